This design comes from an exercise in tuning for small area, a short achievable clock period and few clock cycles per item on the open sky130 flow, not from production work. At most, simulation tests tie the RTL to the original design; equivalence was not proved. The runs stand in the order in which they began. Some may have run side by side, so a run need not build on the results above it, and the first need not be the original design. Some runs may be left out. An edit can pass the tests and still lose a function that they never use. Function not checked in run 23: the RTL went through the layout flow alone.

## design/flow/run.sh

```bash
#!/bin/bash
# synth_recipe.tcl (not shown) runs the flow's synth.tcl, then flattens the netlist and writes it again
# the make line also repeats each setting of config.mk as NAME=value (left out here)
make -C /OpenROAD-flow-scripts/flow DESIGN_CONFIG=/design/flow/config.mk WORK_HOME=/design/flow/orfs CLKGATE_MAP_FILE= SYNTH_SCRIPT=/design/flow/synth_recipe.tcl finish
```

## design/flow/config.mk

```make
export PLATFORM = sky130hd
export DESIGN_NAME = geofence
export DESIGN_NICKNAME = geofence
export VERILOG_FILES = /design/flow/design.v
export SDC_FILE = /design/flow/constraint.sdc
export NUM_CORES = 4
export LEC_CHECK = 0
export CAP_MARGIN = 20
export CORE_MARGIN = 2
export CORE_UTILIZATION = 40
export SLEW_MARGIN = 20
```

## design/flow/constraint.sdc

```tcl
create_clock -name core_clock -period 11.0 [get_ports {clk}]
set_input_delay 2.2000 -clock core_clock [delete_from_list [all_inputs] [get_ports {clk}]]
set_output_delay 2.2000 -clock core_clock [all_outputs]
set_load 0.01 [all_outputs]
```

## design/flow/design.v

```verilog
module geofence ( clk,reset,X,Y,valid,is_inside);
    input clk;
    input reset;
    input [9:0] X;
    input [9:0] Y;
    output reg valid;
    output reg is_inside;
    reg [3:0] cnt;           
    reg [9:0] ox, oy;        
    reg signed [10:0] wx, wy;    
    reg signed [10:0] rx, ry;    
    reg signed [10:0] lx, ly;    
    reg full;
    wire signed [21:0] cr = rx * wy - ry * wx;
    wire signed [21:0] cl = lx * wy - ly * wx;
    wire cr_neg = cr[21];
    wire cl_neg = cl[21];
    wire cr_zero = (cr == 22'sd0);
    wire cl_zero = (cl == 22'sd0);
    wire cr_pos = !cr_neg && !cr_zero;
    wire cl_pos = !cl_neg && !cl_zero;
    wire w_zero = (wx == 11'sd0) && (wy == 11'sd0);
    wire w_opp = (wx[10] != rx[10]) || (wy[10] != ry[10]);
    wire first = (cnt == 4'd2);
    wire step = (cnt >= 4'd3) && (cnt <= 4'd7);
    wire set_l = cl_pos && cr_pos;
    wire set_r = !cl_pos && cr_neg && cl_neg;
    wire to_full = w_zero
                 || (cl_pos && !cr_pos)
                 || (cr_neg && !cl_neg)
                 || (cr_zero && cl_zero && w_opp);
    always @(posedge clk or posedge reset) begin
        if (reset) begin
            cnt <= 4'd0;
            valid <= 1'b0;
        end else begin
            cnt <= (cnt == 4'd8) ? 4'd0 : cnt + 4'd1;
            valid <= (cnt == 4'd7);
        end
    end
    always @(posedge clk) begin
        if (cnt == 4'd0) begin
            ox <= X;
            oy <= Y;
        end
        wx <= $signed({1'b0, X}) - $signed({1'b0, ox});
        wy <= $signed({1'b0, Y}) - $signed({1'b0, oy});
        if (first) begin
            rx <= wx; ry <= wy;
            lx <= wx; ly <= wy;
            full <= w_zero;
        end else if (step) begin
            if (set_l) begin
                lx <= wx; ly <= wy;
            end
            if (set_r) begin
                rx <= wx; ry <= wy;
            end
            full <= full || to_full;
        end
        is_inside <= full || to_full;
    end
endmodule
```

==> results of run 1 <==
## area by class of cell
cell class,instances,share of cell area (%)
Tap cell,765,3.872
Inverter,685,10.40
Clock buffer,9,0.9111
Clock inverter,7,0.1974
Timing Repair Buffer,41,1.508
Sequential cell,93,10.26
Multi-Input combinational cell,1567,72.85
## sequential cells by signal (all words and copies together) (netlist names), 4 cells and up
signal	flops
lx	11
ly	11
rx	11
ry	11
wx	11
wy	11
ox	10
oy	10
cnt	4
## critical path: stages (launching register included)
cell	delay, ns
dfxtp_1	1.00
nand2_1	0.24
inv_1	0.19
fa_1	0.59
fa_1	0.53
fa_1	0.52
inv_1	0.06
fa_1	0.56
fa_1	0.43
fa_1	0.49
inv_1	0.05
fa_1	0.48
inv_1	0.04
ha_1	0.38
a21oi_1	0.28
nand2_1	0.12
or3_1	0.33
o2111ai_1	0.29
a31oi_1	0.13
or2_0	0.29
xnor2_1	0.20
o21ai_0	0.19
and2_1	0.79
## cells by family (layout without fill, tap and decap cells)
| kind of cell | count (synthesis) | count (layout) |
|---|---|---|
| buffers and inverters | 778 | 742 |
| adder cells (fa/ha/maj) | 719 | 719 |
| AND/OR/NAND/NOR | 628 | 628 |
| AO/OA/AOI/OAI | 148 | 148 |
| flip-flops | 93 | 93 |
| XOR/XNOR | 67 | 67 |
| multiplexers | 5 | 5 |
## per-layer routing
metal | global-route usage, % | up-vias | share of wire (%)
li1 | - | 7031 | -
met1 | 25.87 | 7987 | 43
met2 | 32.44 | 386 | 49
met3 | 2.298 | 78 | 5.2
met4 | 4.563 | 0 | 2.5
met5 | 0 | - | 0
## cell usage after synthesis, types with 3 or more instances
master and n:
a2111oi_0 3, a211o_1 4, a211oi_1 5, a21boi_0 6, a21o_1 10, a21oi_1 31
a31oi_1 6, and2_1 291, clkbuf_1 87, dfrtp_1 5, dfxtp_1 23, edfxtp_1 65
fa_1 532, ha_1 187, inv_1 684, mux2i_1 4, nand2_1 186, nand2b_1 26
nand3_1 9, nand4_1 7, nor2_1 51, nor2b_1 26, nor3_1 9, nor3b_1 3
nor4_1 6, o2111ai_1 4, o211ai_1 5, o21a_1 9, o21ai_0 31, o21bai_1 4
o22ai_1 5, o31ai_1 4, or4_1 3, xnor2_1 53, xor2_1 13
## path summary, 6_finish.rpt
| check | to | startpoint | depth (start not counted) |
|---|---|---|---|
| hold / removal | cnt[0]$_DFF_PP0_ | cnt[0]$_DFF_PP0_ | 1 |
| max in group asynchronous | cnt[1]$_DFF_PP0_ | reset | 2 |
| min in group asynchronous | cnt[0]$_DFF_PP0_ | reset | 2 |
| setup / recovery | ry[4]$_DFFE_PP_ | wx[0]$_DFF_P_ | 22 |
| hold reg to reg | cnt[0]$_DFF_PP0_ | cnt[0]$_DFF_PP0_ | 1 |
| setup reg to reg | ry[4]$_DFFE_PP_ | wx[0]$_DFF_P_ | 22 |
## stage by stage
stage / utilization (%) / hold slack, ns / worst slack (ns) / instance area [sq um] / std cells
CTS: 42.72 / 0.4886 / 2.262 / 24690 / 3166
detailed placement: 42.24 / 0.4788 / 2.286 / 24420 / 3150
global route: 42.76 / 0.5198 / 1.945 / 24720 / 3167
floorplan: - / 0.4237 / 2.902 / 23460 / 2438
finish: 42.76 / 0.4889 / 2.440 / 24720 / 3167
global placement: 42.24 / 0.4633 / 2.495 / 24420 / 3150
==> impl_metrics.env, run 1 <==
export IMPL_syn_area_sq_um=23460
export IMPL_cp_end_kind="flip-flop"
export IMPL_grt_max_degree=29
export IMPL_ys_types=65
export IMPL_grt_pass1_vias=17260
export IMPL_worst_slew_pin_slew_ns=1.139
export IMPL_yosys_area_share_simple_pct=14.25
export IMPL_drt_total_wl_um=53870
export IMPL_netlist_instances=2438
export IMPL_rows=88
export IMPL_synth_compound_area_share_pct=4.283
export IMPL_vias=15480
export IMPL_arrival_ns=8.53
export IMPL_period_minus_slack_ns=8.560
export IMPL_grt_usage_pct=19.05
export IMPL_numPortBuffers=23
export IMPL_grt_pass1_wl_um=90580
export IMPL_fmax_mhz=116.8
export IMPL_cts_tree="built"
export IMPL_worstPathMaxFanout=25
export IMPL_synth_enable_flop_cells=65
export IMPL_hpwl_um=43500
export IMPL_muxShareOfSynthArea_pct=0.2187
export IMPL_yosys_warnings=1
export IMPL_multi_input_area_sq_um=18010
export IMPL_synth_fa_ha_area_share_pct=55.37
export IMPL_grt_antenna_before_repair=0
export IMPL_crit_required_ns=10.97
export IMPL_hold_viol=0
export IMPL_cts_setup_buffers=0
export IMPL_critPathLaunchType="flip-flop"
export IMPL_status="timing/DRC/antenna clean"
export IMPL_fp_dieArea_sq_um=60600
export IMPL_fin_tns_setup_ns=0
export IMPL_clockBufferDepth=2
export IMPL_core_area_sq_um=57810
export IMPL_ys_seq_elements=93
export IMPL_synth_seq_area_share_pct=10.82
export IMPL_fill_cells=5587
export IMPL_register_area_sq_um=2537
export IMPL_ant_nets=0
export IMPL_path_class="flip-flop to flip-flop"
export IMPL_fp_dieH_um=246.2
export IMPL_path_clk_slew_ns=0.07
export IMPL_drt_iter0_drc=851
export IMPL_ys_async_sr_fraction_pct=5.376
export IMPL_gp_congestion=0.8887
export IMPL_synth_top_cell_area_share_pct=45.40
export IMPL_period_share_pct=77.81
export IMPL_cts_root_buf="clkbuf_16"
export IMPL_finalSetupViolations=0
export IMPL_max_cap_viol_count=0
export IMPL_area_growth_pct=5.371
export IMPL_mostFrequentLayoutCells="684 x inv_1, 532 x fa_1, 291 x and2_1"
export IMPL_ctsHoldBuffers=0
export IMPL_hold_path_class="flip-flop to flip-flop"
export IMPL_yosysTopAreaCell="fa_1"
export IMPL_final_nets=3138
export IMPL_diodes=0
export IMPL_fin_skew_ns=0.01031
export IMPL_insertion_delay_ns=0.35
export IMPL_layout_commonest_cell="inv_1"
export IMPL_drc=0
export IMPL_maxSlewViolCount=0
export IMPL_io_pins=24
export IMPL_synth_ff_type="edfxtp_1"
export IMPL_cts_num_sinks=93
export IMPL_overflow=0
export IMPL_viasPerCell=4.889
export IMPL_numCtsBuffers=9
export IMPL_drive_gt1_share_pct=1.749
export IMPL_slew_headroom_pct=23.96
export IMPL_synth_top_family_by_area="adder cells"
export IMPL_synth_area_top_cells="fa_1 45%, inv_1 11%, ha_1 10%"
export IMPL_die_w_um=246.2
export IMPL_synth_xor_area_share_pct=2.560
export IMPL_cts_resized=0
export IMPL_h_tree_depth=3
export IMPL_wl_per_cell_um=17.01
export IMPL_r2r_slack_ns=2.44
export IMPL_rsz0062_at_grt="no"
export IMPL_dr_pass1_iters=6
export IMPL_syn_num_nets=3179
export IMPL_initial_core_util_pct=40.58
export IMPL_synth_area_per_cell_sq_um=9.623
Testbench counts, summed over its fixed seeds: cycles 21,600, items 2,400.
Power of run 1 is left out: the tool's default activity adds up to more than one toggle a clock period on the data nets, which glitch-free logic cannot reach.
==> run 2, diff against run 1 <==
==> design/flow/design.v (replaced) <==
module geofence ( clk,reset,X,Y,valid,is_inside);
    input clk;
    input reset;
    input [9:0] X;
    input [9:0] Y;
    output reg valid;
    output reg is_inside;
    reg [3:0] cnt;           
    reg [9:0] ox, oy;        
    reg wsx, wsy, rsx, rsy, lsx, lsy;
    reg [9:0] wmx, wmy, rmx, rmy, lmx, lmy;
    reg wzx, wzy, rzx, rzy, lzx, lzy;
    reg full;
    wire drs_1, drc_2, drs_3, drc_4, drs_5, drc_6, drs_7, drc_8, drs_9, drc_10, drs_11, drc_12, drs_13, drc_14, drs_15, drc_16, drs_17, drc_18, drs_19, drc_20, drs_21, drc_22, drs_23, drc_24, drs_25, drc_26, drs_27, drc_28, drs_29, drc_30, drs_31, drc_32, drs_33, drc_34, drs_35, drc_36, drs_37, drc_38, drs_39, drc_40, drs_41, drc_42, drs_43, drc_44, drs_45, drc_46, drs_47, drc_48, drs_49, drc_50, drs_51, drc_52, drs_53, drc_54, drs_55, drc_56, drs_57, drc_58, drs_59, drc_60, drs_61, drc_62, drs_63, drc_64, drs_65, drc_66, drs_67, drc_68, drs_69, drc_70, drs_71, drc_72, drs_73, drc_74, drs_75, drc_76, drs_77, drc_78, drs_79, drc_80, drs_81, drc_82, drs_83, drc_84, drs_85, drc_86, drs_87, drc_88, drs_89, drc_90, drs_91, drc_92, drs_93, drc_94, drs_95, drc_96, drs_97, drc_98, drs_99, drc_100, drs_101, drc_102, drs_103, drc_104, drs_105, drc_106, drs_107, drc_108, drs_109, drc_110, drs_111, drc_112, drs_113, drc_114, drs_115, drc_116, drs_117, drc_118, drs_119, drc_120, drs_121, drc_122, drs_123, drc_124, drs_125, drc_126, drs_127, drc_128, drs_129, drc_130, drs_131, drc_132, drs_133, drc_134, drs_135, drc_136, drs_137, drc_138, drs_139, drc_140, drs_141, drc_142, drs_143, drc_144, drs_145, drc_146, drs_147, drc_148, drs_149, drc_150, drs_151, drc_152, drs_153, drc_154, drs_155, drc_156, drs_157, drc_158, drs_159, drc_160, drs_161, drc_162, drs_163, drc_164, drs_165, drc_166, drs_167, drc_168, drs_169, drc_170, drs_171, drc_172, drs_173, drc_174, drs_175, drc_176, drs_177, drc_178, drs_179, drc_180, drs_181, drc_182, drs_183, drc_184, drs_185, drc_186, drs_187, drc_188, drs_189, drc_190, drs_191, drc_192, drs_193, drc_194, drs_195, drc_196, drs_197, drc_198, drs_199, drc_200, drs_201, drc_202, drs_203, drc_204, drs_205, drc_206, drs_207, drc_208, drs_209, drc_210, drs_211, drc_212, drs_213, drc_214, drs_215, drc_216, drs_217, drc_218, drs_219, drc_220, drs_221, drc_222, drs_223, drc_224, drs_225, drc_226, drs_227, drc_228, drs_229, drc_230, drs_231, drc_232, drs_233, drc_234, drs_235, drc_236, drs_237, drc_238, drs_239, drc_240, drs_241, drc_242, drs_243, drc_244, drs_245, drc_246, drs_247, drc_248, drs_249, drc_250, drs_251, drc_252, drs_253, drc_254, drs_255, drc_256, drs_257, drc_258, drs_259, drc_260, drs_261, drc_262, drs_263, drc_264, drs_265, drc_266, drs_267, drc_268, drs_269, drc_270, drs_271, drc_272, drs_273, drc_274, drs_275, drc_276, drs_277, drc_278, drs_279, drc_280, drs_281, drc_282, drs_283, drc_284, drs_285, drc_286, drs_287, drc_288, drs_289, drc_290, drs_291, drc_292, drs_293, drc_294, drs_295, drc_296, drs_297, drc_298, drs_299, drc_300, drs_301, drc_302, drs_303, drc_304, drs_305, drc_306, drs_307, drc_308, drs_309, drc_310, drs_311, drc_312, drs_313, drc_314, drs_315, drc_316, drs_317, drc_318, drs_319, drc_320, drs_321, drc_322, drs_323, drc_324, drs_325, drc_326, drs_327, drc_328, drs_329, drc_330, drs_331, drc_332, drs_333, drc_334, drs_335, drc_336, drs_337, drc_338, drs_339, drc_340, drs_341, drc_342, drs_343, drc_344, drs_345, drc_346, drs_347, drc_348, drs_349, drc_350, drs_351, drc_352, drs_353, drc_354, drs_355, drc_356, drs_357, drc_358, drs_359, drc_360, drs_361, drc_362, drs_363, drc_364, drs_365, drc_366, dls_367, dlc_368, dls_369, dlc_370, dls_371, dlc_372, dls_373, dlc_374, dls_375, dlc_376, dls_377, dlc_378, dls_379, dlc_380, dls_381, dlc_382, dls_383, dlc_384, dls_385, dlc_386, dls_387, dlc_388, dls_389, dlc_390, dls_391, dlc_392, dls_393, dlc_394, dls_395, dlc_396, dls_397, dlc_398, dls_399, dlc_400, dls_401, dlc_402, dls_403, dlc_404, dls_405, dlc_406, dls_407, dlc_408, dls_409, dlc_410, dls_411, dlc_412, dls_413, dlc_414, dls_415, dlc_416, dls_417, dlc_418, dls_419, dlc_420, dls_421, dlc_422, dls_423, dlc_424, dls_425, dlc_426, dls_427, dlc_428, dls_429, dlc_430, dls_431, dlc_432, dls_433, dlc_434, dls_435, dlc_436, dls_437, dlc_438, dls_439, dlc_440, dls_441, dlc_442, dls_443, dlc_444, dls_445, dlc_446, dls_447, dlc_448, dls_449, dlc_450, dls_451, dlc_452, dls_453, dlc_454, dls_455, dlc_456, dls_457, dlc_458, dls_459, dlc_460, dls_461, dlc_462, dls_463, dlc_464, dls_465, dlc_466, dls_467, dlc_468, dls_469, dlc_470, dls_471, dlc_472, dls_473, dlc_474, dls_475, dlc_476, dls_477, dlc_478, dls_479, dlc_480, dls_481, dlc_482, dls_483, dlc_484, dls_485, dlc_486, dls_487, dlc_488, dls_489, dlc_490, dls_491, dlc_492, dls_493, dlc_494, dls_495, dlc_496, dls_497, dlc_498, dls_499, dlc_500, dls_501, dlc_502, dls_503, dlc_504, dls_505, dlc_506, dls_507, dlc_508, dls_509, dlc_510, dls_511, dlc_512, dls_513, dlc_514, dls_515, dlc_516, dls_517, dlc_518, dls_519, dlc_520, dls_521, dlc_522, dls_523, dlc_524, dls_525, dlc_526, dls_527, dlc_528, dls_529, dlc_530, dls_531, dlc_532, dls_533, dlc_534, dls_535, dlc_536, dls_537, dlc_538, dls_539, dlc_540, dls_541, dlc_542, dls_543, dlc_544, dls_545, dlc_546, dls_547, dlc_548, dls_549, dlc_550, dls_551, dlc_552, dls_553, dlc_554, dls_555, dlc_556, dls_557, dlc_558, dls_559, dlc_560, dls_561, dlc_562, dls_563, dlc_564, dls_565, dlc_566, dls_567, dlc_568, dls_569, dlc_570, dls_571, dlc_572, dls_573, dlc_574, dls_575, dlc_576, dls_577, dlc_578, dls_579, dlc_580, dls_581, dlc_582, dls_583, dlc_584, dls_585, dlc_586, dls_587, dlc_588, dls_589, dlc_590, dls_591, dlc_592, dls_593, dlc_594, dls_595, dlc_596, dls_597, dlc_598, dls_599, dlc_600, dls_601, dlc_602, dls_603, dlc_604, dls_605, dlc_606, dls_607, dlc_608, dls_609, dlc_610, dls_611, dlc_612, dls_613, dlc_614, dls_615, dlc_616, dls_617, dlc_618, dls_619, dlc_620, dls_621, dlc_622, dls_623, dlc_624, dls_625, dlc_626, dls_627, dlc_628, dls_629, dlc_630, dls_631, dlc_632, dls_633, dlc_634, dls_635, dlc_636, dls_637, dlc_638, dls_639, dlc_640, dls_641, dlc_642, dls_643, dlc_644, dls_645, dlc_646, dls_647, dlc_648, dls_649, dlc_650, dls_651, dlc_652, dls_653, dlc_654, dls_655, dlc_656, dls_657, dlc_658, dls_659, dlc_660, dls_661, dlc_662, dls_663, dlc_664, dls_665, dlc_666, dls_667, dlc_668, dls_669, dlc_670, dls_671, dlc_672, dls_673, dlc_674, dls_675, dlc_676, dls_677, dlc_678, dls_679, dlc_680, dls_681, dlc_682, dls_683, dlc_684, dls_685, dlc_686, dls_687, dlc_688, dls_689, dlc_690, dls_691, dlc_692, dls_693, dlc_694, dls_695, dlc_696, dls_697, dlc_698, dls_699, dlc_700, dls_701, dlc_702, dls_703, dlc_704, dls_705, dlc_706, dls_707, dlc_708, dls_709, dlc_710, dls_711, dlc_712, dls_713, dlc_714, dls_715, dlc_716, dls_717, dlc_718, dls_719, dlc_720, dls_721, dlc_722, dls_723, dlc_724, dls_725, dlc_726, dls_727, dlc_728, dls_729, dlc_730, dls_731, dlc_732;
    assign drs_1 = (rmx[0] & wmy[9]) ^ (rmx[1] & wmy[8]) ^ (rmx[2] & wmy[7]);
    assign drc_2 = ((rmx[0] & wmy[9]) & (rmx[1] & wmy[8])) | ((rmx[2] & wmy[7]) & ((rmx[0] & wmy[9]) ^ (rmx[1] & wmy[8])));
    assign drs_3 = (rmx[1] & wmy[9]) ^ (rmx[2] & wmy[8]);
    assign drc_4 = (rmx[1] & wmy[9]) & (rmx[2] & wmy[8]);
    assign drs_5 = (rmx[0] & wmy[6]) ^ (rmx[1] & wmy[5]) ^ (rmx[2] & wmy[4]);
    assign drc_6 = ((rmx[0] & wmy[6]) & (rmx[1] & wmy[5])) | ((rmx[2] & wmy[4]) & ((rmx[0] & wmy[6]) ^ (rmx[1] & wmy[5])));
    assign drs_7 = (rmx[0] & wmy[7]) ^ (rmx[1] & wmy[6]) ^ (rmx[2] & wmy[5]);
    assign drc_8 = ((rmx[0] & wmy[7]) & (rmx[1] & wmy[6])) | ((rmx[2] & wmy[5]) & ((rmx[0] & wmy[7]) ^ (rmx[1] & wmy[6])));
    assign drs_9 = (rmx[3] & wmy[4]) ^ (rmx[4] & wmy[3]) ^ (rmx[5] & wmy[2]);
    assign drc_10 = ((rmx[3] & wmy[4]) & (rmx[4] & wmy[3])) | ((rmx[5] & wmy[2]) & ((rmx[3] & wmy[4]) ^ (rmx[4] & wmy[3])));
    assign drs_11 = (rmx[6] & wmy[1]) ^ (rmx[7] & wmy[0]);
    assign drc_12 = (rmx[6] & wmy[1]) & (rmx[7] & wmy[0]);
    assign drs_13 = (rmx[0] & wmy[8]) ^ (rmx[1] & wmy[7]) ^ (rmx[2] & wmy[6]);
    assign drc_14 = ((rmx[0] & wmy[8]) & (rmx[1] & wmy[7])) | ((rmx[2] & wmy[6]) & ((rmx[0] & wmy[8]) ^ (rmx[1] & wmy[7])));
    assign drs_15 = (rmx[3] & wmy[5]) ^ (rmx[4] & wmy[4]) ^ (rmx[5] & wmy[3]);
    assign drc_16 = ((rmx[3] & wmy[5]) & (rmx[4] & wmy[4])) | ((rmx[5] & wmy[3]) & ((rmx[3] & wmy[5]) ^ (rmx[4] & wmy[4])));
    assign drs_17 = (rmx[6] & wmy[2]) ^ (rmx[7] & wmy[1]) ^ (rmx[8] & wmy[0]);
    assign drc_18 = ((rmx[6] & wmy[2]) & (rmx[7] & wmy[1])) | ((rmx[8] & wmy[0]) & ((rmx[6] & wmy[2]) ^ (rmx[7] & wmy[1])));
    assign drs_19 = ~(rmy[0] & wmx[8]) ^ ~(rmy[1] & wmx[7]) ^ ~(rmy[2] & wmx[6]);
    assign drc_20 = (~(rmy[0] & wmx[8]) & ~(rmy[1] & wmx[7])) | (~(rmy[2] & wmx[6]) & (~(rmy[0] & wmx[8]) ^ ~(rmy[1] & wmx[7])));
    assign drs_21 = ~(rmy[3] & wmx[5]) ^ ~(rmy[4] & wmx[4]);
    assign drc_22 = ~(rmy[3] & wmx[5]) & ~(rmy[4] & wmx[4]);
    assign drs_23 = drs_1 ^ (rmx[3] & wmy[6]) ^ (rmx[4] & wmy[5]);
    assign drc_24 = (drs_1 & (rmx[3] & wmy[6])) | ((rmx[4] & wmy[5]) & (drs_1 ^ (rmx[3] & wmy[6])));
    assign drs_25 = (rmx[5] & wmy[4]) ^ (rmx[6] & wmy[3]) ^ (rmx[7] & wmy[2]);
    assign drc_26 = ((rmx[5] & wmy[4]) & (rmx[6] & wmy[3])) | ((rmx[7] & wmy[2]) & ((rmx[5] & wmy[4]) ^ (rmx[6] & wmy[3])));
    assign drs_27 = (rmx[8] & wmy[1]) ^ (rmx[9] & wmy[0]) ^ ~(rmy[0] & wmx[9]);
    assign drc_28 = ((rmx[8] & wmy[1]) & (rmx[9] & wmy[0])) | (~(rmy[0] & wmx[9]) & ((rmx[8] & wmy[1]) ^ (rmx[9] & wmy[0])));
    assign drs_29 = ~(rmy[1] & wmx[8]) ^ ~(rmy[2] & wmx[7]) ^ ~(rmy[3] & wmx[6]);
    assign drc_30 = (~(rmy[1] & wmx[8]) & ~(rmy[2] & wmx[7])) | (~(rmy[3] & wmx[6]) & (~(rmy[1] & wmx[8]) ^ ~(rmy[2] & wmx[7])));
    assign drs_31 = ~(rmy[4] & wmx[5]) ^ ~(rmy[5] & wmx[4]) ^ ~(rmy[6] & wmx[3]);
    assign drc_32 = (~(rmy[4] & wmx[5]) & ~(rmy[5] & wmx[4])) | (~(rmy[6] & wmx[3]) & (~(rmy[4] & wmx[5]) ^ ~(rmy[5] & wmx[4])));
    assign drs_33 = ~(rmy[7] & wmx[2]) ^ ~(rmy[8] & wmx[1]);
    assign drc_34 = ~(rmy[7] & wmx[2]) & ~(rmy[8] & wmx[1]);
    assign drs_35 = drc_2 ^ drs_3 ^ (rmx[3] & wmy[7]);
    assign drc_36 = (drc_2 & drs_3) | ((rmx[3] & wmy[7]) & (drc_2 ^ drs_3));
    assign drs_37 = (rmx[4] & wmy[6]) ^ (rmx[5] & wmy[5]) ^ (rmx[6] & wmy[4]);
    assign drc_38 = ((rmx[4] & wmy[6]) & (rmx[5] & wmy[5])) | ((rmx[6] & wmy[4]) & ((rmx[4] & wmy[6]) ^ (rmx[5] & wmy[5])));
    assign drs_39 = (rmx[7] & wmy[3]) ^ (rmx[8] & wmy[2]) ^ (rmx[9] & wmy[1]);
    assign drc_40 = ((rmx[7] & wmy[3]) & (rmx[8] & wmy[2])) | ((rmx[9] & wmy[1]) & ((rmx[7] & wmy[3]) ^ (rmx[8] & wmy[2])));
    assign drs_41 = ~(rmy[1] & wmx[9]) ^ ~(rmy[2] & wmx[8]) ^ ~(rmy[3] & wmx[7]);
    assign drc_42 = (~(rmy[1] & wmx[9]) & ~(rmy[2] & wmx[8])) | (~(rmy[3] & wmx[7]) & (~(rmy[1] & wmx[9]) ^ ~(rmy[2] & wmx[8])));
    assign drs_43 = ~(rmy[4] & wmx[6]) ^ ~(rmy[5] & wmx[5]) ^ ~(rmy[6] & wmx[4]);
    assign drc_44 = (~(rmy[4] & wmx[6]) & ~(rmy[5] & wmx[5])) | (~(rmy[6] & wmx[4]) & (~(rmy[4] & wmx[6]) ^ ~(rmy[5] & wmx[5])));
    assign drs_45 = ~(rmy[7] & wmx[3]) ^ ~(rmy[8] & wmx[2]) ^ ~(rmy[9] & wmx[1]);
    assign drc_46 = (~(rmy[7] & wmx[3]) & ~(rmy[8] & wmx[2])) | (~(rmy[9] & wmx[1]) & (~(rmy[7] & wmx[3]) ^ ~(rmy[8] & wmx[2])));
    assign drs_47 = drc_4 ^ (rmx[2] & wmy[9]) ^ (rmx[3] & wmy[8]);
    assign drc_48 = (drc_4 & (rmx[2] & wmy[9])) | ((rmx[3] & wmy[8]) & (drc_4 ^ (rmx[2] & wmy[9])));
    assign drs_49 = (rmx[4] & wmy[7]) ^ (rmx[5] & wmy[6]) ^ (rmx[6] & wmy[5]);
    assign drc_50 = ((rmx[4] & wmy[7]) & (rmx[5] & wmy[6])) | ((rmx[6] & wmy[5]) & ((rmx[4] & wmy[7]) ^ (rmx[5] & wmy[6])));
    assign drs_51 = (rmx[7] & wmy[4]) ^ (rmx[8] & wmy[3]) ^ (rmx[9] & wmy[2]);
    assign drc_52 = ((rmx[7] & wmy[4]) & (rmx[8] & wmy[3])) | ((rmx[9] & wmy[2]) & ((rmx[7] & wmy[4]) ^ (rmx[8] & wmy[3])));
    assign drs_53 = ~(rmy[2] & wmx[9]) ^ ~(rmy[3] & wmx[8]) ^ ~(rmy[4] & wmx[7]);
    assign drc_54 = (~(rmy[2] & wmx[9]) & ~(rmy[3] & wmx[8])) | (~(rmy[4] & wmx[7]) & (~(rmy[2] & wmx[9]) ^ ~(rmy[3] & wmx[8])));
    assign drs_55 = ~(rmy[5] & wmx[6]) ^ ~(rmy[6] & wmx[5]) ^ ~(rmy[7] & wmx[4]);
    assign drc_56 = (~(rmy[5] & wmx[6]) & ~(rmy[6] & wmx[5])) | (~(rmy[7] & wmx[4]) & (~(rmy[5] & wmx[6]) ^ ~(rmy[6] & wmx[5])));
    assign drs_57 = (rmx[3] & wmy[9]) ^ (rmx[4] & wmy[8]) ^ (rmx[5] & wmy[7]);
    assign drc_58 = ((rmx[3] & wmy[9]) & (rmx[4] & wmy[8])) | ((rmx[5] & wmy[7]) & ((rmx[3] & wmy[9]) ^ (rmx[4] & wmy[8])));
    assign drs_59 = (rmx[6] & wmy[6]) ^ (rmx[7] & wmy[5]) ^ (rmx[8] & wmy[4]);
    assign drc_60 = ((rmx[6] & wmy[6]) & (rmx[7] & wmy[5])) | ((rmx[8] & wmy[4]) & ((rmx[6] & wmy[6]) ^ (rmx[7] & wmy[5])));
    assign drs_61 = (rmx[9] & wmy[3]) ^ ~(rmy[3] & wmx[9]) ^ ~(rmy[4] & wmx[8]);
    assign drc_62 = ((rmx[9] & wmy[3]) & ~(rmy[3] & wmx[9])) | (~(rmy[4] & wmx[8]) & ((rmx[9] & wmy[3]) ^ ~(rmy[3] & wmx[9])));
    assign drs_63 = (rmx[4] & wmy[9]) ^ (rmx[5] & wmy[8]) ^ (rmx[6] & wmy[7]);
    assign drc_64 = ((rmx[4] & wmy[9]) & (rmx[5] & wmy[8])) | ((rmx[6] & wmy[7]) & ((rmx[4] & wmy[9]) ^ (rmx[5] & wmy[8])));
    assign drs_65 = (rmx[0] & wmy[4]) ^ (rmx[1] & wmy[3]) ^ (rmx[2] & wmy[2]);
    assign drc_66 = ((rmx[0] & wmy[4]) & (rmx[1] & wmy[3])) | ((rmx[2] & wmy[2]) & ((rmx[0] & wmy[4]) ^ (rmx[1] & wmy[3])));
    assign drs_67 = (rmx[0] & wmy[5]) ^ (rmx[1] & wmy[4]) ^ (rmx[2] & wmy[3]);
    assign drc_68 = ((rmx[0] & wmy[5]) & (rmx[1] & wmy[4])) | ((rmx[2] & wmy[3]) & ((rmx[0] & wmy[5]) ^ (rmx[1] & wmy[4])));
    assign drs_69 = (rmx[3] & wmy[2]) ^ (rmx[4] & wmy[1]) ^ (rmx[5] & wmy[0]);
    assign drc_70 = ((rmx[3] & wmy[2]) & (rmx[4] & wmy[1])) | ((rmx[5] & wmy[0]) & ((rmx[3] & wmy[2]) ^ (rmx[4] & wmy[1])));
    assign drs_71 = ~(rmy[0] & wmx[5]) ^ ~(rmy[1] & wmx[4]);
    assign drc_72 = ~(rmy[0] & wmx[5]) & ~(rmy[1] & wmx[4]);
    assign drs_73 = drs_5 ^ (rmx[3] & wmy[3]) ^ (rmx[4] & wmy[2]);
    assign drc_74 = (drs_5 & (rmx[3] & wmy[3])) | ((rmx[4] & wmy[2]) & (drs_5 ^ (rmx[3] & wmy[3])));
    assign drs_75 = (rmx[5] & wmy[1]) ^ (rmx[6] & wmy[0]) ^ ~(rmy[0] & wmx[6]);
    assign drc_76 = ((rmx[5] & wmy[1]) & (rmx[6] & wmy[0])) | (~(rmy[0] & wmx[6]) & ((rmx[5] & wmy[1]) ^ (rmx[6] & wmy[0])));
    assign drs_77 = ~(rmy[1] & wmx[5]) ^ ~(rmy[2] & wmx[4]) ^ ~(rmy[3] & wmx[3]);
    assign drc_78 = (~(rmy[1] & wmx[5]) & ~(rmy[2] & wmx[4])) | (~(rmy[3] & wmx[3]) & (~(rmy[1] & wmx[5]) ^ ~(rmy[2] & wmx[4])));
    assign drs_79 = ~(rmy[4] & wmx[2]) ^ ~(rmy[5] & wmx[1]);
    assign drc_80 = ~(rmy[4] & wmx[2]) & ~(rmy[5] & wmx[1]);
    assign drs_81 = drc_6 ^ drs_7 ^ drs_9;
    assign drc_82 = (drc_6 & drs_7) | (drs_9 & (drc_6 ^ drs_7));
    assign drs_83 = drs_11 ^ ~(rmy[0] & wmx[7]) ^ ~(rmy[1] & wmx[6]);
    assign drc_84 = (drs_11 & ~(rmy[0] & wmx[7])) | (~(rmy[1] & wmx[6]) & (drs_11 ^ ~(rmy[0] & wmx[7])));
    assign drs_85 = ~(rmy[2] & wmx[5]) ^ ~(rmy[3] & wmx[4]) ^ ~(rmy[4] & wmx[3]);
    assign drc_86 = (~(rmy[2] & wmx[5]) & ~(rmy[3] & wmx[4])) | (~(rmy[4] & wmx[3]) & (~(rmy[2] & wmx[5]) ^ ~(rmy[3] & wmx[4])));
    assign drs_87 = ~(rmy[5] & wmx[2]) ^ ~(rmy[6] & wmx[1]) ^ ~(rmy[7] & wmx[0]);
    assign drc_88 = (~(rmy[5] & wmx[2]) & ~(rmy[6] & wmx[1])) | (~(rmy[7] & wmx[0]) & (~(rmy[5] & wmx[2]) ^ ~(rmy[6] & wmx[1])));
    assign drs_89 = drc_8 ^ drc_10 ^ drc_12;
    assign drc_90 = (drc_8 & drc_10) | (drc_12 & (drc_8 ^ drc_10));
    assign drs_91 = drs_13 ^ drs_15 ^ drs_17;
    assign drc_92 = (drs_13 & drs_15) | (drs_17 & (drs_13 ^ drs_15));
    assign drs_93 = drs_19 ^ drs_21 ^ ~(rmy[5] & wmx[3]);
    assign drc_94 = (drs_19 & drs_21) | (~(rmy[5] & wmx[3]) & (drs_19 ^ drs_21));
    assign drs_95 = ~(rmy[6] & wmx[2]) ^ ~(rmy[7] & wmx[1]) ^ ~(rmy[8] & wmx[0]);
    assign drc_96 = (~(rmy[6] & wmx[2]) & ~(rmy[7] & wmx[1])) | (~(rmy[8] & wmx[0]) & (~(rmy[6] & wmx[2]) ^ ~(rmy[7] & wmx[1])));
    assign drs_97 = drc_14 ^ drc_16 ^ drc_18;
    assign drc_98 = (drc_14 & drc_16) | (drc_18 & (drc_14 ^ drc_16));
    assign drs_99 = drc_20 ^ drc_22 ^ drs_23;
    assign drc_100 = (drc_20 & drc_22) | (drs_23 & (drc_20 ^ drc_22));
    assign drs_101 = drs_25 ^ drs_27 ^ drs_29;
    assign drc_102 = (drs_25 & drs_27) | (drs_29 & (drs_25 ^ drs_27));
    assign drs_103 = drs_31 ^ drs_33 ^ ~(rmy[9] & wmx[0]);
    assign drc_104 = (drs_31 & drs_33) | (~(rmy[9] & wmx[0]) & (drs_31 ^ drs_33));
    assign drs_105 = drc_24 ^ drc_26 ^ drc_28;
    assign drc_106 = (drc_24 & drc_26) | (drc_28 & (drc_24 ^ drc_26));
    assign drs_107 = drc_30 ^ drc_32 ^ drc_34;
    assign drc_108 = (drc_30 & drc_32) | (drc_34 & (drc_30 ^ drc_32));
    assign drs_109 = drs_35 ^ drs_37 ^ drs_39;
    assign drc_110 = (drs_35 & drs_37) | (drs_39 & (drs_35 ^ drs_37));
    assign drs_111 = drs_41 ^ drs_43 ^ drs_45;
    assign drc_112 = (drs_41 & drs_43) | (drs_45 & (drs_41 ^ drs_43));
    assign drs_113 = drc_36 ^ drc_38 ^ drc_40;
    assign drc_114 = (drc_36 & drc_38) | (drc_40 & (drc_36 ^ drc_38));
    assign drs_115 = drc_42 ^ drc_44 ^ drc_46;
    assign drc_116 = (drc_42 & drc_44) | (drc_46 & (drc_42 ^ drc_44));
    assign drs_117 = drs_47 ^ drs_49 ^ drs_51;
    assign drc_118 = (drs_47 & drs_49) | (drs_51 & (drs_47 ^ drs_49));
    assign drs_119 = drs_53 ^ drs_55 ^ ~(rmy[8] & wmx[3]);
    assign drc_120 = (drs_53 & drs_55) | (~(rmy[8] & wmx[3]) & (drs_53 ^ drs_55));
    assign drs_121 = drc_48 ^ drc_50 ^ drc_52;
    assign drc_122 = (drc_48 & drc_50) | (drc_52 & (drc_48 ^ drc_50));
    assign drs_123 = drc_54 ^ drc_56 ^ drs_57;
    assign drc_124 = (drc_54 & drc_56) | (drs_57 & (drc_54 ^ drc_56));
    assign drs_125 = drs_59 ^ drs_61 ^ ~(rmy[5] & wmx[7]);
    assign drc_126 = (drs_59 & drs_61) | (~(rmy[5] & wmx[7]) & (drs_59 ^ drs_61));
    assign drs_127 = ~(rmy[6] & wmx[6]) ^ ~(rmy[7] & wmx[5]) ^ ~(rmy[8] & wmx[4]);
    assign drc_128 = (~(rmy[6] & wmx[6]) & ~(rmy[7] & wmx[5])) | (~(rmy[8] & wmx[4]) & (~(rmy[6] & wmx[6]) ^ ~(rmy[7] & wmx[5])));
    assign drs_129 = drc_58 ^ drc_60 ^ drc_62;
    assign drc_130 = (drc_58 & drc_60) | (drc_62 & (drc_58 ^ drc_60));
    assign drs_131 = drs_63 ^ (rmx[7] & wmy[6]) ^ (rmx[8] & wmy[5]);
    assign drc_132 = (drs_63 & (rmx[7] & wmy[6])) | ((rmx[8] & wmy[5]) & (drs_63 ^ (rmx[7] & wmy[6])));
    assign drs_133 = (rmx[9] & wmy[4]) ^ ~(rmy[4] & wmx[9]) ^ ~(rmy[5] & wmx[8]);
    assign drc_134 = ((rmx[9] & wmy[4]) & ~(rmy[4] & wmx[9])) | (~(rmy[5] & wmx[8]) & ((rmx[9] & wmy[4]) ^ ~(rmy[4] & wmx[9])));
    assign drs_135 = ~(rmy[6] & wmx[7]) ^ ~(rmy[7] & wmx[6]) ^ ~(rmy[8] & wmx[5]);
    assign drc_136 = (~(rmy[6] & wmx[7]) & ~(rmy[7] & wmx[6])) | (~(rmy[8] & wmx[5]) & (~(rmy[6] & wmx[7]) ^ ~(rmy[7] & wmx[6])));
    assign drs_137 = drc_64 ^ (rmx[5] & wmy[9]) ^ (rmx[6] & wmy[8]);
    assign drc_138 = (drc_64 & (rmx[5] & wmy[9])) | ((rmx[6] & wmy[8]) & (drc_64 ^ (rmx[5] & wmy[9])));
    assign drs_139 = (rmx[7] & wmy[7]) ^ (rmx[8] & wmy[6]) ^ (rmx[9] & wmy[5]);
    assign drc_140 = ((rmx[7] & wmy[7]) & (rmx[8] & wmy[6])) | ((rmx[9] & wmy[5]) & ((rmx[7] & wmy[7]) ^ (rmx[8] & wmy[6])));
    assign drs_141 = ~(rmy[5] & wmx[9]) ^ ~(rmy[6] & wmx[8]) ^ ~(rmy[7] & wmx[7]);
    assign drc_142 = (~(rmy[5] & wmx[9]) & ~(rmy[6] & wmx[8])) | (~(rmy[7] & wmx[7]) & (~(rmy[5] & wmx[9]) ^ ~(rmy[6] & wmx[8])));
    assign drs_143 = (rmx[6] & wmy[9]) ^ (rmx[7] & wmy[8]) ^ (rmx[8] & wmy[7]);
    assign drc_144 = ((rmx[6] & wmy[9]) & (rmx[7] & wmy[8])) | ((rmx[8] & wmy[7]) & ((rmx[6] & wmy[9]) ^ (rmx[7] & wmy[8])));
    assign drs_145 = (rmx[0] & wmy[2]) ^ (rmx[1] & wmy[1]);
    assign drc_146 = (rmx[0] & wmy[2]) & (rmx[1] & wmy[1]);
    assign drs_147 = (rmx[0] & wmy[3]) ^ (rmx[1] & wmy[2]) ^ (rmx[2] & wmy[1]);
    assign drc_148 = ((rmx[0] & wmy[3]) & (rmx[1] & wmy[2])) | ((rmx[2] & wmy[1]) & ((rmx[0] & wmy[3]) ^ (rmx[1] & wmy[2])));
    assign drs_149 = (rmx[3] & wmy[0]) ^ ~(rmy[0] & wmx[3]) ^ ~(rmy[1] & wmx[2]);
    assign drc_150 = ((rmx[3] & wmy[0]) & ~(rmy[0] & wmx[3])) | (~(rmy[1] & wmx[2]) & ((rmx[3] & wmy[0]) ^ ~(rmy[0] & wmx[3])));
    assign drs_151 = drs_65 ^ (rmx[3] & wmy[1]) ^ (rmx[4] & wmy[0]);
    assign drc_152 = (drs_65 & (rmx[3] & wmy[1])) | ((rmx[4] & wmy[0]) & (drs_65 ^ (rmx[3] & wmy[1])));
    assign drs_153 = ~(rmy[0] & wmx[4]) ^ ~(rmy[1] & wmx[3]) ^ ~(rmy[2] & wmx[2]);
    assign drc_154 = (~(rmy[0] & wmx[4]) & ~(rmy[1] & wmx[3])) | (~(rmy[2] & wmx[2]) & (~(rmy[0] & wmx[4]) ^ ~(rmy[1] & wmx[3])));
    assign drs_155 = ~(rmy[3] & wmx[1]) ^ ~(rmy[4] & wmx[0]);
    assign drc_156 = ~(rmy[3] & wmx[1]) & ~(rmy[4] & wmx[0]);
    assign drs_157 = drc_66 ^ drs_67 ^ drs_69;
    assign drc_158 = (drc_66 & drs_67) | (drs_69 & (drc_66 ^ drs_67));
    assign drs_159 = drs_71 ^ ~(rmy[2] & wmx[3]) ^ ~(rmy[3] & wmx[2]);
    assign drc_160 = (drs_71 & ~(rmy[2] & wmx[3])) | (~(rmy[3] & wmx[2]) & (drs_71 ^ ~(rmy[2] & wmx[3])));
    assign drs_161 = ~(rmy[4] & wmx[1]) ^ ~(rmy[5] & wmx[0]) ^ 1'b1;
    assign drc_162 = (~(rmy[4] & wmx[1]) & ~(rmy[5] & wmx[0])) | (1'b1 & (~(rmy[4] & wmx[1]) ^ ~(rmy[5] & wmx[0])));
    assign drs_163 = drc_68 ^ drc_70 ^ drc_72;
    assign drc_164 = (drc_68 & drc_70) | (drc_72 & (drc_68 ^ drc_70));
    assign drs_165 = drs_73 ^ drs_75 ^ drs_77;
    assign drc_166 = (drs_73 & drs_75) | (drs_77 & (drs_73 ^ drs_75));
    assign drs_167 = drs_79 ^ ~(rmy[6] & wmx[0]) ^ 1'b1;
    assign drc_168 = (drs_79 & ~(rmy[6] & wmx[0])) | (1'b1 & (drs_79 ^ ~(rmy[6] & wmx[0])));
    assign drs_169 = drc_74 ^ drc_76 ^ drc_78;
    assign drc_170 = (drc_74 & drc_76) | (drc_78 & (drc_74 ^ drc_76));
    assign drs_171 = drc_80 ^ drs_81 ^ drs_83;
    assign drc_172 = (drc_80 & drs_81) | (drs_83 & (drc_80 ^ drs_81));
    assign drs_173 = drs_85 ^ drs_87 ^ 1'b1;
    assign drc_174 = (drs_85 & drs_87) | (1'b1 & (drs_85 ^ drs_87));
    assign drs_175 = drc_82 ^ drc_84 ^ drc_86;
    assign drc_176 = (drc_82 & drc_84) | (drc_86 & (drc_82 ^ drc_84));
    assign drs_177 = drc_88 ^ drs_89 ^ drs_91;
    assign drc_178 = (drc_88 & drs_89) | (drs_91 & (drc_88 ^ drs_89));
    assign drs_179 = drs_93 ^ drs_95 ^ 1'b1;
    assign drc_180 = (drs_93 & drs_95) | (1'b1 & (drs_93 ^ drs_95));
    assign drs_181 = drc_90 ^ drc_92 ^ drc_94;
    assign drc_182 = (drc_90 & drc_92) | (drc_94 & (drc_90 ^ drc_92));
    assign drs_183 = drc_96 ^ drs_97 ^ drs_99;
    assign drc_184 = (drc_96 & drs_97) | (drs_99 & (drc_96 ^ drs_97));
    assign drs_185 = drs_101 ^ drs_103 ^ 1'b1;
    assign drc_186 = (drs_101 & drs_103) | (1'b1 & (drs_101 ^ drs_103));
    assign drs_187 = drc_98 ^ drc_100 ^ drc_102;
    assign drc_188 = (drc_98 & drc_100) | (drc_102 & (drc_98 ^ drc_100));
    assign drs_189 = drc_104 ^ drs_105 ^ drs_107;
    assign drc_190 = (drc_104 & drs_105) | (drs_107 & (drc_104 ^ drs_105));
    assign drs_191 = drs_109 ^ drs_111 ^ 1'b1;
    assign drc_192 = (drs_109 & drs_111) | (1'b1 & (drs_109 ^ drs_111));
    assign drs_193 = drc_106 ^ drc_108 ^ drc_110;
    assign drc_194 = (drc_106 & drc_108) | (drc_110 & (drc_106 ^ drc_108));
    assign drs_195 = drc_112 ^ drs_113 ^ drs_115;
    assign drc_196 = (drc_112 & drs_113) | (drs_115 & (drc_112 ^ drs_113));
    assign drs_197 = drs_117 ^ drs_119 ^ ~(rmy[9] & wmx[2]);
    assign drc_198 = (drs_117 & drs_119) | (~(rmy[9] & wmx[2]) & (drs_117 ^ drs_119));
    assign drs_199 = drc_114 ^ drc_116 ^ drc_118;
    assign drc_200 = (drc_114 & drc_116) | (drc_118 & (drc_114 ^ drc_116));
    assign drs_201 = drc_120 ^ drs_121 ^ drs_123;
    assign drc_202 = (drc_120 & drs_121) | (drs_123 & (drc_120 ^ drs_121));
    assign drs_203 = drs_125 ^ drs_127 ^ ~(rmy[9] & wmx[3]);
    assign drc_204 = (drs_125 & drs_127) | (~(rmy[9] & wmx[3]) & (drs_125 ^ drs_127));
    assign drs_205 = drc_122 ^ drc_124 ^ drc_126;
    assign drc_206 = (drc_122 & drc_124) | (drc_126 & (drc_122 ^ drc_124));
    assign drs_207 = drc_128 ^ drs_129 ^ drs_131;
    assign drc_208 = (drc_128 & drs_129) | (drs_131 & (drc_128 ^ drs_129));
    assign drs_209 = drs_133 ^ drs_135 ^ ~(rmy[9] & wmx[4]);
    assign drc_210 = (drs_133 & drs_135) | (~(rmy[9] & wmx[4]) & (drs_133 ^ drs_135));
    assign drs_211 = drc_130 ^ drc_132 ^ drc_134;
    assign drc_212 = (drc_130 & drc_132) | (drc_134 & (drc_130 ^ drc_132));
    assign drs_213 = drc_136 ^ drs_137 ^ drs_139;
    assign drc_214 = (drc_136 & drs_137) | (drs_139 & (drc_136 ^ drs_137));
    assign drs_215 = drs_141 ^ ~(rmy[8] & wmx[6]) ^ ~(rmy[9] & wmx[5]);
    assign drc_216 = (drs_141 & ~(rmy[8] & wmx[6])) | (~(rmy[9] & wmx[5]) & (drs_141 ^ ~(rmy[8] & wmx[6])));
    assign drs_217 = drc_138 ^ drc_140 ^ drc_142;
    assign drc_218 = (drc_138 & drc_140) | (drc_142 & (drc_138 ^ drc_140));
    assign drs_219 = drs_143 ^ (rmx[9] & wmy[6]) ^ ~(rmy[6] & wmx[9]);
    assign drc_220 = (drs_143 & (rmx[9] & wmy[6])) | (~(rmy[6] & wmx[9]) & (drs_143 ^ (rmx[9] & wmy[6])));
    assign drs_221 = ~(rmy[7] & wmx[8]) ^ ~(rmy[8] & wmx[7]) ^ ~(rmy[9] & wmx[6]);
    assign drc_222 = (~(rmy[7] & wmx[8]) & ~(rmy[8] & wmx[7])) | (~(rmy[9] & wmx[6]) & (~(rmy[7] & wmx[8]) ^ ~(rmy[8] & wmx[7])));
    assign drs_223 = drc_144 ^ (rmx[7] & wmy[9]) ^ (rmx[8] & wmy[8]);
    assign drc_224 = (drc_144 & (rmx[7] & wmy[9])) | ((rmx[8] & wmy[8]) & (drc_144 ^ (rmx[7] & wmy[9])));
    assign drs_225 = (rmx[9] & wmy[7]) ^ ~(rmy[7] & wmx[9]) ^ ~(rmy[8] & wmx[8]);
    assign drc_226 = ((rmx[9] & wmy[7]) & ~(rmy[7] & wmx[9])) | (~(rmy[8] & wmx[8]) & ((rmx[9] & wmy[7]) ^ ~(rmy[7] & wmx[9])));
    assign drs_227 = (rmx[0] & wmy[1]) ^ (rmx[1] & wmy[0]);
    assign drc_228 = (rmx[0] & wmy[1]) & (rmx[1] & wmy[0]);
    assign drs_229 = drs_145 ^ (rmx[2] & wmy[0]) ^ ~(rmy[0] & wmx[2]);
    assign drc_230 = (drs_145 & (rmx[2] & wmy[0])) | (~(rmy[0] & wmx[2]) & (drs_145 ^ (rmx[2] & wmy[0])));
    assign drs_231 = ~(rmy[1] & wmx[1]) ^ ~(rmy[2] & wmx[0]);
    assign drc_232 = ~(rmy[1] & wmx[1]) & ~(rmy[2] & wmx[0]);
    assign drs_233 = drc_146 ^ drs_147 ^ drs_149;
    assign drc_234 = (drc_146 & drs_147) | (drs_149 & (drc_146 ^ drs_147));
    assign drs_235 = ~(rmy[2] & wmx[1]) ^ ~(rmy[3] & wmx[0]) ^ 1'b1;
    assign drc_236 = (~(rmy[2] & wmx[1]) & ~(rmy[3] & wmx[0])) | (1'b1 & (~(rmy[2] & wmx[1]) ^ ~(rmy[3] & wmx[0])));
    assign drs_237 = drc_148 ^ drc_150 ^ drs_151;
    assign drc_238 = (drc_148 & drc_150) | (drs_151 & (drc_148 ^ drc_150));
    assign drs_239 = drs_153 ^ drs_155 ^ 1'b1;
    assign drc_240 = (drs_153 & drs_155) | (1'b1 & (drs_153 ^ drs_155));
    assign drs_241 = drc_152 ^ drc_154 ^ drc_156;
    assign drc_242 = (drc_152 & drc_154) | (drc_156 & (drc_152 ^ drc_154));
    assign drs_243 = drs_157 ^ drs_159 ^ drs_161;
    assign drc_244 = (drs_157 & drs_159) | (drs_161 & (drs_157 ^ drs_159));
    assign drs_245 = drc_158 ^ drc_160 ^ drc_162;
    assign drc_246 = (drc_158 & drc_160) | (drc_162 & (drc_158 ^ drc_160));
    assign drs_247 = drs_163 ^ drs_165 ^ drs_167;
    assign drc_248 = (drs_163 & drs_165) | (drs_167 & (drs_163 ^ drs_165));
    assign drs_249 = drc_164 ^ drc_166 ^ drc_168;
    assign drc_250 = (drc_164 & drc_166) | (drc_168 & (drc_164 ^ drc_166));
    assign drs_251 = drs_169 ^ drs_171 ^ drs_173;
    assign drc_252 = (drs_169 & drs_171) | (drs_173 & (drs_169 ^ drs_171));
    assign drs_253 = drc_170 ^ drc_172 ^ drc_174;
    assign drc_254 = (drc_170 & drc_172) | (drc_174 & (drc_170 ^ drc_172));
    assign drs_255 = drs_175 ^ drs_177 ^ drs_179;
    assign drc_256 = (drs_175 & drs_177) | (drs_179 & (drs_175 ^ drs_177));
    assign drs_257 = drc_176 ^ drc_178 ^ drc_180;
    assign drc_258 = (drc_176 & drc_178) | (drc_180 & (drc_176 ^ drc_178));
    assign drs_259 = drs_181 ^ drs_183 ^ drs_185;
    assign drc_260 = (drs_181 & drs_183) | (drs_185 & (drs_181 ^ drs_183));
    assign drs_261 = drc_182 ^ drc_184 ^ drc_186;
    assign drc_262 = (drc_182 & drc_184) | (drc_186 & (drc_182 ^ drc_184));
    assign drs_263 = drs_187 ^ drs_189 ^ drs_191;
    assign drc_264 = (drs_187 & drs_189) | (drs_191 & (drs_187 ^ drs_189));
    assign drs_265 = drc_188 ^ drc_190 ^ drc_192;
    assign drc_266 = (drc_188 & drc_190) | (drc_192 & (drc_188 ^ drc_190));
    assign drs_267 = drs_193 ^ drs_195 ^ drs_197;
    assign drc_268 = (drs_193 & drs_195) | (drs_197 & (drs_193 ^ drs_195));
    assign drs_269 = drc_194 ^ drc_196 ^ drc_198;
    assign drc_270 = (drc_194 & drc_196) | (drc_198 & (drc_194 ^ drc_196));
    assign drs_271 = drs_199 ^ drs_201 ^ drs_203;
    assign drc_272 = (drs_199 & drs_201) | (drs_203 & (drs_199 ^ drs_201));
    assign drs_273 = drc_200 ^ drc_202 ^ drc_204;
    assign drc_274 = (drc_200 & drc_202) | (drc_204 & (drc_200 ^ drc_202));
    assign drs_275 = drs_205 ^ drs_207 ^ drs_209;
    assign drc_276 = (drs_205 & drs_207) | (drs_209 & (drs_205 ^ drs_207));
    assign drs_277 = drc_206 ^ drc_208 ^ drc_210;
    assign drc_278 = (drc_206 & drc_208) | (drc_210 & (drc_206 ^ drc_208));
    assign drs_279 = drs_211 ^ drs_213 ^ drs_215;
    assign drc_280 = (drs_211 & drs_213) | (drs_215 & (drs_211 ^ drs_213));
    assign drs_281 = drc_212 ^ drc_214 ^ drc_216;
    assign drc_282 = (drc_212 & drc_214) | (drc_216 & (drc_212 ^ drc_214));
    assign drs_283 = drs_217 ^ drs_219 ^ drs_221;
    assign drc_284 = (drs_217 & drs_219) | (drs_221 & (drs_217 ^ drs_219));
    assign drs_285 = drc_218 ^ drc_220 ^ drc_222;
    assign drc_286 = (drc_218 & drc_220) | (drc_222 & (drc_218 ^ drc_220));
    assign drs_287 = drs_223 ^ drs_225 ^ ~(rmy[9] & wmx[7]);
    assign drc_288 = (drs_223 & drs_225) | (~(rmy[9] & wmx[7]) & (drs_223 ^ drs_225));
    assign drs_289 = drc_224 ^ drc_226 ^ (rmx[8] & wmy[9]);
    assign drc_290 = (drc_224 & drc_226) | ((rmx[8] & wmy[9]) & (drc_224 ^ drc_226));
    assign drs_291 = (rmx[9] & wmy[8]) ^ ~(rmy[8] & wmx[9]) ^ ~(rmy[9] & wmx[8]);
    assign drc_292 = ((rmx[9] & wmy[8]) & ~(rmy[8] & wmx[9])) | (~(rmy[9] & wmx[8]) & ((rmx[9] & wmy[8]) ^ ~(rmy[8] & wmx[9])));
    assign drs_293 = drs_227 ^ ~(rmy[0] & wmx[1]);
    assign drc_294 = drs_227 & ~(rmy[0] & wmx[1]);
    assign drs_295 = drc_228 ^ drs_229 ^ drs_231;
    assign drc_296 = (drc_228 & drs_229) | (drs_231 & (drc_228 ^ drs_229));
    assign drs_297 = drc_230 ^ drc_232 ^ drs_233;
    assign drc_298 = (drc_230 & drc_232) | (drs_233 & (drc_230 ^ drc_232));
    assign drs_299 = drc_234 ^ drc_236 ^ drs_237;
    assign drc_300 = (drc_234 & drc_236) | (drs_237 & (drc_234 ^ drc_236));
    assign drs_301 = drc_238 ^ drc_240 ^ drs_241;
    assign drc_302 = (drc_238 & drc_240) | (drs_241 & (drc_238 ^ drc_240));
    assign drs_303 = drc_242 ^ drc_244 ^ drs_245;
    assign drc_304 = (drc_242 & drc_244) | (drs_245 & (drc_242 ^ drc_244));
    assign drs_305 = drc_246 ^ drc_248 ^ drs_249;
    assign drc_306 = (drc_246 & drc_248) | (drs_249 & (drc_246 ^ drc_248));
    assign drs_307 = drc_250 ^ drc_252 ^ drs_253;
    assign drc_308 = (drc_250 & drc_252) | (drs_253 & (drc_250 ^ drc_252));
    assign drs_309 = drc_254 ^ drc_256 ^ drs_257;
    assign drc_310 = (drc_254 & drc_256) | (drs_257 & (drc_254 ^ drc_256));
    assign drs_311 = drc_258 ^ drc_260 ^ drs_261;
    assign drc_312 = (drc_258 & drc_260) | (drs_261 & (drc_258 ^ drc_260));
    assign drs_313 = drc_262 ^ drc_264 ^ drs_265;
    assign drc_314 = (drc_262 & drc_264) | (drs_265 & (drc_262 ^ drc_264));
    assign drs_315 = drc_266 ^ drc_268 ^ drs_269;
    assign drc_316 = (drc_266 & drc_268) | (drs_269 & (drc_266 ^ drc_268));
    assign drs_317 = drc_270 ^ drc_272 ^ drs_273;
    assign drc_318 = (drc_270 & drc_272) | (drs_273 & (drc_270 ^ drc_272));
    assign drs_319 = drc_274 ^ drc_276 ^ drs_277;
    assign drc_320 = (drc_274 & drc_276) | (drs_277 & (drc_274 ^ drc_276));
    assign drs_321 = drc_278 ^ drc_280 ^ drs_281;
    assign drc_322 = (drc_278 & drc_280) | (drs_281 & (drc_278 ^ drc_280));
    assign drs_323 = drc_282 ^ drc_284 ^ drs_285;
    assign drc_324 = (drc_282 & drc_284) | (drs_285 & (drc_282 ^ drc_284));
    assign drs_325 = drc_286 ^ drc_288 ^ drs_289;
    assign drc_326 = (drc_286 & drc_288) | (drs_289 & (drc_286 ^ drc_288));
    assign drs_327 = drc_290 ^ drc_292 ^ (rmx[9] & wmy[9]);
    assign drc_328 = (drc_290 & drc_292) | ((rmx[9] & wmy[9]) & (drc_290 ^ drc_292));
    assign drs_329 = (rmx[0] & wmy[0]) ^ ~(rmy[0] & wmx[0]);
    assign drc_330 = (rmx[0] & wmy[0]) & ~(rmy[0] & wmx[0]);
    assign drs_331 = drs_293 ^ ~(rmy[1] & wmx[0]) ^ 1'b1;
    assign drc_332 = (drs_293 & ~(rmy[1] & wmx[0])) | (1'b1 & (drs_293 ^ ~(rmy[1] & wmx[0])));
    assign drs_333 = drc_294 ^ drs_295 ^ 1'b1;
    assign drc_334 = (drc_294 & drs_295) | (1'b1 & (drc_294 ^ drs_295));
    assign drs_335 = drc_296 ^ drs_297 ^ drs_235;
    assign drc_336 = (drc_296 & drs_297) | (drs_235 & (drc_296 ^ drs_297));
    assign drs_337 = drc_298 ^ drs_299 ^ drs_239;
    assign drc_338 = (drc_298 & drs_299) | (drs_239 & (drc_298 ^ drs_299));
    assign drs_339 = drc_300 ^ drs_301 ^ drs_243;
    assign drc_340 = (drc_300 & drs_301) | (drs_243 & (drc_300 ^ drs_301));
    assign drs_341 = drc_302 ^ drs_303 ^ drs_247;
    assign drc_342 = (drc_302 & drs_303) | (drs_247 & (drc_302 ^ drs_303));
    assign drs_343 = drc_304 ^ drs_305 ^ drs_251;
    assign drc_344 = (drc_304 & drs_305) | (drs_251 & (drc_304 ^ drs_305));
    assign drs_345 = drc_306 ^ drs_307 ^ drs_255;
    assign drc_346 = (drc_306 & drs_307) | (drs_255 & (drc_306 ^ drs_307));
    assign drs_347 = drc_308 ^ drs_309 ^ drs_259;
    assign drc_348 = (drc_308 & drs_309) | (drs_259 & (drc_308 ^ drs_309));
    assign drs_349 = drc_310 ^ drs_311 ^ drs_263;
    assign drc_350 = (drc_310 & drs_311) | (drs_263 & (drc_310 ^ drs_311));
    assign drs_351 = drc_312 ^ drs_313 ^ drs_267;
    assign drc_352 = (drc_312 & drs_313) | (drs_267 & (drc_312 ^ drs_313));
    assign drs_353 = drc_314 ^ drs_315 ^ drs_271;
    assign drc_354 = (drc_314 & drs_315) | (drs_271 & (drc_314 ^ drs_315));
    assign drs_355 = drc_316 ^ drs_317 ^ drs_275;
    assign drc_356 = (drc_316 & drs_317) | (drs_275 & (drc_316 ^ drs_317));
    assign drs_357 = drc_318 ^ drs_319 ^ drs_279;
    assign drc_358 = (drc_318 & drs_319) | (drs_279 & (drc_318 ^ drs_319));
    assign drs_359 = drc_320 ^ drs_321 ^ drs_283;
    assign drc_360 = (drc_320 & drs_321) | (drs_283 & (drc_320 ^ drs_321));
    assign drs_361 = drc_322 ^ drs_323 ^ drs_287;
    assign drc_362 = (drc_322 & drs_323) | (drs_287 & (drc_322 ^ drs_323));
    assign drs_363 = drc_324 ^ drs_325 ^ drs_291;
    assign drc_364 = (drc_324 & drs_325) | (drs_291 & (drc_324 ^ drs_325));
    assign drs_365 = drc_326 ^ drs_327 ^ ~(rmy[9] & wmx[9]);
    assign drc_366 = (drc_326 & drs_327) | (~(rmy[9] & wmx[9]) & (drc_326 ^ drs_327));
    wire [20:0] dr_a = {1'b1, drc_366, drc_364, drc_362, drc_360, drc_358, drc_356, drc_354, drc_352, drc_350, drc_348, drc_346, drc_344, drc_342, drc_340, drc_338, drc_336, drc_334, drc_332, drc_330, drs_329};
    wire [20:0] dr_b = {1'b0, drc_328, drs_365, drs_363, drs_361, drs_359, drs_357, drs_355, drs_353, drs_351, drs_349, drs_347, drs_345, drs_343, drs_341, drs_339, drs_337, drs_335, drs_333, drs_331, 1'b1};
    wire [20:0] dr_t = {1'b0, dr_a[19:0]} + {1'b0, dr_b[19:0]};
    wire dr_neg = dr_a[20] ^ dr_b[20] ^ dr_t[20];
    wire dr_zero = ~|(dr_a ^ dr_b ^ {dr_a[19:0] | dr_b[19:0], 1'b0});
    assign dls_367 = (lmx[0] & wmy[9]) ^ (lmx[1] & wmy[8]) ^ (lmx[2] & wmy[7]);
    assign dlc_368 = ((lmx[0] & wmy[9]) & (lmx[1] & wmy[8])) | ((lmx[2] & wmy[7]) & ((lmx[0] & wmy[9]) ^ (lmx[1] & wmy[8])));
    assign dls_369 = (lmx[1] & wmy[9]) ^ (lmx[2] & wmy[8]);
    assign dlc_370 = (lmx[1] & wmy[9]) & (lmx[2] & wmy[8]);
    assign dls_371 = (lmx[0] & wmy[6]) ^ (lmx[1] & wmy[5]) ^ (lmx[2] & wmy[4]);
    assign dlc_372 = ((lmx[0] & wmy[6]) & (lmx[1] & wmy[5])) | ((lmx[2] & wmy[4]) & ((lmx[0] & wmy[6]) ^ (lmx[1] & wmy[5])));
    assign dls_373 = (lmx[0] & wmy[7]) ^ (lmx[1] & wmy[6]) ^ (lmx[2] & wmy[5]);
    assign dlc_374 = ((lmx[0] & wmy[7]) & (lmx[1] & wmy[6])) | ((lmx[2] & wmy[5]) & ((lmx[0] & wmy[7]) ^ (lmx[1] & wmy[6])));
    assign dls_375 = (lmx[3] & wmy[4]) ^ (lmx[4] & wmy[3]) ^ (lmx[5] & wmy[2]);
    assign dlc_376 = ((lmx[3] & wmy[4]) & (lmx[4] & wmy[3])) | ((lmx[5] & wmy[2]) & ((lmx[3] & wmy[4]) ^ (lmx[4] & wmy[3])));
    assign dls_377 = (lmx[6] & wmy[1]) ^ (lmx[7] & wmy[0]);
    assign dlc_378 = (lmx[6] & wmy[1]) & (lmx[7] & wmy[0]);
    assign dls_379 = (lmx[0] & wmy[8]) ^ (lmx[1] & wmy[7]) ^ (lmx[2] & wmy[6]);
    assign dlc_380 = ((lmx[0] & wmy[8]) & (lmx[1] & wmy[7])) | ((lmx[2] & wmy[6]) & ((lmx[0] & wmy[8]) ^ (lmx[1] & wmy[7])));
    assign dls_381 = (lmx[3] & wmy[5]) ^ (lmx[4] & wmy[4]) ^ (lmx[5] & wmy[3]);
    assign dlc_382 = ((lmx[3] & wmy[5]) & (lmx[4] & wmy[4])) | ((lmx[5] & wmy[3]) & ((lmx[3] & wmy[5]) ^ (lmx[4] & wmy[4])));
    assign dls_383 = (lmx[6] & wmy[2]) ^ (lmx[7] & wmy[1]) ^ (lmx[8] & wmy[0]);
    assign dlc_384 = ((lmx[6] & wmy[2]) & (lmx[7] & wmy[1])) | ((lmx[8] & wmy[0]) & ((lmx[6] & wmy[2]) ^ (lmx[7] & wmy[1])));
    assign dls_385 = ~(lmy[0] & wmx[8]) ^ ~(lmy[1] & wmx[7]) ^ ~(lmy[2] & wmx[6]);
    assign dlc_386 = (~(lmy[0] & wmx[8]) & ~(lmy[1] & wmx[7])) | (~(lmy[2] & wmx[6]) & (~(lmy[0] & wmx[8]) ^ ~(lmy[1] & wmx[7])));
    assign dls_387 = ~(lmy[3] & wmx[5]) ^ ~(lmy[4] & wmx[4]);
    assign dlc_388 = ~(lmy[3] & wmx[5]) & ~(lmy[4] & wmx[4]);
    assign dls_389 = dls_367 ^ (lmx[3] & wmy[6]) ^ (lmx[4] & wmy[5]);
    assign dlc_390 = (dls_367 & (lmx[3] & wmy[6])) | ((lmx[4] & wmy[5]) & (dls_367 ^ (lmx[3] & wmy[6])));
    assign dls_391 = (lmx[5] & wmy[4]) ^ (lmx[6] & wmy[3]) ^ (lmx[7] & wmy[2]);
    assign dlc_392 = ((lmx[5] & wmy[4]) & (lmx[6] & wmy[3])) | ((lmx[7] & wmy[2]) & ((lmx[5] & wmy[4]) ^ (lmx[6] & wmy[3])));
    assign dls_393 = (lmx[8] & wmy[1]) ^ (lmx[9] & wmy[0]) ^ ~(lmy[0] & wmx[9]);
    assign dlc_394 = ((lmx[8] & wmy[1]) & (lmx[9] & wmy[0])) | (~(lmy[0] & wmx[9]) & ((lmx[8] & wmy[1]) ^ (lmx[9] & wmy[0])));
    assign dls_395 = ~(lmy[1] & wmx[8]) ^ ~(lmy[2] & wmx[7]) ^ ~(lmy[3] & wmx[6]);
    assign dlc_396 = (~(lmy[1] & wmx[8]) & ~(lmy[2] & wmx[7])) | (~(lmy[3] & wmx[6]) & (~(lmy[1] & wmx[8]) ^ ~(lmy[2] & wmx[7])));
    assign dls_397 = ~(lmy[4] & wmx[5]) ^ ~(lmy[5] & wmx[4]) ^ ~(lmy[6] & wmx[3]);
    assign dlc_398 = (~(lmy[4] & wmx[5]) & ~(lmy[5] & wmx[4])) | (~(lmy[6] & wmx[3]) & (~(lmy[4] & wmx[5]) ^ ~(lmy[5] & wmx[4])));
    assign dls_399 = ~(lmy[7] & wmx[2]) ^ ~(lmy[8] & wmx[1]);
    assign dlc_400 = ~(lmy[7] & wmx[2]) & ~(lmy[8] & wmx[1]);
    assign dls_401 = dlc_368 ^ dls_369 ^ (lmx[3] & wmy[7]);
    assign dlc_402 = (dlc_368 & dls_369) | ((lmx[3] & wmy[7]) & (dlc_368 ^ dls_369));
    assign dls_403 = (lmx[4] & wmy[6]) ^ (lmx[5] & wmy[5]) ^ (lmx[6] & wmy[4]);
    assign dlc_404 = ((lmx[4] & wmy[6]) & (lmx[5] & wmy[5])) | ((lmx[6] & wmy[4]) & ((lmx[4] & wmy[6]) ^ (lmx[5] & wmy[5])));
    assign dls_405 = (lmx[7] & wmy[3]) ^ (lmx[8] & wmy[2]) ^ (lmx[9] & wmy[1]);
    assign dlc_406 = ((lmx[7] & wmy[3]) & (lmx[8] & wmy[2])) | ((lmx[9] & wmy[1]) & ((lmx[7] & wmy[3]) ^ (lmx[8] & wmy[2])));
    assign dls_407 = ~(lmy[1] & wmx[9]) ^ ~(lmy[2] & wmx[8]) ^ ~(lmy[3] & wmx[7]);
    assign dlc_408 = (~(lmy[1] & wmx[9]) & ~(lmy[2] & wmx[8])) | (~(lmy[3] & wmx[7]) & (~(lmy[1] & wmx[9]) ^ ~(lmy[2] & wmx[8])));
    assign dls_409 = ~(lmy[4] & wmx[6]) ^ ~(lmy[5] & wmx[5]) ^ ~(lmy[6] & wmx[4]);
    assign dlc_410 = (~(lmy[4] & wmx[6]) & ~(lmy[5] & wmx[5])) | (~(lmy[6] & wmx[4]) & (~(lmy[4] & wmx[6]) ^ ~(lmy[5] & wmx[5])));
    assign dls_411 = ~(lmy[7] & wmx[3]) ^ ~(lmy[8] & wmx[2]) ^ ~(lmy[9] & wmx[1]);
    assign dlc_412 = (~(lmy[7] & wmx[3]) & ~(lmy[8] & wmx[2])) | (~(lmy[9] & wmx[1]) & (~(lmy[7] & wmx[3]) ^ ~(lmy[8] & wmx[2])));
    assign dls_413 = dlc_370 ^ (lmx[2] & wmy[9]) ^ (lmx[3] & wmy[8]);
    assign dlc_414 = (dlc_370 & (lmx[2] & wmy[9])) | ((lmx[3] & wmy[8]) & (dlc_370 ^ (lmx[2] & wmy[9])));
    assign dls_415 = (lmx[4] & wmy[7]) ^ (lmx[5] & wmy[6]) ^ (lmx[6] & wmy[5]);
    assign dlc_416 = ((lmx[4] & wmy[7]) & (lmx[5] & wmy[6])) | ((lmx[6] & wmy[5]) & ((lmx[4] & wmy[7]) ^ (lmx[5] & wmy[6])));
    assign dls_417 = (lmx[7] & wmy[4]) ^ (lmx[8] & wmy[3]) ^ (lmx[9] & wmy[2]);
    assign dlc_418 = ((lmx[7] & wmy[4]) & (lmx[8] & wmy[3])) | ((lmx[9] & wmy[2]) & ((lmx[7] & wmy[4]) ^ (lmx[8] & wmy[3])));
    assign dls_419 = ~(lmy[2] & wmx[9]) ^ ~(lmy[3] & wmx[8]) ^ ~(lmy[4] & wmx[7]);
    assign dlc_420 = (~(lmy[2] & wmx[9]) & ~(lmy[3] & wmx[8])) | (~(lmy[4] & wmx[7]) & (~(lmy[2] & wmx[9]) ^ ~(lmy[3] & wmx[8])));
    assign dls_421 = ~(lmy[5] & wmx[6]) ^ ~(lmy[6] & wmx[5]) ^ ~(lmy[7] & wmx[4]);
    assign dlc_422 = (~(lmy[5] & wmx[6]) & ~(lmy[6] & wmx[5])) | (~(lmy[7] & wmx[4]) & (~(lmy[5] & wmx[6]) ^ ~(lmy[6] & wmx[5])));
    assign dls_423 = (lmx[3] & wmy[9]) ^ (lmx[4] & wmy[8]) ^ (lmx[5] & wmy[7]);
    assign dlc_424 = ((lmx[3] & wmy[9]) & (lmx[4] & wmy[8])) | ((lmx[5] & wmy[7]) & ((lmx[3] & wmy[9]) ^ (lmx[4] & wmy[8])));
    assign dls_425 = (lmx[6] & wmy[6]) ^ (lmx[7] & wmy[5]) ^ (lmx[8] & wmy[4]);
    assign dlc_426 = ((lmx[6] & wmy[6]) & (lmx[7] & wmy[5])) | ((lmx[8] & wmy[4]) & ((lmx[6] & wmy[6]) ^ (lmx[7] & wmy[5])));
    assign dls_427 = (lmx[9] & wmy[3]) ^ ~(lmy[3] & wmx[9]) ^ ~(lmy[4] & wmx[8]);
    assign dlc_428 = ((lmx[9] & wmy[3]) & ~(lmy[3] & wmx[9])) | (~(lmy[4] & wmx[8]) & ((lmx[9] & wmy[3]) ^ ~(lmy[3] & wmx[9])));
    assign dls_429 = (lmx[4] & wmy[9]) ^ (lmx[5] & wmy[8]) ^ (lmx[6] & wmy[7]);
    assign dlc_430 = ((lmx[4] & wmy[9]) & (lmx[5] & wmy[8])) | ((lmx[6] & wmy[7]) & ((lmx[4] & wmy[9]) ^ (lmx[5] & wmy[8])));
    assign dls_431 = (lmx[0] & wmy[4]) ^ (lmx[1] & wmy[3]) ^ (lmx[2] & wmy[2]);
    assign dlc_432 = ((lmx[0] & wmy[4]) & (lmx[1] & wmy[3])) | ((lmx[2] & wmy[2]) & ((lmx[0] & wmy[4]) ^ (lmx[1] & wmy[3])));
    assign dls_433 = (lmx[0] & wmy[5]) ^ (lmx[1] & wmy[4]) ^ (lmx[2] & wmy[3]);
    assign dlc_434 = ((lmx[0] & wmy[5]) & (lmx[1] & wmy[4])) | ((lmx[2] & wmy[3]) & ((lmx[0] & wmy[5]) ^ (lmx[1] & wmy[4])));
    assign dls_435 = (lmx[3] & wmy[2]) ^ (lmx[4] & wmy[1]) ^ (lmx[5] & wmy[0]);
    assign dlc_436 = ((lmx[3] & wmy[2]) & (lmx[4] & wmy[1])) | ((lmx[5] & wmy[0]) & ((lmx[3] & wmy[2]) ^ (lmx[4] & wmy[1])));
    assign dls_437 = ~(lmy[0] & wmx[5]) ^ ~(lmy[1] & wmx[4]);
    assign dlc_438 = ~(lmy[0] & wmx[5]) & ~(lmy[1] & wmx[4]);
    assign dls_439 = dls_371 ^ (lmx[3] & wmy[3]) ^ (lmx[4] & wmy[2]);
    assign dlc_440 = (dls_371 & (lmx[3] & wmy[3])) | ((lmx[4] & wmy[2]) & (dls_371 ^ (lmx[3] & wmy[3])));
    assign dls_441 = (lmx[5] & wmy[1]) ^ (lmx[6] & wmy[0]) ^ ~(lmy[0] & wmx[6]);
    assign dlc_442 = ((lmx[5] & wmy[1]) & (lmx[6] & wmy[0])) | (~(lmy[0] & wmx[6]) & ((lmx[5] & wmy[1]) ^ (lmx[6] & wmy[0])));
    assign dls_443 = ~(lmy[1] & wmx[5]) ^ ~(lmy[2] & wmx[4]) ^ ~(lmy[3] & wmx[3]);
    assign dlc_444 = (~(lmy[1] & wmx[5]) & ~(lmy[2] & wmx[4])) | (~(lmy[3] & wmx[3]) & (~(lmy[1] & wmx[5]) ^ ~(lmy[2] & wmx[4])));
    assign dls_445 = ~(lmy[4] & wmx[2]) ^ ~(lmy[5] & wmx[1]);
    assign dlc_446 = ~(lmy[4] & wmx[2]) & ~(lmy[5] & wmx[1]);
    assign dls_447 = dlc_372 ^ dls_373 ^ dls_375;
    assign dlc_448 = (dlc_372 & dls_373) | (dls_375 & (dlc_372 ^ dls_373));
    assign dls_449 = dls_377 ^ ~(lmy[0] & wmx[7]) ^ ~(lmy[1] & wmx[6]);
    assign dlc_450 = (dls_377 & ~(lmy[0] & wmx[7])) | (~(lmy[1] & wmx[6]) & (dls_377 ^ ~(lmy[0] & wmx[7])));
    assign dls_451 = ~(lmy[2] & wmx[5]) ^ ~(lmy[3] & wmx[4]) ^ ~(lmy[4] & wmx[3]);
    assign dlc_452 = (~(lmy[2] & wmx[5]) & ~(lmy[3] & wmx[4])) | (~(lmy[4] & wmx[3]) & (~(lmy[2] & wmx[5]) ^ ~(lmy[3] & wmx[4])));
    assign dls_453 = ~(lmy[5] & wmx[2]) ^ ~(lmy[6] & wmx[1]) ^ ~(lmy[7] & wmx[0]);
    assign dlc_454 = (~(lmy[5] & wmx[2]) & ~(lmy[6] & wmx[1])) | (~(lmy[7] & wmx[0]) & (~(lmy[5] & wmx[2]) ^ ~(lmy[6] & wmx[1])));
    assign dls_455 = dlc_374 ^ dlc_376 ^ dlc_378;
    assign dlc_456 = (dlc_374 & dlc_376) | (dlc_378 & (dlc_374 ^ dlc_376));
    assign dls_457 = dls_379 ^ dls_381 ^ dls_383;
    assign dlc_458 = (dls_379 & dls_381) | (dls_383 & (dls_379 ^ dls_381));
    assign dls_459 = dls_385 ^ dls_387 ^ ~(lmy[5] & wmx[3]);
    assign dlc_460 = (dls_385 & dls_387) | (~(lmy[5] & wmx[3]) & (dls_385 ^ dls_387));
    assign dls_461 = ~(lmy[6] & wmx[2]) ^ ~(lmy[7] & wmx[1]) ^ ~(lmy[8] & wmx[0]);
    assign dlc_462 = (~(lmy[6] & wmx[2]) & ~(lmy[7] & wmx[1])) | (~(lmy[8] & wmx[0]) & (~(lmy[6] & wmx[2]) ^ ~(lmy[7] & wmx[1])));
    assign dls_463 = dlc_380 ^ dlc_382 ^ dlc_384;
    assign dlc_464 = (dlc_380 & dlc_382) | (dlc_384 & (dlc_380 ^ dlc_382));
    assign dls_465 = dlc_386 ^ dlc_388 ^ dls_389;
    assign dlc_466 = (dlc_386 & dlc_388) | (dls_389 & (dlc_386 ^ dlc_388));
    assign dls_467 = dls_391 ^ dls_393 ^ dls_395;
    assign dlc_468 = (dls_391 & dls_393) | (dls_395 & (dls_391 ^ dls_393));
    assign dls_469 = dls_397 ^ dls_399 ^ ~(lmy[9] & wmx[0]);
    assign dlc_470 = (dls_397 & dls_399) | (~(lmy[9] & wmx[0]) & (dls_397 ^ dls_399));
    assign dls_471 = dlc_390 ^ dlc_392 ^ dlc_394;
    assign dlc_472 = (dlc_390 & dlc_392) | (dlc_394 & (dlc_390 ^ dlc_392));
    assign dls_473 = dlc_396 ^ dlc_398 ^ dlc_400;
    assign dlc_474 = (dlc_396 & dlc_398) | (dlc_400 & (dlc_396 ^ dlc_398));
    assign dls_475 = dls_401 ^ dls_403 ^ dls_405;
    assign dlc_476 = (dls_401 & dls_403) | (dls_405 & (dls_401 ^ dls_403));
    assign dls_477 = dls_407 ^ dls_409 ^ dls_411;
    assign dlc_478 = (dls_407 & dls_409) | (dls_411 & (dls_407 ^ dls_409));
    assign dls_479 = dlc_402 ^ dlc_404 ^ dlc_406;
    assign dlc_480 = (dlc_402 & dlc_404) | (dlc_406 & (dlc_402 ^ dlc_404));
    assign dls_481 = dlc_408 ^ dlc_410 ^ dlc_412;
    assign dlc_482 = (dlc_408 & dlc_410) | (dlc_412 & (dlc_408 ^ dlc_410));
    assign dls_483 = dls_413 ^ dls_415 ^ dls_417;
    assign dlc_484 = (dls_413 & dls_415) | (dls_417 & (dls_413 ^ dls_415));
    assign dls_485 = dls_419 ^ dls_421 ^ ~(lmy[8] & wmx[3]);
    assign dlc_486 = (dls_419 & dls_421) | (~(lmy[8] & wmx[3]) & (dls_419 ^ dls_421));
    assign dls_487 = dlc_414 ^ dlc_416 ^ dlc_418;
    assign dlc_488 = (dlc_414 & dlc_416) | (dlc_418 & (dlc_414 ^ dlc_416));
    assign dls_489 = dlc_420 ^ dlc_422 ^ dls_423;
    assign dlc_490 = (dlc_420 & dlc_422) | (dls_423 & (dlc_420 ^ dlc_422));
    assign dls_491 = dls_425 ^ dls_427 ^ ~(lmy[5] & wmx[7]);
    assign dlc_492 = (dls_425 & dls_427) | (~(lmy[5] & wmx[7]) & (dls_425 ^ dls_427));
    assign dls_493 = ~(lmy[6] & wmx[6]) ^ ~(lmy[7] & wmx[5]) ^ ~(lmy[8] & wmx[4]);
    assign dlc_494 = (~(lmy[6] & wmx[6]) & ~(lmy[7] & wmx[5])) | (~(lmy[8] & wmx[4]) & (~(lmy[6] & wmx[6]) ^ ~(lmy[7] & wmx[5])));
    assign dls_495 = dlc_424 ^ dlc_426 ^ dlc_428;
    assign dlc_496 = (dlc_424 & dlc_426) | (dlc_428 & (dlc_424 ^ dlc_426));
    assign dls_497 = dls_429 ^ (lmx[7] & wmy[6]) ^ (lmx[8] & wmy[5]);
    assign dlc_498 = (dls_429 & (lmx[7] & wmy[6])) | ((lmx[8] & wmy[5]) & (dls_429 ^ (lmx[7] & wmy[6])));
    assign dls_499 = (lmx[9] & wmy[4]) ^ ~(lmy[4] & wmx[9]) ^ ~(lmy[5] & wmx[8]);
    assign dlc_500 = ((lmx[9] & wmy[4]) & ~(lmy[4] & wmx[9])) | (~(lmy[5] & wmx[8]) & ((lmx[9] & wmy[4]) ^ ~(lmy[4] & wmx[9])));
    assign dls_501 = ~(lmy[6] & wmx[7]) ^ ~(lmy[7] & wmx[6]) ^ ~(lmy[8] & wmx[5]);
    assign dlc_502 = (~(lmy[6] & wmx[7]) & ~(lmy[7] & wmx[6])) | (~(lmy[8] & wmx[5]) & (~(lmy[6] & wmx[7]) ^ ~(lmy[7] & wmx[6])));
    assign dls_503 = dlc_430 ^ (lmx[5] & wmy[9]) ^ (lmx[6] & wmy[8]);
    assign dlc_504 = (dlc_430 & (lmx[5] & wmy[9])) | ((lmx[6] & wmy[8]) & (dlc_430 ^ (lmx[5] & wmy[9])));
    assign dls_505 = (lmx[7] & wmy[7]) ^ (lmx[8] & wmy[6]) ^ (lmx[9] & wmy[5]);
    assign dlc_506 = ((lmx[7] & wmy[7]) & (lmx[8] & wmy[6])) | ((lmx[9] & wmy[5]) & ((lmx[7] & wmy[7]) ^ (lmx[8] & wmy[6])));
    assign dls_507 = ~(lmy[5] & wmx[9]) ^ ~(lmy[6] & wmx[8]) ^ ~(lmy[7] & wmx[7]);
    assign dlc_508 = (~(lmy[5] & wmx[9]) & ~(lmy[6] & wmx[8])) | (~(lmy[7] & wmx[7]) & (~(lmy[5] & wmx[9]) ^ ~(lmy[6] & wmx[8])));
    assign dls_509 = (lmx[6] & wmy[9]) ^ (lmx[7] & wmy[8]) ^ (lmx[8] & wmy[7]);
    assign dlc_510 = ((lmx[6] & wmy[9]) & (lmx[7] & wmy[8])) | ((lmx[8] & wmy[7]) & ((lmx[6] & wmy[9]) ^ (lmx[7] & wmy[8])));
    assign dls_511 = (lmx[0] & wmy[2]) ^ (lmx[1] & wmy[1]);
    assign dlc_512 = (lmx[0] & wmy[2]) & (lmx[1] & wmy[1]);
    assign dls_513 = (lmx[0] & wmy[3]) ^ (lmx[1] & wmy[2]) ^ (lmx[2] & wmy[1]);
    assign dlc_514 = ((lmx[0] & wmy[3]) & (lmx[1] & wmy[2])) | ((lmx[2] & wmy[1]) & ((lmx[0] & wmy[3]) ^ (lmx[1] & wmy[2])));
    assign dls_515 = (lmx[3] & wmy[0]) ^ ~(lmy[0] & wmx[3]) ^ ~(lmy[1] & wmx[2]);
    assign dlc_516 = ((lmx[3] & wmy[0]) & ~(lmy[0] & wmx[3])) | (~(lmy[1] & wmx[2]) & ((lmx[3] & wmy[0]) ^ ~(lmy[0] & wmx[3])));
    assign dls_517 = dls_431 ^ (lmx[3] & wmy[1]) ^ (lmx[4] & wmy[0]);
    assign dlc_518 = (dls_431 & (lmx[3] & wmy[1])) | ((lmx[4] & wmy[0]) & (dls_431 ^ (lmx[3] & wmy[1])));
    assign dls_519 = ~(lmy[0] & wmx[4]) ^ ~(lmy[1] & wmx[3]) ^ ~(lmy[2] & wmx[2]);
    assign dlc_520 = (~(lmy[0] & wmx[4]) & ~(lmy[1] & wmx[3])) | (~(lmy[2] & wmx[2]) & (~(lmy[0] & wmx[4]) ^ ~(lmy[1] & wmx[3])));
    assign dls_521 = ~(lmy[3] & wmx[1]) ^ ~(lmy[4] & wmx[0]);
    assign dlc_522 = ~(lmy[3] & wmx[1]) & ~(lmy[4] & wmx[0]);
    assign dls_523 = dlc_432 ^ dls_433 ^ dls_435;
    assign dlc_524 = (dlc_432 & dls_433) | (dls_435 & (dlc_432 ^ dls_433));
    assign dls_525 = dls_437 ^ ~(lmy[2] & wmx[3]) ^ ~(lmy[3] & wmx[2]);
    assign dlc_526 = (dls_437 & ~(lmy[2] & wmx[3])) | (~(lmy[3] & wmx[2]) & (dls_437 ^ ~(lmy[2] & wmx[3])));
    assign dls_527 = ~(lmy[4] & wmx[1]) ^ ~(lmy[5] & wmx[0]) ^ 1'b1;
    assign dlc_528 = (~(lmy[4] & wmx[1]) & ~(lmy[5] & wmx[0])) | (1'b1 & (~(lmy[4] & wmx[1]) ^ ~(lmy[5] & wmx[0])));
    assign dls_529 = dlc_434 ^ dlc_436 ^ dlc_438;
    assign dlc_530 = (dlc_434 & dlc_436) | (dlc_438 & (dlc_434 ^ dlc_436));
    assign dls_531 = dls_439 ^ dls_441 ^ dls_443;
    assign dlc_532 = (dls_439 & dls_441) | (dls_443 & (dls_439 ^ dls_441));
    assign dls_533 = dls_445 ^ ~(lmy[6] & wmx[0]) ^ 1'b1;
    assign dlc_534 = (dls_445 & ~(lmy[6] & wmx[0])) | (1'b1 & (dls_445 ^ ~(lmy[6] & wmx[0])));
    assign dls_535 = dlc_440 ^ dlc_442 ^ dlc_444;
    assign dlc_536 = (dlc_440 & dlc_442) | (dlc_444 & (dlc_440 ^ dlc_442));
    assign dls_537 = dlc_446 ^ dls_447 ^ dls_449;
    assign dlc_538 = (dlc_446 & dls_447) | (dls_449 & (dlc_446 ^ dls_447));
    assign dls_539 = dls_451 ^ dls_453 ^ 1'b1;
    assign dlc_540 = (dls_451 & dls_453) | (1'b1 & (dls_451 ^ dls_453));
    assign dls_541 = dlc_448 ^ dlc_450 ^ dlc_452;
    assign dlc_542 = (dlc_448 & dlc_450) | (dlc_452 & (dlc_448 ^ dlc_450));
    assign dls_543 = dlc_454 ^ dls_455 ^ dls_457;
    assign dlc_544 = (dlc_454 & dls_455) | (dls_457 & (dlc_454 ^ dls_455));
    assign dls_545 = dls_459 ^ dls_461 ^ 1'b1;
    assign dlc_546 = (dls_459 & dls_461) | (1'b1 & (dls_459 ^ dls_461));
    assign dls_547 = dlc_456 ^ dlc_458 ^ dlc_460;
    assign dlc_548 = (dlc_456 & dlc_458) | (dlc_460 & (dlc_456 ^ dlc_458));
    assign dls_549 = dlc_462 ^ dls_463 ^ dls_465;
    assign dlc_550 = (dlc_462 & dls_463) | (dls_465 & (dlc_462 ^ dls_463));
    assign dls_551 = dls_467 ^ dls_469 ^ 1'b1;
    assign dlc_552 = (dls_467 & dls_469) | (1'b1 & (dls_467 ^ dls_469));
    assign dls_553 = dlc_464 ^ dlc_466 ^ dlc_468;
    assign dlc_554 = (dlc_464 & dlc_466) | (dlc_468 & (dlc_464 ^ dlc_466));
    assign dls_555 = dlc_470 ^ dls_471 ^ dls_473;
    assign dlc_556 = (dlc_470 & dls_471) | (dls_473 & (dlc_470 ^ dls_471));
    assign dls_557 = dls_475 ^ dls_477 ^ 1'b1;
    assign dlc_558 = (dls_475 & dls_477) | (1'b1 & (dls_475 ^ dls_477));
    assign dls_559 = dlc_472 ^ dlc_474 ^ dlc_476;
    assign dlc_560 = (dlc_472 & dlc_474) | (dlc_476 & (dlc_472 ^ dlc_474));
    assign dls_561 = dlc_478 ^ dls_479 ^ dls_481;
    assign dlc_562 = (dlc_478 & dls_479) | (dls_481 & (dlc_478 ^ dls_479));
    assign dls_563 = dls_483 ^ dls_485 ^ ~(lmy[9] & wmx[2]);
    assign dlc_564 = (dls_483 & dls_485) | (~(lmy[9] & wmx[2]) & (dls_483 ^ dls_485));
    assign dls_565 = dlc_480 ^ dlc_482 ^ dlc_484;
    assign dlc_566 = (dlc_480 & dlc_482) | (dlc_484 & (dlc_480 ^ dlc_482));
    assign dls_567 = dlc_486 ^ dls_487 ^ dls_489;
    assign dlc_568 = (dlc_486 & dls_487) | (dls_489 & (dlc_486 ^ dls_487));
    assign dls_569 = dls_491 ^ dls_493 ^ ~(lmy[9] & wmx[3]);
    assign dlc_570 = (dls_491 & dls_493) | (~(lmy[9] & wmx[3]) & (dls_491 ^ dls_493));
    assign dls_571 = dlc_488 ^ dlc_490 ^ dlc_492;
    assign dlc_572 = (dlc_488 & dlc_490) | (dlc_492 & (dlc_488 ^ dlc_490));
    assign dls_573 = dlc_494 ^ dls_495 ^ dls_497;
    assign dlc_574 = (dlc_494 & dls_495) | (dls_497 & (dlc_494 ^ dls_495));
    assign dls_575 = dls_499 ^ dls_501 ^ ~(lmy[9] & wmx[4]);
    assign dlc_576 = (dls_499 & dls_501) | (~(lmy[9] & wmx[4]) & (dls_499 ^ dls_501));
    assign dls_577 = dlc_496 ^ dlc_498 ^ dlc_500;
    assign dlc_578 = (dlc_496 & dlc_498) | (dlc_500 & (dlc_496 ^ dlc_498));
    assign dls_579 = dlc_502 ^ dls_503 ^ dls_505;
    assign dlc_580 = (dlc_502 & dls_503) | (dls_505 & (dlc_502 ^ dls_503));
    assign dls_581 = dls_507 ^ ~(lmy[8] & wmx[6]) ^ ~(lmy[9] & wmx[5]);
    assign dlc_582 = (dls_507 & ~(lmy[8] & wmx[6])) | (~(lmy[9] & wmx[5]) & (dls_507 ^ ~(lmy[8] & wmx[6])));
    assign dls_583 = dlc_504 ^ dlc_506 ^ dlc_508;
    assign dlc_584 = (dlc_504 & dlc_506) | (dlc_508 & (dlc_504 ^ dlc_506));
    assign dls_585 = dls_509 ^ (lmx[9] & wmy[6]) ^ ~(lmy[6] & wmx[9]);
    assign dlc_586 = (dls_509 & (lmx[9] & wmy[6])) | (~(lmy[6] & wmx[9]) & (dls_509 ^ (lmx[9] & wmy[6])));
    assign dls_587 = ~(lmy[7] & wmx[8]) ^ ~(lmy[8] & wmx[7]) ^ ~(lmy[9] & wmx[6]);
    assign dlc_588 = (~(lmy[7] & wmx[8]) & ~(lmy[8] & wmx[7])) | (~(lmy[9] & wmx[6]) & (~(lmy[7] & wmx[8]) ^ ~(lmy[8] & wmx[7])));
    assign dls_589 = dlc_510 ^ (lmx[7] & wmy[9]) ^ (lmx[8] & wmy[8]);
    assign dlc_590 = (dlc_510 & (lmx[7] & wmy[9])) | ((lmx[8] & wmy[8]) & (dlc_510 ^ (lmx[7] & wmy[9])));
    assign dls_591 = (lmx[9] & wmy[7]) ^ ~(lmy[7] & wmx[9]) ^ ~(lmy[8] & wmx[8]);
    assign dlc_592 = ((lmx[9] & wmy[7]) & ~(lmy[7] & wmx[9])) | (~(lmy[8] & wmx[8]) & ((lmx[9] & wmy[7]) ^ ~(lmy[7] & wmx[9])));
    assign dls_593 = (lmx[0] & wmy[1]) ^ (lmx[1] & wmy[0]);
    assign dlc_594 = (lmx[0] & wmy[1]) & (lmx[1] & wmy[0]);
    assign dls_595 = dls_511 ^ (lmx[2] & wmy[0]) ^ ~(lmy[0] & wmx[2]);
    assign dlc_596 = (dls_511 & (lmx[2] & wmy[0])) | (~(lmy[0] & wmx[2]) & (dls_511 ^ (lmx[2] & wmy[0])));
    assign dls_597 = ~(lmy[1] & wmx[1]) ^ ~(lmy[2] & wmx[0]);
    assign dlc_598 = ~(lmy[1] & wmx[1]) & ~(lmy[2] & wmx[0]);
    assign dls_599 = dlc_512 ^ dls_513 ^ dls_515;
    assign dlc_600 = (dlc_512 & dls_513) | (dls_515 & (dlc_512 ^ dls_513));
    assign dls_601 = ~(lmy[2] & wmx[1]) ^ ~(lmy[3] & wmx[0]) ^ 1'b1;
    assign dlc_602 = (~(lmy[2] & wmx[1]) & ~(lmy[3] & wmx[0])) | (1'b1 & (~(lmy[2] & wmx[1]) ^ ~(lmy[3] & wmx[0])));
    assign dls_603 = dlc_514 ^ dlc_516 ^ dls_517;
    assign dlc_604 = (dlc_514 & dlc_516) | (dls_517 & (dlc_514 ^ dlc_516));
    assign dls_605 = dls_519 ^ dls_521 ^ 1'b1;
    assign dlc_606 = (dls_519 & dls_521) | (1'b1 & (dls_519 ^ dls_521));
    assign dls_607 = dlc_518 ^ dlc_520 ^ dlc_522;
    assign dlc_608 = (dlc_518 & dlc_520) | (dlc_522 & (dlc_518 ^ dlc_520));
    assign dls_609 = dls_523 ^ dls_525 ^ dls_527;
    assign dlc_610 = (dls_523 & dls_525) | (dls_527 & (dls_523 ^ dls_525));
    assign dls_611 = dlc_524 ^ dlc_526 ^ dlc_528;
    assign dlc_612 = (dlc_524 & dlc_526) | (dlc_528 & (dlc_524 ^ dlc_526));
    assign dls_613 = dls_529 ^ dls_531 ^ dls_533;
    assign dlc_614 = (dls_529 & dls_531) | (dls_533 & (dls_529 ^ dls_531));
    assign dls_615 = dlc_530 ^ dlc_532 ^ dlc_534;
    assign dlc_616 = (dlc_530 & dlc_532) | (dlc_534 & (dlc_530 ^ dlc_532));
    assign dls_617 = dls_535 ^ dls_537 ^ dls_539;
    assign dlc_618 = (dls_535 & dls_537) | (dls_539 & (dls_535 ^ dls_537));
    assign dls_619 = dlc_536 ^ dlc_538 ^ dlc_540;
    assign dlc_620 = (dlc_536 & dlc_538) | (dlc_540 & (dlc_536 ^ dlc_538));
    assign dls_621 = dls_541 ^ dls_543 ^ dls_545;
    assign dlc_622 = (dls_541 & dls_543) | (dls_545 & (dls_541 ^ dls_543));
    assign dls_623 = dlc_542 ^ dlc_544 ^ dlc_546;
    assign dlc_624 = (dlc_542 & dlc_544) | (dlc_546 & (dlc_542 ^ dlc_544));
    assign dls_625 = dls_547 ^ dls_549 ^ dls_551;
    assign dlc_626 = (dls_547 & dls_549) | (dls_551 & (dls_547 ^ dls_549));
    assign dls_627 = dlc_548 ^ dlc_550 ^ dlc_552;
    assign dlc_628 = (dlc_548 & dlc_550) | (dlc_552 & (dlc_548 ^ dlc_550));
    assign dls_629 = dls_553 ^ dls_555 ^ dls_557;
    assign dlc_630 = (dls_553 & dls_555) | (dls_557 & (dls_553 ^ dls_555));
    assign dls_631 = dlc_554 ^ dlc_556 ^ dlc_558;
    assign dlc_632 = (dlc_554 & dlc_556) | (dlc_558 & (dlc_554 ^ dlc_556));
    assign dls_633 = dls_559 ^ dls_561 ^ dls_563;
    assign dlc_634 = (dls_559 & dls_561) | (dls_563 & (dls_559 ^ dls_561));
    assign dls_635 = dlc_560 ^ dlc_562 ^ dlc_564;
    assign dlc_636 = (dlc_560 & dlc_562) | (dlc_564 & (dlc_560 ^ dlc_562));
    assign dls_637 = dls_565 ^ dls_567 ^ dls_569;
    assign dlc_638 = (dls_565 & dls_567) | (dls_569 & (dls_565 ^ dls_567));
    assign dls_639 = dlc_566 ^ dlc_568 ^ dlc_570;
    assign dlc_640 = (dlc_566 & dlc_568) | (dlc_570 & (dlc_566 ^ dlc_568));
    assign dls_641 = dls_571 ^ dls_573 ^ dls_575;
    assign dlc_642 = (dls_571 & dls_573) | (dls_575 & (dls_571 ^ dls_573));
    assign dls_643 = dlc_572 ^ dlc_574 ^ dlc_576;
    assign dlc_644 = (dlc_572 & dlc_574) | (dlc_576 & (dlc_572 ^ dlc_574));
    assign dls_645 = dls_577 ^ dls_579 ^ dls_581;
    assign dlc_646 = (dls_577 & dls_579) | (dls_581 & (dls_577 ^ dls_579));
    assign dls_647 = dlc_578 ^ dlc_580 ^ dlc_582;
    assign dlc_648 = (dlc_578 & dlc_580) | (dlc_582 & (dlc_578 ^ dlc_580));
    assign dls_649 = dls_583 ^ dls_585 ^ dls_587;
    assign dlc_650 = (dls_583 & dls_585) | (dls_587 & (dls_583 ^ dls_585));
    assign dls_651 = dlc_584 ^ dlc_586 ^ dlc_588;
    assign dlc_652 = (dlc_584 & dlc_586) | (dlc_588 & (dlc_584 ^ dlc_586));
    assign dls_653 = dls_589 ^ dls_591 ^ ~(lmy[9] & wmx[7]);
    assign dlc_654 = (dls_589 & dls_591) | (~(lmy[9] & wmx[7]) & (dls_589 ^ dls_591));
    assign dls_655 = dlc_590 ^ dlc_592 ^ (lmx[8] & wmy[9]);
    assign dlc_656 = (dlc_590 & dlc_592) | ((lmx[8] & wmy[9]) & (dlc_590 ^ dlc_592));
    assign dls_657 = (lmx[9] & wmy[8]) ^ ~(lmy[8] & wmx[9]) ^ ~(lmy[9] & wmx[8]);
    assign dlc_658 = ((lmx[9] & wmy[8]) & ~(lmy[8] & wmx[9])) | (~(lmy[9] & wmx[8]) & ((lmx[9] & wmy[8]) ^ ~(lmy[8] & wmx[9])));
    assign dls_659 = dls_593 ^ ~(lmy[0] & wmx[1]);
    assign dlc_660 = dls_593 & ~(lmy[0] & wmx[1]);
    assign dls_661 = dlc_594 ^ dls_595 ^ dls_597;
    assign dlc_662 = (dlc_594 & dls_595) | (dls_597 & (dlc_594 ^ dls_595));
    assign dls_663 = dlc_596 ^ dlc_598 ^ dls_599;
    assign dlc_664 = (dlc_596 & dlc_598) | (dls_599 & (dlc_596 ^ dlc_598));
    assign dls_665 = dlc_600 ^ dlc_602 ^ dls_603;
    assign dlc_666 = (dlc_600 & dlc_602) | (dls_603 & (dlc_600 ^ dlc_602));
    assign dls_667 = dlc_604 ^ dlc_606 ^ dls_607;
    assign dlc_668 = (dlc_604 & dlc_606) | (dls_607 & (dlc_604 ^ dlc_606));
    assign dls_669 = dlc_608 ^ dlc_610 ^ dls_611;
    assign dlc_670 = (dlc_608 & dlc_610) | (dls_611 & (dlc_608 ^ dlc_610));
    assign dls_671 = dlc_612 ^ dlc_614 ^ dls_615;
    assign dlc_672 = (dlc_612 & dlc_614) | (dls_615 & (dlc_612 ^ dlc_614));
    assign dls_673 = dlc_616 ^ dlc_618 ^ dls_619;
    assign dlc_674 = (dlc_616 & dlc_618) | (dls_619 & (dlc_616 ^ dlc_618));
    assign dls_675 = dlc_620 ^ dlc_622 ^ dls_623;
    assign dlc_676 = (dlc_620 & dlc_622) | (dls_623 & (dlc_620 ^ dlc_622));
    assign dls_677 = dlc_624 ^ dlc_626 ^ dls_627;
    assign dlc_678 = (dlc_624 & dlc_626) | (dls_627 & (dlc_624 ^ dlc_626));
    assign dls_679 = dlc_628 ^ dlc_630 ^ dls_631;
    assign dlc_680 = (dlc_628 & dlc_630) | (dls_631 & (dlc_628 ^ dlc_630));
    assign dls_681 = dlc_632 ^ dlc_634 ^ dls_635;
    assign dlc_682 = (dlc_632 & dlc_634) | (dls_635 & (dlc_632 ^ dlc_634));
    assign dls_683 = dlc_636 ^ dlc_638 ^ dls_639;
    assign dlc_684 = (dlc_636 & dlc_638) | (dls_639 & (dlc_636 ^ dlc_638));
    assign dls_685 = dlc_640 ^ dlc_642 ^ dls_643;
    assign dlc_686 = (dlc_640 & dlc_642) | (dls_643 & (dlc_640 ^ dlc_642));
    assign dls_687 = dlc_644 ^ dlc_646 ^ dls_647;
    assign dlc_688 = (dlc_644 & dlc_646) | (dls_647 & (dlc_644 ^ dlc_646));
    assign dls_689 = dlc_648 ^ dlc_650 ^ dls_651;
    assign dlc_690 = (dlc_648 & dlc_650) | (dls_651 & (dlc_648 ^ dlc_650));
    assign dls_691 = dlc_652 ^ dlc_654 ^ dls_655;
    assign dlc_692 = (dlc_652 & dlc_654) | (dls_655 & (dlc_652 ^ dlc_654));
    assign dls_693 = dlc_656 ^ dlc_658 ^ (lmx[9] & wmy[9]);
    assign dlc_694 = (dlc_656 & dlc_658) | ((lmx[9] & wmy[9]) & (dlc_656 ^ dlc_658));
    assign dls_695 = (lmx[0] & wmy[0]) ^ ~(lmy[0] & wmx[0]);
    assign dlc_696 = (lmx[0] & wmy[0]) & ~(lmy[0] & wmx[0]);
    assign dls_697 = dls_659 ^ ~(lmy[1] & wmx[0]) ^ 1'b1;
    assign dlc_698 = (dls_659 & ~(lmy[1] & wmx[0])) | (1'b1 & (dls_659 ^ ~(lmy[1] & wmx[0])));
    assign dls_699 = dlc_660 ^ dls_661 ^ 1'b1;
    assign dlc_700 = (dlc_660 & dls_661) | (1'b1 & (dlc_660 ^ dls_661));
    assign dls_701 = dlc_662 ^ dls_663 ^ dls_601;
    assign dlc_702 = (dlc_662 & dls_663) | (dls_601 & (dlc_662 ^ dls_663));
    assign dls_703 = dlc_664 ^ dls_665 ^ dls_605;
    assign dlc_704 = (dlc_664 & dls_665) | (dls_605 & (dlc_664 ^ dls_665));
    assign dls_705 = dlc_666 ^ dls_667 ^ dls_609;
    assign dlc_706 = (dlc_666 & dls_667) | (dls_609 & (dlc_666 ^ dls_667));
    assign dls_707 = dlc_668 ^ dls_669 ^ dls_613;
    assign dlc_708 = (dlc_668 & dls_669) | (dls_613 & (dlc_668 ^ dls_669));
    assign dls_709 = dlc_670 ^ dls_671 ^ dls_617;
    assign dlc_710 = (dlc_670 & dls_671) | (dls_617 & (dlc_670 ^ dls_671));
    assign dls_711 = dlc_672 ^ dls_673 ^ dls_621;
    assign dlc_712 = (dlc_672 & dls_673) | (dls_621 & (dlc_672 ^ dls_673));
    assign dls_713 = dlc_674 ^ dls_675 ^ dls_625;
    assign dlc_714 = (dlc_674 & dls_675) | (dls_625 & (dlc_674 ^ dls_675));
    assign dls_715 = dlc_676 ^ dls_677 ^ dls_629;
    assign dlc_716 = (dlc_676 & dls_677) | (dls_629 & (dlc_676 ^ dls_677));
    assign dls_717 = dlc_678 ^ dls_679 ^ dls_633;
    assign dlc_718 = (dlc_678 & dls_679) | (dls_633 & (dlc_678 ^ dls_679));
    assign dls_719 = dlc_680 ^ dls_681 ^ dls_637;
    assign dlc_720 = (dlc_680 & dls_681) | (dls_637 & (dlc_680 ^ dls_681));
    assign dls_721 = dlc_682 ^ dls_683 ^ dls_641;
    assign dlc_722 = (dlc_682 & dls_683) | (dls_641 & (dlc_682 ^ dls_683));
    assign dls_723 = dlc_684 ^ dls_685 ^ dls_645;
    assign dlc_724 = (dlc_684 & dls_685) | (dls_645 & (dlc_684 ^ dls_685));
    assign dls_725 = dlc_686 ^ dls_687 ^ dls_649;
    assign dlc_726 = (dlc_686 & dls_687) | (dls_649 & (dlc_686 ^ dls_687));
    assign dls_727 = dlc_688 ^ dls_689 ^ dls_653;
    assign dlc_728 = (dlc_688 & dls_689) | (dls_653 & (dlc_688 ^ dls_689));
    assign dls_729 = dlc_690 ^ dls_691 ^ dls_657;
    assign dlc_730 = (dlc_690 & dls_691) | (dls_657 & (dlc_690 ^ dls_691));
    assign dls_731 = dlc_692 ^ dls_693 ^ ~(lmy[9] & wmx[9]);
    assign dlc_732 = (dlc_692 & dls_693) | (~(lmy[9] & wmx[9]) & (dlc_692 ^ dls_693));
    wire [20:0] dl_a = {1'b1, dlc_732, dlc_730, dlc_728, dlc_726, dlc_724, dlc_722, dlc_720, dlc_718, dlc_716, dlc_714, dlc_712, dlc_710, dlc_708, dlc_706, dlc_704, dlc_702, dlc_700, dlc_698, dlc_696, dls_695};
    wire [20:0] dl_b = {1'b0, dlc_694, dls_731, dls_729, dls_727, dls_725, dls_723, dls_721, dls_719, dls_717, dls_715, dls_713, dls_711, dls_709, dls_707, dls_705, dls_703, dls_701, dls_699, dls_697, 1'b1};
    wire [20:0] dl_t = {1'b0, dl_a[19:0]} + {1'b0, dl_b[19:0]};
    wire dl_neg = dl_a[20] ^ dl_b[20] ^ dl_t[20];
    wire dl_zero = ~|(dl_a ^ dl_b ^ {dl_a[19:0] | dl_b[19:0], 1'b0});
    function [2:0] cross_sign;   
        input asx, asy, azx, azy, bsx, bsy, bzx, bzy, dneg, dzero;
        reg s1, s2, z;
        begin
            s1 = asx ^ bsy;
            s2 = asy ^ bsx;
            z = (azx | bzy) & (azy | bzx);
            if (s1 == s2)
                cross_sign = s1 ? {dneg, !dneg && !dzero, dzero}
                                : {!dneg && !dzero, dneg, dzero};
            else
                cross_sign = {!s1 && !z, s1 && !z, z};
        end
    endfunction
    wire cr_pos, cr_neg, cr_zero, cl_pos, cl_neg, cl_zero;
    assign {cr_pos, cr_neg, cr_zero} = cross_sign(rsx, rsy, rzx, rzy, wsx, wsy, wzx, wzy, dr_neg, dr_zero);
    assign {cl_pos, cl_neg, cl_zero} = cross_sign(lsx, lsy, lzx, lzy, wsx, wsy, wzx, wzy, dl_neg, dl_zero);
    wire w_zero = wzx && wzy;
    wire w_opp = ((wsx != rsx) && !wzx) || ((wsy != rsy) && !wzy);
    wire first = (cnt == 4'd2);
    wire step = (cnt >= 4'd3) && (cnt <= 4'd7);
    wire set_l = cl_pos && cr_pos;
    wire set_r = cr_neg && cl_neg;
    wire to_full = w_zero
                 || (cl_pos && !cr_pos)
                 || (cr_neg && !cl_neg)
                 || (cr_zero && cl_zero && w_opp);
    wire signed [10:0] dx = $signed({1'b0, X}) - $signed({1'b0, ox});
    wire signed [10:0] dy = $signed({1'b0, Y}) - $signed({1'b0, oy});
    wire [9:0] ax = dx[10] ? -dx[9:0] : dx[9:0];
    wire [9:0] ay = dy[10] ? -dy[9:0] : dy[9:0];
    always @(posedge clk or posedge reset) begin
        if (reset) begin
            cnt <= 4'd0;
            valid <= 1'b0;
        end else begin
            cnt <= (cnt == 4'd8) ? 4'd0 : cnt + 4'd1;
            valid <= (cnt == 4'd7);
        end
    end
    always @(posedge clk) begin
        if (cnt == 4'd0) begin
            ox <= X;
            oy <= Y;
        end
        wsx <= dx[10]; wmx <= ax; wzx <= (dx == 11'sd0);
        wsy <= dy[10]; wmy <= ay; wzy <= (dy == 11'sd0);
        if (first || (step && set_r)) begin
            rsx <= wsx; rmx <= wmx; rzx <= wzx;
            rsy <= wsy; rmy <= wmy; rzy <= wzy;
        end
        if (first || (step && set_l)) begin
            lsx <= wsx; lmx <= wmx; lzx <= wzx;
            lsy <= wsy; lmy <= wmy; lzy <= wzy;
        end
        if (first)
            full <= w_zero;
        else if (step)
            full <= full || to_full;
        is_inside <= full || to_full;
    end
endmodule
==> run 2 against run 1 <==
Still clean. Register-to-register slack gained 0.78 ns. Critical path depth is the same. Sequential cell count rose by 6. Non-clock buffer count is 3 lower. Count of clock-buffer cells in the layout is 1 higher. Die area fell by 28%. Critical endpoint is now rmx[5]$_DFFE_PP_.
==> impl_metrics.env, run 2 <==
export IMPL_status="timing/DRC/antenna clean"
export IMPL_arrival_ns=7.80
export IMPL_cts_root_buf="clkbuf_16"
export IMPL_ys_seq_elements=99
export IMPL_gp_congestion=0.8333
export IMPL_max_cap_viol_count=0
export IMPL_crit_buf_inv=5
export IMPL_fin_tns_setup_ns=0
export IMPL_synth_compound_area_share_pct=3.765
export IMPL_worst_slew_pin_slew_ns=1.080
export IMPL_synthMostInstantiatedCell="inv_1"
export IMPL_critPathMostFrequentCell="fa_1"
export IMPL_syn_area_sq_um=16750
export IMPL_rows=74
export IMPL_crit_required_ns=11.03
export IMPL_path_cells="and2_1 > fa_1 > fa_1 > inv_1 > fa_1 > inv_1 > fa_1 > fa_1 > fa_1 > inv_1 > fa_1 > inv_1 > ha_1 > nand2_1 > o21ai_0 > a211oi_1 > o31ai_1 > nor3b_1 > a211oi_1 > or3b_1 > a21oi_2 > buf_4"
export IMPL_vias=11230
export IMPL_cts_tree="built"
export IMPL_grt_usage_pct=19.32
export IMPL_numCtsBuffers=9
export IMPL_insertion_delay_ns=0.34
export IMPL_hold_viol=0
export IMPL_grt_pass1_vias=12760
export IMPL_period_share_pct=70.71
export IMPL_fin_skew_ns=0.01068
export IMPL_synth_fa_ha_area_share_pct=49.56
export IMPL_grt_antenna_before_repair=1
export IMPL_yosys_area_share_simple_pct=14.99
export IMPL_diodes=0
export IMPL_fp_dieArea_sq_um=43520
export IMPL_final_nets=2235
export IMPL_synth_area_per_cell_sq_um=9.430
export IMPL_yosysTopAreaCell="fa_1"
export IMPL_hold_end="cnt[0]$_DFF_PP0_"
export IMPL_worstPathMaxFanout=22
export IMPL_path_class="flip-flop to flip-flop"
export IMPL_die_w_um=208.6
export IMPL_synth_top_cell_area_share_pct=38.73
export IMPL_synth_area_top_cells="fa_1 39%, edfxtp_1 12%, ha_1 11%"
export IMPL_min_from="cnt[0]$_DFF_PP0_"
export IMPL_ys_async_sr_fraction_pct=5.051
export IMPL_rsz0062_at_grt="no"
export IMPL_slew_headroom_pct=27.87
export IMPL_muxShareOfSynthArea_pct=0
export IMPL_ys_types=55
export IMPL_period_minus_slack_ns=7.778
export IMPL_wl_per_cell_um=16.89
export IMPL_cts_resized=0
export IMPL_hold_path_class="flip-flop to flip-flop"
export IMPL_yosys_warnings=1
export IMPL_cts_num_sinks=99
export IMPL_drc=0
export IMPL_synth_common_cells="443 x inv_1, 324 x fa_1, 265 x nand2_1"
export IMPL_dr_pass1_iters=5
export IMPL_h_tree_depth=3
export IMPL_synth_enable_flop_cells=69
export IMPL_finalSetupViolations=0
export IMPL_mostFrequentLayoutCells="443 x inv_1, 324 x fa_1, 265 x nand2_1"
export IMPL_synth_ff_type="edfxtp_1"
export IMPL_numPortBuffers=23
export IMPL_overflow=0
export IMPL_fmax_mhz=128.6
export IMPL_grt_max_degree=25
export IMPL_maxSlewViolCount=0
export IMPL_cts_setup_buffers=0
export IMPL_path_delay_family="adder cells"
export IMPL_hpwl_um=30010
export IMPL_r2r_slack_ns=3.22
export IMPL_syn_num_nets=2267
export IMPL_drive_gt1_share_pct=2.401
export IMPL_synth_top_family_by_area="adder cells"
export IMPL_grt_pass1_wl_um=65830
export IMPL_ctsHoldBuffers=0
export IMPL_rr_startpoint="wmy[9]$_DFF_P_"
export IMPL_core_area_sq_um=41110
export IMPL_cp_slowest_cell="dfxtp_1"
export IMPL_reg2reg_depth=22
export IMPL_clockBufferDepth=2
export IMPL_fp_dieH_um=208.6
export IMPL_cpPeakStageDelay_ns=0.84
export IMPL_synth_xor_area_share_pct=3.818
export IMPL_timing_rr_end="rmx[5]$_DFFE_PP_"
export IMPL_area_growth_pct=6.126
export IMPL_layout_commonest_cell="inv_1"
export IMPL_cp_end_kind="flip-flop"
export IMPL_viasPerCell=4.923
export IMPL_initial_core_util_pct=40.74
export IMPL_drt_iter0_drc=565
export IMPL_drt_total_wl_um=38520
export IMPL_critPathLaunchType="flip-flop"
export IMPL_netlist_instances=1776
export IMPL_path_clk_slew_ns=0.07
export IMPL_synth_seq_area_share_pct=16.11
export IMPL_io_pins=24
export IMPL_hold_depth=1
export IMPL_ant_nets=0
run 2: per-layer routing:
layer | track usage (%) | up-vias | routed length (um)
met5 | 0 | - | 0
met4 | 5.788 | 0 | 1063
met3 | 2.299 | 63 | 1847
met2 | 32.89 | 298 | 18800
met1 | 26.01 | 5726 | 16810
li1 | - | 5142 | -
run 2: through the flow:
step | instance area, sq um | hold WS [ns] | setup slack [ns] | instances | utilization, %
4_1_cts | 17770 | 0.4942 | 3.299 | 2281 | 43.23
5_1_grt | 17770 | 0.5115 | 2.831 | 2281 | 43.23
6_report | 17770 | 0.4901 | 3.222 | 2281 | 43.23
2_1_floorplan | 16750 | 0.4437 | 2.371 | 1776 | -
3_5_place_dp | 17460 | 0.4817 | 3.326 | 2265 | 42.47
3_3_place_gp | 17460 | 0.4751 | 3.509 | 2265 | 42.47
run 2: layout make-up:
| class | count | area, sq um |
|---|---|---|
| clock buffer | 10 | 229.0 |
| clock inverter | 6 | 83.83 |
| fill | 4036 | 23340 |
| inverter | 443 | 1663 |
| multi-input combinational | 1153 | 12090 |
| sequential | 99 | 2698 |
| tap | 532 | 665.6 |
| timing repair buffer | 38 | 342.8 |
run 2: cell families after synthesis:
logic type / after synthesis
xor gates and xnor gates: 73
AOI/OAI and AO/OA: 94
and+or+nand+nor: 517
adders and majority gates: 469
DFF: 99
buffers and inverters: 524
run 2: worst max path at each step:
| stage | startpoint | end | slack [ns] | cells after the start |
|---|---|---|---|---|
| after global placement | wmy[9]$_DFF_P_ | rmx[4]$_DFFE_PP_ | 3.51 | 22 |
| after floorplan | wmy[9]$_DFF_P_ | lmx[0]$_DFFE_PP_ | 2.37 | 21 |
| final | wmy[9]$_DFF_P_ | rmx[5]$_DFFE_PP_ | 3.22 | 22 |
| after global routing | wmy[9]$_DFF_P_ | rmy[7]$_DFFE_PP_ | 2.83 | 22 |
| after CTS | wmy[9]$_DFF_P_ | rmx[8]$_DFFE_PP_ | 3.30 | 22 |
| after detailed placement | wmy[9]$_DFF_P_ | rmy[8]$_DFFE_PP_ | 3.33 | 22 |
Testbench counts for the RTL of run 2, summed over its fixed seeds: cycles 21,600, items 2,400.
Power of run 2 is left out for the same reason.
==> run 3: too many edits to list; what changed since run 2 <==
design/flow/design.v: 818 -> 650 lines; modules unchanged: 0
  geofence: edited, 818 -> 650 lines, shown in part
==> module geofence as of run 3, first 13 of 650 lines <==
module geofence ( clk,reset,X,Y,valid,is_inside);
    input clk;
    input reset;
    input [9:0] X;
    input [9:0] Y;
    output reg valid;
    output reg is_inside;
    reg [3:0] cnt;           
    reg [9:0] ox, oy;        
    reg wsx, wsy, rsx, rsy, lsx, lsy;
    reg [9:0] wmx, wmy, rmx, rmy, lmx, lmy;
    reg wzx, wzy, rzx, rzy, lzx, lzy;
    reg full;
==> run 3 against run 2 <==
Sequential share of layout area grew 0.29 points. Non-clock buffer count grew 10. Critical path depth grew 1. Still clean on timing, DRC and antenna. Maximum frequency shrank 11%. Die area shrank 1.8%. Global-route usage grew 1.7 points. Register-to-register slack lost 0.92 ns. Via count grew 8.8%. Worst setup slack lost 0.92 ns.
==> impl_metrics.env, run 3 <==
export IMPL_status="timing/DRC/antenna clean"
export IMPL_drt_iter0_drc=1058
export IMPL_hold_depth=0
export IMPL_cts_resized=0
export IMPL_r2r_slack_ns=2.31
export IMPL_path_class="flip-flop to flip-flop"
export IMPL_critPathLaunchType="flip-flop"
export IMPL_cp_slowest_cell="clkinv_1"
export IMPL_die_w_um=206.8
export IMPL_fin_tns_setup_ns=0
export IMPL_syn_num_nets=2150
export IMPL_critPathMostFrequentCell="fa_1"
export IMPL_diodes=0
export IMPL_timing_rr_end="lmx[2]$_DFFE_PP_"
export IMPL_viasPerCell=5.412
export IMPL_grt_pass1_wl_um=69490
export IMPL_synth_top_cell_area_share_pct=25.32
export IMPL_cp_end_kind="flip-flop"
export IMPL_synth_area_top_cells="fa_1 25%, edfxtp_1 13%, ha_1 11%"
export IMPL_numPortBuffers=23
export IMPL_ant_nets=0
export IMPL_drt_total_wl_um=42300
export IMPL_grt_usage_pct=21.06
export IMPL_grt_pass1_vias=12640
export IMPL_ctsHoldBuffers=0
export IMPL_fin_skew_ns=0.01595
export IMPL_initial_core_util_pct=40.37
export IMPL_fp_dieArea_sq_um=42760
export IMPL_layout_commonest_cell="inv_1"
export IMPL_io_pins=24
export IMPL_hpwl_um=32130
export IMPL_cts_tree="built"
export IMPL_path_cells="ha_1 > nand2b_1 > clkinv_1 > xnor2_1 > fa_1 > inv_1 > fa_1 > inv_1 > fa_1 > fa_1 > inv_1 > fa_1 > inv_1 > ha_1 > nand4_1 > nor4_1 > a22oi_1 > and4_1 > or2_2 > o22ai_1 > nand2b_1 > o31ai_4 > buf_4"
export IMPL_period_share_pct=79.03
export IMPL_synth_enable_flop_cells=69
export IMPL_yosys_warnings=1
export IMPL_rows=74
export IMPL_finalSetupViolations=0
export IMPL_min_from="wmx[8]$_DFF_P_"
export IMPL_rsz0062_at_grt="no"
export IMPL_cts_num_sinks=99
export IMPL_hold_path_class="flip-flop to flip-flop"
export IMPL_synth_seq_area_share_pct=16.40
export IMPL_worstPathMaxFanout=14
export IMPL_netlist_instances=1772
export IMPL_final_nets=2098
export IMPL_numCtsBuffers=9
export IMPL_crit_required_ns=11.04
export IMPL_cpPeakStageDelay_ns=0.97
export IMPL_vias=12220
export IMPL_period_minus_slack_ns=8.694
export IMPL_hold_viol=0
export IMPL_mostFrequentLayoutCells="336 x inv_1, 208 x fa_1, 200 x xnor2_1"
export IMPL_worst_slew_pin_slew_ns=1.155
export IMPL_hold_end="lmx[8]$_DFFE_PP_"
export IMPL_synthMostInstantiatedCell="inv_1"
export IMPL_ys_seq_elements=99
export IMPL_reg2reg_depth=23
export IMPL_maxSlewViolCount=0
export IMPL_drc=0
export IMPL_ys_types=60
export IMPL_fp_dieH_um=206.8
export IMPL_fmax_mhz=115.0
export IMPL_cts_root_buf="clkbuf_16"
export IMPL_insertion_delay_ns=0.35
export IMPL_area_growth_pct=6.056
export IMPL_grt_antenna_before_repair=0
export IMPL_dr_pass1_iters=5
export IMPL_syn_area_sq_um=16450
export IMPL_grt_max_degree=39
export IMPL_fill_cells=3956
export IMPL_core_area_sq_um=40740
export IMPL_wl_per_cell_um=18.74
export IMPL_yosysTopAreaCell="fa_1"
export IMPL_path_clk_slew_ns=0.07
export IMPL_drive_gt1_share_pct=3.536
export IMPL_cts_setup_buffers=0
export IMPL_synth_area_per_cell_sq_um=9.282
export IMPL_synth_common_cells="336 x inv_1, 208 x fa_1, 200 x xnor2_1"
export IMPL_h_tree_depth=3
export IMPL_arrival_ns=8.74
export IMPL_rr_startpoint="wmy[7]$_DFF_P_"
export IMPL_max_cap_viol_count=0
export IMPL_synth_ff_type="edfxtp_1"
export IMPL_overflow=0
export IMPL_gp_congestion=0.9033
export IMPL_ys_async_sr_fraction_pct=5.051
export IMPL_clockBufferDepth=2
export IMPL_slew_headroom_pct=22.49
-- run 3: changes by cell type after synthesis, sizes merged, moves of 23 or more --
cell    before  now
and2       166   11
a22oi        1  146
nand2      265  121
xnor2       56  200
fa         324  208
inv        443  339
xor2        17   62
nand2b       1   30
mux2i        0   27
o21ai       22   45
-- run 3: worst max-delay path, delay by kind of cell (launching register included) --
family,cells,cell delay (ns)
fa+ha+maj,7,2.87
simple gates,6,2.08
buf+inv,6,1.52
compound gates,3,1.05
flops,1,0.46
xor+xnor,1,0.39
-- run 3: cell families after synthesis --
| logic type | Yosys count | share of synthesized area [%] |
|---|---|---|
| adders and majority gates | 356 | 36.58 |
| and+or+nand+nor | 282 | 8.429 |
| xor gates and xnor gates | 264 | 14.23 |
| DFF | 99 | 16.40 |
| AOI/OAI and AO/OA | 291 | 12.28 |
| buffers and inverters | 451 | 10.31 |
| muxes | 29 | 1.780 |
-- run 3: worst max path at each step --
stage	cells past startpoint	startpoint	slack, ns	to
floorplan	24	wmy[5]$_DFF_P_	2.67	lmx[0]$_DFFE_PP_
global placement	23	wmy[7]$_DFF_P_	2.44	lmx[1]$_DFFE_PP_
detailed placement	23	wmy[7]$_DFF_P_	2.37	lmx[0]$_DFFE_PP_
CTS	23	wmy[7]$_DFF_P_	2.34	lmx[2]$_DFFE_PP_
global route	23	wmy[7]$_DFF_P_	1.79	lmx[2]$_DFFE_PP_
finish	23	wmy[7]$_DFF_P_	2.31	lmx[2]$_DFFE_PP_
-- run 3: stage by stage --
step	hold WS [ns]	std cells	worst slack [ns]	util [%]	area [sq um]
2_1_floorplan	0.4237	1772	2.667	-	16450
3_3_place_gp	0.4753	2241	2.438	42.06	17140
3_5_place_dp	0.4808	2241	2.373	42.06	17140
4_1_cts	0.4940	2257	2.340	42.82	17440
5_1_grt	0.5128	2257	1.791	42.82	17440
6_report	0.4920	2257	2.306	42.82	17440
-- run 3: layout make-up --
type / count / area (sq um) / area share [%]
multi-input cells: 1222 / 12080 / 69.25
flip-flops and latches: 99 / 2698 / 15.47
inverters: 340 / 1276 / 7.317
well taps: 532 / 665.6 / 3.816
repair buffers: 48 / 417.9 / 2.396
clock buffers: 10 / 239.0 / 1.370
clock inverters: 6 / 67.56 / 0.3873
-- run 3: layer usage --
layer	up-vias	global-route usage, %	wire length (um)	part of all wire (%)
met1	6055	28.76	17850	42
li1	5613	-	-	-
met4	0	5.496	1037	2.5
met5	-	0	0	0
met2	477	35.51	20500	48
met3	70	2.527	2911	6.9
Testbench counts for the RTL of run 3, summed over its fixed seeds: cycles 21,600, items 2,400.
Power of run 3 is left out for the same reason.
==> run 4, diff against run 3 <==
--- a/design/flow/design.v
+++ b/design/flow/design.v
@@ -623,6 +623,6 @@
             valid <= 1'b0;
         end else begin
-            cnt <= (cnt == 4'd8) ? 4'd0 : cnt + 4'd1;
-            valid <= (cnt == 4'd7);
+            cnt <= valid ? 4'd0 : cnt + 4'd1;
+            valid <= !valid && ((cnt == 4'd7) || ((cnt == 4'd5 || cnt == 4'd6) && (full || to_full)));
         end
     end
==> run 4 against run 3 <==
Routed wire length grew 3.4%. Clock skew shrank 0.0022 ns. Via count grew 0.74%. Global-route usage shrank 0.059 points. Worst setup slack gained 0.075 ns. Cell count grew 0.13%. Critical endpoint is now lmy[1]$_DFFE_PP_. Largest cell class unchanged.
==> impl_metrics.env, run 4 <==
export IMPL_viasPerCell=5.445
export IMPL_path_delay_family="adder cells"
export IMPL_fill_cells=3948
export IMPL_path_class="flip-flop to flip-flop"
export IMPL_drive_gt1_share_pct=3.414
export IMPL_yosys_warnings=1
export IMPL_fmax_mhz=116.0
export IMPL_cts_num_sinks=99
export IMPL_fp_dieArea_sq_um=42940
export IMPL_die_w_um=207.2
export IMPL_hpwl_um=33290
export IMPL_grt_usage_pct=21.00
export IMPL_synth_enable_flop_cells=69
export IMPL_numCtsBuffers=9
export IMPL_status="timing/DRC/antenna clean"
export IMPL_slew_headroom_pct=24.16
export IMPL_wl_per_cell_um=19.36
export IMPL_netlist_instances=1775
export IMPL_fp_dieH_um=207.2
export IMPL_worstPathMaxFanout=25
export IMPL_synth_area_top_cells="fa_1 25%, edfxtp_1 13%, ha_1 11%"
export IMPL_diodes=0
export IMPL_core_area_sq_um=40830
export IMPL_path_cells="nand2b_1 > clkinv_1 > xnor2_1 > fa_1 > fa_1 > inv_1 > fa_1 > inv_1 > fa_1 > fa_1 > inv_1 > ha_1 > nand4_1 > nor4_1 > o311ai_1 > a41o_1 > or2_2 > a31o_1 > a21oi_1 > o21ba_1 > buf_8"
export IMPL_cts_resized=0
export IMPL_synth_ff_type="edfxtp_1"
export IMPL_dr_pass1_iters=6
export IMPL_initial_core_util_pct=40.46
export IMPL_synth_top_cell_area_share_pct=25.21
export IMPL_finalSetupViolations=0
export IMPL_yosysTopAreaCell="fa_1"
export IMPL_overflow=0
export IMPL_synthMostInstantiatedCell="inv_1"
export IMPL_period_minus_slack_ns=8.619
export IMPL_cp_end_kind="flip-flop"
export IMPL_multi_input_area_sq_um=12110
export IMPL_grt_antenna_before_repair=0
export IMPL_cts_tree="built"
export IMPL_register_area_sq_um=2698
export IMPL_gp_congestion=0.8795
export IMPL_fin_skew_ns=0.01375
export IMPL_syn_num_nets=2154
export IMPL_grt_pass1_wl_um=71140
export IMPL_worst_slew_pin_slew_ns=1.130
export IMPL_numPortBuffers=23
export IMPL_cts_root_buf="clkbuf_16"
export IMPL_max_cap_viol_count=0
export IMPL_drt_iter0_drc=995
export IMPL_layout_commonest_cell="inv_1"
export IMPL_rsz0062_at_grt="no"
export IMPL_drc=0
export IMPL_critPathMostFrequentCell="fa_1"
export IMPL_hold_path_class="flip-flop to flip-flop"
export IMPL_ys_async_sr_fraction_pct=5.051
export IMPL_ctsHoldBuffers=0
export IMPL_path_clk_slew_ns=0.07
export IMPL_clockBufferDepth=2
export IMPL_hold_viol=0
export IMPL_synth_seq_area_share_pct=16.33
export IMPL_grt_pass1_vias=13110
export IMPL_cp_slowest_cell="clkinv_1"
export IMPL_fin_tns_setup_ns=0
export IMPL_drt_total_wl_um=43750
export IMPL_crit_required_ns=11.05
export IMPL_grt_max_degree=39
export IMPL_maxSlewViolCount=0
export IMPL_ys_types=68
export IMPL_critPathLaunchType="flip-flop"
export IMPL_ant_nets=0
export IMPL_synth_common_cells="342 x inv_1, 208 x fa_1, 186 x xnor2_1"
export IMPL_crit_buf_inv=5
export IMPL_final_nets=2102
export IMPL_syn_area_sq_um=16520
export IMPL_h_tree_depth=3
export IMPL_area_growth_pct=5.870
export IMPL_arrival_ns=8.67
export IMPL_vias=12310
export IMPL_cpPeakStageDelay_ns=0.98
export IMPL_io_pins=24
export IMPL_ys_seq_elements=99
export IMPL_synth_area_per_cell_sq_um=9.307
export IMPL_cts_setup_buffers=0
export IMPL_rows=74
export IMPL_insertion_delay_ns=0.35
export IMPL_period_share_pct=78.35
export IMPL_mostFrequentLayoutCells="342 x inv_1, 208 x fa_1, 186 x xnor2_1"
==> run 4: cell count changes after synthesis, sizes merged, moves of 5 or more <==
cell / change
xor2: +12
or3: -7
nand2: -16
xnor2: -14
nor3b: +5
o211ai: +7
o21ai: +5
inv: +6
==> run 4: worst register-to-register path: stages (launching register included) <==
cell and delay, ns:
dfxtp_1 0.59, nand2b_1 0.82, clkinv_1 0.98, xnor2_1 0.40, fa_1 0.42, fa_1 0.54, inv_1 0.06, fa_1 0.41
inv_1 0.08, fa_1 0.43, fa_1 0.54, inv_1 0.05, ha_1 0.31, nand4_1 0.20, nor4_1 0.38, o311ai_1 0.27
a41o_1 0.35, or2_2 0.31, a31o_1 0.27, a21oi_1 0.14, o21ba_1 0.52, buf_8 0.24
==> run 4: cell type report <==
class	instances	share of cell area, %
timing repair buffer	48	2.432
clock buffer	11	1.331
clock inverter	5	0.3506
multi-input combinational	1219	69.23
inverter	346	7.426
sequential	99	15.42
tap	532	3.806
==> run 4: metal layers <==
layer	global-route usage [%]	share of wire [%]	up-vias
li1	-	-	5629
met1	27.62	41	6095
met2	34.70	48	499
met3	3.238	7.6	82
met4	8.399	4.0	0
met5	0	0	-
==> run 4: final timing paths <==
path | slack (ns) | startpoint | cells past startpoint | endpoint
max in group asynchronous | 8.75 | reset | 2 | valid$_DFF_PP0_
worst max register to register | 2.38 | wmy[9]$_DFF_P_ | 21 | lmy[1]$_DFFE_PP_
worst max-delay path | 2.38 | wmy[9]$_DFF_P_ | 21 | lmy[1]$_DFFE_PP_
worst min-delay path | 0.52 | cnt[0]$_DFF_PP0_ | 1 | cnt[0]$_DFF_PP0_
worst min register to register | 0.52 | cnt[0]$_DFF_PP0_ | 1 | cnt[0]$_DFF_PP0_
min in group asynchronous | 2.08 | reset | 2 | cnt[0]$_DFF_PP0_
==> run 4: logic make-up (layout without fill, tap and decap cells) <==
logic type      count (synthesis)  count (layout)  synth area share [%]
fa+ha+maj                     357             357                 36.49
flops                          99              99                 16.33
mux                            29              29                 1.772
buf+inv                       457             410                 10.46
simple gates                  264             264                 7.847
compound gates                307             307                 13.04
xor+xnor                      262             262                 14.06
==> run 4: stage by stage <==
step	setup WS, ns	cells	instance area, sq um	utilization, %	hold slack, ns
after CTS	2.228	2258	17470	42.78	0.5248
after detailed placement	2.215	2242	17170	42.06	0.5141
after floorplan	3.343	1775	16520	-	0.4202
final	2.381	2260	17490	42.83	0.5151
after global placement	2.395	2242	17170	42.06	0.4921
after global routing	2.068	2260	17490	42.83	0.5310
Testbench counts for the RTL of run 4, summed over its fixed seeds: cycles 20,369, items 2,400.
Power of run 4 is left out for the same reason.
==> run 5, diff against run 4 <==
--- a/design/flow/config.mk
+++ b/design/flow/config.mk
@@ -9,3 +9,4 @@
 export CORE_MARGIN = 2
 export CORE_UTILIZATION = 40
+export SETUP_SLACK_MARGIN = 4.5
 export SLEW_MARGIN = 20
==> run 5 against run 4 <==
Worst setup slack better by 2.1 ns. Synthesized cell count is the same. Maximum frequency increased by 33%. Clock skew barely moved. Via count grew 5.6%. Global-route usage rose by 0.73 points. Critical endpoint is now lsx$_DFFE_PP_. Critical path type unchanged. Count of clock-buffer cells in the layout is 2 higher. Cell count increased by 3.8%. Routed wire length up 8.1%. Cell area is 9.0% higher. Still clean on timing, DRC and antenna. Hold slack worse by 0.0080 ns. Die area unchanged.
==> impl_metrics.env, run 5 <==
export IMPL_fill_cells=3791
export IMPL_maxSlewViolCount=0
export IMPL_period_share_pct=58.88
export IMPL_cts_root_buf="clkbuf_16"
export IMPL_placed_cell_area_sq_um=17170
export IMPL_cts_num_sinks=99
export IMPL_register_area_sq_um=2735
export IMPL_synth_xor_area_share_pct=14.06
export IMPL_fin_area_sq_um=19070
export IMPL_status="timing/DRC/antenna clean"
export IMPL_core_area_sq_um=40830
export IMPL_yosysTopAreaCell="fa_1"
export IMPL_max_cap_viol_count=0
export IMPL_ys_async_sr_fraction_pct=5.051
export IMPL_cts_tree="built"
export IMPL_critPathLaunchType="flip-flop"
export IMPL_dp_cells=2240
export IMPL_clockBufferDepth=2
export IMPL_grt_antenna_before_repair=0
export IMPL_r2r_slack_ns=4.52
export IMPL_path_delay_family="adder cells"
export IMPL_path_class="flip-flop to flip-flop"
export IMPL_fin_skew_ns=0.01342
export IMPL_yosys_warnings=1
export IMPL_final_util_pct=46.70
export IMPL_io_pins=24
export IMPL_min_from="wmy[6]$_DFF_P_"
export IMPL_cpPeakStageDelay_ns=0.54
export IMPL_period_minus_slack_ns=6.477
export IMPL_dr_pass1_iters=6
export IMPL_ys_seq_elements=99
export IMPL_fin_cells=2346
export IMPL_layout_commonest_cell="inv_1"
export IMPL_ant_nets=0
export IMPL_numCtsBuffers=9
export IMPL_hold_depth=0
export IMPL_hold_viol=0
export IMPL_h_tree_depth=3
export IMPL_vias=12990
export IMPL_hold_end="rmy[6]$_DFFE_PP_"
export IMPL_synth_ff_type="edfxtp_1"
export IMPL_area_growth_pct=15.43
export IMPL_crit_buf_inv=8
export IMPL_drt_total_wl_um=47310
export IMPL_synth_top_family_by_area="adder cells"
export IMPL_insertion_delay_ns=0.35
export IMPL_synthMostInstantiatedCell="inv_1"
export IMPL_arrival_ns=6.52
export IMPL_die_w_um=207.2
export IMPL_rsz0062_at_grt="yes"
export IMPL_hpwl_um=32860
export IMPL_grt_pass1_wl_um=73600
export IMPL_synth_enable_flop_cells=69
export IMPL_synth_fa_ha_area_share_pct=36.49
export IMPL_path_clk_slew_ns=0.08
export IMPL_drive_gt1_share_pct=13.62
export IMPL_fin_tns_setup_ns=0
export IMPL_mostFrequentLayoutCells="333 x inv_1, 196 x fa_1, 178 x xnor2_1"
export IMPL_synth_common_cells="342 x inv_1, 208 x fa_1, 186 x xnor2_1"
export IMPL_crit_required_ns=11.05
export IMPL_syn_area_sq_um=16520
export IMPL_fp_dieArea_sq_um=42940
export IMPL_rows=74
export IMPL_diodes=0
export IMPL_yosys_area_share_simple_pct=7.847
export IMPL_grt_max_degree=39
export IMPL_synth_top_cell_area_share_pct=25.21
export IMPL_syn_num_nets=2154
export IMPL_ctsHoldBuffers=0
export IMPL_grt_usage_pct=21.73
export IMPL_numPortBuffers=23
export IMPL_synth_area_per_cell_sq_um=9.307
export IMPL_drc=0
export IMPL_rr_startpoint="wmx[1]$_DFF_P_"
export IMPL_cp_end_kind="flip-flop"
export IMPL_worst_path_stages=26
export IMPL_muxShareOfSynthArea_pct=1.772
export IMPL_ys_types=68
export IMPL_fp_dieH_um=207.2
export IMPL_synth_compound_area_share_pct=13.04
export IMPL_hold_path_class="flip-flop to flip-flop"
export IMPL_wl_per_cell_um=20.17
export IMPL_grt_pass1_vias=13260
export IMPL_gp_congestion=0.8735
export IMPL_overflow=0
export IMPL_synth_area_top_cells="fa_1 25%, edfxtp_1 13%, ha_1 11%"
export IMPL_timing_rr_end="lsx$_DFFE_PP_"
export IMPL_fmax_mhz=154.4
export IMPL_worst_slew_pin_slew_ns=0.7521
export IMPL_initial_core_util_pct=40.46
export IMPL_synth_seq_area_share_pct=16.33
export IMPL_reg2reg_depth=26
export IMPL_worstPathMaxFanout=11
export IMPL_finalSetupViolations=0
export IMPL_multi_input_area_sq_um=12760
export IMPL_netlist_instances=1775
export IMPL_final_nets=2188
export IMPL_viasPerCell=5.536
export IMPL_drt_iter0_drc=1099
export IMPL_slew_headroom_pct=49.86
export IMPL_cp_slowest_cell="fa_2"
## run 5: cell counts after synthesis
No cell type changed its count.
## run 5: how the worst max path moves through the flow
stage                             endpoint            from  slack (ns)
after global placement    rmx[1]$_DFFE_PP_  wmx[1]$_DFF_P_        2.26
final                        lsx$_DFFE_PP_  wmx[1]$_DFF_P_        4.52
after CTS                 lmx[0]$_DFFE_PP_  wmy[6]$_DFF_P_        4.50
after detailed placement  rmx[2]$_DFFE_PP_  wmx[1]$_DFF_P_        2.08
after floorplan           rmx[0]$_DFFE_PP_  wmy[1]$_DFF_P_        4.52
after global routing      rmx[5]$_DFFE_PP_  wmx[1]$_DFF_P_        4.26
## run 5: area by class of cell
cell class	instances	area share, %
clock buffer	13	1.371
clock inverter	3	0.1378
inverter	346	7.133
multi-input combinational	1223	66.94
sequential	99	14.34
tap	532	3.491
timing repair buffer	129	6.562
timing repair inverter	1	0.02625
## run 5: timing repair
| action | CTS | global route |
|---|---|---|
| cloned | 6 | 4 |
| endpoints found under the setup margin | 51 | 51 |
| buffers inserted | 38 | 42 |
| resized for setup | 85 | 103 |
| pin swaps | 14 | 48 |
## run 5: kinds of logic after synthesis
kind of cell | Yosys count
multiplexers | 29
adder cells (fa/ha/maj) | 357
flip-flops | 99
XOR/XNOR | 262
buffers and inverters | 457
AO/OA/AOI/OAI | 307
AND/OR/NAND/NOR | 264
## run 5: metal layers
| metal | part of all wire [%] | vias to the layer above | routed length, um | global-route usage, % |
|---|---|---|---|---|
| met5 | 0 | - | 0 | 0 |
| met4 | 3.0 | 0 | 1435 | 7.192 |
| met3 | 9.7 | 98 | 4595 | 4.206 |
| met2 | 47 | 591 | 22190 | 35.23 |
| met1 | 40 | 6492 | 19090 | 29.19 |
| li1 | - | 5807 | - | - |
## run 5: metrics by stage
stage,setup slack (ns),hold WS [ns]
CTS,4.500,0.5217
floorplan,4.521,0.4202
detailed placement,2.079,0.5097
finish,4.523,0.5071
global route,4.264,0.5165
global placement,2.264,0.4959
Power of run 5 is left out for the same reason.
--- run 6: outline of the changes from run 5 ---
design/flow/design.v: 650 -> 818 lines; modules unchanged: 0
  geofence: edited, 650 -> 818 lines, shown in part
==> module geofence as of run 6, first 13 of 818 lines <==
module geofence ( clk,reset,X,Y,valid,is_inside);
    input clk;
    input reset;
    input [9:0] X;
    input [9:0] Y;
    output reg valid;
    output reg is_inside;
    reg [3:0] cnt;           
    reg [9:0] ox, oy;        
    reg wsx, wsy, rsx, rsy, lsx, lsy;
    reg [9:0] wmx, wmy, rmx, rmy, lmx, lmy;
    reg wzx, wzy, rzx, rzy, lzx, lzy;
    reg full;
==> run 6 against run 5 <==
Synthesized area increased by 2.1%. Sequential share of layout area increased by 0.21 points. Synthesized cell count increased by 0.73%. Sequential cell count unchanged. Global-route usage decreased by 1.8 points. Maximum frequency decreased by 0.61%. Clock skew decreased by 0.0026 ns.
==> impl_metrics.env, run 6 <==
export IMPL_max_cap_viol_count=0
export IMPL_syn_area_sq_um=16870
export IMPL_diodes=0
export IMPL_ctsHoldBuffers=0
export IMPL_rsz0062_at_grt="yes"
export IMPL_grt_usage_pct=19.89
export IMPL_dr_pass1_iters=5
export IMPL_hold_viol=0
export IMPL_ant_nets=0
export IMPL_mostFrequentLayoutCells="438 x inv_1, 315 x fa_1, 258 x nand2_1"
export IMPL_yosys_warnings=1
export IMPL_finalSetupViolations=0
export IMPL_path_class="flip-flop to flip-flop"
export IMPL_crit_required_ns=11.06
export IMPL_ys_async_sr_fraction_pct=5.051
export IMPL_drc=0
export IMPL_fin_skew_ns=0.01077
export IMPL_vias=11590
export IMPL_io_pins=24
export IMPL_synth_common_cells="444 x inv_1, 324 x fa_1, 258 x nand2_1"
export IMPL_hold_end="lmy[8]$_DFFE_PP_"
export IMPL_reg2reg_depth=24
export IMPL_hold_path_class="flip-flop to flip-flop"
export IMPL_synth_top_cell_area_share_pct=38.45
export IMPL_gp_congestion=0.8039
export IMPL_numCtsBuffers=9
export IMPL_final_nets=2294
export IMPL_fp_dieArea_sq_um=43830
export IMPL_ys_types=60
export IMPL_arrival_ns=6.57
export IMPL_fp_dieH_um=209.4
export IMPL_netlist_instances=1788
export IMPL_cts_root_buf="clkbuf_16"
export IMPL_grt_pass1_vias=12830
export IMPL_area_growth_pct=10.33
export IMPL_synth_seq_area_share_pct=15.99
export IMPL_hpwl_um=30600
export IMPL_status="timing/DRC/antenna clean"
export IMPL_synth_enable_flop_cells=69
export IMPL_clockBufferDepth=2
export IMPL_wl_per_cell_um=17.47
export IMPL_synth_area_per_cell_sq_um=9.434
export IMPL_min_from="wmy[8]$_DFF_P_"
export IMPL_synth_area_top_cells="fa_1 38%, edfxtp_1 12%, ha_1 11%"
export IMPL_rr_startpoint="wmy[7]$_DFF_P_"
export IMPL_fin_tns_setup_ns=0
export IMPL_cp_end_kind="flip-flop"
export IMPL_hold_depth=0
export IMPL_rows=75
export IMPL_cts_num_sinks=99
export IMPL_worstPathMaxFanout=6
export IMPL_insertion_delay_ns=0.35
export IMPL_overflow=0
export IMPL_numPortBuffers=23
export IMPL_drive_gt1_share_pct=7.807
export IMPL_grt_antenna_before_repair=0
export IMPL_synthMostInstantiatedCell="inv_1"
export IMPL_period_share_pct=59.24
export IMPL_slew_headroom_pct=34.20
export IMPL_initial_core_util_pct=40.39
export IMPL_period_minus_slack_ns=6.516
export IMPL_fmax_mhz=153.5
export IMPL_die_w_um=209.4
export IMPL_critPathLaunchType="flip-flop"
export IMPL_yosysTopAreaCell="fa_1"
export IMPL_layout_commonest_cell="inv_1"
export IMPL_path_clk_slew_ns=0.07
export IMPL_r2r_slack_ns=4.48
export IMPL_viasPerCell=4.942
export IMPL_syn_num_nets=2280
export IMPL_ys_seq_elements=99
export IMPL_core_area_sq_um=41760
export IMPL_grt_pass1_wl_um=67450
export IMPL_drt_total_wl_um=40970
export IMPL_h_tree_depth=3
export IMPL_cts_tree="built"
export IMPL_drt_iter0_drc=666
export IMPL_synth_ff_type="edfxtp_1"
export IMPL_maxSlewViolCount=0
export IMPL_worst_slew_pin_slew_ns=0.9869
export IMPL_grt_max_degree=23
export IMPL_timing_rr_end="lzx$_DFFE_PP_"
## run 6: changes by cell type after synthesis, sizes merged, moves of 99 or more
cell / before / now
a22oi: 144 / 0
and2: 9 / 164
nand2: 105 / 258
fa: 208 / 324
xnor2: 186 / 46
inv: 345 / 444
## run 6: stage by stage
step	utilization (%)	hold slack [ns]	setup slack (ns)	cell area, sq um	instances
CTS	43.88	0.5141	4.503	18320	2326
global route	44.57	0.5284	4.299	18610	2345
detailed placement	42.17	0.5271	3.572	17610	2286
finish	44.57	0.5250	4.484	18610	2345
floorplan	-	0.4237	4.595	16870	1788
global placement	42.17	0.4968	3.797	17610	2286
## run 6: kinds of logic (layout without fill, tap and decap cells)
| logic type | after synthesis | count (layout) | synth area share [%] |
|---|---|---|---|
| xor gates and xnor gates | 77 | 77 | 3.998 |
| buffers and inverters | 527 | 540 | 11.76 |
| DFF | 99 | 99 | 15.99 |
| and+or+nand+nor | 527 | 532 | 15.60 |
| muxes | 2 | 2 | 0.1187 |
| AOI/OAI and AO/OA | 86 | 86 | 3.249 |
| adders and majority gates | 470 | 470 | 49.28 |
## run 6: area by class of cell
cell class | instances | area [sq um]
Clock buffer | 9 | 225.2
Clock inverter | 6 | 81.33
Fill cell | 4042 | 23150
Inverter | 444 | 1667
Multi-Input combinational cell | 1167 | 12500
Sequential cell | 99 | 2708
Tap cell | 539 | 674.4
Timing Repair Buffer | 81 | 758.2
## run 6: how the worst max path moves through the flow
stage	startpoint	endpoint	slack [ns]	depth (start not counted)
final	wmy[7]$_DFF_P_	lzx$_DFFE_PP_	4.48	24
after global placement	wmy[9]$_DFF_P_	rmx[9]$_DFFE_PP_	3.80	21
after global routing	wmy[7]$_DFF_P_	lmx[3]$_DFFE_PP_	4.30	23
after floorplan	lmx[0]$_DFFE_PP_	rmx[0]$_DFFE_PP_	4.60	22
after CTS	wmy[7]$_DFF_P_	rmx[2]$_DFFE_PP_	4.50	24
after detailed placement	wmy[9]$_DFF_P_	lmy[4]$_DFFE_PP_	3.57	21
## run 6: metal layers
| metal | track usage [%] | part of all wire (%) | vias to the layer above |
|---|---|---|---|
| li1 | - | - | 5284 |
| met1 | 26.16 | 42 | 5898 |
| met2 | 34.24 | 50 | 351 |
| met3 | 2.813 | 6.1 | 57 |
| met4 | 5.862 | 2.5 | 0 |
| met5 | 0 | 0 | - |
## run 6: repair_timing
action,4_1_cts,5_1_grt
buffers inserted,20,17
setup endpoints to repair,51,51
pin swaps,16,21
cloned,5,1
gates resized for setup,38,31
## run 6: worst max-delay path, stage by stage, from the launching register on
cell and delay [ns]:
dfxtp_2 0.33, buf_12 0.13, and2_4 0.15, fa_1 0.47
fa_2 0.54, inv_2 0.04, fa_2 0.52, inv_2 0.04
fa_2 0.52, inv_1 0.06, fa_2 0.35, inv_2 0.06
fa_1 0.40, inv_1 0.08, fa_1 0.45, inv_2 0.09
ha_4 0.21, xnor2_1 0.13, nor4_2 0.23, nand4_1 0.32
a21boi_2 0.27, a221o_1 0.38, a31oi_4 0.25, buf_4 0.17
nor2_4 0.05
Testbench counts for the RTL of run 6, summed over its fixed seeds: cycles 20,369, items 2,400.
Power of run 6 is left out for the same reason.
## Run 7: large edit since run 6, in outline
design/flow/design.v: 818 -> 641 lines; modules unchanged: 0
  geofence: edited, 818 -> 641 lines, shown in part
==> module geofence as of run 7, first 17 of 641 lines <==
module geofence ( clk,reset,X,Y,valid,is_inside);
    input clk;
    input reset;
    input [9:0] X;
    input [9:0] Y;
    output reg valid;
    output reg is_inside;
    reg [3:0] cnt;           
    reg [9:0] ox, oy;        
    reg wsx, wsy, rsx, rsy, lsx, lsy;
    reg [9:0] wmx, wmy, rmx, rmy, lmx, lmy;
    reg wzx, wzy, rzx, rzy, lzx, lzy;
    reg full;
    wire signed [10:0] dx = $signed({1'b0, X}) - $signed({1'b0, ox});
    wire signed [10:0] dy = $signed({1'b0, Y}) - $signed({1'b0, oy});
    wire [9:0] ax = dx[10] ? -dx[9:0] : dx[9:0];
    wire [9:0] ay = dy[10] ? -dy[9:0] : dy[9:0];
==> run 7 against run 6 <==
Still clean on timing, DRC and antenna. Count of clock-buffer cells in the layout up 12. Clock skew up 0.0034 ns. Maximum frequency up 2.7%. Cell count down 0.68%. Utilization up 1.6 points. First-iteration DRC count up 80%. Sequential share of layout area up 2.6 points. Die area up 0.52%. Cell area up 3.9%. Synthesized area up 0.53%. Synthesized cell count down 1.3%. Critical path type unchanged. Critical endpoint is now lmy[6]$_DFFE_PP_. Largest cell class unchanged.
==> impl_metrics.env, run 7 <==
export IMPL_arrival_ns=6.47
export IMPL_r2r_slack_ns=4.66
export IMPL_synth_common_cells="333 x inv_1, 255 x xnor2_1, 208 x fa_1"
export IMPL_numPortBuffers=23
export IMPL_viasPerCell=5.456
export IMPL_cp_slowest_cell="fa_1"
export IMPL_core_area_sq_um=41850
export IMPL_min_from="wmy[7]$_DFF_P_"
export IMPL_cp_end_kind="flip-flop"
export IMPL_crit_required_ns=11.13
export IMPL_path_clk_slew_ns=0.05
export IMPL_yosys_warnings=1
export IMPL_numCtsBuffers=17
export IMPL_grt_pass1_vias=13050
export IMPL_mostFrequentLayoutCells="320 x inv_1, 245 x xnor2_1, 185 x fa_1"
export IMPL_grt_max_degree=25
export IMPL_grt_antenna_before_repair=0
export IMPL_status="timing/DRC/antenna clean"
export IMPL_fp_dieH_um=209.9
export IMPL_area_growth_pct=14.02
export IMPL_period_share_pct=57.67
export IMPL_initial_core_util_pct=40.52
export IMPL_synth_area_top_cells="fa_1 25%, xnor2_1 13%, edfxtp_1 12%"
export IMPL_rows=75
export IMPL_insertion_delay_ns=0.42
export IMPL_syn_num_nets=2144
export IMPL_path_cells="buf_4 > buf_4 > a22oi_2 > xnor2_2 > fa_1 > fa_2 > inv_2 > fa_1 > fa_1 > inv_1 > fa_1 > inv_1 > ha_4 > nand4_1 > nor4_1 > a222oi_1 > buf_4 > nand2_4 > xor2_4 > or3_1 > o211a_1 > nand4bb_4 > a21oi_4 > clkbuf_16"
export IMPL_grt_pass1_wl_um=70890
export IMPL_critPathLaunchType="flip-flop"
export IMPL_hold_viol=0
export IMPL_cp_startpoint="rmx[8]$_DFFE_PP_"
export IMPL_gp_congestion=0.8413
export IMPL_yosysTopAreaCell="fa_1"
export IMPL_dr_pass1_iters=6
export IMPL_rr_startpoint="rmx[8]$_DFFE_PP_"
export IMPL_ys_async_sr_fraction_pct=3.968
export IMPL_ant_nets=0
export IMPL_synth_area_per_cell_sq_um=9.608
export IMPL_syn_area_sq_um=16960
export IMPL_clockBufferDepth=2
export IMPL_ys_types=69
export IMPL_drt_total_wl_um=46170
export IMPL_worst_slew_pin_slew_ns=0.8847
export IMPL_fin_tns_setup_ns=0
export IMPL_synth_top_cell_area_share_pct=24.56
export IMPL_fp_dieArea_sq_um=44060
export IMPL_synthMostInstantiatedCell="inv_1"
export IMPL_drive_gt1_share_pct=14.25
export IMPL_drt_iter0_drc=1198
export IMPL_rsz0062_at_grt="yes"
export IMPL_overflow=0
export IMPL_vias=12710
export IMPL_grt_usage_pct=20.85
export IMPL_maxSlewViolCount=0
export IMPL_h_tree_depth=4
export IMPL_finalSetupViolations=0
export IMPL_layout_commonest_cell="inv_1"
export IMPL_hpwl_um=32800
export IMPL_path_class="flip-flop to flip-flop"
export IMPL_fin_skew_ns=0.01419
export IMPL_synth_enable_flop_cells=69
export IMPL_cts_tree="built"
export IMPL_fmax_mhz=157.6
export IMPL_die_w_um=209.9
export IMPL_synth_seq_area_share_pct=19.10
export IMPL_slew_headroom_pct=40.48
export IMPL_diodes=0
export IMPL_period_minus_slack_ns=6.343
export IMPL_drc=0
export IMPL_final_nets=2158
export IMPL_cts_num_sinks=126
export IMPL_io_pins=24
export IMPL_max_cap_viol_count=0
export IMPL_synth_ff_type="edfxtp_1"
export IMPL_wl_per_cell_um=19.82
export IMPL_ys_seq_elements=126
export IMPL_worstPathMaxFanout=7
export IMPL_cts_root_buf="clkbuf_16"
export IMPL_critPathMostFrequentCell="fa_1"
export IMPL_hold_path_class="flip-flop to flip-flop"
export IMPL_cpPeakStageDelay_ns=0.53
export IMPL_fill_cells=3929
export IMPL_netlist_instances=1765
-- run 7: changes by cell type in the layout (fill, tap and decap cells not counted), sizes merged, moves of 27 or more --
cell and change:
inv -100, and2 -156, dfxtp +27, a22oi +180
nand2 -169, xnor2 +209, fa -116
-- run 7: cell families (layout without fill, tap and decap cells) --
group / Yosys count / in the layout / synth area share (%)
fa+ha+maj: 357 / 357 / 35.55
compound gates: 297 / 298 / 12.62
buf+inv: 451 / 475 / 10.05
mux: 12 / 12 / 0.7674
xor+xnor: 304 / 304 / 15.70
simple gates: 218 / 218 / 6.220
flops: 126 / 126 / 19.10
-- run 7: cell type report --
type	instances	area, sq um	share of cell area (%)
Clock buffer	21	481.7	2.491
Clock inverter	9	85.08	0.4400
Inverter	344	1311	6.782
Multi-Input combinational cell	1189	12540	64.86
Sequential cell	126	3316	17.15
Tap cell	539	674.4	3.488
Timing Repair Buffer	101	925.9	4.789
-- run 7: repair_timing --
action                                 CTS  global route
hold buffers                             0             0
cloned                                   1             3
endpoints found under the hold margin    0             0
resized for setup                       37           135
pin swaps                                4            44
setup endpoints to repair               51            49
setup buffers                           29            37
-- run 7: metrics by stage --
| step | hold slack [ns] | util, % | setup slack [ns] | std cells | cell area (sq um) |
|---|---|---|---|---|---|
| final | 0.4192 | 46.20 | 4.657 | 2329 | 19330 |
| after global routing | 0.4404 | 46.20 | 4.450 | 2329 | 19330 |
| after global placement | 0.4092 | 41.90 | 3.236 | 2229 | 17540 |
| after detailed placement | 0.4135 | 41.90 | 3.121 | 2229 | 17540 |
| after floorplan | 0.4037 | - | 4.502 | 1765 | 16980 |
| after CTS | 0.4199 | 44.09 | 4.513 | 2289 | 18450 |
-- run 7: critical path: cells and delay by family (launching register included) --
family                     cells  cell delay [ns]
adders and majority gates      6             2.60
and+or+nand+nor                5             1.09
buffers and inverters          7             0.94
AOI/OAI and AO/OA              4             0.77
DFF                            1             0.41
xor gates and xnor gates       2             0.22
-- run 7: per-layer routing --
metal | wire [um] | GRT usage [%] | vias to the layer above
li1 | - | - | 5725
met1 | 19210 | 28.25 | 6400
met2 | 22310 | 35.00 | 516
met3 | 3505 | 2.499 | 65
met4 | 1152 | 6.383 | 0
met5 | 0 | 0 | -
-- run 7: path summary, 6_finish.rpt --
| path | to | cells after the start |
|---|---|---|
| setup / recovery | lmy[6]$_DFFE_PP_ | 24 |
| hold reg to reg | lmy[7]$_DFFE_PP_ | 0 |
| hold / removal | lmy[7]$_DFFE_PP_ | 0 |
| setup reg to reg | lmy[6]$_DFFE_PP_ | 24 |
| max in group asynchronous | valid$_DFF_PP0_ | 2 |
| min in group asynchronous | cnt[2]$_DFF_PP0_ | 2 |
Testbench counts for the RTL of run 7, summed over its fixed seeds: cycles 20,369, items 2,400.
Power of run 7 is left out for the same reason.
==> run 8: too many edits to list; what changed since run 7 <==
design/flow/design.v: 641 -> 640 lines; modules unchanged: 0
  geofence: edited, 641 -> 640 lines, shown in part
==> module geofence, changes in run 8, first 15 of 1208 lines <==
@@ -8,600 +8,601 @@
     reg [3:0] cnt;           
     reg [9:0] ox, oy;        
-    reg wsx, wsy, rsx, rsy, lsx, lsy;
-    reg [9:0] wmx, wmy, rmx, rmy, lmx, lmy;
-    reg wzx, wzy, rzx, rzy, lzx, lzy;
+    reg signed [10:0] wx, wy;    
+    reg wzx, wzy;                
+    reg signed [10:0] rx, ry;    
+    reg signed [10:0] lx, ly;    
     reg full;
     wire signed [10:0] dx = $signed({1'b0, X}) - $signed({1'b0, ox});
     wire signed [10:0] dy = $signed({1'b0, Y}) - $signed({1'b0, oy});
-    wire [9:0] ax = dx[10] ? -dx[9:0] : dx[9:0];
-    wire [9:0] ay = dy[10] ? -dy[9:0] : dy[9:0];
--- a/design/flow/config.mk
+++ b/design/flow/config.mk
@@ -9,4 +9,4 @@
 export CORE_MARGIN = 2
 export CORE_UTILIZATION = 40
-export SETUP_SLACK_MARGIN = 4.5
+export SETUP_SLACK_MARGIN = 5
 export SLEW_MARGIN = 20
==> run 8 against run 7 <==
Die area is 2.6% higher. Register-to-register slack improved by 0.33 ns. Routed wire length rose by 11%. Maximum frequency up 5.5%. Count of clock-buffer cells in the layout did not move. Largest cell class unchanged.
==> impl_metrics.env, run 8 <==
export IMPL_fin_skew_ns=0.01204
export IMPL_max_cap_viol_count=0
export IMPL_cp_end_kind="flip-flop"
export IMPL_clockBufferDepth=2
export IMPL_hold_viol=0
export IMPL_fill_cells=4036
export IMPL_drc=0
export IMPL_worst_slew_pin_slew_ns=0.6771
export IMPL_numPortBuffers=23
export IMPL_gr_usage_met3_pct=5.539
export IMPL_reg2reg_depth=22
export IMPL_mostFrequentLayoutCells="335 x inv_1, 260 x xnor2_1, 191 x fa_1"
export IMPL_met2_usage_pct=37.56
export IMPL_core_area_sq_um=42980
export IMPL_worstPathMaxFanout=6
export IMPL_fp_dieArea_sq_um=45180
export IMPL_netlist_instances=1823
export IMPL_ctsHoldBuffers=0
export IMPL_final_nets=2276
export IMPL_yosys_warnings=1
export IMPL_io_pins=24
export IMPL_synth_area_per_cell_sq_um=9.544
export IMPL_rr_startpoint="lx[9]$_DFFE_PP_"
export IMPL_drive_gt1_share_pct=16.63
export IMPL_ys_async_sr_fraction_pct=3.968
export IMPL_syn_num_nets=2212
export IMPL_drt_iter0_drc=1398
export IMPL_busiest_layer="met2"
export IMPL_endpoint="ry[2]$_DFFE_PP_"
export IMPL_status="timing/DRC/antenna clean"
export IMPL_numCtsBuffers=17
export IMPL_grt_pass1_vias=13940
export IMPL_slew_headroom_pct=54.86
export IMPL_initial_core_util_pct=40.48
export IMPL_synth_common_cells="348 x inv_1, 266 x xnor2_1, 212 x fa_1"
export IMPL_h_tree_depth=4
export IMPL_grt_usage_pct=23.01
export IMPL_multi_input_area_sq_um=13020
export IMPL_rsz0062_at_grt="yes"
export IMPL_synth_ff_type="edfxtp_1"
export IMPL_fin_tns_setup_ns=0
export IMPL_overflow=0
export IMPL_ys_types=53
export IMPL_timing_rr_end="ry[2]$_DFFE_PP_"
export IMPL_wl_per_cell_um=20.58
export IMPL_diodes=0
export IMPL_yosysTopAreaCell="fa_1"
export IMPL_worst_slack_ns=4.988
export IMPL_path_class="flip-flop to flip-flop"
export IMPL_hpwl_um=33810
export IMPL_dr_pass1_iters=7
export IMPL_syn_area_sq_um=17400
export IMPL_grt_max_degree=27
export IMPL_register_area_sq_um=3233
export IMPL_fp_dieH_um=212.6
export IMPL_viasPerCell=5.392
export IMPL_hold_path_class="flip-flop to flip-flop"
export IMPL_synthMostInstantiatedCell="inv_1"
export IMPL_fmax_mhz=166.3
export IMPL_vias=13400
export IMPL_rows=76
export IMPL_cts_root_buf="clkbuf_16"
export IMPL_ant_nets=0
export IMPL_synth_area_top_cells="fa_1 24%, xnor2_1 13%, edfxtp_1 11%"
export IMPL_synth_top_cell_area_share_pct=24.39
export IMPL_critPathLaunchType="flip-flop"
export IMPL_drt_total_wl_um=51150
export IMPL_synth_seq_area_share_pct=18.38
export IMPL_grt_pass1_wl_um=78120
export IMPL_cts_tree="built"
export IMPL_period_share_pct=54.65
export IMPL_pre_cts_ws_ns=3.294
export IMPL_layout_commonest_cell="inv_1"
export IMPL_area_growth_pct=18.07
export IMPL_ys_seq_elements=126
export IMPL_insertion_delay_ns=0.41
export IMPL_cp_startpoint="lx[9]$_DFFE_PP_"
export IMPL_use_met1_pct=29.77
export IMPL_finalSetupViolations=0
export IMPL_maxSlewViolCount=0
export IMPL_gp_congestion=0.8466
export IMPL_grt_antenna_before_repair=0
export IMPL_r2r_slack_ns=4.99
export IMPL_period_minus_slack_ns=6.012
export IMPL_die_w_um=212.6
export IMPL_arrival_ns=6.14
export IMPL_path_clk_slew_ns=0.06
export IMPL_cts_num_sinks=126
export IMPL_synth_enable_flop_cells=65
export IMPL_crit_required_ns=11.13
==> run 8: layout make-up <==
type	count	share of cell area, %
well taps	585	3.563
clock inverters	11	0.4568
clock buffers	21	2.241
flip-flops and latches	126	15.74
inverters	353	6.523
multi-input cells	1222	63.40
repair buffers	167	8.082
==> run 8: per-stage QoR <==
stage | instances | instance area, sq um | util [%] | hold WS, ns
after floorplan | 1823 | 17450 | - | 0.4037
after global placement | 2337 | 18150 | 42.22 | 0.4193
after detailed placement | 2337 | 18150 | 42.22 | 0.4224
after CTS | 2455 | 19810 | 46.09 | 0.4345
after global routing | 2485 | 20540 | 47.80 | 0.4396
final | 2485 | 20540 | 47.80 | 0.4379
==> run 8: worst min-delay path by stage <==
| stage | from | endpoint | depth (start not counted) |
|---|---|---|---|
| global placement | wy[4]$_DFF_P_ | ry[4]$_DFFE_PP_ | 0 |
| CTS | wy[4]$_DFF_P_ | ry[4]$_DFFE_PP_ | 0 |
| finish | wy[2]$_DFF_P_ | ry[2]$_DFFE_PP_ | 0 |
| global route | wy[3]$_DFF_P_ | ry[3]$_DFFE_PP_ | 0 |
| floorplan | wx[1]$_DFF_P_ | lx[1]$_DFFE_PP_ | 0 |
| detailed placement | wy[4]$_DFF_P_ | ry[4]$_DFFE_PP_ | 0 |
==> run 8: repair_timing <==
item | CTS | global route
pin swaps | 34 | 79
cloned | 5 | 2
setup endpoints to repair | 47 | 46
gates resized for setup | 84 | 109
buffers inserted | 81 | 28
==> run 8: worst max-delay path, stage by stage, from the launching register on <==
cell and delay (ns):
edfxtp_1 0.52, buf_6 0.20, a22oi_2 0.21, xnor2_2 0.12, fa_1 0.59, inv_1 0.08
fa_1 0.48, fa_1 0.39, inv_1 0.08, fa_1 0.43, fa_1 0.51, inv_1 0.07
ha_4 0.27, nand3_1 0.09, nor3_2 0.16, nand2_1 0.13, a21oi_4 0.20, nor3_2 0.09
buf_4 0.15, or4_4 0.45, buf_6 0.16, a21oi_4 0.17, buf_6 0.16
==> run 8: cell families (layout without fill, tap and decap cells) <==
logic type                 count (synthesis)  count (layout)  share of synthesized area (%)
muxes                                     17              17                          1.050
xor gates and xnor gates                 346             346                          17.62
AOI/OAI and AO/OA                        299             301                          11.94
DFF                                      126             126                          18.38
and+or+nand+nor                          191             191                          5.170
adders and majority gates                367             367                          35.54
buffers and inverters                    477             552                          10.30
==> run 8: layer usage <==
metal  wire length [um]  share of wire, %  vias up
met1              20380                40     6707
met4               1779               3.5        0
met2              24190                47      619
met5                  0                 0        -
met3               4791               9.4      113
li1                   -                 -     5959
Testbench counts for the RTL of run 8, summed over its fixed seeds: cycles 20,369, items 2,400.
Power of run 8 is left out for the same reason.
==> run 9, diff against run 8 <==
==> design/flow/design.v (replaced) <==
module geofence ( clk,reset,X,Y,valid,is_inside);
    input clk;
    input reset;
    input [9:0] X;
    input [9:0] Y;
    output reg valid;
    output reg is_inside;
    reg [3:0] cnt;           
    reg [9:0] ox, oy;        
    reg wsx, wsy, rsx, rsy, lsx, lsy;
    reg [9:0] wmx, wmy, rmx, rmy, lmx, lmy;
    reg wzx, wzy, rzx, rzy, lzx, lzy;
    reg full;
    wire signed [10:0] dx = $signed({1'b0, X}) - $signed({1'b0, ox});
    wire signed [10:0] dy = $signed({1'b0, Y}) - $signed({1'b0, oy});
    wire [9:0] ax = dx[10] ? -dx[9:0] : dx[9:0];
    wire [9:0] ay = dy[10] ? -dy[9:0] : dy[9:0];
    wire r_s1 = rsx ^ wsy, r_s2 = rsy ^ wsx;
    wire l_s1 = lsx ^ wsy, l_s2 = lsy ^ wsx;
    wire r_z = (rzx | wzy) & (rzy | wzx);
    wire l_z = (lzx | wzy) & (lzy | wzx);
    wire dr_cin = !r_s1;
    wire dl_cin = !l_s1;
    wire drs_1, drc_2, drs_3, drc_4, drs_5, drc_6, drs_7, drc_8, drs_9, drc_10, drs_11, drc_12, drs_13, drc_14, drs_15, drc_16, drs_17, drc_18, drs_19, drc_20, drs_21, drc_22, drs_23, drc_24, drs_25, drc_26, drs_27, drc_28, drs_29, drc_30, drs_31, drc_32, drs_33, drc_34, drs_35, drc_36, drs_37, drc_38, drs_39, drc_40, drs_41, drc_42, drs_43, drc_44, drs_45, drc_46, drs_47, drc_48, drs_49, drc_50, drs_51, drc_52, drs_53, drc_54, drs_55, drc_56, drs_57, drc_58, drs_59, drc_60, drs_61, drc_62, drs_63, drc_64, drs_65, drc_66, drs_67, drc_68, drs_69, drc_70, drs_71, drc_72, drs_73, drc_74, drs_75, drc_76, drs_77, drc_78, drs_79, drc_80, drs_81, drc_82, drs_83, drc_84, drs_85, drc_86, drs_87, drc_88, drs_89, drc_90, drs_91, drc_92, drs_93, drc_94, drs_95, drc_96, drs_97, drc_98, drs_99, drc_100, drs_101, drc_102, drs_103, drc_104, drs_105, drc_106, drs_107, drc_108, drs_109, drc_110, drs_111, drc_112, drs_113, drc_114, drs_115, drc_116, drs_117, drc_118, drs_119, drc_120, drs_121, drc_122, drs_123, drc_124, drs_125, drc_126, drs_127, drc_128, drs_129, drc_130, drs_131, drc_132, drs_133, drc_134, drs_135, drc_136, drs_137, drc_138, drs_139, drc_140, drs_141, drc_142, drs_143, drc_144, drs_145, drc_146, drs_147, drc_148, drs_149, drc_150, drs_151, drc_152, drs_153, drc_154, drs_155, drc_156, drs_157, drc_158, drs_159, drc_160, drs_161, drc_162, drs_163, drc_164, drs_165, drc_166, drs_167, drc_168, drs_169, drc_170, drs_171, drc_172, drs_173, drc_174, drs_175, drc_176, drs_177, drc_178, drs_179, drc_180, drs_181, drc_182, drs_183, drc_184, drs_185, drc_186, drs_187, drc_188, drs_189, drc_190, drs_191, drc_192, drs_193, drc_194, drs_195, drc_196, drs_197, drc_198, drs_199, drc_200, drs_201, drc_202, drs_203, drc_204, drs_205, drc_206, drs_207, drc_208, drs_209, drc_210, drs_211, drc_212, drs_213, drc_214, drs_215, drc_216, drs_217, drc_218, drs_219, drc_220, drs_221, drc_222, drs_223, drc_224, drs_225, drc_226, drs_227, drc_228, drs_229, drc_230, drs_231, drc_232, drs_233, drc_234, drs_235, drc_236, drs_237, drc_238, drs_239, drc_240, drs_241, drc_242, drs_243, drc_244, drs_245, drc_246, drs_247, drc_248, drs_249, drc_250, drs_251, drc_252, drs_253, drc_254, drs_255, drc_256, drs_257, drc_258, drs_259, drc_260, drs_261, drc_262, drs_263, drc_264, drs_265, drc_266, drs_267, drc_268, drs_269, drc_270, drs_271, drc_272, drs_273, drc_274, drs_275, drc_276, drs_277, drc_278, drs_279, drc_280, drs_281, drc_282, drs_283, drc_284, drs_285, drc_286, drs_287, drc_288, drs_289, drc_290, drs_291, drc_292, drs_293, drc_294, drs_295, drc_296, drs_297, drc_298, drs_299, drc_300, drs_301, drc_302, drs_303, drc_304, drs_305, drc_306, drs_307, drc_308, drs_309, drc_310, drs_311, drc_312, drs_313, drc_314, drs_315, drc_316, drs_317, drc_318, drs_319, drc_320, drs_321, drc_322, drs_323, drc_324, drs_325, drc_326, drs_327, drc_328, drs_329, drc_330, drs_331, drc_332, drs_333, drc_334, drs_335, drc_336, drs_337, drc_338, drs_339, drc_340, drs_341, drc_342, drs_343, drc_344, drs_345, drc_346, drs_347, drc_348, drs_349, drc_350, drs_351, drc_352, drs_353, drc_354, drs_355, drc_356, drs_357, drc_358, drs_359, drc_360, drs_361, drc_362, drs_363, drc_364, dls_365, dlc_366, dls_367, dlc_368, dls_369, dlc_370, dls_371, dlc_372, dls_373, dlc_374, dls_375, dlc_376, dls_377, dlc_378, dls_379, dlc_380, dls_381, dlc_382, dls_383, dlc_384, dls_385, dlc_386, dls_387, dlc_388, dls_389, dlc_390, dls_391, dlc_392, dls_393, dlc_394, dls_395, dlc_396, dls_397, dlc_398, dls_399, dlc_400, dls_401, dlc_402, dls_403, dlc_404, dls_405, dlc_406, dls_407, dlc_408, dls_409, dlc_410, dls_411, dlc_412, dls_413, dlc_414, dls_415, dlc_416, dls_417, dlc_418, dls_419, dlc_420, dls_421, dlc_422, dls_423, dlc_424, dls_425, dlc_426, dls_427, dlc_428, dls_429, dlc_430, dls_431, dlc_432, dls_433, dlc_434, dls_435, dlc_436, dls_437, dlc_438, dls_439, dlc_440, dls_441, dlc_442, dls_443, dlc_444, dls_445, dlc_446, dls_447, dlc_448, dls_449, dlc_450, dls_451, dlc_452, dls_453, dlc_454, dls_455, dlc_456, dls_457, dlc_458, dls_459, dlc_460, dls_461, dlc_462, dls_463, dlc_464, dls_465, dlc_466, dls_467, dlc_468, dls_469, dlc_470, dls_471, dlc_472, dls_473, dlc_474, dls_475, dlc_476, dls_477, dlc_478, dls_479, dlc_480, dls_481, dlc_482, dls_483, dlc_484, dls_485, dlc_486, dls_487, dlc_488, dls_489, dlc_490, dls_491, dlc_492, dls_493, dlc_494, dls_495, dlc_496, dls_497, dlc_498, dls_499, dlc_500, dls_501, dlc_502, dls_503, dlc_504, dls_505, dlc_506, dls_507, dlc_508, dls_509, dlc_510, dls_511, dlc_512, dls_513, dlc_514, dls_515, dlc_516, dls_517, dlc_518, dls_519, dlc_520, dls_521, dlc_522, dls_523, dlc_524, dls_525, dlc_526, dls_527, dlc_528, dls_529, dlc_530, dls_531, dlc_532, dls_533, dlc_534, dls_535, dlc_536, dls_537, dlc_538, dls_539, dlc_540, dls_541, dlc_542, dls_543, dlc_544, dls_545, dlc_546, dls_547, dlc_548, dls_549, dlc_550, dls_551, dlc_552, dls_553, dlc_554, dls_555, dlc_556, dls_557, dlc_558, dls_559, dlc_560, dls_561, dlc_562, dls_563, dlc_564, dls_565, dlc_566, dls_567, dlc_568, dls_569, dlc_570, dls_571, dlc_572, dls_573, dlc_574, dls_575, dlc_576, dls_577, dlc_578, dls_579, dlc_580, dls_581, dlc_582, dls_583, dlc_584, dls_585, dlc_586, dls_587, dlc_588, dls_589, dlc_590, dls_591, dlc_592, dls_593, dlc_594, dls_595, dlc_596, dls_597, dlc_598, dls_599, dlc_600, dls_601, dlc_602, dls_603, dlc_604, dls_605, dlc_606, dls_607, dlc_608, dls_609, dlc_610, dls_611, dlc_612, dls_613, dlc_614, dls_615, dlc_616, dls_617, dlc_618, dls_619, dlc_620, dls_621, dlc_622, dls_623, dlc_624, dls_625, dlc_626, dls_627, dlc_628, dls_629, dlc_630, dls_631, dlc_632, dls_633, dlc_634, dls_635, dlc_636, dls_637, dlc_638, dls_639, dlc_640, dls_641, dlc_642, dls_643, dlc_644, dls_645, dlc_646, dls_647, dlc_648, dls_649, dlc_650, dls_651, dlc_652, dls_653, dlc_654, dls_655, dlc_656, dls_657, dlc_658, dls_659, dlc_660, dls_661, dlc_662, dls_663, dlc_664, dls_665, dlc_666, dls_667, dlc_668, dls_669, dlc_670, dls_671, dlc_672, dls_673, dlc_674, dls_675, dlc_676, dls_677, dlc_678, dls_679, dlc_680, dls_681, dlc_682, dls_683, dlc_684, dls_685, dlc_686, dls_687, dlc_688, dls_689, dlc_690, dls_691, dlc_692, dls_693, dlc_694, dls_695, dlc_696, dls_697, dlc_698, dls_699, dlc_700, dls_701, dlc_702, dls_703, dlc_704, dls_705, dlc_706, dls_707, dlc_708, dls_709, dlc_710, dls_711, dlc_712, dls_713, dlc_714, dls_715, dlc_716, dls_717, dlc_718, dls_719, dlc_720, dls_721, dlc_722, dls_723, dlc_724, dls_725, dlc_726, dls_727, dlc_728;
    assign {drc_2, drs_1} = {1'b0, (rmx[0] & wmy[9])} + {1'b0, (rmx[1] & wmy[8])} + {1'b0, (rmx[2] & wmy[7])};
    assign {drc_4, drs_3} = {1'b0, (rmx[1] & wmy[9])} + {1'b0, (rmx[2] & wmy[8])};
    assign {drc_6, drs_5} = {1'b0, (rmx[0] & wmy[6])} + {1'b0, (rmx[1] & wmy[5])} + {1'b0, (rmx[2] & wmy[4])};
    assign {drc_8, drs_7} = {1'b0, (rmx[0] & wmy[7])} + {1'b0, (rmx[1] & wmy[6])} + {1'b0, (rmx[2] & wmy[5])};
    assign {drc_10, drs_9} = {1'b0, (rmx[3] & wmy[4])} + {1'b0, (rmx[4] & wmy[3])} + {1'b0, (rmx[5] & wmy[2])};
    assign {drc_12, drs_11} = {1'b0, (rmx[6] & wmy[1])} + {1'b0, (rmx[7] & wmy[0])};
    assign {drc_14, drs_13} = {1'b0, (rmx[0] & wmy[8])} + {1'b0, (rmx[1] & wmy[7])} + {1'b0, (rmx[2] & wmy[6])};
    assign {drc_16, drs_15} = {1'b0, (rmx[3] & wmy[5])} + {1'b0, (rmx[4] & wmy[4])} + {1'b0, (rmx[5] & wmy[3])};
    assign {drc_18, drs_17} = {1'b0, (rmx[6] & wmy[2])} + {1'b0, (rmx[7] & wmy[1])} + {1'b0, (rmx[8] & wmy[0])};
    assign {drc_20, drs_19} = {1'b0, ~(rmy[0] & wmx[8])} + {1'b0, ~(rmy[1] & wmx[7])} + {1'b0, ~(rmy[2] & wmx[6])};
    assign {drc_22, drs_21} = {1'b0, ~(rmy[3] & wmx[5])} + {1'b0, ~(rmy[4] & wmx[4])};
    assign {drc_24, drs_23} = {1'b0, drs_1} + {1'b0, (rmx[3] & wmy[6])} + {1'b0, (rmx[4] & wmy[5])};
    assign {drc_26, drs_25} = {1'b0, (rmx[5] & wmy[4])} + {1'b0, (rmx[6] & wmy[3])} + {1'b0, (rmx[7] & wmy[2])};
    assign {drc_28, drs_27} = {1'b0, (rmx[8] & wmy[1])} + {1'b0, (rmx[9] & wmy[0])} + {1'b0, ~(rmy[0] & wmx[9])};
    assign {drc_30, drs_29} = {1'b0, ~(rmy[1] & wmx[8])} + {1'b0, ~(rmy[2] & wmx[7])} + {1'b0, ~(rmy[3] & wmx[6])};
    assign {drc_32, drs_31} = {1'b0, ~(rmy[4] & wmx[5])} + {1'b0, ~(rmy[5] & wmx[4])} + {1'b0, ~(rmy[6] & wmx[3])};
    assign {drc_34, drs_33} = {1'b0, ~(rmy[7] & wmx[2])} + {1'b0, ~(rmy[8] & wmx[1])};
    assign {drc_36, drs_35} = {1'b0, drc_2} + {1'b0, drs_3} + {1'b0, (rmx[3] & wmy[7])};
    assign {drc_38, drs_37} = {1'b0, (rmx[4] & wmy[6])} + {1'b0, (rmx[5] & wmy[5])} + {1'b0, (rmx[6] & wmy[4])};
    assign {drc_40, drs_39} = {1'b0, (rmx[7] & wmy[3])} + {1'b0, (rmx[8] & wmy[2])} + {1'b0, (rmx[9] & wmy[1])};
    assign {drc_42, drs_41} = {1'b0, ~(rmy[1] & wmx[9])} + {1'b0, ~(rmy[2] & wmx[8])} + {1'b0, ~(rmy[3] & wmx[7])};
    assign {drc_44, drs_43} = {1'b0, ~(rmy[4] & wmx[6])} + {1'b0, ~(rmy[5] & wmx[5])} + {1'b0, ~(rmy[6] & wmx[4])};
    assign {drc_46, drs_45} = {1'b0, ~(rmy[7] & wmx[3])} + {1'b0, ~(rmy[8] & wmx[2])} + {1'b0, ~(rmy[9] & wmx[1])};
    assign {drc_48, drs_47} = {1'b0, drc_4} + {1'b0, (rmx[2] & wmy[9])} + {1'b0, (rmx[3] & wmy[8])};
    assign {drc_50, drs_49} = {1'b0, (rmx[4] & wmy[7])} + {1'b0, (rmx[5] & wmy[6])} + {1'b0, (rmx[6] & wmy[5])};
    assign {drc_52, drs_51} = {1'b0, (rmx[7] & wmy[4])} + {1'b0, (rmx[8] & wmy[3])} + {1'b0, (rmx[9] & wmy[2])};
    assign {drc_54, drs_53} = {1'b0, ~(rmy[2] & wmx[9])} + {1'b0, ~(rmy[3] & wmx[8])} + {1'b0, ~(rmy[4] & wmx[7])};
    assign {drc_56, drs_55} = {1'b0, ~(rmy[5] & wmx[6])} + {1'b0, ~(rmy[6] & wmx[5])} + {1'b0, ~(rmy[7] & wmx[4])};
    assign {drc_58, drs_57} = {1'b0, (rmx[3] & wmy[9])} + {1'b0, (rmx[4] & wmy[8])} + {1'b0, (rmx[5] & wmy[7])};
    assign {drc_60, drs_59} = {1'b0, (rmx[6] & wmy[6])} + {1'b0, (rmx[7] & wmy[5])} + {1'b0, (rmx[8] & wmy[4])};
    assign {drc_62, drs_61} = {1'b0, (rmx[9] & wmy[3])} + {1'b0, ~(rmy[3] & wmx[9])} + {1'b0, ~(rmy[4] & wmx[8])};
    assign {drc_64, drs_63} = {1'b0, (rmx[4] & wmy[9])} + {1'b0, (rmx[5] & wmy[8])} + {1'b0, (rmx[6] & wmy[7])};
    assign {drc_66, drs_65} = {1'b0, (rmx[0] & wmy[4])} + {1'b0, (rmx[1] & wmy[3])} + {1'b0, (rmx[2] & wmy[2])};
    assign {drc_68, drs_67} = {1'b0, (rmx[0] & wmy[5])} + {1'b0, (rmx[1] & wmy[4])} + {1'b0, (rmx[2] & wmy[3])};
    assign {drc_70, drs_69} = {1'b0, (rmx[3] & wmy[2])} + {1'b0, (rmx[4] & wmy[1])} + {1'b0, (rmx[5] & wmy[0])};
    assign {drc_72, drs_71} = {1'b0, ~(rmy[0] & wmx[5])} + {1'b0, ~(rmy[1] & wmx[4])};
    assign {drc_74, drs_73} = {1'b0, drs_5} + {1'b0, (rmx[3] & wmy[3])} + {1'b0, (rmx[4] & wmy[2])};
    assign {drc_76, drs_75} = {1'b0, (rmx[5] & wmy[1])} + {1'b0, (rmx[6] & wmy[0])} + {1'b0, ~(rmy[0] & wmx[6])};
    assign {drc_78, drs_77} = {1'b0, ~(rmy[1] & wmx[5])} + {1'b0, ~(rmy[2] & wmx[4])} + {1'b0, ~(rmy[3] & wmx[3])};
    assign {drc_80, drs_79} = {1'b0, ~(rmy[4] & wmx[2])} + {1'b0, ~(rmy[5] & wmx[1])};
    assign {drc_82, drs_81} = {1'b0, drc_6} + {1'b0, drs_7} + {1'b0, drs_9};
    assign {drc_84, drs_83} = {1'b0, drs_11} + {1'b0, ~(rmy[0] & wmx[7])} + {1'b0, ~(rmy[1] & wmx[6])};
    assign {drc_86, drs_85} = {1'b0, ~(rmy[2] & wmx[5])} + {1'b0, ~(rmy[3] & wmx[4])} + {1'b0, ~(rmy[4] & wmx[3])};
    assign {drc_88, drs_87} = {1'b0, ~(rmy[5] & wmx[2])} + {1'b0, ~(rmy[6] & wmx[1])} + {1'b0, ~(rmy[7] & wmx[0])};
    assign {drc_90, drs_89} = {1'b0, drc_8} + {1'b0, drc_10} + {1'b0, drc_12};
    assign {drc_92, drs_91} = {1'b0, drs_13} + {1'b0, drs_15} + {1'b0, drs_17};
    assign {drc_94, drs_93} = {1'b0, drs_19} + {1'b0, drs_21} + {1'b0, ~(rmy[5] & wmx[3])};
    assign {drc_96, drs_95} = {1'b0, ~(rmy[6] & wmx[2])} + {1'b0, ~(rmy[7] & wmx[1])} + {1'b0, ~(rmy[8] & wmx[0])};
    assign {drc_98, drs_97} = {1'b0, drc_14} + {1'b0, drc_16} + {1'b0, drc_18};
    assign {drc_100, drs_99} = {1'b0, drc_20} + {1'b0, drc_22} + {1'b0, drs_23};
    assign {drc_102, drs_101} = {1'b0, drs_25} + {1'b0, drs_27} + {1'b0, drs_29};
    assign {drc_104, drs_103} = {1'b0, drs_31} + {1'b0, drs_33} + {1'b0, ~(rmy[9] & wmx[0])};
    assign {drc_106, drs_105} = {1'b0, drc_24} + {1'b0, drc_26} + {1'b0, drc_28};
    assign {drc_108, drs_107} = {1'b0, drc_30} + {1'b0, drc_32} + {1'b0, drc_34};
    assign {drc_110, drs_109} = {1'b0, drs_35} + {1'b0, drs_37} + {1'b0, drs_39};
    assign {drc_112, drs_111} = {1'b0, drs_41} + {1'b0, drs_43} + {1'b0, drs_45};
    assign {drc_114, drs_113} = {1'b0, drc_36} + {1'b0, drc_38} + {1'b0, drc_40};
    assign {drc_116, drs_115} = {1'b0, drc_42} + {1'b0, drc_44} + {1'b0, drc_46};
    assign {drc_118, drs_117} = {1'b0, drs_47} + {1'b0, drs_49} + {1'b0, drs_51};
    assign {drc_120, drs_119} = {1'b0, drs_53} + {1'b0, drs_55} + {1'b0, ~(rmy[8] & wmx[3])};
    assign {drc_122, drs_121} = {1'b0, drc_48} + {1'b0, drc_50} + {1'b0, drc_52};
    assign {drc_124, drs_123} = {1'b0, drc_54} + {1'b0, drc_56} + {1'b0, drs_57};
    assign {drc_126, drs_125} = {1'b0, drs_59} + {1'b0, drs_61} + {1'b0, ~(rmy[5] & wmx[7])};
    assign {drc_128, drs_127} = {1'b0, ~(rmy[6] & wmx[6])} + {1'b0, ~(rmy[7] & wmx[5])} + {1'b0, ~(rmy[8] & wmx[4])};
    assign {drc_130, drs_129} = {1'b0, drc_58} + {1'b0, drc_60} + {1'b0, drc_62};
    assign {drc_132, drs_131} = {1'b0, drs_63} + {1'b0, (rmx[7] & wmy[6])} + {1'b0, (rmx[8] & wmy[5])};
    assign {drc_134, drs_133} = {1'b0, (rmx[9] & wmy[4])} + {1'b0, ~(rmy[4] & wmx[9])} + {1'b0, ~(rmy[5] & wmx[8])};
    assign {drc_136, drs_135} = {1'b0, ~(rmy[6] & wmx[7])} + {1'b0, ~(rmy[7] & wmx[6])} + {1'b0, ~(rmy[8] & wmx[5])};
    assign {drc_138, drs_137} = {1'b0, drc_64} + {1'b0, (rmx[5] & wmy[9])} + {1'b0, (rmx[6] & wmy[8])};
    assign {drc_140, drs_139} = {1'b0, (rmx[7] & wmy[7])} + {1'b0, (rmx[8] & wmy[6])} + {1'b0, (rmx[9] & wmy[5])};
    assign {drc_142, drs_141} = {1'b0, ~(rmy[5] & wmx[9])} + {1'b0, ~(rmy[6] & wmx[8])} + {1'b0, ~(rmy[7] & wmx[7])};
    assign {drc_144, drs_143} = {1'b0, (rmx[6] & wmy[9])} + {1'b0, (rmx[7] & wmy[8])} + {1'b0, (rmx[8] & wmy[7])};
    assign {drc_146, drs_145} = {1'b0, (rmx[0] & wmy[2])} + {1'b0, (rmx[1] & wmy[1])};
    assign {drc_148, drs_147} = {1'b0, (rmx[0] & wmy[3])} + {1'b0, (rmx[1] & wmy[2])} + {1'b0, (rmx[2] & wmy[1])};
    assign {drc_150, drs_149} = {1'b0, (rmx[3] & wmy[0])} + {1'b0, ~(rmy[0] & wmx[3])} + {1'b0, ~(rmy[1] & wmx[2])};
    assign {drc_152, drs_151} = {1'b0, drs_65} + {1'b0, (rmx[3] & wmy[1])} + {1'b0, (rmx[4] & wmy[0])};
    assign {drc_154, drs_153} = {1'b0, ~(rmy[0] & wmx[4])} + {1'b0, ~(rmy[1] & wmx[3])} + {1'b0, ~(rmy[2] & wmx[2])};
    assign {drc_156, drs_155} = {1'b0, ~(rmy[3] & wmx[1])} + {1'b0, ~(rmy[4] & wmx[0])};
    assign {drc_158, drs_157} = {1'b0, drc_66} + {1'b0, drs_67} + {1'b0, drs_69};
    assign {drc_160, drs_159} = {1'b0, drs_71} + {1'b0, ~(rmy[2] & wmx[3])} + {1'b0, ~(rmy[3] & wmx[2])};
    assign {drc_162, drs_161} = {1'b0, ~(rmy[4] & wmx[1])} + {1'b0, ~(rmy[5] & wmx[0])} + {1'b0, 1'b1};
    assign {drc_164, drs_163} = {1'b0, drc_68} + {1'b0, drc_70} + {1'b0, drc_72};
    assign {drc_166, drs_165} = {1'b0, drs_73} + {1'b0, drs_75} + {1'b0, drs_77};
    assign {drc_168, drs_167} = {1'b0, drs_79} + {1'b0, ~(rmy[6] & wmx[0])} + {1'b0, 1'b1};
    assign {drc_170, drs_169} = {1'b0, drc_74} + {1'b0, drc_76} + {1'b0, drc_78};
    assign {drc_172, drs_171} = {1'b0, drc_80} + {1'b0, drs_81} + {1'b0, drs_83};
    assign {drc_174, drs_173} = {1'b0, drs_85} + {1'b0, drs_87} + {1'b0, 1'b1};
    assign {drc_176, drs_175} = {1'b0, drc_82} + {1'b0, drc_84} + {1'b0, drc_86};
    assign {drc_178, drs_177} = {1'b0, drc_88} + {1'b0, drs_89} + {1'b0, drs_91};
    assign {drc_180, drs_179} = {1'b0, drs_93} + {1'b0, drs_95} + {1'b0, 1'b1};
    assign {drc_182, drs_181} = {1'b0, drc_90} + {1'b0, drc_92} + {1'b0, drc_94};
    assign {drc_184, drs_183} = {1'b0, drc_96} + {1'b0, drs_97} + {1'b0, drs_99};
    assign {drc_186, drs_185} = {1'b0, drs_101} + {1'b0, drs_103} + {1'b0, 1'b1};
    assign {drc_188, drs_187} = {1'b0, drc_98} + {1'b0, drc_100} + {1'b0, drc_102};
    assign {drc_190, drs_189} = {1'b0, drc_104} + {1'b0, drs_105} + {1'b0, drs_107};
    assign {drc_192, drs_191} = {1'b0, drs_109} + {1'b0, drs_111} + {1'b0, 1'b1};
    assign {drc_194, drs_193} = {1'b0, drc_106} + {1'b0, drc_108} + {1'b0, drc_110};
    assign {drc_196, drs_195} = {1'b0, drc_112} + {1'b0, drs_113} + {1'b0, drs_115};
    assign {drc_198, drs_197} = {1'b0, drs_117} + {1'b0, drs_119} + {1'b0, ~(rmy[9] & wmx[2])};
    assign {drc_200, drs_199} = {1'b0, drc_114} + {1'b0, drc_116} + {1'b0, drc_118};
    assign {drc_202, drs_201} = {1'b0, drc_120} + {1'b0, drs_121} + {1'b0, drs_123};
    assign {drc_204, drs_203} = {1'b0, drs_125} + {1'b0, drs_127} + {1'b0, ~(rmy[9] & wmx[3])};
    assign {drc_206, drs_205} = {1'b0, drc_122} + {1'b0, drc_124} + {1'b0, drc_126};
    assign {drc_208, drs_207} = {1'b0, drc_128} + {1'b0, drs_129} + {1'b0, drs_131};
    assign {drc_210, drs_209} = {1'b0, drs_133} + {1'b0, drs_135} + {1'b0, ~(rmy[9] & wmx[4])};
    assign {drc_212, drs_211} = {1'b0, drc_130} + {1'b0, drc_132} + {1'b0, drc_134};
    assign {drc_214, drs_213} = {1'b0, drc_136} + {1'b0, drs_137} + {1'b0, drs_139};
    assign {drc_216, drs_215} = {1'b0, drs_141} + {1'b0, ~(rmy[8] & wmx[6])} + {1'b0, ~(rmy[9] & wmx[5])};
    assign {drc_218, drs_217} = {1'b0, drc_138} + {1'b0, drc_140} + {1'b0, drc_142};
    assign {drc_220, drs_219} = {1'b0, drs_143} + {1'b0, (rmx[9] & wmy[6])} + {1'b0, ~(rmy[6] & wmx[9])};
    assign {drc_222, drs_221} = {1'b0, ~(rmy[7] & wmx[8])} + {1'b0, ~(rmy[8] & wmx[7])} + {1'b0, ~(rmy[9] & wmx[6])};
    assign {drc_224, drs_223} = {1'b0, drc_144} + {1'b0, (rmx[7] & wmy[9])} + {1'b0, (rmx[8] & wmy[8])};
    assign {drc_226, drs_225} = {1'b0, (rmx[9] & wmy[7])} + {1'b0, ~(rmy[7] & wmx[9])} + {1'b0, ~(rmy[8] & wmx[8])};
    assign {drc_228, drs_227} = {1'b0, (rmx[0] & wmy[1])} + {1'b0, (rmx[1] & wmy[0])};
    assign {drc_230, drs_229} = {1'b0, drs_145} + {1'b0, (rmx[2] & wmy[0])} + {1'b0, ~(rmy[0] & wmx[2])};
    assign {drc_232, drs_231} = {1'b0, ~(rmy[1] & wmx[1])} + {1'b0, ~(rmy[2] & wmx[0])};
    assign {drc_234, drs_233} = {1'b0, drc_146} + {1'b0, drs_147} + {1'b0, drs_149};
    assign {drc_236, drs_235} = {1'b0, ~(rmy[2] & wmx[1])} + {1'b0, ~(rmy[3] & wmx[0])} + {1'b0, 1'b1};
    assign {drc_238, drs_237} = {1'b0, drc_148} + {1'b0, drc_150} + {1'b0, drs_151};
    assign {drc_240, drs_239} = {1'b0, drs_153} + {1'b0, drs_155} + {1'b0, 1'b1};
    assign {drc_242, drs_241} = {1'b0, drc_152} + {1'b0, drc_154} + {1'b0, drc_156};
    assign {drc_244, drs_243} = {1'b0, drs_157} + {1'b0, drs_159} + {1'b0, drs_161};
    assign {drc_246, drs_245} = {1'b0, drc_158} + {1'b0, drc_160} + {1'b0, drc_162};
    assign {drc_248, drs_247} = {1'b0, drs_163} + {1'b0, drs_165} + {1'b0, drs_167};
    assign {drc_250, drs_249} = {1'b0, drc_164} + {1'b0, drc_166} + {1'b0, drc_168};
    assign {drc_252, drs_251} = {1'b0, drs_169} + {1'b0, drs_171} + {1'b0, drs_173};
    assign {drc_254, drs_253} = {1'b0, drc_170} + {1'b0, drc_172} + {1'b0, drc_174};
    assign {drc_256, drs_255} = {1'b0, drs_175} + {1'b0, drs_177} + {1'b0, drs_179};
    assign {drc_258, drs_257} = {1'b0, drc_176} + {1'b0, drc_178} + {1'b0, drc_180};
    assign {drc_260, drs_259} = {1'b0, drs_181} + {1'b0, drs_183} + {1'b0, drs_185};
    assign {drc_262, drs_261} = {1'b0, drc_182} + {1'b0, drc_184} + {1'b0, drc_186};
    assign {drc_264, drs_263} = {1'b0, drs_187} + {1'b0, drs_189} + {1'b0, drs_191};
    assign {drc_266, drs_265} = {1'b0, drc_188} + {1'b0, drc_190} + {1'b0, drc_192};
    assign {drc_268, drs_267} = {1'b0, drs_193} + {1'b0, drs_195} + {1'b0, drs_197};
    assign {drc_270, drs_269} = {1'b0, drc_194} + {1'b0, drc_196} + {1'b0, drc_198};
    assign {drc_272, drs_271} = {1'b0, drs_199} + {1'b0, drs_201} + {1'b0, drs_203};
    assign {drc_274, drs_273} = {1'b0, drc_200} + {1'b0, drc_202} + {1'b0, drc_204};
    assign {drc_276, drs_275} = {1'b0, drs_205} + {1'b0, drs_207} + {1'b0, drs_209};
    assign {drc_278, drs_277} = {1'b0, drc_206} + {1'b0, drc_208} + {1'b0, drc_210};
    assign {drc_280, drs_279} = {1'b0, drs_211} + {1'b0, drs_213} + {1'b0, drs_215};
    assign {drc_282, drs_281} = {1'b0, drc_212} + {1'b0, drc_214} + {1'b0, drc_216};
    assign {drc_284, drs_283} = {1'b0, drs_217} + {1'b0, drs_219} + {1'b0, drs_221};
    assign {drc_286, drs_285} = {1'b0, drc_218} + {1'b0, drc_220} + {1'b0, drc_222};
    assign {drc_288, drs_287} = {1'b0, drs_223} + {1'b0, drs_225} + {1'b0, ~(rmy[9] & wmx[7])};
    assign {drc_290, drs_289} = {1'b0, drc_224} + {1'b0, drc_226} + {1'b0, (rmx[8] & wmy[9])};
    assign {drc_292, drs_291} = {1'b0, (rmx[9] & wmy[8])} + {1'b0, ~(rmy[8] & wmx[9])} + {1'b0, ~(rmy[9] & wmx[8])};
    assign {drc_294, drs_293} = {1'b0, drs_227} + {1'b0, ~(rmy[0] & wmx[1])};
    assign {drc_296, drs_295} = {1'b0, drc_228} + {1'b0, drs_229} + {1'b0, drs_231};
    assign {drc_298, drs_297} = {1'b0, drc_230} + {1'b0, drc_232} + {1'b0, drs_233};
    assign {drc_300, drs_299} = {1'b0, drc_234} + {1'b0, drc_236} + {1'b0, drs_237};
    assign {drc_302, drs_301} = {1'b0, drc_238} + {1'b0, drc_240} + {1'b0, drs_241};
    assign {drc_304, drs_303} = {1'b0, drc_242} + {1'b0, drc_244} + {1'b0, drs_245};
    assign {drc_306, drs_305} = {1'b0, drc_246} + {1'b0, drc_248} + {1'b0, drs_249};
    assign {drc_308, drs_307} = {1'b0, drc_250} + {1'b0, drc_252} + {1'b0, drs_253};
    assign {drc_310, drs_309} = {1'b0, drc_254} + {1'b0, drc_256} + {1'b0, drs_257};
    assign {drc_312, drs_311} = {1'b0, drc_258} + {1'b0, drc_260} + {1'b0, drs_261};
    assign {drc_314, drs_313} = {1'b0, drc_262} + {1'b0, drc_264} + {1'b0, drs_265};
    assign {drc_316, drs_315} = {1'b0, drc_266} + {1'b0, drc_268} + {1'b0, drs_269};
    assign {drc_318, drs_317} = {1'b0, drc_270} + {1'b0, drc_272} + {1'b0, drs_273};
    assign {drc_320, drs_319} = {1'b0, drc_274} + {1'b0, drc_276} + {1'b0, drs_277};
    assign {drc_322, drs_321} = {1'b0, drc_278} + {1'b0, drc_280} + {1'b0, drs_281};
    assign {drc_324, drs_323} = {1'b0, drc_282} + {1'b0, drc_284} + {1'b0, drs_285};
    assign {drc_326, drs_325} = {1'b0, drc_286} + {1'b0, drc_288} + {1'b0, drs_289};
    assign {drc_328, drs_327} = {1'b0, drc_290} + {1'b0, drc_292} + {1'b0, (rmx[9] & wmy[9])};
    assign {drc_330, drs_329} = {1'b0, drs_293} + {1'b0, ~(rmy[1] & wmx[0])};
    assign {drc_332, drs_331} = {1'b0, drc_294} + {1'b0, drs_295} + {1'b0, 1'b1};
    assign {drc_334, drs_333} = {1'b0, drc_296} + {1'b0, drs_297} + {1'b0, drs_235};
    assign {drc_336, drs_335} = {1'b0, drc_298} + {1'b0, drs_299} + {1'b0, drs_239};
    assign {drc_338, drs_337} = {1'b0, drc_300} + {1'b0, drs_301} + {1'b0, drs_243};
    assign {drc_340, drs_339} = {1'b0, drc_302} + {1'b0, drs_303} + {1'b0, drs_247};
    assign {drc_342, drs_341} = {1'b0, drc_304} + {1'b0, drs_305} + {1'b0, drs_251};
    assign {drc_344, drs_343} = {1'b0, drc_306} + {1'b0, drs_307} + {1'b0, drs_255};
    assign {drc_346, drs_345} = {1'b0, drc_308} + {1'b0, drs_309} + {1'b0, drs_259};
    assign {drc_348, drs_347} = {1'b0, drc_310} + {1'b0, drs_311} + {1'b0, drs_263};
    assign {drc_350, drs_349} = {1'b0, drc_312} + {1'b0, drs_313} + {1'b0, drs_267};
    assign {drc_352, drs_351} = {1'b0, drc_314} + {1'b0, drs_315} + {1'b0, drs_271};
    assign {drc_354, drs_353} = {1'b0, drc_316} + {1'b0, drs_317} + {1'b0, drs_275};
    assign {drc_356, drs_355} = {1'b0, drc_318} + {1'b0, drs_319} + {1'b0, drs_279};
    assign {drc_358, drs_357} = {1'b0, drc_320} + {1'b0, drs_321} + {1'b0, drs_283};
    assign {drc_360, drs_359} = {1'b0, drc_322} + {1'b0, drs_323} + {1'b0, drs_287};
    assign {drc_362, drs_361} = {1'b0, drc_324} + {1'b0, drs_325} + {1'b0, drs_291};
    assign {drc_364, drs_363} = {1'b0, drc_326} + {1'b0, drs_327} + {1'b0, ~(rmy[9] & wmx[9])};
    wire [20:0] dr_a = {1'b1, drc_364, drc_362, drc_360, drc_358, drc_356, drc_354, drc_352, drc_350, drc_348, drc_346, drc_344, drc_342, drc_340, drc_338, drc_336, drc_334, drc_332, drc_330, drs_329, (rmx[0] & wmy[0])};
    wire [20:0] dr_b = {1'b0, drc_328, drs_363, drs_361, drs_359, drs_357, drs_355, drs_353, drs_351, drs_349, drs_347, drs_345, drs_343, drs_341, drs_339, drs_337, drs_335, drs_333, drs_331, 1'b1, ~(rmy[0] & wmx[0])};
    wire [20:0] dr_t = {1'b0, dr_a[19:0]} + {1'b0, dr_b[19:0]} + {20'd0, dr_cin};
    wire dr_sgn = dr_a[20] ^ dr_b[20] ^ dr_t[20];
    wire dr_zero = &(dr_a ^ dr_b ^ {dr_a[19:0] & dr_b[19:0], 1'b0});
    assign {dlc_366, dls_365} = {1'b0, (lmx[0] & wmy[9])} + {1'b0, (lmx[1] & wmy[8])} + {1'b0, (lmx[2] & wmy[7])};
    assign {dlc_368, dls_367} = {1'b0, (lmx[1] & wmy[9])} + {1'b0, (lmx[2] & wmy[8])};
    assign {dlc_370, dls_369} = {1'b0, (lmx[0] & wmy[6])} + {1'b0, (lmx[1] & wmy[5])} + {1'b0, (lmx[2] & wmy[4])};
    assign {dlc_372, dls_371} = {1'b0, (lmx[0] & wmy[7])} + {1'b0, (lmx[1] & wmy[6])} + {1'b0, (lmx[2] & wmy[5])};
    assign {dlc_374, dls_373} = {1'b0, (lmx[3] & wmy[4])} + {1'b0, (lmx[4] & wmy[3])} + {1'b0, (lmx[5] & wmy[2])};
    assign {dlc_376, dls_375} = {1'b0, (lmx[6] & wmy[1])} + {1'b0, (lmx[7] & wmy[0])};
    assign {dlc_378, dls_377} = {1'b0, (lmx[0] & wmy[8])} + {1'b0, (lmx[1] & wmy[7])} + {1'b0, (lmx[2] & wmy[6])};
    assign {dlc_380, dls_379} = {1'b0, (lmx[3] & wmy[5])} + {1'b0, (lmx[4] & wmy[4])} + {1'b0, (lmx[5] & wmy[3])};
    assign {dlc_382, dls_381} = {1'b0, (lmx[6] & wmy[2])} + {1'b0, (lmx[7] & wmy[1])} + {1'b0, (lmx[8] & wmy[0])};
    assign {dlc_384, dls_383} = {1'b0, ~(lmy[0] & wmx[8])} + {1'b0, ~(lmy[1] & wmx[7])} + {1'b0, ~(lmy[2] & wmx[6])};
    assign {dlc_386, dls_385} = {1'b0, ~(lmy[3] & wmx[5])} + {1'b0, ~(lmy[4] & wmx[4])};
    assign {dlc_388, dls_387} = {1'b0, dls_365} + {1'b0, (lmx[3] & wmy[6])} + {1'b0, (lmx[4] & wmy[5])};
    assign {dlc_390, dls_389} = {1'b0, (lmx[5] & wmy[4])} + {1'b0, (lmx[6] & wmy[3])} + {1'b0, (lmx[7] & wmy[2])};
    assign {dlc_392, dls_391} = {1'b0, (lmx[8] & wmy[1])} + {1'b0, (lmx[9] & wmy[0])} + {1'b0, ~(lmy[0] & wmx[9])};
    assign {dlc_394, dls_393} = {1'b0, ~(lmy[1] & wmx[8])} + {1'b0, ~(lmy[2] & wmx[7])} + {1'b0, ~(lmy[3] & wmx[6])};
    assign {dlc_396, dls_395} = {1'b0, ~(lmy[4] & wmx[5])} + {1'b0, ~(lmy[5] & wmx[4])} + {1'b0, ~(lmy[6] & wmx[3])};
    assign {dlc_398, dls_397} = {1'b0, ~(lmy[7] & wmx[2])} + {1'b0, ~(lmy[8] & wmx[1])};
    assign {dlc_400, dls_399} = {1'b0, dlc_366} + {1'b0, dls_367} + {1'b0, (lmx[3] & wmy[7])};
    assign {dlc_402, dls_401} = {1'b0, (lmx[4] & wmy[6])} + {1'b0, (lmx[5] & wmy[5])} + {1'b0, (lmx[6] & wmy[4])};
    assign {dlc_404, dls_403} = {1'b0, (lmx[7] & wmy[3])} + {1'b0, (lmx[8] & wmy[2])} + {1'b0, (lmx[9] & wmy[1])};
    assign {dlc_406, dls_405} = {1'b0, ~(lmy[1] & wmx[9])} + {1'b0, ~(lmy[2] & wmx[8])} + {1'b0, ~(lmy[3] & wmx[7])};
    assign {dlc_408, dls_407} = {1'b0, ~(lmy[4] & wmx[6])} + {1'b0, ~(lmy[5] & wmx[5])} + {1'b0, ~(lmy[6] & wmx[4])};
    assign {dlc_410, dls_409} = {1'b0, ~(lmy[7] & wmx[3])} + {1'b0, ~(lmy[8] & wmx[2])} + {1'b0, ~(lmy[9] & wmx[1])};
    assign {dlc_412, dls_411} = {1'b0, dlc_368} + {1'b0, (lmx[2] & wmy[9])} + {1'b0, (lmx[3] & wmy[8])};
    assign {dlc_414, dls_413} = {1'b0, (lmx[4] & wmy[7])} + {1'b0, (lmx[5] & wmy[6])} + {1'b0, (lmx[6] & wmy[5])};
    assign {dlc_416, dls_415} = {1'b0, (lmx[7] & wmy[4])} + {1'b0, (lmx[8] & wmy[3])} + {1'b0, (lmx[9] & wmy[2])};
    assign {dlc_418, dls_417} = {1'b0, ~(lmy[2] & wmx[9])} + {1'b0, ~(lmy[3] & wmx[8])} + {1'b0, ~(lmy[4] & wmx[7])};
    assign {dlc_420, dls_419} = {1'b0, ~(lmy[5] & wmx[6])} + {1'b0, ~(lmy[6] & wmx[5])} + {1'b0, ~(lmy[7] & wmx[4])};
    assign {dlc_422, dls_421} = {1'b0, (lmx[3] & wmy[9])} + {1'b0, (lmx[4] & wmy[8])} + {1'b0, (lmx[5] & wmy[7])};
    assign {dlc_424, dls_423} = {1'b0, (lmx[6] & wmy[6])} + {1'b0, (lmx[7] & wmy[5])} + {1'b0, (lmx[8] & wmy[4])};
    assign {dlc_426, dls_425} = {1'b0, (lmx[9] & wmy[3])} + {1'b0, ~(lmy[3] & wmx[9])} + {1'b0, ~(lmy[4] & wmx[8])};
    assign {dlc_428, dls_427} = {1'b0, (lmx[4] & wmy[9])} + {1'b0, (lmx[5] & wmy[8])} + {1'b0, (lmx[6] & wmy[7])};
    assign {dlc_430, dls_429} = {1'b0, (lmx[0] & wmy[4])} + {1'b0, (lmx[1] & wmy[3])} + {1'b0, (lmx[2] & wmy[2])};
    assign {dlc_432, dls_431} = {1'b0, (lmx[0] & wmy[5])} + {1'b0, (lmx[1] & wmy[4])} + {1'b0, (lmx[2] & wmy[3])};
    assign {dlc_434, dls_433} = {1'b0, (lmx[3] & wmy[2])} + {1'b0, (lmx[4] & wmy[1])} + {1'b0, (lmx[5] & wmy[0])};
    assign {dlc_436, dls_435} = {1'b0, ~(lmy[0] & wmx[5])} + {1'b0, ~(lmy[1] & wmx[4])};
    assign {dlc_438, dls_437} = {1'b0, dls_369} + {1'b0, (lmx[3] & wmy[3])} + {1'b0, (lmx[4] & wmy[2])};
    assign {dlc_440, dls_439} = {1'b0, (lmx[5] & wmy[1])} + {1'b0, (lmx[6] & wmy[0])} + {1'b0, ~(lmy[0] & wmx[6])};
    assign {dlc_442, dls_441} = {1'b0, ~(lmy[1] & wmx[5])} + {1'b0, ~(lmy[2] & wmx[4])} + {1'b0, ~(lmy[3] & wmx[3])};
    assign {dlc_444, dls_443} = {1'b0, ~(lmy[4] & wmx[2])} + {1'b0, ~(lmy[5] & wmx[1])};
    assign {dlc_446, dls_445} = {1'b0, dlc_370} + {1'b0, dls_371} + {1'b0, dls_373};
    assign {dlc_448, dls_447} = {1'b0, dls_375} + {1'b0, ~(lmy[0] & wmx[7])} + {1'b0, ~(lmy[1] & wmx[6])};
    assign {dlc_450, dls_449} = {1'b0, ~(lmy[2] & wmx[5])} + {1'b0, ~(lmy[3] & wmx[4])} + {1'b0, ~(lmy[4] & wmx[3])};
    assign {dlc_452, dls_451} = {1'b0, ~(lmy[5] & wmx[2])} + {1'b0, ~(lmy[6] & wmx[1])} + {1'b0, ~(lmy[7] & wmx[0])};
    assign {dlc_454, dls_453} = {1'b0, dlc_372} + {1'b0, dlc_374} + {1'b0, dlc_376};
    assign {dlc_456, dls_455} = {1'b0, dls_377} + {1'b0, dls_379} + {1'b0, dls_381};
    assign {dlc_458, dls_457} = {1'b0, dls_383} + {1'b0, dls_385} + {1'b0, ~(lmy[5] & wmx[3])};
    assign {dlc_460, dls_459} = {1'b0, ~(lmy[6] & wmx[2])} + {1'b0, ~(lmy[7] & wmx[1])} + {1'b0, ~(lmy[8] & wmx[0])};
    assign {dlc_462, dls_461} = {1'b0, dlc_378} + {1'b0, dlc_380} + {1'b0, dlc_382};
    assign {dlc_464, dls_463} = {1'b0, dlc_384} + {1'b0, dlc_386} + {1'b0, dls_387};
    assign {dlc_466, dls_465} = {1'b0, dls_389} + {1'b0, dls_391} + {1'b0, dls_393};
    assign {dlc_468, dls_467} = {1'b0, dls_395} + {1'b0, dls_397} + {1'b0, ~(lmy[9] & wmx[0])};
    assign {dlc_470, dls_469} = {1'b0, dlc_388} + {1'b0, dlc_390} + {1'b0, dlc_392};
    assign {dlc_472, dls_471} = {1'b0, dlc_394} + {1'b0, dlc_396} + {1'b0, dlc_398};
    assign {dlc_474, dls_473} = {1'b0, dls_399} + {1'b0, dls_401} + {1'b0, dls_403};
    assign {dlc_476, dls_475} = {1'b0, dls_405} + {1'b0, dls_407} + {1'b0, dls_409};
    assign {dlc_478, dls_477} = {1'b0, dlc_400} + {1'b0, dlc_402} + {1'b0, dlc_404};
    assign {dlc_480, dls_479} = {1'b0, dlc_406} + {1'b0, dlc_408} + {1'b0, dlc_410};
    assign {dlc_482, dls_481} = {1'b0, dls_411} + {1'b0, dls_413} + {1'b0, dls_415};
    assign {dlc_484, dls_483} = {1'b0, dls_417} + {1'b0, dls_419} + {1'b0, ~(lmy[8] & wmx[3])};
    assign {dlc_486, dls_485} = {1'b0, dlc_412} + {1'b0, dlc_414} + {1'b0, dlc_416};
    assign {dlc_488, dls_487} = {1'b0, dlc_418} + {1'b0, dlc_420} + {1'b0, dls_421};
    assign {dlc_490, dls_489} = {1'b0, dls_423} + {1'b0, dls_425} + {1'b0, ~(lmy[5] & wmx[7])};
    assign {dlc_492, dls_491} = {1'b0, ~(lmy[6] & wmx[6])} + {1'b0, ~(lmy[7] & wmx[5])} + {1'b0, ~(lmy[8] & wmx[4])};
    assign {dlc_494, dls_493} = {1'b0, dlc_422} + {1'b0, dlc_424} + {1'b0, dlc_426};
    assign {dlc_496, dls_495} = {1'b0, dls_427} + {1'b0, (lmx[7] & wmy[6])} + {1'b0, (lmx[8] & wmy[5])};
    assign {dlc_498, dls_497} = {1'b0, (lmx[9] & wmy[4])} + {1'b0, ~(lmy[4] & wmx[9])} + {1'b0, ~(lmy[5] & wmx[8])};
    assign {dlc_500, dls_499} = {1'b0, ~(lmy[6] & wmx[7])} + {1'b0, ~(lmy[7] & wmx[6])} + {1'b0, ~(lmy[8] & wmx[5])};
    assign {dlc_502, dls_501} = {1'b0, dlc_428} + {1'b0, (lmx[5] & wmy[9])} + {1'b0, (lmx[6] & wmy[8])};
    assign {dlc_504, dls_503} = {1'b0, (lmx[7] & wmy[7])} + {1'b0, (lmx[8] & wmy[6])} + {1'b0, (lmx[9] & wmy[5])};
    assign {dlc_506, dls_505} = {1'b0, ~(lmy[5] & wmx[9])} + {1'b0, ~(lmy[6] & wmx[8])} + {1'b0, ~(lmy[7] & wmx[7])};
    assign {dlc_508, dls_507} = {1'b0, (lmx[6] & wmy[9])} + {1'b0, (lmx[7] & wmy[8])} + {1'b0, (lmx[8] & wmy[7])};
    assign {dlc_510, dls_509} = {1'b0, (lmx[0] & wmy[2])} + {1'b0, (lmx[1] & wmy[1])};
    assign {dlc_512, dls_511} = {1'b0, (lmx[0] & wmy[3])} + {1'b0, (lmx[1] & wmy[2])} + {1'b0, (lmx[2] & wmy[1])};
    assign {dlc_514, dls_513} = {1'b0, (lmx[3] & wmy[0])} + {1'b0, ~(lmy[0] & wmx[3])} + {1'b0, ~(lmy[1] & wmx[2])};
    assign {dlc_516, dls_515} = {1'b0, dls_429} + {1'b0, (lmx[3] & wmy[1])} + {1'b0, (lmx[4] & wmy[0])};
    assign {dlc_518, dls_517} = {1'b0, ~(lmy[0] & wmx[4])} + {1'b0, ~(lmy[1] & wmx[3])} + {1'b0, ~(lmy[2] & wmx[2])};
    assign {dlc_520, dls_519} = {1'b0, ~(lmy[3] & wmx[1])} + {1'b0, ~(lmy[4] & wmx[0])};
    assign {dlc_522, dls_521} = {1'b0, dlc_430} + {1'b0, dls_431} + {1'b0, dls_433};
    assign {dlc_524, dls_523} = {1'b0, dls_435} + {1'b0, ~(lmy[2] & wmx[3])} + {1'b0, ~(lmy[3] & wmx[2])};
    assign {dlc_526, dls_525} = {1'b0, ~(lmy[4] & wmx[1])} + {1'b0, ~(lmy[5] & wmx[0])} + {1'b0, 1'b1};
    assign {dlc_528, dls_527} = {1'b0, dlc_432} + {1'b0, dlc_434} + {1'b0, dlc_436};
    assign {dlc_530, dls_529} = {1'b0, dls_437} + {1'b0, dls_439} + {1'b0, dls_441};
    assign {dlc_532, dls_531} = {1'b0, dls_443} + {1'b0, ~(lmy[6] & wmx[0])} + {1'b0, 1'b1};
    assign {dlc_534, dls_533} = {1'b0, dlc_438} + {1'b0, dlc_440} + {1'b0, dlc_442};
    assign {dlc_536, dls_535} = {1'b0, dlc_444} + {1'b0, dls_445} + {1'b0, dls_447};
    assign {dlc_538, dls_537} = {1'b0, dls_449} + {1'b0, dls_451} + {1'b0, 1'b1};
    assign {dlc_540, dls_539} = {1'b0, dlc_446} + {1'b0, dlc_448} + {1'b0, dlc_450};
    assign {dlc_542, dls_541} = {1'b0, dlc_452} + {1'b0, dls_453} + {1'b0, dls_455};
    assign {dlc_544, dls_543} = {1'b0, dls_457} + {1'b0, dls_459} + {1'b0, 1'b1};
    assign {dlc_546, dls_545} = {1'b0, dlc_454} + {1'b0, dlc_456} + {1'b0, dlc_458};
    assign {dlc_548, dls_547} = {1'b0, dlc_460} + {1'b0, dls_461} + {1'b0, dls_463};
    assign {dlc_550, dls_549} = {1'b0, dls_465} + {1'b0, dls_467} + {1'b0, 1'b1};
    assign {dlc_552, dls_551} = {1'b0, dlc_462} + {1'b0, dlc_464} + {1'b0, dlc_466};
    assign {dlc_554, dls_553} = {1'b0, dlc_468} + {1'b0, dls_469} + {1'b0, dls_471};
    assign {dlc_556, dls_555} = {1'b0, dls_473} + {1'b0, dls_475} + {1'b0, 1'b1};
    assign {dlc_558, dls_557} = {1'b0, dlc_470} + {1'b0, dlc_472} + {1'b0, dlc_474};
    assign {dlc_560, dls_559} = {1'b0, dlc_476} + {1'b0, dls_477} + {1'b0, dls_479};
    assign {dlc_562, dls_561} = {1'b0, dls_481} + {1'b0, dls_483} + {1'b0, ~(lmy[9] & wmx[2])};
    assign {dlc_564, dls_563} = {1'b0, dlc_478} + {1'b0, dlc_480} + {1'b0, dlc_482};
    assign {dlc_566, dls_565} = {1'b0, dlc_484} + {1'b0, dls_485} + {1'b0, dls_487};
    assign {dlc_568, dls_567} = {1'b0, dls_489} + {1'b0, dls_491} + {1'b0, ~(lmy[9] & wmx[3])};
    assign {dlc_570, dls_569} = {1'b0, dlc_486} + {1'b0, dlc_488} + {1'b0, dlc_490};
    assign {dlc_572, dls_571} = {1'b0, dlc_492} + {1'b0, dls_493} + {1'b0, dls_495};
    assign {dlc_574, dls_573} = {1'b0, dls_497} + {1'b0, dls_499} + {1'b0, ~(lmy[9] & wmx[4])};
    assign {dlc_576, dls_575} = {1'b0, dlc_494} + {1'b0, dlc_496} + {1'b0, dlc_498};
    assign {dlc_578, dls_577} = {1'b0, dlc_500} + {1'b0, dls_501} + {1'b0, dls_503};
    assign {dlc_580, dls_579} = {1'b0, dls_505} + {1'b0, ~(lmy[8] & wmx[6])} + {1'b0, ~(lmy[9] & wmx[5])};
    assign {dlc_582, dls_581} = {1'b0, dlc_502} + {1'b0, dlc_504} + {1'b0, dlc_506};
    assign {dlc_584, dls_583} = {1'b0, dls_507} + {1'b0, (lmx[9] & wmy[6])} + {1'b0, ~(lmy[6] & wmx[9])};
    assign {dlc_586, dls_585} = {1'b0, ~(lmy[7] & wmx[8])} + {1'b0, ~(lmy[8] & wmx[7])} + {1'b0, ~(lmy[9] & wmx[6])};
    assign {dlc_588, dls_587} = {1'b0, dlc_508} + {1'b0, (lmx[7] & wmy[9])} + {1'b0, (lmx[8] & wmy[8])};
    assign {dlc_590, dls_589} = {1'b0, (lmx[9] & wmy[7])} + {1'b0, ~(lmy[7] & wmx[9])} + {1'b0, ~(lmy[8] & wmx[8])};
    assign {dlc_592, dls_591} = {1'b0, (lmx[0] & wmy[1])} + {1'b0, (lmx[1] & wmy[0])};
    assign {dlc_594, dls_593} = {1'b0, dls_509} + {1'b0, (lmx[2] & wmy[0])} + {1'b0, ~(lmy[0] & wmx[2])};
    assign {dlc_596, dls_595} = {1'b0, ~(lmy[1] & wmx[1])} + {1'b0, ~(lmy[2] & wmx[0])};
    assign {dlc_598, dls_597} = {1'b0, dlc_510} + {1'b0, dls_511} + {1'b0, dls_513};
    assign {dlc_600, dls_599} = {1'b0, ~(lmy[2] & wmx[1])} + {1'b0, ~(lmy[3] & wmx[0])} + {1'b0, 1'b1};
    assign {dlc_602, dls_601} = {1'b0, dlc_512} + {1'b0, dlc_514} + {1'b0, dls_515};
    assign {dlc_604, dls_603} = {1'b0, dls_517} + {1'b0, dls_519} + {1'b0, 1'b1};
    assign {dlc_606, dls_605} = {1'b0, dlc_516} + {1'b0, dlc_518} + {1'b0, dlc_520};
    assign {dlc_608, dls_607} = {1'b0, dls_521} + {1'b0, dls_523} + {1'b0, dls_525};
    assign {dlc_610, dls_609} = {1'b0, dlc_522} + {1'b0, dlc_524} + {1'b0, dlc_526};
    assign {dlc_612, dls_611} = {1'b0, dls_527} + {1'b0, dls_529} + {1'b0, dls_531};
    assign {dlc_614, dls_613} = {1'b0, dlc_528} + {1'b0, dlc_530} + {1'b0, dlc_532};
    assign {dlc_616, dls_615} = {1'b0, dls_533} + {1'b0, dls_535} + {1'b0, dls_537};
    assign {dlc_618, dls_617} = {1'b0, dlc_534} + {1'b0, dlc_536} + {1'b0, dlc_538};
    assign {dlc_620, dls_619} = {1'b0, dls_539} + {1'b0, dls_541} + {1'b0, dls_543};
    assign {dlc_622, dls_621} = {1'b0, dlc_540} + {1'b0, dlc_542} + {1'b0, dlc_544};
    assign {dlc_624, dls_623} = {1'b0, dls_545} + {1'b0, dls_547} + {1'b0, dls_549};
    assign {dlc_626, dls_625} = {1'b0, dlc_546} + {1'b0, dlc_548} + {1'b0, dlc_550};
    assign {dlc_628, dls_627} = {1'b0, dls_551} + {1'b0, dls_553} + {1'b0, dls_555};
    assign {dlc_630, dls_629} = {1'b0, dlc_552} + {1'b0, dlc_554} + {1'b0, dlc_556};
    assign {dlc_632, dls_631} = {1'b0, dls_557} + {1'b0, dls_559} + {1'b0, dls_561};
    assign {dlc_634, dls_633} = {1'b0, dlc_558} + {1'b0, dlc_560} + {1'b0, dlc_562};
    assign {dlc_636, dls_635} = {1'b0, dls_563} + {1'b0, dls_565} + {1'b0, dls_567};
    assign {dlc_638, dls_637} = {1'b0, dlc_564} + {1'b0, dlc_566} + {1'b0, dlc_568};
    assign {dlc_640, dls_639} = {1'b0, dls_569} + {1'b0, dls_571} + {1'b0, dls_573};
    assign {dlc_642, dls_641} = {1'b0, dlc_570} + {1'b0, dlc_572} + {1'b0, dlc_574};
    assign {dlc_644, dls_643} = {1'b0, dls_575} + {1'b0, dls_577} + {1'b0, dls_579};
    assign {dlc_646, dls_645} = {1'b0, dlc_576} + {1'b0, dlc_578} + {1'b0, dlc_580};
    assign {dlc_648, dls_647} = {1'b0, dls_581} + {1'b0, dls_583} + {1'b0, dls_585};
    assign {dlc_650, dls_649} = {1'b0, dlc_582} + {1'b0, dlc_584} + {1'b0, dlc_586};
    assign {dlc_652, dls_651} = {1'b0, dls_587} + {1'b0, dls_589} + {1'b0, ~(lmy[9] & wmx[7])};
    assign {dlc_654, dls_653} = {1'b0, dlc_588} + {1'b0, dlc_590} + {1'b0, (lmx[8] & wmy[9])};
    assign {dlc_656, dls_655} = {1'b0, (lmx[9] & wmy[8])} + {1'b0, ~(lmy[8] & wmx[9])} + {1'b0, ~(lmy[9] & wmx[8])};
    assign {dlc_658, dls_657} = {1'b0, dls_591} + {1'b0, ~(lmy[0] & wmx[1])};
    assign {dlc_660, dls_659} = {1'b0, dlc_592} + {1'b0, dls_593} + {1'b0, dls_595};
    assign {dlc_662, dls_661} = {1'b0, dlc_594} + {1'b0, dlc_596} + {1'b0, dls_597};
    assign {dlc_664, dls_663} = {1'b0, dlc_598} + {1'b0, dlc_600} + {1'b0, dls_601};
    assign {dlc_666, dls_665} = {1'b0, dlc_602} + {1'b0, dlc_604} + {1'b0, dls_605};
    assign {dlc_668, dls_667} = {1'b0, dlc_606} + {1'b0, dlc_608} + {1'b0, dls_609};
    assign {dlc_670, dls_669} = {1'b0, dlc_610} + {1'b0, dlc_612} + {1'b0, dls_613};
    assign {dlc_672, dls_671} = {1'b0, dlc_614} + {1'b0, dlc_616} + {1'b0, dls_617};
    assign {dlc_674, dls_673} = {1'b0, dlc_618} + {1'b0, dlc_620} + {1'b0, dls_621};
    assign {dlc_676, dls_675} = {1'b0, dlc_622} + {1'b0, dlc_624} + {1'b0, dls_625};
    assign {dlc_678, dls_677} = {1'b0, dlc_626} + {1'b0, dlc_628} + {1'b0, dls_629};
    assign {dlc_680, dls_679} = {1'b0, dlc_630} + {1'b0, dlc_632} + {1'b0, dls_633};
    assign {dlc_682, dls_681} = {1'b0, dlc_634} + {1'b0, dlc_636} + {1'b0, dls_637};
    assign {dlc_684, dls_683} = {1'b0, dlc_638} + {1'b0, dlc_640} + {1'b0, dls_641};
    assign {dlc_686, dls_685} = {1'b0, dlc_642} + {1'b0, dlc_644} + {1'b0, dls_645};
    assign {dlc_688, dls_687} = {1'b0, dlc_646} + {1'b0, dlc_648} + {1'b0, dls_649};
    assign {dlc_690, dls_689} = {1'b0, dlc_650} + {1'b0, dlc_652} + {1'b0, dls_653};
    assign {dlc_692, dls_691} = {1'b0, dlc_654} + {1'b0, dlc_656} + {1'b0, (lmx[9] & wmy[9])};
    assign {dlc_694, dls_693} = {1'b0, dls_657} + {1'b0, ~(lmy[1] & wmx[0])};
    assign {dlc_696, dls_695} = {1'b0, dlc_658} + {1'b0, dls_659} + {1'b0, 1'b1};
    assign {dlc_698, dls_697} = {1'b0, dlc_660} + {1'b0, dls_661} + {1'b0, dls_599};
    assign {dlc_700, dls_699} = {1'b0, dlc_662} + {1'b0, dls_663} + {1'b0, dls_603};
    assign {dlc_702, dls_701} = {1'b0, dlc_664} + {1'b0, dls_665} + {1'b0, dls_607};
    assign {dlc_704, dls_703} = {1'b0, dlc_666} + {1'b0, dls_667} + {1'b0, dls_611};
    assign {dlc_706, dls_705} = {1'b0, dlc_668} + {1'b0, dls_669} + {1'b0, dls_615};
    assign {dlc_708, dls_707} = {1'b0, dlc_670} + {1'b0, dls_671} + {1'b0, dls_619};
    assign {dlc_710, dls_709} = {1'b0, dlc_672} + {1'b0, dls_673} + {1'b0, dls_623};
    assign {dlc_712, dls_711} = {1'b0, dlc_674} + {1'b0, dls_675} + {1'b0, dls_627};
    assign {dlc_714, dls_713} = {1'b0, dlc_676} + {1'b0, dls_677} + {1'b0, dls_631};
    assign {dlc_716, dls_715} = {1'b0, dlc_678} + {1'b0, dls_679} + {1'b0, dls_635};
    assign {dlc_718, dls_717} = {1'b0, dlc_680} + {1'b0, dls_681} + {1'b0, dls_639};
    assign {dlc_720, dls_719} = {1'b0, dlc_682} + {1'b0, dls_683} + {1'b0, dls_643};
    assign {dlc_722, dls_721} = {1'b0, dlc_684} + {1'b0, dls_685} + {1'b0, dls_647};
    assign {dlc_724, dls_723} = {1'b0, dlc_686} + {1'b0, dls_687} + {1'b0, dls_651};
    assign {dlc_726, dls_725} = {1'b0, dlc_688} + {1'b0, dls_689} + {1'b0, dls_655};
    assign {dlc_728, dls_727} = {1'b0, dlc_690} + {1'b0, dls_691} + {1'b0, ~(lmy[9] & wmx[9])};
    wire [20:0] dl_a = {1'b1, dlc_728, dlc_726, dlc_724, dlc_722, dlc_720, dlc_718, dlc_716, dlc_714, dlc_712, dlc_710, dlc_708, dlc_706, dlc_704, dlc_702, dlc_700, dlc_698, dlc_696, dlc_694, dls_693, (lmx[0] & wmy[0])};
    wire [20:0] dl_b = {1'b0, dlc_692, dls_727, dls_725, dls_723, dls_721, dls_719, dls_717, dls_715, dls_713, dls_711, dls_709, dls_707, dls_705, dls_703, dls_701, dls_699, dls_697, dls_695, 1'b1, ~(lmy[0] & wmx[0])};
    wire [20:0] dl_t = {1'b0, dl_a[19:0]} + {1'b0, dl_b[19:0]} + {20'd0, dl_cin};
    wire dl_sgn = dl_a[20] ^ dl_b[20] ^ dl_t[20];
    wire dl_zero = &(dl_a ^ dl_b ^ {dl_a[19:0] & dl_b[19:0], 1'b0});
    wire cr_neg = (r_s1 == r_s2) ? (dr_sgn ^ r_s1) : (r_s1 && !r_z);
    wire cl_neg = (l_s1 == l_s2) ? (dl_sgn ^ l_s1) : (l_s1 && !l_z);
    wire cr_zero = (r_s1 == r_s2) ? dr_zero : r_z;
    wire cl_zero = (l_s1 == l_s2) ? dl_zero : l_z;
    wire cr_pos = !cr_neg && !cr_zero;
    wire cl_pos = !cl_neg && !cl_zero;
    wire w_zero = wzx && wzy;
    wire w_opp = ((wsx != rsx) && !wzx) || ((wsy != rsy) && !wzy);
    wire first = (cnt == 4'd2);
    wire step = (cnt >= 4'd3) && (cnt <= 4'd7);
    wire set_l = !cl_neg && !cr_neg;
    wire set_r = cr_neg && cl_neg;
    wire to_full = w_zero
                 || (cl_pos && !cr_pos)
                 || (cr_neg && !cl_neg)
                 || (cr_zero && cl_zero && w_opp);
    always @(posedge clk or posedge reset) begin
        if (reset) begin
            cnt <= 4'd0;
            valid <= 1'b0;
        end else begin
            cnt <= valid ? 4'd0 : cnt + 4'd1;
            valid <= !valid && ((cnt == 4'd7) || ((cnt == 4'd5 || cnt == 4'd6) && (full || to_full)));
        end
    end
    always @(posedge clk) begin
        if (cnt == 4'd0) begin
            ox <= X;
            oy <= Y;
        end
        wsx <= dx[10]; wmx <= ax; wzx <= (dx == 11'sd0);
        wsy <= dy[10]; wmy <= ay; wzy <= (dy == 11'sd0);
        if (first || (step && set_r)) begin
            rsx <= wsx; rmx <= wmx; rzx <= wzx;
            rsy <= wsy; rmy <= wmy; rzy <= wzy;
        end
        if (first || (step && set_l)) begin
            lsx <= wsx; lmx <= wmx; lzx <= wzx;
            lsy <= wsy; lmy <= wmy; lzy <= wzy;
        end
        if (first)
            full <= w_zero;
        else if (step)
            full <= full || to_full;
        is_inside <= full || to_full;
    end
endmodule
==> run 9 against run 8 <==
Sequential share of layout area is 0.56 points lower. Worst setup slack worse by 0.39 ns. First-iteration DRC count is 51% lower. Hold slack better by 0.087 ns. Clock skew is 0.0024 ns lower. Synthesized cell count is 18% lower. Sequential cell count is 27 lower. Via count is 21% lower. Count of clock-buffer cells in the layout is 9 lower.
==> impl_metrics.env, run 9 <==
export IMPL_numCtsBuffers=9
export IMPL_final_nets=2018
export IMPL_rr_startpoint="rmy[4]$_DFFE_PP_"
export IMPL_cp_startpoint="rmy[4]$_DFFE_PP_"
export IMPL_drc=0
export IMPL_critPathMostFrequentCell="fa_1"
export IMPL_core_area_sq_um=38740
export IMPL_wl_per_cell_um=18.70
export IMPL_fin_tns_setup_ns=0
export IMPL_cts_root_buf="clkbuf_16"
export IMPL_r2r_slack_ns=4.60
export IMPL_worst_path_stages=19
export IMPL_multi_input_area_sq_um=12270
export IMPL_initial_core_util_pct=40.69
export IMPL_drive_gt1_share_pct=10.82
export IMPL_area_growth_pct=13.49
export IMPL_io_pins=24
export IMPL_fin_skew_ns=0.009666
export IMPL_synth_ff_type="edfxtp_1"
export IMPL_synth_enable_flop_cells=69
export IMPL_reg2reg_depth=19
export IMPL_fill_cells=3641
export IMPL_period_minus_slack_ns=6.398
export IMPL_numPortBuffers=23
export IMPL_vias=10520
export IMPL_timing_rr_end="rsx$_DFFE_PP_"
export IMPL_syn_area_sq_um=15760
export IMPL_layout_commonest_cell="fa_1"
export IMPL_diodes=0
export IMPL_synth_top_cell_area_share_pct=43.43
export IMPL_worst_slew_pin_slew_ns=0.9041
export IMPL_drt_total_wl_um=38740
export IMPL_fp_dieArea_sq_um=41010
export IMPL_viasPerCell=5.079
export IMPL_register_area_sq_um=2715
export IMPL_gp_congestion=0.8161
export IMPL_grt_usage_pct=20.23
export IMPL_rsz0062_at_grt="yes"
export IMPL_synthMostInstantiatedCell="fa_1"
export IMPL_yosysTopAreaCell="fa_1"
export IMPL_fmax_mhz=156.3
export IMPL_worstPathMaxFanout=10
export IMPL_cp_end_kind="flip-flop"
export IMPL_ys_types=56
export IMPL_crit_buf_inv=3
export IMPL_rows=72
export IMPL_cpPeakStageDelay_ns=0.61
export IMPL_arrival_ns=6.46
export IMPL_ctsHoldBuffers=0
export IMPL_hold_path_class="flip-flop to flip-flop"
export IMPL_die_w_um=202.5
export IMPL_maxSlewViolCount=0
export IMPL_insertion_delay_ns=0.34
export IMPL_period_share_pct=58.17
export IMPL_synth_area_top_cells="fa_1 43%, edfxtp_1 13%, and2_1 11%"
export IMPL_cp_slowest_cell="edfxtp_1"
export IMPL_netlist_instances=1492
export IMPL_max_cap_viol_count=0
export IMPL_synth_area_per_cell_sq_um=10.57
export IMPL_grt_antenna_before_repair=2
export IMPL_ys_seq_elements=99
export IMPL_finalSetupViolations=0
export IMPL_crit_required_ns=11.06
export IMPL_syn_num_nets=1962
export IMPL_hold_viol=0
export IMPL_grt_pass1_wl_um=64050
export IMPL_path_cells="and2_1 > fa_1 > fa_1 > fa_2 > fa_1 > fa_1 > fa_1 > inv_1 > ha_1 > fa_1 > a311oi_2 > o311ai_4 > a21oi_4 > mux2i_1 > o31a_1 > nand3b_1 > buf_4 > a21oi_4 > buf_6"
export IMPL_endpoint="rsx$_DFFE_PP_"
export IMPL_status="timing/DRC/antenna clean"
export IMPL_path_delay_family="adder cells"
export IMPL_mostFrequentLayoutCells="319 x fa_1, 271 x and2_1, 237 x inv_1"
export IMPL_yosys_warnings=1
export IMPL_hpwl_um=28870
export IMPL_path_class="flip-flop to flip-flop"
export IMPL_grt_pass1_vias=12010
export IMPL_fp_dieH_um=202.5
export IMPL_critPathLaunchType="flip-flop"
export IMPL_grt_max_degree=23
export IMPL_cts_tree="built"
export IMPL_synth_seq_area_share_pct=17.11
export IMPL_path_clk_slew_ns=0.07
export IMPL_clockBufferDepth=2
export IMPL_cts_num_sinks=99
export IMPL_overflow=0
export IMPL_ys_async_sr_fraction_pct=5.051
export IMPL_drt_iter0_drc=685
export IMPL_slew_headroom_pct=39.09
export IMPL_ant_nets=0
export IMPL_h_tree_depth=3
export IMPL_synth_common_cells="342 x fa_1, 271 x and2_1, 238 x inv_1"
export IMPL_dr_pass1_iters=5
-- run 9: cell types whose count changed after synthesis, moves of 30 or more --
cell      delta
and2_1     +269
xnor2_1    -225
a22oi_1    -200
fa_1       +130
inv_1      -110
xor2_1      -63
nand2_1     +58
ha_1        -49
clkbuf_1    -31
dfxtp_1     -31
buf_1       -30
-- run 9: cell type report --
class,count,share of cell area [%]
clock buffers,12,1.441
inverters,239,5.015
repair buffers,106,5.728
flip-flops and latches,99,15.18
clock inverters,4,0.4476
well taps,518,3.623
multi-input cells,1093,68.57
-- run 9: per-layer routing --
layer | up-vias | routed length, um | part of all wire [%] | GRT usage [%]
met2 | 297 | 19690 | 51 | 35.41
met4 | 0 | 935 | 2.4 | 5.553
met5 | - | 0 | 0 | 0
met1 | 5482 | 15820 | 41 | 26.16
met3 | 53 | 2293 | 5.9 | 3.098
li1 | 4686 | - | - | -
-- run 9: per-stage QoR --
step	setup WS [ns]	utilization (%)	hold WS (ns)	instance area [sq um]	cells
4_1_cts	4.599	45.74	0.5223	17720	2058
2_1_floorplan	4.696	-	0.4338	15900	1492
6_report	4.602	46.18	0.5251	17890	2071
3_5_place_dp	3.845	42.86	0.5034	16600	1984
5_1_grt	4.415	46.18	0.5704	17890	2071
3_3_place_gp	3.903	42.86	0.5045	16600	1984
-- run 9: cell families (layout without fill, tap and decap cells) --
group | Yosys count | after routing | synth area share, %
xor gates and xnor gates | 56 | 56 | 3.159
DFF | 99 | 99 | 17.11
adders and majority gates | 448 | 448 | 51.85
and+or+nand+nor | 517 | 517 | 17.63
AOI/OAI and AO/OA | 69 | 71 | 2.992
muxes | 1 | 1 | 0.06350
buffers and inverters | 302 | 361 | 7.199
-- run 9: how the worst min path moves through the flow --
stage | from | to | slack (ns) | cells past startpoint
2_1_floorplan | wmy[7]$_DFF_P_ | lmy[7]$_DFFE_PP_ | 0.43 | 0
3_5_place_dp | cnt[0]$_DFF_PP0_ | cnt[0]$_DFF_PP0_ | 0.50 | 1
3_3_place_gp | cnt[0]$_DFF_PP0_ | cnt[0]$_DFF_PP0_ | 0.50 | 1
6_report | cnt[0]$_DFF_PP0_ | cnt[0]$_DFF_PP0_ | 0.53 | 1
4_1_cts | cnt[0]$_DFF_PP0_ | cnt[0]$_DFF_PP0_ | 0.52 | 1
5_1_grt | cnt[0]$_DFF_PP0_ | cnt[0]$_DFF_PP0_ | 0.57 | 1
-- run 9: timing repair --
item                                    4_1_cts  5_1_grt
setup buffers                                53       13
gates cloned                                  5        0
gates resized for setup                      58       18
endpoints found under the setup margin       51       51
pin swaps                                    30       23
Testbench counts for the RTL of run 9, summed over its fixed seeds: cycles 20,369, items 2,400.
Power of run 9 is left out for the same reason.
==> run 10, diff against run 9 <==
--- a/design/flow/config.mk
+++ b/design/flow/config.mk
@@ -8,5 +8,5 @@
 export CAP_MARGIN = 20
 export CORE_MARGIN = 2
-export CORE_UTILIZATION = 40
+export CORE_UTILIZATION = 60
 export SETUP_SLACK_MARGIN = 5
 export SLEW_MARGIN = 20
==> run 10 against run 9 <==
Clock skew increased by 0.0026 ns. Largest cell class unchanged. Critical path type unchanged. Hold slack worse by 0.00076 ns. Non-clock buffer count shrank 25. Utilization is 21 points higher. Sequential share of layout area is 0.59 points higher. Synthesized area stayed put. Critical path depth rose by 4. Still clean on timing, DRC and antenna. Highest routed layer is now met5.
==> impl_metrics.env, run 10 <==
export IMPL_cts_tree="built"
export IMPL_cp_end_kind="flip-flop"
export IMPL_diodes=0
export IMPL_synth_common_cells="342 x fa_1, 271 x and2_1, 238 x inv_1"
export IMPL_ys_types=56
export IMPL_fp_dieH_um=166.1
export IMPL_maxSlewViolCount=0
export IMPL_initial_core_util_pct=60.84
export IMPL_path_cells="nand2_4 > fa_1 > fa_1 > inv_1 > fa_1 > inv_1 > fa_2 > fa_2 > fa_1 > fa_1 > inv_1 > ha_2 > fa_2 > a31oi_4 > or3_1 > o311ai_1 > a21oi_2 > mux2i_1 > o31a_1 > nand3b_1 > buf_6 > a21oi_4 > buf_6"
export IMPL_period_share_pct=58.85
export IMPL_grt_max_degree=23
export IMPL_muxShareOfSynthArea_pct=0.06350
export IMPL_synth_area_per_cell_sq_um=10.57
export IMPL_cts_num_sinks=99
export IMPL_hpwl_um=28250
export IMPL_path_class="flip-flop to flip-flop"
export IMPL_slew_headroom_pct=42.93
export IMPL_core_area_sq_um=25910
export IMPL_rsz0062_at_grt="yes"
export IMPL_cpPeakStageDelay_ns=0.54
export IMPL_area_growth_pct=9.683
export IMPL_die_w_um=166.1
export IMPL_dr_pass1_iters=7
export IMPL_synth_area_top_cells="fa_1 43%, edfxtp_1 13%, and2_1 11%"
export IMPL_numPortBuffers=23
export IMPL_netlist_instances=1492
export IMPL_synth_seq_area_share_pct=17.11
export IMPL_status="timing/DRC/antenna clean"
export IMPL_synth_enable_flop_cells=69
export IMPL_worstPathMaxFanout=8
export IMPL_met2_length_um=19530
export IMPL_cp_slowest_cell="fa_2"
export IMPL_path_clk_slew_ns=0.07
export IMPL_h_tree_depth=3
export IMPL_fmax_mhz=154.5
export IMPL_cts_root_buf="clkbuf_16"
export IMPL_numCtsBuffers=9
export IMPL_highest_layer="met5"
export IMPL_synthMostInstantiatedCell="fa_1"
export IMPL_fp_dieArea_sq_um=27590
export IMPL_drive_gt1_share_pct=8.966
export IMPL_drt_total_wl_um=38840
export IMPL_synth_top_cell_area_share_pct=43.43
export IMPL_crit_required_ns=11.05
export IMPL_reg2reg_depth=23
export IMPL_wl_per_cell_um=20.85
export IMPL_period_minus_slack_ns=6.473
export IMPL_viasPerCell=5.652
export IMPL_mostFrequentLayoutCells="324 x fa_1, 271 x and2_1, 237 x inv_1"
export IMPL_fin_skew_ns=0.01229
export IMPL_worst_slew_pin_slew_ns=0.8499
export IMPL_ys_async_sr_fraction_pct=5.051
export IMPL_synth_compound_area_share_pct=2.992
export IMPL_wl_met1_um=15730
export IMPL_clockBufferDepth=2
export IMPL_rr_startpoint="rmx[1]$_DFFE_PP_"
export IMPL_hold_path_class="flip-flop to flip-flop"
export IMPL_cp_startpoint="rmx[1]$_DFFE_PP_"
export IMPL_rows=59
export IMPL_syn_area_sq_um=15760
export IMPL_grt_pass1_wl_um=64520
export IMPL_drc=0
export IMPL_grt_antenna_before_repair=2
export IMPL_finalSetupViolations=0
export IMPL_arrival_ns=6.53
export IMPL_fin_area_sq_um=17290
export IMPL_io_pins=24
export IMPL_max_cap_viol_count=0
export IMPL_insertion_delay_ns=0.34
export IMPL_grt_usage_pct=30.55
export IMPL_grt_pass1_vias=11930
export IMPL_overflow=0
export IMPL_placed_cell_area_sq_um=16360
export IMPL_ctsHoldBuffers=0
export IMPL_critPathMostFrequentCell="fa_1"
export IMPL_final_nets=1993
export IMPL_fill_cells=2104
export IMPL_vias=10530
export IMPL_synth_fa_ha_area_share_pct=51.85
export IMPL_yosys_warnings=1
export IMPL_yosys_area_share_simple_pct=17.63
export IMPL_layout_commonest_cell="fa_1"
export IMPL_ant_nets=0
export IMPL_hold_viol=0
export IMPL_fin_tns_setup_ns=0
export IMPL_synth_xor_area_share_pct=3.159
export IMPL_drt_iter0_drc=694
export IMPL_synth_ff_type="edfxtp_1"
export IMPL_min_from="cnt[0]$_DFF_PP0_"
export IMPL_wl_met3_um=2742
export IMPL_hold_depth=1
export IMPL_critPathLaunchType="flip-flop"
export IMPL_gp_congestion=0.8807
export IMPL_fin_cells=1863
export IMPL_yosysTopAreaCell="fa_1"
export IMPL_synth_top_family_by_area="adder cells"
export IMPL_syn_num_nets=1962
export IMPL_dp_cells=1799
export IMPL_ys_seq_elements=99
==> run 10: final cells by class <==
| class | instances | area (sq um) | area share, % |
|---|---|---|---|
| clock buffer | 9 | 225.2 | 1.303 |
| timing repair buffer | 81 | 753.2 | 4.356 |
| multi-input combinational | 1093 | 12200 | 70.58 |
| clock inverter | 7 | 65.06 | 0.3763 |
| tap | 335 | 419.2 | 2.424 |
| inverter | 239 | 897.1 | 5.189 |
| sequential | 99 | 2726 | 15.77 |
==> run 10: path summary, 6_finish.rpt <==
path                       slack, ns          endpoint
hold reg to reg                 0.52  cnt[0]$_DFF_PP0_
min in group asynchronous       2.05   valid$_DFF_PP0_
hold / removal                  0.52  cnt[0]$_DFF_PP0_
max in group asynchronous       8.79  cnt[3]$_DFF_PP0_
setup / recovery                4.53  rmy[0]$_DFFE_PP_
setup reg to reg                4.53  rmy[0]$_DFFE_PP_
==> run 10: logic make-up after synthesis <==
family,count (synthesis)
adder cells (fa/ha/maj),448
XOR/XNOR,56
AND/OR/NAND/NOR,517
buffers and inverters,302
AO/OA/AOI/OAI,69
flip-flops,99
multiplexers,1
==> run 10: timing repair <==
action | CTS | global route
cloned | 3 | 0
pin swaps | 25 | 5
setup endpoints to repair | 51 | 51
buffers inserted | 42 | 3
resized for setup | 46 | 11
==> run 10: through the flow <==
stage	utilization, %	hold WS, ns	setup slack [ns]
floorplan	-	0.4338	4.696
global placement	63.13	0.5036	3.791
detailed placement	63.13	0.5133	3.699
CTS	66.47	0.5225	4.594
global route	66.73	0.5652	4.289
finish	66.73	0.5243	4.527
==> run 10: per-layer routing <==
layer / GRT usage, % / vias to the layer above
li1: - / 4639
met1: 41.22 / 5468
met2: 52.41 / 352
met3: 4.361 / 69
met4: 8.280 / 2
met5: 0 / -
==> run 10: critical path: cells and delay by family, from the launching register on <==
family	cells	cell delay (ns)
compound gates	5	0.83
buf+inv	5	0.49
flops	1	0.44
mux	1	0.24
fa+ha+maj	9	3.79
simple gates	3	0.39
Power of run 10 is left out for the same reason.
==> run 11, diff against run 10 <==
==> design/flow/design.v (replaced) <==
module geofence ( clk,reset,X,Y,valid,is_inside);
    input clk;
    input reset;
    input [9:0] X;
    input [9:0] Y;
    output reg valid;
    output reg is_inside;
    reg [3:0] cnt;           
    reg [9:0] ox, oy;        
    reg wsx, wsy, rsx, rsy, lsx, lsy;
    reg [9:0] wmx, wmy, rmx, rmy, lmx, lmy;
    reg wzx, wzy, rzx, rzy, lzx, lzy;
    reg full;
    wire signed [10:0] dx = $signed({1'b0, X}) - $signed({1'b0, ox});
    wire signed [10:0] dy = $signed({1'b0, Y}) - $signed({1'b0, oy});
    wire [9:0] ax = dx[10] ? -dx[9:0] : dx[9:0];
    wire [9:0] ay = dy[10] ? -dy[9:0] : dy[9:0];
    wire r_s1 = rsx ^ wsy, r_s2 = rsy ^ wsx;
    wire l_s1 = lsx ^ wsy, l_s2 = lsy ^ wsx;
    wire r_z = (rzx | wzy) & (rzy | wzx);
    wire l_z = (lzx | wzy) & (lzy | wzx);
    wire dr_cin = !r_s1;
    wire dl_cin = !l_s1;
    wire drs_1, drc_2, drs_3, drc_4, drs_5, drc_6, drs_7, drc_8, drs_9, drc_10, drs_11, drc_12, drs_13, drc_14, drs_15, drc_16, drs_17, drc_18, drs_19, drc_20, drs_21, drc_22, drs_23, drc_24, drs_25, drc_26, drs_27, drc_28, drs_29, drc_30, drs_31, drc_32, drs_33, drc_34, drs_35, drc_36, drs_37, drc_38, drs_39, drc_40, drs_41, drc_42, drs_43, drc_44, drs_45, drc_46, drs_47, drc_48, drs_49, drc_50, drs_51, drc_52, drs_53, drc_54, drs_55, drc_56, drs_57, drc_58, drs_59, drc_60, drs_61, drc_62, drs_63, drc_64, drs_65, drc_66, drs_67, drc_68, drs_69, drc_70, drs_71, drc_72, drs_73, drc_74, drs_75, drc_76, drs_77, drc_78, drs_79, drc_80, drs_81, drc_82, drs_83, drc_84, drs_85, drc_86, drs_87, drc_88, drs_89, drc_90, drs_91, drc_92, drs_93, drc_94, drs_95, drc_96, drs_97, drc_98, drs_99, drc_100, drs_101, drc_102, drs_103, drc_104, drs_105, drc_106, drs_107, drc_108, drs_109, drc_110, drs_111, drc_112, drs_113, drc_114, drs_115, drc_116, drs_117, drc_118, drs_119, drc_120, drs_121, drc_122, drs_123, drc_124, drs_125, drc_126, drs_127, drc_128, drs_129, drc_130, drs_131, drc_132, drs_133, drc_134, drs_135, drc_136, drs_137, drc_138, drs_139, drc_140, drs_141, drc_142, drs_143, drc_144, drs_145, drc_146, drs_147, drc_148, drs_149, drc_150, drs_151, drc_152, drs_153, drc_154, drs_155, drc_156, drs_157, drc_158, drs_159, drc_160, drs_161, drc_162, drs_163, drc_164, drs_165, drc_166, drs_167, drc_168, drs_169, drc_170, drs_171, drc_172, drs_173, drc_174, drs_175, drc_176, drs_177, drc_178, drs_179, drc_180, drs_181, drc_182, drs_183, drc_184, drs_185, drc_186, drs_187, drc_188, drs_189, drc_190, drs_191, drc_192, drs_193, drc_194, drs_195, drc_196, drs_197, drc_198, drs_199, drc_200, drs_201, drc_202, drs_203, drc_204, drs_205, drc_206, drs_207, drc_208, drs_209, drc_210, drs_211, drc_212, drs_213, drc_214, drs_215, drc_216, drs_217, drc_218, drs_219, drc_220, drs_221, drc_222, drs_223, drc_224, drs_225, drc_226, drs_227, drc_228, drs_229, drc_230, drs_231, drc_232, drs_233, drc_234, drs_235, drc_236, drs_237, drc_238, drs_239, drc_240, drs_241, drc_242, drs_243, drc_244, drs_245, drc_246, drs_247, drc_248, drs_249, drc_250, drs_251, drc_252, drs_253, drc_254, drs_255, drc_256, drs_257, drc_258, drs_259, drc_260, drs_261, drc_262, drs_263, drc_264, drs_265, drc_266, drs_267, drc_268, drs_269, drc_270, drs_271, drc_272, drs_273, drc_274, drs_275, drc_276, drs_277, drc_278, drs_279, drc_280, drs_281, drc_282, drs_283, drc_284, drs_285, drc_286, drs_287, drc_288, drs_289, drc_290, drs_291, drc_292, drs_293, drc_294, drs_295, drc_296, drs_297, drc_298, drs_299, drc_300, drs_301, drc_302, drs_303, drc_304, drs_305, drc_306, drs_307, drc_308, drs_309, drc_310, drs_311, drc_312, drs_313, drc_314, drs_315, drc_316, drs_317, drc_318, drs_319, drc_320, drs_321, drc_322, drs_323, drc_324, drs_325, drc_326, drs_327, drc_328, drs_329, drc_330, drs_331, drc_332, drs_333, drc_334, drs_335, drc_336, drs_337, drc_338, drs_339, drc_340, drs_341, drc_342, drs_343, drc_344, drs_345, drc_346, drs_347, drc_348, drs_349, drc_350, drs_351, drc_352, drs_353, drc_354, drs_355, drc_356, drs_357, drc_358, drs_359, drc_360, dls_361, dlc_362, dls_363, dlc_364, dls_365, dlc_366, dls_367, dlc_368, dls_369, dlc_370, dls_371, dlc_372, dls_373, dlc_374, dls_375, dlc_376, dls_377, dlc_378, dls_379, dlc_380, dls_381, dlc_382, dls_383, dlc_384, dls_385, dlc_386, dls_387, dlc_388, dls_389, dlc_390, dls_391, dlc_392, dls_393, dlc_394, dls_395, dlc_396, dls_397, dlc_398, dls_399, dlc_400, dls_401, dlc_402, dls_403, dlc_404, dls_405, dlc_406, dls_407, dlc_408, dls_409, dlc_410, dls_411, dlc_412, dls_413, dlc_414, dls_415, dlc_416, dls_417, dlc_418, dls_419, dlc_420, dls_421, dlc_422, dls_423, dlc_424, dls_425, dlc_426, dls_427, dlc_428, dls_429, dlc_430, dls_431, dlc_432, dls_433, dlc_434, dls_435, dlc_436, dls_437, dlc_438, dls_439, dlc_440, dls_441, dlc_442, dls_443, dlc_444, dls_445, dlc_446, dls_447, dlc_448, dls_449, dlc_450, dls_451, dlc_452, dls_453, dlc_454, dls_455, dlc_456, dls_457, dlc_458, dls_459, dlc_460, dls_461, dlc_462, dls_463, dlc_464, dls_465, dlc_466, dls_467, dlc_468, dls_469, dlc_470, dls_471, dlc_472, dls_473, dlc_474, dls_475, dlc_476, dls_477, dlc_478, dls_479, dlc_480, dls_481, dlc_482, dls_483, dlc_484, dls_485, dlc_486, dls_487, dlc_488, dls_489, dlc_490, dls_491, dlc_492, dls_493, dlc_494, dls_495, dlc_496, dls_497, dlc_498, dls_499, dlc_500, dls_501, dlc_502, dls_503, dlc_504, dls_505, dlc_506, dls_507, dlc_508, dls_509, dlc_510, dls_511, dlc_512, dls_513, dlc_514, dls_515, dlc_516, dls_517, dlc_518, dls_519, dlc_520, dls_521, dlc_522, dls_523, dlc_524, dls_525, dlc_526, dls_527, dlc_528, dls_529, dlc_530, dls_531, dlc_532, dls_533, dlc_534, dls_535, dlc_536, dls_537, dlc_538, dls_539, dlc_540, dls_541, dlc_542, dls_543, dlc_544, dls_545, dlc_546, dls_547, dlc_548, dls_549, dlc_550, dls_551, dlc_552, dls_553, dlc_554, dls_555, dlc_556, dls_557, dlc_558, dls_559, dlc_560, dls_561, dlc_562, dls_563, dlc_564, dls_565, dlc_566, dls_567, dlc_568, dls_569, dlc_570, dls_571, dlc_572, dls_573, dlc_574, dls_575, dlc_576, dls_577, dlc_578, dls_579, dlc_580, dls_581, dlc_582, dls_583, dlc_584, dls_585, dlc_586, dls_587, dlc_588, dls_589, dlc_590, dls_591, dlc_592, dls_593, dlc_594, dls_595, dlc_596, dls_597, dlc_598, dls_599, dlc_600, dls_601, dlc_602, dls_603, dlc_604, dls_605, dlc_606, dls_607, dlc_608, dls_609, dlc_610, dls_611, dlc_612, dls_613, dlc_614, dls_615, dlc_616, dls_617, dlc_618, dls_619, dlc_620, dls_621, dlc_622, dls_623, dlc_624, dls_625, dlc_626, dls_627, dlc_628, dls_629, dlc_630, dls_631, dlc_632, dls_633, dlc_634, dls_635, dlc_636, dls_637, dlc_638, dls_639, dlc_640, dls_641, dlc_642, dls_643, dlc_644, dls_645, dlc_646, dls_647, dlc_648, dls_649, dlc_650, dls_651, dlc_652, dls_653, dlc_654, dls_655, dlc_656, dls_657, dlc_658, dls_659, dlc_660, dls_661, dlc_662, dls_663, dlc_664, dls_665, dlc_666, dls_667, dlc_668, dls_669, dlc_670, dls_671, dlc_672, dls_673, dlc_674, dls_675, dlc_676, dls_677, dlc_678, dls_679, dlc_680, dls_681, dlc_682, dls_683, dlc_684, dls_685, dlc_686, dls_687, dlc_688, dls_689, dlc_690, dls_691, dlc_692, dls_693, dlc_694, dls_695, dlc_696, dls_697, dlc_698, dls_699, dlc_700, dls_701, dlc_702, dls_703, dlc_704, dls_705, dlc_706, dls_707, dlc_708, dls_709, dlc_710, dls_711, dlc_712, dls_713, dlc_714, dls_715, dlc_716, dls_717, dlc_718, dls_719, dlc_720;
    assign {drc_2, drs_1} = {1'b0, 1'b1} + {1'b0, (rmx[0] & wmy[1])} + {1'b0, (rmx[1] & wmy[0])};
    assign {drc_4, drs_3} = {1'b0, ~(rmy[0] & wmx[1])} + {1'b0, ~(rmy[1] & wmx[0])};
    assign {drc_6, drs_5} = {1'b0, 1'b1} + {1'b0, (rmx[0] & wmy[2])} + {1'b0, (rmx[1] & wmy[1])};
    assign {drc_8, drs_7} = {1'b0, (rmx[2] & wmy[0])} + {1'b0, ~(rmy[0] & wmx[2])} + {1'b0, ~(rmy[1] & wmx[1])};
    assign {drc_10, drs_9} = {1'b0, ~(rmy[2] & wmx[0])} + {1'b0, drc_4} + {1'b0, drc_2};
    assign {drc_12, drs_11} = {1'b0, drs_5} + {1'b0, drs_7};
    assign {drc_14, drs_13} = {1'b0, 1'b1} + {1'b0, (rmx[0] & wmy[3])} + {1'b0, (rmx[1] & wmy[2])};
    assign {drc_16, drs_15} = {1'b0, (rmx[2] & wmy[1])} + {1'b0, (rmx[3] & wmy[0])} + {1'b0, ~(rmy[0] & wmx[3])};
    assign {drc_18, drs_17} = {1'b0, ~(rmy[1] & wmx[2])} + {1'b0, ~(rmy[2] & wmx[1])} + {1'b0, ~(rmy[3] & wmx[0])};
    assign {drc_20, drs_19} = {1'b0, drc_6} + {1'b0, drc_8} + {1'b0, drs_13};
    assign {drc_22, drs_21} = {1'b0, drs_15} + {1'b0, drs_17} + {1'b0, drc_12};
    assign {drc_24, drs_23} = {1'b0, drc_10} + {1'b0, drs_19};
    assign {drc_26, drs_25} = {1'b0, 1'b1} + {1'b0, (rmx[0] & wmy[4])} + {1'b0, (rmx[1] & wmy[3])};
    assign {drc_28, drs_27} = {1'b0, (rmx[2] & wmy[2])} + {1'b0, (rmx[3] & wmy[1])} + {1'b0, (rmx[4] & wmy[0])};
    assign {drc_30, drs_29} = {1'b0, ~(rmy[0] & wmx[4])} + {1'b0, ~(rmy[1] & wmx[3])} + {1'b0, ~(rmy[2] & wmx[2])};
    assign {drc_32, drs_31} = {1'b0, ~(rmy[3] & wmx[1])} + {1'b0, ~(rmy[4] & wmx[0])} + {1'b0, drc_14};
    assign {drc_34, drs_33} = {1'b0, drc_16} + {1'b0, drc_18} + {1'b0, drs_25};
    assign {drc_36, drs_35} = {1'b0, drs_27} + {1'b0, drs_29} + {1'b0, drc_20};
    assign {drc_38, drs_37} = {1'b0, drs_31} + {1'b0, drs_33} + {1'b0, drc_22};
    assign {drc_40, drs_39} = {1'b0, drc_24} + {1'b0, drs_35};
    assign {drc_42, drs_41} = {1'b0, 1'b1} + {1'b0, (rmx[0] & wmy[5])} + {1'b0, (rmx[1] & wmy[4])};
    assign {drc_44, drs_43} = {1'b0, (rmx[2] & wmy[3])} + {1'b0, (rmx[3] & wmy[2])} + {1'b0, (rmx[4] & wmy[1])};
    assign {drc_46, drs_45} = {1'b0, (rmx[5] & wmy[0])} + {1'b0, ~(rmy[0] & wmx[5])} + {1'b0, ~(rmy[1] & wmx[4])};
    assign {drc_48, drs_47} = {1'b0, ~(rmy[2] & wmx[3])} + {1'b0, ~(rmy[3] & wmx[2])} + {1'b0, ~(rmy[4] & wmx[1])};
    assign {drc_50, drs_49} = {1'b0, ~(rmy[5] & wmx[0])} + {1'b0, drc_26} + {1'b0, drc_28};
    assign {drc_52, drs_51} = {1'b0, drc_30} + {1'b0, drs_41} + {1'b0, drs_43};
    assign {drc_54, drs_53} = {1'b0, drs_45} + {1'b0, drs_47} + {1'b0, drc_32};
    assign {drc_56, drs_55} = {1'b0, drc_34} + {1'b0, drs_49} + {1'b0, drs_51};
    assign {drc_58, drs_57} = {1'b0, drc_36} + {1'b0, drs_53} + {1'b0, drc_38};
    assign {drc_60, drs_59} = {1'b0, drs_55} + {1'b0, drc_40};
    assign {drc_62, drs_61} = {1'b0, 1'b1} + {1'b0, (rmx[0] & wmy[6])} + {1'b0, (rmx[1] & wmy[5])};
    assign {drc_64, drs_63} = {1'b0, (rmx[2] & wmy[4])} + {1'b0, (rmx[3] & wmy[3])} + {1'b0, (rmx[4] & wmy[2])};
    assign {drc_66, drs_65} = {1'b0, (rmx[5] & wmy[1])} + {1'b0, (rmx[6] & wmy[0])} + {1'b0, ~(rmy[0] & wmx[6])};
    assign {drc_68, drs_67} = {1'b0, ~(rmy[1] & wmx[5])} + {1'b0, ~(rmy[2] & wmx[4])} + {1'b0, ~(rmy[3] & wmx[3])};
    assign {drc_70, drs_69} = {1'b0, ~(rmy[4] & wmx[2])} + {1'b0, ~(rmy[5] & wmx[1])} + {1'b0, ~(rmy[6] & wmx[0])};
    assign {drc_72, drs_71} = {1'b0, drc_42} + {1'b0, drc_44} + {1'b0, drc_46};
    assign {drc_74, drs_73} = {1'b0, drc_48} + {1'b0, drs_61} + {1'b0, drs_63};
    assign {drc_76, drs_75} = {1'b0, drs_65} + {1'b0, drs_67} + {1'b0, drs_69};
    assign {drc_78, drs_77} = {1'b0, drc_50} + {1'b0, drc_52} + {1'b0, drs_71};
    assign {drc_80, drs_79} = {1'b0, drs_73} + {1'b0, drs_75} + {1'b0, drc_54};
    assign {drc_82, drs_81} = {1'b0, drc_56} + {1'b0, drs_77} + {1'b0, drs_79};
    assign {drc_84, drs_83} = {1'b0, drc_60} + {1'b0, drc_58};
    assign {drc_86, drs_85} = {1'b0, 1'b1} + {1'b0, (rmx[0] & wmy[7])} + {1'b0, (rmx[1] & wmy[6])};
    assign {drc_88, drs_87} = {1'b0, (rmx[2] & wmy[5])} + {1'b0, (rmx[3] & wmy[4])} + {1'b0, (rmx[4] & wmy[3])};
    assign {drc_90, drs_89} = {1'b0, (rmx[5] & wmy[2])} + {1'b0, (rmx[6] & wmy[1])} + {1'b0, (rmx[7] & wmy[0])};
    assign {drc_92, drs_91} = {1'b0, ~(rmy[0] & wmx[7])} + {1'b0, ~(rmy[1] & wmx[6])} + {1'b0, ~(rmy[2] & wmx[5])};
    assign {drc_94, drs_93} = {1'b0, ~(rmy[3] & wmx[4])} + {1'b0, ~(rmy[4] & wmx[3])} + {1'b0, ~(rmy[5] & wmx[2])};
    assign {drc_96, drs_95} = {1'b0, ~(rmy[6] & wmx[1])} + {1'b0, ~(rmy[7] & wmx[0])} + {1'b0, drc_62};
    assign {drc_98, drs_97} = {1'b0, drc_64} + {1'b0, drc_66} + {1'b0, drc_68};
    assign {drc_100, drs_99} = {1'b0, drc_70} + {1'b0, drs_85} + {1'b0, drs_87};
    assign {drc_102, drs_101} = {1'b0, drs_89} + {1'b0, drs_91} + {1'b0, drs_93};
    assign {drc_104, drs_103} = {1'b0, drc_72} + {1'b0, drc_74} + {1'b0, drc_76};
    assign {drc_106, drs_105} = {1'b0, drs_95} + {1'b0, drs_97} + {1'b0, drs_99};
    assign {drc_108, drs_107} = {1'b0, drs_101} + {1'b0, drc_78} + {1'b0, drs_103};
    assign {drc_110, drs_109} = {1'b0, drs_105} + {1'b0, drc_80} + {1'b0, drs_107};
    assign {drc_112, drs_111} = {1'b0, drc_82} + {1'b0, drc_84};
    assign {drc_114, drs_113} = {1'b0, 1'b1} + {1'b0, (rmx[0] & wmy[8])} + {1'b0, (rmx[1] & wmy[7])};
    assign {drc_116, drs_115} = {1'b0, (rmx[2] & wmy[6])} + {1'b0, (rmx[3] & wmy[5])} + {1'b0, (rmx[4] & wmy[4])};
    assign {drc_118, drs_117} = {1'b0, (rmx[5] & wmy[3])} + {1'b0, (rmx[6] & wmy[2])} + {1'b0, (rmx[7] & wmy[1])};
    assign {drc_120, drs_119} = {1'b0, (rmx[8] & wmy[0])} + {1'b0, ~(rmy[0] & wmx[8])} + {1'b0, ~(rmy[1] & wmx[7])};
    assign {drc_122, drs_121} = {1'b0, ~(rmy[2] & wmx[6])} + {1'b0, ~(rmy[3] & wmx[5])} + {1'b0, ~(rmy[4] & wmx[4])};
    assign {drc_124, drs_123} = {1'b0, ~(rmy[5] & wmx[3])} + {1'b0, ~(rmy[6] & wmx[2])} + {1'b0, ~(rmy[7] & wmx[1])};
    assign {drc_126, drs_125} = {1'b0, ~(rmy[8] & wmx[0])} + {1'b0, drc_86} + {1'b0, drc_88};
    assign {drc_128, drs_127} = {1'b0, drc_90} + {1'b0, drc_92} + {1'b0, drc_94};
    assign {drc_130, drs_129} = {1'b0, drs_113} + {1'b0, drs_115} + {1'b0, drs_117};
    assign {drc_132, drs_131} = {1'b0, drs_119} + {1'b0, drs_121} + {1'b0, drs_123};
    assign {drc_134, drs_133} = {1'b0, drc_96} + {1'b0, drc_98} + {1'b0, drc_100};
    assign {drc_136, drs_135} = {1'b0, drc_102} + {1'b0, drs_125} + {1'b0, drs_127};
    assign {drc_138, drs_137} = {1'b0, drs_129} + {1'b0, drs_131} + {1'b0, drc_104};
    assign {drc_140, drs_139} = {1'b0, drc_106} + {1'b0, drs_133} + {1'b0, drs_135};
    assign {drc_142, drs_141} = {1'b0, drc_108} + {1'b0, drs_137} + {1'b0, drs_139};
    assign {drc_144, drs_143} = {1'b0, drc_110} + {1'b0, drc_112};
    assign {drc_146, drs_145} = {1'b0, 1'b1} + {1'b0, (rmx[0] & wmy[9])} + {1'b0, (rmx[1] & wmy[8])};
    assign {drc_148, drs_147} = {1'b0, (rmx[2] & wmy[7])} + {1'b0, (rmx[3] & wmy[6])} + {1'b0, (rmx[4] & wmy[5])};
    assign {drc_150, drs_149} = {1'b0, (rmx[5] & wmy[4])} + {1'b0, (rmx[6] & wmy[3])} + {1'b0, (rmx[7] & wmy[2])};
    assign {drc_152, drs_151} = {1'b0, (rmx[8] & wmy[1])} + {1'b0, (rmx[9] & wmy[0])} + {1'b0, ~(rmy[0] & wmx[9])};
    assign {drc_154, drs_153} = {1'b0, ~(rmy[1] & wmx[8])} + {1'b0, ~(rmy[2] & wmx[7])} + {1'b0, ~(rmy[3] & wmx[6])};
    assign {drc_156, drs_155} = {1'b0, ~(rmy[4] & wmx[5])} + {1'b0, ~(rmy[5] & wmx[4])} + {1'b0, ~(rmy[6] & wmx[3])};
    assign {drc_158, drs_157} = {1'b0, ~(rmy[7] & wmx[2])} + {1'b0, ~(rmy[8] & wmx[1])} + {1'b0, ~(rmy[9] & wmx[0])};
    assign {drc_160, drs_159} = {1'b0, drc_114} + {1'b0, drc_116} + {1'b0, drc_118};
    assign {drc_162, drs_161} = {1'b0, drc_120} + {1'b0, drc_122} + {1'b0, drc_124};
    assign {drc_164, drs_163} = {1'b0, drs_145} + {1'b0, drs_147} + {1'b0, drs_149};
    assign {drc_166, drs_165} = {1'b0, drs_151} + {1'b0, drs_153} + {1'b0, drs_155};
    assign {drc_168, drs_167} = {1'b0, drs_157} + {1'b0, drc_126} + {1'b0, drc_128};
    assign {drc_170, drs_169} = {1'b0, drc_130} + {1'b0, drc_132} + {1'b0, drs_159};
    assign {drc_172, drs_171} = {1'b0, drs_161} + {1'b0, drs_163} + {1'b0, drs_165};
    assign {drc_174, drs_173} = {1'b0, drc_134} + {1'b0, drc_136} + {1'b0, drs_167};
    assign {drc_176, drs_175} = {1'b0, drs_169} + {1'b0, drs_171} + {1'b0, drc_138};
    assign {drc_178, drs_177} = {1'b0, drc_140} + {1'b0, drs_173} + {1'b0, drs_175};
    assign {drc_180, drs_179} = {1'b0, drc_142} + {1'b0, drc_144};
    assign {drc_182, drs_181} = {1'b0, 1'b1} + {1'b0, (rmx[1] & wmy[9])} + {1'b0, (rmx[2] & wmy[8])};
    assign {drc_184, drs_183} = {1'b0, (rmx[3] & wmy[7])} + {1'b0, (rmx[4] & wmy[6])} + {1'b0, (rmx[5] & wmy[5])};
    assign {drc_186, drs_185} = {1'b0, (rmx[6] & wmy[4])} + {1'b0, (rmx[7] & wmy[3])} + {1'b0, (rmx[8] & wmy[2])};
    assign {drc_188, drs_187} = {1'b0, (rmx[9] & wmy[1])} + {1'b0, ~(rmy[1] & wmx[9])} + {1'b0, ~(rmy[2] & wmx[8])};
    assign {drc_190, drs_189} = {1'b0, ~(rmy[3] & wmx[7])} + {1'b0, ~(rmy[4] & wmx[6])} + {1'b0, ~(rmy[5] & wmx[5])};
    assign {drc_192, drs_191} = {1'b0, ~(rmy[6] & wmx[4])} + {1'b0, ~(rmy[7] & wmx[3])} + {1'b0, ~(rmy[8] & wmx[2])};
    assign {drc_194, drs_193} = {1'b0, ~(rmy[9] & wmx[1])} + {1'b0, drc_146} + {1'b0, drc_148};
    assign {drc_196, drs_195} = {1'b0, drc_150} + {1'b0, drc_152} + {1'b0, drc_154};
    assign {drc_198, drs_197} = {1'b0, drc_156} + {1'b0, drc_158} + {1'b0, drs_181};
    assign {drc_200, drs_199} = {1'b0, drs_183} + {1'b0, drs_185} + {1'b0, drs_187};
    assign {drc_202, drs_201} = {1'b0, drs_189} + {1'b0, drs_191} + {1'b0, drc_160};
    assign {drc_204, drs_203} = {1'b0, drc_162} + {1'b0, drc_164} + {1'b0, drc_166};
    assign {drc_206, drs_205} = {1'b0, drs_193} + {1'b0, drs_195} + {1'b0, drs_197};
    assign {drc_208, drs_207} = {1'b0, drs_199} + {1'b0, drc_168} + {1'b0, drc_170};
    assign {drc_210, drs_209} = {1'b0, drs_201} + {1'b0, drc_172} + {1'b0, drs_203};
    assign {drc_212, drs_211} = {1'b0, drs_205} + {1'b0, drc_174} + {1'b0, drs_207};
    assign {drc_214, drs_213} = {1'b0, drs_209} + {1'b0, drc_176} + {1'b0, drs_211};
    assign {drc_216, drs_215} = {1'b0, drc_178} + {1'b0, drc_180};
    assign {drc_218, drs_217} = {1'b0, (rmx[2] & wmy[9])} + {1'b0, (rmx[3] & wmy[8])} + {1'b0, (rmx[4] & wmy[7])};
    assign {drc_220, drs_219} = {1'b0, (rmx[5] & wmy[6])} + {1'b0, (rmx[6] & wmy[5])} + {1'b0, (rmx[7] & wmy[4])};
    assign {drc_222, drs_221} = {1'b0, (rmx[8] & wmy[3])} + {1'b0, (rmx[9] & wmy[2])} + {1'b0, ~(rmy[2] & wmx[9])};
    assign {drc_224, drs_223} = {1'b0, ~(rmy[3] & wmx[8])} + {1'b0, ~(rmy[4] & wmx[7])} + {1'b0, ~(rmy[5] & wmx[6])};
    assign {drc_226, drs_225} = {1'b0, ~(rmy[6] & wmx[5])} + {1'b0, ~(rmy[7] & wmx[4])} + {1'b0, ~(rmy[8] & wmx[3])};
    assign {drc_228, drs_227} = {1'b0, ~(rmy[9] & wmx[2])} + {1'b0, drc_182} + {1'b0, drc_184};
    assign {drc_230, drs_229} = {1'b0, drc_186} + {1'b0, drc_188} + {1'b0, drc_190};
    assign {drc_232, drs_231} = {1'b0, drc_192} + {1'b0, drs_217} + {1'b0, drs_219};
    assign {drc_234, drs_233} = {1'b0, drs_221} + {1'b0, drs_223} + {1'b0, drs_225};
    assign {drc_236, drs_235} = {1'b0, drc_194} + {1'b0, drc_196} + {1'b0, drc_198};
    assign {drc_238, drs_237} = {1'b0, drc_200} + {1'b0, drs_227} + {1'b0, drs_229};
    assign {drc_240, drs_239} = {1'b0, drs_231} + {1'b0, drs_233} + {1'b0, drc_202};
    assign {drc_242, drs_241} = {1'b0, drc_204} + {1'b0, drc_206} + {1'b0, drs_235};
    assign {drc_244, drs_243} = {1'b0, drs_237} + {1'b0, drc_208} + {1'b0, drs_239};
    assign {drc_246, drs_245} = {1'b0, drc_210} + {1'b0, drs_241} + {1'b0, drc_212};
    assign {drc_248, drs_247} = {1'b0, drs_243} + {1'b0, drc_214} + {1'b0, drs_245};
    assign {drc_250, drs_249} = {1'b0, (rmx[3] & wmy[9])} + {1'b0, (rmx[4] & wmy[8])} + {1'b0, (rmx[5] & wmy[7])};
    assign {drc_252, drs_251} = {1'b0, (rmx[6] & wmy[6])} + {1'b0, (rmx[7] & wmy[5])} + {1'b0, (rmx[8] & wmy[4])};
    assign {drc_254, drs_253} = {1'b0, (rmx[9] & wmy[3])} + {1'b0, ~(rmy[3] & wmx[9])} + {1'b0, ~(rmy[4] & wmx[8])};
    assign {drc_256, drs_255} = {1'b0, ~(rmy[5] & wmx[7])} + {1'b0, ~(rmy[6] & wmx[6])} + {1'b0, ~(rmy[7] & wmx[5])};
    assign {drc_258, drs_257} = {1'b0, ~(rmy[8] & wmx[4])} + {1'b0, ~(rmy[9] & wmx[3])} + {1'b0, drc_218};
    assign {drc_260, drs_259} = {1'b0, drc_220} + {1'b0, drc_222} + {1'b0, drc_224};
    assign {drc_262, drs_261} = {1'b0, drc_226} + {1'b0, drs_249} + {1'b0, drs_251};
    assign {drc_264, drs_263} = {1'b0, drs_253} + {1'b0, drs_255} + {1'b0, drc_228};
    assign {drc_266, drs_265} = {1'b0, drc_230} + {1'b0, drc_232} + {1'b0, drc_234};
    assign {drc_268, drs_267} = {1'b0, drs_257} + {1'b0, drs_259} + {1'b0, drs_261};
    assign {drc_270, drs_269} = {1'b0, drc_236} + {1'b0, drc_238} + {1'b0, drs_263};
    assign {drc_272, drs_271} = {1'b0, drs_265} + {1'b0, drs_267} + {1'b0, drc_240};
    assign {drc_274, drs_273} = {1'b0, drc_242} + {1'b0, drs_269} + {1'b0, drc_244};
    assign {drc_276, drs_275} = {1'b0, drs_271} + {1'b0, drc_246} + {1'b0, drs_273};
    assign {drc_278, drs_277} = {1'b0, (rmx[4] & wmy[9])} + {1'b0, (rmx[5] & wmy[8])} + {1'b0, (rmx[6] & wmy[7])};
    assign {drc_280, drs_279} = {1'b0, (rmx[7] & wmy[6])} + {1'b0, (rmx[8] & wmy[5])} + {1'b0, (rmx[9] & wmy[4])};
    assign {drc_282, drs_281} = {1'b0, ~(rmy[4] & wmx[9])} + {1'b0, ~(rmy[5] & wmx[8])} + {1'b0, ~(rmy[6] & wmx[7])};
    assign {drc_284, drs_283} = {1'b0, ~(rmy[7] & wmx[6])} + {1'b0, ~(rmy[8] & wmx[5])} + {1'b0, ~(rmy[9] & wmx[4])};
    assign {drc_286, drs_285} = {1'b0, drc_250} + {1'b0, drc_252} + {1'b0, drc_254};
    assign {drc_288, drs_287} = {1'b0, drc_256} + {1'b0, drs_277} + {1'b0, drs_279};
    assign {drc_290, drs_289} = {1'b0, drs_281} + {1'b0, drs_283} + {1'b0, drc_258};
    assign {drc_292, drs_291} = {1'b0, drc_260} + {1'b0, drc_262} + {1'b0, drs_285};
    assign {drc_294, drs_293} = {1'b0, drs_287} + {1'b0, drc_264} + {1'b0, drc_266};
    assign {drc_296, drs_295} = {1'b0, drs_289} + {1'b0, drc_268} + {1'b0, drs_291};
    assign {drc_298, drs_297} = {1'b0, drc_270} + {1'b0, drs_293} + {1'b0, drs_295};
    assign {drc_300, drs_299} = {1'b0, drc_272} + {1'b0, drs_297} + {1'b0, drc_274};
    assign {drc_302, drs_301} = {1'b0, (rmx[5] & wmy[9])} + {1'b0, (rmx[6] & wmy[8])} + {1'b0, (rmx[7] & wmy[7])};
    assign {drc_304, drs_303} = {1'b0, (rmx[8] & wmy[6])} + {1'b0, (rmx[9] & wmy[5])} + {1'b0, ~(rmy[5] & wmx[9])};
    assign {drc_306, drs_305} = {1'b0, ~(rmy[6] & wmx[8])} + {1'b0, ~(rmy[7] & wmx[7])} + {1'b0, ~(rmy[8] & wmx[6])};
    assign {drc_308, drs_307} = {1'b0, ~(rmy[9] & wmx[5])} + {1'b0, drc_278} + {1'b0, drc_280};
    assign {drc_310, drs_309} = {1'b0, drc_282} + {1'b0, drc_284} + {1'b0, drs_301};
    assign {drc_312, drs_311} = {1'b0, drs_303} + {1'b0, drs_305} + {1'b0, drc_286};
    assign {drc_314, drs_313} = {1'b0, drc_288} + {1'b0, drs_307} + {1'b0, drs_309};
    assign {drc_316, drs_315} = {1'b0, drc_290} + {1'b0, drc_292} + {1'b0, drs_311};
    assign {drc_318, drs_317} = {1'b0, drs_313} + {1'b0, drc_294} + {1'b0, drc_296};
    assign {drc_320, drs_319} = {1'b0, drs_315} + {1'b0, drc_298} + {1'b0, drs_317};
    assign {drc_322, drs_321} = {1'b0, (rmx[6] & wmy[9])} + {1'b0, (rmx[7] & wmy[8])} + {1'b0, (rmx[8] & wmy[7])};
    assign {drc_324, drs_323} = {1'b0, (rmx[9] & wmy[6])} + {1'b0, ~(rmy[6] & wmx[9])} + {1'b0, ~(rmy[7] & wmx[8])};
    assign {drc_326, drs_325} = {1'b0, ~(rmy[8] & wmx[7])} + {1'b0, ~(rmy[9] & wmx[6])} + {1'b0, drc_302};
    assign {drc_328, drs_327} = {1'b0, drc_304} + {1'b0, drc_306} + {1'b0, drs_321};
    assign {drc_330, drs_329} = {1'b0, drs_323} + {1'b0, drc_308} + {1'b0, drc_310};
    assign {drc_332, drs_331} = {1'b0, drs_325} + {1'b0, drs_327} + {1'b0, drc_312};
    assign {drc_334, drs_333} = {1'b0, drc_314} + {1'b0, drs_329} + {1'b0, drc_316};
    assign {drc_336, drs_335} = {1'b0, drs_331} + {1'b0, drc_318} + {1'b0, drs_333};
    assign {drc_338, drs_337} = {1'b0, (rmx[7] & wmy[9])} + {1'b0, (rmx[8] & wmy[8])} + {1'b0, (rmx[9] & wmy[7])};
    assign {drc_340, drs_339} = {1'b0, ~(rmy[7] & wmx[9])} + {1'b0, ~(rmy[8] & wmx[8])} + {1'b0, ~(rmy[9] & wmx[7])};
    assign {drc_342, drs_341} = {1'b0, drc_322} + {1'b0, drc_324} + {1'b0, drs_337};
    assign {drc_344, drs_343} = {1'b0, drs_339} + {1'b0, drc_326} + {1'b0, drc_328};
    assign {drc_346, drs_345} = {1'b0, drs_341} + {1'b0, drc_330} + {1'b0, drs_343};
    assign {drc_348, drs_347} = {1'b0, drc_332} + {1'b0, drs_345} + {1'b0, drc_334};
    assign {drc_350, drs_349} = {1'b0, (rmx[8] & wmy[9])} + {1'b0, (rmx[9] & wmy[8])} + {1'b0, ~(rmy[8] & wmx[9])};
    assign {drc_352, drs_351} = {1'b0, ~(rmy[9] & wmx[8])} + {1'b0, drc_338} + {1'b0, drc_340};
    assign {drc_354, drs_353} = {1'b0, drs_349} + {1'b0, drc_342} + {1'b0, drs_351};
    assign {drc_356, drs_355} = {1'b0, drc_344} + {1'b0, drs_353} + {1'b0, drc_346};
    assign {drc_358, drs_357} = {1'b0, (rmx[9] & wmy[9])} + {1'b0, ~(rmy[9] & wmx[9])} + {1'b0, drc_350};
    assign {drc_360, drs_359} = {1'b0, drc_352} + {1'b0, drs_357} + {1'b0, drc_354};
    wire [20:0] dr_a = {1'b1, drc_358, drc_356, drc_348, drc_336, drc_320, drc_300, drc_276, drc_248, drc_216, drs_213, drs_177, drs_141, drs_109, drs_81, drs_57, drs_37, drs_21, drs_9, drs_1, (rmx[0] & wmy[0])};
    wire [20:0] dr_b = {1'b0, drc_360, drs_359, drs_355, drs_347, drs_335, drs_319, drs_299, drs_275, drs_247, drs_215, drs_179, drs_143, drs_111, drs_83, drs_59, drs_39, drs_23, drs_11, drs_3, ~(rmy[0] & wmx[0])};
    wire [20:0] dr_t = {1'b0, dr_a[19:0]} + {1'b0, dr_b[19:0]} + {20'd0, dr_cin};
    wire dr_sgn = dr_a[20] ^ dr_b[20] ^ dr_t[20];
    wire dr_zero = &(dr_a ^ dr_b ^ {dr_a[19:0] & dr_b[19:0], 1'b0});
    assign {dlc_362, dls_361} = {1'b0, 1'b1} + {1'b0, (lmx[0] & wmy[1])} + {1'b0, (lmx[1] & wmy[0])};
    assign {dlc_364, dls_363} = {1'b0, ~(lmy[0] & wmx[1])} + {1'b0, ~(lmy[1] & wmx[0])};
    assign {dlc_366, dls_365} = {1'b0, 1'b1} + {1'b0, (lmx[0] & wmy[2])} + {1'b0, (lmx[1] & wmy[1])};
    assign {dlc_368, dls_367} = {1'b0, (lmx[2] & wmy[0])} + {1'b0, ~(lmy[0] & wmx[2])} + {1'b0, ~(lmy[1] & wmx[1])};
    assign {dlc_370, dls_369} = {1'b0, ~(lmy[2] & wmx[0])} + {1'b0, dlc_364} + {1'b0, dlc_362};
    assign {dlc_372, dls_371} = {1'b0, dls_365} + {1'b0, dls_367};
    assign {dlc_374, dls_373} = {1'b0, 1'b1} + {1'b0, (lmx[0] & wmy[3])} + {1'b0, (lmx[1] & wmy[2])};
    assign {dlc_376, dls_375} = {1'b0, (lmx[2] & wmy[1])} + {1'b0, (lmx[3] & wmy[0])} + {1'b0, ~(lmy[0] & wmx[3])};
    assign {dlc_378, dls_377} = {1'b0, ~(lmy[1] & wmx[2])} + {1'b0, ~(lmy[2] & wmx[1])} + {1'b0, ~(lmy[3] & wmx[0])};
    assign {dlc_380, dls_379} = {1'b0, dlc_366} + {1'b0, dlc_368} + {1'b0, dls_373};
    assign {dlc_382, dls_381} = {1'b0, dls_375} + {1'b0, dls_377} + {1'b0, dlc_372};
    assign {dlc_384, dls_383} = {1'b0, dlc_370} + {1'b0, dls_379};
    assign {dlc_386, dls_385} = {1'b0, 1'b1} + {1'b0, (lmx[0] & wmy[4])} + {1'b0, (lmx[1] & wmy[3])};
    assign {dlc_388, dls_387} = {1'b0, (lmx[2] & wmy[2])} + {1'b0, (lmx[3] & wmy[1])} + {1'b0, (lmx[4] & wmy[0])};
    assign {dlc_390, dls_389} = {1'b0, ~(lmy[0] & wmx[4])} + {1'b0, ~(lmy[1] & wmx[3])} + {1'b0, ~(lmy[2] & wmx[2])};
    assign {dlc_392, dls_391} = {1'b0, ~(lmy[3] & wmx[1])} + {1'b0, ~(lmy[4] & wmx[0])} + {1'b0, dlc_374};
    assign {dlc_394, dls_393} = {1'b0, dlc_376} + {1'b0, dlc_378} + {1'b0, dls_385};
    assign {dlc_396, dls_395} = {1'b0, dls_387} + {1'b0, dls_389} + {1'b0, dlc_380};
    assign {dlc_398, dls_397} = {1'b0, dls_391} + {1'b0, dls_393} + {1'b0, dlc_382};
    assign {dlc_400, dls_399} = {1'b0, dlc_384} + {1'b0, dls_395};
    assign {dlc_402, dls_401} = {1'b0, 1'b1} + {1'b0, (lmx[0] & wmy[5])} + {1'b0, (lmx[1] & wmy[4])};
    assign {dlc_404, dls_403} = {1'b0, (lmx[2] & wmy[3])} + {1'b0, (lmx[3] & wmy[2])} + {1'b0, (lmx[4] & wmy[1])};
    assign {dlc_406, dls_405} = {1'b0, (lmx[5] & wmy[0])} + {1'b0, ~(lmy[0] & wmx[5])} + {1'b0, ~(lmy[1] & wmx[4])};
    assign {dlc_408, dls_407} = {1'b0, ~(lmy[2] & wmx[3])} + {1'b0, ~(lmy[3] & wmx[2])} + {1'b0, ~(lmy[4] & wmx[1])};
    assign {dlc_410, dls_409} = {1'b0, ~(lmy[5] & wmx[0])} + {1'b0, dlc_386} + {1'b0, dlc_388};
    assign {dlc_412, dls_411} = {1'b0, dlc_390} + {1'b0, dls_401} + {1'b0, dls_403};
    assign {dlc_414, dls_413} = {1'b0, dls_405} + {1'b0, dls_407} + {1'b0, dlc_392};
    assign {dlc_416, dls_415} = {1'b0, dlc_394} + {1'b0, dls_409} + {1'b0, dls_411};
    assign {dlc_418, dls_417} = {1'b0, dlc_396} + {1'b0, dls_413} + {1'b0, dlc_398};
    assign {dlc_420, dls_419} = {1'b0, dls_415} + {1'b0, dlc_400};
    assign {dlc_422, dls_421} = {1'b0, 1'b1} + {1'b0, (lmx[0] & wmy[6])} + {1'b0, (lmx[1] & wmy[5])};
    assign {dlc_424, dls_423} = {1'b0, (lmx[2] & wmy[4])} + {1'b0, (lmx[3] & wmy[3])} + {1'b0, (lmx[4] & wmy[2])};
    assign {dlc_426, dls_425} = {1'b0, (lmx[5] & wmy[1])} + {1'b0, (lmx[6] & wmy[0])} + {1'b0, ~(lmy[0] & wmx[6])};
    assign {dlc_428, dls_427} = {1'b0, ~(lmy[1] & wmx[5])} + {1'b0, ~(lmy[2] & wmx[4])} + {1'b0, ~(lmy[3] & wmx[3])};
    assign {dlc_430, dls_429} = {1'b0, ~(lmy[4] & wmx[2])} + {1'b0, ~(lmy[5] & wmx[1])} + {1'b0, ~(lmy[6] & wmx[0])};
    assign {dlc_432, dls_431} = {1'b0, dlc_402} + {1'b0, dlc_404} + {1'b0, dlc_406};
    assign {dlc_434, dls_433} = {1'b0, dlc_408} + {1'b0, dls_421} + {1'b0, dls_423};
    assign {dlc_436, dls_435} = {1'b0, dls_425} + {1'b0, dls_427} + {1'b0, dls_429};
    assign {dlc_438, dls_437} = {1'b0, dlc_410} + {1'b0, dlc_412} + {1'b0, dls_431};
    assign {dlc_440, dls_439} = {1'b0, dls_433} + {1'b0, dls_435} + {1'b0, dlc_414};
    assign {dlc_442, dls_441} = {1'b0, dlc_416} + {1'b0, dls_437} + {1'b0, dls_439};
    assign {dlc_444, dls_443} = {1'b0, dlc_420} + {1'b0, dlc_418};
    assign {dlc_446, dls_445} = {1'b0, 1'b1} + {1'b0, (lmx[0] & wmy[7])} + {1'b0, (lmx[1] & wmy[6])};
    assign {dlc_448, dls_447} = {1'b0, (lmx[2] & wmy[5])} + {1'b0, (lmx[3] & wmy[4])} + {1'b0, (lmx[4] & wmy[3])};
    assign {dlc_450, dls_449} = {1'b0, (lmx[5] & wmy[2])} + {1'b0, (lmx[6] & wmy[1])} + {1'b0, (lmx[7] & wmy[0])};
    assign {dlc_452, dls_451} = {1'b0, ~(lmy[0] & wmx[7])} + {1'b0, ~(lmy[1] & wmx[6])} + {1'b0, ~(lmy[2] & wmx[5])};
    assign {dlc_454, dls_453} = {1'b0, ~(lmy[3] & wmx[4])} + {1'b0, ~(lmy[4] & wmx[3])} + {1'b0, ~(lmy[5] & wmx[2])};
    assign {dlc_456, dls_455} = {1'b0, ~(lmy[6] & wmx[1])} + {1'b0, ~(lmy[7] & wmx[0])} + {1'b0, dlc_422};
    assign {dlc_458, dls_457} = {1'b0, dlc_424} + {1'b0, dlc_426} + {1'b0, dlc_428};
    assign {dlc_460, dls_459} = {1'b0, dlc_430} + {1'b0, dls_445} + {1'b0, dls_447};
    assign {dlc_462, dls_461} = {1'b0, dls_449} + {1'b0, dls_451} + {1'b0, dls_453};
    assign {dlc_464, dls_463} = {1'b0, dlc_432} + {1'b0, dlc_434} + {1'b0, dlc_436};
    assign {dlc_466, dls_465} = {1'b0, dls_455} + {1'b0, dls_457} + {1'b0, dls_459};
    assign {dlc_468, dls_467} = {1'b0, dls_461} + {1'b0, dlc_438} + {1'b0, dls_463};
    assign {dlc_470, dls_469} = {1'b0, dls_465} + {1'b0, dlc_440} + {1'b0, dls_467};
    assign {dlc_472, dls_471} = {1'b0, dlc_442} + {1'b0, dlc_444};
    assign {dlc_474, dls_473} = {1'b0, 1'b1} + {1'b0, (lmx[0] & wmy[8])} + {1'b0, (lmx[1] & wmy[7])};
    assign {dlc_476, dls_475} = {1'b0, (lmx[2] & wmy[6])} + {1'b0, (lmx[3] & wmy[5])} + {1'b0, (lmx[4] & wmy[4])};
    assign {dlc_478, dls_477} = {1'b0, (lmx[5] & wmy[3])} + {1'b0, (lmx[6] & wmy[2])} + {1'b0, (lmx[7] & wmy[1])};
    assign {dlc_480, dls_479} = {1'b0, (lmx[8] & wmy[0])} + {1'b0, ~(lmy[0] & wmx[8])} + {1'b0, ~(lmy[1] & wmx[7])};
    assign {dlc_482, dls_481} = {1'b0, ~(lmy[2] & wmx[6])} + {1'b0, ~(lmy[3] & wmx[5])} + {1'b0, ~(lmy[4] & wmx[4])};
    assign {dlc_484, dls_483} = {1'b0, ~(lmy[5] & wmx[3])} + {1'b0, ~(lmy[6] & wmx[2])} + {1'b0, ~(lmy[7] & wmx[1])};
    assign {dlc_486, dls_485} = {1'b0, ~(lmy[8] & wmx[0])} + {1'b0, dlc_446} + {1'b0, dlc_448};
    assign {dlc_488, dls_487} = {1'b0, dlc_450} + {1'b0, dlc_452} + {1'b0, dlc_454};
    assign {dlc_490, dls_489} = {1'b0, dls_473} + {1'b0, dls_475} + {1'b0, dls_477};
    assign {dlc_492, dls_491} = {1'b0, dls_479} + {1'b0, dls_481} + {1'b0, dls_483};
    assign {dlc_494, dls_493} = {1'b0, dlc_456} + {1'b0, dlc_458} + {1'b0, dlc_460};
    assign {dlc_496, dls_495} = {1'b0, dlc_462} + {1'b0, dls_485} + {1'b0, dls_487};
    assign {dlc_498, dls_497} = {1'b0, dls_489} + {1'b0, dls_491} + {1'b0, dlc_464};
    assign {dlc_500, dls_499} = {1'b0, dlc_466} + {1'b0, dls_493} + {1'b0, dls_495};
    assign {dlc_502, dls_501} = {1'b0, dlc_468} + {1'b0, dls_497} + {1'b0, dls_499};
    assign {dlc_504, dls_503} = {1'b0, dlc_470} + {1'b0, dlc_472};
    assign {dlc_506, dls_505} = {1'b0, 1'b1} + {1'b0, (lmx[0] & wmy[9])} + {1'b0, (lmx[1] & wmy[8])};
    assign {dlc_508, dls_507} = {1'b0, (lmx[2] & wmy[7])} + {1'b0, (lmx[3] & wmy[6])} + {1'b0, (lmx[4] & wmy[5])};
    assign {dlc_510, dls_509} = {1'b0, (lmx[5] & wmy[4])} + {1'b0, (lmx[6] & wmy[3])} + {1'b0, (lmx[7] & wmy[2])};
    assign {dlc_512, dls_511} = {1'b0, (lmx[8] & wmy[1])} + {1'b0, (lmx[9] & wmy[0])} + {1'b0, ~(lmy[0] & wmx[9])};
    assign {dlc_514, dls_513} = {1'b0, ~(lmy[1] & wmx[8])} + {1'b0, ~(lmy[2] & wmx[7])} + {1'b0, ~(lmy[3] & wmx[6])};
    assign {dlc_516, dls_515} = {1'b0, ~(lmy[4] & wmx[5])} + {1'b0, ~(lmy[5] & wmx[4])} + {1'b0, ~(lmy[6] & wmx[3])};
    assign {dlc_518, dls_517} = {1'b0, ~(lmy[7] & wmx[2])} + {1'b0, ~(lmy[8] & wmx[1])} + {1'b0, ~(lmy[9] & wmx[0])};
    assign {dlc_520, dls_519} = {1'b0, dlc_474} + {1'b0, dlc_476} + {1'b0, dlc_478};
    assign {dlc_522, dls_521} = {1'b0, dlc_480} + {1'b0, dlc_482} + {1'b0, dlc_484};
    assign {dlc_524, dls_523} = {1'b0, dls_505} + {1'b0, dls_507} + {1'b0, dls_509};
    assign {dlc_526, dls_525} = {1'b0, dls_511} + {1'b0, dls_513} + {1'b0, dls_515};
    assign {dlc_528, dls_527} = {1'b0, dls_517} + {1'b0, dlc_486} + {1'b0, dlc_488};
    assign {dlc_530, dls_529} = {1'b0, dlc_490} + {1'b0, dlc_492} + {1'b0, dls_519};
    assign {dlc_532, dls_531} = {1'b0, dls_521} + {1'b0, dls_523} + {1'b0, dls_525};
    assign {dlc_534, dls_533} = {1'b0, dlc_494} + {1'b0, dlc_496} + {1'b0, dls_527};
    assign {dlc_536, dls_535} = {1'b0, dls_529} + {1'b0, dls_531} + {1'b0, dlc_498};
    assign {dlc_538, dls_537} = {1'b0, dlc_500} + {1'b0, dls_533} + {1'b0, dls_535};
    assign {dlc_540, dls_539} = {1'b0, dlc_502} + {1'b0, dlc_504};
    assign {dlc_542, dls_541} = {1'b0, 1'b1} + {1'b0, (lmx[1] & wmy[9])} + {1'b0, (lmx[2] & wmy[8])};
    assign {dlc_544, dls_543} = {1'b0, (lmx[3] & wmy[7])} + {1'b0, (lmx[4] & wmy[6])} + {1'b0, (lmx[5] & wmy[5])};
    assign {dlc_546, dls_545} = {1'b0, (lmx[6] & wmy[4])} + {1'b0, (lmx[7] & wmy[3])} + {1'b0, (lmx[8] & wmy[2])};
    assign {dlc_548, dls_547} = {1'b0, (lmx[9] & wmy[1])} + {1'b0, ~(lmy[1] & wmx[9])} + {1'b0, ~(lmy[2] & wmx[8])};
    assign {dlc_550, dls_549} = {1'b0, ~(lmy[3] & wmx[7])} + {1'b0, ~(lmy[4] & wmx[6])} + {1'b0, ~(lmy[5] & wmx[5])};
    assign {dlc_552, dls_551} = {1'b0, ~(lmy[6] & wmx[4])} + {1'b0, ~(lmy[7] & wmx[3])} + {1'b0, ~(lmy[8] & wmx[2])};
    assign {dlc_554, dls_553} = {1'b0, ~(lmy[9] & wmx[1])} + {1'b0, dlc_506} + {1'b0, dlc_508};
    assign {dlc_556, dls_555} = {1'b0, dlc_510} + {1'b0, dlc_512} + {1'b0, dlc_514};
    assign {dlc_558, dls_557} = {1'b0, dlc_516} + {1'b0, dlc_518} + {1'b0, dls_541};
    assign {dlc_560, dls_559} = {1'b0, dls_543} + {1'b0, dls_545} + {1'b0, dls_547};
    assign {dlc_562, dls_561} = {1'b0, dls_549} + {1'b0, dls_551} + {1'b0, dlc_520};
    assign {dlc_564, dls_563} = {1'b0, dlc_522} + {1'b0, dlc_524} + {1'b0, dlc_526};
    assign {dlc_566, dls_565} = {1'b0, dls_553} + {1'b0, dls_555} + {1'b0, dls_557};
    assign {dlc_568, dls_567} = {1'b0, dls_559} + {1'b0, dlc_528} + {1'b0, dlc_530};
    assign {dlc_570, dls_569} = {1'b0, dls_561} + {1'b0, dlc_532} + {1'b0, dls_563};
    assign {dlc_572, dls_571} = {1'b0, dls_565} + {1'b0, dlc_534} + {1'b0, dls_567};
    assign {dlc_574, dls_573} = {1'b0, dls_569} + {1'b0, dlc_536} + {1'b0, dls_571};
    assign {dlc_576, dls_575} = {1'b0, dlc_538} + {1'b0, dlc_540};
    assign {dlc_578, dls_577} = {1'b0, (lmx[2] & wmy[9])} + {1'b0, (lmx[3] & wmy[8])} + {1'b0, (lmx[4] & wmy[7])};
    assign {dlc_580, dls_579} = {1'b0, (lmx[5] & wmy[6])} + {1'b0, (lmx[6] & wmy[5])} + {1'b0, (lmx[7] & wmy[4])};
    assign {dlc_582, dls_581} = {1'b0, (lmx[8] & wmy[3])} + {1'b0, (lmx[9] & wmy[2])} + {1'b0, ~(lmy[2] & wmx[9])};
    assign {dlc_584, dls_583} = {1'b0, ~(lmy[3] & wmx[8])} + {1'b0, ~(lmy[4] & wmx[7])} + {1'b0, ~(lmy[5] & wmx[6])};
    assign {dlc_586, dls_585} = {1'b0, ~(lmy[6] & wmx[5])} + {1'b0, ~(lmy[7] & wmx[4])} + {1'b0, ~(lmy[8] & wmx[3])};
    assign {dlc_588, dls_587} = {1'b0, ~(lmy[9] & wmx[2])} + {1'b0, dlc_542} + {1'b0, dlc_544};
    assign {dlc_590, dls_589} = {1'b0, dlc_546} + {1'b0, dlc_548} + {1'b0, dlc_550};
    assign {dlc_592, dls_591} = {1'b0, dlc_552} + {1'b0, dls_577} + {1'b0, dls_579};
    assign {dlc_594, dls_593} = {1'b0, dls_581} + {1'b0, dls_583} + {1'b0, dls_585};
    assign {dlc_596, dls_595} = {1'b0, dlc_554} + {1'b0, dlc_556} + {1'b0, dlc_558};
    assign {dlc_598, dls_597} = {1'b0, dlc_560} + {1'b0, dls_587} + {1'b0, dls_589};
    assign {dlc_600, dls_599} = {1'b0, dls_591} + {1'b0, dls_593} + {1'b0, dlc_562};
    assign {dlc_602, dls_601} = {1'b0, dlc_564} + {1'b0, dlc_566} + {1'b0, dls_595};
    assign {dlc_604, dls_603} = {1'b0, dls_597} + {1'b0, dlc_568} + {1'b0, dls_599};
    assign {dlc_606, dls_605} = {1'b0, dlc_570} + {1'b0, dls_601} + {1'b0, dlc_572};
    assign {dlc_608, dls_607} = {1'b0, dls_603} + {1'b0, dlc_574} + {1'b0, dls_605};
    assign {dlc_610, dls_609} = {1'b0, (lmx[3] & wmy[9])} + {1'b0, (lmx[4] & wmy[8])} + {1'b0, (lmx[5] & wmy[7])};
    assign {dlc_612, dls_611} = {1'b0, (lmx[6] & wmy[6])} + {1'b0, (lmx[7] & wmy[5])} + {1'b0, (lmx[8] & wmy[4])};
    assign {dlc_614, dls_613} = {1'b0, (lmx[9] & wmy[3])} + {1'b0, ~(lmy[3] & wmx[9])} + {1'b0, ~(lmy[4] & wmx[8])};
    assign {dlc_616, dls_615} = {1'b0, ~(lmy[5] & wmx[7])} + {1'b0, ~(lmy[6] & wmx[6])} + {1'b0, ~(lmy[7] & wmx[5])};
    assign {dlc_618, dls_617} = {1'b0, ~(lmy[8] & wmx[4])} + {1'b0, ~(lmy[9] & wmx[3])} + {1'b0, dlc_578};
    assign {dlc_620, dls_619} = {1'b0, dlc_580} + {1'b0, dlc_582} + {1'b0, dlc_584};
    assign {dlc_622, dls_621} = {1'b0, dlc_586} + {1'b0, dls_609} + {1'b0, dls_611};
    assign {dlc_624, dls_623} = {1'b0, dls_613} + {1'b0, dls_615} + {1'b0, dlc_588};
    assign {dlc_626, dls_625} = {1'b0, dlc_590} + {1'b0, dlc_592} + {1'b0, dlc_594};
    assign {dlc_628, dls_627} = {1'b0, dls_617} + {1'b0, dls_619} + {1'b0, dls_621};
    assign {dlc_630, dls_629} = {1'b0, dlc_596} + {1'b0, dlc_598} + {1'b0, dls_623};
    assign {dlc_632, dls_631} = {1'b0, dls_625} + {1'b0, dls_627} + {1'b0, dlc_600};
    assign {dlc_634, dls_633} = {1'b0, dlc_602} + {1'b0, dls_629} + {1'b0, dlc_604};
    assign {dlc_636, dls_635} = {1'b0, dls_631} + {1'b0, dlc_606} + {1'b0, dls_633};
    assign {dlc_638, dls_637} = {1'b0, (lmx[4] & wmy[9])} + {1'b0, (lmx[5] & wmy[8])} + {1'b0, (lmx[6] & wmy[7])};
    assign {dlc_640, dls_639} = {1'b0, (lmx[7] & wmy[6])} + {1'b0, (lmx[8] & wmy[5])} + {1'b0, (lmx[9] & wmy[4])};
    assign {dlc_642, dls_641} = {1'b0, ~(lmy[4] & wmx[9])} + {1'b0, ~(lmy[5] & wmx[8])} + {1'b0, ~(lmy[6] & wmx[7])};
    assign {dlc_644, dls_643} = {1'b0, ~(lmy[7] & wmx[6])} + {1'b0, ~(lmy[8] & wmx[5])} + {1'b0, ~(lmy[9] & wmx[4])};
    assign {dlc_646, dls_645} = {1'b0, dlc_610} + {1'b0, dlc_612} + {1'b0, dlc_614};
    assign {dlc_648, dls_647} = {1'b0, dlc_616} + {1'b0, dls_637} + {1'b0, dls_639};
    assign {dlc_650, dls_649} = {1'b0, dls_641} + {1'b0, dls_643} + {1'b0, dlc_618};
    assign {dlc_652, dls_651} = {1'b0, dlc_620} + {1'b0, dlc_622} + {1'b0, dls_645};
    assign {dlc_654, dls_653} = {1'b0, dls_647} + {1'b0, dlc_624} + {1'b0, dlc_626};
    assign {dlc_656, dls_655} = {1'b0, dls_649} + {1'b0, dlc_628} + {1'b0, dls_651};
    assign {dlc_658, dls_657} = {1'b0, dlc_630} + {1'b0, dls_653} + {1'b0, dls_655};
    assign {dlc_660, dls_659} = {1'b0, dlc_632} + {1'b0, dls_657} + {1'b0, dlc_634};
    assign {dlc_662, dls_661} = {1'b0, (lmx[5] & wmy[9])} + {1'b0, (lmx[6] & wmy[8])} + {1'b0, (lmx[7] & wmy[7])};
    assign {dlc_664, dls_663} = {1'b0, (lmx[8] & wmy[6])} + {1'b0, (lmx[9] & wmy[5])} + {1'b0, ~(lmy[5] & wmx[9])};
    assign {dlc_666, dls_665} = {1'b0, ~(lmy[6] & wmx[8])} + {1'b0, ~(lmy[7] & wmx[7])} + {1'b0, ~(lmy[8] & wmx[6])};
    assign {dlc_668, dls_667} = {1'b0, ~(lmy[9] & wmx[5])} + {1'b0, dlc_638} + {1'b0, dlc_640};
    assign {dlc_670, dls_669} = {1'b0, dlc_642} + {1'b0, dlc_644} + {1'b0, dls_661};
    assign {dlc_672, dls_671} = {1'b0, dls_663} + {1'b0, dls_665} + {1'b0, dlc_646};
    assign {dlc_674, dls_673} = {1'b0, dlc_648} + {1'b0, dls_667} + {1'b0, dls_669};
    assign {dlc_676, dls_675} = {1'b0, dlc_650} + {1'b0, dlc_652} + {1'b0, dls_671};
    assign {dlc_678, dls_677} = {1'b0, dls_673} + {1'b0, dlc_654} + {1'b0, dlc_656};
    assign {dlc_680, dls_679} = {1'b0, dls_675} + {1'b0, dlc_658} + {1'b0, dls_677};
    assign {dlc_682, dls_681} = {1'b0, (lmx[6] & wmy[9])} + {1'b0, (lmx[7] & wmy[8])} + {1'b0, (lmx[8] & wmy[7])};
    assign {dlc_684, dls_683} = {1'b0, (lmx[9] & wmy[6])} + {1'b0, ~(lmy[6] & wmx[9])} + {1'b0, ~(lmy[7] & wmx[8])};
    assign {dlc_686, dls_685} = {1'b0, ~(lmy[8] & wmx[7])} + {1'b0, ~(lmy[9] & wmx[6])} + {1'b0, dlc_662};
    assign {dlc_688, dls_687} = {1'b0, dlc_664} + {1'b0, dlc_666} + {1'b0, dls_681};
    assign {dlc_690, dls_689} = {1'b0, dls_683} + {1'b0, dlc_668} + {1'b0, dlc_670};
    assign {dlc_692, dls_691} = {1'b0, dls_685} + {1'b0, dls_687} + {1'b0, dlc_672};
    assign {dlc_694, dls_693} = {1'b0, dlc_674} + {1'b0, dls_689} + {1'b0, dlc_676};
    assign {dlc_696, dls_695} = {1'b0, dls_691} + {1'b0, dlc_678} + {1'b0, dls_693};
    assign {dlc_698, dls_697} = {1'b0, (lmx[7] & wmy[9])} + {1'b0, (lmx[8] & wmy[8])} + {1'b0, (lmx[9] & wmy[7])};
    assign {dlc_700, dls_699} = {1'b0, ~(lmy[7] & wmx[9])} + {1'b0, ~(lmy[8] & wmx[8])} + {1'b0, ~(lmy[9] & wmx[7])};
    assign {dlc_702, dls_701} = {1'b0, dlc_682} + {1'b0, dlc_684} + {1'b0, dls_697};
    assign {dlc_704, dls_703} = {1'b0, dls_699} + {1'b0, dlc_686} + {1'b0, dlc_688};
    assign {dlc_706, dls_705} = {1'b0, dls_701} + {1'b0, dlc_690} + {1'b0, dls_703};
    assign {dlc_708, dls_707} = {1'b0, dlc_692} + {1'b0, dls_705} + {1'b0, dlc_694};
    assign {dlc_710, dls_709} = {1'b0, (lmx[8] & wmy[9])} + {1'b0, (lmx[9] & wmy[8])} + {1'b0, ~(lmy[8] & wmx[9])};
    assign {dlc_712, dls_711} = {1'b0, ~(lmy[9] & wmx[8])} + {1'b0, dlc_698} + {1'b0, dlc_700};
    assign {dlc_714, dls_713} = {1'b0, dls_709} + {1'b0, dlc_702} + {1'b0, dls_711};
    assign {dlc_716, dls_715} = {1'b0, dlc_704} + {1'b0, dls_713} + {1'b0, dlc_706};
    assign {dlc_718, dls_717} = {1'b0, (lmx[9] & wmy[9])} + {1'b0, ~(lmy[9] & wmx[9])} + {1'b0, dlc_710};
    assign {dlc_720, dls_719} = {1'b0, dlc_712} + {1'b0, dls_717} + {1'b0, dlc_714};
    wire [20:0] dl_a = {1'b1, dlc_718, dlc_716, dlc_708, dlc_696, dlc_680, dlc_660, dlc_636, dlc_608, dlc_576, dls_573, dls_537, dls_501, dls_469, dls_441, dls_417, dls_397, dls_381, dls_369, dls_361, (lmx[0] & wmy[0])};
    wire [20:0] dl_b = {1'b0, dlc_720, dls_719, dls_715, dls_707, dls_695, dls_679, dls_659, dls_635, dls_607, dls_575, dls_539, dls_503, dls_471, dls_443, dls_419, dls_399, dls_383, dls_371, dls_363, ~(lmy[0] & wmx[0])};
    wire [20:0] dl_t = {1'b0, dl_a[19:0]} + {1'b0, dl_b[19:0]} + {20'd0, dl_cin};
    wire dl_sgn = dl_a[20] ^ dl_b[20] ^ dl_t[20];
    wire dl_zero = &(dl_a ^ dl_b ^ {dl_a[19:0] & dl_b[19:0], 1'b0});
    wire cr_neg = (r_s1 == r_s2) ? (dr_sgn ^ r_s1) : (r_s1 && !r_z);
    wire cl_neg = (l_s1 == l_s2) ? (dl_sgn ^ l_s1) : (l_s1 && !l_z);
    wire cr_zero = (r_s1 == r_s2) ? dr_zero : r_z;
    wire cl_zero = (l_s1 == l_s2) ? dl_zero : l_z;
    wire cr_pos = !cr_neg && !cr_zero;
    wire cl_pos = !cl_neg && !cl_zero;
    wire w_zero = wzx && wzy;
    wire w_opp = ((wsx != rsx) && !wzx) || ((wsy != rsy) && !wzy);
    wire first = (cnt == 4'd2);
    wire step = (cnt >= 4'd3) && (cnt <= 4'd7);
    wire set_l = !cl_neg && !cr_neg;
    wire set_r = cr_neg && cl_neg;
    wire to_full = w_zero
                 || (cl_pos && !cr_pos)
                 || (cr_neg && !cl_neg)
                 || (cr_zero && cl_zero && w_opp);
    always @(posedge clk or posedge reset) begin
        if (reset) begin
            cnt <= 4'd0;
            valid <= 1'b0;
        end else begin
            cnt <= valid ? 4'd0 : cnt + 4'd1;
            valid <= !valid && ((cnt == 4'd7) || ((cnt == 4'd5 || cnt == 4'd6) && (full || to_full)));
        end
    end
    always @(posedge clk) begin
        if (cnt == 4'd0) begin
            ox <= X;
            oy <= Y;
        end
        wsx <= dx[10]; wmx <= ax; wzx <= (dx == 11'sd0);
        wsy <= dy[10]; wmy <= ay; wzy <= (dy == 11'sd0);
        if (first || (step && set_r)) begin
            rsx <= wsx; rmx <= wmx; rzx <= wzx;
            rsy <= wsy; rmy <= wmy; rzy <= wzy;
        end
        if (first || (step && set_l)) begin
            lsx <= wsx; lmx <= wmx; lzx <= wzx;
            lsy <= wsy; lmy <= wmy; lzy <= wzy;
        end
        if (first)
            full <= w_zero;
        else if (step)
            full <= full || to_full;
        is_inside <= full || to_full;
    end
endmodule
--- a/design/flow/config.mk
+++ b/design/flow/config.mk
@@ -8,5 +8,5 @@
 export CAP_MARGIN = 20
 export CORE_MARGIN = 2
-export CORE_UTILIZATION = 60
+export CORE_UTILIZATION = 40
 export SETUP_SLACK_MARGIN = 5
 export SLEW_MARGIN = 20
==> run 11 against run 10 <==
Cell count up 11%. Utilization down 21 points. Synthesized area up 0.31%. Routed wire length up 2.7%. Via count up 0.35%. Hold slack worse by 0.034 ns. Die area up 49%. Register-to-register slack better by 0.17 ns. Critical endpoint is now lsx$_DFFE_PP_.
==> impl_metrics.env, run 11 <==
export IMPL_status="timing/DRC/antenna clean"
export IMPL_critPathLaunchType="flip-flop"
export IMPL_synth_area_per_cell_sq_um=10.76
export IMPL_grt_usage_pct=20.79
export IMPL_syn_num_nets=1938
export IMPL_yosysTopAreaCell="fa_1"
export IMPL_synth_top_cell_area_share_pct=43.04
export IMPL_synth_fa_ha_area_share_pct=51.43
export IMPL_ys_seq_elements=99
export IMPL_die_w_um=202.8
export IMPL_drt_total_wl_um=39870
export IMPL_hold_viol=0
export IMPL_synth_compound_area_share_pct=3.402
export IMPL_yosys_warnings=1
export IMPL_drive_gt1_share_pct=13.73
export IMPL_synth_ff_type="edfxtp_1"
export IMPL_synth_xor_area_share_pct=3.482
export IMPL_h_tree_depth=3
export IMPL_synthMostInstantiatedCell="fa_1"
export IMPL_clockBufferDepth=2
export IMPL_numPortBuffers=23
export IMPL_mostFrequentLayoutCells="301 x fa_1, 281 x and2_1, 208 x inv_1"
export IMPL_hpwl_um=29790
export IMPL_gp_congestion=0.8800
export IMPL_layout_commonest_cell="fa_1"
export IMPL_ant_nets=0
export IMPL_drc=0
export IMPL_synth_area_top_cells="fa_1 43%, edfxtp_1 13%, and2_1 12%"
export IMPL_fill_cells=3554
export IMPL_area_growth_pct=13.14
export IMPL_period_minus_slack_ns=6.303
export IMPL_synth_enable_flop_cells=69
export IMPL_core_area_sq_um=38830
export IMPL_slew_headroom_pct=44.92
export IMPL_crit_required_ns=11.07
export IMPL_grt_pass1_vias=11940
export IMPL_viasPerCell=5.125
export IMPL_fp_dieH_um=202.8
export IMPL_cts_num_sinks=99
export IMPL_cts_tree="built"
export IMPL_grt_pass1_wl_um=65300
export IMPL_worst_slew_pin_slew_ns=0.8204
export IMPL_yosys_area_share_simple_pct=18.00
export IMPL_drt_iter0_drc=608
export IMPL_synth_top_family_by_area="adder cells"
export IMPL_path_clk_slew_ns=0.07
export IMPL_fin_tns_setup_ns=0
export IMPL_period_share_pct=57.30
export IMPL_maxSlewViolCount=0
export IMPL_cts_root_buf="clkbuf_16"
export IMPL_numCtsBuffers=9
export IMPL_muxShareOfSynthArea_pct=0.1583
export IMPL_dr_pass1_iters=5
export IMPL_initial_core_util_pct=40.73
export IMPL_grt_antenna_before_repair=0
export IMPL_vias=10570
export IMPL_fin_skew_ns=0.01225
export IMPL_max_cap_viol_count=0
export IMPL_worstPathMaxFanout=10
export IMPL_wl_per_cell_um=19.34
export IMPL_final_nets=2007
export IMPL_insertion_delay_ns=0.35
export IMPL_diodes=0
export IMPL_syn_area_sq_um=15810
export IMPL_path_class="flip-flop to flip-flop"
export IMPL_ys_types=65
export IMPL_overflow=0
export IMPL_finalSetupViolations=0
export IMPL_netlist_instances=1470
export IMPL_rows=72
export IMPL_grt_max_degree=23
export IMPL_cp_end_kind="flip-flop"
export IMPL_io_pins=24
export IMPL_arrival_ns=6.37
export IMPL_synth_common_cells="340 x fa_1, 293 x and2_1, 211 x inv_1"
export IMPL_rsz0062_at_grt="yes"
export IMPL_fp_dieArea_sq_um=41140
export IMPL_hold_path_class="flip-flop to flip-flop"
export IMPL_ys_async_sr_fraction_pct=5.051
export IMPL_fmax_mhz=158.6
export IMPL_synth_seq_area_share_pct=17.06
## run 11: final cells by class
type	count	area, sq um	area share [%]
Clock inverter	6	48.80	0.2727
Multi-Input combinational cell	1101	12400	69.31
Tap cell	518	648.1	3.623
Timing Repair Buffer	115	1012	5.658
Inverter	213	799.5	4.469
Sequential cell	99	2743	15.33
Clock buffer	10	239.0	1.336
## run 11: layer usage
metal | track usage (%) | vias up | routed length [um]
li1 | - | 4681 | -
met1 | 27.94 | 5479 | 16940
met2 | 36.03 | 337 | 19960
met3 | 2.279 | 70 | 1996
met4 | 5.214 | 0 | 969
met5 | 0 | - | 0
## run 11: kinds of logic (layout without fill, tap and decap cells)
group / count (synthesis) / after routing
XOR/XNOR: 62 / 62
flip-flops: 99 / 99
buffers and inverters: 272 / 344
multiplexers: 2 / 2
adder cells (fa/ha/maj): 446 / 446
AND/OR/NAND/NOR: 520 / 520
AO/OA/AOI/OAI: 69 / 71
## run 11: repair_timing
item                                    in CTS  in global routing
buffers inserted                            73                  9
hold buffers                                 0                  0
gates resized for setup                     54                 11
endpoints found under the setup margin      51                 51
cloned                                       3                  0
pin swaps                                   19                  8
## run 11: worst paths after layout
kind / startpoint / to / slack [ns] / depth (start not counted)
min reg2reg: full$_DFFE_PP_ / is_inside$_DFF_P_ / 0.49 / 2
max reg2reg: rmy[7]$_DFFE_PP_ / lsx$_DFFE_PP_ / 4.70 / 19
min: full$_DFFE_PP_ / is_inside$_DFF_P_ / 0.49 / 2
max in group asynchronous: reset / cnt[2]$_DFF_PP0_ / 8.78 / 2
min in group asynchronous: reset / cnt[3]$_DFF_PP0_ / 2.05 / 2
max: rmy[7]$_DFFE_PP_ / lsx$_DFFE_PP_ / 4.70 / 19
## run 11: metrics by stage
| step | cells | hold WS, ns | instance area, sq um | setup WS, ns | utilization (%) |
|---|---|---|---|---|---|
| floorplan | 1470 | 0.4345 | 16000 | 5.013 | - |
| global placement | 1961 | 0.4642 | 16680 | 3.915 | 42.97 |
| detailed placement | 1961 | 0.4696 | 16680 | 3.782 | 42.97 |
| CTS | 2053 | 0.4924 | 17780 | 4.695 | 45.80 |
| global route | 2062 | 0.5578 | 17890 | 4.508 | 46.08 |
| finish | 2062 | 0.4905 | 17890 | 4.697 | 46.08 |
## run 11: worst max-delay path, cell delays in order, from the launching register on
cell	delay, ns
edfxtp_1	0.57
and2_1	0.26
fa_1	0.48
fa_2	0.38
fa_2	0.41
fa_2	0.42
fa_2	0.53
inv_1	0.05
fa_2	0.34
fa_2	0.58
ha_4	0.20
nand4_1	0.13
o221ai_1	0.13
a21oi_1	0.18
a21oi_2	0.13
o32a_4	0.40
a211o_4	0.37
buf_6	0.13
a21oi_4	0.17
buf_6	0.14
Testbench counts for the RTL of run 11, summed over its fixed seeds: cycles 20,369, items 2,400.
Power of run 11 is left out for the same reason.
==> run 12, diff against run 11 <==
--- a/design/flow/config.mk
+++ b/design/flow/config.mk
@@ -9,4 +9,4 @@
 export CORE_MARGIN = 2
 export CORE_UTILIZATION = 40
-export SETUP_SLACK_MARGIN = 5
+export SETUP_SLACK_MARGIN = 4.5
 export SLEW_MARGIN = 20
==> run 12 against run 11 <==
Maximum frequency down 1.5%. Utilization rose by 0.68 points. Sequential cell count did not move. Clock skew is 0.0045 ns lower. Register-to-register slack worse by 0.097 ns. Sequential share of layout area is 0.25 points lower. Hold slack better by 0.023 ns. Die area did not move. Critical endpoint is now lmy[4]$_DFFE_PP_.
==> impl_metrics.env, run 12 <==
export IMPL_cts_root_buf="clkbuf_16"
export IMPL_path_delay_family="adder cells"
export IMPL_synth_top_cell_area_share_pct=43.04
export IMPL_fp_dieArea_sq_um=41140
export IMPL_cp_end_kind="flip-flop"
export IMPL_fill_cells=3549
export IMPL_cp_startpoint="rmy[3]$_DFFE_PP_"
export IMPL_grt_pass1_wl_um=66230
export IMPL_endpoint="lmy[4]$_DFFE_PP_"
export IMPL_period_share_pct=58.19
export IMPL_yosysTopAreaCell="fa_1"
export IMPL_fin_skew_ns=0.007757
export IMPL_overflow=0
export IMPL_core_area_sq_um=38830
export IMPL_hpwl_um=30050
export IMPL_timing_rr_end="lmy[4]$_DFFE_PP_"
export IMPL_critPathMostFrequentCell="fa_2"
export IMPL_synth_enable_flop_cells=69
export IMPL_cp_slowest_cell="edfxtp_1"
export IMPL_worst_slew_pin_slew_ns=0.8454
export IMPL_arrival_ns=6.46
export IMPL_ant_nets=0
export IMPL_layout_commonest_cell="fa_1"
export IMPL_fmax_mhz=156.2
export IMPL_synth_area_per_cell_sq_um=10.76
export IMPL_final_nets=2030
export IMPL_fp_dieH_um=202.8
export IMPL_path_class="flip-flop to flip-flop"
export IMPL_syn_num_nets=1938
export IMPL_drive_gt1_share_pct=15.06
export IMPL_ctsHoldBuffers=0
export IMPL_initial_core_util_pct=40.73
export IMPL_mostFrequentLayoutCells="300 x fa_1, 284 x and2_1, 208 x inv_1"
export IMPL_crit_buf_inv=4
export IMPL_max_cap_viol_count=0
export IMPL_fin_tns_setup_ns=0
export IMPL_drt_iter0_drc=754
export IMPL_rr_startpoint="rmy[3]$_DFFE_PP_"
export IMPL_critPathLaunchType="flip-flop"
export IMPL_numCtsBuffers=9
export IMPL_path_cells="buf_6 > and2_4 > fa_1 > fa_2 > fa_2 > fa_2 > fa_2 > fa_1 > inv_1 > fa_1 > ha_2 > fa_2 > a31oi_1 > o21ai_1 > a31o_2 > o32a_4 > a211o_4 > a21oi_4 > buf_6 > buf_16"
export IMPL_ys_async_sr_fraction_pct=5.051
export IMPL_finalSetupViolations=0
export IMPL_cpPeakStageDelay_ns=0.50
export IMPL_insertion_delay_ns=0.34
export IMPL_numPortBuffers=23
export IMPL_drc=0
export IMPL_r2r_slack_ns=4.60
export IMPL_path_clk_slew_ns=0.07
export IMPL_status="timing/DRC/antenna clean"
export IMPL_yosys_warnings=1
export IMPL_cts_num_sinks=99
export IMPL_wl_per_cell_um=19.70
export IMPL_whs_ns=0.5139
export IMPL_synthMostInstantiatedCell="fa_1"
export IMPL_area_growth_pct=14.82
export IMPL_worst_path_stages=20
export IMPL_synth_common_cells="340 x fa_1, 293 x and2_1, 211 x inv_1"
export IMPL_dr_pass1_iters=5
export IMPL_worstPathMaxFanout=6
export IMPL_grt_pass1_vias=11830
export IMPL_final_util_pct=46.76
export IMPL_period_minus_slack_ns=6.400
export IMPL_cts_tree="built"
export IMPL_die_w_um=202.8
export IMPL_viasPerCell=5.113
export IMPL_rsz0062_at_grt="yes"
export IMPL_h_tree_depth=3
export IMPL_ys_seq_elements=99
export IMPL_vias=10670
export IMPL_slew_headroom_pct=43.45
export IMPL_rows=72
export IMPL_crit_required_ns=11.06
export IMPL_netlist_instances=1470
export IMPL_syn_area_sq_um=15810
export IMPL_grt_usage_pct=21.09
export IMPL_fin_cells=2086
export IMPL_synth_seq_area_share_pct=17.06
export IMPL_grt_antenna_before_repair=1
export IMPL_dp_cells=1968
export IMPL_clockBufferDepth=2
export IMPL_io_pins=24
export IMPL_maxSlewViolCount=0
export IMPL_synth_area_top_cells="fa_1 43%, edfxtp_1 13%, and2_1 12%"
export IMPL_synth_ff_type="edfxtp_1"
export IMPL_gp_congestion=0.8660
export IMPL_grt_max_degree=23
export IMPL_reg2reg_depth=20
export IMPL_drt_total_wl_um=41090
export IMPL_hold_viol=0
export IMPL_ys_types=65
export IMPL_hold_path_class="flip-flop to flip-flop"
[run 12: area by class of cell]
class,count,area (sq um),area share (%)
clock inverter,7,61.31,0.3377
antenna,1,2.502,0.01378
sequential,99,2738,15.08
tap,518,648.1,3.570
timing repair buffer,138,1261,6.946
clock buffer,9,225.2,1.240
multi-input combinational,1101,12420,68.41
inverter,213,799.5,4.404
[run 12: worst reg2reg max path: cells and delay by family (launching register included)]
family | cells | cell delay, ns
flops | 1 | 0.50
simple gates | 1 | 0.15
compound gates | 6 | 1.43
fa+ha+maj | 9 | 3.58
buf+inv | 4 | 0.47
[run 12: logic make-up (layout without fill, tap and decap cells)]
| family | after synthesis | in the layout | share of synthesized area (%) |
|---|---|---|---|
| buf+inv | 272 | 367 | 6.465 |
| mux | 2 | 2 | 0.1582 |
| xor+xnor | 62 | 62 | 3.482 |
| simple gates | 520 | 520 | 18.00 |
| fa+ha+maj | 446 | 446 | 51.43 |
| compound gates | 69 | 71 | 3.403 |
| flops | 99 | 99 | 17.06 |
| other cells | 0 | 1 | 0 |
[run 12: through the flow]
step           instance area, sq um  setup slack, ns
3_3_place_gp                  16610            3.791
5_1_grt                       18150            4.450
3_5_place_dp                  16610            3.702
4_1_cts                       17790            4.507
2_1_floorplan                 15840            4.508
6_report                      18160            4.600
[run 12: worst min path at each step]
stage | start | endpoint | slack [ns] | depth (start not counted)
after floorplan | full$_DFFE_PP_ | is_inside$_DFF_P_ | 0.43 | 2
after global placement | full$_DFFE_PP_ | is_inside$_DFF_P_ | 0.46 | 2
after detailed placement | full$_DFFE_PP_ | is_inside$_DFF_P_ | 0.48 | 2
after CTS | full$_DFFE_PP_ | is_inside$_DFF_P_ | 0.50 | 2
after global routing | full$_DFFE_PP_ | is_inside$_DFF_P_ | 0.54 | 2
final | full$_DFFE_PP_ | is_inside$_DFF_P_ | 0.51 | 2
[run 12: what timing repair did]
action                                  4_1_cts  5_1_grt
buffers inserted                             82       15
gates resized for setup                      62       67
hold endpoints to repair                      0        0
pin swaps                                    13       38
endpoints found under the setup margin       51       51
gates cloned                                  3        1
[run 12: layer usage]
layer	global-route usage (%)	wire length [um]	up-vias
met4	5.396	1083	0
li1	-	-	4723
met3	2.600	2464	67
met5	0	0	-
met2	35.91	20080	358
met1	28.66	17450	5518
Power of run 12 is left out for the same reason.
==> run 13, diff against run 12 <==
--- a/design/flow/config.mk
+++ b/design/flow/config.mk
@@ -9,4 +9,4 @@
 export CORE_MARGIN = 2
 export CORE_UTILIZATION = 40
-export SETUP_SLACK_MARGIN = 4.5
+export SETUP_SLACK_MARGIN = 4.0
 export SLEW_MARGIN = 20
==> run 13 against run 12 <==
Still clean on timing, DRC and antenna. Utilization decreased by 2.8 points. Critical path depth decreased by 1. Maximum frequency decreased by 5.3%. Register-to-register slack got worse by 0.36 ns. Critical endpoint is now lmy[0]$_DFFE_PP_.
==> impl_metrics.env, run 13 <==
export IMPL_synth_ff_type="edfxtp_1"
export IMPL_cts_num_sinks=99
export IMPL_ctsHoldBuffers=0
export IMPL_cts_tree="built"
export IMPL_worst_slack_ns=4.242
export IMPL_diodes=0
export IMPL_vias=10220
export IMPL_drive_gt1_share_pct=5.331
export IMPL_period_share_pct=61.43
export IMPL_synthMostInstantiatedCell="fa_1"
export IMPL_final_nets=1945
export IMPL_grt_usage_pct=19.97
export IMPL_clockBufferDepth=2
export IMPL_status="timing/DRC/antenna clean"
export IMPL_cp_end_kind="flip-flop"
export IMPL_path_class="flip-flop to flip-flop"
export IMPL_pre_cts_ws_ns=3.794
export IMPL_drt_iter0_drc=589
export IMPL_hpwl_um=30120
export IMPL_ys_seq_elements=99
export IMPL_syn_area_sq_um=15810
export IMPL_rows=72
export IMPL_numCtsBuffers=9
export IMPL_fp_dieArea_sq_um=41140
export IMPL_numPortBuffers=23
export IMPL_die_w_um=202.8
export IMPL_finalSetupViolations=0
export IMPL_gp_congestion=0.8508
export IMPL_yosysTopAreaCell="fa_1"
export IMPL_h_tree_depth=3
export IMPL_multi_input_area_sq_um=12110
export IMPL_syn_num_nets=1938
export IMPL_fin_skew_ns=0.01341
export IMPL_drc=0
export IMPL_rsz0062_at_grt="no"
export IMPL_grt_pass1_wl_um=62610
export IMPL_crit_required_ns=11.04
export IMPL_fp_dieH_um=202.8
export IMPL_drt_total_wl_um=38350
export IMPL_grt_antenna_before_repair=0
export IMPL_yosys_warnings=1
export IMPL_overflow=0
export IMPL_max_cap_viol_count=0
export IMPL_fmax_mhz=148.0
export IMPL_core_area_sq_um=38830
export IMPL_path_delay_family="adder cells"
export IMPL_layout_commonest_cell="fa_1"
export IMPL_initial_core_util_pct=40.73
export IMPL_synth_enable_flop_cells=69
export IMPL_insertion_delay_ns=0.36
export IMPL_worstPathMaxFanout=24
export IMPL_dr_pass1_iters=5
export IMPL_synth_area_per_cell_sq_um=10.76
export IMPL_hold_path_class="flip-flop to flip-flop"
export IMPL_wl_per_cell_um=19.18
export IMPL_crit_buf_inv=3
export IMPL_cp_slowest_cell="edfxtp_1"
export IMPL_synth_area_top_cells="fa_1 43%, edfxtp_1 13%, and2_1 12%"
export IMPL_ys_async_sr_fraction_pct=5.051
export IMPL_ant_nets=0
export IMPL_ys_types=65
export IMPL_worst_slew_pin_slew_ns=1.184
export IMPL_grt_pass1_vias=11410
export IMPL_synth_common_cells="340 x fa_1, 293 x and2_1, 211 x inv_1"
export IMPL_path_cells="and2_1 > fa_1 > inv_1 > fa_1 > fa_1 > fa_1 > fa_1 > fa_1 > inv_1 > fa_1 > ha_1 > fa_1 > a31oi_1 > o21ai_0 > a31o_2 > o32a_4 > a211o_1 > a21oi_2 > buf_6"
export IMPL_cpPeakStageDelay_ns=0.60
export IMPL_fin_tns_setup_ns=0
export IMPL_hold_viol=0
export IMPL_grt_max_degree=25
export IMPL_cts_root_buf="clkbuf_16"
export IMPL_path_clk_slew_ns=0.08
export IMPL_mostFrequentLayoutCells="340 x fa_1, 293 x and2_1, 211 x inv_1"
export IMPL_register_area_sq_um=2710
export IMPL_maxSlewViolCount=0
export IMPL_arrival_ns=6.80
export IMPL_critPathLaunchType="flip-flop"
export IMPL_synth_top_cell_area_share_pct=43.04
export IMPL_viasPerCell=5.109
export IMPL_netlist_instances=1470
export IMPL_critPathMostFrequentCell="fa_1"
export IMPL_synth_seq_area_share_pct=17.06
export IMPL_area_growth_pct=7.857
export IMPL_io_pins=24
export IMPL_period_minus_slack_ns=6.758
export IMPL_fill_cells=3686
export IMPL_slew_headroom_pct=20.34
[run 13: cell count changes in the layout (fill, tap and decap cells not counted), moves of 4 or more]
cell     before  now
buf_4        91   31
fa_1        300  340
fa_2         40    0
buf_6        16    1
and2_1      284  293
and2_4        9    0
dfxtp_4      10    1
buf_12        5    0
dfxtp_2       2    7
a21oi_4       5    1
dfxtp_1      13   17
[run 13: path summary, 6_finish.rpt]
check,slack [ns],endpoint,cells after the start,startpoint
worst max-delay path,4.24,lmy[0]$_DFFE_PP_,19,rmx[3]$_DFFE_PP_
worst min-delay path,0.50,is_inside$_DFF_P_,2,full$_DFFE_PP_
worst max register to register,4.24,lmy[0]$_DFFE_PP_,19,rmx[3]$_DFFE_PP_
worst min register to register,0.50,is_inside$_DFF_P_,2,full$_DFFE_PP_
max in group asynchronous,8.77,valid$_DFF_PP0_,2,reset
min in group asynchronous,2.05,cnt[1]$_DFF_PP0_,2,reset
[run 13: timing repair]
| item | CTS | global route |
|---|---|---|
| pin swaps | 1 | 0 |
| gates cloned | 0 | 0 |
| endpoints found under the hold margin | 0 | 0 |
| gates resized for setup | 2 | 9 |
| buffers inserted | 1 | 12 |
| endpoints found under the setup margin | 39 | 49 |
[run 13: kinds of logic (layout without fill, tap and decap cells)]
| kind of cell | Yosys count | count (layout) | share of synthesized area [%] |
|---|---|---|---|
| XOR/XNOR | 62 | 62 | 3.482 |
| AO/OA/AOI/OAI | 69 | 69 | 3.403 |
| multiplexers | 2 | 2 | 0.1582 |
| flip-flops | 99 | 99 | 17.06 |
| adder cells (fa/ha/maj) | 446 | 446 | 51.43 |
| AND/OR/NAND/NOR | 520 | 520 | 18.00 |
| buffers and inverters | 272 | 284 | 6.465 |
[run 13: metrics by stage]
stage / util (%) / area (sq um) / hold slack, ns / cells
5_1_grt: 43.93 / 17060 / 0.5045 / 2000
6_report: 43.93 / 17060 / 0.4958 / 2000
4_1_cts: 43.65 / 16950 / 0.4951 / 1988
3_5_place_dp: 42.80 / 16620 / 0.4703 / 1971
2_1_floorplan: - / 15820 / 0.4345 / 1470
3_3_place_gp: 42.80 / 16620 / 0.4655 / 1971
[run 13: worst register-to-register path: cells and delay by family (launching register included)]
kind	cells	cell delay [ns]
AND/OR/NAND/NOR	1	0.27
buffers and inverters	3	0.35
AO/OA/AOI/OAI	6	1.44
flip-flops	1	0.60
adder cells (fa/ha/maj)	9	3.79
[run 13: routing by layer]
layer | up-vias | routed length, um | global-route usage, %
met5 | - | 0 | 0
met1 | 5375 | 16420 | 26.96
met4 | 0 | 566 | 4.041
met3 | 32 | 2056 | 2.488
li1 | 4549 | - | -
met2 | 262 | 19310 | 34.69
[run 13: final cells by class]
type / count / area share (%)
well taps: 518 / 3.800
inverters: 213 / 4.688
multi-input cells: 1099 / 71.00
clock buffers: 9 / 1.321
flip-flops and latches: 99 / 15.89
clock inverters: 7 / 0.5209
repair buffers: 55 / 2.780
Power of run 13 is left out for the same reason.
==> run 14, diff against run 13 <==
--- a/design/flow/design.v
+++ b/design/flow/design.v
@@ -8,8 +8,13 @@
     reg [3:0] cnt;           
     reg [9:0] ox, oy;        
-    reg wsx, wsy, rsx, rsy, lsx, lsy;
-    reg [9:0] wmx, wmy, rmx, rmy, lmx, lmy;
-    reg wzx, wzy, rzx, rzy, lzx, lzy;
+    reg wsx, wsy, wzx, wzy;
+    reg [9:0] wmx, wmy;
+    reg [23:0] wp, rq, lq;
+    reg ld_rq, ld_lq;
     reg full;
+    wire rsx, rsy, lsx, lsy, rzx, rzy, lzx, lzy;
+    wire [9:0] rmx, rmy, lmx, lmy;
+    assign {rsx, rmx, rzx, rsy, rmy, rzy} = ld_rq ? wp : rq;
+    assign {lsx, lmx, lzx, lsy, lmy, lzy} = ld_lq ? wp : lq;
     wire signed [10:0] dx = $signed({1'b0, X}) - $signed({1'b0, ox});
     wire signed [10:0] dy = $signed({1'b0, Y}) - $signed({1'b0, oy});
@@ -425,12 +430,9 @@
         wsx <= dx[10]; wmx <= ax; wzx <= (dx == 11'sd0);
         wsy <= dy[10]; wmy <= ay; wzy <= (dy == 11'sd0);
-        if (first || (step && set_r)) begin
-            rsx <= wsx; rmx <= wmx; rzx <= wzx;
-            rsy <= wsy; rmy <= wmy; rzy <= wzy;
-        end
-        if (first || (step && set_l)) begin
-            lsx <= wsx; lmx <= wmx; lzx <= wzx;
-            lsy <= wsy; lmy <= wmy; lzy <= wzy;
-        end
+        wp <= {wsx, wmx, wzx, wsy, wmy, wzy};
+        rq <= {rsx, rmx, rzx, rsy, rmy, rzy};
+        lq <= {lsx, lmx, lzx, lsy, lmy, lzy};
+        ld_rq <= first || (step && set_r);
+        ld_lq <= first || (step && set_l);
         if (first)
             full <= w_zero;
--- a/design/flow/config.mk
+++ b/design/flow/config.mk
@@ -9,4 +9,4 @@
 export CORE_MARGIN = 2
 export CORE_UTILIZATION = 40
-export SETUP_SLACK_MARGIN = 4.0
+export SETUP_SLACK_MARGIN = 5
 export SLEW_MARGIN = 20
==> run 14 against run 13 <==
Register-to-register slack better by 0.31 ns. Hold slack got worse by 0.018 ns. Die area is 4.5% higher. Clock skew rose by 0.0018 ns. Highest routed layer unchanged.
==> impl_metrics.env, run 14 <==
export IMPL_status="timing/DRC/antenna clean"
export IMPL_numCtsBuffers=17
export IMPL_maxSlewViolCount=0
export IMPL_layout_commonest_cell="fa_1"
export IMPL_h_tree_depth=4
export IMPL_crit_required_ns=11.15
export IMPL_drc=0
export IMPL_cts_tree="built"
export IMPL_io_pins=24
export IMPL_grt_pass1_vias=12940
export IMPL_synthMostInstantiatedCell="fa_1"
export IMPL_period_share_pct=58.64
export IMPL_arrival_ns=6.60
export IMPL_vias=11200
export IMPL_drt_total_wl_um=43180
export IMPL_ys_async_sr_fraction_pct=4.000
export IMPL_r2r_slack_ns=4.55
export IMPL_worst_slew_pin_slew_ns=0.8155
export IMPL_fin_skew_ns=0.01516
export IMPL_overflow=0
export IMPL_cts_num_sinks=125
export IMPL_drt_iter0_drc=713
export IMPL_period_minus_slack_ns=6.451
export IMPL_grt_max_degree=22
export IMPL_area_growth_pct=16.08
export IMPL_ctsHoldBuffers=0
export IMPL_hold_path_class="flip-flop to flip-flop"
export IMPL_syn_num_nets=2055
export IMPL_numPortBuffers=23
export IMPL_whs_ns=0.4777
export IMPL_hpwl_um=31430
export IMPL_viasPerCell=5.097
export IMPL_ys_seq_elements=125
export IMPL_fp_dieArea_sq_um=43000
export IMPL_ys_types=55
export IMPL_hold_end="lq[12]$_DFF_P_"
export IMPL_fill_cells=3736
export IMPL_initial_core_util_pct=40.52
export IMPL_wl_per_cell_um=19.64
export IMPL_largestRegisters="lq x24, rq x24, wp x24"
export IMPL_reg2reg_depth=22
export IMPL_netlist_instances=1587
export IMPL_fmax_mhz=155.0
export IMPL_synth_common_cells="340 x fa_1, 237 x inv_1, 216 x nor2b_1"
export IMPL_mostFrequentLayoutCells="288 x fa_1, 233 x inv_1, 211 x nor2b_1"
export IMPL_final_nets=2120
export IMPL_core_area_sq_um=40830
export IMPL_path_class="flip-flop to flip-flop"
export IMPL_path_clk_slew_ns=0.06
export IMPL_rr_startpoint="ld_lq$_DFF_P_"
export IMPL_slew_headroom_pct=45.63
export IMPL_fin_tns_setup_ns=0
export IMPL_max_cap_viol_count=0
export IMPL_yosys_warnings=1
export IMPL_die_w_um=207.4
export IMPL_drive_gt1_share_pct=16.04
export IMPL_synth_area_per_cell_sq_um=10.43
export IMPL_fp_dieH_um=207.4
export IMPL_cts_root_buf="clkbuf_16"
export IMPL_synth_area_top_cells="fa_1 41%, dfxtp_1 12%, nor2b_1 8.2%"
export IMPL_synth_top_cell_area_share_pct=41.14
export IMPL_worstPathMaxFanout=6
export IMPL_insertion_delay_ns=0.42
export IMPL_rows=74
export IMPL_synth_enable_flop_cells=21
export IMPL_timing_rr_end="full$_DFFE_PP_"
export IMPL_grt_pass1_wl_um=70640
export IMPL_min_from="lq[12]$_DFF_P_"
export IMPL_rsz0062_at_grt="yes"
export IMPL_ant_nets=0
export IMPL_cp_end_kind="flip-flop"
export IMPL_synth_seq_area_share_pct=16.55
export IMPL_critPathLaunchType="flip-flop"
export IMPL_clockBufferDepth=2
export IMPL_synth_ff_type="dfxtp_1"
export IMPL_finalSetupViolations=0
export IMPL_dr_pass1_iters=6
export IMPL_grt_antenna_before_repair=1
export IMPL_yosysTopAreaCell="fa_1"
export IMPL_syn_area_sq_um=16540
export IMPL_gp_congestion=0.8394
export IMPL_grt_usage_pct=21.18
export IMPL_hold_depth=1
export IMPL_hold_viol=0
run 14: cell types whose count changed after synthesis, sizes merged, moves of 16 or more:
cell	before	now
mux2i	1	29
edfxtp	69	21
xor2	24	8
clkbuf	58	74
and2	293	85
mux2	1	24
nor2b	4	216
inv	213	237
dfxtp	25	99
run 14: worst max-delay path by stage:
stage,start,end,slack [ns],cells past startpoint
2_1_floorplan,ld_lq$_DFF_P_,ld_rq$_DFF_P_,4.89,22
3_3_place_gp,ld_lq$_DFF_P_,ld_rq$_DFF_P_,3.39,19
3_5_place_dp,ld_lq$_DFF_P_,ld_rq$_DFF_P_,3.59,17
4_1_cts,ld_lq$_DFF_P_,full$_DFFE_PP_,4.62,28
5_1_grt,ld_lq$_DFF_P_,full$_DFFE_PP_,4.36,23
6_report,ld_lq$_DFF_P_,full$_DFFE_PP_,4.55,22
run 14: logic make-up (layout without fill, tap and decap cells):
kind of cell               after synthesis  after routing  share of synthesized area [%]
xor gates and xnor gates                58             58                          3.161
other                                    0              1                              0
AOI/OAI and AO/OA                       90             90                          3.645
DFF                                    125            125                          16.55
buffers and inverters                  317            394                          7.260
and+or+nand+nor                        498            498                          16.72
muxes                                   53             54                          3.509
adders and majority gates              446            446                          49.16
run 14: layout make-up:
class	count	area [sq um]	share of cell area, %
sequential	125	2750	14.32
multi-input combinational	1146	13110	68.28
tap	532	665.6	3.466
antenna	1	2.502	0.01303
timing repair buffer	125	1175	6.118
clock inverter	14	168.9	0.8795
inverter	237	889.6	4.632
clock buffer	18	439.2	2.287
run 14: critical path, stage by stage, from the launching register on:
cell and delay, ns:
dfxtp_4 0.38, buf_12 0.14, buf_12 0.13, mux2i_4 0.29, buf_6 0.14, nor2b_1 0.04, fa_1 0.48, fa_2 0.41
fa_2 0.40, fa_2 0.43, fa_2 0.52, inv_1 0.05, fa_2 0.34, fa_2 0.57, inv_2 0.04, fa_2 0.39
or3_4 0.35, nor4_4 0.21, nand4_1 0.24, mux2i_1 0.27, nor2b_1 0.09, a21boi_2 0.18, a22oi_2 0.09
run 14: repair_timing:
item / in CTS / in global routing
setup endpoints to repair: 5 / 5
gates resized for setup: 38 / 37
setup buffers: 67 / 5
cloned: 2 / 0
pin swaps: 15 / 25
run 14: metal layers:
layer / global-route usage, % / vias up / wire length [um]
li1: - / 5023 / -
met1: 27.52 / 5745 / 17870
met2: 36.51 / 370 / 21770
met3: 3.737 / 65 / 2648
met4: 5.665 / 0 / 892
met5: 0 / - / 0
run 14: stage by stage:
stage          cells  area (sq um)  utilization (%)  setup WS (ns)
2_1_floorplan   1587         16950                -          4.894
3_3_place_gp    2091         17600            43.11          3.389
3_5_place_dp    2091         17620            43.14          3.593
4_1_cts         2192         19010            46.55          4.622
5_1_grt         2198         19200            47.03          4.364
6_report        2198         19200            47.03          4.549
Testbench counts for the RTL of run 14, summed over its fixed seeds: cycles 20,369, items 2,400.
Power of run 14 is left out for the same reason.
==> run 15, diff against run 14 <==
--- a/design/flow/design.v
+++ b/design/flow/design.v
@@ -8,13 +8,8 @@
     reg [3:0] cnt;           
     reg [9:0] ox, oy;        
-    reg wsx, wsy, wzx, wzy;
-    reg [9:0] wmx, wmy;
-    reg [23:0] wp, rq, lq;
-    reg ld_rq, ld_lq;
+    reg wsx, wsy, rsx, rsy, lsx, lsy;
+    reg [9:0] wmx, wmy, rmx, rmy, lmx, lmy;
+    reg wzx, wzy, rzx, rzy, lzx, lzy;
     reg full;
-    wire rsx, rsy, lsx, lsy, rzx, rzy, lzx, lzy;
-    wire [9:0] rmx, rmy, lmx, lmy;
-    assign {rsx, rmx, rzx, rsy, rmy, rzy} = ld_rq ? wp : rq;
-    assign {lsx, lmx, lzx, lsy, lmy, lzy} = ld_lq ? wp : lq;
     wire signed [10:0] dx = $signed({1'b0, X}) - $signed({1'b0, ox});
     wire signed [10:0] dy = $signed({1'b0, Y}) - $signed({1'b0, oy});
@@ -430,9 +425,12 @@
         wsx <= dx[10]; wmx <= ax; wzx <= (dx == 11'sd0);
         wsy <= dy[10]; wmy <= ay; wzy <= (dy == 11'sd0);
-        wp <= {wsx, wmx, wzx, wsy, wmy, wzy};
-        rq <= {rsx, rmx, rzx, rsy, rmy, rzy};
-        lq <= {lsx, lmx, lzx, lsy, lmy, lzy};
-        ld_rq <= first || (step && set_r);
-        ld_lq <= first || (step && set_l);
+        if (first || (step && set_r)) begin
+            rsx <= wsx; rmx <= wmx; rzx <= wzx;
+            rsy <= wsy; rmy <= wmy; rzy <= wzy;
+        end
+        if (first || (step && set_l)) begin
+            lsx <= wsx; lmx <= wmx; lzx <= wzx;
+            lsy <= wsy; lmy <= wmy; lzy <= wzy;
+        end
         if (first)
             full <= w_zero;
--- a/design/flow/config.mk
+++ b/design/flow/config.mk
@@ -6,4 +6,5 @@
 export NUM_CORES = 4
 export LEC_CHECK = 0
+export ABC_AREA = 1
 export CAP_MARGIN = 20
 export CORE_MARGIN = 2
==> run 15 against run 14 <==
Sequential cell count shrank 26. Maximum frequency is 9.1% higher. Hold slack worse by 0.0051 ns. Register-to-register slack better by 0.54 ns. Routed wire length grew 1.9%. Highest routed layer unchanged. Still clean. First-iteration DRC count grew 61%. Largest cell class unchanged. Count of clock-buffer cells in the layout decreased by 6. Via count up 9.5%. Utilization decreased by 0.21 points.
==> impl_metrics.env, run 15 <==
export IMPL_overflow=0
export IMPL_initial_core_util_pct=40.37
export IMPL_final_nets=2441
export IMPL_synth_ff_type="edfxtp_1"
export IMPL_dr_pass1_iters=6
export IMPL_syn_num_nets=2348
export IMPL_fp_dieArea_sq_um=42650
export IMPL_area_growth_pct=16.00
export IMPL_fin_skew_ns=0.007895
export IMPL_cts_root_buf="clkbuf_16"
export IMPL_clockBufferDepth=2
export IMPL_cp_end_kind="flip-flop"
export IMPL_synth_area_top_cells="fa_1 41%, edfxtp_1 13%, inv_1 12%"
export IMPL_io_pins=24
export IMPL_arrival_ns=5.96
export IMPL_mostFrequentLayoutCells="521 x inv_1, 497 x nand2_1, 271 x fa_1"
export IMPL_hold_viol=0
export IMPL_synth_top_cell_area_share_pct=41.49
export IMPL_synth_enable_flop_cells=69
export IMPL_hpwl_um=31570
export IMPL_core_area_sq_um=40650
export IMPL_grt_antenna_before_repair=0
export IMPL_worst_slack_ns=5.085
export IMPL_fin_cells=2510
export IMPL_worst_slew_pin_slew_ns=1.070
export IMPL_fin_area_sq_um=19030
export IMPL_placed_cell_area_sq_um=17190
export IMPL_yosys_warnings=1
export IMPL_max_cap_viol_count=0
export IMPL_period_share_pct=53.77
export IMPL_grt_max_degree=23
export IMPL_fmax_mhz=169.1
export IMPL_fp_dieH_um=206.5
export IMPL_grt_pass1_wl_um=69230
export IMPL_path_clk_slew_ns=0.07
export IMPL_h_tree_depth=3
export IMPL_worstPathMaxFanout=7
export IMPL_netlist_instances=1880
export IMPL_path_class="flip-flop to flip-flop"
export IMPL_drt_iter0_drc=1151
export IMPL_ys_async_sr_fraction_pct=5.051
export IMPL_ys_types=43
export IMPL_numCtsBuffers=9
export IMPL_pre_cts_ws_ns=3.991
export IMPL_slew_headroom_pct=28.48
export IMPL_drc=0
export IMPL_crit_required_ns=11.04
export IMPL_vias=12270
export IMPL_fin_tns_setup_ns=0
export IMPL_cts_tree="built"
export IMPL_syn_area_sq_um=16410
export IMPL_critPathLaunchType="flip-flop"
export IMPL_period_minus_slack_ns=5.915
export IMPL_dp_cells=2370
export IMPL_wl_per_cell_um=17.52
export IMPL_die_w_um=206.5
export IMPL_grt_usage_pct=21.49
export IMPL_cts_num_sinks=99
export IMPL_gp_congestion=0.9000
export IMPL_hold_path_class="flip-flop to flip-flop"
export IMPL_drive_gt1_share_pct=15.57
export IMPL_viasPerCell=4.888
export IMPL_synthMostInstantiatedCell="inv_1"
export IMPL_synth_common_cells="536 x inv_1, 504 x nand2_1, 340 x fa_1"
export IMPL_rows=74
export IMPL_insertion_delay_ns=0.35
export IMPL_synth_seq_area_share_pct=16.44
export IMPL_ys_seq_elements=99
export IMPL_rsz0062_at_grt="yes"
export IMPL_numPortBuffers=23
export IMPL_yosysTopAreaCell="fa_1"
export IMPL_diodes=0
export IMPL_drt_total_wl_um=43980
export IMPL_status="timing/DRC/antenna clean"
export IMPL_maxSlewViolCount=0
export IMPL_fill_cells=3771
export IMPL_synth_area_per_cell_sq_um=8.727
export IMPL_grt_pass1_vias=13110
export IMPL_ant_nets=0
export IMPL_finalSetupViolations=0
export IMPL_layout_commonest_cell="inv_1"
==> run 15: changes by cell type in the layout (fill, tap and decap cells not counted), sizes merged, moves of 48 or more <==
cell,before,now
nand2,125,511
inv,246,543
nor2b,216,0
and2,85,0
dfxtp,99,25
edfxtp,21,69
==> run 15: area by class of cell <==
cell class              instances  area, sq um  area share (%)
repair buffers                158         1525           8.014
multi-input cells            1164        11790           61.92
clock buffers                  12        257.7           1.354
flip-flops and latches         99         2738           14.38
well taps                     532        665.6           3.497
inverters                     541         2031           10.67
clock inverters                 4        30.03          0.1578
==> run 15: critical path, stage by stage (launching register included) <==
cell	delay, ns
edfxtp_1	0.41
buf_4	0.16
buf_4	0.17
nand2_1	0.07
inv_1	0.05
fa_1	0.40
inv_1	0.08
fa_2	0.47
fa_2	0.58
fa_2	0.46
fa_2	0.53
inv_1	0.05
fa_2	0.34
ha_4	0.28
nand2_1	0.07
inv_1	0.05
nand4_1	0.16
nor4_2	0.34
nand2_1	0.13
nand2_1	0.08
nand2_1	0.08
nand3_4	0.18
nand3_4	0.24
nand2_4	0.22
==> run 15: final timing paths <==
| kind | startpoint | endpoint | slack [ns] | cells after the start |
|---|---|---|---|---|
| setup reg to reg | lmx[6]$_DFFE_PP_ | lmx[6]$_DFFE_PP_ | 5.09 | 23 |
| hold reg to reg | valid$_DFF_PP0_ | cnt[0]$_DFF_PP0_ | 0.47 | 1 |
| max in group asynchronous | reset | cnt[2]$_DFF_PP0_ | 8.81 | 2 |
| setup / recovery | lmx[6]$_DFFE_PP_ | lmx[6]$_DFFE_PP_ | 5.09 | 23 |
| min in group asynchronous | reset | valid$_DFF_PP0_ | 2.03 | 2 |
| hold / removal | valid$_DFF_PP0_ | cnt[0]$_DFF_PP0_ | 0.47 | 1 |
==> run 15: metrics by stage <==
| stage | utilization, % | hold slack (ns) |
|---|---|---|
| floorplan | - | 0.4437 |
| global placement | 42.28 | 0.4674 |
| detailed placement | 42.28 | 0.4650 |
| CTS | 44.79 | 0.4828 |
| global route | 46.82 | 0.5079 |
| finish | 46.82 | 0.4727 |
==> run 15: timing repair <==
item | CTS | global route
buffers inserted | 71 | 45
gates resized for setup | 43 | 133
pin swaps | 14 | 80
hold buffers | 0 | 0
cloned | 3 | 5
setup endpoints to repair | 51 | 51
hold endpoints to repair | 0 | 0
==> run 15: cells by family after synthesis <==
group	Yosys count	synth area share, %
AO/OA/AOI/OAI	53	2.173
adder cells (fa/ha/maj)	446	49.57
AND/OR/NAND/NOR	614	14.87
buffers and inverters	621	14.21
flip-flops	99	16.44
XOR/XNOR	47	2.738
==> run 15: metal layers <==
metal  track usage, %  part of all wire [%]  vias up  routed length (um)
li1                 -                     -     5547                   -
met5                0                     0        -                   0
met2            36.38                    48      533               21310
met1            28.53                    40     6071               17390
met3            2.570                   8.3      118                3648
met4            7.602                   3.7        0                1637
Testbench counts for the RTL of run 15, summed over its fixed seeds: cycles 20,369, items 2,400.
Power of run 15 is left out for the same reason.
==> run 16, diff against run 15 <==
==> design/flow/flow/run.sh (new file) <==
#!/bin/bash
set -euo pipefail
grep -q 'SETUP_SLACK_MARGIN=5 ' standard.sh
sed 's/SETUP_SLACK_MARGIN=5 /SETUP_SLACK_MARGIN=6.5 /' standard.sh > flow_standard.sh
bash flow_standard.sh > layout.log 2>&1
==> design/flow/standard.sh (new file) <==
#!/bin/bash
# synth_recipe.tcl (not shown) runs the flow's synth.tcl, then flattens the netlist and writes it again
# the make line also repeats each setting of config.mk as NAME=value (left out here)
make -C /OpenROAD-flow-scripts/flow DESIGN_CONFIG=/design/flow/config.mk WORK_HOME=/design/flow/orfs CLKGATE_MAP_FILE= SYNTH_SCRIPT=/design/flow/synth_recipe.tcl "${@:-finish}"
removed: design/flow/run.sh
==> run 16 against run 15 <==
Critical path type unchanged. First-iteration DRC count is 25% lower. Clock skew is 0.0042 ns higher. Synthesized cell count stayed put. Global-route usage is 0.33 points higher. Count of clock-buffer cells in the layout is 3 lower. Register-to-register slack hardly changed. Via count hardly changed. Highest routed layer unchanged. Hold slack better by 0.021 ns. Cell count is 0.32% higher.
==> impl_metrics.env, run 16 <==
export IMPL_min_from="valid$_DFF_PP0_"
export IMPL_grt_antenna_before_repair=0
export IMPL_cts_tree="built"
export IMPL_cp_end_kind="flip-flop"
export IMPL_io_pins=24
export IMPL_yosysTopAreaCell="fa_1"
export IMPL_fp_dieH_um=206.5
export IMPL_synth_area_per_cell_sq_um=8.727
export IMPL_final_nets=2449
export IMPL_period_minus_slack_ns=5.929
export IMPL_mostFrequentLayoutCells="519 x inv_1, 492 x nand2_1, 260 x fa_1"
export IMPL_max_cap_viol_count=0
export IMPL_ys_async_sr_fraction_pct=5.051
export IMPL_final_util_pct=47.23
export IMPL_diodes=0
export IMPL_wl_met1_um=17100
export IMPL_vias=12260
export IMPL_viasPerCell=4.869
export IMPL_hpwl_um=31720
export IMPL_numCtsBuffers=9
export IMPL_wl_met3_um=3314
export IMPL_finalSetupViolations=0
export IMPL_worstPathMaxFanout=6
export IMPL_grt_pass1_wl_um=70350
export IMPL_synth_ff_type="edfxtp_1"
export IMPL_synth_area_top_cells="fa_1 41%, edfxtp_1 13%, inv_1 12%"
export IMPL_placed_cell_area_sq_um=17260
export IMPL_fmax_mhz=168.7
export IMPL_highest_layer="met4"
export IMPL_grt_usage_pct=21.82
export IMPL_area_growth_pct=17.01
export IMPL_critPathMostFrequentCell="fa_2"
export IMPL_synth_common_cells="536 x inv_1, 504 x nand2_1, 340 x fa_1"
export IMPL_critPathLaunchType="flip-flop"
export IMPL_rsz0062_at_grt="yes"
export IMPL_layout_commonest_cell="inv_1"
export IMPL_period_share_pct=53.90
export IMPL_numPortBuffers=23
export IMPL_grt_pass1_vias=13510
export IMPL_cp_slowest_cell="fa_2"
export IMPL_path_clk_slew_ns=0.08
export IMPL_status="timing/DRC/antenna clean"
export IMPL_synth_enable_flop_cells=69
export IMPL_wl_per_cell_um=17.30
export IMPL_cp_startpoint="lmx[5]$_DFFE_PP_"
export IMPL_hold_viol=0
export IMPL_insertion_delay_ns=0.36
export IMPL_rows=74
export IMPL_netlist_instances=1880
export IMPL_h_tree_depth=3
export IMPL_synthMostInstantiatedCell="inv_1"
export IMPL_arrival_ns=6.01
export IMPL_cpPeakStageDelay_ns=0.56
export IMPL_gp_congestion=0.8949
export IMPL_grt_max_degree=23
export IMPL_rr_startpoint="lmx[5]$_DFFE_PP_"
export IMPL_clockBufferDepth=2
export IMPL_initial_core_util_pct=40.37
export IMPL_core_area_sq_um=40650
export IMPL_syn_area_sq_um=16410
export IMPL_crit_required_ns=11.08
export IMPL_drt_total_wl_um=43570
export IMPL_ant_nets=0
export IMPL_path_cells="nand2_1 > inv_2 > fa_2 > inv_2 > fa_2 > fa_2 > fa_2 > fa_2 > fa_2 > inv_2 > fa_2 > ha_1 > nand2_2 > nor2_1 > a21oi_1 > nor2_1 > nor2_2 > nand2_1 > nand2_2 > nand3_4 > buf_4 > o31ai_4 > buf_6"
export IMPL_ys_seq_elements=99
export IMPL_yosys_warnings=1
export IMPL_ys_types=43
export IMPL_path_class="flip-flop to flip-flop"
export IMPL_hold_path_class="flip-flop to flip-flop"
export IMPL_synth_seq_area_share_pct=16.44
export IMPL_fin_area_sq_um=19200
export IMPL_synth_top_cell_area_share_pct=41.49
export IMPL_drive_gt1_share_pct=17.12
export IMPL_slew_headroom_pct=34.32
export IMPL_fin_skew_ns=0.01213
export IMPL_die_w_um=206.5
export IMPL_maxSlewViolCount=0
export IMPL_whs_ns=0.4936
export IMPL_met2_length_um=21700
export IMPL_ctsHoldBuffers=0
export IMPL_cts_num_sinks=99
export IMPL_overflow=0
export IMPL_cts_root_buf="clkbuf_16"
export IMPL_worst_slew_pin_slew_ns=0.9828
export IMPL_fp_dieArea_sq_um=42650
export IMPL_drc=0
export IMPL_dr_pass1_iters=5
export IMPL_drt_iter0_drc=861
export IMPL_syn_num_nets=2348
export IMPL_fin_tns_setup_ns=0
-- run 16: cell families (layout without fill, tap and decap cells) --
group	count (synthesis)	in the layout	synth area share, %
fa+ha+maj	446	446	49.57
xor+xnor	47	47	2.738
buf+inv	621	723	14.21
simple gates	614	617	14.87
flops	99	99	16.44
compound gates	53	54	2.173
-- run 16: critical path: cells and delay by family (launching register included) --
kind / cells / cell delay, ns
simple gates: 8 / 0.75
buf+inv: 5 / 0.48
compound gates: 2 / 0.41
flops: 1 / 0.50
fa+ha+maj: 8 / 3.51
-- run 16: stage by stage --
stage	instances	setup slack [ns]
3_5_place_dp	2370	4.057
4_1_cts	2505	5.163
5_1_grt	2518	4.871
3_3_place_gp	2370	4.237
6_report	2518	5.071
2_1_floorplan	1880	5.208
-- run 16: layer usage --
layer,track usage (%),vias to the layer above
li1,-,5566
met1,27.68,6131
met2,38.22,471
met3,3.138,92
met4,7.347,0
met5,0,-
-- run 16: area by class of cell --
cell class	instances	area, sq um
Clock buffer	9	225.2
Fill cell	3781	21450
Inverter	541	2031
Clock inverter	7	78.83
Multi-Input combinational cell	1164	11860
Sequential cell	99	2743
Tap cell	532	665.6
Timing Repair Buffer	166	1590
-- run 16: timing repair --
action | CTS | global route
buffers inserted | 112 | 13
cloned | 7 | 0
endpoints found under the setup margin | 51 | 53
pin swaps | 46 | 48
gates resized for setup | 124 | 51
-- run 16: final timing paths --
path                       slack, ns               end  cells after the start
max                             5.07  rmy[8]$_DFFE_PP_                     23
max reg2reg                     5.07  rmy[8]$_DFFE_PP_                     23
min reg2reg                     0.49  cnt[1]$_DFF_PP0_                      1
min in group asynchronous       2.02  cnt[2]$_DFF_PP0_                      2
max in group asynchronous       8.82   valid$_DFF_PP0_                      2
min                             0.49  cnt[1]$_DFF_PP0_                      1
Power of run 16 is left out for the same reason.
==> run 17, diff against run 16 <==
==> design/flow/flow/run.sh (replaced) <==
#!/bin/bash
set -euo pipefail
grep -q 'SETUP_SLACK_MARGIN=5 ' standard.sh
sed 's/SETUP_SLACK_MARGIN=5 /SETUP_SLACK_MARGIN=5.5 /' standard.sh > flow_standard.sh
bash flow_standard.sh > layout.log 2>&1
==> run 17 against run 16 <==
Sequential cell count is the same. Die area did not move. Worst setup slack improved by 0.017 ns. Largest cell class unchanged.
==> impl_metrics.env, run 17 <==
export IMPL_synth_area_top_cells="fa_1 41%, edfxtp_1 13%, inv_1 12%"
export IMPL_final_nets=2467
export IMPL_reg2reg_depth=27
export IMPL_cts_root_buf="clkbuf_16"
export IMPL_path_clk_slew_ns=0.08
export IMPL_h_tree_depth=3
export IMPL_fin_tns_setup_ns=0
export IMPL_synthMostInstantiatedCell="inv_1"
export IMPL_synth_top_cell_area_share_pct=41.49
export IMPL_synth_seq_area_share_pct=16.44
export IMPL_grt_usage_pct=21.22
export IMPL_whs_ns=0.4746
export IMPL_initial_core_util_pct=40.37
export IMPL_crit_required_ns=11.29
export IMPL_drc=0
export IMPL_overflow=0
export IMPL_ant_nets=0
export IMPL_hpwl_um=32050
export IMPL_synth_common_cells="536 x inv_1, 504 x nand2_1, 340 x fa_1"
export IMPL_viasPerCell=4.912
export IMPL_cts_num_sinks=99
export IMPL_r2r_slack_ns=5.09
export IMPL_vias=12460
export IMPL_ys_seq_elements=99
export IMPL_wl_per_cell_um=17.63
export IMPL_arrival_ns=6.20
export IMPL_hold_path_class="flip-flop to flip-flop"
export IMPL_mostFrequentLayoutCells="507 x inv_1, 485 x nand2_1, 258 x fa_1"
export IMPL_io_pins=24
export IMPL_multi_input_area_sq_um=11890
export IMPL_path_delay_family="adder cells"
export IMPL_fin_area_sq_um=19410
export IMPL_netlist_instances=1880
export IMPL_fp_dieArea_sq_um=42650
export IMPL_drt_total_wl_um=44710
export IMPL_placed_cell_area_sq_um=17240
export IMPL_numCtsBuffers=9
export IMPL_syn_num_nets=2348
export IMPL_cp_end_kind="flip-flop"
export IMPL_synth_ff_type="edfxtp_1"
export IMPL_worst_slew_pin_slew_ns=0.9367
export IMPL_drt_iter0_drc=955
export IMPL_numPortBuffers=23
export IMPL_ys_async_sr_fraction_pct=5.051
export IMPL_fp_dieH_um=206.5
export IMPL_crit_buf_inv=6
export IMPL_cp_slowest_cell="fa_2"
export IMPL_slew_headroom_pct=37.40
export IMPL_layout_commonest_cell="inv_1"
export IMPL_synth_enable_flop_cells=69
export IMPL_period_minus_slack_ns=5.912
export IMPL_maxSlewViolCount=0
export IMPL_ctsHoldBuffers=0
export IMPL_rows=74
export IMPL_synth_area_per_cell_sq_um=8.727
export IMPL_clockBufferDepth=2
export IMPL_grt_max_degree=23
export IMPL_grt_antenna_before_repair=1
export IMPL_area_growth_pct=18.33
export IMPL_path_class="flip-flop to flip-flop"
export IMPL_hold_depth=1
export IMPL_critPathLaunchType="flip-flop"
export IMPL_fmax_mhz=169.1
export IMPL_ys_types=43
export IMPL_cts_tree="built"
export IMPL_worstPathMaxFanout=3
export IMPL_hold_viol=0
export IMPL_rsz0062_at_grt="yes"
export IMPL_cpPeakStageDelay_ns=0.56
export IMPL_timing_rr_end="valid$_DFF_PP0_"
export IMPL_rr_startpoint="lmx[5]$_DFFE_PP_"
export IMPL_grt_pass1_wl_um=68680
export IMPL_register_area_sq_um=2754
export IMPL_period_share_pct=53.75
export IMPL_syn_area_sq_um=16410
export IMPL_finalSetupViolations=0
export IMPL_yosysTopAreaCell="fa_1"
export IMPL_dr_pass1_iters=5
export IMPL_max_cap_viol_count=0
export IMPL_fin_skew_ns=0.01317
export IMPL_gp_congestion=0.9129
export IMPL_min_from="valid$_DFF_PP0_"
export IMPL_yosys_warnings=1
export IMPL_grt_pass1_vias=13240
export IMPL_critPathMostFrequentCell="fa_2"
export IMPL_fill_cells=3685
export IMPL_die_w_um=206.5
export IMPL_core_area_sq_um=40650
export IMPL_diodes=0
export IMPL_status="timing/DRC/antenna clean"
export IMPL_hold_end="cnt[0]$_DFF_PP0_"
export IMPL_drive_gt1_share_pct=19.01
export IMPL_insertion_delay_ns=0.35
## run 17: cell counts after synthesis
No cell type changed its count.
## run 17: final cells by class
type,count,share of cell area [%]
Tap cell,532,3.428
Timing Repair Buffer,184,9.222
Sequential cell,99,14.18
Clock inverter,7,0.3029
Inverter,541,10.46
Multi-Input combinational cell,1164,61.24
Clock buffer,9,1.160
## run 17: worst reg2reg max path, delay by kind of cell, from the launching register on
| kind | cells | cell delay [ns] |
|---|---|---|
| AND/OR/NAND/NOR | 12 | 1.24 |
| AO/OA/AOI/OAI | 1 | 0.13 |
| flip-flops | 1 | 0.46 |
| buffers and inverters | 6 | 0.38 |
| adder cells (fa/ha/maj) | 8 | 3.62 |
## run 17: how the worst max path moves through the flow
stage                          start          endpoint  slack [ns]  cells after the start
finish              lmx[5]$_DFFE_PP_   valid$_DFF_PP0_        5.09                     27
global route        lmy[4]$_DFFE_PP_    full$_DFFE_PP_        4.89                     25
CTS                   wmy[1]$_DFF_P_  rmx[6]$_DFFE_PP_        5.09                     24
detailed placement    wmy[0]$_DFF_P_  rmy[8]$_DFFE_PP_        4.12                     20
global placement      wmy[1]$_DFF_P_  rmy[7]$_DFFE_PP_        4.17                     22
floorplan           lmx[3]$_DFFE_PP_  rmx[0]$_DFFE_PP_        5.21                     23
## run 17: logic make-up (layout without fill, tap and decap cells)
group | Yosys count | after routing | synth area share (%)
simple gates | 614 | 617 | 14.87
buf+inv | 621 | 741 | 14.21
fa+ha+maj | 446 | 446 | 49.57
flops | 99 | 99 | 16.44
xor+xnor | 47 | 47 | 2.738
compound gates | 53 | 54 | 2.173
## run 17: metal layers
metal	share of wire, %	global-route usage (%)
met1	38	27.07
met2	49	35.87
met3	8.3	3.642
met4	4.5	8.571
met5	0	0
## run 17: metrics by stage
step	setup WS [ns]	util, %	cells
final	5.088	47.77	2536
after global routing	4.894	47.77	2536
after global placement	4.166	42.41	2369
after CTS	5.094	45.82	2484
after detailed placement	4.118	42.41	2369
after floorplan	5.208	-	1880
## run 17: timing repair
action                                  in CTS  in global routing
gates cloned                                 5                  3
setup buffers                               94                 49
endpoints found under the setup margin      51                 51
pin swaps                                   42                 63
resized for setup                           92                120
Power of run 17 is left out for the same reason.
==> run 18, diff against run 17 <==
==> design/flow/run.sh (new file) <==
#!/bin/bash
# synth_recipe.tcl (not shown) runs the flow's synth.tcl, then flattens the netlist and writes it again
# the make line also repeats each setting of config.mk as NAME=value (left out here)
make -C /OpenROAD-flow-scripts/flow DESIGN_CONFIG=/design/flow/config.mk WORK_HOME=/design/flow/orfs CLKGATE_MAP_FILE= SYNTH_SCRIPT=/design/flow/synth_recipe.tcl finish
--- a/design/flow/config.mk
+++ b/design/flow/config.mk
@@ -6,5 +6,4 @@
 export NUM_CORES = 4
 export LEC_CHECK = 0
-export ABC_AREA = 1
 export CAP_MARGIN = 20
 export CORE_MARGIN = 2
@@ -12,2 +11,3 @@
 export SETUP_SLACK_MARGIN = 5
 export SLEW_MARGIN = 20
+export TNS_END_PERCENT = 0
removed: design/flow/flow/run.sh
removed: design/flow/standard.sh
==> run 18 against run 17 <==
Still clean. Global-route usage down 0.58 points. Cell area fell by 9.0%. Sequential share of layout area grew 1.3 points. Critical path type unchanged. Critical endpoint is now lmy[3]$_DFFE_PP_.
==> impl_metrics.env, run 18 <==
export IMPL_max_cap_viol_count=0
export IMPL_r2r_slack_ns=4.64
export IMPL_diodes=0
export IMPL_overflow=0
export IMPL_drt_iter0_drc=545
export IMPL_critPathLaunchType="flip-flop"
export IMPL_fp_dieH_um=202.8
export IMPL_fp_dieArea_sq_um=41140
export IMPL_path_delay_family="adder cells"
export IMPL_vias=10500
export IMPL_yosys_warnings=1
export IMPL_core_area_sq_um=38830
export IMPL_drc=0
export IMPL_synth_area_top_cells="fa_1 43%, edfxtp_1 13%, and2_1 12%"
export IMPL_drive_gt1_share_pct=11.86
export IMPL_grt_antenna_before_repair=0
export IMPL_rows=72
export IMPL_gp_congestion=0.8800
export IMPL_status="timing/DRC/antenna clean"
export IMPL_numCtsBuffers=9
export IMPL_wl_per_cell_um=19.40
export IMPL_clockBufferDepth=2
export IMPL_hold_viol=0
export IMPL_crit_required_ns=11.08
export IMPL_fin_skew_ns=0.009716
export IMPL_cpPeakStageDelay_ns=0.57
export IMPL_synthMostInstantiatedCell="fa_1"
export IMPL_rsz0062_at_grt="yes"
export IMPL_period_minus_slack_ns=6.362
export IMPL_dr_pass1_iters=5
export IMPL_ctsHoldBuffers=0
export IMPL_synth_ff_type="edfxtp_1"
export IMPL_initial_core_util_pct=40.73
export IMPL_fin_tns_setup_ns=0
export IMPL_mostFrequentLayoutCells="306 x fa_1, 282 x and2_1, 210 x inv_1"
export IMPL_critPathMostFrequentCell="fa_2"
export IMPL_finalSetupViolations=0
export IMPL_arrival_ns=6.44
export IMPL_synth_seq_area_share_pct=17.06
export IMPL_worst_slew_pin_slew_ns=0.8318
export IMPL_ys_seq_elements=99
export IMPL_ys_types=65
export IMPL_h_tree_depth=3
export IMPL_min_from="full$_DFFE_PP_"
export IMPL_io_pins=24
export IMPL_synth_enable_flop_cells=69
export IMPL_path_class="flip-flop to flip-flop"
export IMPL_maxSlewViolCount=0
export IMPL_cts_root_buf="clkbuf_16"
export IMPL_cp_slowest_cell="edfxtp_1"
export IMPL_rr_startpoint="rmx[7]$_DFFE_PP_"
export IMPL_ys_async_sr_fraction_pct=5.051
export IMPL_syn_area_sq_um=15810
export IMPL_synth_area_per_cell_sq_um=10.76
export IMPL_die_w_um=202.8
export IMPL_hpwl_um=29790
export IMPL_worstPathMaxFanout=7
export IMPL_synth_common_cells="340 x fa_1, 293 x and2_1, 211 x inv_1"
export IMPL_grt_pass1_wl_um=64890
export IMPL_grt_max_degree=23
export IMPL_period_share_pct=57.83
export IMPL_cts_num_sinks=99
export IMPL_area_growth_pct=11.69
export IMPL_slew_headroom_pct=44.15
export IMPL_yosysTopAreaCell="fa_1"
export IMPL_viasPerCell=5.138
export IMPL_ant_nets=0
export IMPL_numPortBuffers=23
export IMPL_grt_pass1_vias=11890
export IMPL_cp_end_kind="flip-flop"
export IMPL_synth_top_cell_area_share_pct=43.04
export IMPL_insertion_delay_ns=0.35
export IMPL_final_nets=1989
export IMPL_cp_startpoint="rmx[7]$_DFFE_PP_"
export IMPL_cts_tree="built"
export IMPL_path_cells="and2_1 > fa_1 > inv_1 > fa_2 > fa_2 > fa_2 > fa_2 > fa_1 > inv_1 > fa_1 > ha_2 > fa_2 > a31oi_1 > o21ai_1 > a31o_2 > o32a_4 > a211o_1 > buf_4 > a21oi_4 > buf_6"
export IMPL_fmax_mhz=157.2
export IMPL_grt_usage_pct=20.65
export IMPL_path_clk_slew_ns=0.08
export IMPL_netlist_instances=1470
export IMPL_syn_num_nets=1938
export IMPL_layout_commonest_cell="fa_1"
export IMPL_drt_total_wl_um=39650
export IMPL_crit_buf_inv=4
export IMPL_hold_path_class="flip-flop to flip-flop"
==> run 18: final cells by class <==
class	count	area, sq um
multi-input combinational	1101	12320
inverter	213	799.5
clock buffer	10	239.0
clock inverter	6	48.80
timing repair buffer	97	862.1
tap	518	648.1
fill	3595	21170
sequential	99	2743
==> run 18: cell families (layout without fill, tap and decap cells) <==
kind of cell,Yosys count,after routing,share of synthesized area [%]
and+or+nand+nor,520,520,18.00
adders and majority gates,446,446,51.43
buffers and inverters,272,326,6.465
DFF,99,99,17.06
AOI/OAI and AO/OA,69,71,3.403
xor gates and xnor gates,62,62,3.482
muxes,2,2,0.1582
==> run 18: tightest hold or removal path, cell delays in order (launching register included) <==
cell      delay, ns
edfxtp_1       0.32
a21oi_1        0.06
nand3_1        0.08
==> run 18: final timing paths <==
path / endpoint / cells past startpoint
setup / recovery: lmy[3]$_DFFE_PP_ / 20
hold / removal: is_inside$_DFF_P_ / 2
setup reg to reg: lmy[3]$_DFFE_PP_ / 20
hold reg to reg: is_inside$_DFF_P_ / 2
max in group asynchronous: cnt[2]$_DFF_PP0_ / 2
min in group asynchronous: cnt[3]$_DFF_PP0_ / 2
==> run 18: repair_timing <==
item / CTS / global route
setup buffers: 54 / 10
setup endpoints to repair: 51 / 51
resized for setup: 40 / 4
cloned: 3 / 0
pin swaps: 13 / 5
==> run 18: per-layer routing <==
metal	part of all wire [%]	track usage, %	routed length [um]
met1	42	27.73	16570
met2	50	35.89	19830
met3	5.7	2.006	2247
met4	2.5	5.422	1007
met5	0	0	0
==> run 18: stage by stage <==
stage          hold slack, ns  setup slack, ns  util, %  std cells  cell area (sq um)
6_report               0.4908            4.638    45.49       2044              17660
5_1_grt                0.5578            4.400    45.49       2044              17660
4_1_cts                0.4924            4.679    45.25       2034              17570
3_5_place_dp           0.4696            3.782    42.97       1961              16680
3_3_place_gp           0.4642            3.915    42.97       1961              16680
2_1_floorplan          0.4345            5.013        -       1470              16000
Power of run 18 is left out for the same reason.
==> run 19, diff against run 18 <==
--- a/design/flow/config.mk
+++ b/design/flow/config.mk
@@ -11,3 +11,3 @@
 export SETUP_SLACK_MARGIN = 5
 export SLEW_MARGIN = 20
-export TNS_END_PERCENT = 0
+export TNS_END_PERCENT = 20
==> run 19 against run 18 <==
Die area is the same. Hold slack gained 0.0011 ns. Utilization rose by 0.32 points. Count of clock-buffer cells in the layout did not move. Critical endpoint unchanged. Largest cell class unchanged.
==> impl_metrics.env, run 19 <==
export IMPL_use_met1_pct=27.80
export IMPL_fp_dieH_um=202.8
export IMPL_fin_area_sq_um=17790
export IMPL_rr_startpoint="lmx[5]$_DFFE_PP_"
export IMPL_slew_headroom_pct=44.54
export IMPL_layout_commonest_cell="fa_1"
export IMPL_dr_pass1_iters=5
export IMPL_hold_viol=0
export IMPL_ys_async_sr_fraction_pct=5.051
export IMPL_register_area_sq_um=2743
export IMPL_synth_common_cells="340 x fa_1, 293 x and2_1, 211 x inv_1"
export IMPL_grt_max_degree=23
export IMPL_syn_area_sq_um=15810
export IMPL_hpwl_um=29790
export IMPL_period_share_pct=57.62
export IMPL_rows=72
export IMPL_overflow=0
export IMPL_initial_core_util_pct=40.73
export IMPL_placed_cell_area_sq_um=16680
export IMPL_gr_usage_met3_pct=2.006
export IMPL_worstPathMaxFanout=6
export IMPL_finalSetupViolations=0
export IMPL_fmax_mhz=157.8
export IMPL_ys_seq_elements=99
export IMPL_grt_usage_pct=20.65
export IMPL_cts_num_sinks=99
export IMPL_drc=0
export IMPL_h_tree_depth=3
export IMPL_area_growth_pct=12.48
export IMPL_min_from="full$_DFFE_PP_"
export IMPL_yosysTopAreaCell="fa_1"
export IMPL_drt_iter0_drc=520
export IMPL_fin_tns_setup_ns=0
export IMPL_ctsHoldBuffers=0
export IMPL_max_cap_viol_count=0
export IMPL_status="timing/DRC/antenna clean"
export IMPL_cts_root_buf="clkbuf_16"
export IMPL_arrival_ns=6.41
export IMPL_synthMostInstantiatedCell="fa_1"
export IMPL_synth_ff_type="edfxtp_1"
export IMPL_multi_input_area_sq_um=12370
export IMPL_gp_congestion=0.8800
export IMPL_io_pins=24
export IMPL_vias=10520
export IMPL_cp_startpoint="lmx[5]$_DFFE_PP_"
export IMPL_critPathLaunchType="flip-flop"
export IMPL_synth_enable_flop_cells=69
export IMPL_met2_usage_pct=35.81
export IMPL_numCtsBuffers=9
export IMPL_path_clk_slew_ns=0.07
export IMPL_fin_skew_ns=0.009380
export IMPL_mostFrequentLayoutCells="301 x fa_1, 281 x and2_1, 209 x inv_1"
export IMPL_busiest_layer="met2"
export IMPL_synth_area_top_cells="fa_1 43%, edfxtp_1 13%, and2_1 12%"
export IMPL_diodes=0
export IMPL_final_nets=1998
export IMPL_insertion_delay_ns=0.35
export IMPL_grt_antenna_before_repair=0
export IMPL_ant_nets=0
export IMPL_period_minus_slack_ns=6.338
export IMPL_drt_total_wl_um=39780
export IMPL_hold_path_class="flip-flop to flip-flop"
export IMPL_grt_pass1_wl_um=64890
export IMPL_path_class="flip-flop to flip-flop"
export IMPL_cts_tree="built"
export IMPL_ys_types=65
export IMPL_worst_slew_pin_slew_ns=0.8260
export IMPL_fill_cells=3590
export IMPL_synth_top_cell_area_share_pct=43.04
export IMPL_die_w_um=202.8
export IMPL_syn_num_nets=1938
export IMPL_wl_per_cell_um=19.38
export IMPL_maxSlewViolCount=0
export IMPL_clockBufferDepth=2
export IMPL_grt_pass1_vias=11860
export IMPL_synth_seq_area_share_pct=17.06
export IMPL_core_area_sq_um=38830
export IMPL_drive_gt1_share_pct=13.03
export IMPL_cp_end_kind="flip-flop"
export IMPL_netlist_instances=1470
export IMPL_viasPerCell=5.126
export IMPL_rsz0062_at_grt="yes"
export IMPL_crit_required_ns=11.08
export IMPL_synth_area_per_cell_sq_um=10.76
export IMPL_numPortBuffers=23
export IMPL_r2r_slack_ns=4.66
export IMPL_yosys_warnings=1
export IMPL_fp_dieArea_sq_um=41140
-- run 19: per-stage QoR --
stage	util [%]	setup WS [ns]	cells	hold WS, ns
final	45.81	4.662	2053	0.4919
after global routing	45.81	4.486	2053	0.5578
after CTS	45.29	4.679	2034	0.4924
after detailed placement	42.97	3.782	1961	0.4696
after global placement	42.97	3.915	1961	0.4642
after floorplan	-	5.013	1470	0.4345
-- run 19: path summary, 6_finish.rpt --
path / to / cells past startpoint
setup / recovery: lmy[3]$_DFFE_PP_ / 21
hold / removal: is_inside$_DFF_P_ / 2
setup reg to reg: lmy[3]$_DFFE_PP_ / 21
hold reg to reg: is_inside$_DFF_P_ / 2
max in group asynchronous: cnt[2]$_DFF_PP0_ / 2
min in group asynchronous: cnt[3]$_DFF_PP0_ / 2
-- run 19: critical path, cell delays in order (launching register included) --
cell      delay [ns]
edfxtp_1        0.52
buf_4           0.20
buf_4           0.13
nand2_1         0.08
fa_2            0.45
fa_1            0.40
fa_1            0.61
fa_2            0.47
fa_1            0.51
inv_1           0.05
fa_1            0.37
ha_1            0.23
fa_1            0.37
a31oi_1         0.15
o221ai_1        0.14
a21oi_1         0.14
a21bo_4         0.27
mux2i_2         0.18
a211o_1         0.30
buf_6           0.15
a21oi_4         0.20
buf_6           0.15
-- run 19: layer usage --
metal / share of wire (%) / vias to the layer above
met1: 42 / 5478
met4: 2.2 / 0
met3: 5.5 / 61
met5: 0 / -
li1: - / 4658
met2: 50 / 327
-- run 19: kinds of logic (layout without fill, tap and decap cells) --
kind of cell	Yosys count	count (layout)	synth area share (%)
adders and majority gates	446	446	51.43
muxes	2	2	0.1582
and+or+nand+nor	520	520	18.00
AOI/OAI and AO/OA	69	71	3.403
buffers and inverters	272	335	6.465
DFF	99	99	17.06
xor gates and xnor gates	62	62	3.482
-- run 19: layout make-up --
type / instances / share of cell area [%]
Sequential cell: 99 / 15.42
Clock buffer: 10 / 1.344
Inverter: 213 / 4.495
Multi-Input combinational cell: 1101 / 69.55
Clock inverter: 6 / 0.2744
Timing Repair Buffer: 106 / 5.269
Tap cell: 518 / 3.644
-- run 19: repair_timing --
action,CTS,global route
gates resized for setup,42,15
pin swaps,15,11
cloned,3,0
setup endpoints to repair,51,51
buffers inserted,54,19
Power of run 19 is left out for the same reason.
==> run 20, diff against run 19 <==
--- a/design/flow/design.v
+++ b/design/flow/design.v
@@ -403,10 +403,8 @@
     wire first = (cnt == 4'd2);
     wire step = (cnt >= 4'd3) && (cnt <= 4'd7);
-    wire set_l = !cl_neg && !cr_neg;
-    wire set_r = cr_neg && cl_neg;
+    wire set_l = !cl_neg;
+    wire set_r = cr_neg;
     wire to_full = w_zero
-                 || (cl_pos && !cr_pos)
-                 || (cr_neg && !cl_neg)
-                 || (cr_zero && cl_zero && w_opp);
+                 || (!cl_neg && (cr_neg || cr_zero) && !(cl_zero && cr_zero && !w_opp));
     always @(posedge clk or posedge reset) begin
         if (reset) begin
--- a/design/flow/config.mk
+++ b/design/flow/config.mk
@@ -11,3 +11,2 @@
 export SETUP_SLACK_MARGIN = 5
 export SLEW_MARGIN = 20
-export TNS_END_PERCENT = 20
==> run 20 against run 19 <==
Still clean. Sequential cell count unchanged. Non-clock buffer count grew 41. Synthesized area fell by 0.88%. Global-route usage increased by 0.16 points.
==> impl_metrics.env, run 20 <==
export IMPL_synth_top_cell_area_share_pct=43.43
export IMPL_max_cap_viol_count=0
export IMPL_rr_startpoint="rmy[3]$_DFFE_PP_"
export IMPL_yosys_warnings=1
export IMPL_mostFrequentLayoutCells="284 x fa_1, 282 x and2_1, 204 x inv_1"
export IMPL_synth_seq_area_share_pct=17.21
export IMPL_final_nets=2027
export IMPL_grt_usage_pct=20.80
export IMPL_final_util_pct=47.20
export IMPL_fp_dieH_um=202.0
export IMPL_wl_per_cell_um=19.56
export IMPL_fmax_mhz=158.2
export IMPL_vias=10610
export IMPL_period_minus_slack_ns=6.319
export IMPL_numCtsBuffers=9
export IMPL_yosysTopAreaCell="fa_1"
export IMPL_layout_commonest_cell="fa_1"
export IMPL_slew_headroom_pct=29.96
export IMPL_crit_required_ns=11.21
export IMPL_worst_slew_pin_slew_ns=1.041
export IMPL_path_cells="buf_6 > buf_6 > and2_4 > fa_1 > fa_2 > fa_2 > fa_2 > fa_2 > fa_1 > inv_1 > fa_1 > inv_2 > fa_1 > nor4b_2 > nand4_1 > nor4_4 > a31o_2 > nor3_1 > a311o_1 > a21oi_2"
export IMPL_cpPeakStageDelay_ns=0.55
export IMPL_hold_viol=0
export IMPL_hpwl_um=29460
export IMPL_critPathLaunchType="flip-flop"
export IMPL_worstPathMaxFanout=5
export IMPL_period_share_pct=57.45
export IMPL_die_w_um=202.0
export IMPL_drt_iter0_drc=660
export IMPL_hold_path_class="flip-flop to flip-flop"
export IMPL_drt_total_wl_um=40750
export IMPL_dr_pass1_iters=8
export IMPL_fin_skew_ns=0.009213
export IMPL_cp_end_kind="flip-flop"
export IMPL_arrival_ns=6.53
export IMPL_synth_ff_type="edfxtp_1"
export IMPL_status="timing/DRC/antenna clean"
export IMPL_rsz0062_at_grt="yes"
export IMPL_min_from="cnt[0]$_DFF_PP0_"
export IMPL_fin_tns_setup_ns=0
export IMPL_rows=72
export IMPL_fp_dieArea_sq_um=40780
export IMPL_syn_area_sq_um=15670
export IMPL_drive_gt1_share_pct=16.94
export IMPL_ys_types=54
export IMPL_cts_num_sinks=99
export IMPL_h_tree_depth=3
export IMPL_ctsHoldBuffers=0
export IMPL_dp_cells=1951
export IMPL_path_class="flip-flop to flip-flop"
export IMPL_gp_congestion=0.8581
export IMPL_core_area_sq_um=38650
export IMPL_drc=0
export IMPL_ys_async_sr_fraction_pct=5.051
export IMPL_path_clk_slew_ns=0.07
export IMPL_grt_pass1_wl_um=65110
export IMPL_grt_pass1_vias=11970
export IMPL_netlist_instances=1454
export IMPL_maxSlewViolCount=0
export IMPL_finalSetupViolations=0
export IMPL_grt_max_degree=23
export IMPL_overflow=0
export IMPL_io_pins=24
export IMPL_cp_startpoint="rmy[3]$_DFFE_PP_"
export IMPL_synth_enable_flop_cells=69
export IMPL_numPortBuffers=23
export IMPL_synth_area_top_cells="fa_1 43%, edfxtp_1 13%, and2_1 12%"
export IMPL_cts_root_buf="clkbuf_16"
export IMPL_initial_core_util_pct=40.56
export IMPL_ys_seq_elements=99
export IMPL_fin_cells=2083
export IMPL_syn_num_nets=1922
export IMPL_grt_antenna_before_repair=0
export IMPL_synth_area_per_cell_sq_um=10.78
export IMPL_viasPerCell=5.095
export IMPL_ant_nets=0
export IMPL_cts_tree="built"
export IMPL_synth_common_cells="340 x fa_1, 300 x and2_1, 209 x inv_1"
export IMPL_synthMostInstantiatedCell="fa_1"
export IMPL_clockBufferDepth=2
export IMPL_area_growth_pct=16.39
export IMPL_insertion_delay_ns=0.35
export IMPL_cp_slowest_cell="fa_1"
-- run 20: worst paths after layout --
| check | endpoint | slack, ns | cells past startpoint |
|---|---|---|---|
| max in group asynchronous | cnt[1]$_DFF_PP0_ | 8.75 | 2 |
| min | cnt[0]$_DFF_PP0_ | 0.52 | 1 |
| max reg2reg | full$_DFFE_PP_ | 4.68 | 20 |
| min in group asynchronous | cnt[2]$_DFF_PP0_ | 2.06 | 2 |
| max | full$_DFFE_PP_ | 4.68 | 20 |
| min reg2reg | cnt[0]$_DFF_PP0_ | 0.52 | 1 |
-- run 20: logic make-up (layout without fill, tap and decap cells) --
| logic type | Yosys count | count (layout) | share of synthesized area, % |
|---|---|---|---|
| AO/OA/AOI/OAI | 72 | 74 | 3.225 |
| XOR/XNOR | 60 | 60 | 3.353 |
| adder cells (fa/ha/maj) | 446 | 446 | 51.89 |
| buffers and inverters | 265 | 373 | 6.354 |
| flip-flops | 99 | 99 | 17.21 |
| other | 0 | 1 | 0 |
| AND/OR/NAND/NOR | 512 | 512 | 17.97 |
-- run 20: final cells by class --
class                   count  area, sq um
fillers                  3517        20400
multi-input cells        1092        12370
flip-flops and latches     99         2739
repair buffers            147         1374
inverters                 210        788.3
well taps                 518        648.1
clock buffers               9        225.2
clock inverters             7        93.84
diodes                      1        2.502
-- run 20: metal layers --
layer / vias to the layer above / global-route usage [%] / share of wire [%]
li1: 4713 / - / -
met1: 5483 / 27.51 / 41
met2: 347 / 35.52 / 49
met3: 70 / 3.080 / 6.7
met4: 0 / 6.145 / 3.1
met5: - / 0 / 0
-- run 20: what timing repair did --
action	in CTS	in global routing
gates resized for setup	87	61
setup endpoints to repair	51	51
pin swaps	45	42
buffers inserted	79	32
cloned	4	0
-- run 20: worst max-delay path: cells and delay by family (launching register included) --
kind	cells	cell delay (ns)
adder cells (fa/ha/maj)	8	3.45
flip-flops	1	0.51
AO/OA/AOI/OAI	3	0.80
AND/OR/NAND/NOR	5	1.04
buffers and inverters	4	0.37
-- run 20: stage by stage --
step           cell area, sq um  setup slack (ns)  hold slack [ns]
2_1_floorplan             15780             5.012           0.4437
3_3_place_gp              16500             4.008           0.4748
3_5_place_dp              16500             3.888           0.5007
4_1_cts                   17790             4.727           0.5218
5_1_grt                   18240             4.529           0.5534
6_report                  18240             4.681           0.5153
Testbench counts for the RTL of run 20, summed over its fixed seeds: cycles 20,369, items 2,400.
Power of run 20 is left out for the same reason.
==> run 21, diff against run 20 <==
--- a/design/flow/design.v
+++ b/design/flow/design.v
@@ -4,6 +4,6 @@
     input [9:0] X;
     input [9:0] Y;
-    output reg valid;
-    output reg is_inside;
+    output valid;
+    output is_inside;
     reg [3:0] cnt;           
     reg [9:0] ox, oy;        
@@ -405,14 +405,15 @@
     wire set_l = !cl_neg;
     wire set_r = cr_neg;
-    wire to_full = w_zero
-                 || (!cl_neg && (cr_neg || cr_zero) && !(cl_zero && cr_zero && !w_opp));
+    reg f_wz, f_step, f_cln, f_crn, f_clz, f_crz, f_opp;
+    wire to_full = f_wz
+                 || (f_step && !f_cln && (f_crn || f_crz) && !(f_clz && f_crz && !f_opp));
+    wire full_now = (cnt == 4'd3) ? to_full : (full || to_full);
+    assign valid = (cnt == 4'd8) || ((cnt == 4'd6 || cnt == 4'd7) && full_now);
+    assign is_inside = full_now;
     always @(posedge clk or posedge reset) begin
-        if (reset) begin
+        if (reset)
             cnt <= 4'd0;
-            valid <= 1'b0;
-        end else begin
+        else
             cnt <= valid ? 4'd0 : cnt + 4'd1;
-            valid <= !valid && ((cnt == 4'd7) || ((cnt == 4'd5 || cnt == 4'd6) && (full || to_full)));
-        end
     end
     always @(posedge clk) begin
@@ -431,9 +432,9 @@
             lsy <= wsy; lmy <= wmy; lzy <= wzy;
         end
-        if (first)
-            full <= w_zero;
-        else if (step)
-            full <= full || to_full;
-        is_inside <= full || to_full;
+        f_wz <= w_zero; f_step <= step;
+        f_cln <= cl_neg; f_crn <= cr_neg;
+        f_clz <= cl_zero; f_crz <= cr_zero;
+        f_opp <= w_opp;
+        full <= full_now;
     end
 endmodule
==> run 21 against run 20 <==
Utilization decreased by 0.78 points. First-iteration DRC count fell by 1.8%. Global-route usage is 0.30 points lower. Routed wire length is 2.7% lower. Maximum frequency up 4.1%. Die area up 0.93%. Largest cell class unchanged.
==> impl_metrics.env, run 21 <==
export IMPL_status="timing/DRC/antenna clean"
export IMPL_drc=0
export IMPL_ant_nets=0
export IMPL_arrival_ns=6.12
export IMPL_numPortBuffers=23
export IMPL_layout_commonest_cell="fa_1"
export IMPL_synthMostInstantiatedCell="fa_1"
export IMPL_cts_num_sinks=104
export IMPL_insertion_delay_ns=0.34
export IMPL_synth_top_cell_area_share_pct=43.02
export IMPL_yosys_warnings=1
export IMPL_grt_antenna_before_repair=1
export IMPL_hold_viol=0
export IMPL_hpwl_um=29350
export IMPL_max_cap_viol_count=0
export IMPL_ys_types=53
export IMPL_reg2reg_depth=20
export IMPL_worst_slew_pin_slew_ns=0.8722
export IMPL_area_growth_pct=13.91
export IMPL_grt_usage_pct=20.51
export IMPL_grt_pass1_wl_um=64330
export IMPL_synth_enable_flop_cells=68
export IMPL_wl_per_cell_um=19.06
export IMPL_vias=10490
export IMPL_clockBufferDepth=2
export IMPL_fin_tns_setup_ns=0
export IMPL_diodes=0
export IMPL_drive_gt1_share_pct=13.96
export IMPL_hold_path_class="flip-flop to flip-flop"
export IMPL_final_nets=2024
export IMPL_period_minus_slack_ns=6.069
export IMPL_cts_root_buf="clkbuf_16"
export IMPL_grt_max_degree=23
export IMPL_maxSlewViolCount=0
export IMPL_drt_iter0_drc=648
export IMPL_period_share_pct=55.17
export IMPL_hold_depth=1
export IMPL_ys_seq_elements=104
export IMPL_synth_ff_type="edfxtp_1"
export IMPL_cts_tree="built"
export IMPL_h_tree_depth=3
export IMPL_crit_required_ns=11.05
export IMPL_synth_area_per_cell_sq_um=10.72
export IMPL_path_class="flip-flop to flip-flop"
export IMPL_grt_pass1_vias=11860
export IMPL_syn_num_nets=1943
export IMPL_path_clk_slew_ns=0.06
export IMPL_netlist_instances=1476
export IMPL_overflow=0
export IMPL_fp_dieArea_sq_um=41160
export IMPL_synth_area_top_cells="fa_1 43%, edfxtp_1 13%, and2_1 12%"
export IMPL_cp_end_kind="flip-flop"
export IMPL_critPathLaunchType="flip-flop"
export IMPL_drt_total_wl_um=39650
export IMPL_yosysTopAreaCell="fa_1"
export IMPL_io_pins=24
export IMPL_slew_headroom_pct=41.86
export IMPL_core_area_sq_um=38830
export IMPL_synth_seq_area_share_pct=17.59
export IMPL_worstPathMaxFanout=8
export IMPL_fp_dieH_um=202.9
export IMPL_mostFrequentLayoutCells="304 x fa_1, 275 x and2_1, 209 x inv_1"
export IMPL_numCtsBuffers=9
export IMPL_fmax_mhz=164.8
export IMPL_synth_common_cells="340 x fa_1, 294 x and2_1, 213 x inv_1"
export IMPL_initial_core_util_pct=40.75
export IMPL_gp_congestion=0.8320
export IMPL_viasPerCell=5.045
export IMPL_die_w_um=202.9
export IMPL_syn_area_sq_um=15820
export IMPL_ys_async_sr_fraction_pct=3.846
export IMPL_dr_pass1_iters=5
export IMPL_fin_skew_ns=0.009427
export IMPL_finalSetupViolations=0
export IMPL_rows=72
export IMPL_rsz0062_at_grt="yes"
## run 21: cell types whose count changed in the layout (fill, tap and decap cells not counted), moves of 5 or more
cell	before	now
and2_1	282	275
inv_1	204	209
buf_6	25	17
xor2_1	14	20
nand3_1	11	6
a21oi_1	11	16
dfxtp_1	14	19
nand2b_1	0	6
xnor2_1	46	38
fa_2	56	36
fa_1	284	304
buf_4	90	83
a31oi_1	3	8
## run 21: final timing paths
kind / start / end / slack (ns)
min in group asynchronous: reset / cnt[0]$_DFF_PP0_ / 2.04
worst max register to register: rmx[6]$_DFFE_PP_ / rmx[5]$_DFFE_PP_ / 4.93
worst min-delay path: cnt[0]$_DFF_PP0_ / cnt[0]$_DFF_PP0_ / 0.48
worst min register to register: cnt[0]$_DFF_PP0_ / cnt[0]$_DFF_PP0_ / 0.48
max in group asynchronous: reset / cnt[2]$_DFF_PP0_ / 8.81
worst max-delay path: rmx[6]$_DFFE_PP_ / rmx[5]$_DFFE_PP_ / 4.93
## run 21: layout make-up
| cell class | instances | area (sq um) |
|---|---|---|
| Clock buffer | 15 | 289.0 |
| Clock inverter | 1 | 7.507 |
| Fill cell | 3538 | 20800 |
| Inverter | 213 | 799.5 |
| Multi-Input combinational cell | 1101 | 12300 |
| Sequential cell | 104 | 2824 |
| Tap cell | 518 | 648.1 |
| Timing Repair Buffer | 128 | 1152 |
## run 21: kinds of logic after synthesis
| family | count (synthesis) | share of synthesized area (%) |
|---|---|---|
| simple gates | 510 | 17.77 |
| fa+ha+maj | 445 | 51.32 |
| buf+inv | 273 | 6.484 |
| flops | 104 | 17.59 |
| compound gates | 82 | 3.369 |
| xor+xnor | 58 | 3.211 |
| mux | 4 | 0.2610 |
## run 21: routing by layer
metal	vias to the layer above	part of all wire (%)	global-route usage, %
met5	-	0.033	0
met4	2	2.1	5.474
met3	60	5.4	2.632
met2	263	51	35.73
met1	5445	42	27.00
li1	4724	-	-
## run 21: worst max-delay path, cell delays in order (launching register included)
cell	delay (ns)
edfxtp_1	0.57
and2_4	0.25
fa_1	0.47
inv_1	0.05
fa_2	0.35
fa_2	0.38
fa_1	0.46
fa_2	0.54
inv_2	0.04
fa_2	0.33
fa_1	0.52
ha_4	0.30
nand4_1	0.13
o221a_2	0.29
o21ai_2	0.13
a21oi_2	0.07
o21ai_2	0.24
mux2i_2	0.11
buf_4	0.17
o31ai_4	0.21
buf_6	0.18
## run 21: timing repair
| item | in CTS | in global routing |
|---|---|---|
| hold buffers | 0 | 0 |
| buffers inserted | 83 | 10 |
| resized for setup | 73 | 26 |
| pin swaps | 22 | 22 |
| endpoints found under the setup margin | 52 | 50 |
| gates cloned | 3 | 0 |
## run 21: metrics by stage
step | worst slack [ns] | hold WS (ns) | cell area, sq um | utilization (%) | instances
after floorplan | 5.010 | 0.4437 | 15940 | - | 1476
after global placement | 3.970 | 0.4815 | 16640 | 42.86 | 1968
after detailed placement | 3.887 | 0.4781 | 16640 | 42.86 | 1968
after CTS | 4.989 | 0.4862 | 17860 | 45.99 | 2070
after global routing | 4.731 | 0.5443 | 18020 | 46.42 | 2080
final | 4.931 | 0.4824 | 18020 | 46.42 | 2080
Testbench counts for the RTL of run 21, summed over its fixed seeds: cycles 20,369, items 2,400.
Power of run 21 is left out for the same reason.
==> run 22, diff against run 21 <==
--- a/design/flow/config.mk
+++ b/design/flow/config.mk
@@ -6,4 +6,5 @@
 export NUM_CORES = 4
 export LEC_CHECK = 0
+export ABC_AREA = 1
 export CAP_MARGIN = 20
 export CORE_MARGIN = 2
==> run 22 against run 21 <==
Count of clock-buffer cells in the layout is 4 lower. Die area is 4.9% higher. Synthesized cell count is 32% higher. Critical path type unchanged.
==> impl_metrics.env, run 22 <==
export IMPL_status="timing/DRC/antenna clean"
export IMPL_rsz0062_at_grt="yes"
export IMPL_final_nets=2475
export IMPL_critPathMostFrequentCell="fa_1"
export IMPL_overflow=0
export IMPL_multi_input_area_sq_um=11620
export IMPL_hold_viol=0
export IMPL_cts_num_sinks=104
export IMPL_path_class="flip-flop to flip-flop"
export IMPL_netlist_instances=1946
export IMPL_syn_area_sq_um=16610
export IMPL_worst_slew_pin_slew_ns=1.254
export IMPL_grt_max_degree=23
export IMPL_numPortBuffers=23
export IMPL_slew_headroom_pct=16.17
export IMPL_hold_path_class="flip-flop to flip-flop"
export IMPL_grt_pass1_wl_um=68230
export IMPL_path_cells="buf_4 > nand2_1 > inv_1 > fa_1 > inv_1 > fa_1 > fa_1 > fa_2 > fa_1 > fa_1 > inv_1 > ha_1 > ha_1 > inv_1 > fa_1 > nor3_2 > nand3_1 > nor4_1 > nand3_1 > nand2_1"
export IMPL_max_cap_viol_count=0
export IMPL_fill_cells=3976
export IMPL_drive_gt1_share_pct=9.141
export IMPL_diodes=0
export IMPL_insertion_delay_ns=0.35
export IMPL_grt_usage_pct=20.26
export IMPL_ys_async_sr_fraction_pct=3.846
export IMPL_h_tree_depth=3
export IMPL_core_area_sq_um=40920
export IMPL_cp_end_kind="flip-flop"
export IMPL_yosysTopAreaCell="fa_1"
export IMPL_hpwl_um=32280
export IMPL_viasPerCell=4.866
export IMPL_register_area_sq_um=2821
export IMPL_die_w_um=207.8
export IMPL_cp_slowest_cell="fa_1"
export IMPL_synth_area_per_cell_sq_um=8.536
export IMPL_initial_core_util_pct=40.59
export IMPL_maxSlewViolCount=0
export IMPL_finalSetupViolations=0
export IMPL_ctsHoldBuffers=0
export IMPL_path_clk_slew_ns=0.07
export IMPL_layout_commonest_cell="inv_1"
export IMPL_synth_enable_flop_cells=68
export IMPL_dr_pass1_iters=6
export IMPL_mostFrequentLayoutCells="561 x inv_1, 538 x nand2_1, 315 x fa_1"
export IMPL_synth_top_cell_area_share_pct=40.98
export IMPL_ys_seq_elements=104
export IMPL_cpPeakStageDelay_ns=0.54
export IMPL_ant_nets=0
export IMPL_worstPathMaxFanout=4
export IMPL_period_share_pct=52.79
export IMPL_drt_iter0_drc=1018
export IMPL_vias=12380
export IMPL_area_growth_pct=12.36
export IMPL_drc=0
export IMPL_io_pins=24
export IMPL_crit_required_ns=11.27
export IMPL_grt_pass1_vias=12940
export IMPL_fin_tns_setup_ns=0
export IMPL_period_minus_slack_ns=5.807
export IMPL_ys_types=40
export IMPL_synth_area_top_cells="fa_1 41%, inv_1 13%, edfxtp_1 12%"
export IMPL_fp_dieH_um=207.8
export IMPL_clockBufferDepth=2
export IMPL_synth_ff_type="edfxtp_1"
export IMPL_numCtsBuffers=9
export IMPL_gp_congestion=0.8765
export IMPL_fmax_mhz=172.2
export IMPL_critPathLaunchType="flip-flop"
export IMPL_yosys_warnings=1
export IMPL_cts_root_buf="clkbuf_16"
export IMPL_synth_common_cells="562 x inv_1, 541 x nand2_1, 340 x fa_1"
export IMPL_fp_dieArea_sq_um=43170
export IMPL_synthMostInstantiatedCell="inv_1"
export IMPL_grt_antenna_before_repair=0
export IMPL_arrival_ns=6.08
export IMPL_syn_num_nets=2413
export IMPL_rows=74
export IMPL_cts_tree="built"
export IMPL_fin_skew_ns=0.01149
export IMPL_synth_seq_area_share_pct=16.75
export IMPL_wl_per_cell_um=16.89
export IMPL_drt_total_wl_um=42990
run 22: cell types whose count changed in the layout (fill, tap and decap cells not counted), moves of 6 or more:
| cell | previous run | this run |
|---|---|---|
| nand2_1 | 129 | 538 |
| and2_4 | 19 | 0 |
| buf_6 | 17 | 6 |
| nand3b_1 | 0 | 7 |
| and2_1 | 275 | 0 |
| inv_1 | 209 | 561 |
| nor2_1 | 28 | 41 |
| xnor2_1 | 38 | 8 |
| fa_2 | 36 | 25 |
| a31oi_1 | 8 | 1 |
| nand3_1 | 6 | 39 |
| fa_1 | 304 | 315 |
| nand2b_1 | 6 | 0 |
run 22: routing by layer:
metal / GRT usage, % / wire length, um / up-vias
li1: - / - / 5698
met1: 26.49 / 16910 / 6067
met2: 34.05 / 20760 / 514
met3: 3.525 / 3691 / 104
met4: 6.897 / 1622 / 0
met5: 0 / 0 / -
run 22: area by class of cell:
type / count / share of cell area (%)
clock inverters: 5 / 0.1743
multi-input cells: 1204 / 62.28
flip-flops and latches: 104 / 15.12
inverters: 563 / 11.32
well taps: 532 / 3.566
repair buffers: 126 / 6.235
clock buffers: 11 / 1.301
run 22: per-stage QoR:
stage	area (sq um)	utilization [%]	hold WS, ns	std cells	worst slack, ns
3_5_place_dp	17330	42.34	0.4794	2436	4.345
3_3_place_gp	17330	42.34	0.4795	2436	4.417
6_report	18660	45.61	0.4883	2545	5.193
4_1_cts	18040	44.08	0.4908	2502	5.011
5_1_grt	18660	45.61	0.5178	2545	4.966
2_1_floorplan	16620	-	0.4437	1946	5.188
run 22: final timing paths:
kind / cells after the start / from / end / slack (ns)
setup reg to reg: 20 / lmx[5]$_DFFE_PP_ / f_clz$_DFF_P_ / 5.19
setup / recovery: 20 / lmx[5]$_DFFE_PP_ / f_clz$_DFF_P_ / 5.19
max in group asynchronous: 2 / reset / cnt[0]$_DFF_PP0_ / 8.80
hold / removal: 1 / cnt[0]$_DFF_PP0_ / cnt[0]$_DFF_PP0_ / 0.49
min in group asynchronous: 2 / reset / cnt[3]$_DFF_PP0_ / 2.05
hold reg to reg: 1 / cnt[0]$_DFF_PP0_ / cnt[0]$_DFF_PP0_ / 0.49
run 22: kinds of logic (layout without fill, tap and decap cells):
| kind of cell | count (synthesis) | count (layout) | share of synthesized area (%) |
|---|---|---|---|
| adder cells (fa/ha/maj) | 445 | 445 | 48.89 |
| buffers and inverters | 644 | 705 | 14.60 |
| AND/OR/NAND/NOR | 665 | 671 | 15.98 |
| AO/OA/AOI/OAI | 61 | 61 | 2.320 |
| XOR/XNOR | 27 | 27 | 1.469 |
| flip-flops | 104 | 104 | 16.75 |
run 22: repair_timing:
item                       4_1_cts  5_1_grt
buffers inserted                44       41
pin swaps                        6       24
gates resized for setup         21       79
setup endpoints to repair       50       51
cloned                           6        2
run 22: critical path, delay by kind of cell (launching register included):
family                   cells  cell delay, ns
buffers and inverters        5            0.45
AND/OR/NAND/NOR              6            1.16
flip-flops                   1            0.49
adder cells (fa/ha/maj)      9            3.63
Power of run 22 is left out for the same reason.
==> run 23, diff against run 22 <==
--- a/design/flow/design.v
+++ b/design/flow/design.v
@@ -405,4 +405,8 @@
     wire set_l = !cl_neg;
     wire set_r = cr_neg;
+    wire r_eq = step && (r_s1 == r_s2);
+    wire l_eq = step && (l_s1 == l_s2);
+    wire ld_r = r_eq ? (dr_sgn ^ r_s1) : (first || (step && r_s1 && !r_z));
+    wire ld_l = l_eq ? !(dl_sgn ^ l_s1) : (first || (step && !(l_s1 && !l_z)));
     reg f_wz, f_step, f_cln, f_crn, f_clz, f_crz, f_opp;
     wire to_full = f_wz
@@ -424,9 +428,9 @@
         wsx <= dx[10]; wmx <= ax; wzx <= (dx == 11'sd0);
         wsy <= dy[10]; wmy <= ay; wzy <= (dy == 11'sd0);
-        if (first || (step && set_r)) begin
+        if (ld_r) begin
             rsx <= wsx; rmx <= wmx; rzx <= wzx;
             rsy <= wsy; rmy <= wmy; rzy <= wzy;
         end
-        if (first || (step && set_l)) begin
+        if (ld_l) begin
             lsx <= wsx; lmx <= wmx; lzx <= wzx;
             lsy <= wsy; lmy <= wmy; lzy <= wzy;
--- a/design/flow/config.mk
+++ b/design/flow/config.mk
@@ -6,5 +6,4 @@
 export NUM_CORES = 4
 export LEC_CHECK = 0
-export ABC_AREA = 1
 export CAP_MARGIN = 20
 export CORE_MARGIN = 2
@@ -12,2 +11,3 @@
 export SETUP_SLACK_MARGIN = 5
 export SLEW_MARGIN = 20
+export TNS_END_PERCENT = 0
==> run 23 against run 22 <==
Cell area fell by 1.7%. Via count fell by 13%. First-iteration DRC count fell by 35%. Synthesized area fell by 3.0%. Maximum frequency fell by 4.1%. Hold slack improved by 0.0055 ns. Sequential share of layout area rose by 0.18 points. Count of clock-buffer cells in the layout fell by 1. Still clean on timing, DRC and antenna.
==> impl_metrics.env, run 23 <==
export IMPL_arrival_ns=6.13
export IMPL_ctsHoldBuffers=0
export IMPL_worstPathMaxFanout=4
export IMPL_period_minus_slack_ns=6.057
export IMPL_path_class="flip-flop to flip-flop"
export IMPL_ys_seq_elements=104
export IMPL_path_clk_slew_ns=0.07
export IMPL_mostFrequentLayoutCells="294 x fa_1, 287 x and2_1, 212 x inv_1"
export IMPL_fmax_mhz=165.1
export IMPL_maxSlewViolCount=0
export IMPL_initial_core_util_pct=40.54
export IMPL_grt_pass1_wl_um=65250
export IMPL_rsz0062_at_grt="yes"
export IMPL_hpwl_um=30120
export IMPL_overflow=0
export IMPL_synth_seq_area_share_pct=17.28
export IMPL_viasPerCell=5.083
export IMPL_clockBufferDepth=2
export IMPL_syn_num_nets=1986
export IMPL_numCtsBuffers=9
export IMPL_critPathLaunchType="flip-flop"
export IMPL_status="timing/DRC/antenna clean"
export IMPL_final_nets=2068
export IMPL_cts_root_buf="clkbuf_16"
export IMPL_whs_ns=0.4938
export IMPL_diodes=0
export IMPL_core_area_sq_um=39730
export IMPL_final_util_pct=46.17
export IMPL_ys_async_sr_fraction_pct=3.846
export IMPL_rows=73
export IMPL_hold_viol=0
export IMPL_fp_dieH_um=204.7
export IMPL_fin_tns_setup_ns=0
export IMPL_dr_pass1_iters=9
export IMPL_max_cap_viol_count=0
export IMPL_yosys_warnings=1
export IMPL_hold_path_class="flip-flop to flip-flop"
export IMPL_numPortBuffers=23
export IMPL_synth_enable_flop_cells=68
export IMPL_drive_gt1_share_pct=13.82
export IMPL_grt_max_degree=23
export IMPL_drt_total_wl_um=40410
export IMPL_insertion_delay_ns=0.36
export IMPL_synth_area_top_cells="fa_1 42%, edfxtp_1 13%, and2_1 11%"
export IMPL_cp_end_kind="flip-flop"
export IMPL_vias=10830
export IMPL_fin_skew_ns=0.008192
export IMPL_netlist_instances=1519
export IMPL_cts_tree="built"
export IMPL_grt_usage_pct=20.49
export IMPL_synth_area_per_cell_sq_um=10.60
export IMPL_crit_required_ns=11.08
export IMPL_syn_area_sq_um=16110
export IMPL_grt_pass1_vias=11920
export IMPL_synth_common_cells="340 x fa_1, 296 x and2_1, 216 x inv_1"
export IMPL_worst_slew_pin_slew_ns=0.9389
export IMPL_finalSetupViolations=0
export IMPL_cts_num_sinks=104
export IMPL_fp_dieArea_sq_um=41890
export IMPL_ys_types=64
export IMPL_synthMostInstantiatedCell="fa_1"
export IMPL_gp_congestion=0.8558
export IMPL_drc=0
export IMPL_synth_ff_type="edfxtp_1"
export IMPL_synth_top_cell_area_share_pct=42.26
export IMPL_slew_headroom_pct=37.41
export IMPL_area_growth_pct=13.89
export IMPL_yosysTopAreaCell="fa_1"
export IMPL_drt_iter0_drc=665
export IMPL_die_w_um=204.7
export IMPL_period_share_pct=55.06
export IMPL_layout_commonest_cell="fa_1"
export IMPL_wl_per_cell_um=18.96
export IMPL_io_pins=24
export IMPL_ant_nets=0
export IMPL_grt_antenna_before_repair=2
export IMPL_h_tree_depth=3
-- run 23: cell count changes in the layout (fill, tap and decap cells not counted), moves of 21 or more --
| cell | previous run | this run |
|---|---|---|
| fa_1 | 315 | 294 |
| nand2_1 | 538 | 141 |
| inv_1 | 561 | 212 |
| nand3_1 | 39 | 6 |
| fa_2 | 25 | 46 |
| xnor2_1 | 8 | 32 |
| and2_1 | 0 | 287 |
-- run 23: worst paths after layout --
kind	startpoint	endpoint	slack [ns]	cells past startpoint
setup / recovery	lmx[6]$_DFFE_PP_	lzy$_DFFE_PP_	4.94	20
hold / removal	cnt[0]$_DFF_PP0_	cnt[0]$_DFF_PP0_	0.49	1
max in group asynchronous	reset	cnt[1]$_DFF_PP0_	8.81	2
hold reg to reg	cnt[0]$_DFF_PP0_	cnt[0]$_DFF_PP0_	0.49	1
setup reg to reg	lmx[6]$_DFFE_PP_	lzy$_DFFE_PP_	4.94	20
min in group asynchronous	reset	cnt[2]$_DFF_PP0_	2.03	2
-- run 23: stage by stage --
stage,worst slack [ns],std cells,cell area (sq um)
3_5_place_dp,4.079,2022,16960
2_1_floorplan,4.967,1519,16200
4_1_cts,4.996,2117,18130
5_1_grt,4.801,2131,18350
6_report,4.943,2131,18350
3_3_place_gp,4.244,2022,16960
-- run 23: layout make-up --
class,instances,area (sq um)
clock inverters,6,77.57
flip-flops and latches,104,2806
multi-input cells,1137,12580
clock buffers,10,229.0
repair buffers,132,1184
well taps,525,656.9
fillers,3700,21390
inverters,217,814.5
-- run 23: cells by family (layout without fill, tap and decap cells) --
family	count (synthesis)	after routing	synth area share [%]
multiplexers	3	3	0.1942
adder cells (fa/ha/maj)	445	445	50.41
AO/OA/AOI/OAI	105	106	4.466
buffers and inverters	279	365	6.525
AND/OR/NAND/NOR	528	528	18.05
flip-flops	104	104	17.28
XOR/XNOR	55	55	3.076
-- run 23: what timing repair did --
| action | CTS | global route |
|---|---|---|
| pin swaps | 29 | 29 |
| resized for setup | 73 | 33 |
| hold endpoints to repair | 0 | 0 |
| setup buffers | 77 | 14 |
| cloned | 2 | 0 |
| setup endpoints to repair | 52 | 50 |
-- run 23: worst max-delay path, cell delays in order, from the launching register on --
cell and delay, ns:
edfxtp_1 0.44, buf_6 0.15, and2_4 0.15, fa_2 0.57
inv_2 0.04, fa_2 0.37, fa_2 0.39, fa_2 0.49
fa_2 0.37, fa_1 0.50, inv_2 0.04, fa_2 0.47
ha_4 0.29, nand2_4 0.06, nor4_4 0.28, a211oi_2 0.16
o41ai_4 0.21, buf_4 0.19, mux2i_4 0.26, o22a_2 0.21
buf_6 0.13
-- run 23: metal layers --
| metal | GRT usage, % | up-vias | share of wire (%) |
|---|---|---|---|
| met1 | 27.22 | 5629 | 43 |
| met3 | 3.166 | 45 | 5.0 |
| met4 | 4.633 | 0 | 1.8 |
| met5 | 0 | - | 0 |
| met2 | 35.30 | 253 | 50 |
| li1 | - | 4904 | - |
Power of run 23 is left out for the same reason.
==> run 24, diff against run 23 <==
--- a/design/flow/design.v
+++ b/design/flow/design.v
@@ -405,8 +405,4 @@
     wire set_l = !cl_neg;
     wire set_r = cr_neg;
-    wire r_eq = step && (r_s1 == r_s2);
-    wire l_eq = step && (l_s1 == l_s2);
-    wire ld_r = r_eq ? (dr_sgn ^ r_s1) : (first || (step && r_s1 && !r_z));
-    wire ld_l = l_eq ? !(dl_sgn ^ l_s1) : (first || (step && !(l_s1 && !l_z)));
     reg f_wz, f_step, f_cln, f_crn, f_clz, f_crz, f_opp;
     wire to_full = f_wz
@@ -428,9 +424,9 @@
         wsx <= dx[10]; wmx <= ax; wzx <= (dx == 11'sd0);
         wsy <= dy[10]; wmy <= ay; wzy <= (dy == 11'sd0);
-        if (ld_r) begin
+        if (first || (step && set_r)) begin
             rsx <= wsx; rmx <= wmx; rzx <= wzx;
             rsy <= wsy; rmy <= wmy; rzy <= wzy;
         end
-        if (ld_l) begin
+        if (first || (step && set_l)) begin
             lsx <= wsx; lmx <= wmx; lzx <= wzx;
             lsy <= wsy; lmy <= wmy; lzy <= wzy;
==> run 24 against run 23 <==
Sequential share of layout area is 0.46 points higher. Register-to-register slack got worse by 0.02 ns. Die area decreased by 1.7%. Highest routed layer unchanged. Count of clock-buffer cells in the layout rose by 2. Synthesized cell count fell by 2.8%. Cell count shrank 2.9%.
==> impl_metrics.env, run 24 <==
export IMPL_rows=72
export IMPL_numPortBuffers=23
export IMPL_fmax_mhz=164.7
export IMPL_synth_top_cell_area_share_pct=43.02
export IMPL_maxSlewViolCount=0
export IMPL_fp_dieArea_sq_um=41160
export IMPL_pre_cts_ws_ns=3.971
export IMPL_h_tree_depth=3
export IMPL_synth_xor_area_share_pct=3.211
export IMPL_grt_pass1_vias=11960
export IMPL_synth_fa_ha_area_share_pct=51.32
export IMPL_crit_required_ns=11.05
export IMPL_fin_skew_ns=0.007766
export IMPL_slew_headroom_pct=41.45
export IMPL_vias=10630
export IMPL_grt_pass1_wl_um=65610
export IMPL_period_minus_slack_ns=6.072
export IMPL_hpwl_um=29850
export IMPL_critPathLaunchType="flip-flop"
export IMPL_critPathMostFrequentCell="fa_2"
export IMPL_dr_pass1_iters=5
export IMPL_overflow=0
export IMPL_drt_iter0_drc=703
export IMPL_path_cells="and2_4 > fa_1 > fa_2 > fa_2 > fa_1 > fa_2 > inv_1 > fa_2 > fa_1 > ha_1 > nand4_1 > o221a_2 > o21ai_2 > a21oi_2 > o21ai_2 > mux2i_2 > buf_4 > o31ai_4 > buf_6"
export IMPL_rsz0062_at_grt="yes"
export IMPL_worstPathMaxFanout=8
export IMPL_worst_slack_ns=4.928
export IMPL_worst_slew_pin_slew_ns=0.8783
export IMPL_synth_top_family_by_area="adder cells"
export IMPL_wl_per_cell_um=19.53
export IMPL_status="timing/DRC/antenna clean"
export IMPL_gp_congestion=0.8306
export IMPL_synth_ff_type="edfxtp_1"
export IMPL_hold_viol=0
export IMPL_mostFrequentLayoutCells="308 x fa_1, 284 x and2_1, 213 x inv_1"
export IMPL_cp_end_kind="flip-flop"
export IMPL_area_growth_pct=12.97
export IMPL_core_area_sq_um=38830
export IMPL_max_cap_viol_count=0
export IMPL_muxShareOfSynthArea_pct=0.2610
export IMPL_ys_async_sr_fraction_pct=3.846
export IMPL_synthMostInstantiatedCell="fa_1"
export IMPL_synth_compound_area_share_pct=3.369
export IMPL_period_share_pct=55.20
export IMPL_diodes=0
export IMPL_drive_gt1_share_pct=11.99
export IMPL_numCtsBuffers=9
export IMPL_viasPerCell=5.135
export IMPL_cpPeakStageDelay_ns=0.57
export IMPL_ys_types=53
export IMPL_io_pins=24
export IMPL_register_area_sq_um=2816
export IMPL_synth_seq_area_share_pct=17.59
export IMPL_synth_common_cells="340 x fa_1, 294 x and2_1, 213 x inv_1"
export IMPL_insertion_delay_ns=0.34
export IMPL_finalSetupViolations=0
export IMPL_cts_root_buf="clkbuf_16"
export IMPL_synth_area_top_cells="fa_1 43%, edfxtp_1 13%, and2_1 12%"
export IMPL_fp_dieH_um=202.9
export IMPL_yosysTopAreaCell="fa_1"
export IMPL_die_w_um=202.9
export IMPL_fill_cells=3567
export IMPL_yosys_area_share_simple_pct=17.77
export IMPL_ant_nets=0
export IMPL_cts_tree="built"
export IMPL_synth_enable_flop_cells=68
export IMPL_drt_total_wl_um=40410
export IMPL_fin_tns_setup_ns=0
export IMPL_cts_num_sinks=104
export IMPL_ys_seq_elements=104
export IMPL_grt_max_degree=23
export IMPL_arrival_ns=6.13
export IMPL_drc=0
export IMPL_hold_path_class="flip-flop to flip-flop"
export IMPL_netlist_instances=1476
export IMPL_path_class="flip-flop to flip-flop"
export IMPL_yosys_warnings=1
export IMPL_layout_commonest_cell="fa_1"
export IMPL_cp_slowest_cell="edfxtp_1"
export IMPL_synth_area_per_cell_sq_um=10.72
export IMPL_grt_usage_pct=21.01
export IMPL_path_clk_slew_ns=0.07
export IMPL_clockBufferDepth=2
export IMPL_multi_input_area_sq_um=12250
export IMPL_initial_core_util_pct=40.75
export IMPL_final_nets=2013
export IMPL_syn_area_sq_um=15820
export IMPL_ctsHoldBuffers=0
export IMPL_grt_antenna_before_repair=0
export IMPL_syn_num_nets=1943
==> run 24: final cells by class <==
cell class | instances | share of cell area, %
tap | 518 | 3.626
sequential | 104 | 15.76
timing repair buffer | 117 | 5.817
clock buffer | 12 | 1.617
clock inverter | 4 | 0.1610
multi-input combinational | 1101 | 68.55
inverter | 213 | 4.473
==> run 24: per-layer routing <==
layer / vias up / GRT usage, % / part of all wire (%)
li1: 4702 / - / -
met3: 65 / 3.933 / 6.7
met1: 5536 / 27.61 / 41
met5: - / 0 / 0
met2: 322 / 35.65 / 50
met4: 0 / 5.761 / 2.5
==> run 24: through the flow <==
stage                     cells  util, %  instance area (sq um)  hold WS [ns]
final                      2069    46.04                  17870        0.4983
after global routing       2069    46.04                  17870        0.5223
after CTS                  2056    45.59                  17700        0.5021
after detailed placement   1971    42.91                  16660        0.4905
after global placement     1971    42.91                  16660        0.4810
after floorplan            1476        -                  15940        0.4437
==> run 24: repair_timing <==
action | 4_1_cts | 5_1_grt
hold endpoints to repair | 0 | 0
resized for setup | 53 | 22
endpoints found under the setup margin | 52 | 50
pin swaps | 20 | 13
gates cloned | 2 | 0
buffers inserted | 67 | 13
==> run 24: worst paths after layout <==
path / startpoint / end / slack (ns) / cells after the start
setup / recovery: rmy[6]$_DFFE_PP_ / rmx[8]$_DFFE_PP_ / 4.93 / 19
hold reg to reg: cnt[0]$_DFF_PP0_ / cnt[0]$_DFF_PP0_ / 0.50 / 1
setup reg to reg: rmy[6]$_DFFE_PP_ / rmx[8]$_DFFE_PP_ / 4.93 / 19
min in group asynchronous: reset / cnt[1]$_DFF_PP0_ / 2.04 / 2
hold / removal: cnt[0]$_DFF_PP0_ / cnt[0]$_DFF_PP0_ / 0.50 / 1
max in group asynchronous: reset / cnt[2]$_DFF_PP0_ / 8.82 / 2
==> run 24: worst max-delay path, delay by kind of cell (launching register included) <==
family                   cells  cell delay, ns
buffers and inverters        3            0.41
multiplexers                 1            0.11
adder cells (fa/ha/maj)      8            3.39
AND/OR/NAND/NOR              2            0.36
AO/OA/AOI/OAI                5            0.92
flip-flops                   1            0.57
==> run 24: cells by family (layout without fill, tap and decap cells) <==
logic type	count (synthesis)	in the layout
compound gates	82	84
xor+xnor	58	58
fa+ha+maj	445	445
buf+inv	273	346
flops	104	104
mux	4	4
simple gates	510	510
Testbench counts for the RTL of run 24, summed over its fixed seeds: cycles 20,369, items 2,400.
Power of run 24 is left out for the same reason.
==> run 25, diff against run 24 <==
--- a/design/flow/config.mk
+++ b/design/flow/config.mk
@@ -6,4 +6,5 @@
 export NUM_CORES = 4
 export LEC_CHECK = 0
+export ABC_AREA = 1
 export CAP_MARGIN = 20
 export CORE_MARGIN = 2
==> run 25 against run 24 <==
Still clean on timing, DRC and antenna. Clock skew rose by 0.0094 ns. Cell count rose by 23%. Synthesized cell count rose by 32%.
==> impl_metrics.env, run 25 <==
export IMPL_status="timing/DRC/antenna clean"
export IMPL_cp_slowest_cell="fa_1"
export IMPL_cp_end_kind="flip-flop"
export IMPL_reg2reg_depth=22
export IMPL_synthMostInstantiatedCell="inv_1"
export IMPL_synth_top_cell_area_share_pct=40.98
export IMPL_cts_tree="built"
export IMPL_synth_area_per_cell_sq_um=8.536
export IMPL_rsz0062_at_grt="yes"
export IMPL_grt_pass1_wl_um=70590
export IMPL_path_delay_family="adder cells"
export IMPL_hold_depth=1
export IMPL_yosys_area_share_simple_pct=15.98
export IMPL_viasPerCell=4.880
export IMPL_synth_compound_area_share_pct=2.320
export IMPL_muxShareOfSynthArea_pct=0
export IMPL_grt_pass1_vias=13610
export IMPL_path_clk_slew_ns=0.08
export IMPL_arrival_ns=5.85
export IMPL_netlist_instances=1946
export IMPL_core_area_sq_um=40920
export IMPL_gp_congestion=0.9111
export IMPL_fp_dieArea_sq_um=43170
export IMPL_ys_types=40
export IMPL_h_tree_depth=3
export IMPL_final_util_pct=45.43
export IMPL_r2r_slack_ns=5.19
export IMPL_min_from="cnt[0]$_DFF_PP0_"
export IMPL_fin_tns_setup_ns=0
export IMPL_grt_usage_pct=20.97
export IMPL_max_cap_viol_count=0
export IMPL_synth_area_top_cells="fa_1 41%, inv_1 13%, edfxtp_1 12%"
export IMPL_ant_nets=0
export IMPL_met2_usage_pct=34.69
export IMPL_insertion_delay_ns=0.36
export IMPL_whs_ns=0.4948
export IMPL_synth_ff_type="edfxtp_1"
export IMPL_hpwl_um=32420
export IMPL_critPathLaunchType="flip-flop"
export IMPL_syn_area_sq_um=16610
export IMPL_fp_dieH_um=207.8
export IMPL_io_pins=24
export IMPL_hold_path_class="flip-flop to flip-flop"
export IMPL_drt_iter0_drc=979
export IMPL_die_w_um=207.8
export IMPL_mostFrequentLayoutCells="562 x inv_1, 538 x nand2_1, 309 x fa_1"
export IMPL_rr_startpoint="lmx[7]$_DFFE_PP_"
export IMPL_syn_num_nets=2413
export IMPL_period_share_pct=52.81
export IMPL_drc=0
export IMPL_ys_seq_elements=104
export IMPL_period_minus_slack_ns=5.809
export IMPL_diodes=0
export IMPL_dr_pass1_iters=5
export IMPL_cpPeakStageDelay_ns=0.55
export IMPL_hold_end="cnt[0]$_DFF_PP0_"
export IMPL_wl_per_cell_um=16.95
export IMPL_area_growth_pct=11.92
export IMPL_busiest_layer="met2"
export IMPL_initial_core_util_pct=40.59
export IMPL_grt_max_degree=23
export IMPL_maxSlewViolCount=0
export IMPL_numCtsBuffers=9
export IMPL_rows=74
export IMPL_finalSetupViolations=0
export IMPL_crit_buf_inv=5
export IMPL_worst_slew_pin_slew_ns=1.316
export IMPL_yosysTopAreaCell="fa_1"
export IMPL_cts_num_sinks=104
export IMPL_synth_seq_area_share_pct=16.75
export IMPL_slew_headroom_pct=12.02
export IMPL_synth_xor_area_share_pct=1.469
export IMPL_worstPathMaxFanout=7
export IMPL_grt_antenna_before_repair=0
export IMPL_fmax_mhz=172.2
export IMPL_crit_required_ns=11.05
export IMPL_hold_viol=0
export IMPL_drt_total_wl_um=43060
export IMPL_fill_cells=3944
export IMPL_final_nets=2471
export IMPL_gr_usage_met3_pct=4.297
export IMPL_ys_async_sr_fraction_pct=3.846
export IMPL_overflow=0
export IMPL_fin_skew_ns=0.01716
export IMPL_cts_root_buf="clkbuf_16"
export IMPL_ctsHoldBuffers=0
export IMPL_drive_gt1_share_pct=8.960
export IMPL_layout_commonest_cell="inv_1"
export IMPL_synth_fa_ha_area_share_pct=48.89
export IMPL_synth_common_cells="562 x inv_1, 541 x nand2_1, 340 x fa_1"
export IMPL_synth_enable_flop_cells=68
export IMPL_vias=12400
export IMPL_path_class="flip-flop to flip-flop"
export IMPL_timing_rr_end="lmx[2]$_DFFE_PP_"
export IMPL_yosys_warnings=1
export IMPL_use_met1_pct=26.91
export IMPL_path_cells="buf_4 > nand2_1 > inv_1 > fa_1 > inv_1 > fa_1 > fa_1 > fa_2 > fa_1 > fa_1 > inv_1 > ha_1 > nand2_1 > inv_1 > nand4_1 > nor3b_2 > nand2_1 > nand2_1 > nand2_1 > nand3b_1 > nand2_4 > nand2_4"
export IMPL_numPortBuffers=23
export IMPL_synth_top_family_by_area="adder cells"
export IMPL_clockBufferDepth=2
==> run 25: cell types whose count changed after synthesis, moves of 21 or more <==
cell / delta
and2_1: -294
clkbuf_1: +21
inv_1: +349
nand2_1: +412
nand3_1: +33
xnor2_1: -30
==> run 25: cell type report <==
type | instances | area, sq um | area share, %
clock buffers | 10 | 229.0 | 1.232
multi-input cells | 1204 | 11660 | 62.72
repair buffers | 122 | 1074 | 5.774
well taps | 532 | 665.6 | 3.580
clock inverters | 6 | 47.55 | 0.2557
flip-flops and latches | 104 | 2801 | 15.07
inverters | 563 | 2113 | 11.37
==> run 25: worst reg2reg max path, delay by kind of cell (launching register included) <==
family | cells | cell delay [ns]
adder cells (fa/ha/maj) | 7 | 3.22
buffers and inverters | 5 | 0.42
flip-flops | 1 | 0.49
AND/OR/NAND/NOR | 10 | 1.38
==> run 25: worst max-delay path by stage <==
stage | startpoint | to | slack (ns) | cells past startpoint
floorplan | rmx[5]$_DFFE_PP_ | rmx[0]$_DFFE_PP_ | 5.00 | 23
global placement | wmy[0]$_DFF_P_ | rmy[7]$_DFFE_PP_ | 4.13 | 20
detailed placement | wmy[0]$_DFF_P_ | rmy[8]$_DFFE_PP_ | 4.10 | 20
CTS | lmx[5]$_DFFE_PP_ | lsy$_DFFE_PP_ | 5.00 | 24
global route | wmy[3]$_DFF_P_ | rmy[6]$_DFFE_PP_ | 4.99 | 24
finish | lmx[7]$_DFFE_PP_ | lmx[2]$_DFFE_PP_ | 5.19 | 22
==> run 25: metrics by stage <==
| stage | worst slack (ns) | instances | instance area [sq um] |
|---|---|---|---|
| 2_1_floorplan | 4.998 | 1946 | 16610 |
| 3_3_place_gp | 4.130 | 2438 | 17340 |
| 3_5_place_dp | 4.095 | 2438 | 17340 |
| 4_1_cts | 4.999 | 2516 | 18200 |
| 5_1_grt | 4.985 | 2541 | 18590 |
| 6_report | 5.191 | 2541 | 18590 |
==> run 25: layer usage <==
metal,part of all wire (%),vias up
li1,-,5697
met1,39,6100
met2,48,492
met3,8.5,111
met4,3.9,0
met5,0,-
==> run 25: cells by family after synthesis <==
family / after synthesis
simple gates: 665
buf+inv: 644
fa+ha+maj: 445
flops: 104
compound gates: 61
xor+xnor: 27
==> run 25: repair_timing <==
item,CTS,global route
buffers inserted,57,24
pin swaps,10,21
cloned,5,1
gates resized for setup,35,56
endpoints found under the setup margin,50,49
Power of run 25 is left out for the same reason.
==> run 26, diff against run 25 <==
--- a/design/flow/design.v
+++ b/design/flow/design.v
@@ -8,8 +8,13 @@
     reg [3:0] cnt;           
     reg [9:0] ox, oy;        
-    reg wsx, wsy, rsx, rsy, lsx, lsy;
-    reg [9:0] wmx, wmy, rmx, rmy, lmx, lmy;
-    reg wzx, wzy, rzx, rzy, lzx, lzy;
+    reg wsx, wsy, wzx, wzy;
+    reg [9:0] wmx, wmy;
+    reg [23:0] wp, rq, lq;
+    reg ld_rq, ld_lq;
     reg full;
+    wire rsx, rsy, lsx, lsy, rzx, rzy, lzx, lzy;
+    wire [9:0] rmx, rmy, lmx, lmy;
+    assign {rsx, rmx, rzx, rsy, rmy, rzy} = ld_rq ? wp : rq;
+    assign {lsx, lmx, lzx, lsy, lmy, lzy} = ld_lq ? wp : lq;
     wire signed [10:0] dx = $signed({1'b0, X}) - $signed({1'b0, ox});
     wire signed [10:0] dy = $signed({1'b0, Y}) - $signed({1'b0, oy});
@@ -424,12 +429,9 @@
         wsx <= dx[10]; wmx <= ax; wzx <= (dx == 11'sd0);
         wsy <= dy[10]; wmy <= ay; wzy <= (dy == 11'sd0);
-        if (first || (step && set_r)) begin
-            rsx <= wsx; rmx <= wmx; rzx <= wzx;
-            rsy <= wsy; rmy <= wmy; rzy <= wzy;
-        end
-        if (first || (step && set_l)) begin
-            lsx <= wsx; lmx <= wmx; lzx <= wzx;
-            lsy <= wsy; lmy <= wmy; lzy <= wzy;
-        end
+        wp <= {wsx, wmx, wzx, wsy, wmy, wzy};
+        rq <= {rsx, rmx, rzx, rsy, rmy, rzy};
+        lq <= {lsx, lmx, lzx, lsy, lmy, lzy};
+        ld_rq <= first || (step && set_r);
+        ld_lq <= first || (step && set_l);
         f_wz <= w_zero; f_step <= step;
         f_cln <= cl_neg; f_crn <= cr_neg;
--- a/design/flow/config.mk
+++ b/design/flow/config.mk
@@ -6,5 +6,4 @@
 export NUM_CORES = 4
 export LEC_CHECK = 0
-export ABC_AREA = 1
 export CAP_MARGIN = 20
 export CORE_MARGIN = 2
==> run 26 against run 25 <==
Synthesized cell count is 18% lower. Clock skew shrank 0.0065 ns. Cell count fell by 13%. Cell area increased by 3.5%. Utilization rose by 1.7 points. Via count shrank 7.7%. Maximum frequency is 4.0% lower. Die area shrank 0.47%. Non-clock buffer count increased by 12. Register-to-register slack worse by 0.25 ns. Still clean. Count of clock-buffer cells in the layout up 8. Routed wire length rose by 5.0%.
==> impl_metrics.env, run 26 <==
export IMPL_area_growth_pct=16.41
export IMPL_largestRegisters="lq x24, rq x24, wp x24"
export IMPL_rr_startpoint="ld_rq$_DFF_P_"
export IMPL_synthMostInstantiatedCell="fa_1"
export IMPL_mostFrequentLayoutCells="295 x fa_1, 232 x inv_1, 206 x nor2b_1"
export IMPL_cts_tree="built"
export IMPL_vias=11450
export IMPL_fin_tns_setup_ns=0
export IMPL_finalSetupViolations=0
export IMPL_crit_required_ns=11.32
export IMPL_h_tree_depth=4
export IMPL_max_cap_viol_count=0
export IMPL_register_area_sq_um=2839
export IMPL_ys_async_sr_fraction_pct=3.077
export IMPL_diodes=0
export IMPL_clockBufferDepth=2
export IMPL_cts_root_buf="clkbuf_16"
export IMPL_gp_congestion=0.8373
export IMPL_arrival_ns=6.37
export IMPL_fin_skew_ns=0.01065
export IMPL_path_class="flip-flop to flip-flop"
export IMPL_synth_seq_area_share_pct=17.08
export IMPL_critPathLaunchType="flip-flop"
export IMPL_syn_area_sq_um=16530
export IMPL_wl_per_cell_um=20.47
export IMPL_overflow=0
export IMPL_endpoint="ld_rq$_DFF_P_"
export IMPL_fmax_mhz=165.2
export IMPL_fp_dieH_um=207.3
export IMPL_worst_slew_pin_slew_ns=0.9835
export IMPL_viasPerCell=5.183
export IMPL_reg2reg_depth=22
export IMPL_status="timing/DRC/antenna clean"
export IMPL_final_nets=2130
export IMPL_ys_types=56
export IMPL_insertion_delay_ns=0.44
export IMPL_numCtsBuffers=17
export IMPL_rows=74
export IMPL_fp_dieArea_sq_um=42970
export IMPL_numPortBuffers=23
export IMPL_synth_ff_type="dfxtp_1"
export IMPL_cp_end_kind="flip-flop"
export IMPL_r2r_slack_ns=4.95
export IMPL_synth_top_cell_area_share_pct=41.17
export IMPL_dr_pass1_iters=5
export IMPL_drt_total_wl_um=45200
export IMPL_worstPathMaxFanout=6
export IMPL_period_share_pct=55.03
export IMPL_drc=0
export IMPL_layout_commonest_cell="fa_1"
export IMPL_grt_usage_pct=22.08
export IMPL_synth_common_cells="340 x fa_1, 235 x inv_1, 214 x nor2b_1"
export IMPL_netlist_instances=1587
export IMPL_slew_headroom_pct=34.43
export IMPL_drive_gt1_share_pct=16.35
export IMPL_cp_startpoint="ld_rq$_DFF_P_"
export IMPL_maxSlewViolCount=0
export IMPL_period_minus_slack_ns=6.054
export IMPL_yosysTopAreaCell="fa_1"
export IMPL_rsz0062_at_grt="yes"
export IMPL_grt_pass1_vias=12860
export IMPL_grt_pass1_wl_um=72150
export IMPL_grt_max_degree=22
export IMPL_core_area_sq_um=40830
export IMPL_die_w_um=207.3
export IMPL_fill_cells=3683
export IMPL_cts_num_sinks=130
export IMPL_ant_nets=0
export IMPL_grt_antenna_before_repair=2
export IMPL_hold_path_class="flip-flop to flip-flop"
export IMPL_synth_enable_flop_cells=20
export IMPL_io_pins=24
export IMPL_timing_rr_end="ld_rq$_DFF_P_"
export IMPL_yosys_warnings=1
export IMPL_ys_seq_elements=130
export IMPL_initial_core_util_pct=40.49
export IMPL_synth_area_per_cell_sq_um=10.42
export IMPL_synth_area_top_cells="fa_1 41%, dfxtp_1 13%, nor2b_1 8.1%"
export IMPL_path_clk_slew_ns=0.06
export IMPL_hold_viol=0
export IMPL_multi_input_area_sq_um=13000
export IMPL_drt_iter0_drc=751
export IMPL_hpwl_um=31460
export IMPL_syn_num_nets=2054
run 26: cell types whose count changed in the layout (fill, tap and decap cells not counted), moves of 14 or more:
cell | previous run | this run
inv_1 | 562 | 232
nor2b_1 | 0 | 206
fa_2 | 31 | 45
nand3_1 | 39 | 7
fa_1 | 309 | 295
edfxtp_1 | 68 | 20
and2_1 | 0 | 78
nand2_1 | 538 | 131
nor2_1 | 41 | 26
dfxtp_1 | 27 | 97
mux2_4 | 0 | 18
xnor2_1 | 8 | 34
run 26: repair_timing:
item,4_1_cts,5_1_grt
pin swaps,32,38
gates resized for setup,115,28
endpoints found under the setup margin,6,6
setup buffers,68,16
hold buffers,0,0
cloned,4,0
run 26: area by class of cell:
| type | instances | share of cell area (%) |
|---|---|---|
| clock buffers | 18 | 2.282 |
| repair buffers | 134 | 6.684 |
| well taps | 532 | 3.459 |
| inverters | 236 | 4.603 |
| flip-flops and latches | 130 | 14.75 |
| clock inverters | 14 | 0.6762 |
| multi-input cells | 1144 | 67.54 |
run 26: routing by layer:
layer	wire length, um	part of all wire [%]	track usage (%)
met1	18930	42	28.69
met2	21630	48	36.48
met3	3160	7.0	4.281
met4	1488	3.3	8.645
met5	0	0	0
run 26: worst min-delay path by stage:
stage               cells after the start           start        endpoint  slack [ns]
global placement                        0     wzy$_DFF_P_   wp[0]$_DFF_P_        0.45
detailed placement                      0     wzx$_DFF_P_  wp[12]$_DFF_P_        0.46
floorplan                               0  wmy[9]$_DFF_P_  wp[10]$_DFF_P_        0.35
finish                                  0     wzy$_DFF_P_   wp[0]$_DFF_P_        0.47
global route                            0     wzx$_DFF_P_  wp[12]$_DFF_P_        0.47
CTS                                     0     wzx$_DFF_P_  wp[12]$_DFF_P_        0.46
run 26: kinds of logic (layout without fill, tap and decap cells):
family / Yosys count / in the layout / share of synthesized area, %
and+or+nand+nor: 510 / 510 / 17.06
adders and majority gates: 445 / 445 / 49.12
buffers and inverters: 313 / 402 / 7.130
DFF: 130 / 130 / 17.08
AOI/OAI and AO/OA: 80 / 80 / 3.255
xor gates and xnor gates: 60 / 60 / 3.224
muxes: 49 / 49 / 3.134
run 26: per-stage QoR:
step | utilization, % | instances | setup slack (ns) | hold slack (ns) | cell area [sq um]
after floorplan | - | 1587 | 4.998 | 0.3475 | 16600
after global placement | 42.49 | 2088 | 4.031 | 0.4508 | 17350
after detailed placement | 42.49 | 2088 | 3.918 | 0.4598 | 17350
after CTS | 46.63 | 2192 | 4.959 | 0.4638 | 19040
after global routing | 47.13 | 2208 | 4.761 | 0.4702 | 19240
final | 47.13 | 2208 | 4.946 | 0.4701 | 19240
run 26: worst max-delay path, stage by stage, from the launching register on:
cell and delay, ns:
dfxtp_4 0.40, buf_12 0.16, buf_4 0.13, buf_12 0.10
mux2i_4 0.25, buf_6 0.15, nor2b_4 0.04, fa_1 0.48
fa_2 0.42, fa_2 0.42, fa_1 0.52, fa_2 0.54
inv_1 0.05, fa_2 0.36, fa_2 0.36, ha_2 0.19
fa_1 0.36, a31oi_1 0.18, o21ai_1 0.07, a31oi_1 0.22
o211ai_1 0.16, mux2i_1 0.16, a22o_1 0.21
Testbench counts for the RTL of run 26, summed over its fixed seeds: cycles 20,369, items 2,400.
Power of run 26 is left out for the same reason.
==> run 27, diff against run 26 <==
--- a/design/flow/design.v
+++ b/design/flow/design.v
@@ -8,13 +8,8 @@
     reg [3:0] cnt;           
     reg [9:0] ox, oy;        
-    reg wsx, wsy, wzx, wzy;
-    reg [9:0] wmx, wmy;
-    reg [23:0] wp, rq, lq;
-    reg ld_rq, ld_lq;
+    reg wsx, wsy, rsx, rsy, lsx, lsy;
+    reg [9:0] wmx, wmy, rmx, rmy, lmx, lmy;
+    reg wzx, wzy, rzx, rzy, lzx, lzy;
     reg full;
-    wire rsx, rsy, lsx, lsy, rzx, rzy, lzx, lzy;
-    wire [9:0] rmx, rmy, lmx, lmy;
-    assign {rsx, rmx, rzx, rsy, rmy, rzy} = ld_rq ? wp : rq;
-    assign {lsx, lmx, lzx, lsy, lmy, lzy} = ld_lq ? wp : lq;
     wire signed [10:0] dx = $signed({1'b0, X}) - $signed({1'b0, ox});
     wire signed [10:0] dy = $signed({1'b0, Y}) - $signed({1'b0, oy});
@@ -429,9 +424,12 @@
         wsx <= dx[10]; wmx <= ax; wzx <= (dx == 11'sd0);
         wsy <= dy[10]; wmy <= ay; wzy <= (dy == 11'sd0);
-        wp <= {wsx, wmx, wzx, wsy, wmy, wzy};
-        rq <= {rsx, rmx, rzx, rsy, rmy, rzy};
-        lq <= {lsx, lmx, lzx, lsy, lmy, lzy};
-        ld_rq <= first || (step && set_r);
-        ld_lq <= first || (step && set_l);
+        if (first || (step && set_r)) begin
+            rsx <= wsx; rmx <= wmx; rzx <= wzx;
+            rsy <= wsy; rmy <= wmy; rzy <= wzy;
+        end
+        if (first || (step && set_l)) begin
+            lsx <= wsx; lmx <= wmx; lzx <= wzx;
+            lsy <= wsy; lmy <= wmy; lzy <= wzy;
+        end
         f_wz <= w_zero; f_step <= step;
         f_cln <= cl_neg; f_crn <= cr_neg;
==> design/flow/flow/run.sh (new file) <==
#!/bin/bash
set -euo pipefail
grep -q 'SETUP_SLACK_MARGIN=5 ' standard.sh
sed 's/SETUP_SLACK_MARGIN=5 /SETUP_SLACK_MARGIN=5.6 /' standard.sh > flow_standard.sh
bash flow_standard.sh > layout.log 2>&1
==> design/flow/standard.sh (new file) <==
#!/bin/bash
# synth_recipe.tcl (not shown) runs the flow's synth.tcl, then flattens the netlist and writes it again
# the make line also repeats each setting of config.mk as NAME=value (left out here)
make -C /OpenROAD-flow-scripts/flow DESIGN_CONFIG=/design/flow/config.mk WORK_HOME=/design/flow/orfs CLKGATE_MAP_FILE= SYNTH_SCRIPT=/design/flow/synth_recipe.tcl "${@:-finish}"
--- a/design/flow/config.mk
+++ b/design/flow/config.mk
@@ -6,4 +6,5 @@
 export NUM_CORES = 4
 export LEC_CHECK = 0
+export ABC_AREA = 1
 export CAP_MARGIN = 20
 export CORE_MARGIN = 2
removed: design/flow/run.sh
==> run 27 against run 26 <==
Worst setup slack better by 0.29 ns. Largest cell class unchanged. Still clean on timing, DRC and antenna. Via count is 8.6% higher. Non-clock buffer count is 11 higher. Critical endpoint is now lsy$_DFFE_PP_. Critical path depth is 1 lower. Critical path type unchanged. Die area is 0.47% higher. Clock skew is 0.0020 ns lower. First-iteration DRC count is 16% higher. Synthesized cell count is 23% higher.
==> impl_metrics.env, run 27 <==
export IMPL_status="timing/DRC/antenna clean"
export IMPL_layout_commonest_cell="inv_1"
export IMPL_fin_area_sq_um=19080
export IMPL_rsz0062_at_grt="yes"
export IMPL_ctsHoldBuffers=0
export IMPL_drt_iter0_drc=868
export IMPL_wl_per_cell_um=17.03
export IMPL_r2r_slack_ns=5.24
export IMPL_path_class="flip-flop to flip-flop"
export IMPL_netlist_instances=1946
export IMPL_insertion_delay_ns=0.34
export IMPL_ys_types=40
export IMPL_drc=0
export IMPL_rows=74
export IMPL_ys_async_sr_fraction_pct=3.846
export IMPL_numPortBuffers=23
export IMPL_overflow=0
export IMPL_hold_path_class="flip-flop to flip-flop"
export IMPL_path_delay_family="adder cells"
export IMPL_syn_num_nets=2413
export IMPL_synth_area_top_cells="fa_1 41%, inv_1 13%, edfxtp_1 12%"
export IMPL_cts_tree="built"
export IMPL_worst_path_stages=21
export IMPL_dr_pass1_iters=7
export IMPL_cpPeakStageDelay_ns=0.55
export IMPL_finalSetupViolations=0
export IMPL_synthMostInstantiatedCell="inv_1"
export IMPL_reg2reg_depth=21
export IMPL_grt_pass1_vias=13370
export IMPL_min_from="cnt[0]$_DFF_PP0_"
export IMPL_synth_seq_area_share_pct=16.75
export IMPL_critPathLaunchType="flip-flop"
export IMPL_diodes=0
export IMPL_hold_viol=0
export IMPL_core_area_sq_um=40920
export IMPL_arrival_ns=5.79
export IMPL_slew_headroom_pct=43.72
export IMPL_mostFrequentLayoutCells="551 x inv_1, 532 x nand2_1, 288 x fa_1"
export IMPL_rr_startpoint="lmx[3]$_DFFE_PP_"
export IMPL_viasPerCell=4.849
export IMPL_fill_cells=3901
export IMPL_yosysTopAreaCell="fa_1"
export IMPL_worst_slew_pin_slew_ns=0.8412
export IMPL_timing_rr_end="lsy$_DFFE_PP_"
export IMPL_crit_buf_inv=4
export IMPL_maxSlewViolCount=0
export IMPL_grt_pass1_wl_um=70280
export IMPL_ys_seq_elements=104
export IMPL_cts_num_sinks=104
export IMPL_drt_total_wl_um=43670
export IMPL_worstPathMaxFanout=8
export IMPL_critPathMostFrequentCell="fa_2"
export IMPL_gp_congestion=0.9114
export IMPL_io_pins=24
export IMPL_fp_dieArea_sq_um=43170
export IMPL_grt_usage_pct=20.92
export IMPL_vias=12430
export IMPL_period_minus_slack_ns=5.759
export IMPL_grt_antenna_before_repair=1
export IMPL_placed_cell_area_sq_um=17360
export IMPL_cp_end_kind="flip-flop"
export IMPL_h_tree_depth=3
export IMPL_synth_ff_type="edfxtp_1"
export IMPL_ant_nets=0
export IMPL_cp_slowest_cell="edfxtp_1"
export IMPL_grt_max_degree=23
export IMPL_cts_root_buf="clkbuf_16"
export IMPL_fin_tns_setup_ns=0
export IMPL_crit_required_ns=11.04
export IMPL_fp_dieH_um=207.8
export IMPL_fmax_mhz=173.7
export IMPL_synth_enable_flop_cells=68
export IMPL_cp_startpoint="lmx[3]$_DFFE_PP_"
export IMPL_clockBufferDepth=2
export IMPL_final_nets=2494
export IMPL_synth_common_cells="562 x inv_1, 541 x nand2_1, 340 x fa_1"
export IMPL_area_growth_pct=14.87
export IMPL_syn_area_sq_um=16610
export IMPL_synth_area_per_cell_sq_um=8.536
export IMPL_drive_gt1_share_pct=12.30
export IMPL_endpoint="lsy$_DFFE_PP_"
export IMPL_synth_top_cell_area_share_pct=40.98
export IMPL_numCtsBuffers=9
export IMPL_max_cap_viol_count=0
export IMPL_initial_core_util_pct=40.59
export IMPL_die_w_um=207.8
export IMPL_period_share_pct=52.35
export IMPL_path_cells="nand2_2 > inv_2 > fa_2 > inv_2 > fa_2 > fa_2 > fa_2 > fa_2 > fa_2 > inv_2 > fa_2 > inv_2 > fa_2 > o21a_1 > a21oi_2 > nor2_2 > nand2_1 > nand2_1 > nand3b_1 > nand2_4 > nand2_4"
export IMPL_hpwl_um=32210
export IMPL_path_clk_slew_ns=0.07
export IMPL_yosys_warnings=1
export IMPL_fin_skew_ns=0.008698
run 27: kinds of logic (layout without fill, tap and decap cells):
group	count (synthesis)	in the layout	synth area share (%)
simple gates	665	671	15.98
compound gates	61	61	2.320
buf+inv	644	724	14.60
xor+xnor	27	27	1.469
fa+ha+maj	445	445	48.89
flops	104	104	16.75
run 27: worst min-delay path by stage:
stage / endpoint / slack (ns) / cells after the start
detailed placement: cnt[0]$_DFF_PP0_ / 0.49 / 1
CTS: cnt[0]$_DFF_PP0_ / 0.50 / 1
floorplan: lmx[0]$_DFFE_PP_ / 0.44 / 0
global placement: cnt[0]$_DFF_PP0_ / 0.48 / 1
finish: cnt[0]$_DFF_PP0_ / 0.49 / 1
global route: cnt[0]$_DFF_PP0_ / 0.54 / 1
run 27: metal layers:
layer	vias to the layer above	GRT usage [%]	part of all wire [%]
li1	5732	-	-
met2	441	36.27	51
met4	0	6.554	2.4
met3	76	3.646	7.5
met5	-	0	0
met1	6183	26.64	39
run 27: stage by stage:
| step | util, % | setup WS [ns] | hold slack (ns) | instances |
|---|---|---|---|---|
| 2_1_floorplan | - | 5.586 | 0.4437 | 1946 |
| 3_3_place_gp | 42.41 | 4.783 | 0.4815 | 2433 |
| 3_5_place_dp | 42.41 | 4.688 | 0.4915 | 2433 |
| 4_1_cts | 46.06 | 5.397 | 0.5016 | 2550 |
| 5_1_grt | 46.62 | 5.142 | 0.5441 | 2564 |
| 6_report | 46.62 | 5.241 | 0.4945 | 2564 |
run 27: final cells by class:
cell class	count	area, sq um	share of cell area (%)
clock inverter	1	30.03	0.1574
tap	532	665.6	3.489
multi-input combinational	1204	11780	61.72
inverter	563	2113	11.08
clock buffer	15	300.3	1.574
sequential	104	2826	14.81
timing repair buffer	145	1368	7.167
run 27: timing repair:
| item | CTS | global route |
|---|---|---|
| pin swaps | 32 | 45 |
| gates resized for setup | 95 | 48 |
| gates cloned | 9 | 0 |
| buffers inserted | 92 | 14 |
| endpoints found under the setup margin | 52 | 51 |
Testbench counts for the RTL of run 27, summed over its fixed seeds: cycles 20,369, items 2,400.
Power of run 27 is left out for the same reason.
==> run 28: too many edits to list; what changed since run 27 <==
design/flow/design.v: 440 -> 371 lines; modules unchanged: 0
  geofence: edited, 440 -> 371 lines, shown in part
==> module geofence, changes in run 28, first 21 of 736 lines <==
@@ -8,397 +8,330 @@
     reg [3:0] cnt;           
     reg [9:0] ox, oy;        
-    reg wsx, wsy, rsx, rsy, lsx, lsy;
-    reg [9:0] wmx, wmy, rmx, rmy, lmx, lmy;
-    reg wzx, wzy, rzx, rzy, lzx, lzy;
+    reg signed [10:0] wx, wy;    
+    reg wzx, wzy;                
+    reg signed [10:0] rx, ry;    
+    reg signed [10:0] lx, ly;    
     reg full;
     wire signed [10:0] dx = $signed({1'b0, X}) - $signed({1'b0, ox});
     wire signed [10:0] dy = $signed({1'b0, Y}) - $signed({1'b0, oy});
-    wire [9:0] ax = dx[10] ? -dx[9:0] : dx[9:0];
-    wire [9:0] ay = dy[10] ? -dy[9:0] : dy[9:0];
-    wire r_s1 = rsx ^ wsy, r_s2 = rsy ^ wsx;
-    wire l_s1 = lsx ^ wsy, l_s2 = lsy ^ wsx;
-    wire r_z = (rzx | wzy) & (rzy | wzx);
-    wire l_z = (lzx | wzy) & (lzy | wzx);
-    wire dr_cin = !r_s1;
-    wire dl_cin = !l_s1;
removed: design/flow/flow/run.sh
removed: design/flow/standard.sh
==> design/flow/run.sh (new file) <==
#!/bin/bash
# synth_recipe.tcl (not shown) runs the flow's synth.tcl, then flattens the netlist and writes it again
# the make line also repeats each setting of config.mk as NAME=value (left out here)
make -C /OpenROAD-flow-scripts/flow DESIGN_CONFIG=/design/flow/config.mk WORK_HOME=/design/flow/orfs CLKGATE_MAP_FILE= SYNTH_SCRIPT=/design/flow/synth_recipe.tcl finish
--- a/design/flow/config.mk
+++ b/design/flow/config.mk
@@ -6,5 +6,4 @@
 export NUM_CORES = 4
 export LEC_CHECK = 0
-export ABC_AREA = 1
 export CAP_MARGIN = 20
 export CORE_MARGIN = 2
==> run 28 against run 27 <==
Hold slack got worse by 0.065 ns. Die area rose by 2.1%. Synthesized area grew 2.1%. Clock skew down 0.0021 ns. Via count grew 4.3%. Count of clock-buffer cells in the layout increased by 11. Register-to-register slack got worse by 0.18 ns.
==> impl_metrics.env, run 28 <==
export IMPL_synth_enable_flop_cells=64
export IMPL_status="timing/DRC/antenna clean"
export IMPL_max_cap_viol_count=0
export IMPL_synth_area_top_cells="fa_1 25%, xor2_1 12%, ha_1 12%"
export IMPL_mostFrequentLayoutCells="233 x xor2_1, 201 x inv_1, 184 x a22oi_1"
export IMPL_netlist_instances=1694
export IMPL_area_growth_pct=16.13
export IMPL_cpPeakStageDelay_ns=0.55
export IMPL_ant_nets=0
export IMPL_fmax_mhz=168.3
export IMPL_numCtsBuffers=17
export IMPL_critPathLaunchType="flip-flop"
export IMPL_fin_skew_ns=0.006598
export IMPL_crit_buf_inv=4
export IMPL_hpwl_um=34030
export IMPL_clockBufferDepth=2
export IMPL_synth_common_cells="235 x xor2_1, 208 x fa_1, 204 x inv_1"
export IMPL_rsz0062_at_grt="yes"
export IMPL_h_tree_depth=4
export IMPL_ys_async_sr_fraction_pct=3.053
export IMPL_whs_ns=0.4295
export IMPL_path_cells="buf_4 > a22oi_2 > xor2_1 > fa_1 > fa_2 > fa_2 > fa_2 > fa_2 > fa_1 > inv_2 > ha_4 > and3_4 > a221oi_4 > a31oi_4 > or4b_4 > buf_6 > a31oi_4 > clkbuf_16"
export IMPL_final_nets=2140
export IMPL_diodes=0
export IMPL_path_delay_family="adder cells"
export IMPL_arrival_ns=6.09
export IMPL_yosys_warnings=1
export IMPL_cp_end_kind="flip-flop"
export IMPL_worst_slew_pin_slew_ns=0.8879
export IMPL_maxSlewViolCount=0
export IMPL_fp_dieH_um=210.0
export IMPL_cts_root_buf="clkbuf_16"
export IMPL_grt_max_degree=27
export IMPL_viasPerCell=5.625
export IMPL_gp_congestion=0.8436
export IMPL_period_share_pct=54.01
export IMPL_slew_headroom_pct=40.81
export IMPL_wl_per_cell_um=21.20
export IMPL_layout_commonest_cell="xor2_1"
export IMPL_grt_pass1_wl_um=76880
export IMPL_worstPathMaxFanout=6
export IMPL_path_clk_slew_ns=0.06
export IMPL_synth_area_per_cell_sq_um=10.02
export IMPL_core_area_sq_um=41950
export IMPL_drc=0
export IMPL_die_w_um=210.0
export IMPL_drive_gt1_share_pct=15.06
export IMPL_yosysTopAreaCell="fa_1"
export IMPL_ys_types=58
export IMPL_initial_core_util_pct=40.45
export IMPL_drt_total_wl_um=48870
export IMPL_dr_pass1_iters=7
export IMPL_synth_top_cell_area_share_pct=24.54
export IMPL_hold_viol=0
export IMPL_grt_usage_pct=22.64
export IMPL_numPortBuffers=23
export IMPL_drt_iter0_drc=1299
export IMPL_synth_seq_area_share_pct=19.35
export IMPL_vias=12970
export IMPL_syn_area_sq_um=16970
export IMPL_grt_pass1_vias=13560
export IMPL_crit_required_ns=11.14
export IMPL_synthMostInstantiatedCell="xor2_1"
export IMPL_overflow=0
export IMPL_rows=75
export IMPL_syn_num_nets=2081
export IMPL_cts_tree="built"
export IMPL_ys_seq_elements=131
export IMPL_fin_tns_setup_ns=0
export IMPL_period_minus_slack_ns=5.941
export IMPL_cp_slowest_cell="fa_1"
export IMPL_cts_num_sinks=131
export IMPL_synth_ff_type="edfxtp_1"
export IMPL_finalSetupViolations=0
export IMPL_fp_dieArea_sq_um=44080
export IMPL_insertion_delay_ns=0.42
export IMPL_grt_antenna_before_repair=0
export IMPL_hold_path_class="flip-flop to flip-flop"
export IMPL_critPathMostFrequentCell="fa_2"
export IMPL_io_pins=24
export IMPL_path_class="flip-flop to flip-flop"
-- run 28: final cells by class --
type	count	area, sq um
clock buffers	26	565.5
clock inverters	6	51.30
fillers	3795	22240
inverters	204	769.5
multi-input cells	1235	12820
flip-flops and latches	131	3356
well taps	539	674.4
repair buffers	164	1468
-- run 28: path summary, 6_finish.rpt --
path | startpoint | to | depth (start not counted) | slack (ns)
setup / recovery | lx[7]$_DFFE_PP_ | lx[8]$_DFFE_PP_ | 18 | 5.06
hold / removal | wx[1]$_DFF_P_ | rx[1]$_DFFE_PP_ | 0 | 0.43
setup reg to reg | lx[7]$_DFFE_PP_ | lx[8]$_DFFE_PP_ | 18 | 5.06
hold reg to reg | wx[1]$_DFF_P_ | rx[1]$_DFFE_PP_ | 0 | 0.43
max in group asynchronous | reset | cnt[3]$_DFF_PP0_ | 2 | 8.89
min in group asynchronous | reset | cnt[0]$_DFF_PP0_ | 2 | 1.96
-- run 28: cells by family (layout without fill, tap and decap cells) --
logic type,after synthesis,after routing,synth area share (%)
AO/OA/AOI/OAI,322,323,13.39
adder cells (fa/ha/maj),365,365,36.12
XOR/XNOR,343,343,17.71
AND/OR/NAND/NOR,188,188,5.192
multiplexers,16,16,0.9513
buffers and inverters,329,400,7.286
flip-flops,131,131,19.35
-- run 28: routing by layer --
layer | GRT usage (%) | share of wire [%] | vias to the layer above
li1 | - | - | 5765
met1 | 30.54 | 41 | 6432
met2 | 36.65 | 47 | 672
met3 | 4.276 | 8.8 | 97
met4 | 7.753 | 3.3 | 0
met5 | 0 | 0 | -
-- run 28: through the flow --
step,area [sq um],setup WS (ns),cells,util (%)
final,19700,5.059,2305,46.97
after global placement,17620,3.981,2157,42.00
after CTS,19210,4.995,2285,45.79
after detailed placement,17620,3.796,2157,42.00
after floorplan,17040,4.994,1694,-
after global routing,19700,4.893,2305,46.97
-- run 28: repair_timing --
| item | CTS | global route |
|---|---|---|
| setup buffers | 92 | 18 |
| setup endpoints to repair | 47 | 44 |
| resized for setup | 76 | 64 |
| pin swaps | 11 | 29 |
| hold buffers | 0 | 0 |
| cloned | 4 | 2 |
Testbench counts for the RTL of run 28, summed over its fixed seeds: cycles 20,369, items 2,400.
Power of run 28 is left out for the same reason.
==> run 29, diff against run 28 <==
--- a/design/flow/config.mk
+++ b/design/flow/config.mk
@@ -6,4 +6,5 @@
 export NUM_CORES = 4
 export LEC_CHECK = 0
+export ABC_AREA = 1
 export CAP_MARGIN = 20
 export CORE_MARGIN = 2
==> run 29 against run 28 <==
Highest routed layer unchanged. First-iteration DRC count increased by 28%. Critical path depth is 1 higher. Synthesized cell count grew 16%. Still clean.
==> impl_metrics.env, run 29 <==
export IMPL_status="timing/DRC/antenna clean"
export IMPL_grt_pass1_vias=14160
export IMPL_numCtsBuffers=17
export IMPL_grt_max_degree=25
export IMPL_netlist_instances=1961
export IMPL_fmax_mhz=170.3
export IMPL_final_nets=2405
export IMPL_cts_tree="built"
export IMPL_rows=76
export IMPL_grt_usage_pct=23.74
export IMPL_gp_congestion=0.9242
export IMPL_die_w_um=212.2
export IMPL_fp_dieH_um=212.2
export IMPL_ys_async_sr_fraction_pct=3.053
export IMPL_core_area_sq_um=42890
export IMPL_hold_path_class="flip-flop to flip-flop"
export IMPL_grt_pass1_wl_um=80500
export IMPL_h_tree_depth=4
export IMPL_yosys_warnings=1
export IMPL_slew_headroom_pct=26.82
export IMPL_drt_iter0_drc=1658
export IMPL_fp_dieArea_sq_um=45010
export IMPL_path_class="flip-flop to flip-flop"
export IMPL_ant_nets=0
export IMPL_crit_required_ns=11.10
export IMPL_crit_buf_inv=2
export IMPL_drive_gt1_share_pct=9.749
export IMPL_hpwl_um=39140
export IMPL_dr_pass1_iters=6
export IMPL_synth_enable_flop_cells=64
export IMPL_synth_area_per_cell_sq_um=8.839
export IMPL_wl_per_cell_um=20.57
export IMPL_overflow=0
export IMPL_path_delay_family="adder cells"
export IMPL_drc=0
export IMPL_drt_total_wl_um=53820
export IMPL_viasPerCell=5.517
export IMPL_cts_root_buf="clkbuf_16"
export IMPL_ys_seq_elements=131
export IMPL_worstPathMaxFanout=22
export IMPL_ctsHoldBuffers=0
export IMPL_yosysTopAreaCell="fa_1"
export IMPL_critPathMostFrequentCell="fa_1"
export IMPL_fin_tns_setup_ns=0
export IMPL_fill_cells=4114
export IMPL_syn_num_nets=2348
export IMPL_layout_commonest_cell="inv_1"
export IMPL_path_cells="inv_4 > xor2_1 > fa_1 > fa_1 > fa_1 > fa_1 > fa_1 > fa_1 > inv_1 > ha_1 > nand2_1 > nand2_1 > nand2_1 > nand2_1 > a21oi_1 > nand3_1 > nand2_1 > nand3_4 > nand2_8"
export IMPL_max_cap_viol_count=0
export IMPL_critPathLaunchType="flip-flop"
export IMPL_io_pins=24
export IMPL_cp_end_kind="flip-flop"
export IMPL_synthMostInstantiatedCell="inv_1"
export IMPL_cpPeakStageDelay_ns=0.66
export IMPL_synth_common_cells="316 x inv_1, 287 x xor2_1, 278 x nand2_1"
export IMPL_period_share_pct=53.39
export IMPL_ys_types=43
export IMPL_vias=14430
export IMPL_synth_ff_type="edfxtp_1"
export IMPL_area_growth_pct=12.19
export IMPL_arrival_ns=5.97
export IMPL_synth_seq_area_share_pct=18.94
export IMPL_worst_slew_pin_slew_ns=1.096
export IMPL_register_area_sq_um=3312
export IMPL_cts_num_sinks=131
export IMPL_hold_viol=0
export IMPL_synth_area_top_cells="fa_1 24%, xor2_1 15%, ha_1 11%"
export IMPL_multi_input_area_sq_um=12450
export IMPL_diodes=0
export IMPL_numPortBuffers=23
export IMPL_finalSetupViolations=0
export IMPL_period_minus_slack_ns=5.873
export IMPL_insertion_delay_ns=0.42
export IMPL_synth_top_cell_area_share_pct=24.02
export IMPL_path_clk_slew_ns=0.06
export IMPL_syn_area_sq_um=17330
export IMPL_cp_slowest_cell="dfxtp_1"
export IMPL_fin_skew_ns=0.01514
export IMPL_maxSlewViolCount=0
export IMPL_mostFrequentLayoutCells="298 x inv_1, 287 x xor2_1, 276 x nand2_1"
export IMPL_initial_core_util_pct=40.42
export IMPL_rsz0062_at_grt="yes"
export IMPL_clockBufferDepth=2
export IMPL_grt_antenna_before_repair=1
==> run 29: changes by cell type after synthesis, moves of 13 or more <==
| cell | before | now |
|---|---|---|
| clkbuf_1 | 98 | 32 |
| nand2_1 | 84 | 278 |
| buf_1 | 26 | 2 |
| o22ai_1 | 4 | 204 |
| nor2_1 | 34 | 77 |
| xnor2_1 | 108 | 13 |
| xor2_1 | 235 | 287 |
| nand3_1 | 9 | 49 |
| clkinv_1 | 0 | 36 |
| buf_2 | 1 | 37 |
| a22oi_1 | 201 | 0 |
| inv_2 | 0 | 13 |
| inv_1 | 204 | 316 |
| mux2i_1 | 15 | 0 |
==> run 29: worst paths after layout <==
| check | startpoint | end | slack (ns) | cells past startpoint |
|---|---|---|---|---|
| min in group asynchronous | reset | cnt[0]$_DFF_PP0_ | 1.96 | 2 |
| min | wx[1]$_DFF_P_ | rx[1]$_DFFE_PP_ | 0.43 | 0 |
| max | wy_d1_neg$_DFF_P_ | ly[1]$_DFFE_PP_ | 5.13 | 19 |
| min reg2reg | wx[1]$_DFF_P_ | rx[1]$_DFFE_PP_ | 0.43 | 0 |
| max reg2reg | wy_d1_neg$_DFF_P_ | ly[1]$_DFFE_PP_ | 5.13 | 19 |
| max in group asynchronous | reset | cnt[3]$_DFF_PP0_ | 8.88 | 2 |
==> run 29: final cells by class <==
class | instances | share of cell area, %
multi-input combinational | 1395 | 64.01
clock inverter | 10 | 0.4118
sequential | 131 | 17.03
inverter | 365 | 7.547
clock buffer | 22 | 2.612
tap | 585 | 3.764
timing repair buffer | 93 | 4.079
timing repair inverter | 15 | 0.5405
==> run 29: logic make-up (layout without fill, tap and decap cells) <==
kind of cell / count (synthesis) / count (layout) / share of synthesized area [%]
AOI/OAI and AO/OA: 286 / 286 / 10.08
muxes: 7 / 7 / 0.4548
adders and majority gates: 365 / 365 / 35.36
and+or+nand+nor: 433 / 437 / 10.15
DFF: 131 / 131 / 18.94
buffers and inverters: 439 / 505 / 9.861
xor gates and xnor gates: 300 / 300 / 15.16
==> run 29: repair_timing <==
action,CTS,global route
resized for setup,26,53
pin swaps,0,4
gates cloned,9,10
buffers inserted,22,39
endpoints found under the setup margin,47,45
==> run 29: stage by stage <==
stage	cells	hold WS (ns)	worst slack [ns]	utilization, %	instance area (sq um)
6_report	2616	0.4289	5.127	45.34	19450
3_5_place_dp	2504	0.4149	3.897	42.04	18030
5_1_grt	2616	0.4309	4.958	45.34	19450
3_3_place_gp	2504	0.4237	4.109	42.04	18030
4_1_cts	2567	0.4249	4.991	44.08	18910
2_1_floorplan	1961	0.4037	5.338	-	17330
==> run 29: routing by layer <==
layer  share of wire [%]  track usage [%]
met1                  38            30.61
met2                  45            38.42
met3                  11            5.436
met4                 5.2            9.762
met5                   0                0
Power of run 29 is left out for the same reason.

## static timing again, ports no longer ideal
In the flow no input, the clock included, has a driving cell. The finished layouts below were timed again as built, in two steps. Step 1 (the two cells are an assumption about what drives the block):
set clk [get_ports {clk}]
set_driving_cell -lib_cell sky130_fd_sc_hd__clkbuf_16 $clk
set_driving_cell -lib_cell sky130_fd_sc_hd__buf_2 [delete_from_list [all_inputs] $clk]
Step 2 also shifts input and output timing later by t, the mid clock arrival at the registers, as if the neighbouring blocks saw the same clock. Slacks: ideal / step 1 / step 2; pairs: ideal / step 1.
run	t (ns)	setup WS [ns]	hold WS [ns]	slew at the worst register clock pin (ns)
run 1	0.380	2.440 / 2.440 / 2.440	0.489 / 0.489 / 0.489	0.07 / 0.07
run 2	0.385	3.222 / 3.222 / 3.222	0.490 / 0.490 / 0.490	0.07 / 0.07
run 3	0.386	2.306 / 2.306 / 2.306	0.492 / 0.492 / 0.492	0.08 / 0.08
run 4	0.384	2.381 / 2.381 / 2.381	0.515 / 0.515 / 0.515	0.07 / 0.07
run 5	0.392	4.523 / 4.523 / 4.523	0.507 / 0.507 / 0.507	0.08 / 0.08
run 6	0.385	4.484 / 4.484 / 4.484	0.525 / 0.525 / 0.525	0.07 / 0.07
run 7	0.453	4.657 / 4.657 / 4.657	0.419 / 0.419 / 0.419	0.06 / 0.06
run 8	0.451	4.988 / 4.988 / 4.988	0.438 / 0.438 / 0.438	0.06 / 0.06
run 9	0.374	4.602 / 4.602 / 4.602	0.525 / 0.525 / 0.525	0.07 / 0.07
run 10	0.380	4.527 / 4.527 / 4.527	0.524 / 0.524 / 0.524	0.08 / 0.08
run 11	0.383	4.697 / 4.697 / 4.697	0.490 / 0.490 / 0.490	0.08 / 0.08
run 12	0.383	4.600 / 4.600 / 4.600	0.514 / 0.514 / 0.514	0.07 / 0.07
run 13	0.397	4.242 / 4.242 / 4.242	0.496 / 0.496 / 0.496	0.08 / 0.08
run 14	0.459	4.549 / 4.549 / 4.549	0.478 / 0.478 / 0.478	0.07 / 0.07
run 15	0.393	5.085 / 5.085 / 5.085	0.473 / 0.473 / 0.473	0.07 / 0.07
run 16	0.401	5.071 / 5.071 / 5.071	0.494 / 0.494 / 0.494	0.08 / 0.08
run 17	0.394	5.088 / 5.088 / 5.088	0.475 / 0.475 / 0.475	0.08 / 0.08
run 18	0.384	4.638 / 4.638 / 4.638	0.491 / 0.491 / 0.491	0.08 / 0.08
run 19	0.387	4.662 / 4.662 / 4.662	0.492 / 0.492 / 0.492	0.07 / 0.07
run 20	0.390	4.681 / 4.681 / 4.681	0.515 / 0.515 / 0.515	0.08 / 0.08
run 21	0.381	4.931 / 4.931 / 4.931	0.482 / 0.482 / 0.482	0.07 / 0.07
run 22	0.385	5.193 / 5.193 / 5.193	0.488 / 0.488 / 0.488	0.07 / 0.07
run 23	0.398	4.943 / 4.943 / 4.943	0.494 / 0.494 / 0.494	0.07 / 0.07
run 24	0.384	4.928 / 4.928 / 4.928	0.498 / 0.498 / 0.498	0.07 / 0.07
run 25	0.394	5.191 / 5.191 / 5.191	0.495 / 0.495 / 0.495	0.08 / 0.08
run 26	0.476	4.946 / 4.946 / 4.946	0.470 / 0.470 / 0.470	0.07 / 0.07
run 27	0.386	5.241 / 5.241 / 5.241	0.495 / 0.495 / 0.495	0.07 / 0.07
run 28	0.459	5.059 / 5.059 / 5.059	0.430 / 0.430 / 0.430	0.06 / 0.06
run 29	0.457	5.127 / 5.127 / 5.127	0.429 / 0.429 / 0.429	0.06 / 0.06
After both steps every run listed still meets setup and hold.
